From an optimization exercise on the open Yosys and OpenROAD flow, aimed at small area; shortcuts taken in it are not production practice. At most, simulation tests tie the RTL to the original design; equivalence was not proved. Runs are listed by start time; runs that overlapped did not see each other's results, and the first one shown may already differ from the original design. The series may have gaps, and a smaller design here may also do less where the tests do not look. The RTL of runs 2, 16, 23, 25 and 26 was laid out without a check of its function. Power figures rest on the tool's default switching activity, not on a simulated workload.

## flow/config.mk

```make
export PLATFORM = sky130hd
export DESIGN_NAME = alu
export DESIGN_NICKNAME = alu
export VERILOG_FILES = /design/flow/design.v
export SDC_FILE = /design/flow/constraint.sdc
export NUM_CORES = 4
export LEC_CHECK = 0
export CAP_MARGIN = 20
export CORE_MARGIN = 2
export CORE_UTILIZATION = 40
export SLEW_MARGIN = 20
```

## flow/constraint.sdc

```tcl
create_clock -name core_clock -period 5.0 [get_ports {clk}]
set_input_delay 1.0000 -clock core_clock [delete_from_list [all_inputs] [get_ports {clk}]]
set_output_delay 1.0000 -clock core_clock [all_outputs]
set_load 0.01 [all_outputs]
```

## flow/design.v

```verilog
module alu(clk, rst, d1,d2, op,dout );
    input clk,rst;
    input [3:0] op;
    output reg [31:0] dout;
    input [31:0] d1;
    input [31:0] d2;
    wire signed[31:0] d1s,d2s;
    reg [31:0] ones;
    reg [31:0] test;
    assign d1s = d1;
    assign d2s = d2;
always @ (posedge clk) begin
    if(rst==1'b1) begin
        dout<=32'b0;
        ones<=32'hFFFFFFFF;
    end
    else begin
        case(op)
            4'b0000 : dout<=d1+d2;
            4'b0001 : dout<=d1-d2;
            4'b0011  : dout<=d1|d2;
            4'b0100 : dout<=d1^d2;
            4'b0010 : dout<=d1&d2;
            4'b0101 : dout<=d1>>d2;
            4'b0110 : dout<=d1<<d2;
            4'b1000 : if(d1[31]==1'b1) begin  
                        dout<=( (d1>>d2) | (ones<<(31-d2)) );  
                   end
                   else begin
                        dout<=d1>>d2; 
                   end
            4'b0111 : if(d1s < d2s) dout<=32'b1; else dout <=32'b0;
            4'b1001 : if(d1 < d2) dout<=32'b1; else dout <=32'b0;
        endcase
    end
end
endmodule
```

## flow/run.sh

```bash
#!/bin/bash
# synth_recipe.tcl (not shown) runs the flow's synth.tcl, then flattens the netlist and writes it again
# the make line also repeats each setting of config.mk as NAME=value (left out here)
make -C /OpenROAD-flow-scripts/flow DESIGN_CONFIG=/design/flow/config.mk WORK_HOME=/design/flow/orfs CLKGATE_MAP_FILE= SYNTH_SCRIPT=/design/flow/synth_recipe.tcl finish
```

==> summary.md, run 1 <==
| Metric | Value |
|---|---|
| Status | no timing/DRC/antenna violations |
| Setup Buffers After CTS | 0 |
| Cell row count | 59 |
| Fmax | 0.217 GHz |
| Setup crit end kind | flip-flop |
| Peak VDD IR | 0.102 mV |
| Total detailed-routing wirelength | roughly 57 mm |
| CP Class | input pin to flip-flop |
| Post-CTS Hold Buffers | 0 |
| Cell variety after synth | 76 |
| Top flop regs | dout: 32 flops |
| Share of cells above drive strength 1 | 0.123 |
| Grt total ovfl | 0 |
| Xor and xnor area share after synthesis | 0.0213 |
| Switching Share | 0.487 |
| Internal power | about 1.1 mW |
| Slew Viols, Final | 0 |
| Post-synth EDFFs | 0 |
| Syn_nets | 1747 |
| Die Wd | 168 um |
| Largest net degree at the start of global routing | 83 |
| I/O Pins | 102 |
| Area grow syn2layout | 18.7% |
| Clock latency on the worst-skew pair | 290 ps |
| Placed cell count | 2004 |
| Final number of setup-violating endpoints | 0 |
| Synthesized area per cell | 6.79 um^2 |
| Drt initial violations | 2072 |
| GRT Util Overall | 0.396 |
| Period minus WS final | between 4000 and 5000 ps |
| Die height | 168 um |
| Slowest CP cell | clkdlybuf4s50_1 |
| Vias in the first global route | 12500 |
| Unrepaired setup endpoints after global routing | no |
| Seq pwr share | 0.147 |
| Synth warn | 1 |
| Non-Filler Instances | between 2000 and 2500 |
| Syn Inst Count | 1578 |
| Crit path cell chain | clkdlybuf4s50_1 > inv_1 > ha_1 > or4_1 > or3_1 > a21oi_1 > nor4_1 > buf_4 > or3_1 > a211oi_1 > o21ai_0 > a21oi_1 > o21ai_0 |
| Compound-cell area share of the yosys netlist | 0.357 |
| Worst Clk Skew | 0 ps |
| Lkg Pwr | 5.07 nW |
| NetSw | 1.01 mW |
| Slew @ Worst Pin | between 800 and 900 ps |
| Pre-antenna DRT Iters | 8 |
| Register area share after synthesis | 0.0598 |
| Number of H-tree levels | 2 |
| Initial antenna violation count | 1 |
| WL/cell | 28.5 um |
| Setup TNS | 0 ps |
| Max-Slew Margin vs Limit | 0.394 |
| Post-synthesis mux area share | 0.144 |
| Final ANT Viol Nets | 0 |
| Max reg flops | 32 |
| Crit Path Max Fanout | 5 |
| Largest family of logic cells by synthesized area | compound AO/OA/AOI/OAI gates |
| Post-synth top flop | dfxtp_1 |
| Vias per cell | 6.88 |
| Post-layout nets | ~1800 |
| Die area | 28100 um^2 |
| Largest Register | dout |
| Max-capacitance violation count | 0 |
| Critical Path AT | 4770 ps |
| Hpwl dp | 45.4 mm |
| Core Region | 26200 um^2 |
| Worst hold path class | flip-flop to flip-flop |
| Clock Path Buffers | 2 |
| TritonCTS Buffers | 5 |
| Worst stage delay on the critical path | 610 ps |
| Port-buffer cells | a little over 100 |
| CTS tree | done |
| Clock sinks | 32 |
| Post_cts resized | 0 |
| Final period util | 0.920 |
| Flops & latches, synth | 32 |
| Post-Synth Adder-Cell Area | 0.117 |
| Root Buffer | clkbuf_16 |
| Clk pwr share | 0.200 |
| Vias | 13800 |
| RePlAce Congestion | between 1 and 1.5 |
| Power per cell area | 163 nW/um^2 |
| Worst EP required | 5170 ps |
| Fillers | about 2800 |
| Simple-gate share of the synthesized area | 0.222 |
| DRC | 0 |
| Fin. Hold Viols | 0 |
| Clk slew on worst S/H paths | 70 ps |
| Gate power share | 0.654 |
| Starting Density | 0.409 |
| First-pass GRT wire length | 83.6 mm |
| Syn Std Cell Area | approximately 11000 um^2 |
| Worst setup SP type | input pin |
| Async set-reset flop share out of synthesis | 0 |
## cell usage after synthesis (7+ instances only)
cell,count,area share
nor2_1,175,0.061
a21oi_1,143,0.067
nand2_1,131,0.046
o21ai_0,119,0.056
ha_1,97,0.11
inv_1,96,0.034
clkbuf_1,93,0.033
mux2i_1,65,0.061
nor3_1,47,0.022
a211oi_1,36,0.025
a221oi_1,35,0.029
dfxtp_1,32,0.060
nand3_1,29,0.014
a31oi_1,28,0.016
mux4_2,27,0.057
o22ai_1,27,0.016
mux2_2,25,0.026
nor4_1,23,0.013
xnor2_1,23,0.019
o221ai_1,20,0.016
nand2b_1,19,0.011
buf_1,17,0.0060
nand4_1,17,0.0099
o211ai_1,17,0.012
o31ai_1,15,0.011
a21o_1,14,0.0098
or3_1,14,0.0082
o21a_1,13,0.0091
a22oi_1,11,0.0077
a311oi_1,11,0.0090
o21bai_1,11,0.0077
buf_2,10,0.0047
nor2b_1,9,0.0053
o31a_1,8,0.0065
or4_1,8,0.0056
a211o_1,7,0.0057
## layout make-up
| cell class | count | area, um^2 | share of cell area |
|---|---|---|---|
| repair buffers | 212 | 1850 | 0.146 |
| multi-input cells | 1327 | 9250 | 0.727 |
| inverters | 98 | 368 | 0.0289 |
| flip-flops and latches | 32 | 641 | 0.0504 |
| diodes | 1 | 2.50 | 0.000197 |
| well taps | 335 | 419 | 0.0330 |
| clock inverters | 1 | 30.0 | 0.00236 |
| clock buffers | 7 | 153 | 0.0120 |
## kinds of logic (layout without fill, tap and decap cells)
kind of cell / Yosys count / after routing
fa+ha+maj: 99 / 99
compound gates: 578 / 578
simple gates: 507 / 507
flops: 32 / 32
buf+inv: 219 / 318
other cells: 0 / 1
mux: 117 / 117
xor+xnor: 26 / 26
## metal layers
| metal | vias up | routed length [um] | track usage |
|---|---|---|---|
| met1 | 6548 | 23600 | 0.545 |
| met2 | 990 | 23500 | 0.580 |
| li1 | 6149 | - | - |
| met4 | 0 | 3770 | 0.208 |
| met5 | - | 0 | 0 |
| met3 | 160 | 6510 | 0.0801 |
## power groups by stage
stage	Sequential [mW]	Combinational, mW	Clock, mW
after floorplan	0.313	0.765	0
after global placement	0.308	1.31	0
after detailed placement	0.308	1.31	0
after CTS	0.302	1.31	0.417
after global routing	0.305	1.44	0.425
final	0.304	1.35	0.414
## worst paths after layout
check / start / to / cells after the start / slack [ps]
max: d2[11] / dout[0] / 13 / 400
min: dout[9] / dout[9] / 2 / 500
max reg2reg: dout[0] / dout[0] / 4 / 3840
min reg2reg: dout[9] / dout[9] / 2 / 500
## critical path, delay by kind of cell
kind | cells | cell delay, ps
and+or+nand+nor | 4 | 1400
buffers and inverters | 3 | 880
adders and majority gates | 1 | 310
AOI/OAI and AO/OA | 5 | 1180
## cell usage in the layout, fill, tap and decap left out, types with 17 or more instances in the layout
master | Yosys | layout
o211ai_1 | 17 | 17
nand2b_1 | 19 | 19
a211oi_1 | 36 | 36
nor4_1 | 23 | 23
mux2_2 | 25 | 25
nand3_1 | 29 | 29
o22ai_1 | 27 | 27
a31oi_1 | 28 | 28
mux2i_1 | 65 | 65
a221oi_1 | 35 | 35
inv_1 | 96 | 96
nor3_1 | 47 | 45
o21ai_0 | 119 | 119
clkdlybuf4s50_1 | 0 | 96
buf_4 | 0 | 112
nor2_1 | 175 | 175
xnor2_1 | 23 | 23
nand4_1 | 17 | 17
dfxtp_1 | 32 | 32
mux4_2 | 27 | 27
nand2_1 | 131 | 131
a21oi_1 | 143 | 142
o221ai_1 | 20 | 20
ha_1 | 97 | 97
## metrics by stage
stage / util / hold slack (ps) / setup slack, ps / instance area, um^2 / total power [mW]
after floorplan: - / 507 / 812 / 10700 / 1.08
after detailed placement: 0.478 / 498 / 175 / 12500 / 1.61
after CTS: 0.485 / 507 / 462 / 12700 / 2.03
final: 0.485 / 501 / 400 / 12700 / 2.07
after global routing: 0.485 / 521 / 233 / 12700 / 2.17
after global placement: 0.478 / 485 / 196 / 12500 / 1.62
==> run 2, diff against run 1 <==
==> flow/design.v (replaced) <==
module alu(clk, rst, d1, d2, op, dout);
    input clk, rst;
    input [3:0] op;
    input [31:0] d1;
    input [31:0] d2;
    output reg [31:0] dout;
    wire is_add  = (op == 4'd0);
    wire is_sub  = (op == 4'd1);
    wire is_and  = (op == 4'd2);
    wire is_or   = (op == 4'd3);
    wire is_xor  = (op == 4'd4);
    wire is_srl  = (op == 4'd5);
    wire is_sll  = (op == 4'd6);
    wire is_slt  = (op == 4'd7);
    wire is_sra  = (op == 4'd8);
    wire is_sltu = (op == 4'd9);
    wire hold    = op[3] & (op[2] | op[1]);
    wire        sub = is_sub | is_slt | is_sltu;
    wire [31:0] bx  = d2 ^ {32{sub}};
    wire [31:0] pp  = d1 ^ bx;
    wire [31:0] gg  = d1 & bx;
    wire [32:0] pg0 = {pp, 1'b0};
    wire [32:0] gg0 = {gg, sub};
    wire G0_1 = gg0[1] | (pg0[1] & gg0[0]);
    wire P0_1 = pg0[1] & pg0[0];
    wire G0_3 = gg0[3] | (pg0[3] & gg0[2]);
    wire P0_3 = pg0[3] & pg0[2];
    wire G0_5 = gg0[5] | (pg0[5] & gg0[4]);
    wire P0_5 = pg0[5] & pg0[4];
    wire G0_7 = gg0[7] | (pg0[7] & gg0[6]);
    wire P0_7 = pg0[7] & pg0[6];
    wire G0_9 = gg0[9] | (pg0[9] & gg0[8]);
    wire P0_9 = pg0[9] & pg0[8];
    wire G0_11 = gg0[11] | (pg0[11] & gg0[10]);
    wire P0_11 = pg0[11] & pg0[10];
    wire G0_13 = gg0[13] | (pg0[13] & gg0[12]);
    wire P0_13 = pg0[13] & pg0[12];
    wire G0_15 = gg0[15] | (pg0[15] & gg0[14]);
    wire P0_15 = pg0[15] & pg0[14];
    wire G0_17 = gg0[17] | (pg0[17] & gg0[16]);
    wire P0_17 = pg0[17] & pg0[16];
    wire G0_19 = gg0[19] | (pg0[19] & gg0[18]);
    wire P0_19 = pg0[19] & pg0[18];
    wire G0_21 = gg0[21] | (pg0[21] & gg0[20]);
    wire P0_21 = pg0[21] & pg0[20];
    wire G0_23 = gg0[23] | (pg0[23] & gg0[22]);
    wire P0_23 = pg0[23] & pg0[22];
    wire G0_25 = gg0[25] | (pg0[25] & gg0[24]);
    wire P0_25 = pg0[25] & pg0[24];
    wire G0_27 = gg0[27] | (pg0[27] & gg0[26]);
    wire P0_27 = pg0[27] & pg0[26];
    wire G0_29 = gg0[29] | (pg0[29] & gg0[28]);
    wire P0_29 = pg0[29] & pg0[28];
    wire G0_31 = gg0[31] | (pg0[31] & gg0[30]);
    wire P0_31 = pg0[31] & pg0[30];
    wire G1_3 = G0_3 | (P0_3 & G0_1);
    wire P1_3 = P0_3 & P0_1;
    wire G1_7 = G0_7 | (P0_7 & G0_5);
    wire P1_7 = P0_7 & P0_5;
    wire G1_11 = G0_11 | (P0_11 & G0_9);
    wire P1_11 = P0_11 & P0_9;
    wire G1_15 = G0_15 | (P0_15 & G0_13);
    wire P1_15 = P0_15 & P0_13;
    wire G1_19 = G0_19 | (P0_19 & G0_17);
    wire P1_19 = P0_19 & P0_17;
    wire G1_23 = G0_23 | (P0_23 & G0_21);
    wire P1_23 = P0_23 & P0_21;
    wire G1_27 = G0_27 | (P0_27 & G0_25);
    wire P1_27 = P0_27 & P0_25;
    wire G1_31 = G0_31 | (P0_31 & G0_29);
    wire P1_31 = P0_31 & P0_29;
    wire G2_7 = G1_7 | (P1_7 & G1_3);
    wire P2_7 = P1_7 & P1_3;
    wire G2_15 = G1_15 | (P1_15 & G1_11);
    wire P2_15 = P1_15 & P1_11;
    wire G2_23 = G1_23 | (P1_23 & G1_19);
    wire P2_23 = P1_23 & P1_19;
    wire G2_31 = G1_31 | (P1_31 & G1_27);
    wire P2_31 = P1_31 & P1_27;
    wire G3_15 = G2_15 | (P2_15 & G2_7);
    wire P3_15 = P2_15 & P2_7;
    wire G3_31 = G2_31 | (P2_31 & G2_23);
    wire P3_31 = P2_31 & P2_23;
    wire G4_31 = G3_31 | (P3_31 & G3_15);
    wire P4_31 = P3_31 & P3_15;
    wire G6_23 = G2_23 | (P2_23 & G3_15);
    wire P6_23 = P2_23 & P3_15;
    wire G7_11 = G1_11 | (P1_11 & G2_7);
    wire P7_11 = P1_11 & P2_7;
    wire G7_19 = G1_19 | (P1_19 & G3_15);
    wire P7_19 = P1_19 & P3_15;
    wire G7_27 = G1_27 | (P1_27 & G6_23);
    wire P7_27 = P1_27 & P6_23;
    wire G8_5 = G0_5 | (P0_5 & G1_3);
    wire P8_5 = P0_5 & P1_3;
    wire G8_9 = G0_9 | (P0_9 & G2_7);
    wire P8_9 = P0_9 & P2_7;
    wire G8_13 = G0_13 | (P0_13 & G7_11);
    wire P8_13 = P0_13 & P7_11;
    wire G8_17 = G0_17 | (P0_17 & G3_15);
    wire P8_17 = P0_17 & P3_15;
    wire G8_21 = G0_21 | (P0_21 & G7_19);
    wire P8_21 = P0_21 & P7_19;
    wire G8_25 = G0_25 | (P0_25 & G6_23);
    wire P8_25 = P0_25 & P6_23;
    wire G8_29 = G0_29 | (P0_29 & G7_27);
    wire P8_29 = P0_29 & P7_27;
    wire G9_2 = gg0[2] | (pg0[2] & G0_1);
    wire P9_2 = pg0[2] & P0_1;
    wire G9_4 = gg0[4] | (pg0[4] & G1_3);
    wire P9_4 = pg0[4] & P1_3;
    wire G9_6 = gg0[6] | (pg0[6] & G8_5);
    wire P9_6 = pg0[6] & P8_5;
    wire G9_8 = gg0[8] | (pg0[8] & G2_7);
    wire P9_8 = pg0[8] & P2_7;
    wire G9_10 = gg0[10] | (pg0[10] & G8_9);
    wire P9_10 = pg0[10] & P8_9;
    wire G9_12 = gg0[12] | (pg0[12] & G7_11);
    wire P9_12 = pg0[12] & P7_11;
    wire G9_14 = gg0[14] | (pg0[14] & G8_13);
    wire P9_14 = pg0[14] & P8_13;
    wire G9_16 = gg0[16] | (pg0[16] & G3_15);
    wire P9_16 = pg0[16] & P3_15;
    wire G9_18 = gg0[18] | (pg0[18] & G8_17);
    wire P9_18 = pg0[18] & P8_17;
    wire G9_20 = gg0[20] | (pg0[20] & G7_19);
    wire P9_20 = pg0[20] & P7_19;
    wire G9_22 = gg0[22] | (pg0[22] & G8_21);
    wire P9_22 = pg0[22] & P8_21;
    wire G9_24 = gg0[24] | (pg0[24] & G6_23);
    wire P9_24 = pg0[24] & P6_23;
    wire G9_26 = gg0[26] | (pg0[26] & G8_25);
    wire P9_26 = pg0[26] & P8_25;
    wire G9_28 = gg0[28] | (pg0[28] & G7_27);
    wire P9_28 = pg0[28] & P7_27;
    wire G9_30 = gg0[30] | (pg0[30] & G8_29);
    wire P9_30 = pg0[30] & P8_29;
    wire G9_32 = gg0[32] | (pg0[32] & G4_31);
    wire P9_32 = pg0[32] & P4_31;
    wire [32:0] cy;
    assign cy[0] = gg0[0];
    assign cy[1] = G0_1;
    assign cy[2] = G9_2;
    assign cy[3] = G1_3;
    assign cy[4] = G9_4;
    assign cy[5] = G8_5;
    assign cy[6] = G9_6;
    assign cy[7] = G2_7;
    assign cy[8] = G9_8;
    assign cy[9] = G8_9;
    assign cy[10] = G9_10;
    assign cy[11] = G7_11;
    assign cy[12] = G9_12;
    assign cy[13] = G8_13;
    assign cy[14] = G9_14;
    assign cy[15] = G3_15;
    assign cy[16] = G9_16;
    assign cy[17] = G8_17;
    assign cy[18] = G9_18;
    assign cy[19] = G7_19;
    assign cy[20] = G9_20;
    assign cy[21] = G8_21;
    assign cy[22] = G9_22;
    assign cy[23] = G6_23;
    assign cy[24] = G9_24;
    assign cy[25] = G8_25;
    assign cy[26] = G9_26;
    assign cy[27] = G7_27;
    assign cy[28] = G9_28;
    assign cy[29] = G8_29;
    assign cy[30] = G9_30;
    assign cy[31] = G4_31;
    assign cy[32] = G9_32;
    wire [31:0] sum = pp ^ cy[31:0];
    wire        ltu = ~cy[32];
    wire        lt  = ltu ^ d1[31] ^ d2[31];
    wire        big = |d2[31:5];
    wire [31:0] ar, x, y, yr;
    genvar i;
    generate for (i = 0; i < 32; i = i + 1) begin : g_rev
        assign ar[i] = d1[31 - i];
        assign yr[i] = y[31 - i];
    end endgenerate
    assign x = is_sll ? ar : d1;
    wire fill = is_sra & d1[31];
    wire [31:0] s0 = d2[0] ? {fill, x[31:1]}          : x;
    wire [31:0] s1 = d2[1] ? {{2{fill}}, s0[31:2]}    : s0;
    wire [31:0] s2 = d2[2] ? {{4{fill}}, s1[31:4]}    : s1;
    wire [31:0] s3 = d2[3] ? {{8{fill}}, s2[31:8]}    : s2;
    assign      y  = d2[4] ? {{16{fill}}, s3[31:16]}  : s3;
    wire nr    = ~rst;
    wire e_sum = nr & (is_add | is_sub);
    wire e_p   = nr & (is_xor | is_or);
    wire e_g   = nr & (is_and | is_or);
    wire e_r   = nr & (is_srl | is_sra) & ~big;
    wire e_l   = nr & is_sll & ~big;
    wire e_h   = nr & hold;
    wire e_lt  = nr & ((is_slt & lt) | (is_sltu & ltu));
    wire [31:0] nxt = ({32{e_sum}} & sum) | ({32{e_p}} & pp) | ({32{e_g}} & gg)
                    | ({32{e_r}} & y) | ({32{e_l}} & yr) | ({32{e_h}} & dout)
                    | {31'd0, e_lt};
    always @(posedge clk)
        dout <= nxt;
endmodule
==> summary.md, run 2 <==
| Metric | Value |
|---|---|
| Worst hold margin | 531 ps (+30.7 ps) |
| Clock sinks | 32 (unchanged) |
| Syn Inst Count | 680 (-57%) |
| Leading cell type in the layout, fill and taps excluded | buf_4 |
| CP Class | input pin to flip-flop |
| Fin. Hold Viols | 0 (unchanged) |
| Worst setup SP type | input pin |
| Crit Path Max Fanout | 6 (+1) |
| Worst stage delay on the critical path | 500 ps (-110 ps) |
| CTS tree | done |
| Worst hold path class | flip-flop to flip-flop |
| Syn_nets | 798 (-54%) |
| Setup crit end | dout[29] |
| Synth warn | 1 (unchanged) |
| Async set-reset flop share out of synthesis | 0 (unchanged) |
| Core Region | 13800 um^2 (-47%) |
| Total detailed-routing wirelength | 24.4 mm (-58%) |
| Grt total ovfl | 0 (unchanged) |
| Initial antenna violation count | 1 (unchanged) |
| Vias per cell | 6.40 (-6.9%) |
| Hpwl dp | 19.2 mm (-58%) |
| Worst Clk Skew | 0 ps (unchanged) |
| Most frequent cells in the layout | buf_4, clkdlybuf4s50_1, mux2i_1 |
| Post-CTS Hold Buffers | 0 (unchanged) |
| Max-Slew Margin vs Limit | 0.248 (-0.147) |
| Clock latency on the worst-skew pair | 280 ps (about the same) |
| DRC | 0 (unchanged) |
| Area grow syn2layout | 39.6% |
| CP most frequent cell | buf_4 |
| Share of cells above drive strength 1 | 0.234 (+0.111) |
| TritonCTS Buffers | 5 (unchanged) |
| Worst flop-to-flop path startpoint | dout[17] |
| Crit path cell chain | clkdlybuf4s15_1 > and3b_2 > o21ai_4 > buf_6 > buf_12 > buf_4 > buf_8 > xnor2_1 > ha_1 > nand2_1 > o21ai_2 > a41o_1 > o31a_1 > a2111oi_2 > or3_4 > buf_4 > buf_4 > fa_1 > o21ai_0 > a221o_1 > a211o_1 |
| Final number of setup-violating endpoints | 0 (unchanged) |
| Slew Viols, Final | 0 (unchanged) |
| Largest Register | dout |
| Vias in the first global route | 6216 (-50%) |
| Flops & latches, synth | 32 (unchanged) |
| GRT Util Overall | 0.319 (-0.0764) |
| WL/cell | 23.6 um (-17%) |
| Clk slew on worst S/H paths | 50 ps (-20 ps) |
| Power per cell area | 201 nW/um^2 (+24%) |
| Dpl ws | -703 ps (-877 ps) |
| Max reg flops | 32 (unchanged) |
| Slowest CP cell | fa_1 |
| Status | no timing/DRC/antenna violations |
| Fmax | 0.204 GHz (-5.9%) |
| Critical path buffers and inverters | 7 (+4) |
| Post-synth EDFFs | 0 (unchanged) |
| Final period util | 0.978 (+0.0581) |
| First-pass GRT wire length | 35.9 mm (-57%) |
| Critical Path AT | 5050 ps (+280 ps) |
| Die Wd | 123 um (-27%) |
| Yosys top cell area share | 0.126 (+0.0125) |
| Antenna diodes | 0 (-1) |
| Slew @ Worst Pin | 1130 ps (+234 ps) |
| Setup TNS | 0 ps (unchanged) |
| Count leader, synth | mux2i_1 |
| Top post-synthesis cells by area | mux2i_1, dfxtp_1, mux4_2, ha_1, fa_1 |
| Critical path depth | 21 (+8) |
| Number of H-tree levels | 2 (unchanged) |
| Period minus WS final | 4890 ps (+291 ps) |
| Post-layout nets | 969 (-47%) |
| CP top delay family | compound AO/OA/AOI/OAI gates |
| Setup crit end kind | flip-flop |
| Final ANT Viol Nets | 0 (unchanged) |
| Post-synth top flop | dfxtp_1 |
| Clock Path Buffers | 2 (unchanged) |
| Cell variety after synth | 61 (-20%) |
| Worst reg2reg setup slack | 3820 ps (-20 ps) |
| Starting Density | 0.409 (about the same) |
| Largest net degree at the start of global routing | 41 (-51%) |
| List of most frequent post-synthesis cells | mux2i_1, nand2_1, a21oi_1 |
| Peak VDD IR | 0.129 mV (+26%) |
| HP Start | dout[14] |
| Port-buffer cells | 101 (unchanged) |
| RePlAce Congestion | 1.01 (about the same) |
| Worst Setup Slack, final | 109 ps (-291 ps) |
| I/O Pins | 102 (unchanged) |
| Area leader, netlist | mux2i_1 |
| Drt initial violations | 834 (-60%) |
| Pre-antenna DRT Iters | 8 (unchanged) |
| FF-to-FF End | dout[17] |
| Cell row count | 43 (-27%) |
| Vias | 6608 (-52%) |
| Lkg Pwr | 3.26 nW (-36%) |
| Worst reg2reg path depth | 5 (+1) |
| Die height | 123 um (-27%) |
| Synthesized area per cell | 8.31 um^2 (+22%) |
| Syn Std Cell Area | 5650 um^2 (-47%) |
| Top flop regs | dout: 32 flops |
| Worst setup startpoint | op[2] |
| Die area | 15100 um^2 (-46%) |
| Root Buffer | clkbuf_16 |
| Max-capacitance violation count | 0 (unchanged) |
| Worst EP required | 5160 ps (about the same) |
| Register area share after synthesis | 0.113 (+0.0536) |
-- run 2: cell types whose count changed in the layout (fill, tap and decap cells not counted), sizes merged, moves of 43 or more --
| cell | before | now |
|---|---|---|
| a21oi | 143 | 60 |
| o21ai | 120 | 46 |
| nand2 | 131 | 69 |
| nor2 | 175 | 50 |
| inv | 97 | 15 |
| nor3 | 51 | 8 |
| ha | 97 | 32 |
-- run 2: how the worst min path moves through the flow --
stage	end	cells after the start
CTS	dout[14]	2
detailed placement	dout[14]	2
finish	dout[14]	2
global placement	dout[14]	2
global route	dout[14]	2
floorplan	dout[26]	2
-- run 2: cell families after synthesis --
| family | share of synthesized area |
|---|---|
| AOI/OAI and AO/OA | 0.268 |
| buffers and inverters | 0.0551 |
| and+or+nand+nor | 0.146 |
| adders and majority gates | 0.128 |
| DFF | 0.113 |
| muxes | 0.233 |
| xor gates and xnor gates | 0.0558 |
-- run 2: area by class of cell --
class	instances	area, um^2
multi-input combinational	581	4890
inverter	15	56.3
clock buffer	6	139
clock inverter	2	10.0
fill	1237	5940
sequential	32	641
tap	180	225
timing repair buffer	216	1930
-- run 2: worst reg2reg max path, stage by stage (launching register included) --
cell and delay (ps):
dfxtp_1 310, nand2_1 70, o21ai_0 110, a221o_1 350, a21oi_1 110, o21ai_0 100
-- run 2: stage by stage --
step | instance area [um^2] | power, mW | util | std cells
after floorplan | 5680 | 0.792 | - | 680
after CTS | 7780 | 1.55 | 0.563 | 1031
final | 7890 | 1.59 | 0.570 | 1032
after global routing | 7890 | 1.67 | 0.570 | 1032
after global placement | 7450 | 1.19 | 0.539 | 1012
after detailed placement | 7450 | 1.20 | 0.539 | 1012
-- run 2: where the power goes --
part | total [mW] | switching [mW] | internal [mW]
clock | 0.317 | 0.121 | 0.196
sequential | 0.312 | 0.0234 | 0.289
combinational | 0.960 | 0.490 | 0.470
total | 1.59 | 0.634 | 0.955
-- run 2: timing repair --
| action | 4_1_cts | 5_1_grt |
|---|---|---|
| resized for setup | 26 | 26 |
| endpoints found under the setup margin | 11 | 12 |
| setup buffers | 10 | 1 |
| pin swaps | 19 | 25 |
| cloned | 1 | 0 |
-- run 2: per-layer routing --
metal,track usage,routed length [um]
met3,0.0539,2660
met4,0.0970,629
met2,0.480,10500
met5,0,0
met1,0.464,10600
==> run 3, diff against run 2 <==
--- a/flow/design.v
+++ b/flow/design.v
@@ -176,17 +176,222 @@
     wire        lt  = ltu ^ d1[31] ^ d2[31];
     wire        big = |d2[31:5];
-    wire [31:0] ar, x, y, yr;
+    wire [31:0] y, yr;
     genvar i;
+    wire sh_l = is_sll;
+    wire sh_r = is_srl | is_sra;
+    wire sh_on = sh_l | sh_r;
+    wire fill = is_sra & d1[31];
+    wire [31:0] t0;
+    assign t0[0] = ~((sh_l & d1[31]) | (sh_r & d1[0]));
+    assign t0[1] = ~((sh_l & d1[30]) | (sh_r & d1[1]));
+    assign t0[2] = ~((sh_l & d1[29]) | (sh_r & d1[2]));
+    assign t0[3] = ~((sh_l & d1[28]) | (sh_r & d1[3]));
+    assign t0[4] = ~((sh_l & d1[27]) | (sh_r & d1[4]));
+    assign t0[5] = ~((sh_l & d1[26]) | (sh_r & d1[5]));
+    assign t0[6] = ~((sh_l & d1[25]) | (sh_r & d1[6]));
+    assign t0[7] = ~((sh_l & d1[24]) | (sh_r & d1[7]));
+    assign t0[8] = ~((sh_l & d1[23]) | (sh_r & d1[8]));
+    assign t0[9] = ~((sh_l & d1[22]) | (sh_r & d1[9]));
+    assign t0[10] = ~((sh_l & d1[21]) | (sh_r & d1[10]));
+    assign t0[11] = ~((sh_l & d1[20]) | (sh_r & d1[11]));
+    assign t0[12] = ~((sh_l & d1[19]) | (sh_r & d1[12]));
+    assign t0[13] = ~((sh_l & d1[18]) | (sh_r & d1[13]));
+    assign t0[14] = ~((sh_l & d1[17]) | (sh_r & d1[14]));
+    assign t0[15] = ~((sh_l & d1[16]) | (sh_r & d1[15]));
+    assign t0[16] = ~((sh_l & d1[15]) | (sh_r & d1[16]));
+    assign t0[17] = ~((sh_l & d1[14]) | (sh_r & d1[17]));
+    assign t0[18] = ~((sh_l & d1[13]) | (sh_r & d1[18]));
+    assign t0[19] = ~((sh_l & d1[12]) | (sh_r & d1[19]));
+    assign t0[20] = ~((sh_l & d1[11]) | (sh_r & d1[20]));
+    assign t0[21] = ~((sh_l & d1[10]) | (sh_r & d1[21]));
+    assign t0[22] = ~((sh_l & d1[9]) | (sh_r & d1[22]));
+    assign t0[23] = ~((sh_l & d1[8]) | (sh_r & d1[23]));
+    assign t0[24] = ~((sh_l & d1[7]) | (sh_r & d1[24]));
+    assign t0[25] = ~((sh_l & d1[6]) | (sh_r & d1[25]));
+    assign t0[26] = ~((sh_l & d1[5]) | (sh_r & d1[26]));
+    assign t0[27] = ~((sh_l & d1[4]) | (sh_r & d1[27]));
+    assign t0[28] = ~((sh_l & d1[3]) | (sh_r & d1[28]));
+    assign t0[29] = ~((sh_l & d1[2]) | (sh_r & d1[29]));
+    assign t0[30] = ~((sh_l & d1[1]) | (sh_r & d1[30]));
+    assign t0[31] = ~((sh_l & d1[0]) | (sh_r & d1[31]));
+    wire m0 = sh_on & d2[0];
+    wire n0 = sh_on & ~d2[0];
+    wire [31:0] t1;
+    assign t1[0] = ~((m0 & t0[1]) | (n0 & t0[0]));
+    assign t1[1] = ~((m0 & t0[2]) | (n0 & t0[1]));
+    assign t1[2] = ~((m0 & t0[3]) | (n0 & t0[2]));
+    assign t1[3] = ~((m0 & t0[4]) | (n0 & t0[3]));
+    assign t1[4] = ~((m0 & t0[5]) | (n0 & t0[4]));
+    assign t1[5] = ~((m0 & t0[6]) | (n0 & t0[5]));
+    assign t1[6] = ~((m0 & t0[7]) | (n0 & t0[6]));
+    assign t1[7] = ~((m0 & t0[8]) | (n0 & t0[7]));
+    assign t1[8] = ~((m0 & t0[9]) | (n0 & t0[8]));
+    assign t1[9] = ~((m0 & t0[10]) | (n0 & t0[9]));
+    assign t1[10] = ~((m0 & t0[11]) | (n0 & t0[10]));
+    assign t1[11] = ~((m0 & t0[12]) | (n0 & t0[11]));
+    assign t1[12] = ~((m0 & t0[13]) | (n0 & t0[12]));
+    assign t1[13] = ~((m0 & t0[14]) | (n0 & t0[13]));
+    assign t1[14] = ~((m0 & t0[15]) | (n0 & t0[14]));
+    assign t1[15] = ~((m0 & t0[16]) | (n0 & t0[15]));
+    assign t1[16] = ~((m0 & t0[17]) | (n0 & t0[16]));
+    assign t1[17] = ~((m0 & t0[18]) | (n0 & t0[17]));
+    assign t1[18] = ~((m0 & t0[19]) | (n0 & t0[18]));
+    assign t1[19] = ~((m0 & t0[20]) | (n0 & t0[19]));
+    assign t1[20] = ~((m0 & t0[21]) | (n0 & t0[20]));
+    assign t1[21] = ~((m0 & t0[22]) | (n0 & t0[21]));
+    assign t1[22] = ~((m0 & t0[23]) | (n0 & t0[22]));
+    assign t1[23] = ~((m0 & t0[24]) | (n0 & t0[23]));
+    assign t1[24] = ~((m0 & t0[25]) | (n0 & t0[24]));
+    assign t1[25] = ~((m0 & t0[26]) | (n0 & t0[25]));
+    assign t1[26] = ~((m0 & t0[27]) | (n0 & t0[26]));
+    assign t1[27] = ~((m0 & t0[28]) | (n0 & t0[27]));
+    assign t1[28] = ~((m0 & t0[29]) | (n0 & t0[28]));
+    assign t1[29] = ~((m0 & t0[30]) | (n0 & t0[29]));
+    assign t1[30] = ~((m0 & t0[31]) | (n0 & t0[30]));
+    assign t1[31] = ~((m0 & ~fill) | (n0 & t0[31]));
+    wire m1 = sh_on & d2[1];
+    wire n1 = sh_on & ~d2[1];
+    wire [31:0] t2;
+    assign t2[0] = ~((m1 & t1[2]) | (n1 & t1[0]));
+    assign t2[1] = ~((m1 & t1[3]) | (n1 & t1[1]));
+    assign t2[2] = ~((m1 & t1[4]) | (n1 & t1[2]));
+    assign t2[3] = ~((m1 & t1[5]) | (n1 & t1[3]));
+    assign t2[4] = ~((m1 & t1[6]) | (n1 & t1[4]));
+    assign t2[5] = ~((m1 & t1[7]) | (n1 & t1[5]));
+    assign t2[6] = ~((m1 & t1[8]) | (n1 & t1[6]));
+    assign t2[7] = ~((m1 & t1[9]) | (n1 & t1[7]));
+    assign t2[8] = ~((m1 & t1[10]) | (n1 & t1[8]));
+    assign t2[9] = ~((m1 & t1[11]) | (n1 & t1[9]));
+    assign t2[10] = ~((m1 & t1[12]) | (n1 & t1[10]));
+    assign t2[11] = ~((m1 & t1[13]) | (n1 & t1[11]));
+    assign t2[12] = ~((m1 & t1[14]) | (n1 & t1[12]));
+    assign t2[13] = ~((m1 & t1[15]) | (n1 & t1[13]));
+    assign t2[14] = ~((m1 & t1[16]) | (n1 & t1[14]));
+    assign t2[15] = ~((m1 & t1[17]) | (n1 & t1[15]));
+    assign t2[16] = ~((m1 & t1[18]) | (n1 & t1[16]));
+    assign t2[17] = ~((m1 & t1[19]) | (n1 & t1[17]));
+    assign t2[18] = ~((m1 & t1[20]) | (n1 & t1[18]));
+    assign t2[19] = ~((m1 & t1[21]) | (n1 & t1[19]));
+    assign t2[20] = ~((m1 & t1[22]) | (n1 & t1[20]));
+    assign t2[21] = ~((m1 & t1[23]) | (n1 & t1[21]));
+    assign t2[22] = ~((m1 & t1[24]) | (n1 & t1[22]));
+    assign t2[23] = ~((m1 & t1[25]) | (n1 & t1[23]));
+    assign t2[24] = ~((m1 & t1[26]) | (n1 & t1[24]));
+    assign t2[25] = ~((m1 & t1[27]) | (n1 & t1[25]));
+    assign t2[26] = ~((m1 & t1[28]) | (n1 & t1[26]));
+    assign t2[27] = ~((m1 & t1[29]) | (n1 & t1[27]));
+    assign t2[28] = ~((m1 & t1[30]) | (n1 & t1[28]));
+    assign t2[29] = ~((m1 & t1[31]) | (n1 & t1[29]));
+    assign t2[30] = ~((m1 & fill) | (n1 & t1[30]));
+    assign t2[31] = ~((m1 & fill) | (n1 & t1[31]));
+    wire m2 = sh_on & d2[2];
+    wire n2 = sh_on & ~d2[2];
+    wire [31:0] t3;
+    assign t3[0] = ~((m2 & t2[4]) | (n2 & t2[0]));
+    assign t3[1] = ~((m2 & t2[5]) | (n2 & t2[1]));
+    assign t3[2] = ~((m2 & t2[6]) | (n2 & t2[2]));
+    assign t3[3] = ~((m2 & t2[7]) | (n2 & t2[3]));
+    assign t3[4] = ~((m2 & t2[8]) | (n2 & t2[4]));
+    assign t3[5] = ~((m2 & t2[9]) | (n2 & t2[5]));
+    assign t3[6] = ~((m2 & t2[10]) | (n2 & t2[6]));
+    assign t3[7] = ~((m2 & t2[11]) | (n2 & t2[7]));
+    assign t3[8] = ~((m2 & t2[12]) | (n2 & t2[8]));
+    assign t3[9] = ~((m2 & t2[13]) | (n2 & t2[9]));
+    assign t3[10] = ~((m2 & t2[14]) | (n2 & t2[10]));
+    assign t3[11] = ~((m2 & t2[15]) | (n2 & t2[11]));
+    assign t3[12] = ~((m2 & t2[16]) | (n2 & t2[12]));
+    assign t3[13] = ~((m2 & t2[17]) | (n2 & t2[13]));
+    assign t3[14] = ~((m2 & t2[18]) | (n2 & t2[14]));
+    assign t3[15] = ~((m2 & t2[19]) | (n2 & t2[15]));
+    assign t3[16] = ~((m2 & t2[20]) | (n2 & t2[16]));
+    assign t3[17] = ~((m2 & t2[21]) | (n2 & t2[17]));
+    assign t3[18] = ~((m2 & t2[22]) | (n2 & t2[18]));
+    assign t3[19] = ~((m2 & t2[23]) | (n2 & t2[19]));
+    assign t3[20] = ~((m2 & t2[24]) | (n2 & t2[20]));
+    assign t3[21] = ~((m2 & t2[25]) | (n2 & t2[21]));
+    assign t3[22] = ~((m2 & t2[26]) | (n2 & t2[22]));
+    assign t3[23] = ~((m2 & t2[27]) | (n2 & t2[23]));
+    assign t3[24] = ~((m2 & t2[28]) | (n2 & t2[24]));
+    assign t3[25] = ~((m2 & t2[29]) | (n2 & t2[25]));
+    assign t3[26] = ~((m2 & t2[30]) | (n2 & t2[26]));
+    assign t3[27] = ~((m2 & t2[31]) | (n2 & t2[27]));
+    assign t3[28] = ~((m2 & ~fill) | (n2 & t2[28]));
+    assign t3[29] = ~((m2 & ~fill) | (n2 & t2[29]));
+    assign t3[30] = ~((m2 & ~fill) | (n2 & t2[30]));
+    assign t3[31] = ~((m2 & ~fill) | (n2 & t2[31]));
+    wire m3 = sh_on & d2[3];
+    wire n3 = sh_on & ~d2[3];
+    wire [31:0] t4;
+    assign t4[0] = ~((m3 & t3[8]) | (n3 & t3[0]));
+    assign t4[1] = ~((m3 & t3[9]) | (n3 & t3[1]));
+    assign t4[2] = ~((m3 & t3[10]) | (n3 & t3[2]));
+    assign t4[3] = ~((m3 & t3[11]) | (n3 & t3[3]));
+    assign t4[4] = ~((m3 & t3[12]) | (n3 & t3[4]));
+    assign t4[5] = ~((m3 & t3[13]) | (n3 & t3[5]));
+    assign t4[6] = ~((m3 & t3[14]) | (n3 & t3[6]));
+    assign t4[7] = ~((m3 & t3[15]) | (n3 & t3[7]));
+    assign t4[8] = ~((m3 & t3[16]) | (n3 & t3[8]));
+    assign t4[9] = ~((m3 & t3[17]) | (n3 & t3[9]));
+    assign t4[10] = ~((m3 & t3[18]) | (n3 & t3[10]));
+    assign t4[11] = ~((m3 & t3[19]) | (n3 & t3[11]));
+    assign t4[12] = ~((m3 & t3[20]) | (n3 & t3[12]));
+    assign t4[13] = ~((m3 & t3[21]) | (n3 & t3[13]));
+    assign t4[14] = ~((m3 & t3[22]) | (n3 & t3[14]));
+    assign t4[15] = ~((m3 & t3[23]) | (n3 & t3[15]));
+    assign t4[16] = ~((m3 & t3[24]) | (n3 & t3[16]));
+    assign t4[17] = ~((m3 & t3[25]) | (n3 & t3[17]));
+    assign t4[18] = ~((m3 & t3[26]) | (n3 & t3[18]));
+    assign t4[19] = ~((m3 & t3[27]) | (n3 & t3[19]));
+    assign t4[20] = ~((m3 & t3[28]) | (n3 & t3[20]));
+    assign t4[21] = ~((m3 & t3[29]) | (n3 & t3[21]));
+    assign t4[22] = ~((m3 & t3[30]) | (n3 & t3[22]));
+    assign t4[23] = ~((m3 & t3[31]) | (n3 & t3[23]));
+    assign t4[24] = ~((m3 & fill) | (n3 & t3[24]));
+    assign t4[25] = ~((m3 & fill) | (n3 & t3[25]));
+    assign t4[26] = ~((m3 & fill) | (n3 & t3[26]));
+    assign t4[27] = ~((m3 & fill) | (n3 & t3[27]));
+    assign t4[28] = ~((m3 & fill) | (n3 & t3[28]));
+    assign t4[29] = ~((m3 & fill) | (n3 & t3[29]));
+    assign t4[30] = ~((m3 & fill) | (n3 & t3[30]));
+    assign t4[31] = ~((m3 & fill) | (n3 & t3[31]));
+    wire m4 = sh_on & d2[4];
+    wire n4 = sh_on & ~d2[4];
+    wire [31:0] t5;
+    assign t5[0] = ~((m4 & t4[16]) | (n4 & t4[0]));
+    assign t5[1] = ~((m4 & t4[17]) | (n4 & t4[1]));
+    assign t5[2] = ~((m4 & t4[18]) | (n4 & t4[2]));
+    assign t5[3] = ~((m4 & t4[19]) | (n4 & t4[3]));
+    assign t5[4] = ~((m4 & t4[20]) | (n4 & t4[4]));
+    assign t5[5] = ~((m4 & t4[21]) | (n4 & t4[5]));
+    assign t5[6] = ~((m4 & t4[22]) | (n4 & t4[6]));
+    assign t5[7] = ~((m4 & t4[23]) | (n4 & t4[7]));
+    assign t5[8] = ~((m4 & t4[24]) | (n4 & t4[8]));
+    assign t5[9] = ~((m4 & t4[25]) | (n4 & t4[9]));
+    assign t5[10] = ~((m4 & t4[26]) | (n4 & t4[10]));
+    assign t5[11] = ~((m4 & t4[27]) | (n4 & t4[11]));
+    assign t5[12] = ~((m4 & t4[28]) | (n4 & t4[12]));
+    assign t5[13] = ~((m4 & t4[29]) | (n4 & t4[13]));
+    assign t5[14] = ~((m4 & t4[30]) | (n4 & t4[14]));
+    assign t5[15] = ~((m4 & t4[31]) | (n4 & t4[15]));
+    assign t5[16] = ~((m4 & ~fill) | (n4 & t4[16]));
+    assign t5[17] = ~((m4 & ~fill) | (n4 & t4[17]));
+    assign t5[18] = ~((m4 & ~fill) | (n4 & t4[18]));
+    assign t5[19] = ~((m4 & ~fill) | (n4 & t4[19]));
+    assign t5[20] = ~((m4 & ~fill) | (n4 & t4[20]));
+    assign t5[21] = ~((m4 & ~fill) | (n4 & t4[21]));
+    assign t5[22] = ~((m4 & ~fill) | (n4 & t4[22]));
+    assign t5[23] = ~((m4 & ~fill) | (n4 & t4[23]));
+    assign t5[24] = ~((m4 & ~fill) | (n4 & t4[24]));
+    assign t5[25] = ~((m4 & ~fill) | (n4 & t4[25]));
+    assign t5[26] = ~((m4 & ~fill) | (n4 & t4[26]));
+    assign t5[27] = ~((m4 & ~fill) | (n4 & t4[27]));
+    assign t5[28] = ~((m4 & ~fill) | (n4 & t4[28]));
+    assign t5[29] = ~((m4 & ~fill) | (n4 & t4[29]));
+    assign t5[30] = ~((m4 & ~fill) | (n4 & t4[30]));
+    assign t5[31] = ~((m4 & ~fill) | (n4 & t4[31]));
+    assign y = t5;
     generate for (i = 0; i < 32; i = i + 1) begin : g_rev
-        assign ar[i] = d1[31 - i];
         assign yr[i] = y[31 - i];
     end endgenerate
-    assign x = is_sll ? ar : d1;
-    wire fill = is_sra & d1[31];
-    wire [31:0] s0 = d2[0] ? {fill, x[31:1]}          : x;
-    wire [31:0] s1 = d2[1] ? {{2{fill}}, s0[31:2]}    : s0;
-    wire [31:0] s2 = d2[2] ? {{4{fill}}, s1[31:4]}    : s1;
-    wire [31:0] s3 = d2[3] ? {{8{fill}}, s2[31:8]}    : s2;
-    assign      y  = d2[4] ? {{16{fill}}, s3[31:16]}  : s3;
     wire nr    = ~rst;
     wire e_sum = nr & (is_add | is_sub);
==> flow/flow/run.sh (new file) <==
#!/bin/bash
# Own layout flow: the standard ORFS flow, with
#  - ORFS's synthesis run unchanged except that ABC maps with an area script
#    (flow/abc_area.script) in place of the delay-oriented one;
#  - ports buffered with sky130_fd_sc_hd__buf_1.
# Each tool's output goes to the ORFS logs under orfs/logs; make's to flow.log.
set -euo pipefail
W=$PWD
export AREA_ABC_SCRIPT=$W/flow/abc_area.script
{ head -n 1 synth_recipe.tcl; echo "source $W/flow/abc_hook.tcl"; tail -n +2 synth_recipe.tcl; } > synth_area.tcl
EXTRA=()
if [[ -f flow/make_args.txt ]]; then mapfile -t EXTRA < flow/make_args.txt; fi
bash standard.sh SYNTH_SCRIPT=$W/synth_area.tcl "${EXTRA[@]}" finish > flow.log 2>&1
==> flow/flow/abc_area.script (new file) <==
&get -n
&st
&dch
&nf -R 1000
&put
topo
stime -c
buffer -c
upsize -c
dnsize -c
==> flow/flow/abc_hook.tcl (new file) <==
# Run ABC with an area-oriented script instead of ORFS's delay-oriented one.
# Everything else in ORFS's synthesis is left as it is.
proc abc {args} {
  set i [lsearch -exact $args -script]
  if { $i >= 0 } {
    set args [lreplace $args [expr {$i + 1}] [expr {$i + 1}] $::env(AREA_ABC_SCRIPT)]
  }
  set j [lsearch -exact $args -D]
  if { $j >= 0 } {
    set args [lreplace $args $j [expr {$j + 1}]]
  }
  yosys abc {*}$args
}
==> flow/flow/make_args.txt (new file) <==
BUFFER_PORTS_ARGS=-buffer_cell sky130_fd_sc_hd__buf_1
==> flow/standard.sh (new file) <==
#!/bin/bash
# synth_recipe.tcl (not shown) runs the flow's synth.tcl, then flattens the netlist and writes it again
# the make line also repeats each setting of config.mk as NAME=value (left out here)
make -C /OpenROAD-flow-scripts/flow DESIGN_CONFIG=/design/flow/config.mk WORK_HOME=/design/flow/orfs CLKGATE_MAP_FILE= SYNTH_SCRIPT=/design/flow/synth_recipe.tcl "${@:-finish}"
removed: flow/run.sh
==> summary.md, run 3 <==
| Metric | Value |
|---|---|
| CP Class | input pin to flip-flop |
| Post-synth top flop | dfxtp_1 |
| Vias per cell | 6.59 (+3.0%) |
| Top flop regs | dout: 32 flops |
| Hpwl dp | 16.5 mm (-14%) |
| Syn_nets | 801 (+0.38%) |
| Pre-antenna DRT Iters | 6 (-2) |
| First-pass GRT wire length | 32.3 mm (-9.8%) |
| Setup TNS | 0 ps (unchanged) |
| I/O Pins | 102 (unchanged) |
| Clock sinks | 32 (unchanged) |
| Final number of setup-violating endpoints | 0 (unchanged) |
| Clock latency on the worst-skew pair | 280 ps (about the same) |
| Die height | 116 um (-5.8%) |
| Max reg flops | 32 (unchanged) |
| Max-Slew Margin vs Limit | 0.312 (+0.0648) |
| Slew @ Worst Pin | 1020 ps (-106 ps) |
| Vias in the first global route | 5987 (-3.7%) |
| Multi-input gate area | 4070 um^2 (-17%) |
| GRT Util Overall | 0.312 (-0.00740) |
| Post-synth EDFFs | 0 (unchanged) |
| Max-capacitance violation count | 0 (unchanged) |
| Register area share after synthesis | 0.128 (+0.0150) |
| Final ANT Viol Nets | 0 (unchanged) |
| Die area | 13400 um^2 (-11%) |
| Worst stage delay on the critical path | 420 ps (-80 ps) |
| Crit Path Max Fanout | 4 (-2) |
| Slowest CP cell | fa_1 |
| Clock Path Buffers | 2 (unchanged) |
| Crit path cell chain | buf_1 > inv_1 > nand2_1 > o21a_2 > xnor2_1 > ha_1 > a21oi_1 > nand2_2 > nand3_2 > nand2_2 > a31oi_4 > nor3_4 > nor3_2 > nor2_2 > inv_2 > nor3_2 > nor3_2 > o31a_1 > o31ai_2 > fa_1 > a222oi_1 > o21ai_1 > a221o_1 |
| Lkg Pwr | 2.21 nW (-32%) |
| Area leader, netlist | dfxtp_1 |
| Period minus WS final | 4670 ps (-219 ps) |
| Most frequent cells in the layout | o22ai_1, buf_1, nand2_1, a21oi_1, nor2_1 |
| Antenna diodes | 0 (unchanged) |
| Async set-reset flop share out of synthesis | 0 (unchanged) |
| Grt total ovfl | 0 (unchanged) |
| Total detailed-routing wirelength | 20.9 mm (-14%) |
| Slew Viols, Final | 0 (unchanged) |
| Syn Inst Count | 683 (+0.44%) |
| Dpl ws | -43.8 ps (+659 ps) |
| Largest net degree at the start of global routing | 36 (-12%) |
| Synth warn | 1 (unchanged) |
| CTS tree | done |
| Count leader, synth | o22ai_1 |
| Layout Utilization | 0.485 (-0.0857) |
| Root Buffer | clkbuf_16 |
| WL/cell | 22.3 um (-5.7%) |
| Register area | 641 um^2 (unchanged) |
| Largest Register | dout |
| Cell row count | 40 (-7.0%) |
| List of most frequent post-synthesis cells | o22ai_1, a21oi_1, nand2_1 |
| Unrepaired setup endpoints after global routing | no |
| CP most frequent cell | nor3_2 |
| Worst setup SP type | input pin |
| Area grow syn2layout | 17.6% |
| Worst EP required | 5170 ps (about the same) |
| Core Region | 12100 um^2 (-12%) |
| Worst hold path class | flip-flop to flip-flop |
| Final period util | 0.934 (-0.0438) |
| Die Wd | 116 um (-5.8%) |
| Drt initial violations | 791 (-5.2%) |
| Power per cell area | 223 nW/um^2 (+11%) |
| Share of cells above drive strength 1 | 0.0973 (-0.136) |
| Syn Std Cell Area | 4990 um^2 (-12%) |
| Port-buffer cells | 101 (unchanged) |
| Non-Filler Instances | 939 (-9.0%) |
| Peak VDD IR | 0.155 mV (+20%) |
| Yosys top cell area share | 0.128 (+0.00255) |
| Synthesized area per cell | 7.31 um^2 (-12%) |
| Vias | 6190 (-6.3%) |
| Status | no timing/DRC/antenna violations |
| Fmax | 0.214 GHz (+4.7%) |
| RePlAce Congestion | 0.956 (-5.7%) |
| TritonCTS Buffers | 5 (unchanged) |
| Flops & latches, synth | 32 (unchanged) |
| Post-layout nets | 888 (-8.4%) |
| Initial antenna violation count | 0 (-1) |
| Top post-synthesis cells by area | dfxtp_1, o22ai_1, ha_1, xnor2_1, fa_1 |
| Post-CTS Hold Buffers | 0 (unchanged) |
| Cell variety after synth | 51 (-16%) |
| Clk slew on worst S/H paths | 60 ps (about the same) |
| Setup crit end kind | flip-flop |
| DRC | 0 (unchanged) |
| Worst Clk Skew | 0 ps (unchanged) |
| Fin. Hold Viols | 0 (unchanged) |
| Worst Setup Slack, final | 329 ps (+219 ps) |
| Critical Path AT | 4840 ps (-210 ps) |
| Fillers | 1277 (+3.2%) |
| Number of H-tree levels | 2 (unchanged) |
| Starting Density | 0.412 (+0.00353) |
| Placed cell count | 931 (-8.0%) |
[run 3: cell count changes in the layout (fill, tap and decap cells not counted), sizes merged, moves of 9 or more]
cell,previous run,this run
a221o,22,1
a222oi,11,26
a22o,0,30
a22oi,9,28
buf,117,142
clkdlybuf4s50,95,0
mux2,10,0
mux2i,71,1
mux4,22,0
nand2,69,60
nand3,4,29
o21ai,46,17
o22ai,1,100
[run 3: path summary, 6_finish.rpt]
kind,start,endpoint,slack [ps],cells past startpoint
setup / recovery,op[1],dout[31],330,23
hold / removal,dout[24],dout[24],520,2
setup reg to reg,dout[31],dout[31],3910,3
hold reg to reg,dout[24],dout[24],520,2
[run 3: cell families (layout without fill, tap and decap cells)]
group | count (synthesis) | count (layout) | share of synthesized area
flip-flops | 32 | 32 | 0.128
AND/OR/NAND/NOR | 174 | 174 | 0.160
adder cells (fa/ha/maj) | 48 | 48 | 0.144
XOR/XNOR | 50 | 50 | 0.0877
buffers and inverters | 84 | 172 | 0.0702
multiplexers | 1 | 1 | 0.00451
AO/OA/AOI/OAI | 294 | 294 | 0.405
[run 3: report_power, final]
part / internal [mW] / switching [mW]
clock network: 0.235 / 0.136
logic: 0.253 / 0.391
registers: 0.278 / 0.0145
[run 3: worst max-delay path, delay by kind of cell]
family | cells | cell delay, ps
AND/OR/NAND/NOR | 9 | 1010
XOR/XNOR | 1 | 150
buffers and inverters | 3 | 290
adder cells (fa/ha/maj) | 2 | 770
AO/OA/AOI/OAI | 8 | 1610
[run 3: area by class of cell]
| cell class | instances | share of cell area |
|---|---|---|
| timing repair buffer | 143 | 0.119 |
| inverter | 21 | 0.0134 |
| tap | 168 | 0.0358 |
| clock inverter | 3 | 0.00725 |
| clock buffer | 5 | 0.0213 |
| multi-input combinational | 567 | 0.694 |
| sequential | 32 | 0.109 |
[run 3: through the flow]
stage / power [mW] / area (um^2) / hold WS (ps)
after global routing: 1.38 / 5870 / 539
after detailed placement: 0.916 / 5660 / 505
final: 1.31 / 5870 / 521
after global placement: 0.907 / 5660 / 505
after CTS: 1.29 / 5830 / 518
after floorplan: 0.715 / 5010 / 534
[run 3: repair_timing]
item / in CTS / in global routing
buffers inserted: 0 / 0
resized for setup: 0 / 8
setup endpoints to repair: 0 / 4
[run 3: routing by layer]
layer | track usage | share of wire
met1 | 0.411 | 0.41
met2 | 0.503 | 0.46
met4 | 0.162 | 0.056
met3 | 0.0371 | 0.080
met5 | 0 | 0
==> run 4, diff against run 3 <==
==> flow/flow/make_args.txt (replaced) <==
BUFFER_PORTS_ARGS=-buffer_cell sky130_fd_sc_hd__buf_1
CTS_ARGS=-sink_clustering_enable -repair_clock_nets -dont_use_dummy_load -buf_list sky130_fd_sc_hd__clkbuf_8
--- a/flow/config.mk
+++ b/flow/config.mk
@@ -6,6 +6,7 @@
 export NUM_CORES = 4
 export LEC_CHECK = 0
-export CAP_MARGIN = 20
+export CAP_MARGIN = 0
 export CORE_MARGIN = 2
-export CORE_UTILIZATION = 40
-export SLEW_MARGIN = 20
+export CORE_UTILIZATION = 60
+export PLACE_DENSITY = 0.7
+export SLEW_MARGIN = 0
==> summary.md, run 4 <==
| Metric | Value |
|---|---|
| Flops & latches, synth | 32 (unchanged) |
| Internal power | 641 uW (-16%) |
| CP top delay family | compound AO/OA/AOI/OAI gates |
| Grt total ovfl | 0 (unchanged) |
| Synth warn | 1 (unchanged) |
| Peak VDD IR | 0.136 mV (-12%) |
| Drt initial violations | 1178 (+49%) |
| I/O Pins | 102 (unchanged) |
| Status | no timing/DRC/antenna violations |
| Slowest CP cell | fa_1 |
| Clk slew on worst S/H paths | 70 ps (about the same) |
| Slew Viols, Final | 0 (unchanged) |
| Final number of setup-violating endpoints | 0 (unchanged) |
| Register area share after synthesis | 0.128 (unchanged) |
| Number of H-tree levels | 2 (unchanged) |
| Critical path buffers and inverters | 3 (unchanged) |
| Layout Utilization | 0.712 (+0.227) |
| Crit path cell chain | buf_1 > nor2b_4 > nand3_2 > o21a_4 > xnor2_1 > ha_1 > nand3_2 > nand2_2 > nand3_2 > nand2_2 > a31oi_1 > buf_4 > nor3_4 > nor3_2 > nor2_2 > inv_2 > nor3_2 > nor3_2 > o31a_1 > o31ai_4 > fa_1 > a222oi_1 > o21ai_1 > a221o_1 |
| Die area | 9060 um^2 (-32%) |
| Cell row count | 33 (-18%) |
| Clk pwr share | 0.168 (-0.115) |
| Root Buffer | clkbuf_8 |
| Worst stage delay on the critical path | 450 ps (+30 ps) |
| TritonCTS Buffers | 5 (unchanged) |
| RePlAce Congestion | 0.979 (+2.4%) |
| Seq pwr share | 0.251 (+0.027) |
| Share of cells above drive strength 1 | 0.106 (+0.00826) |
| Area grow syn2layout | 16.0% |
| Placed cell count | 873 (-6.2%) |
| Vias | 6431 (+3.9%) |
| Fmax | 0.210 GHz (-1.7%) |
| Port-buffer cells | 101 (unchanged) |
| Starting Density | 0.614 (+0.202) |
| CTS tree | done |
| Die Wd | 95.2 um (-18%) |
| Gate power share | 0.582 (+0.089) |
| Worst setup SP type | input pin |
| Area leader, netlist | dfxtp_1 |
| Cell variety after synth | 51 (unchanged) |
| Worst hold margin | 516 ps (-5.39 ps) |
| Placed cell area | 5630 um^2 (-0.51%) |
| Worst reg2reg setup slack | 3800 ps (-110 ps) |
| Largest net degree at the start of global routing | 36 (unchanged) |
| Clock Path Buffers | 2 (unchanged) |
| Lkg Pwr | 2.22 nW (+0.47%) |
| WL/cell | 22.6 um (+1.2%) |
| Hpwl dp | 15.0 mm (-9.1%) |
| NetSw | 523 uW (-3.6%) |
| Max reg flops | 32 (unchanged) |
| DRC | 0 (unchanged) |
| Total detailed-routing wirelength | 19.9 mm (-4.9%) |
| Core Region | 8130 um^2 (-33%) |
| Worst hold path class | flip-flop to flip-flop |
| Initial antenna violation count | 0 (unchanged) |
| Critical Path AT | 4940 ps (+100 ps) |
| Vias per cell | 7.29 (+11%) |
| Top flop regs | dout: 32 flops |
| Largest Register | dout |
| Clock latency on the worst-skew pair | 290 ps (about the same) |
| Crit Path Max Fanout | 4 (unchanged) |
| Antenna diodes | 0 (unchanged) |
| Yosys top cell area share | 0.128 (unchanged) |
| GRT Util Overall | 0.428 (+0.116) |
| First-pass GRT wire length | 30.0 mm (-7.3%) |
| Top post-synthesis cells by area | dfxtp_1, o22ai_1, ha_1, xnor2_1, fa_1 |
| Non-Filler Instances | 882 (-6.1%) |
| Count leader, synth | o22ai_1 |
| Max-capacitance violation count | 0 (unchanged) |
| Max-Slew Margin vs Limit | 0.410 (+0.0979) |
| Worst Clk Skew | 0 ps (unchanged) |
| Slew @ Worst Pin | 881 ps (-142 ps) |
| Leading cell type in the layout, fill and taps excluded | buf_1 |
| Period minus WS final | 4750 ps (+81.2 ps) |
| Most frequent cells in the layout | buf_1, o22ai_1, nand2_1, a21oi_1, nor2_1 |
| Pre-antenna DRT Iters | 9 (+3) |
| Die height | 95.2 um (-18%) |
| Post-synth top flop | dfxtp_1 |
| Setup crit end kind | flip-flop |
| Post-CTS Hold Buffers | 0 (unchanged) |
| Worst EP required | 5180 ps (about the same) |
| Synthesized area per cell | 7.31 um^2 (unchanged) |
| Syn_nets | 801 (unchanged) |
| Fillers | 714 (-44%) |
| CP Class | input pin to flip-flop |
| Clock sinks | 32 (unchanged) |
| List of most frequent post-synthesis cells | o22ai_1, a21oi_1, nand2_1 |
| Post-layout nets | 897 (+1.0%) |
| Fin. Hold Viols | 0 (unchanged) |
| Power per cell area | 201 nW/um^2 (-9.8%) |
| Final Cell Area | 5790 um^2 (-1.4%) |
| Syn Std Cell Area | 4990 um^2 (unchanged) |
| Async set-reset flop share out of synthesis | 0 (unchanged) |
| Switching Share | 0.449 (+0.0347) |
| Vias in the first global route | 5791 (-3.3%) |
| Post-synth EDFFs | 0 (unchanged) |
| Final ANT Viol Nets | 0 (unchanged) |
| Final period util | 0.951 (+0.0162) |
| Syn Inst Count | 683 (unchanged) |
| Pwr Total | 1.16 mW (-11%) |
run 4: changes by cell type in the layout (fill, tap and decap cells not counted), sizes merged:
cell,delta
bufinv,-1
clkbuf,-1
clkinv,-1
clkinvlp,-1
buf,+10
run 4: final timing paths:
kind / startpoint / end / cells past startpoint
worst max-delay path: op[3] / dout[31] / 24
worst min-delay path: dout[12] / dout[12] / 2
worst max register to register: dout[31] / dout[31] / 3
worst min register to register: dout[12] / dout[12] / 2
run 4: what timing repair did:
item                       in CTS  in global routing
setup endpoints to repair       0                  2
buffers inserted                0                  4
resized for setup               0                  9
run 4: cell type report:
| cell class | count | area (um^2) | area share |
|---|---|---|---|
| Sequential cell | 32 | 641 | 0.111 |
| Inverter | 21 | 78.8 | 0.0136 |
| Clock buffer | 5 | 68.8 | 0.0119 |
| Tap cell | 105 | 131 | 0.0227 |
| Timing Repair Buffer | 152 | 778 | 0.134 |
| Multi-Input combinational cell | 567 | 4090 | 0.707 |
run 4: power by group through the flow:
stage | registers [mW] | clock network (mW) | logic, mW
floorplan | 0.305 | 0 | 0.410
global placement | 0.295 | 0 | 0.608
detailed placement | 0.297 | 0 | 0.631
CTS | 0.291 | 0.194 | 0.637
global route | 0.293 | 0.202 | 0.729
finish | 0.292 | 0.195 | 0.677
run 4: cells by family (layout without fill, tap and decap cells):
| family | Yosys count | count (layout) | synth area share |
|---|---|---|---|
| compound gates | 294 | 294 | 0.405 |
| xor+xnor | 50 | 50 | 0.0877 |
| fa+ha+maj | 48 | 48 | 0.144 |
| buf+inv | 84 | 178 | 0.0702 |
| flops | 32 | 32 | 0.128 |
| mux | 1 | 1 | 0.00451 |
| simple gates | 174 | 174 | 0.160 |
run 4: per-layer routing:
| metal | vias up | GRT usage | share of wire |
|---|---|---|---|
| li1 | 2860 | - | - |
| met5 | - | 0 | 0 |
| met4 | 0 | 0.157 | 0.034 |
| met1 | 2991 | 0.592 | 0.39 |
| met3 | 65 | 0.104 | 0.14 |
| met2 | 515 | 0.646 | 0.44 |
run 4: tightest hold or removal path: cells and delay by family (launching register included):
family,cells,cell delay [ps]
DFF,1,330
and+or+nand+nor,1,80
AOI/OAI and AO/OA,1,80
run 4: metrics by stage:
step                      TNS, ps  setup slack [ps]
final                           0               247
after global routing        -3.05             -3.05
after CTS                       0              97.6
after detailed placement     -268              -211
after global placement          0              33.6
after floorplan                 0              5.55
==> run 5, diff against run 4 <==
--- a/flow/config.mk
+++ b/flow/config.mk
@@ -6,7 +6,6 @@
 export NUM_CORES = 4
 export LEC_CHECK = 0
-export CAP_MARGIN = 0
+export CAP_MARGIN = 20
 export CORE_MARGIN = 2
-export CORE_UTILIZATION = 60
-export PLACE_DENSITY = 0.7
-export SLEW_MARGIN = 0
+export CORE_UTILIZATION = 40
+export SLEW_MARGIN = 20
==> summary.md, run 5 <==
| Metric | Value |
|---|---|
| Fin. Hold Viols | 0 (unchanged) |
| Post-synth top flop | dfxtp_1 |
| Clk slew on worst S/H paths | 60 ps (about the same) |
| Synth warn | 1 (unchanged) |
| Gate power share | 0.567 (-0.015) |
| List of most frequent post-synthesis cells | o22ai_1, a21oi_1, nand2_1 |
| Starting Density | 0.412 (-0.202) |
| Internal power | 623 uW (-2.8%) |
| Hpwl dp | 16.5 mm (+10%) |
| Lkg Pwr | 2.17 nW (-2.2%) |
| Setup TNS | 0 ps (unchanged) |
| Grt total ovfl | 0 (unchanged) |
| Placed cell area | 5660 um^2 (+0.51%) |
| Area leader, netlist | dfxtp_1 |
| Total detailed-routing wirelength | 21.0 mm (+5.7%) |
| Yosys top cell area share | 0.128 (unchanged) |
| Root Buffer | clkbuf_8 |
| NetSw | 517 uW (-1.1%) |
| I/O Pins | 102 (unchanged) |
| Period minus WS final | 4740 ps (-10.0 ps) |
| Area grow syn2layout | 15.8% |
| Most frequent cells in the layout | o22ai_1, buf_1, nand2_1, a21oi_1, nor2_1 |
| Post-CTS Hold Buffers | 0 (unchanged) |
| Vias per cell | 6.62 (-9.2%) |
| Setup crit end kind | flip-flop |
| Cell row count | 40 (+21%) |
| Peak VDD IR | 0.112 mV (-18%) |
| Slew @ Worst Pin | 1020 ps (+137 ps) |
| Max reg flops | 32 (unchanged) |
| Cell variety after synth | 51 (unchanged) |
| Max-capacitance violation count | 0 (unchanged) |
| Worst setup SP type | input pin |
| Largest Register | dout |
| Antenna diodes | 0 (unchanged) |
| WL/cell | 22.4 um (-0.49%) |
| Die area | 13400 um^2 (+48%) |
| Worst hold path class | flip-flop to flip-flop |
| Final Cell Area | 5780 um^2 (-0.17%) |
| Vias in the first global route | 5985 (+3.4%) |
| Register area share after synthesis | 0.128 (unchanged) |
| DRC | 0 (unchanged) |
| Critical Path AT | 4910 ps (-30 ps) |
| First-pass GRT wire length | 32.3 mm (+7.7%) |
| Synthesized area per cell | 7.31 um^2 (unchanged) |
| CTS tree | done |
| Final period util | 0.949 (-0.00201) |
| Top post-synthesis cells by area | dfxtp_1, o22ai_1, ha_1, xnor2_1, fa_1 |
| CP Class | input pin to flip-flop |
| Worst EP required | 5170 ps (about the same) |
| Die Wd | 116 um (+22%) |
| Crit Path Max Fanout | 4 (unchanged) |
| Syn Inst Count | 683 (unchanged) |
| Drt initial violations | 812 (-31%) |
| Clk pwr share | 0.176 (+0.008) |
| Die height | 116 um (+22%) |
| Core Region | 12100 um^2 (+49%) |
| Top flop regs | dout: 32 flops |
| Status | no timing/DRC/antenna violations |
| TritonCTS Buffers | 5 (unchanged) |
| Final number of setup-violating endpoints | 0 (unchanged) |
| Pwr Total | 1.14 mW (-2.0%) |
| Number of H-tree levels | 2 (unchanged) |
| Final ANT Viol Nets | 0 (unchanged) |
| Worst hold margin | 521 ps (+5.60 ps) |
| RePlAce Congestion | 0.956 (-2.3%) |
| Post-synth EDFFs | 0 (unchanged) |
| Seq pwr share | 0.257 (+0.006) |
| Post-layout nets | 889 (-0.89%) |
| Power per cell area | 197 nW/um^2 (-1.9%) |
| Vias | 6201 (-3.6%) |
| Flops & latches, synth | 32 (unchanged) |
| Clock Path Buffers | 2 (unchanged) |
| Syn Std Cell Area | 4990 um^2 (unchanged) |
| Share of cells above drive strength 1 | 0.0949 (-0.0106) |
| Layout Utilization | 0.477 (-0.235) |
| Fmax | 0.211 GHz (+0.21%) |
| Pre-antenna DRT Iters | 6 (-3) |
| Max-Slew Margin vs Limit | 0.315 (-0.0951) |
| Async set-reset flop share out of synthesis | 0 (unchanged) |
| Switching Share | 0.454 (+0.00447) |
| Count leader, synth | o22ai_1 |
| GRT Util Overall | 0.311 (-0.117) |
| Initial antenna violation count | 0 (unchanged) |
| Largest net degree at the start of global routing | 36 (unchanged) |
| Syn_nets | 801 (unchanged) |
| Slew Viols, Final | 0 (unchanged) |
| Clock latency on the worst-skew pair | 290 ps (about the same) |
| Port-buffer cells | 101 (unchanged) |
| Clock sinks | 32 (unchanged) |
| Worst Clk Skew | 0 ps (unchanged) |
run 5: cell type report:
class / instances / area, um^2
multi-input cells: 567 / 4070
inverters: 21 / 78.8
flip-flops and latches: 32 / 641
fillers: 1290 / 6330
clock buffers: 5 / 68.8
well taps: 168 / 210
repair buffers: 144 / 707
run 5: logic make-up after synthesis:
| logic type | share of synthesized area |
|---|---|
| xor gates and xnor gates | 0.0877 |
| DFF | 0.128 |
| AOI/OAI and AO/OA | 0.405 |
| adders and majority gates | 0.144 |
| muxes | 0.00451 |
| buffers and inverters | 0.0702 |
| and+or+nand+nor | 0.160 |
run 5: metal layers:
| metal | up-vias | GRT usage | wire length [um] |
|---|---|---|---|
| met5 | - | 0 | 0 |
| met4 | 0 | 0.163 | 1230 |
| met3 | 55 | 0.0429 | 1550 |
| met2 | 338 | 0.501 | 9540 |
| met1 | 2978 | 0.407 | 8720 |
| li1 | 2830 | - | - |
run 5: worst paths after layout:
kind,startpoint,to,slack [ps],cells past startpoint
worst max-delay path,op[1],dout[0],260,26
worst min-delay path,dout[1],dout[1],520,2
worst max register to register,dout[31],dout[31],3910,3
worst min register to register,dout[1],dout[1],520,2
run 5: critical path: stages:
cell and delay, ps:
buf_1 130, inv_1 90, nand2_1 70, o21a_2 260
xnor2_1 150, ha_1 350, a21oi_1 180, nand2_2 100
nand3_2 90, nand2_2 90, a31oi_4 260, nor3_4 60
nor3_2 190, nor2_2 70, inv_2 80, nor3_2 50
nor3_2 250, o31a_1 210, o31ai_2 80, fa_1 480
xnor2_1 190, nor2_1 60, nor2_1 90, o21ai_0 80
a21oi_1 130, o211ai_1 90
run 5: through the flow:
step           worst slack (ps)  cells
5_1_grt                   -4.65    937
4_1_cts                     230    936
3_5_place_dp              -43.8    931
3_3_place_gp               76.9    931
2_1_floorplan              5.55    683
6_report                    257    937
run 5: what timing repair did:
item	4_1_cts	5_1_grt
setup endpoints to repair	0	3
hold endpoints to repair	0	0
gates resized for setup	0	8
setup buffers	0	1
run 5: power groups by stage:
stage / registers [mW] / clock network, mW / logic [mW]
final: 0.293 / 0.201 / 0.647
after global routing: 0.295 / 0.211 / 0.710
after CTS: 0.292 / 0.204 / 0.624
after detailed placement: 0.297 / 0 / 0.619
after global placement: 0.298 / 0 / 0.609
after floorplan: 0.305 / 0 / 0.410
==> run 6, diff against run 5 <==
==> flow/flow/make_args.txt (replaced) <==
BUFFER_PORTS_ARGS=-buffer_cell sky130_fd_sc_hd__buf_1
CTS_ARGS=-sink_clustering_enable -repair_clock_nets -dont_use_dummy_load -buf_list sky130_fd_sc_hd__clkbuf_8 -sink_clustering_size 32 -sink_clustering_max_diameter 150
==> summary.md, run 6 <==
| Metric | Value |
|---|---|
| Final number of setup-violating endpoints | 0 (unchanged) |
| Fin. Hold Viols | 0 (unchanged) |
| Top flop regs | dout: 32 flops |
| Die Wd | 116 um (unchanged) |
| Cell variety after synth | 51 (unchanged) |
| WL/cell | 22.4 um (unchanged) |
| Post-CTS Hold Buffers | 0 (unchanged) |
| Post-synth EDFFs | 0 (unchanged) |
| Slew Viols, Final | 0 (unchanged) |
| Vias | 6201 (unchanged) |
| Critical Path AT | 4910 ps (about the same) |
| Max reg flops | 32 (unchanged) |
| Post-synth top flop | dfxtp_1 |
| I/O Pins | 102 (unchanged) |
| GRT Util Overall | 0.311 (unchanged) |
| Crit Path Max Fanout | 4 (unchanged) |
| Hpwl dp | 16.5 mm (unchanged) |
| Pre-antenna DRT Iters | 6 (unchanged) |
| Worst flop-to-flop path startpoint | dout[31] |
| Die height | 116 um (unchanged) |
| Initial antenna violation count | 0 (unchanged) |
| Root Buffer | clkbuf_8 |
| Drt initial violations | 812 (unchanged) |
| Seq pwr share | 0.257 (about the same) |
| Final ANT Viol Nets | 0 (unchanged) |
| Largest Register | dout |
| Area leader, netlist | dfxtp_1 |
| Clock latency on the worst-skew pair | 290 ps (about the same) |
| Flops & latches, synth | 32 (unchanged) |
| Peak VDD IR | 0.112 mV (unchanged) |
| CTS tree | done |
| Slew @ Worst Pin | 1020 ps (unchanged) |
| CP Class | input pin to flip-flop |
| Worst setup SP type | input pin |
| Number of H-tree levels | 2 (unchanged) |
| Switching Share | 0.454 (unchanged) |
| TritonCTS Buffers | 5 (unchanged) |
| Worst hold path class | flip-flop to flip-flop |
| Setup crit end kind | flip-flop |
| Placed cell count | 931 (unchanged) |
| Period minus WS final | 4740 ps (unchanged) |
| Register area share after synthesis | 0.128 (unchanged) |
| List of most frequent post-synthesis cells | o22ai_1, a21oi_1, nand2_1 |
| Worst EP required | 5170 ps (about the same) |
| Max-capacitance violation count | 0 (unchanged) |
| Clock Path Buffers | 2 (unchanged) |
| Port-buffer cells | 101 (unchanged) |
| Worst reg2reg path depth | 3 (unchanged) |
| Final period util | 0.949 (unchanged) |
| Starting Density | 0.412 (unchanged) |
| Setup crit end | dout[0] |
| Fmax | 0.211 GHz (unchanged) |
| Antenna diodes | 0 (unchanged) |
| Power per cell area | 197 nW/um^2 (unchanged) |
| Most frequent cells in the layout | o22ai_1, buf_1, nand2_1, a21oi_1, nor2_1 |
| Total detailed-routing wirelength | 21.0 mm (unchanged) |
| Synthesized area per cell | 7.31 um^2 (unchanged) |
| Worst Clk Skew | 0 ps (unchanged) |
| Die area | 13400 um^2 (unchanged) |
| Clk slew on worst S/H paths | 60 ps (about the same) |
| Count leader, synth | o22ai_1 |
| Vias per cell | 6.62 (unchanged) |
| Share of cells above drive strength 1 | 0.0949 (unchanged) |
| Yosys top cell area share | 0.128 (unchanged) |
| NetSw | 517 uW (unchanged) |
| Clk pwr share | 0.176 (about the same) |
| Core Region | 12100 um^2 (unchanged) |
| Internal power | 623 uW (unchanged) |
| Syn Std Cell Area | 4990 um^2 (unchanged) |
| Hold depth | 2 (unchanged) |
| Syn_nets | 801 (unchanged) |
| Post-layout nets | 889 (unchanged) |
| Area grow syn2layout | 15.8% (unchanged) |
| First-pass GRT wire length | 32.3 mm (unchanged) |
| Non-Filler Instances | 937 (unchanged) |
| Setup TNS | 0 ps (unchanged) |
| Status | no timing/DRC/antenna violations |
| DRC | 0 (unchanged) |
| Vias in the first global route | 5985 (unchanged) |
| RePlAce Congestion | 0.956 (unchanged) |
| Syn Inst Count | 683 (unchanged) |
| Top post-synthesis cells by area | dfxtp_1, o22ai_1, ha_1, xnor2_1, fa_1 |
| Layout Utilization | 0.477 (unchanged) |
| Largest net degree at the start of global routing | 36 (unchanged) |
| Cell row count | 40 (unchanged) |
| Worst setup startpoint | op[1] |
| Worst reg2reg setup slack | 3910 ps (about the same) |
| Grt total ovfl | 0 (unchanged) |
| Clock sinks | 32 (unchanged) |
| Synth warn | 1 (unchanged) |
| Async set-reset flop share out of synthesis | 0 (unchanged) |
| Final Cell Area | 5780 um^2 (unchanged) |
| Max-Slew Margin vs Limit | 0.315 (unchanged) |
| Placed cell area | 5660 um^2 (unchanged) |
| Gate power share | 0.567 (about the same) |
| Lkg Pwr | 2.17 nW (unchanged) |
| FF-to-FF End | dout[31] |
==> run 6: cell counts after synthesis <==
No cell type changed its count.
==> run 6: timing repair <==
| action | CTS | global route |
|---|---|---|
| setup endpoints to repair | 0 | 3 |
| setup buffers | 0 | 1 |
| gates resized for setup | 0 | 8 |
==> run 6: critical path, cell delays in order <==
cell	delay [ps]
buf_1	130
inv_1	90
nand2_1	70
o21a_2	260
xnor2_1	150
ha_1	350
a21oi_1	180
nand2_2	100
nand3_2	90
nand2_2	90
a31oi_4	260
nor3_4	60
nor3_2	190
nor2_2	70
inv_2	80
nor3_2	50
nor3_2	250
o31a_1	210
o31ai_2	80
fa_1	480
xnor2_1	190
nor2_1	60
nor2_1	90
o21ai_0	80
a21oi_1	130
o211ai_1	90
==> run 6: worst min path at each step <==
stage | start | slack, ps | end
2_1_floorplan | dout[24] | 530 | dout[24]
3_3_place_gp | dout[30] | 510 | dout[30]
3_5_place_dp | dout[1] | 510 | dout[1]
4_1_cts | dout[1] | 520 | dout[1]
5_1_grt | dout[1] | 540 | dout[1]
6_report | dout[1] | 520 | dout[1]
==> run 6: power by group through the flow <==
stage	Sequential [mW]	Clock [mW]	Combinational [mW]
2_1_floorplan	0.305	0	0.410
3_3_place_gp	0.298	0	0.609
3_5_place_dp	0.297	0	0.619
4_1_cts	0.292	0.204	0.624
5_1_grt	0.295	0.211	0.710
6_report	0.293	0.201	0.647
==> run 6: layout make-up <==
cell class / count / area [um^2]
Multi-Input combinational cell: 567 / 4070
Tap cell: 168 / 210
Fill cell: 1290 / 6330
Clock buffer: 5 / 68.8
Inverter: 21 / 78.8
Timing Repair Buffer: 144 / 707
Sequential cell: 32 / 641
==> run 6: routing by layer <==
layer,global-route usage,routed length [um],up-vias
met1,0.407,8720,2978
met5,0,0,-
met2,0.501,9540,338
met3,0.0429,1550,55
li1,-,-,2830
met4,0.163,1230,0
==> run 6: cells by family (layout without fill, tap and decap cells) <==
family,count (synthesis),after routing,share of synthesized area
simple gates,174,174,0.160
fa+ha+maj,48,48,0.144
buf+inv,84,170,0.0702
compound gates,294,294,0.405
xor+xnor,50,50,0.0877
mux,1,1,0.00451
flops,32,32,0.128
==> run 6: per-stage QoR <==
step           hold slack, ps  total power, mW  worst slack, ps
6_report                  521             1.14              257
5_1_grt                   541             1.22            -4.65
4_1_cts                   520             1.12              230
3_5_place_dp              505            0.916            -43.8
3_3_place_gp              505            0.907             76.9
2_1_floorplan             534            0.715             5.55
==> run 7, diff against run 6 <==
==> flow/flow/make_args.txt (replaced) <==
BUFFER_PORTS_ARGS=-buffer_cell sky130_fd_sc_hd__buf_1
CTS_ARGS=-sink_clustering_enable -repair_clock_nets -dont_use_dummy_load -buf_list sky130_fd_sc_hd__clkbuf_8
RECOVER_POWER=100
==> summary.md, run 7 <==
| Metric | Value |
|---|---|
| CP Class | input pin to flip-flop |
| Vias per cell | 6.60 (-0.29%) |
| Critical Path AT | 4920 ps (about the same) |
| Largest net degree at the start of global routing | 36 (unchanged) |
| List of most frequent post-synthesis cells | o22ai_1, a21oi_1, nand2_1 |
| Post-layout nets | 889 (unchanged) |
| Syn Inst Count | 683 (unchanged) |
| Die Wd | 116 um (unchanged) |
| Die height | 116 um (unchanged) |
| Status | no timing/DRC/antenna violations |
| Core Region | 12100 um^2 (unchanged) |
| Register area share after synthesis | 0.128 (unchanged) |
| Worst EP required | 5170 ps (about the same) |
| CP most frequent cell | nor3_2 |
| TritonCTS Buffers | 5 (unchanged) |
| Clk slew on worst S/H paths | 80 ps (+20 ps) |
| Cell row count | 40 (unchanged) |
| Worst setup SP type | input pin |
| GRT Util Overall | 0.311 (unchanged) |
| Max-capacitance violation count | 0 (unchanged) |
| Multi-input gate area | 4070 um^2 (-0.18%) |
| Synth warn | 1 (unchanged) |
| Peak VDD IR | 0.111 mV (-0.67%) |
| Slowest CP cell | fa_1 |
| Syn Std Cell Area | 4990 um^2 (unchanged) |
| Port-buffer cells | 101 (unchanged) |
| Fin. Hold Viols | 0 (unchanged) |
| Post-synth EDFFs | 0 (unchanged) |
| Lkg Pwr | 2.17 nW (about the same) |
| Max reg flops | 32 (unchanged) |
| Post-CTS Hold Buffers | 0 (unchanged) |
| Power per cell area | 197 nW/um^2 (about the same) |
| Max-Slew Margin vs Limit | 0.262 (-0.0528) |
| Vias in the first global route | 5985 (unchanged) |
| First-pass GRT wire length | 32.3 mm (unchanged) |
| Pre-antenna DRT Iters | 9 (+3) |
| Worst Clk Skew | 0 ps (unchanged) |
| Largest Register | dout |
| WL/cell | 22.4 um (about the same) |
| Dpl ws | -43.8 ps (unchanged) |
| CTS tree | done |
| Antenna diodes | 0 (unchanged) |
| I/O Pins | 102 (unchanged) |
| Fillers | 1292 (+0.16%) |
| Vias | 6183 (-0.29%) |
| Grt total ovfl | 0 (unchanged) |
| DRC | 0 (unchanged) |
| Async set-reset flop share out of synthesis | 0 (unchanged) |
| Hpwl dp | 16.5 mm (unchanged) |
| Count leader, synth | o22ai_1 |
| Syn_nets | 801 (unchanged) |
| Root Buffer | clkbuf_8 |
| Clock Path Buffers | 2 (unchanged) |
| Register area | 641 um^2 (unchanged) |
| Share of cells above drive strength 1 | 0.0923 (-0.00260) |
| Flops & latches, synth | 32 (unchanged) |
| Total detailed-routing wirelength | 21.0 mm (about the same) |
| Top post-synthesis cells by area | dfxtp_1, o22ai_1, ha_1, xnor2_1, fa_1 |
| Worst hold path class | flip-flop to flip-flop |
| Setup crit end kind | flip-flop |
| Slew @ Worst Pin | 1110 ps (+87.7 ps) |
| Most frequent cells in the layout | o22ai_1, buf_1, nand2_1, a21oi_1, nor2_1 |
| Initial antenna violation count | 0 (unchanged) |
| Area grow syn2layout | 15.6% |
| Fmax | 0.210 GHz (-0.23%) |
| Area leader, netlist | dfxtp_1 |
| Final period util | 0.951 (+0.00219) |
| Yosys top cell area share | 0.128 (unchanged) |
| Drt initial violations | 843 (+3.8%) |
| Starting Density | 0.412 (unchanged) |
| Worst Setup Slack, final | 247 ps (-11.0 ps) |
| Synthesized area per cell | 7.31 um^2 (unchanged) |
| Worst hold margin | 527 ps (+5.32 ps) |
| Top flop regs | dout: 32 flops |
| Number of H-tree levels | 2 (unchanged) |
| Post-synth top flop | dfxtp_1 |
| Crit Path Max Fanout | 4 (unchanged) |
| Final ANT Viol Nets | 0 (unchanged) |
| Clock latency on the worst-skew pair | 290 ps (about the same) |
| RePlAce Congestion | 0.956 (unchanged) |
| Period minus WS final | 4750 ps (+11.0 ps) |
| Cell variety after synth | 51 (unchanged) |
| Slew Viols, Final | 0 (unchanged) |
| Die area | 13400 um^2 (unchanged) |
| Worst stage delay on the critical path | 480 ps (about the same) |
| Final number of setup-violating endpoints | 0 (unchanged) |
| Clock sinks | 32 (unchanged) |
-- run 7: changes by cell type in the layout (fill, tap and decap cells not counted) --
cell and delta:
nand2b_1 +1, nor3_2 -1, nand2b_2 -1, nor3_1 +1
-- run 7: critical path, delay by kind of cell --
family | cells | cell delay, ps
buffers and inverters | 3 | 300
adder cells (fa/ha/maj) | 2 | 840
XOR/XNOR | 2 | 350
AO/OA/AOI/OAI | 8 | 1300
AND/OR/NAND/NOR | 11 | 1120
-- run 7: metal layers --
| layer | GRT usage | share of wire |
|---|---|---|
| met5 | 0 | 0 |
| met3 | 0.0429 | 0.087 |
| met4 | 0.163 | 0.058 |
| met1 | 0.407 | 0.40 |
| met2 | 0.501 | 0.45 |
-- run 7: layout make-up --
cell class	instances	area share
multi-input combinational	567	0.704
inverter	21	0.0137
timing repair buffer	144	0.123
tap	168	0.0364
clock buffer	5	0.0119
sequential	32	0.111
-- run 7: final timing paths --
path / from / endpoint / slack, ps / cells after the start
worst max register to register: dout[31] / dout[31] / 3900 / 3
worst max-delay path: op[1] / dout[0] / 250 / 26
worst min register to register: dout[24] / dout[24] / 530 / 2
worst min-delay path: dout[24] / dout[24] / 530 / 2
-- run 7: what timing repair did --
item | in CTS | in global routing
resized for setup | 0 | 8
buffers inserted | 0 | 1
setup endpoints to repair | 0 | 3
-- run 7: power breakdown --
part           leakage (nW)  switching (mW)  internal (mW)
clock                0.0359           0.111         0.0901
sequential            0.262          0.0148          0.278
combinational          1.87           0.391          0.255
-- run 7: logic make-up after synthesis --
group / synth area share
simple gates: 0.160
flops: 0.128
compound gates: 0.405
mux: 0.00451
fa+ha+maj: 0.144
buf+inv: 0.0702
xor+xnor: 0.0877
-- run 7: stage by stage --
stage	area, um^2	util	power [mW]	instances	TNS (ps)
floorplan	5010	-	0.715	683	0
global placement	5660	0.468	0.907	931	0
detailed placement	5660	0.468	0.916	931	-85.5
CTS	5730	0.473	1.12	936	0
global route	5770	0.476	1.22	937	-4.65
finish	5770	0.476	1.14	937	0
==> run 8, diff against run 7 <==
==> flow/flow/abc_area.script (replaced) <==
&get -n
&st
&dch
&nf -R 1000
&put
==> summary.md, run 8 <==
| Metric | Value |
|---|---|
| Lkg Pwr | 2.19 nW (+1.3%) |
| Largest net degree at the start of global routing | 36 (unchanged) |
| Gate power share | 0.580 (+0.013) |
| Grt total ovfl | 0 (unchanged) |
| Cell row count | 39 (-2.5%) |
| Vias in the first global route | 5925 (-1.0%) |
| Cell variety after synth | 38 (-25%) |
| Fillers | 1220 (-5.6%) |
| Peak VDD IR | 0.121 mV (+8.8%) |
| Starting Density | 0.409 (-0.00358) |
| Antenna diodes | 0 (unchanged) |
| Count leader, synth | o22ai_1 |
| Clock latency on the worst-skew pair | 320 ps (+30 ps) |
| CP Class | input pin to flip-flop |
| Async set-reset flop share out of synthesis | 0 (unchanged) |
| I/O Pins | 102 (unchanged) |
| Max-capacitance violation count | 0 (unchanged) |
| Area leader, netlist | dfxtp_1 |
| Pwr Total | 1.18 mW (+3.8%) |
| Syn_nets | 738 (-7.9%) |
| Root Buffer | clkbuf_8 |
| Pre-antenna DRT Iters | 6 (-3) |
| NetSw | 534 uW (+3.4%) |
| Critical Path AT | 4960 ps (+40 ps) |
| Initial antenna violation count | 0 (unchanged) |
| Clock sinks | 32 (unchanged) |
| Die Wd | 112 um (-3.2%) |
| Layout Utilization | 0.516 (+0.0398) |
| Final ANT Viol Nets | 0 (unchanged) |
| Largest Register | dout |
| Post-synth EDFFs | 0 (unchanged) |
| Vias per cell | 6.78 (+2.7%) |
| Worst hold margin | 522 ps (-5.07 ps) |
| Switching Share | 0.452 (-0.00175) |
| GRT Util Overall | 0.326 (+0.0148) |
| List of most frequent post-synthesis cells | o22ai_1, nand2_1, a21oi_1 |
| HP Start | dout[4] |
| First-pass GRT wire length | 32.3 mm (+0.17%) |
| Max reg flops | 32 (unchanged) |
| Total detailed-routing wirelength | 21.0 mm (about the same) |
| Crit Path Max Fanout | 4 (unchanged) |
| Worst Setup Slack, final | 245 ps (-1.79 ps) |
| Die area | 12500 um^2 (-6.3%) |
| Worst reg2reg setup slack | 3910 ps (about the same) |
| Fin. Hold Viols | 0 (unchanged) |
| Met3 routed WL | 1.81 mm (-0.66%) |
| Unrepaired setup endpoints after global routing | no |
| Final Cell Area | 5890 um^2 (+2.1%) |
| Power per cell area | 201 nW/um^2 (+1.6%) |
| Leading cell type in the layout, fill and taps excluded | o22ai_1 |
| Status | no timing/DRC/antenna violations |
| Final period util | 0.951 (about the same) |
| Port-buffer cells | 101 (unchanged) |
| Post-synth top flop | dfxtp_1 |
| Synthesized area per cell | 7.52 um^2 (+3.0%) |
| Worst EP required | 5210 ps (+40 ps) |
| WL/cell | 22.6 um (+0.90%) |
| Synth warn | 1 (unchanged) |
| Placed cell area | 5720 um^2 (+1.0%) |
| Most frequent cells in the layout | o22ai_1, buf_1, nand2_1, a21oi_1, buf_4 |
| Clock Path Buffers | 2 (unchanged) |
| Drt initial violations | 801 (-5.0%) |
| Slew @ Worst Pin | 881 ps (-225 ps) |
| TritonCTS Buffers | 5 (unchanged) |
| Top flop regs | dout: 32 flops |
| DRC | 0 (unchanged) |
| Syn Std Cell Area | 4660 um^2 (-6.5%) |
| Worst Clk Skew | 0 ps (unchanged) |
| Worst setup startpoint | op[2] |
| Top post-synthesis cells by area | dfxtp_1, o22ai_1, ha_1, xnor2_1, fa_1 |
| Slowest CP cell | fa_1 |
| Register area share after synthesis | 0.137 (+0.00899) |
| DR top layer | met4 |
| Setup crit end kind | flip-flop |
| Final number of setup-violating endpoints | 0 (unchanged) |
| Max-Slew Margin vs Limit | 0.413 (+0.150) |
| Worst stage delay on the critical path | 500 ps (+20 ps) |
| Vias | 6289 (+1.7%) |
| WL met1 | 9.02 mm (+7.0%) |
| Worst hold path class | flip-flop to flip-flop |
| Die height | 112 um (-3.2%) |
| Number of H-tree levels | 2 (unchanged) |
| Period minus WS final | 4760 ps (+1.79 ps) |
| Wire length on met2 | 9.54 mm (about the same) |
| Seq pwr share | 0.246 (-0.011) |
| Flops & latches, synth | 32 (unchanged) |
| Hpwl dp | 16.2 mm (-1.4%) |
| Clk slew on worst S/H paths | 80 ps (about the same) |
| Fmax | 0.210 GHz (about the same) |
| Internal power | 649 uW (+4.1%) |
| Syn Inst Count | 620 (-9.2%) |
| Slew Viols, Final | 0 (unchanged) |
| Dpl ws | -161 ps (-117 ps) |
| CTS tree | done |
| Post-layout nets | 905 (+1.8%) |
| Share of cells above drive strength 1 | 0.110 (+0.0172) |
| RePlAce Congestion | 1.04 (+8.7%) |
| Core Region | 11400 um^2 (-5.7%) |
| Worst flop-to-flop path startpoint | dout[31] |
| Clk pwr share | 0.174 (-0.003) |
| Yosys top cell area share | 0.137 (+0.00899) |
| Area grow syn2layout | 26.4% |
| Worst setup SP type | input pin |
==> run 8: cell types whose count changed after synthesis, moves of 2 or more <==
cell	change
clkbuf_1	-41
clkinv_1	+21
inv_1	-20
buf_2	-15
and2_0	+3
and2_1	-3
buf_1	-3
nor3_1	+3
nor3_2	-3
o21ai_0	+3
o21ai_1	-3
buf_4	-2
nand2_1	+2
nand2_2	-2
==> run 8: per-stage QoR <==
stage / instances / setup TNS [ps]
after floorplan: 620 / 0
after global placement: 917 / 0
after detailed placement: 917 / -330
after CTS: 922 / 0
after global routing: 928 / 0
final: 928 / 0
==> run 8: kinds of logic (layout without fill, tap and decap cells) <==
family / Yosys count / after routing / synth area share
and+or+nand+nor: 174 / 174 / 0.163
buffers and inverters: 21 / 186 / 0.0169
DFF: 32 / 32 / 0.137
AOI/OAI and AO/OA: 294 / 294 / 0.432
muxes: 1 / 1 / 0.00215
xor gates and xnor gates: 50 / 50 / 0.0939
adders and majority gates: 48 / 48 / 0.155
==> run 8: final timing paths <==
check             depth (start not counted)  endpoint
setup reg to reg                          3  dout[31]
hold / removal                            2   dout[4]
setup / recovery                         25  dout[29]
hold reg to reg                           2   dout[4]
==> run 8: cell type report <==
| class | count | area [um^2] | share of cell area |
|---|---|---|---|
| multi-input combinational | 567 | 4080 | 0.692 |
| timing repair buffer | 160 | 847 | 0.144 |
| sequential | 32 | 641 | 0.109 |
| tap | 143 | 179 | 0.0304 |
| inverter | 21 | 80.1 | 0.0136 |
| clock buffer | 5 | 68.8 | 0.0117 |
==> run 8: repair_timing <==
| item | in CTS | in global routing |
|---|---|---|
| setup endpoints to repair | 0 | 4 |
| gates resized for setup | 0 | 9 |
| hold buffers | 0 | 0 |
| hold endpoints to repair | 0 | 0 |
| buffers inserted | 0 | 6 |
==> run 8: power groups by stage <==
stage	combinational (mW)	sequential [mW]	clock [mW]
finish	0.686	0.290	0.206
global route	0.748	0.293	0.218
floorplan	0.392	0.305	0
global placement	0.636	0.296	0
detailed placement	0.646	0.296	0
CTS	0.650	0.290	0.211
==> run 8: routing by layer <==
metal,vias to the layer above,track usage
met1,3019,0.451
met2,362,0.522
li1,2859,-
met4,0,0.103
met5,-,0
met3,49,0.0528
==> run 8: worst max-delay path, delay by kind of cell <==
| kind | cells | cell delay [ps] |
|---|---|---|
| simple gates | 12 | 1440 |
| buf+inv | 4 | 480 |
| fa+ha+maj | 2 | 810 |
| xor+xnor | 1 | 140 |
| compound gates | 6 | 1080 |
==> run 9, diff against run 8 <==
--- a/flow/design.v
+++ b/flow/design.v
@@ -16,4 +16,6 @@
     wire is_sltu = (op == 4'd9);
     wire hold    = op[3] & (op[2] | op[1]);
+    wire nr      = ~rst;
+    genvar i;
     wire        sub = is_sub | is_slt | is_sltu;
     wire [31:0] bx  = d2 ^ {32{sub}};
@@ -172,14 +174,13 @@
     assign cy[31] = G4_31;
     assign cy[32] = G9_32;
-    wire [31:0] sum = pp ^ cy[31:0];
     wire        ltu = ~cy[32];
     wire        lt  = ltu ^ d1[31] ^ d2[31];
-    wire        big = |d2[31:5];
-    wire [31:0] y, yr;
-    genvar i;
-    wire sh_l = is_sll;
-    wire sh_r = is_srl | is_sra;
-    wire sh_on = sh_l | sh_r;
-    wire fill = is_sra & d1[31];
+    wire        use_cy = is_add | is_sub;
+    wire [31:0] sum = pp ^ (cy[31:0] & {32{use_cy}});
+    wire        big  = |d2[31:5];
+    wire        sh_l = is_sll;
+    wire        sh_r = is_srl | is_sra;
+    wire        sh_on = sh_l | sh_r;
+    wire        fill = is_sra & d1[31];
     wire [31:0] t0;
     assign t0[0] = ~((sh_l & d1[31]) | (sh_r & d1[0]));
@@ -390,19 +391,17 @@
     assign t5[30] = ~((m4 & ~fill) | (n4 & t4[30]));
     assign t5[31] = ~((m4 & ~fill) | (n4 & t4[31]));
-    assign y = t5;
-    generate for (i = 0; i < 32; i = i + 1) begin : g_rev
-        assign yr[i] = y[31 - i];
+    wire [31:0] y = t5;
+    wire e_r = nr & sh_r & ~big;
+    wire e_l = nr & sh_l & ~big;
+    wire [31:0] shres;
+    generate for (i = 0; i < 32; i = i + 1) begin : g_sh
+        assign shres[i] = (e_r & y[i]) | (e_l & y[31 - i]);
     end endgenerate
-    wire nr    = ~rst;
-    wire e_sum = nr & (is_add | is_sub);
-    wire e_p   = nr & (is_xor | is_or);
-    wire e_g   = nr & (is_and | is_or);
-    wire e_r   = nr & (is_srl | is_sra) & ~big;
-    wire e_l   = nr & is_sll & ~big;
     wire e_h   = nr & hold;
     wire e_lt  = nr & ((is_slt & lt) | (is_sltu & ltu));
-    wire [31:0] nxt = ({32{e_sum}} & sum) | ({32{e_p}} & pp) | ({32{e_g}} & gg)
-                    | ({32{e_r}} & y) | ({32{e_l}} & yr) | ({32{e_h}} & dout)
-                    | {31'd0, e_lt};
+    wire e_sum = nr & (is_add | is_sub | is_xor | is_or);
+    wire e_g   = nr & (is_and | is_or);
+    wire [31:0] nxt = ({32{e_sum}} & sum) | ({32{e_g}} & gg) | shres
+                    | ({32{e_h}} & dout) | {31'd0, e_lt};
     always @(posedge clk)
         dout <= nxt;
==> flow/flow/abc_area.script (replaced) <==
&get -n
&st
&dch
&nf -R 1000
&put
topo
stime -c
buffer -c
upsize -c
dnsize -c
==> summary.md, run 9 <==
| Metric | Value |
|---|---|
| Placed cell area | 5430 um^2 (-5.1%) |
| Leading cell type in the layout, fill and taps excluded | o22ai_1 |
| Top post-synthesis cells by area | dfxtp_1, o22ai_1, a22oi_1, xnor2_1, ha_1 |
| Clock sinks | 32 (unchanged) |
| Cell row count | 40 (+2.6%) |
| Vias | 6026 (-4.2%) |
| Power per cell area | 192 nW/um^2 (-4.3%) |
| Final Cell Area | 5510 um^2 (-6.5%) |
| Vias in the first global route | 5388 (-9.1%) |
| Most frequent cells in the layout | o22ai_1, buf_1, a21oi_1 |
| CP top delay family | compound AO/OA/AOI/OAI gates |
| Initial antenna violation count | 0 (unchanged) |
| Largest Register | dout |
| Critical path depth | 22 (-12%) |
| Starting Density | 0.405 (-0.00302) |
| Syn Std Cell Area | 4810 um^2 (+3.1%) |
| Slew Viols, Final | 0 (unchanged) |
| Lkg Pwr | 2.03 nW (-7.4%) |
| Syn Inst Count | 695 (+12%) |
| Status | no timing/DRC/antenna violations |
| Fin. Hold Viols | 0 (unchanged) |
| Crit path cell chain | buf_1 > nor2b_2 > nand3_1 > a21boi_4 > buf_4 > xnor2_1 > ha_1 > a21oi_1 > nor2_1 > a2111oi_4 > nor3_1 > or3_4 > a211oi_4 > o31ai_1 > a21oi_2 > nand2b_1 > and2b_1 > xnor2_1 > xor2_1 > nor2_1 > a41oi_1 > o21ai_1 |
| WL/cell | 21.5 um (-5.1%) |
| First-pass GRT wire length | 29.8 mm (-7.9%) |
| Die area | 12900 um^2 (+3.0%) |
| Die height | 114 um (+1.5%) |
| Worst hold path class | flip-flop to flip-flop |
| Drt initial violations | 704 (-12%) |
| Max-Slew Margin vs Limit | 0.483 (+0.0702) |
| Flops & latches, synth | 32 (unchanged) |
| Crit Path Max Fanout | 6 (+2) |
| Count leader, synth | o22ai_1 |
| Peak VDD IR | 0.133 mV (+10%) |
| Root Buffer | clkbuf_8 |
| Critical Path AT | 4940 ps (-20 ps) |
| Final number of setup-violating endpoints | 0 (unchanged) |
| Worst stage delay on the critical path | 410 ps (-90 ps) |
| Layout Utilization | 0.465 (-0.0514) |
| Area leader, netlist | dfxtp_1 |
| TritonCTS Buffers | 5 (unchanged) |
| Max-capacitance violation count | 0 (unchanged) |
| Die Wd | 114 um (+1.5%) |
| Worst EP required | 5150 ps (-60 ps) |
| Critical path buffers and inverters | 2 (-2) |
| GRT Util Overall | 0.297 (-0.0289) |
| FF-to-FF End | dout[0] |
| Area grow syn2layout | 14.6% |
| Async set-reset flop share out of synthesis | 0 (unchanged) |
| Clock latency on the worst-skew pair | 270 ps (-50 ps) |
| Port-buffer cells | 101 (unchanged) |
| Register area share after synthesis | 0.133 (-0.00414) |
| DRC | 0 (unchanged) |
| Share of cells above drive strength 1 | 0.0697 (-0.0399) |
| Worst flop-to-flop path startpoint | dout[0] |
| Post-synth EDFFs | 0 (unchanged) |
| Clock Path Buffers | 2 (unchanged) |
| Max reg flops | 32 (unchanged) |
| Setup crit end | dout[0] |
| Slew @ Worst Pin | 774 ps (-107 ps) |
| Period minus WS final | 4790 ps (+35.5 ps) |
| Grt total ovfl | 0 (unchanged) |
| Clk slew on worst S/H paths | 60 ps (-20 ps) |
| Synth warn | 1 (unchanged) |
| Worst Clk Skew | 0 ps (unchanged) |
| Worst setup startpoint | op[2] |
| CP Class | input pin to flip-flop |
| I/O Pins | 102 (unchanged) |
| Core Region | 11900 um^2 (+3.9%) |
| Worst setup SP type | input pin |
| Post-layout nets | 879 (-2.9%) |
| Hpwl dp | 16.1 mm (-0.89%) |
| Synthesized area per cell | 6.92 um^2 (-8.0%) |
| Final period util | 0.958 (+0.00710) |
| Final ANT Viol Nets | 0 (unchanged) |
| Setup crit end kind | flip-flop |
| Pre-antenna DRT Iters | 5 (-1) |
| Syn_nets | 797 (+8.0%) |
| Number of H-tree levels | 2 (unchanged) |
| Vias per cell | 6.54 (-3.6%) |
| RePlAce Congestion | 1.01 (-3.0%) |
| Slowest CP cell | or3_4 |
| Largest net degree at the start of global routing | 36 (unchanged) |
| Antenna diodes | 0 (unchanged) |
| CTS tree | done |
| Worst reg2reg setup slack | 4300 ps (+390 ps) |
| Total detailed-routing wirelength | 19.8 mm (-5.7%) |
| Post-synth top flop | dfxtp_1 |
| Cell variety after synth | 50 (+32%) |
| List of most frequent post-synthesis cells | o22ai_1, a21oi_1, a22oi_1 |
| Worst reg2reg path depth | 2 (-1) |
| Yosys top cell area share | 0.133 (-0.00414) |
| Top flop regs | dout: 32 flops |
| Fmax | 0.209 GHz (-0.74%) |
==> run 9: worst min-delay path by stage <==
stage,startpoint,end,slack (ps),cells after the start
after global routing,dout[29],dout[29],480,2
after floorplan,dout[10],dout[10],480,2
after global placement,dout[18],dout[18],440,2
after CTS,dout[29],dout[29],460,2
final,dout[29],dout[29],450,2
after detailed placement,dout[29],dout[29],440,2
==> run 9: what timing repair did <==
| action | 4_1_cts | 5_1_grt |
|---|---|---|
| resized for setup | 0 | 2 |
| endpoints found under the setup margin | 0 | 1 |
| hold buffers | 0 | 0 |
| setup buffers | 0 | 2 |
| hold endpoints to repair | 0 | 0 |
==> run 9: cell type report <==
cell class                      count  area [um^2]
Multi-Input combinational cell    596         3970
Sequential cell                    32          641
Tap cell                          147          184
Clock buffer                        5         68.8
Fill cell                        1234         6350
Inverter                            7         26.3
Timing Repair Buffer              135          627
==> run 9: layer usage <==
| layer | vias up | GRT usage | part of all wire |
|---|---|---|---|
| met5 | - | 0 | 0 |
| met4 | 0 | 0.0894 | 0.030 |
| met3 | 43 | 0.0319 | 0.076 |
| met2 | 302 | 0.514 | 0.48 |
| met1 | 2827 | 0.390 | 0.42 |
| li1 | 2854 | - | - |
==> run 9: power breakdown <==
group,internal (mW),switching (mW),total [mW]
clock,0.0897,0.0943,0.184
combinational,0.228,0.356,0.585
sequential,0.277,0.0135,0.290
total,0.595,0.464,1.06
==> run 9: metrics by stage <==
stage                     power [mW]  hold WS [ps]  std cells  setup WS (ps)  TNS (ps)
after floorplan                0.679           482        695           40.1         0
after global placement         0.852           439        915           79.8         0
after detailed placement       0.859           441        915          -13.6     -13.6
after CTS                       1.04           455        920            256         0
after global routing            1.12           480        922          -75.0     -75.0
final                           1.06           452        922            209         0
==> run 9: logic make-up after synthesis <==
logic type | synth area share
mux | 0.00468
xor+xnor | 0.109
flops | 0.133
fa+ha+maj | 0.0832
compound gates | 0.431
simple gates | 0.186
buf+inv | 0.0533
==> run 9: worst reg2reg max path, cell delays in order (launching register included) <==
cell and delay [ps]:
dfxtp_1 350, a21oi_1 140, o21ai_1 80
==> run 10, diff against run 9 <==
==> flow/flow/abc_area.script (replaced) <==
&get -n
&st
&synch2
&nf -R 1000 -p
&put
topo
stime -c
buffer -c
upsize -c
dnsize -c
==> summary.md, run 10 <==
| Metric | Value |
|---|---|
| Status | no timing/DRC/antenna violations |
| Die area | 12700 um^2 (-1.3%) |
| CP Class | input pin to flip-flop |
| Crit Path Max Fanout | 13 (+7) |
| Xor and xnor area share after synthesis | 0.122 (+0.0126) |
| Syn Std Cell Area | 4740 um^2 (-1.4%) |
| Pre-antenna DRT Iters | 9 (+4) |
| Post-synth EDFFs | 0 (unchanged) |
| Fillers | 1217 (-1.4%) |
| Worst hold path class | flip-flop to flip-flop |
| Total detailed-routing wirelength | 20.4 mm (+3.2%) |
| WL/cell | 23.4 um (+8.8%) |
| Max reg flops | 32 (unchanged) |
| Power per cell area | 200 nW/um^2 (+4.1%) |
| Largest Register | dout |
| Die Wd | 113 um (-0.66%) |
| Vias | 6027 (+0.017%) |
| DRC | 0 (unchanged) |
| Starting Density | 0.412 (+0.00651) |
| Max-capacitance violation count | 0 (unchanged) |
| Fin. Hold Viols | 0 (unchanged) |
| Largest family of logic cells by synthesized area | compound AO/OA/AOI/OAI gates |
| Fmax | 0.220 GHz (+5.3%) |
| Period minus WS final | 4550 ps (-241 ps) |
| Synthesized area per cell | 7.16 um^2 (+3.4%) |
| Vias in the first global route | 5357 (-0.58%) |
| TritonCTS Buffers | 5 (unchanged) |
| Worst stage delay on the critical path | 330 ps (-80 ps) |
| Syn Inst Count | 663 (-4.6%) |
| Area grow syn2layout | 12.3% |
| GRT Util Overall | 0.308 (+0.0106) |
| Top post-synthesis cells by area | dfxtp_1, o22ai_1, xnor2_1, ha_1, a222oi_1 |
| Post-CTS Hold Buffers | 0 (unchanged) |
| Area leader, netlist | dfxtp_1 |
| Unrepaired setup endpoints after global routing | no |
| Post-layout nets | 835 (-5.0%) |
| Final period util | 0.910 (-0.0483) |
| Worst hold margin | 506 ps (+53.9 ps) |
| Number of H-tree levels | 2 (unchanged) |
| Top flop regs | dout: 32 flops |
| Antenna diodes | 0 (unchanged) |
| CP most frequent cell | nand2_2 |
| Largest net degree at the start of global routing | 36 (unchanged) |
| Synth warn | 1 (unchanged) |
| Post-synth top flop | dfxtp_1 |
| CTS tree | done |
| Vias per cell | 6.90 (+5.5%) |
| Clock latency on the worst-skew pair | 290 ps (+20 ps) |
| Worst setup SP type | input pin |
| Worst Clk Skew | 0 ps (unchanged) |
| Yosys top cell area share | 0.135 (+0.00183) |
| I/O Pins | 102 (unchanged) |
| Slew Viols, Final | 0 (unchanged) |
| Final ANT Viol Nets | 0 (unchanged) |
| Count leader, synth | o22ai_1 |
| Flops & latches, synth | 32 (unchanged) |
| Critical Path AT | 4700 ps (-240 ps) |
| Syn_nets | 765 (-4.0%) |
| Core Region | 11500 um^2 (-2.9%) |
| Most frequent cells in the layout | o22ai_1, buf_1, nand2_1 |
| Lkg Pwr | 1.92 nW (-5.4%) |
| Grt total ovfl | 0 (unchanged) |
| Cell row count | 39 (-2.5%) |
| DR top layer | met4 |
| Post_cts resized | 0 (unchanged) |
| WL met1 | 8.58 mm (+3.7%) |
| Root Buffer | clkbuf_8 |
| Wire length on met2 | 9.14 mm (-3.0%) |
| Clock sinks | 32 (unchanged) |
| First-pass GRT wire length | 30.8 mm (+3.5%) |
| Critical path buffers and inverters | 2 (unchanged) |
| Crit path cell chain | buf_1 > nor2b_4 > nand2_2 > o21ai_2 > nand2_2 > buf_4 > xnor2_1 > ha_1 > nand2_1 > o21ai_0 > a21oi_2 > nor2b_2 > a221o_1 > and4b_1 > nand2_1 > nand2_2 > a21oi_4 > o31ai_2 > a21oi_2 > and4b_1 > a41oi_1 > o221ai_1 |
| Setup crit end kind | flip-flop |
| Die height | 113 um (-0.66%) |
| Async set-reset flop share out of synthesis | 0 (unchanged) |
| CP top delay family | simple AND/OR/NAND/NOR gates |
| Max-Slew Margin vs Limit | 0.381 (-0.102) |
| Cell variety after synth | 56 (+12%) |
| RePlAce Congestion | 1.01 (+0.40%) |
| Clk slew on worst S/H paths | 70 ps (about the same) |
| Peak VDD IR | 0.170 mV (+27%) |
| Worst EP required | 5150 ps (about the same) |
| Setup TNS | 0 ps (unchanged) |
| Register area share after synthesis | 0.135 (+0.00183) |
| Post-synthesis mux area share | 0.00422 (-0.000463) |
| Slew @ Worst Pin | 929 ps (+155 ps) |
| Slowest CP cell | ha_1 |
| Post-Synth Adder-Cell Area | 0.0844 (+0.00114) |
| Port-buffer cells | 101 (unchanged) |
| Final number of setup-violating endpoints | 0 (unchanged) |
| Leading cell type in the layout, fill and taps excluded | o22ai_1 |
| Met3 routed WL | 2.32 mm (+54%) |
| List of most frequent post-synthesis cells | o22ai_1, nand2_1, o21ai_0 |
| Simple-gate share of the synthesized area | 0.153 (-0.0325) |
| Compound-cell area share of the yosys netlist | 0.450 (+0.0194) |
| Drt initial violations | 908 (+29%) |
| Share of cells above drive strength 1 | 0.0616 (-0.00812) |
| Clock Path Buffers | 2 (unchanged) |
| Pwr Total | 1.06 mW (+0.57%) |
| Initial antenna violation count | 0 (unchanged) |
| Setup Buffers After CTS | 0 (unchanged) |
| Hpwl dp | 15.8 mm (-1.8%) |
[run 10: layout make-up]
| type | count | area, um^2 | share of cell area |
|---|---|---|---|
| Multi-Input combinational cell | 569 | 3890 | 0.730 |
| Sequential cell | 32 | 641 | 0.120 |
| Timing Repair Buffer | 123 | 544 | 0.102 |
| Tap cell | 143 | 179 | 0.0336 |
| Clock buffer | 5 | 68.8 | 0.0129 |
| Inverter | 2 | 7.51 | 0.00141 |
[run 10: stage by stage]
stage | cells | area (um^2) | setup slack, ps | util
after global routing | 874 | 5330 | 92.2 | 0.463
after CTS | 874 | 5330 | 477 | 0.463
after global placement | 869 | 5250 | 242 | 0.456
final | 874 | 5330 | 450 | 0.463
after floorplan | 663 | 4740 | 435 | -
after detailed placement | 869 | 5260 | 180 | 0.457
[run 10: kinds of logic (layout without fill, tap and decap cells)]
| logic type | Yosys count | in the layout |
|---|---|---|
| compound gates | 310 | 310 |
| xor+xnor | 66 | 66 |
| fa+ha+maj | 32 | 32 |
| buf+inv | 62 | 130 |
| flops | 32 | 32 |
| mux | 2 | 2 |
| simple gates | 159 | 159 |
[run 10: power by group]
| part | total [mW] | internal, mW | switching [mW] |
|---|---|---|---|
| Sequential | 0.290 | 0.276 | 0.0132 |
| Clock | 0.194 | 0.0899 | 0.104 |
| Combinational | 0.581 | 0.217 | 0.365 |
[run 10: routing by layer]
layer / GRT usage / vias up
met1: 0.435 / 2812
met2: 0.494 / 415
li1: - / 2762
met5: 0 / -
met3: 0.0471 / 38
met4: 0.0740 / 0
[run 10: tightest hold or removal path, cell delays in order (launching register included)]
cell      delay (ps)
dfxtp_1          330
a222oi_1          90
nand2_1           60
[run 10: final timing paths]
check / from / end / slack [ps] / cells past startpoint
max: op[2] / dout[0] / 450 / 22
min reg2reg: dout[20] / dout[20] / 510 / 2
max reg2reg: dout[0] / dout[0] / 3870 / 3
min: dout[20] / dout[20] / 510 / 2
==> run 11, diff against run 10 <==
--- a/flow/flow/run.sh
+++ b/flow/flow/run.sh
@@ -1,8 +1,12 @@
 #!/bin/bash
-# Own layout flow: the standard ORFS flow, with
+# Own layout flow: the standard ORFS flow (standard.sh), with
 #  - ORFS's synthesis run unchanged except that ABC maps with an area script
-#    (flow/abc_area.script) in place of the delay-oriented one;
-#  - ports buffered with sky130_fd_sc_hd__buf_1.
-# Each tool's output goes to the ORFS logs under orfs/logs; make's to flow.log.
+#    (flow/abc_area.script, hooked in by flow/abc_hook.tcl) in place of the
+#    delay-oriented one;
+#  - the extra make settings in flow/make_args.txt (one per line): ports
+#    buffered with sky130_fd_sc_hd__buf_1, clock tree built from clkbuf_8
+#    without dummy loads, and ORFS's power recovery (gate downsizing) after
+#    global routing.
+# The tools' logs are ORFS's own, under orfs/logs; make's output is flow.log.
 set -euo pipefail
 W=$PWD
==> flow/flow/abc_area.script (replaced) <==
&get -n
&st
&dch
&nf -R 1000
&put
topo
stime -c
buffer -c
upsize -c
dnsize -c
==> summary.md, run 11 <==
| Metric | Value |
|---|---|
| Cell variety after synth | 50 (-11%) |
| Power per cell area | 192 nW/um^2 (-3.9%) |
| Crit Path Max Fanout | 6 (-7) |
| Number of H-tree levels | 2 (unchanged) |
| Count leader, synth | o22ai_1 |
| Syn Inst Count | 695 (+4.8%) |
| Max-capacitance violation count | 0 (unchanged) |
| Register area share after synthesis | 0.133 (-0.00183) |
| Worst EP required | 5150 ps (about the same) |
| List of most frequent post-synthesis cells | o22ai_1, a21oi_1, a22oi_1 |
| Synthesized area per cell | 6.92 um^2 (-3.3%) |
| Root Buffer | clkbuf_8 |
| I/O Pins | 102 (unchanged) |
| Drt initial violations | 704 (-22%) |
| Worst Clk Skew | 0 ps (unchanged) |
| Clock Path Buffers | 2 (unchanged) |
| Post-synth EDFFs | 0 (unchanged) |
| Vias in the first global route | 5388 (+0.58%) |
| First-pass GRT wire length | 29.8 mm (-3.4%) |
| Hpwl dp | 16.1 mm (+1.9%) |
| Status | no timing/DRC/antenna violations |
| Slew Viols, Final | 0 (unchanged) |
| Area leader, netlist | dfxtp_1 |
| Leading cell type in the layout, fill and taps excluded | o22ai_1 |
| Max-Slew Margin vs Limit | 0.483 (+0.102) |
| Async set-reset flop share out of synthesis | 0 (unchanged) |
| Slew @ Worst Pin | 774 ps (-155 ps) |
| Post-synth top flop | dfxtp_1 |
| Post-CTS Hold Buffers | 0 (unchanged) |
| Lkg Pwr | 2.03 nW (+5.7%) |
| Port-buffer cells | 101 (unchanged) |
| Core Region | 11900 um^2 (+3.0%) |
| Syn_nets | 797 (+4.2%) |
| RePlAce Congestion | 1.01 (-0.40%) |
| Total detailed-routing wirelength | 19.8 mm (-3.1%) |
| Setup crit end kind | flip-flop |
| Critical Path AT | 4940 ps (+240 ps) |
| Flops & latches, synth | 32 (unchanged) |
| Share of cells above drive strength 1 | 0.0697 (+0.00812) |
| Cell row count | 40 (+2.6%) |
| GRT Util Overall | 0.297 (-0.0106) |
| Worst setup SP type | input pin |
| Dpl ws | -13.6 ps (-194 ps) |
| DRC | 0 (unchanged) |
| TritonCTS Buffers | 5 (unchanged) |
| Die Wd | 114 um (+0.66%) |
| Fin. Hold Viols | 0 (unchanged) |
| Vias per cell | 6.54 (-5.2%) |
| Clk slew on worst S/H paths | 60 ps (about the same) |
| Initial antenna violation count | 0 (unchanged) |
| Final period util | 0.958 (+0.0483) |
| Top flop regs | dout: 32 flops |
| Grt total ovfl | 0 (unchanged) |
| Worst hold path class | flip-flop to flip-flop |
| Antenna diodes | 0 (unchanged) |
| Final number of setup-violating endpoints | 0 (unchanged) |
| Peak VDD IR | 0.133 mV (-22%) |
| Clock sinks | 32 (unchanged) |
| Largest net degree at the start of global routing | 36 (unchanged) |
| Most frequent cells in the layout | o22ai_1, buf_1, a21oi_1 |
| Worst Setup Slack, final | 209 ps (-241 ps) |
| Yosys top cell area share | 0.133 (-0.00183) |
| Synth warn | 1 (unchanged) |
| CTS tree | done |
| CP Class | input pin to flip-flop |
| Largest Register | dout |
| Max reg flops | 32 (unchanged) |
| Pre-antenna DRT Iters | 5 (-4) |
| Fmax | 0.209 GHz (-5.0%) |
| Period minus WS final | 4790 ps (+241 ps) |
| Clock latency on the worst-skew pair | 270 ps (-20 ps) |
| Post-layout nets | 879 (+5.3%) |
| Top post-synthesis cells by area | dfxtp_1, o22ai_1, a22oi_1, xnor2_1, ha_1 |
| Final ANT Viol Nets | 0 (unchanged) |
| Die area | 12900 um^2 (+1.3%) |
| Pwr Total | 1.06 mW (-0.57%) |
| Die height | 114 um (+0.66%) |
| WL/cell | 21.5 um (-8.1%) |
| Syn Std Cell Area | 4810 um^2 (+1.4%) |
| Starting Density | 0.405 (-0.00651) |
| Area grow syn2layout | 14.6% |
| Vias | 6026 (-0.017%) |
-- run 11: cell types whose count changed in the layout (fill, tap and decap cells not counted), moves of 5 or more --
cell      delta
a22oi_1     +58
o21ai_0     -42
a21oi_1     +35
a222oi_1    -26
nand3_1     +25
o211ai_1    -15
o221ai_1    -13
buf_4       +10
nor2_1      +10
nand2_1      -8
and3_1       +5
inv_1        +5
xor2_1       -5
-- run 11: kinds of logic (layout without fill, tap and decap cells) --
kind of cell    count (synthesis)  count (layout)  synth area share
xor+xnor                       60              60             0.109
fa+ha+maj                      32              32            0.0832
compound gates                309             309             0.431
simple gates                  194             194             0.186
mux                             1               1           0.00468
buf+inv                        67             147            0.0533
flops                          32              32             0.133
-- run 11: repair_timing --
| item | 4_1_cts | 5_1_grt |
|---|---|---|
| resized for setup | 0 | 2 |
| setup endpoints to repair | 0 | 1 |
| buffers inserted | 0 | 2 |
-- run 11: metal layers --
layer	share of wire	global-route usage
met2	0.48	0.514
met5	0	0
met3	0.076	0.0319
met4	0.030	0.0894
met1	0.42	0.390
-- run 11: layout make-up --
class | count | area (um^2)
fill | 1234 | 6350
multi-input combinational | 596 | 3970
sequential | 32 | 641
timing repair buffer | 135 | 627
tap | 147 | 184
clock buffer | 5 | 68.8
inverter | 7 | 26.3
-- run 11: report_power, final --
group          internal, mW  switching (mW)
Clock                0.0897          0.0943
Sequential            0.277          0.0135
Combinational         0.228           0.356
-- run 11: path summary, 6_finish.rpt --
path,start,end,slack [ps],cells past startpoint
worst max register to register,dout[0],dout[0],4300,2
worst min-delay path,dout[29],dout[29],450,2
worst min register to register,dout[29],dout[29],450,2
worst max-delay path,op[2],dout[0],210,22
-- run 11: per-stage QoR --
step / instance area [um^2] / cells / setup TNS [ps] / hold WS [ps] / util
floorplan: 4810 / 695 / 0 / 482 / -
global placement: 5430 / 915 / 0 / 439 / 0.457
detailed placement: 5430 / 915 / -13.6 / 441 / 0.457
CTS: 5500 / 920 / 0 / 455 / 0.463
global route: 5510 / 922 / -75.0 / 480 / 0.465
finish: 5510 / 922 / 0 / 452 / 0.465
-- run 11: worst max-delay path: stages --
cell and delay, ps:
buf_1 150, nor2b_2 230, nand3_1 130, a21boi_4 190, buf_4 180, xnor2_1 130, ha_1 340, a21oi_1 190
nor2_1 90, a2111oi_4 400, nor3_1 110, or3_4 410, a211oi_4 220, o31ai_1 150, a21oi_2 160, nand2b_1 110
and2b_1 150, xnor2_1 130, xor2_1 160, nor2_1 50, a41oi_1 170, o21ai_1 80
==> run 12, diff against run 11 <==
==> flow/flow/abc_area.script (replaced) <==
&get -n
&st
&synch2
&nf -R 1000 -p
&put
topo
stime -c
buffer -c
upsize -c
dnsize -c
--- a/flow/config.mk
+++ b/flow/config.mk
@@ -9,3 +9,5 @@
 export CORE_MARGIN = 2
 export CORE_UTILIZATION = 40
+export GPL_TIMING_DRIVEN = 0
+export SETUP_SLACK_MARGIN = 0.05
 export SLEW_MARGIN = 20
==> summary.md, run 12 <==
| Metric | Value |
|---|---|
| Status | no timing/DRC/antenna violations |
| Post-synth EDFFs | 0 (unchanged) |
| Clock Path Buffers | 2 (unchanged) |
| Final number of setup-violating endpoints | 0 (unchanged) |
| Drt initial violations | 952 (+35%) |
| Share of cells above drive strength 1 | 0.0405 (-0.0292) |
| Unrepaired setup endpoints after global routing | no |
| Register area share after synthesis | 0.135 (+0.00183) |
| Most frequent cells in the layout | buf_1, o22ai_1, nand2_1 |
| Vias in the first global route | 6047 (+12%) |
| Hpwl dp | 19.3 mm (+20%) |
| Leading cell type in the layout, fill and taps excluded | buf_1 |
| TritonCTS Buffers | 5 (unchanged) |
| Port-buffer cells | 95 (-5.9%) |
| Simple-gate share of the synthesized area | 0.153 (-0.0325) |
| Die Wd | 113 um (-0.66%) |
| Critical Path AT | 4950 ps (about the same) |
| Worst Clk Skew | 0 ps (unchanged) |
| Largest Register | dout |
| Post-Synth Adder-Cell Area | 0.0844 (+0.00114) |
| Switching Share | 0.463 (+0.0249) |
| Placed cell area | 5310 um^2 (-2.2%) |
| Pre-antenna DRT Iters | 6 (+1) |
| Worst setup SP type | input pin |
| Final period util | 0.958 (about the same) |
| Period minus WS final | 4790 ps (-3.01 ps) |
| Number of H-tree levels | 2 (unchanged) |
| Syn Std Cell Area | 4740 um^2 (-1.4%) |
| Initial antenna violation count | 0 (unchanged) |
| Grt total ovfl | 0 (unchanged) |
| Max reg flops | 32 (unchanged) |
| Fin. Hold Viols | 0 (unchanged) |
| Flops & latches, synth | 32 (unchanged) |
| Largest family of logic cells by synthesized area | compound AO/OA/AOI/OAI gates |
| Crit Path Max Fanout | 10 (+4) |
| Synth warn | 1 (unchanged) |
| Dpl ws | -579 ps (-565 ps) |
| Cell variety after synth | 56 (+12%) |
| DRC | 0 (unchanged) |
| Top flop regs | dout: 32 flops |
| Worst setup startpoint | op[2] |
| Starting Density | 0.412 (+0.00651) |
| Slew Viols, Final | 0 (unchanged) |
| Multi-input gate area | 3890 um^2 (-2.0%) |
| CTS tree | done |
| Non-Filler Instances | 908 (-1.5%) |
| Largest net degree at the start of global routing | 11 (-69%) |
| Worst flop-to-flop path startpoint | dout[0] |
| Setup Buffers After CTS | 0 (unchanged) |
| Final Cell Area | 5400 um^2 (-2.0%) |
| Antenna diodes | 0 (unchanged) |
| Vias per cell | 6.95 (+6.4%) |
| Cell row count | 39 (-2.5%) |
| Fmax | 0.209 GHz (about the same) |
| Syn_nets | 765 (-4.0%) |
| Root Buffer | clkbuf_8 |
| Clock latency on the worst-skew pair | 300 ps (+30 ps) |
| Setup crit end | dout[26] |
| Gate power share | 0.554 (+0.002) |
| Placed cell count | 903 (-1.3%) |
| Setup crit end kind | flip-flop |
| Internal power | 583 uW (-2.0%) |
| WL/cell | 26.2 um (+22%) |
| Lkg Pwr | 1.92 nW (-5.5%) |
| Area grow syn2layout | 13.8% |
| Yosys top cell area share | 0.135 (+0.00183) |
| Syn Inst Count | 663 (-4.6%) |
| GRT Util Overall | 0.371 (+0.0738) |
| Power per cell area | 201 nW/um^2 (+4.7%) |
| FF-to-FF End | dout[0] |
| Pwr Total | 1.09 mW (+2.5%) |
| NetSw | 503 uW (+8.4%) |
| Max-Slew Margin vs Limit | 0.301 (-0.182) |
| Worst reg2reg setup slack | 3840 ps (-460 ps) |
| Post-layout nets | 869 (-1.1%) |
| Area leader, netlist | dfxtp_1 |
| Core Region | 11500 um^2 (-2.9%) |
| Fillers | 1227 (-0.57%) |
| Seq pwr share | 0.266 (-0.008) |
| Slew @ Worst Pin | 1050 ps (+272 ps) |
| Total detailed-routing wirelength | 23.8 mm (+20%) |
| Top post-synthesis cells by area | dfxtp_1, o22ai_1, xnor2_1, ha_1, a222oi_1 |
| CP Class | input pin to flip-flop |
| Post-synthesis mux area share | 0.00422 (-0.000463) |
| Worst Setup Slack, final | 212 ps (+3.01 ps) |
| Worst hold path class | flip-flop to flip-flop |
| Die height | 113 um (-0.66%) |
| Clk pwr share | 0.180 (+0.006) |
| RePlAce Congestion | 1.09 (+8.6%) |
| Count leader, synth | o22ai_1 |
| Final ANT Viol Nets | 0 (unchanged) |
| Clock sinks | 32 (unchanged) |
| Synthesized area per cell | 7.16 um^2 (+3.4%) |
| Clk slew on worst S/H paths | 70 ps (about the same) |
| Compound-cell area share of the yosys netlist | 0.450 (+0.0194) |
| Worst EP required | 5160 ps (about the same) |
| Register area | 641 um^2 (unchanged) |
| I/O Pins | 102 (unchanged) |
| Peak VDD IR | 0.133 mV (-0.40%) |
| Async set-reset flop share out of synthesis | 0 (unchanged) |
| Xor and xnor area share after synthesis | 0.122 (+0.0126) |
| Vias | 6314 (+4.8%) |
| List of most frequent post-synthesis cells | o22ai_1, nand2_1, o21ai_0 |
| First-pass GRT wire length | 35.9 mm (+21%) |
| Post-synth top flop | dfxtp_1 |
| Max-capacitance violation count | 0 (unchanged) |
| Worst reg2reg path depth | 3 (+1) |
| Die area | 12700 um^2 (-1.3%) |
run 12: changes by cell type after synthesis, sizes merged, moves of 5 or more:
cell,before,now
o221ai,0,13
nand3,37,11
nor2,58,49
and3,6,1
nand2,57,68
inv,7,2
a21oi,71,39
o211ai,0,15
a22oi,67,9
o21ai,12,54
xor2,11,16
clkbuf,51,42
buf,9,18
a222oi,0,26
run 12: logic make-up after synthesis:
kind of cell / count (synthesis)
mux: 2
compound gates: 310
simple gates: 159
xor+xnor: 66
fa+ha+maj: 32
flops: 32
buf+inv: 62
run 12: worst min-delay path by stage:
stage,from,endpoint,cells after the start
after floorplan,dout[11],dout[11],2
after global placement,dout[11],dout[11],2
after detailed placement,dout[23],dout[23],2
after CTS,dout[20],dout[20],2
after global routing,dout[23],dout[23],2
final,dout[20],dout[20],2
run 12: worst max-delay path, stage by stage:
cell and delay (ps):
buf_4 160, nor2b_4 190, nand2_2 100, nor2_1 530
or2_1 180, buf_2 210, nand2_1 90, clkbuf_1 280
o21ai_0 540, mux2i_1 290, o22ai_1 350, o21ai_0 200
o21ai_0 440, o21ai_0 160, a21oi_1 130, o21ai_0 90
run 12: stage by stage:
step	TNS [ps]	hold slack [ps]	util
after floorplan	0	538	-
final	0	520	0.469
after CTS	0	522	0.467
after global placement	-2100	486	0.458
after detailed placement	-3260	503	0.461
after global routing	0	545	0.469
run 12: final cells by class:
class	instances	share of cell area
plain buffers	60	0.0459
inverters	2	0.00139
well taps	143	0.0331
clock buffers	5	0.0127
multi-input cells	569	0.720
flip-flops and latches	32	0.119
repair buffers	97	0.0684
run 12: layer usage:
metal | wire [um] | track usage
met3 | 2240 | 0.0573
met2 | 10900 | 0.606
met1 | 9410 | 0.476
met5 | 0 | 0
met4 | 1270 | 0.188
run 12: what timing repair did:
action,4_1_cts,5_1_grt
hold buffers,0,0
endpoints found under the setup margin,7,5
resized for setup,8,11
run 12: power by group through the flow:
stage / sequential (mW) / combinational (mW) / clock, mW
after floorplan: 0.302 / 0.383 / 0
after global placement: 0.294 / 0.570 / 0
final: 0.289 / 0.602 / 0.195
after detailed placement: 0.294 / 0.574 / 0
after CTS: 0.289 / 0.578 / 0.195
after global routing: 0.291 / 0.648 / 0.204
==> run 13, diff against run 12 <==
--- a/flow/config.mk
+++ b/flow/config.mk
@@ -9,5 +9,3 @@
 export CORE_MARGIN = 2
 export CORE_UTILIZATION = 40
-export GPL_TIMING_DRIVEN = 0
-export SETUP_SLACK_MARGIN = 0.05
 export SLEW_MARGIN = 20
==> summary.md, run 13 <==
| Metric | Value |
|---|---|
| Status | no timing/DRC/antenna violations |
| I/O Pins | 102 (unchanged) |
| FF-to-FF End | dout[0] |
| List of most frequent post-synthesis cells | o22ai_1, nand2_1, o21ai_0 |
| Post-synth EDFFs | 0 (unchanged) |
| Post-layout nets | 835 (-3.9%) |
| Lkg Pwr | 1.92 nW (+0.15%) |
| Total detailed-routing wirelength | 20.4 mm (-14%) |
| Post-CTS Hold Buffers | 0 (unchanged) |
| Critical Path AT | 4700 ps (-250 ps) |
| First-pass GRT wire length | 30.8 mm (-14%) |
| Worst setup SP type | input pin |
| Met3 routed WL | 2.32 mm (+3.5%) |
| Setup Buffers After CTS | 0 (unchanged) |
| Syn_nets | 765 (unchanged) |
| Largest net degree at the start of global routing | 36 (+25) |
| Flops & latches, synth | 32 (unchanged) |
| Worst stage delay on the critical path | 330 ps (-210 ps) |
| Worst EP required | 5150 ps (about the same) |
| HP Start | dout[20] |
| Cell row count | 39 (unchanged) |
| Pwr Total | 1.06 mW (-1.9%) |
| Slew Viols, Final | 0 (unchanged) |
| Worst hold path class | flip-flop to flip-flop |
| Post_cts resized | 0 (-8) |
| Final period util | 0.910 (-0.0476) |
| DRC | 0 (unchanged) |
| Syn Inst Count | 663 (unchanged) |
| Hpwl dp | 15.8 mm (-18%) |
| Crit path cell chain | buf_1 > nor2b_4 > nand2_2 > o21ai_2 > nand2_2 > buf_4 > xnor2_1 > ha_1 > nand2_1 > o21ai_0 > a21oi_2 > nor2b_2 > a221o_1 > and4b_1 > nand2_1 > nand2_2 > a21oi_4 > o31ai_2 > a21oi_2 > and4b_1 > a41oi_1 > o221ai_1 |
| Starting Density | 0.412 (unchanged) |
| RePlAce Congestion | 1.01 (-7.5%) |
| Die height | 113 um (unchanged) |
| Vias in the first global route | 5357 (-11%) |
| Final ANT Viol Nets | 0 (unchanged) |
| Vias | 6027 (-4.5%) |
| Largest Register | dout |
| Port-buffer cells | 101 (+6.3%) |
| Synthesized area per cell | 7.16 um^2 (unchanged) |
| CP most frequent cell | nand2_2 |
| Clock Path Buffers | 2 (unchanged) |
| Placed cell count | 869 (-3.8%) |
| Die Wd | 113 um (unchanged) |
| Non-Filler Instances | 874 (-3.7%) |
| Worst setup startpoint | op[2] |
| Top flop regs | dout: 32 flops |
| Syn Std Cell Area | 4740 um^2 (unchanged) |
| WL/cell | 23.4 um (-11%) |
| CTS tree | done |
| Core Region | 11500 um^2 (unchanged) |
| Clk slew on worst S/H paths | 70 ps (about the same) |
| Vias per cell | 6.90 (-0.83%) |
| Number of H-tree levels | 2 (unchanged) |
| Period minus WS final | 4550 ps (-238 ps) |
| Worst Clk Skew | 0 ps (unchanged) |
| Die area | 12700 um^2 (unchanged) |
| Most frequent cells in the layout | o22ai_1, buf_1, nand2_1 |
| Crit Path Max Fanout | 13 (+3) |
| Register area share after synthesis | 0.135 (unchanged) |
| Slowest CP cell | ha_1 |
| Root Buffer | clkbuf_8 |
| Area leader, netlist | dfxtp_1 |
| Worst hold margin | 506 ps (-13.7 ps) |
| Power per cell area | 200 nW/um^2 (-0.59%) |
| Yosys top cell area share | 0.135 (unchanged) |
| Antenna diodes | 0 (unchanged) |
| TritonCTS Buffers | 5 (unchanged) |
| Wire length on met2 | 9.14 mm (-16%) |
| Worst flop-to-flop path startpoint | dout[0] |
| Drt initial violations | 908 (-4.6%) |
| Area grow syn2layout | 12.3% |
| Async set-reset flop share out of synthesis | 0 (unchanged) |
| Max reg flops | 32 (unchanged) |
| Final number of setup-violating endpoints | 0 (unchanged) |
| CP Class | input pin to flip-flop |
| Setup crit end kind | flip-flop |
| Cell variety after synth | 56 (unchanged) |
| Post-synth top flop | dfxtp_1 |
| Clock latency on the worst-skew pair | 290 ps (about the same) |
| Slew @ Worst Pin | 929 ps (-117 ps) |
| Worst reg2reg path depth | 3 (unchanged) |
| Clock sinks | 32 (unchanged) |
| Pre-antenna DRT Iters | 9 (+3) |
| GRT Util Overall | 0.308 (-0.0633) |
| Fmax | 0.220 GHz (+5.2%) |
| Peak VDD IR | 0.170 mV (+28%) |
| Grt total ovfl | 0 (unchanged) |
| Max-capacitance violation count | 0 (unchanged) |
| Initial antenna violation count | 0 (unchanged) |
| DR top layer | met4 |
| Top post-synthesis cells by area | dfxtp_1, o22ai_1, xnor2_1, ha_1, a222oi_1 |
| Leading cell type in the layout, fill and taps excluded | o22ai_1 |
| Synth warn | 1 (unchanged) |
| Fin. Hold Viols | 0 (unchanged) |
| Share of cells above drive strength 1 | 0.0616 (+0.0210) |
| Worst reg2reg setup slack | 3870 ps (+30 ps) |
| Max-Slew Margin vs Limit | 0.381 (+0.0797) |
| Setup crit end | dout[0] |
| Unrepaired setup endpoints after global routing | no |
| WL met1 | 8.58 mm (-8.8%) |
| Count leader, synth | o22ai_1 |
| Setup TNS | 0 ps (unchanged) |
-- run 13: critical path: cells and delay by family --
family                     cells  cell delay, ps
AOI/OAI and AO/OA              9            1420
xor gates and xnor gates       1             130
adders and majority gates      1             330
buffers and inverters          2             390
and+or+nand+nor                9            1420
-- run 13: worst min path at each step --
| stage | endpoint | slack, ps | cells after the start |
|---|---|---|---|
| global route | dout[20] | 550 | 2 |
| global placement | dout[11] | 490 | 2 |
| detailed placement | dout[20] | 490 | 2 |
| finish | dout[20] | 510 | 2 |
| floorplan | dout[11] | 540 | 2 |
| CTS | dout[20] | 510 | 2 |
-- run 13: kinds of logic after synthesis --
kind of cell | count (synthesis) | synth area share
DFF | 32 | 0.135
xor gates and xnor gates | 66 | 0.122
buffers and inverters | 62 | 0.0514
adders and majority gates | 32 | 0.0844
muxes | 2 | 0.00422
AOI/OAI and AO/OA | 310 | 0.450
and+or+nand+nor | 159 | 0.153
-- run 13: area by class of cell --
type | instances | area (um^2)
fill | 1217 | 6190
multi-input combinational | 569 | 3890
sequential | 32 | 641
timing repair buffer | 123 | 544
tap | 143 | 179
clock buffer | 5 | 68.8
inverter | 2 | 7.51
-- run 13: per-layer routing --
layer,GRT usage,vias to the layer above
met2,0.494,415
li1,-,2762
met5,0,-
met3,0.0471,38
met1,0.435,2812
met4,0.0740,0
-- run 13: power breakdown --
| group | total [mW] | switching, mW | leakage (nW) | internal, mW |
|---|---|---|---|---|
| Sequential | 0.290 | 0.0132 | 0.262 | 0.276 |
| Clock | 0.194 | 0.104 | 0.0359 | 0.0899 |
| Combinational | 0.581 | 0.365 | 1.62 | 0.217 |
| Total | 1.06 | 0.482 | 1.92 | 0.583 |
-- run 13: stage by stage --
step,instance area (um^2),worst slack [ps],util
global route,5330,92.2,0.463
detailed placement,5260,180,0.457
floorplan,4740,435,-
global placement,5250,242,0.456
CTS,5330,477,0.463
finish,5330,450,0.463
==> run 14, diff against run 13 <==
==> flow/flow/make_args.txt (replaced) <==
BUFFER_PORTS_ARGS=-buffer_cell sky130_fd_sc_hd__buf_1
CTS_ARGS=-repair_clock_nets -dont_use_dummy_load -buf_list sky130_fd_sc_hd__clkbuf_8
RECOVER_POWER=100
==> summary.md, run 14 <==
| Metric | Value |
|---|---|
| Status | no timing/DRC/antenna violations |
| Power per cell area | 200 nW/um^2 (unchanged) |
| Vias | 6027 (unchanged) |
| Multi-input gate area | 3890 um^2 (unchanged) |
| Drt initial violations | 908 (unchanged) |
| Async set-reset flop share out of synthesis | 0 (unchanged) |
| Post_cts resized | 0 (unchanged) |
| Syn Inst Count | 663 (unchanged) |
| Crit path cell chain | buf_1 > nor2b_4 > nand2_2 > o21ai_2 > nand2_2 > buf_4 > xnor2_1 > ha_1 > nand2_1 > o21ai_0 > a21oi_2 > nor2b_2 > a221o_1 > and4b_1 > nand2_1 > nand2_2 > a21oi_4 > o31ai_2 > a21oi_2 > and4b_1 > a41oi_1 > o221ai_1 |
| CP top delay family | simple AND/OR/NAND/NOR gates |
| Worst reg2reg path depth | 3 (unchanged) |
| Synthesized area per cell | 7.16 um^2 (unchanged) |
| Lkg Pwr | 1.92 nW (unchanged) |
| Die height | 113 um (unchanged) |
| Clock latency on the worst-skew pair | 290 ps (about the same) |
| Vias per cell | 6.90 (unchanged) |
| Unrepaired setup endpoints after global routing | no |
| Pre-antenna DRT Iters | 9 (unchanged) |
| Largest Register | dout |
| DRC | 0 (unchanged) |
| CTS tree | done |
| Die area | 12700 um^2 (unchanged) |
| Setup TNS | 0 ps (unchanged) |
| Syn_nets | 765 (unchanged) |
| Clock sinks | 32 (unchanged) |
| Cell row count | 39 (unchanged) |
| Port-buffer cells | 101 (unchanged) |
| RePlAce Congestion | 1.01 (unchanged) |
| Count leader, synth | o22ai_1 |
| Slew @ Worst Pin | 929 ps (unchanged) |
| Area grow syn2layout | 12.3% (unchanged) |
| Max-capacitance violation count | 0 (unchanged) |
| Syn Std Cell Area | 4740 um^2 (unchanged) |
| Number of H-tree levels | 2 (unchanged) |
| Vias in the first global route | 5357 (unchanged) |
| Worst EP required | 5150 ps (about the same) |
| Die Wd | 113 um (unchanged) |
| Yosys top cell area share | 0.135 (unchanged) |
| CP Class | input pin to flip-flop |
| Max reg flops | 32 (unchanged) |
| Period minus WS final | 4550 ps (unchanged) |
| Worst hold path class | flip-flop to flip-flop |
| Post-synth top flop | dfxtp_1 |
| Largest net degree at the start of global routing | 36 (unchanged) |
| Grt total ovfl | 0 (unchanged) |
| Final period util | 0.910 (unchanged) |
| Critical path buffers and inverters | 2 (unchanged) |
| Worst reg2reg setup slack | 3870 ps (about the same) |
| Root Buffer | clkbuf_8 |
| Synth warn | 1 (unchanged) |
| Post-CTS Hold Buffers | 0 (unchanged) |
| FF-to-FF End | dout[0] |
| Cell variety after synth | 56 (unchanged) |
| Setup Buffers After CTS | 0 (unchanged) |
| Top flop regs | dout: 32 flops |
| Most frequent cells in the layout | o22ai_1, buf_1, nand2_1 |
| Worst setup SP type | input pin |
| Leading cell type in the layout, fill and taps excluded | o22ai_1 |
| Fillers | 1217 (unchanged) |
| Worst setup startpoint | op[2] |
| Post-synth EDFFs | 0 (unchanged) |
| GRT Util Overall | 0.308 (unchanged) |
| Initial antenna violation count | 0 (unchanged) |
| CP most frequent cell | nand2_2 |
| Register area share after synthesis | 0.135 (unchanged) |
| Area leader, netlist | dfxtp_1 |
| Clock Path Buffers | 2 (unchanged) |
| Worst flop-to-flop path startpoint | dout[0] |
| First-pass GRT wire length | 30.8 mm (unchanged) |
| Fin. Hold Viols | 0 (unchanged) |
| Share of cells above drive strength 1 | 0.0616 (unchanged) |
| Final ANT Viol Nets | 0 (unchanged) |
| Setup crit end kind | flip-flop |
| Pwr Total | 1.06 mW (unchanged) |
| Core Region | 11500 um^2 (unchanged) |
| Setup crit end | dout[0] |
| Total detailed-routing wirelength | 20.4 mm (unchanged) |
| Max-Slew Margin vs Limit | 0.381 (unchanged) |
| List of most frequent post-synthesis cells | o22ai_1, nand2_1, o21ai_0 |
| Antenna diodes | 0 (unchanged) |
| Register area | 641 um^2 (unchanged) |
| Hold depth | 2 (unchanged) |
| Final number of setup-violating endpoints | 0 (unchanged) |
| Slew Viols, Final | 0 (unchanged) |
| Peak VDD IR | 0.170 mV (unchanged) |
| Critical path depth | 22 (unchanged) |
| Worst stage delay on the critical path | 330 ps (about the same) |
| Slowest CP cell | ha_1 |
| Fmax | 0.220 GHz (unchanged) |
| Clk slew on worst S/H paths | 70 ps (about the same) |
| TritonCTS Buffers | 5 (unchanged) |
| Crit Path Max Fanout | 13 (unchanged) |
| WL/cell | 23.4 um (unchanged) |
| Top post-synthesis cells by area | dfxtp_1, o22ai_1, xnor2_1, ha_1, a222oi_1 |
| Critical Path AT | 4700 ps (about the same) |
| Starting Density | 0.412 (unchanged) |
| Worst Clk Skew | 0 ps (unchanged) |
| I/O Pins | 102 (unchanged) |
| Flops & latches, synth | 32 (unchanged) |
| Hpwl dp | 15.8 mm (unchanged) |
| Post-layout nets | 835 (unchanged) |
[run 14: cell counts after synthesis]
Identical to the previous run, type by type.
[run 14: stage by stage]
stage               std cells  hold slack [ps]  cell area, um^2  utilization  setup slack, ps
floorplan                 663              538             4740            -              435
finish                    874              506             5330        0.463              450
CTS                       874              513             5330        0.463              477
detailed placement        869              494             5260        0.457              180
global route              874              552             5330        0.463             92.2
global placement          869              488             5250        0.456              242
[run 14: worst min-delay path: stages (launching register included)]
cell	delay, ps
dfxtp_1	330
a222oi_1	90
nand2_1	60
[run 14: cell families (layout without fill, tap and decap cells)]
family	Yosys count	in the layout	synth area share
xor gates and xnor gates	66	66	0.122
and+or+nand+nor	159	159	0.153
adders and majority gates	32	32	0.0844
buffers and inverters	62	130	0.0514
muxes	2	2	0.00422
DFF	32	32	0.135
AOI/OAI and AO/OA	310	310	0.450
[run 14: how the worst min path moves through the flow]
stage	to	slack, ps	start
after floorplan	dout[11]	540	dout[11]
after global placement	dout[11]	490	dout[11]
after detailed placement	dout[20]	490	dout[20]
after CTS	dout[20]	510	dout[20]
after global routing	dout[20]	550	dout[20]
final	dout[20]	510	dout[20]
[run 14: layout make-up]
type | instances | area share
repair buffers | 123 | 0.102
flip-flops and latches | 32 | 0.120
inverters | 2 | 0.00141
multi-input cells | 569 | 0.730
well taps | 143 | 0.0336
clock buffers | 5 | 0.0129
[run 14: power by group]
| part | internal [mW] | leakage [nW] | total, mW | switching [mW] |
|---|---|---|---|---|
| combinational | 0.217 | 1.62 | 0.581 | 0.365 |
| clock | 0.0899 | 0.0359 | 0.194 | 0.104 |
| sequential | 0.276 | 0.262 | 0.290 | 0.0132 |
[run 14: routing by layer]
layer,up-vias,global-route usage,wire (um)
met5,-,0,0
met4,0,0.0740,389
met3,38,0.0471,2320
met2,415,0.494,9140
met1,2812,0.435,8580
li1,2762,-,-
==> run 15, diff against run 14 <==
==> flow/flow/make_args.txt (replaced) <==
BUFFER_PORTS_ARGS=-buffer_cell sky130_fd_sc_hd__buf_1
CTS_ARGS=-sink_clustering_enable -repair_clock_nets -dont_use_dummy_load -buf_list sky130_fd_sc_hd__clkbuf_8
RECOVER_POWER=100
--- a/flow/config.mk
+++ b/flow/config.mk
@@ -6,6 +6,6 @@
 export NUM_CORES = 4
 export LEC_CHECK = 0
-export CAP_MARGIN = 20
+export CAP_MARGIN = 0
 export CORE_MARGIN = 2
 export CORE_UTILIZATION = 40
-export SLEW_MARGIN = 20
+export SLEW_MARGIN = 0
==> summary.md, run 15 <==
| Metric | Value |
|---|---|
| Max-capacitance violation count | 0 (unchanged) |
| Non-Filler Instances | 874 (unchanged) |
| Unrepaired setup endpoints after global routing | no |
| Worst stage delay on the critical path | 380 ps (+50 ps) |
| Worst Setup Slack, final | 344 ps (-106 ps) |
| Peak VDD IR | 0.109 mV (-36%) |
| Fillers | 1209 (-0.66%) |
| Worst hold path class | flip-flop to flip-flop |
| Max reg flops | 32 (unchanged) |
| Antenna diodes | 0 (unchanged) |
| Clk pwr share | 0.181 (about the same) |
| Flops & latches, synth | 32 (unchanged) |
| Power per cell area | 199 nW/um^2 (-0.36%) |
| Multi-input gate area | 3870 um^2 (-0.32%) |
| Syn Std Cell Area | 4740 um^2 (unchanged) |
| Clk slew on worst S/H paths | 80 ps (about the same) |
| Seq pwr share | 0.274 (+0.002) |
| Top post-synthesis cells by area | dfxtp_1, o22ai_1, xnor2_1, ha_1, a222oi_1 |
| Post-CTS Hold Buffers | 0 (unchanged) |
| Dpl ws | 153 ps (-27.6 ps) |
| Final period util | 0.931 (+0.0212) |
| Async set-reset flop share out of synthesis | 0 (unchanged) |
| Register area share after synthesis | 0.135 (unchanged) |
| Total detailed-routing wirelength | 20.4 mm (about the same) |
| Status | no timing/DRC/antenna violations |
| Fmax | 0.215 GHz (-2.3%) |
| GRT Util Overall | 0.311 (+0.00315) |
| Final number of setup-violating endpoints | 0 (unchanged) |
| Clock sinks | 32 (unchanged) |
| Gate power share | 0.545 (about the same) |
| Setup Buffers After CTS | 0 (unchanged) |
| CP Class | input pin to flip-flop |
| Slew Viols, Final | 0 (unchanged) |
| Post-synth top flop | dfxtp_1 |
| Worst setup SP type | input pin |
| Worst Clk Skew | 0 ps (unchanged) |
| Port-buffer cells | 101 (unchanged) |
| I/O Pins | 102 (unchanged) |
| Area grow syn2layout | 12.0% |
| Final Cell Area | 5320 um^2 (-0.23%) |
| Leading cell type in the layout, fill and taps excluded | o22ai_1 |
| Post_cts resized | 0 (unchanged) |
| Hpwl dp | 15.9 mm (+0.53%) |
| NetSw | 477 uW (-1.1%) |
| Lkg Pwr | 1.92 nW (-0.12%) |
| Cell row count | 39 (unchanged) |
| Post-layout nets | 835 (unchanged) |
| Slowest CP cell | a221o_1 |
| Register area | 641 um^2 (unchanged) |
| Largest Register | dout |
| Setup TNS | 0 ps (unchanged) |
| Count leader, synth | o22ai_1 |
| Crit path cell chain | buf_1 > nor2b_4 > nand2_2 > o21ai_2 > nand2_2 > xnor2_1 > ha_1 > a21oi_1 > o21ai_2 > a21oi_2 > nor2b_2 > a221o_1 > and4b_1 > nand2_1 > nand2_2 > a21oi_2 > o31ai_2 > a21oi_2 > xnor2_1 > a41oi_1 > o221ai_1 |
| Syn_nets | 765 (unchanged) |
| Internal power | 582 uW (-0.20%) |
| TritonCTS Buffers | 5 (unchanged) |
| Synth warn | 1 (unchanged) |
| Area leader, netlist | dfxtp_1 |
| Cell variety after synth | 56 (unchanged) |
| Share of cells above drive strength 1 | 0.0616 (unchanged) |
| Vias | 6020 (-0.12%) |
| Placed cell count | 869 (unchanged) |
| Switching Share | 0.450 (-0.00217) |
| RePlAce Congestion | 1.01 (unchanged) |
| Initial antenna violation count | 0 (unchanged) |
| CTS tree | done |
| Slew @ Worst Pin | 1350 ps (+423 ps) |
| Clock latency on the worst-skew pair | 280 ps (about the same) |
| Number of H-tree levels | 2 (unchanged) |
| Die area | 12700 um^2 (unchanged) |
| Starting Density | 0.412 (unchanged) |
| Core Region | 11500 um^2 (unchanged) |
| Clock Path Buffers | 2 (unchanged) |
| Syn Inst Count | 663 (unchanged) |
| First-pass GRT wire length | 30.9 mm (+0.29%) |
| Fin. Hold Viols | 0 (unchanged) |
| WL/cell | 23.4 um (about the same) |
| Vias in the first global route | 5479 (+2.3%) |
| Synthesized area per cell | 7.16 um^2 (unchanged) |
| Most frequent cells in the layout | o22ai_1, buf_1, nand2_1 |
| Die height | 113 um (unchanged) |
| Die Wd | 113 um (unchanged) |
| Drt initial violations | 845 (-6.9%) |
| Final ANT Viol Nets | 0 (unchanged) |
| Root Buffer | clkbuf_8 |
| Vias per cell | 6.89 (-0.12%) |
| DRC | 0 (unchanged) |
| Top flop regs | dout: 32 flops |
| Yosys top cell area share | 0.135 (unchanged) |
| Setup crit end kind | flip-flop |
| Critical Path AT | 4780 ps (+80 ps) |
| Largest net degree at the start of global routing | 36 (unchanged) |
| Post-synth EDFFs | 0 (unchanged) |
| Worst EP required | 5130 ps (-20 ps) |
| Pre-antenna DRT Iters | 6 (-3) |
| Crit Path Max Fanout | 13 (unchanged) |
| Max-Slew Margin vs Limit | 0.0977 (-0.283) |
| Grt total ovfl | 0 (unchanged) |
| Placed cell area | 5250 um^2 (about the same) |
| List of most frequent post-synthesis cells | o22ai_1, nand2_1, o21ai_0 |
| Period minus WS final | 4660 ps (+106 ps) |
-- run 15: cells by family after synthesis --
group	Yosys count	share of synthesized area
AOI/OAI and AO/OA	310	0.450
DFF	32	0.135
xor gates and xnor gates	66	0.122
adders and majority gates	32	0.0844
buffers and inverters	62	0.0514
muxes	2	0.00422
and+or+nand+nor	159	0.153
-- run 15: final timing paths --
check,startpoint,end,slack [ps],cells past startpoint
hold / removal,dout[20],dout[20],510,2
setup reg to reg,dout[15],dout[15],3890,3
setup / recovery,op[2],dout[0],340,21
hold reg to reg,dout[20],dout[20],510,2
-- run 15: per-layer routing --
metal / vias to the layer above / track usage / part of all wire
met4: 0 / 0.0959 / 0.026
met5: - / 0 / 0
met2: 370 / 0.487 / 0.45
met1: 2840 / 0.434 / 0.42
met3: 49 / 0.0573 / 0.11
li1: 2761 / - / -
-- run 15: per-stage QoR --
step	power [mW]	hold WS, ps	utilization
after detailed placement	0.856	494	0.456
after floorplan	0.685	538	-
after CTS	1.05	515	0.462
after global routing	1.12	554	0.462
final	1.06	511	0.462
after global placement	0.846	488	0.456
-- run 15: layout make-up --
type	count	share of cell area
Tap cell	143	0.0337
Inverter	2	0.00141
Multi-Input combinational cell	569	0.729
Sequential cell	32	0.121
Timing Repair Buffer	123	0.102
Clock buffer	5	0.0129
-- run 15: power by group through the flow --
stage	Combinational, mW	Sequential, mW	Clock [mW]
5_1_grt	0.626	0.291	0.204
4_1_cts	0.563	0.290	0.196
3_3_place_gp	0.552	0.294	0
2_1_floorplan	0.383	0.302	0
3_5_place_dp	0.560	0.295	0
6_report	0.576	0.290	0.192
-- run 15: worst max-delay path: cells and delay by family --
kind            cells  cell delay [ps]
fa+ha+maj           1              330
xor+xnor            2              310
buf+inv             1              110
simple gates        7             1010
compound gates     10             2000
==> run 16, diff against run 15 <==
--- a/flow/design.v
+++ b/flow/design.v
@@ -177,5 +177,7 @@
     wire        lt  = ltu ^ d1[31] ^ d2[31];
     wire        use_cy = is_add | is_sub;
-    wire [31:0] sum = pp ^ (cy[31:0] & {32{use_cy}});
+    wire        use_g  = is_or | is_and;
+    wire        use_p  = is_and;
+    wire [31:0] sum = pp ^ ((cy[31:0] & {32{use_cy}}) | (gg & {32{use_g}}) | (pp & {32{use_p}}));
     wire        big  = |d2[31:5];
     wire        sh_l = is_sll;
@@ -400,7 +402,6 @@
     wire e_h   = nr & hold;
     wire e_lt  = nr & ((is_slt & lt) | (is_sltu & ltu));
-    wire e_sum = nr & (is_add | is_sub | is_xor | is_or);
-    wire e_g   = nr & (is_and | is_or);
-    wire [31:0] nxt = ({32{e_sum}} & sum) | ({32{e_g}} & gg) | shres
+    wire e_sum = nr & (is_add | is_sub | is_xor | is_or | is_and);
+    wire [31:0] nxt = ({32{e_sum}} & sum) | shres
                     | ({32{e_h}} & dout) | {31'd0, e_lt};
     always @(posedge clk)
==> flow/flow/abc_area.script (replaced) <==
&get -n
&st
&synch2
&nf -R 1000 -p -F 8 -A 4
&put
topo
stime -c
buffer -c
upsize -c
dnsize -c
--- a/flow/config.mk
+++ b/flow/config.mk
@@ -6,6 +6,6 @@
 export NUM_CORES = 4
 export LEC_CHECK = 0
-export CAP_MARGIN = 0
+export CAP_MARGIN = 20
 export CORE_MARGIN = 2
 export CORE_UTILIZATION = 40
-export SLEW_MARGIN = 0
+export SLEW_MARGIN = 20
==> summary.md, run 16 <==
| Metric | Value |
|---|---|
| Setup TNS | 0 ps (unchanged) |
| Power per cell area | 199 nW/um^2 (-0.16%) |
| Fmax | 0.219 GHz (+2.0%) |
| FF-to-FF End | dout[0] |
| DRC | 0 (unchanged) |
| Placed cell count | 885 (+1.8%) |
| Count leader, synth | o22ai_1 |
| Synth warn | 1 (unchanged) |
| Clk slew on worst S/H paths | 80 ps (about the same) |
| Leading cell type in the layout, fill and taps excluded | o22ai_1 |
| Largest net degree at the start of global routing | 35 (-2.8%) |
| Syn Inst Count | 680 (+2.6%) |
| Final ANT Viol Nets | 0 (unchanged) |
| I/O Pins | 102 (unchanged) |
| Vias in the first global route | 5482 (+0.055%) |
| Slowest CP cell | nand2_1 |
| Die area | 12900 um^2 (+1.2%) |
| Post-layout nets | 848 (+1.6%) |
| Total detailed-routing wirelength | 20.2 mm (-0.97%) |
| CTS tree | done |
| Clock sinks | 32 (unchanged) |
| Critical path depth | 15 (-29%) |
| Top flop regs | dout: 32 flops |
| Most frequent cells in the layout | o22ai_1, o21ai_0, buf_1 |
| Fin. Hold Viols | 0 (unchanged) |
| Worst EP required | 5150 ps (+20 ps) |
| Cell variety after synth | 53 (-5.4%) |
| Async set-reset flop share out of synthesis | 0 (unchanged) |
| Slew Viols, Final | 0 (unchanged) |
| Worst reg2reg path depth | 2 (-1) |
| CP Class | input pin to flip-flop |
| Clock Path Buffers | 2 (unchanged) |
| Port-buffer cells | 101 (unchanged) |
| Period minus WS final | 4560 ps (-91.9 ps) |
| Gate power share | 0.555 (+0.010) |
| Syn Std Cell Area | 4800 um^2 (+1.3%) |
| Unrepaired setup endpoints after global routing | no |
| Cell row count | 40 (+2.6%) |
| CP top delay family | compound AO/OA/AOI/OAI gates |
| Max-capacitance violation count | 0 (unchanged) |
| Final period util | 0.913 (-0.0184) |
| Slew @ Worst Pin | 959 ps (-393 ps) |
| Drt initial violations | 821 (-2.8%) |
| Worst reg2reg setup slack | 4020 ps (+130 ps) |
| Peak VDD IR | 0.123 mV (+13%) |
| Internal power | 575 uW (-1.1%) |
| Worst hold path class | flip-flop to flip-flop |
| Yosys top cell area share | 0.167 (+0.0316) |
| Antenna diodes | 0 (unchanged) |
| Largest Register | dout |
| Starting Density | 0.405 (-0.00693) |
| Critical path buffers and inverters | 2 (+1) |
| Max reg flops | 32 (unchanged) |
| Worst setup startpoint | op[1] |
| Post-synth top flop | dfxtp_1 |
| Initial antenna violation count | 1 (+1) |
| Worst Setup Slack, final | 436 ps (+91.9 ps) |
| NetSw | 487 uW (+2.2%) |
| Dpl ws | 112 ps (-41.2 ps) |
| Setup crit end | dout[22] |
| WL/cell | 22.7 um (-2.7%) |
| Vias | 6104 (+1.4%) |
| Switching Share | 0.459 (+0.00820) |
| Core Region | 11900 um^2 (+3.0%) |
| Final number of setup-violating endpoints | 0 (unchanged) |
| Synthesized area per cell | 7.07 um^2 (-1.3%) |
| CP most frequent cell | o22ai_1 |
| Clock latency on the worst-skew pair | 280 ps (about the same) |
| Critical Path AT | 4710 ps (-70 ps) |
| Number of H-tree levels | 2 (unchanged) |
| Worst stage delay on the critical path | 460 ps (+80 ps) |
| Post-CTS Hold Buffers | 0 (unchanged) |
| Pwr Total | 1.06 mW (+0.38%) |
| Crit Path Max Fanout | 27 (+14) |
| List of most frequent post-synthesis cells | o22ai_1, o21ai_0, nand2_1 |
| Crit path cell chain | clkbuf_1 > clkbuf_1 > or2_2 > nor3b_2 > a21o_1 > or2_2 > nand2_1 > o22ai_1 > o22ai_1 > o22ai_1 > o22ai_1 > o22ai_1 > o22ai_1 > a21oi_1 > o21ai_0 |
| Seq pwr share | 0.271 (-0.003) |
| Post-synth EDFFs | 0 (unchanged) |
| Max-Slew Margin vs Limit | 0.361 (+0.263) |
| Syn_nets | 783 (+2.4%) |
| Worst setup SP type | input pin |
| Setup crit end kind | flip-flop |
| Top post-synthesis cells by area | o22ai_1, dfxtp_1, o21ai_0, ha_1, a22o_1 |
| TritonCTS Buffers | 5 (unchanged) |
| Clk pwr share | 0.174 (-0.007) |
| Vias per cell | 6.86 (-0.43%) |
| Register area share after synthesis | 0.133 (-0.00169) |
| Worst hold margin | 501 ps (-9.67 ps) |
| Fillers | 1229 (+1.7%) |
| Pre-antenna DRT Iters | 6 (unchanged) |
| Flops & latches, synth | 32 (unchanged) |
| Worst Clk Skew | 0 ps (unchanged) |
| Area leader, netlist | o22ai_1 |
| GRT Util Overall | 0.304 (-0.00653) |
| Status | no timing/DRC/antenna violations |
| Die height | 114 um (+0.61%) |
| Lkg Pwr | 1.87 nW (-2.4%) |
| First-pass GRT wire length | 30.9 mm (-0.18%) |
| RePlAce Congestion | 0.973 (-3.8%) |
| Non-Filler Instances | 890 (+1.8%) |
| Die Wd | 114 um (+0.61%) |
| Hpwl dp | 16.1 mm (+1.6%) |
| Share of cells above drive strength 1 | 0.0606 (-0.000994) |
| Grt total ovfl | 0 (unchanged) |
| Root Buffer | clkbuf_8 |
| Area grow syn2layout | 11.2% |
| Worst flop-to-flop path startpoint | dout[0] |
-- run 16: cell types whose count changed after synthesis, moves of 6 or more --
cell      change
xor2_1       -15
xnor2_1      -11
a222oi_1     -15
a22o_1       +13
nand2_1      -13
o21ai_0      +63
o21a_1       +10
buf_1         -9
o22ai_1      +26
clkbuf_1     +10
o211ai_1     -15
nor2_1       -32
o221a_2       +6
-- run 16: area by class of cell --
| type | instances | area (um^2) | area share |
|---|---|---|---|
| clock buffer | 5 | 68.8 | 0.0129 |
| inverter | 4 | 15.0 | 0.00281 |
| multi-input combinational | 581 | 3910 | 0.732 |
| sequential | 32 | 641 | 0.120 |
| tap | 147 | 184 | 0.0344 |
| timing repair buffer | 121 | 526 | 0.0983 |
-- run 16: through the flow --
| step | utilization | area [um^2] |
|---|---|---|
| 5_1_grt | 0.451 | 5340 |
| 3_3_place_gp | 0.444 | 5270 |
| 2_1_floorplan | - | 4800 |
| 4_1_cts | 0.451 | 5350 |
| 3_5_place_dp | 0.445 | 5280 |
| 6_report | 0.451 | 5340 |
-- run 16: routing by layer --
layer	up-vias	share of wire	global-route usage
met2	333	0.45	0.490
met1	2844	0.44	0.420
met5	-	0.00064	0
met3	58	0.074	0.0324
li1	2867	-	-
met4	2	0.042	0.115
-- run 16: how the worst min path moves through the flow --
stage          startpoint       end  slack (ps)  cells after the start
2_1_floorplan    dout[13]  dout[13]         500                      2
3_3_place_gp     dout[13]  dout[13]         460                      2
3_5_place_dp     dout[23]  dout[23]         480                      2
4_1_cts          dout[14]  dout[14]         510                      2
5_1_grt          dout[13]  dout[13]         530                      2
6_report         dout[14]  dout[14]         500                      2
-- run 16: cells by family after synthesis --
group / Yosys count / synth area share
compound gates: 394 / 0.536
buf+inv: 67 / 0.0565
simple gates: 113 / 0.113
fa+ha+maj: 33 / 0.0859
xor+xnor: 40 / 0.0729
mux: 1 / 0.00208
flops: 32 / 0.133
-- run 16: what timing repair did --
item	in CTS	in global routing
buffers inserted	0	0
gates resized for setup	0	2
endpoints found under the setup margin	0	4
-- run 16: worst min-delay path, stage by stage (launching register included) --
cell	delay (ps)
dfxtp_1	330
a221oi_1	70
o21ai_0	60
-- run 16: power groups by stage --
stage	registers (mW)	logic [mW]	clock network (mW)
global route	0.289	0.640	0.197
CTS	0.287	0.576	0.187
detailed placement	0.293	0.573	0
floorplan	0.298	0.378	0
finish	0.288	0.590	0.185
global placement	0.292	0.571	0
==> run 17, diff against run 16 <==
--- a/flow/design.v
+++ b/flow/design.v
@@ -177,7 +177,5 @@
     wire        lt  = ltu ^ d1[31] ^ d2[31];
     wire        use_cy = is_add | is_sub;
-    wire        use_g  = is_or | is_and;
-    wire        use_p  = is_and;
-    wire [31:0] sum = pp ^ ((cy[31:0] & {32{use_cy}}) | (gg & {32{use_g}}) | (pp & {32{use_p}}));
+    wire [31:0] sum = pp ^ (cy[31:0] & {32{use_cy}});
     wire        big  = |d2[31:5];
     wire        sh_l = is_sll;
@@ -402,6 +400,7 @@
     wire e_h   = nr & hold;
     wire e_lt  = nr & ((is_slt & lt) | (is_sltu & ltu));
-    wire e_sum = nr & (is_add | is_sub | is_xor | is_or | is_and);
-    wire [31:0] nxt = ({32{e_sum}} & sum) | shres
+    wire e_sum = nr & (is_add | is_sub | is_xor | is_or);
+    wire e_g   = nr & (is_and | is_or);
+    wire [31:0] nxt = ({32{e_sum}} & sum) | ({32{e_g}} & gg) | shres
                     | ({32{e_h}} & dout) | {31'd0, e_lt};
     always @(posedge clk)
--- a/flow/config.mk
+++ b/flow/config.mk
@@ -6,6 +6,6 @@
 export NUM_CORES = 4
 export LEC_CHECK = 0
-export CAP_MARGIN = 20
+export CAP_MARGIN = 0
 export CORE_MARGIN = 2
 export CORE_UTILIZATION = 40
-export SLEW_MARGIN = 20
+export SLEW_MARGIN = 0
==> summary.md, run 17 <==
| Metric | Value |
|---|---|
| Vias | 5971 (-2.2%) |
| Initial antenna violation count | 0 (-1) |
| WL/cell | 22.8 um (+0.46%) |
| NetSw | 460 uW (-5.5%) |
| Worst hold margin | 520 ps (+18.8 ps) |
| Drt initial violations | 823 (+0.24%) |
| Worst EP required | 5130 ps (-20 ps) |
| Number of H-tree levels | 2 (unchanged) |
| FF-to-FF End | dout[9] |
| Share of cells above drive strength 1 | 0.0557 (-0.00485) |
| Area grow syn2layout | 11.4% |
| Peak VDD IR | 0.130 mV (+6.3%) |
| Synth warn | 1 (unchanged) |
| Post-synth EDFFs | 0 (unchanged) |
| Top flop regs | dout: 32 flops |
| Xor and xnor area share after synthesis | 0.122 (+0.0494) |
| Hpwl dp | 15.3 mm (-5.4%) |
| Post-synth top flop | dfxtp_1 |
| Largest family of logic cells by synthesized area | compound AO/OA/AOI/OAI gates |
| Post-Synth Adder-Cell Area | 0.0847 (-0.00124) |
| Setup crit end kind | flip-flop |
| Grt total ovfl | 0 (unchanged) |
| Vias in the first global route | 5239 (-4.4%) |
| Worst setup SP type | input pin |
| Total detailed-routing wirelength | 19.6 mm (-2.8%) |
| Unrepaired setup endpoints after global routing | no |
| Leading cell type in the layout, fill and taps excluded | o22ai_1 |
| CP Class | input pin to flip-flop |
| Clk slew on worst S/H paths | 60 ps (-20 ps) |
| Async set-reset flop share out of synthesis | 0 (unchanged) |
| Count leader, synth | o22ai_1 |
| Core Region | 11500 um^2 (-3.3%) |
| DRC | 0 (unchanged) |
| Worst hold path class | flip-flop to flip-flop |
| Worst reg2reg path depth | 2 (unchanged) |
| Simple-gate share of the synthesized area | 0.144 (+0.0315) |
| Cell variety after synth | 51 (-3.8%) |
| Cell row count | 39 (-2.5%) |
| Max-Slew Margin vs Limit | 0.358 (-0.00243) |
| TritonCTS Buffers | 5 (unchanged) |
| Crit Path Max Fanout | 15 (-44%) |
| Setup TNS | 0 ps (unchanged) |
| Die Wd | 113 um (-0.78%) |
| Internal power | 579 uW (+0.55%) |
| Post-synthesis mux area share | 0.00212 (+0.0000342) |
| Flops & latches, synth | 32 (unchanged) |
| GRT Util Overall | 0.295 (-0.00885) |
| Status | no timing/DRC/antenna violations |
| Post-layout nets | 822 (-3.1%) |
| Top post-synthesis cells by area | o22ai_1, dfxtp_1, xnor2_1, ha_1, o21ai_0 |
| Register area share after synthesis | 0.136 (+0.00219) |
| Seq pwr share | 0.279 (+0.008) |
| Vias per cell | 6.93 (+1.1%) |
| Gate power share | 0.540 (-0.015) |
| Clock Path Buffers | 2 (unchanged) |
| List of most frequent post-synthesis cells | o22ai_1, nand2_1, o21ai_0 |
| Largest net degree at the start of global routing | 34 (-2.9%) |
| Setup Buffers After CTS | 0 (unchanged) |
| Non-Filler Instances | 861 (-3.3%) |
| Starting Density | 0.412 (+0.00716) |
| Final number of setup-violating endpoints | 0 (unchanged) |
| Compound-cell area share of the yosys netlist | 0.456 (-0.0809) |
| Die height | 113 um (-0.78%) |
| HP Start | dout[20] |
| Max reg flops | 32 (unchanged) |
| Final ANT Viol Nets | 0 (unchanged) |
| Yosys top cell area share | 0.148 (-0.0184) |
| Critical Path AT | 4760 ps (+50 ps) |
| Synthesized area per cell | 7.24 um^2 (+2.5%) |
| Die area | 12700 um^2 (-1.6%) |
| Post_cts resized | 0 (unchanged) |
| Clock latency on the worst-skew pair | 280 ps (about the same) |
| Slew Viols, Final | 0 (unchanged) |
| Fin. Hold Viols | 0 (unchanged) |
| Root Buffer | clkbuf_8 |
| Hold Path Sink | dout[20] |
| Post-CTS Hold Buffers | 0 (unchanged) |
| Syn Inst Count | 653 (-4.0%) |
| Slew @ Worst Pin | 960 ps (+1.32 ps) |
| Fmax | 0.216 GHz (-1.4%) |
| Port-buffer cells | 101 (unchanged) |
| Pre-antenna DRT Iters | 8 (+2) |
| Clock sinks | 32 (unchanged) |
| First-pass GRT wire length | 29.7 mm (-3.9%) |
| Worst flop-to-flop path startpoint | dout[9] |
| Area leader, netlist | o22ai_1 |
| Final period util | 0.926 (+0.0129) |
| CTS tree | done |
| RePlAce Congestion | 0.992 (+2.0%) |
| Worst reg2reg setup slack | 3780 ps (-240 ps) |
| Period minus WS final | 4630 ps (+64.4 ps) |
| Most frequent cells in the layout | o22ai_1, buf_1, nand2_1 |
| Lkg Pwr | 1.90 nW (+1.3%) |
| Syn_nets | 755 (-3.6%) |
| Clk pwr share | 0.181 (+0.007) |
| Power per cell area | 197 nW/um^2 (-0.81%) |
| Placed cell count | 856 (-3.3%) |
| Hold depth | 2 (unchanged) |
| Switching Share | 0.443 (-0.0154) |
| Worst Clk Skew | 0 ps (unchanged) |
| Largest Register | dout |
| Max-capacitance violation count | 0 (unchanged) |
| Antenna diodes | 0 (unchanged) |
| I/O Pins | 102 (unchanged) |
| Syn Std Cell Area | 4730 um^2 (-1.6%) |
-- run 17: cell count changes in the layout (fill, tap and decap cells not counted), moves of 12 or more --
| cell | delta |
|---|---|
| o22ai_1 | -16 |
| o21ai_0 | -65 |
| o211ai_1 | +15 |
| nor2_1 | +17 |
| a22o_1 | -13 |
| nand2_1 | +12 |
| xor2_1 | +16 |
| a222oi_1 | +13 |
-- run 17: metrics by stage --
stage	area [um^2]	utilization	worst slack (ps)	power (mW)
3_3_place_gp	5200	0.454	384	0.834
3_5_place_dp	5200	0.454	243	0.839
5_1_grt	5270	0.459	148	1.10
2_1_floorplan	4730	-	665	0.681
6_report	5270	0.459	372	1.04
4_1_cts	5270	0.460	534	1.03
-- run 17: logic make-up (layout without fill, tap and decap cells) --
| logic type | Yosys count | count (layout) |
|---|---|---|
| buffers and inverters | 62 | 127 |
| AND/OR/NAND/NOR | 145 | 145 |
| adder cells (fa/ha/maj) | 32 | 32 |
| AO/OA/AOI/OAI | 315 | 315 |
| multiplexers | 1 | 1 |
| XOR/XNOR | 66 | 66 |
| flip-flops | 32 | 32 |
-- run 17: area by class of cell --
class / count / area, um^2
timing repair buffer: 119 / 527
sequential: 32 / 641
fill: 1163 / 6200
tap: 143 / 179
multi-input combinational: 559 / 3840
inverter: 3 / 11.3
clock buffer: 5 / 68.8
-- run 17: power by group through the flow --
stage / Clock, mW / Combinational [mW] / Sequential (mW)
2_1_floorplan: 0 / 0.379 / 0.302
3_3_place_gp: 0 / 0.539 / 0.294
3_5_place_dp: 0 / 0.544 / 0.295
4_1_cts: 0.189 / 0.547 / 0.290
5_1_grt: 0.201 / 0.605 / 0.291
6_report: 0.188 / 0.561 / 0.290
-- run 17: worst max path at each step --
stage | from | to | cells past startpoint | slack [ps]
6_report | op[2] | dout[0] | 21 | 370
5_1_grt | op[2] | dout[30] | 21 | 150
4_1_cts | op[2] | dout[0] | 21 | 530
3_5_place_dp | op[2] | dout[0] | 21 | 240
3_3_place_gp | op[2] | dout[30] | 21 | 380
2_1_floorplan | op[1] | dout[0] | 22 | 670
-- run 17: per-layer routing --
| metal | track usage | share of wire | up-vias | routed length (um) |
|---|---|---|---|---|
| met3 | 0.0370 | 0.097 | 45 | 1910 |
| li1 | - | - | 2729 | - |
| met1 | 0.430 | 0.44 | 2838 | 8560 |
| met2 | 0.453 | 0.44 | 359 | 8700 |
| met5 | 0 | 0 | - | 0 |
| met4 | 0.0951 | 0.024 | 0 | 470 |
-- run 17: worst max-delay path: stages --
cell and delay [ps]:
clkbuf_1 280, nand3b_4 140, o21ai_2 90, nand2_2 320, xnor2_1 240, ha_1 350
a21oi_1 210, o21ai_0 130, a21oi_2 200, nor2b_1 100, a221o_1 380, and4b_1 210
nand2_1 90, nand2_2 100, a21oi_4 200, o31ai_2 120, a21oi_2 190, xnor2_1 140
o21ai_1 70, nand3b_1 100, o211ai_1 90
==> run 18, diff against run 17 <==
==> flow/flow/make_args.txt (replaced) <==
BUFFER_PORTS_ARGS=-buffer_cell sky130_fd_sc_hd__buf_1
CTS_ARGS=-repair_clock_nets -dont_use_dummy_load -buf_list sky130_fd_sc_hd__clkbuf_16 -sink_clustering_enable -sink_clustering_size 32
RECOVER_POWER=100
--- a/flow/config.mk
+++ b/flow/config.mk
@@ -6,6 +6,6 @@
 export NUM_CORES = 4
 export LEC_CHECK = 0
-export CAP_MARGIN = 0
+export CAP_MARGIN = 20
 export CORE_MARGIN = 2
 export CORE_UTILIZATION = 40
-export SLEW_MARGIN = 0
+export SLEW_MARGIN = 20
==> summary.md, run 18 <==
| Metric | Value |
|---|---|
| Seq pwr share | 0.255 (-0.024) |
| Worst hold path class | flip-flop to flip-flop |
| Setup TNS | 0 ps (unchanged) |
| Placed cell area | 5200 um^2 (unchanged) |
| Period minus WS final | 4630 ps (-0.146 ps) |
| Worst flop-to-flop path startpoint | dout[9] |
| Root Buffer | clkbuf_16 |
| Max-capacitance violation count | 0 (unchanged) |
| Most frequent cells in the layout | o22ai_1, buf_1, nand2_1 |
| CTS tree | done |
| Count leader, synth | o22ai_1 |
| Clk pwr share | 0.253 (+0.072) |
| I/O Pins | 102 (unchanged) |
| Number of H-tree levels | 2 (unchanged) |
| Area leader, netlist | o22ai_1 |
| CP top delay family | compound AO/OA/AOI/OAI gates |
| Drt initial violations | 788 (-4.3%) |
| Pwr Total | 1.14 mW (+9.6%) |
| Post-synth top flop | dfxtp_1 |
| Syn_nets | 755 (unchanged) |
| Largest family of logic cells by synthesized area | compound AO/OA/AOI/OAI gates |
| Worst EP required | 5130 ps (about the same) |
| Worst reg2reg setup slack | 3800 ps (+20 ps) |
| Flops & latches, synth | 32 (unchanged) |
| Top flop regs | dout: 32 flops |
| Synthesized area per cell | 7.24 um^2 (unchanged) |
| Share of cells above drive strength 1 | 0.0543 (-0.00139) |
| Xor and xnor area share after synthesis | 0.122 (unchanged) |
| Core Region | 11500 um^2 (unchanged) |
| Setup crit end kind | flip-flop |
| Grt total ovfl | 0 (unchanged) |
| Clock Path Buffers | 2 (unchanged) |
| GRT Util Overall | 0.297 (+0.00135) |
| Top post-synthesis cells by area | o22ai_1, dfxtp_1, xnor2_1, ha_1, o21ai_0 |
| Async set-reset flop share out of synthesis | 0 (unchanged) |
| Post-synthesis mux area share | 0.00212 (unchanged) |
| Final Cell Area | 5330 um^2 (+1.1%) |
| Die area | 12700 um^2 (unchanged) |
| Worst setup SP type | input pin |
| TritonCTS Buffers | 5 (unchanged) |
| Worst Clk Skew | 0 ps (unchanged) |
| Status | no timing/DRC/antenna violations |
| Initial antenna violation count | 0 (unchanged) |
| Port-buffer cells | 101 (unchanged) |
| Largest Register | dout |
| Pre-antenna DRT Iters | 7 (-1) |
| Hpwl dp | 15.3 mm (unchanged) |
| Critical Path AT | 4750 ps (about the same) |
| Cell row count | 39 (unchanged) |
| Final period util | 0.926 (about the same) |
| FF-to-FF End | dout[9] |
| Critical path buffers and inverters | 1 (unchanged) |
| Final number of setup-violating endpoints | 0 (unchanged) |
| Synth warn | 1 (unchanged) |
| Cell variety after synth | 51 (unchanged) |
| Compound-cell area share of the yosys netlist | 0.456 (unchanged) |
| Power per cell area | 214 nW/um^2 (+8.4%) |
| Hold depth | 2 (unchanged) |
| Setup Buffers After CTS | 0 (unchanged) |
| Dpl ws | 243 ps (unchanged) |
| Clock sinks | 32 (unchanged) |
| Post-layout nets | 822 (unchanged) |
| Register area share after synthesis | 0.136 (unchanged) |
| Max reg flops | 32 (unchanged) |
| Yosys top cell area share | 0.148 (unchanged) |
| Post-synth EDFFs | 0 (unchanged) |
| Die Wd | 113 um (unchanged) |
| Switching Share | 0.416 (-0.0272) |
| Post-Synth Adder-Cell Area | 0.0847 (unchanged) |
| Worst reg2reg path depth | 2 (unchanged) |
| Slowest CP cell | a221o_1 |
| Layout Utilization | 0.464 (+0.00502) |
| Post-CTS Hold Buffers | 0 (unchanged) |
| Slew @ Worst Pin | 943 ps (-17.4 ps) |
| Slew Viols, Final | 0 (unchanged) |
| DRC | 0 (unchanged) |
| Unrepaired setup endpoints after global routing | no |
| Lkg Pwr | 1.93 nW (+1.6%) |
| Clk slew on worst S/H paths | 50 ps (about the same) |
| Crit path cell chain | clkbuf_1 > nand3b_4 > o21ai_2 > nand2_4 > xnor2_1 > ha_1 > a21oi_1 > o21ai_0 > a21oi_1 > nor2b_1 > a221o_1 > and4b_1 > nand2_1 > nand2_2 > a21oi_4 > o31ai_2 > a21oi_2 > xnor2_1 > o21ai_1 > nand3b_1 > o211ai_1 |
| Syn Inst Count | 653 (unchanged) |
| Vias | 5957 (-0.23%) |
| Die height | 113 um (unchanged) |
| List of most frequent post-synthesis cells | o22ai_1, nand2_1, o21ai_0 |
| Antenna diodes | 0 (unchanged) |
| Largest net degree at the start of global routing | 34 (unchanged) |
| NetSw | 474 uW (+2.9%) |
| Syn Std Cell Area | 4730 um^2 (unchanged) |
| Non-Filler Instances | 861 (unchanged) |
| Hold Path Sink | dout[20] |
| Worst hold margin | 511 ps (-8.99 ps) |
| Post_cts resized | 0 (unchanged) |
| Gate power share | 0.492 (-0.048) |
| Fmax | 0.216 GHz (about the same) |
| Peak VDD IR | 0.117 mV (-9.9%) |
| Placed cell count | 856 (unchanged) |
| Simple-gate share of the synthesized area | 0.144 (unchanged) |
| CP Class | input pin to flip-flop |
| Leading cell type in the layout, fill and taps excluded | o22ai_1 |
| First-pass GRT wire length | 29.7 mm (about the same) |
| Final ANT Viol Nets | 0 (unchanged) |
| Fin. Hold Viols | 0 (unchanged) |
| Total detailed-routing wirelength | 19.7 mm (+0.24%) |
| Internal power | 665 uW (+15%) |
| Starting Density | 0.412 (unchanged) |
| Worst Setup Slack, final | 372 ps (+0.146 ps) |
| Clock latency on the worst-skew pair | 280 ps (about the same) |
| WL/cell | 22.9 um (+0.24%) |
| RePlAce Congestion | 0.992 (unchanged) |
| Crit Path Max Fanout | 15 (unchanged) |
| Vias in the first global route | 5223 (-0.31%) |
| Worst stage delay on the critical path | 390 ps (about the same) |
| HP Start | dout[20] |
| Area grow syn2layout | 12.7% |
| Vias per cell | 6.92 (-0.23%) |
| Max-Slew Margin vs Limit | 0.370 (+0.0117) |
[run 18: cells by family after synthesis]
family          count (synthesis)
compound gates                315
xor+xnor                       66
fa+ha+maj                      32
buf+inv                        62
flops                          32
mux                             1
simple gates                  145
[run 18: layout make-up]
class                      instances  area [um^2]
fill                            1158         6140
sequential                        32          641
inverter                           3         11.3
clock buffer                       5          125
multi-input combinational        559         3840
tap                              143          179
timing repair buffer             119          527
[run 18: worst reg2reg max path, cell delays in order (launching register included)]
cell	delay, ps
dfxtp_1	320
a222oi_1	410
o221ai_1	270
[run 18: layer usage]
metal	part of all wire	global-route usage
met1	0.42	0.431
met2	0.44	0.451
met3	0.11	0.0402
met4	0.031	0.100
met5	0	0
[run 18: power groups by stage]
stage / Combinational, mW / Clock [mW] / Sequential [mW]
2_1_floorplan: 0.379 / 0 / 0.302
6_report: 0.560 / 0.288 / 0.291
4_1_cts: 0.547 / 0.288 / 0.290
3_3_place_gp: 0.539 / 0 / 0.294
3_5_place_dp: 0.544 / 0 / 0.295
5_1_grt: 0.605 / 0.301 / 0.292
[run 18: how the worst max path moves through the flow]
| stage | start | endpoint | slack [ps] | cells after the start |
|---|---|---|---|---|
| CTS | op[2] | dout[0] | 520 | 21 |
| detailed placement | op[2] | dout[0] | 240 | 21 |
| finish | op[2] | dout[0] | 370 | 21 |
| floorplan | op[1] | dout[0] | 670 | 22 |
| global route | op[2] | dout[30] | 170 | 21 |
| global placement | op[2] | dout[30] | 380 | 21 |
==> run 19, diff against run 18 <==
==> flow/flow/make_args.txt (replaced) <==
BUFFER_PORTS_ARGS=-buffer_cell sky130_fd_sc_hd__buf_1
CTS_ARGS=-repair_clock_nets -dont_use_dummy_load -buf_list sky130_fd_sc_hd__clkbuf_8 -sink_clustering_enable -sink_buffer_max_cap_derate 1.0 -sink_clustering_size 32 -sink_clustering_max_diameter 300
RECOVER_POWER=100
==> summary.md, run 19 <==
| Metric | Value |
|---|---|
| Grt total ovfl | 0 (unchanged) |
| Hpwl dp | 15.3 mm (unchanged) |
| Drt initial violations | 823 (+4.4%) |
| Worst EP required | 5130 ps (about the same) |
| Core Region | 11500 um^2 (unchanged) |
| First-pass GRT wire length | 29.7 mm (about the same) |
| TritonCTS Buffers | 5 (unchanged) |
| Area leader, netlist | o22ai_1 |
| Syn Inst Count | 653 (unchanged) |
| Top post-synthesis cells by area | o22ai_1, dfxtp_1, xnor2_1, ha_1, o21ai_0 |
| Fillers | 1163 (+0.43%) |
| Largest net degree at the start of global routing | 34 (unchanged) |
| DR top layer | met4 |
| GRT Util Overall | 0.295 (-0.00135) |
| Final number of setup-violating endpoints | 0 (unchanged) |
| Fin. Hold Viols | 0 (unchanged) |
| Syn Std Cell Area | 4730 um^2 (unchanged) |
| Count leader, synth | o22ai_1 |
| Wire length on met2 | 8.70 mm (+1.2%) |
| Max reg flops | 32 (unchanged) |
| Top flop regs | dout: 32 flops |
| Fmax | 0.216 GHz (about the same) |
| Worst hold path class | flip-flop to flip-flop |
| Root Buffer | clkbuf_8 |
| Slew @ Worst Pin | 960 ps (+17.4 ps) |
| CP Class | input pin to flip-flop |
| Async set-reset flop share out of synthesis | 0 (unchanged) |
| Yosys top cell area share | 0.148 (unchanged) |
| RePlAce Congestion | 0.992 (unchanged) |
| Met3 routed WL | 1.91 mm (-12%) |
| Lkg Pwr | 1.90 nW (-1.6%) |
| Multi-input gate area | 3840 um^2 (about the same) |
| Post-synth top flop | dfxtp_1 |
| Vias per cell | 6.93 (+0.24%) |
| Final ANT Viol Nets | 0 (unchanged) |
| Vias | 5971 (+0.24%) |
| Vias in the first global route | 5239 (+0.31%) |
| Cell row count | 39 (unchanged) |
| Setup TNS | 0 ps (unchanged) |
| Power per cell area | 197 nW/um^2 (-7.7%) |
| Peak VDD IR | 0.130 mV (+11%) |
| Setup crit end kind | flip-flop |
| Period minus WS final | 4630 ps (+0.146 ps) |
| WL met1 | 8.56 mm (+2.8%) |
| Pwr Total | 1.04 mW (-8.7%) |
| Slew Viols, Final | 0 (unchanged) |
| Final Cell Area | 5270 um^2 (-1.1%) |
| Die Wd | 113 um (unchanged) |
| Largest Register | dout |
| Max-capacitance violation count | 0 (unchanged) |
| Post-synth EDFFs | 0 (unchanged) |
| Worst Clk Skew | 0 ps (unchanged) |
| Number of H-tree levels | 2 (unchanged) |
| Crit Path Max Fanout | 15 (unchanged) |
| Flops & latches, synth | 32 (unchanged) |
| Starting Density | 0.412 (unchanged) |
| Clk slew on worst S/H paths | 60 ps (about the same) |
| Synth warn | 1 (unchanged) |
| Max-Slew Margin vs Limit | 0.358 (-0.0117) |
| Register area share after synthesis | 0.136 (unchanged) |
| Share of cells above drive strength 1 | 0.0557 (+0.00139) |
| Final period util | 0.926 (about the same) |
| Worst reg2reg setup slack | 3780 ps (-20 ps) |
| CTS tree | done |
| Die height | 113 um (unchanged) |
| Post_cts resized | 0 (unchanged) |
| Worst Setup Slack, final | 372 ps (-0.146 ps) |
| I/O Pins | 102 (unchanged) |
| Unrepaired setup endpoints after global routing | no |
| Synthesized area per cell | 7.24 um^2 (unchanged) |
| Dpl ws | 243 ps (unchanged) |
| Total detailed-routing wirelength | 19.6 mm (-0.24%) |
| Critical Path AT | 4760 ps (about the same) |
| Antenna diodes | 0 (unchanged) |
| Status | no timing/DRC/antenna violations |
| WL/cell | 22.8 um (-0.24%) |
| Port-buffer cells | 101 (unchanged) |
| Clock Path Buffers | 2 (unchanged) |
| DRC | 0 (unchanged) |
| Most frequent cells in the layout | o22ai_1, buf_1, nand2_1 |
| Syn_nets | 755 (unchanged) |
| Area grow syn2layout | 11.4% |
| Die area | 12700 um^2 (unchanged) |
| Worst hold margin | 520 ps (+8.99 ps) |
| Initial antenna violation count | 0 (unchanged) |
| Setup Buffers After CTS | 0 (unchanged) |
| Register area | 641 um^2 (unchanged) |
| Cell variety after synth | 51 (unchanged) |
| Hold depth | 2 (unchanged) |
| Worst reg2reg path depth | 2 (unchanged) |
| Post-CTS Hold Buffers | 0 (unchanged) |
| Leading cell type in the layout, fill and taps excluded | o22ai_1 |
| Pre-antenna DRT Iters | 8 (+1) |
| List of most frequent post-synthesis cells | o22ai_1, nand2_1, o21ai_0 |
| Clock latency on the worst-skew pair | 280 ps (about the same) |
| Placed cell area | 5200 um^2 (unchanged) |
| Post-layout nets | 822 (unchanged) |
| Worst setup SP type | input pin |
| Clock sinks | 32 (unchanged) |
run 19: cell counts after synthesis:
Identical to the previous run, type by type.
run 19: report_power, final:
| part | internal [mW] | switching (mW) |
|---|---|---|
| clock network | 0.0898 | 0.0978 |
| registers | 0.276 | 0.0138 |
| logic | 0.212 | 0.349 |
run 19: cell type report:
cell class / count / area share
multi-input cells: 559 / 0.729
flip-flops and latches: 32 / 0.122
repair buffers: 119 / 0.100
well taps: 143 / 0.0340
clock buffers: 5 / 0.0131
inverters: 3 / 0.00214
run 19: final timing paths:
| kind | from | to |
|---|---|---|
| hold reg to reg | dout[20] | dout[20] |
| setup / recovery | op[2] | dout[0] |
| hold / removal | dout[20] | dout[20] |
| setup reg to reg | dout[9] | dout[9] |
run 19: kinds of logic (layout without fill, tap and decap cells):
| logic type | Yosys count | after routing | synth area share |
|---|---|---|---|
| AO/OA/AOI/OAI | 315 | 315 | 0.456 |
| buffers and inverters | 62 | 127 | 0.0556 |
| flip-flops | 32 | 32 | 0.136 |
| AND/OR/NAND/NOR | 145 | 145 | 0.144 |
| multiplexers | 1 | 1 | 0.00212 |
| XOR/XNOR | 66 | 66 | 0.122 |
| adder cells (fa/ha/maj) | 32 | 32 | 0.0847 |
run 19: worst max-delay path: stages:
cell and delay [ps]:
clkbuf_1 280, nand3b_4 140, o21ai_2 90, nand2_2 320, xnor2_1 240, ha_1 350, a21oi_1 210, o21ai_0 130
a21oi_2 200, nor2b_1 100, a221o_1 380, and4b_1 210, nand2_1 90, nand2_2 100, a21oi_4 200, o31ai_2 120
a21oi_2 190, xnor2_1 140, o21ai_1 70, nand3b_1 100, o211ai_1 90
run 19: metal layers:
metal	track usage	vias to the layer above
li1	-	2729
met1	0.430	2838
met3	0.0370	45
met2	0.453	359
met4	0.0951	0
met5	0	-
run 19: metrics by stage:
stage | cells | util
after detailed placement | 856 | 0.454
final | 861 | 0.459
after global placement | 856 | 0.454
after global routing | 861 | 0.459
after CTS | 861 | 0.460
after floorplan | 653 | -
==> run 20, diff against run 19 <==
==> flow/flow/make_args.txt (replaced) <==
BUFFER_PORTS_ARGS=-buffer_cell sky130_fd_sc_hd__buf_1
CTS_ARGS=-sink_clustering_enable -repair_clock_nets -dont_use_dummy_load -buf_list sky130_fd_sc_hd__clkbuf_8
RECOVER_POWER=100
==> summary.md, run 20 <==
| Metric | Value |
|---|---|
| Total detailed-routing wirelength | 19.6 mm (unchanged) |
| Die Wd | 113 um (unchanged) |
| Vias per cell | 6.93 (unchanged) |
| Final period util | 0.926 (unchanged) |
| Final ANT Viol Nets | 0 (unchanged) |
| Port-buffer cells | 101 (unchanged) |
| Fin. Hold Viols | 0 (unchanged) |
| List of most frequent post-synthesis cells | o22ai_1, nand2_1, o21ai_0 |
| First-pass GRT wire length | 29.7 mm (unchanged) |
| Peak VDD IR | 0.130 mV (unchanged) |
| CP Class | input pin to flip-flop |
| Leading cell type in the layout, fill and taps excluded | o22ai_1 |
| Die area | 12700 um^2 (unchanged) |
| Number of H-tree levels | 2 (unchanged) |
| Worst setup SP type | input pin |
| CTS tree | done |
| Register area | 641 um^2 (unchanged) |
| Setup TNS | 0 ps (unchanged) |
| Cell variety after synth | 51 (unchanged) |
| Clock Path Buffers | 2 (unchanged) |
| Fillers | 1163 (unchanged) |
| Largest net degree at the start of global routing | 34 (unchanged) |
| Async set-reset flop share out of synthesis | 0 (unchanged) |
| Post-CTS Hold Buffers | 0 (unchanged) |
| DRC | 0 (unchanged) |
| RePlAce Congestion | 0.992 (unchanged) |
| Grt total ovfl | 0 (unchanged) |
| WL/cell | 22.8 um (unchanged) |
| Core Region | 11500 um^2 (unchanged) |
| Post-synth top flop | dfxtp_1 |
| I/O Pins | 102 (unchanged) |
| Root Buffer | clkbuf_8 |
| Count leader, synth | o22ai_1 |
| Area leader, netlist | o22ai_1 |
| Clock sinks | 32 (unchanged) |
| Initial antenna violation count | 0 (unchanged) |
| Top post-synthesis cells by area | o22ai_1, dfxtp_1, xnor2_1, ha_1, o21ai_0 |
| Clk slew on worst S/H paths | 60 ps (about the same) |
| Fmax | 0.216 GHz (unchanged) |
| Period minus WS final | 4630 ps (unchanged) |
| Setup crit end kind | flip-flop |
| Post-synth EDFFs | 0 (unchanged) |
| Max-Slew Margin vs Limit | 0.358 (unchanged) |
| Slew @ Worst Pin | 960 ps (unchanged) |
| Synth warn | 1 (unchanged) |
| Crit Path Max Fanout | 15 (unchanged) |
| Status | no timing/DRC/antenna violations |
| Worst Clk Skew | 0 ps (unchanged) |
| Hpwl dp | 15.3 mm (unchanged) |
| Vias | 5971 (unchanged) |
| Unrepaired setup endpoints after global routing | no |
| Area grow syn2layout | 11.4% (unchanged) |
| Synthesized area per cell | 7.24 um^2 (unchanged) |
| Max reg flops | 32 (unchanged) |
| Worst EP required | 5130 ps (about the same) |
| GRT Util Overall | 0.295 (unchanged) |
| Max-capacitance violation count | 0 (unchanged) |
| Setup Buffers After CTS | 0 (unchanged) |
| Antenna diodes | 0 (unchanged) |
| Post-layout nets | 822 (unchanged) |
| Pre-antenna DRT Iters | 8 (unchanged) |
| Critical Path AT | 4760 ps (about the same) |
| Vias in the first global route | 5239 (unchanged) |
| Yosys top cell area share | 0.148 (unchanged) |
| Clock latency on the worst-skew pair | 280 ps (about the same) |
| Drt initial violations | 823 (unchanged) |
| Die height | 113 um (unchanged) |
| Worst hold path class | flip-flop to flip-flop |
| Power per cell area | 197 nW/um^2 (unchanged) |
| Post_cts resized | 0 (unchanged) |
| Syn Inst Count | 653 (unchanged) |
| Starting Density | 0.412 (unchanged) |
| Lkg Pwr | 1.90 nW (unchanged) |
| Syn Std Cell Area | 4730 um^2 (unchanged) |
| Final Cell Area | 5270 um^2 (unchanged) |
| Register area share after synthesis | 0.136 (unchanged) |
| Largest Register | dout |
| Flops & latches, synth | 32 (unchanged) |
| Final number of setup-violating endpoints | 0 (unchanged) |
| Multi-input gate area | 3840 um^2 (unchanged) |
| Share of cells above drive strength 1 | 0.0557 (unchanged) |
| Slew Viols, Final | 0 (unchanged) |
| Most frequent cells in the layout | o22ai_1, buf_1, nand2_1 |
| TritonCTS Buffers | 5 (unchanged) |
| Placed cell area | 5200 um^2 (unchanged) |
| Cell row count | 39 (unchanged) |
| Syn_nets | 755 (unchanged) |
| Top flop regs | dout: 32 flops |
run 20: cell counts after synthesis:
Identical to the previous run, type by type.
run 20: final timing paths:
path                            startpoint       end  slack, ps  cells past startpoint
worst max register to register     dout[9]   dout[9]       3780                      2
worst max-delay path                 op[2]   dout[0]        370                     21
worst min register to register    dout[20]  dout[20]        520                      2
worst min-delay path              dout[20]  dout[20]        520                      2
run 20: worst max-delay path: stages:
cell and delay (ps):
clkbuf_1 280, nand3b_4 140, o21ai_2 90, nand2_2 320, xnor2_1 240, ha_1 350, a21oi_1 210, o21ai_0 130
a21oi_2 200, nor2b_1 100, a221o_1 380, and4b_1 210, nand2_1 90, nand2_2 100, a21oi_4 200, o31ai_2 120
a21oi_2 190, xnor2_1 140, o21ai_1 70, nand3b_1 100, o211ai_1 90
run 20: logic make-up after synthesis:
group	after synthesis	share of synthesized area
XOR/XNOR	66	0.122
adder cells (fa/ha/maj)	32	0.0847
buffers and inverters	62	0.0556
AND/OR/NAND/NOR	145	0.144
AO/OA/AOI/OAI	315	0.456
multiplexers	1	0.00212
flip-flops	32	0.136
run 20: cell type report:
| class | count | share of cell area |
|---|---|---|
| clock buffers | 5 | 0.0131 |
| multi-input cells | 559 | 0.729 |
| inverters | 3 | 0.00214 |
| repair buffers | 119 | 0.100 |
| flip-flops and latches | 32 | 0.122 |
| well taps | 143 | 0.0340 |
run 20: power by group:
part	internal [mW]	switching, mW
registers	0.276	0.0138
logic	0.212	0.349
clock network	0.0898	0.0978
total	0.579	0.460
run 20: per-stage QoR:
step                      setup WS, ps   util  hold slack, ps  instances  total power [mW]
after floorplan                    665      -             538        653             0.681
after global placement             384  0.454             489        856             0.834
after detailed placement           243  0.454             496        856             0.839
after CTS                          534  0.460             514        861              1.03
after global routing               148  0.459             545        861              1.10
final                              372  0.459             520        861              1.04
run 20: metal layers:
metal	GRT usage	share of wire	up-vias	routed length, um
met5	0	0	-	0
met3	0.0370	0.097	45	1910
met2	0.453	0.44	359	8700
met4	0.0951	0.024	0	470
li1	-	-	2729	-
met1	0.430	0.44	2838	8560
==> run 21, diff against run 20 <==
==> flow/flow/make_args.txt (replaced) <==
BUFFER_PORTS_ARGS=-buffer_cell sky130_fd_sc_hd__buf_1
CTS_ARGS=-sink_clustering_enable -repair_clock_nets -dont_use_dummy_load -buf_list sky130_fd_sc_hd__clkbuf_8
RECOVER_POWER=100
GPL_KEEP_OVERFLOW=0.3
==> summary.md, run 21 <==
| Metric | Value |
|---|---|
| Worst hold margin | 495 ps (-24.9 ps) |
| Most frequent cells in the layout | o22ai_1, buf_1, nand2_1 |
| Area grow syn2layout | 17.6% |
| Setup crit end kind | flip-flop |
| Top post-synthesis cells by area | o22ai_1, dfxtp_1, xnor2_1, ha_1, o21ai_0 |
| Final ANT Viol Nets | 0 (unchanged) |
| Fin. Hold Viols | 0 (unchanged) |
| WL/cell | 22.3 um (-2.4%) |
| Leading cell type in the layout, fill and taps excluded | o22ai_1 |
| Gate power share | 0.555 (+0.015) |
| Worst setup SP type | input pin |
| Number of H-tree levels | 2 (unchanged) |
| CP most frequent cell | a21oi_1 |
| Largest net degree at the start of global routing | 34 (unchanged) |
| Clock Path Buffers | 2 (unchanged) |
| Syn Inst Count | 653 (unchanged) |
| Share of cells above drive strength 1 | 0.0967 (+0.0410) |
| Critical path buffers and inverters | 2 (+1) |
| CP top delay family | compound AO/OA/AOI/OAI gates |
| Crit Path Max Fanout | 14 (-1) |
| Cell variety after synth | 51 (unchanged) |
| Slew @ Worst Pin | 1130 ps (+173 ps) |
| Critical Path AT | 4650 ps (-110 ps) |
| DRC | 0 (unchanged) |
| Async set-reset flop share out of synthesis | 0 (unchanged) |
| Post-synth EDFFs | 0 (unchanged) |
| Clk slew on worst S/H paths | 70 ps (about the same) |
| Vias per cell | 6.77 (-2.3%) |
| Post-synth top flop | dfxtp_1 |
| Core Region | 11500 um^2 (unchanged) |
| Die Wd | 113 um (unchanged) |
| CP Class | input pin to flip-flop |
| Vias | 6082 (+1.9%) |
| Max reg flops | 32 (unchanged) |
| Die area | 12700 um^2 (unchanged) |
| Crit path cell chain | buf_1 > buf_4 > o21ai_2 > nand2_4 > xnor2_1 > ha_1 > a21oi_1 > o21ai_2 > a21oi_1 > nor2b_1 > a221o_1 > and4b_1 > nand2_1 > nand2_2 > a21oi_4 > o31ai_2 > a21oi_1 > xnor2_1 > o21ai_1 > nand3b_1 > o211ai_1 |
| Final number of setup-violating endpoints | 0 (unchanged) |
| Pre-antenna DRT Iters | 7 (-1) |
| Yosys top cell area share | 0.148 (unchanged) |
| Cell row count | 39 (unchanged) |
| Clock latency on the worst-skew pair | 280 ps (about the same) |
| Starting Density | 0.412 (unchanged) |
| Worst flop-to-flop path startpoint | dout[9] |
| Vias in the first global route | 5648 (+7.8%) |
| Fillers | 1164 (+0.086%) |
| HP Start | dout[11] |
| Internal power | 604 uW (+4.4%) |
| Drt initial violations | 789 (-4.1%) |
| Met2 Use GR | 0.483 (+0.0299) |
| Port-buffer cells | 101 (unchanged) |
| Unrepaired setup endpoints after global routing | no |
| NetSw | 470 uW (+2.2%) |
| Lkg Pwr | 2.08 nW (+9.5%) |
| Flops & latches, synth | 32 (unchanged) |
| GRT busiest layer | met2 |
| Antenna diodes | 0 (unchanged) |
| RePlAce Congestion | 0.977 (-1.5%) |
| Worst Clk Skew | 0 ps (unchanged) |
| Max-capacitance violation count | 0 (unchanged) |
| Synthesized area per cell | 7.24 um^2 (unchanged) |
| Setup Buffers After CTS | 0 (unchanged) |
| Syn_nets | 755 (unchanged) |
| Power per cell area | 193 nW/um^2 (-2.0%) |
| Post_cts resized | 0 (unchanged) |
| Initial antenna violation count | 0 (unchanged) |
| Slew Viols, Final | 0 (unchanged) |
| Switching Share | 0.438 (-0.00536) |
| Root Buffer | clkbuf_8 |
| Peak VDD IR | 0.118 mV (-9.9%) |
| Status | no timing/DRC/antenna violations |
| Max-Slew Margin vs Limit | 0.238 (-0.120) |
| Largest Register | dout |
| GRT Util Overall | 0.304 (+0.00883) |
| Register area share after synthesis | 0.136 (unchanged) |
| Worst hold path class | flip-flop to flip-flop |
| Post-CTS Hold Buffers | 0 (unchanged) |
| Period minus WS final | 4530 ps (-103 ps) |
| Worst EP required | 5120 ps (about the same) |
| Post-layout nets | 859 (+4.5%) |
| Worst setup startpoint | op[2] |
| Syn Std Cell Area | 4730 um^2 (unchanged) |
| Setup TNS | 0 ps (unchanged) |
| Die height | 113 um (unchanged) |
| TritonCTS Buffers | 5 (unchanged) |
| I/O Pins | 102 (unchanged) |
| Synth warn | 1 (unchanged) |
| Grt total ovfl | 0 (unchanged) |
| GR Util met3 | 0.0589 (+0.0220) |
| M1 GR Usage | 0.415 (-0.0152) |
| Count leader, synth | o22ai_1 |
| Area leader, netlist | o22ai_1 |
| Slowest CP cell | a221o_1 |
| Fmax | 0.221 GHz (+2.3%) |
| Top flop regs | dout: 32 flops |
| List of most frequent post-synthesis cells | o22ai_1, nand2_1, o21ai_0 |
| Seq pwr share | 0.270 (-0.009) |
| Total detailed-routing wirelength | 20.0 mm (+1.8%) |
| Clk pwr share | 0.175 (-0.006) |
| Hpwl dp | 15.6 mm (+2.5%) |
| Clock sinks | 32 (unchanged) |
| Worst stage delay on the critical path | 360 ps (-20 ps) |
| CTS tree | done |
| Final period util | 0.905 (-0.0206) |
| First-pass GRT wire length | 30.8 mm (+3.7%) |
## run 21: changes by cell type in the layout (fill, tap and decap cells not counted), sizes merged
| cell | before | now |
|---|---|---|
| clkbuf | 7 | 10 |
| buf | 117 | 151 |
## run 21: cells by family after synthesis
family,count (synthesis),share of synthesized area
XOR/XNOR,66,0.122
buffers and inverters,62,0.0556
adder cells (fa/ha/maj),32,0.0847
multiplexers,1,0.00212
AO/OA/AOI/OAI,315,0.456
flip-flops,32,0.136
AND/OR/NAND/NOR,145,0.144
## run 21: stage by stage
step	instances	utilization	instance area [um^2]	worst slack, ps	total power, mW
2_1_floorplan	653	-	4730	665	0.681
3_3_place_gp	893	0.481	5510	513	0.869
3_5_place_dp	893	0.481	5510	396	0.876
4_1_cts	898	0.487	5580	683	1.06
5_1_grt	898	0.485	5560	194	1.14
6_report	898	0.485	5560	475	1.07
## run 21: final cells by class
| cell class | instances | area, um^2 | area share |
|---|---|---|---|
| Clock buffer | 5 | 68.8 | 0.0124 |
| Tap cell | 143 | 179 | 0.0322 |
| Multi-Input combinational cell | 559 | 3860 | 0.694 |
| Sequential cell | 32 | 641 | 0.115 |
| Inverter | 3 | 11.3 | 0.00203 |
| Timing Repair Buffer | 156 | 802 | 0.144 |
## run 21: routing by layer
| layer | routed length, um | part of all wire | vias to the layer above |
|---|---|---|---|
| met4 | 586 | 0.029 | 0 |
| met5 | 0 | 0 | - |
| met1 | 8400 | 0.42 | 2873 |
| met3 | 2080 | 0.10 | 46 |
| li1 | - | - | 2799 |
| met2 | 8930 | 0.45 | 364 |
## run 21: worst register-to-register path: cells and delay by family, from the launching register on
kind	cells	cell delay, ps
AOI/OAI and AO/OA	2	740
DFF	1	310
## run 21: path summary, 6_finish.rpt
kind | end | slack (ps) | cells after the start
setup / recovery | dout[0] | 470 | 21
hold / removal | dout[11] | 500 | 2
setup reg to reg | dout[9] | 3750 | 2
hold reg to reg | dout[11] | 500 | 2
## run 21: power groups by stage
stage                     Sequential [mW]  Clock (mW)  Combinational, mW
after floorplan                     0.302           0              0.379
after global placement              0.294           0              0.575
after detailed placement            0.295           0              0.581
after CTS                           0.290       0.189              0.585
after global routing                0.291       0.200              0.646
final                               0.290       0.188              0.597
==> run 22, diff against run 21 <==
==> flow/flow/make_args.txt (replaced) <==
BUFFER_PORTS_ARGS=-buffer_cell sky130_fd_sc_hd__buf_1
CTS_ARGS=-sink_clustering_enable -repair_clock_nets -dont_use_dummy_load -buf_list sky130_fd_sc_hd__clkbuf_8
RECOVER_POWER=100
--- a/flow/config.mk
+++ b/flow/config.mk
@@ -9,3 +9,4 @@
 export CORE_MARGIN = 2
 export CORE_UTILIZATION = 40
+export PLACE_DENSITY = 0.8
 export SLEW_MARGIN = 20
==> summary.md, run 22 <==
| Metric | Value |
|---|---|
| Synth warn | 1 (unchanged) |
| I/O Pins | 102 (unchanged) |
| Share of cells above drive strength 1 | 0.0529 (-0.0438) |
| Lkg Pwr | 1.90 nW (-8.5%) |
| Vias | 6002 (-1.3%) |
| Final number of setup-violating endpoints | 0 (unchanged) |
| Setup crit end | dout[30] |
| Final period util | 0.909 (+0.00418) |
| Setup TNS | 0 ps (unchanged) |
| TritonCTS Buffers | 5 (unchanged) |
| Clock sinks | 32 (unchanged) |
| Worst stage delay on the critical path | 390 ps (+30 ps) |
| Vias in the first global route | 5092 (-9.8%) |
| Area leader, netlist | o22ai_1 |
| Setup Buffers After CTS | 0 (unchanged) |
| Async set-reset flop share out of synthesis | 0 (unchanged) |
| Vias per cell | 6.96 (+2.8%) |
| Die height | 113 um (unchanged) |
| Non-Filler Instances | 862 (-4.0%) |
| Worst reg2reg setup slack | 3820 ps (+70 ps) |
| Worst flop-to-flop path startpoint | dout[0] |
| Slew Viols, Final | 0 (unchanged) |
| Period minus WS final | 4550 ps (+20.9 ps) |
| Grt total ovfl | 0 (unchanged) |
| GRT Util Overall | 0.269 (-0.0352) |
| Port-buffer cells | 101 (unchanged) |
| Critical path buffers and inverters | 2 (unchanged) |
| Initial antenna violation count | 0 (unchanged) |
| Met3 routed WL | 2.08 mm (-0.14%) |
| Top post-synthesis cells by area | o22ai_1, dfxtp_1, xnor2_1, ha_1, o21ai_0 |
| Synthesized area per cell | 7.24 um^2 (unchanged) |
| Total detailed-routing wirelength | 18.0 mm (-9.9%) |
| Peak VDD IR | 0.148 mV (+26%) |
| Final ANT Viol Nets | 0 (unchanged) |
| Count leader, synth | o22ai_1 |
| Status | no timing/DRC/antenna violations |
| Number of H-tree levels | 2 (unchanged) |
| Worst EP required | 5160 ps (+40 ps) |
| Antenna diodes | 0 (unchanged) |
| CP top delay family | compound AO/OA/AOI/OAI gates |
| Worst Setup Slack, final | 454 ps (-20.9 ps) |
| Top flop regs | dout: 32 flops |
| Post-CTS Hold Buffers | 0 (unchanged) |
| Flops & latches, synth | 32 (unchanged) |
| Die area | 12700 um^2 (unchanged) |
| FF-to-FF End | dout[0] |
| DRC | 0 (unchanged) |
| Worst setup startpoint | op[2] |
| Setup crit end kind | flip-flop |
| Post-synth EDFFs | 0 (unchanged) |
| Power per cell area | 197 nW/um^2 (+1.9%) |
| Cell variety after synth | 51 (unchanged) |
| Core Region | 11500 um^2 (unchanged) |
| CP Class | input pin to flip-flop |
| Critical path depth | 21 (unchanged) |
| Fillers | 1185 (+1.8%) |
| Max-capacitance violation count | 0 (unchanged) |
| Unrepaired setup endpoints after global routing | no |
| Drt initial violations | 1019 (+29%) |
| Largest Register | dout |
| Register area share after synthesis | 0.136 (unchanged) |
| Slew @ Worst Pin | 877 ps (-256 ps) |
| Yosys top cell area share | 0.148 (unchanged) |
| CTS tree | done |
| Crit path cell chain | buf_1 > buf_4 > o21ai_2 > nand2_4 > xnor2_1 > ha_1 > a21oi_1 > o21ai_2 > a21oi_1 > nor2b_1 > a221o_1 > and4b_1 > nand2_1 > nand2_1 > a21oi_4 > o21ai_0 > a21oi_1 > nor2_1 > xor2_1 > nand2_1 > o211ai_1 |
| Wire length on met2 | 7.88 mm (-12%) |
| Crit Path Max Fanout | 20 (+6) |
| Starting Density | 0.412 (unchanged) |
| Worst hold path class | flip-flop to flip-flop |
| Syn Std Cell Area | 4730 um^2 (unchanged) |
| Cell row count | 39 (unchanged) |
| Max-Slew Margin vs Limit | 0.414 (+0.176) |
| Most frequent cells in the layout | o22ai_1, buf_1, nand2_1 |
| Largest net degree at the start of global routing | 34 (unchanged) |
| List of most frequent post-synthesis cells | o22ai_1, nand2_1, o21ai_0 |
| Pre-antenna DRT Iters | 9 (+2) |
| Critical Path AT | 4700 ps (+50 ps) |
| DR top layer | met4 |
| Area grow syn2layout | 11.2% |
| Clk slew on worst S/H paths | 80 ps (about the same) |
| First-pass GRT wire length | 27.6 mm (-10%) |
| Worst hold margin | 510 ps (+14.9 ps) |
| Max reg flops | 32 (unchanged) |
| Post-synth top flop | dfxtp_1 |
| Post-layout nets | 823 (-4.2%) |
| Syn_nets | 755 (unchanged) |
| Fin. Hold Viols | 0 (unchanged) |
| Worst reg2reg path depth | 3 (+1) |
| WL/cell | 20.9 um (-6.1%) |
| RePlAce Congestion | 1.03 (+5.4%) |
| Clock latency on the worst-skew pair | 310 ps (+30 ps) |
| Post_cts resized | 0 (unchanged) |
| Syn Inst Count | 653 (unchanged) |
| Placed cell count | 857 (-4.0%) |
| Worst setup SP type | input pin |
| Slowest CP cell | a221o_1 |
| Clock Path Buffers | 2 (unchanged) |
| Fmax | 0.220 GHz (-0.46%) |
| Dpl ws | 338 ps (-58.7 ps) |
| Root Buffer | clkbuf_8 |
| WL met1 | 7.22 mm (-14%) |
| Hpwl dp | 13.9 mm (-11%) |
| Die Wd | 113 um (unchanged) |
| Leading cell type in the layout, fill and taps excluded | o22ai_1 |
| Worst Clk Skew | 0 ps (unchanged) |
==> run 22: kinds of logic after synthesis <==
| family | after synthesis | share of synthesized area |
|---|---|---|
| buffers and inverters | 62 | 0.0556 |
| adders and majority gates | 32 | 0.0847 |
| and+or+nand+nor | 145 | 0.144 |
| DFF | 32 | 0.136 |
| muxes | 1 | 0.00212 |
| AOI/OAI and AO/OA | 315 | 0.456 |
| xor gates and xnor gates | 66 | 0.122 |
==> run 22: worst min-delay path by stage <==
stage	slack (ps)	from	to	cells past startpoint
final	510	dout[11]	dout[11]	2
after global routing	570	dout[22]	dout[22]	2
after CTS	520	dout[11]	dout[11]	2
after detailed placement	510	dout[11]	dout[11]	2
after global placement	490	dout[20]	dout[20]	2
after floorplan	540	dout[11]	dout[11]	2
==> run 22: power by group <==
part           leakage [nW]  internal, mW  switching [mW]
clock network        0.0359        0.0898           0.104
logic                  1.60         0.211           0.342
registers             0.262         0.276          0.0133
==> run 22: metrics by stage <==
step | util | total power [mW] | instance area, um^2
CTS | 0.459 | 1.02 | 5270
detailed placement | 0.453 | 0.827 | 5200
global placement | 0.453 | 0.823 | 5200
finish | 0.459 | 1.04 | 5260
floorplan | - | 0.681 | 4730
global route | 0.459 | 1.09 | 5260
==> run 22: final cells by class <==
cell class	instances	area, um^2	share of cell area
multi-input combinational	559	3840	0.730
sequential	32	641	0.122
tap	143	179	0.0340
clock buffer	5	68.8	0.0131
timing repair buffer	120	522	0.0992
inverter	3	11.3	0.00214
==> run 22: routing by layer <==
layer | global-route usage | vias up
met5 | 0 | -
met4 | 0.127 | 0
met3 | 0.0295 | 71
met2 | 0.422 | 447
met1 | 0.370 | 2746
li1 | - | 2738
==> run 22: tightest hold or removal path, cell delays in order (launching register included) <==
cell	delay [ps]
dfxtp_1	330
a222oi_1	90
nand2_1	60
==> run 23, diff against run 22 <==
--- a/flow/design.v
+++ b/flow/design.v
@@ -56,122 +56,168 @@
     wire G0_31 = gg0[31] | (pg0[31] & gg0[30]);
     wire P0_31 = pg0[31] & pg0[30];
+    wire G1_2 = gg0[2] | (pg0[2] & G0_1);
+    wire P1_2 = pg0[2] & P0_1;
     wire G1_3 = G0_3 | (P0_3 & G0_1);
     wire P1_3 = P0_3 & P0_1;
+    wire G1_6 = gg0[6] | (pg0[6] & G0_5);
+    wire P1_6 = pg0[6] & P0_5;
     wire G1_7 = G0_7 | (P0_7 & G0_5);
     wire P1_7 = P0_7 & P0_5;
+    wire G1_10 = gg0[10] | (pg0[10] & G0_9);
+    wire P1_10 = pg0[10] & P0_9;
     wire G1_11 = G0_11 | (P0_11 & G0_9);
     wire P1_11 = P0_11 & P0_9;
+    wire G1_14 = gg0[14] | (pg0[14] & G0_13);
+    wire P1_14 = pg0[14] & P0_13;
     wire G1_15 = G0_15 | (P0_15 & G0_13);
     wire P1_15 = P0_15 & P0_13;
+    wire G1_18 = gg0[18] | (pg0[18] & G0_17);
+    wire P1_18 = pg0[18] & P0_17;
     wire G1_19 = G0_19 | (P0_19 & G0_17);
     wire P1_19 = P0_19 & P0_17;
+    wire G1_22 = gg0[22] | (pg0[22] & G0_21);
+    wire P1_22 = pg0[22] & P0_21;
     wire G1_23 = G0_23 | (P0_23 & G0_21);
     wire P1_23 = P0_23 & P0_21;
+    wire G1_26 = gg0[26] | (pg0[26] & G0_25);
+    wire P1_26 = pg0[26] & P0_25;
     wire G1_27 = G0_27 | (P0_27 & G0_25);
     wire P1_27 = P0_27 & P0_25;
+    wire G1_30 = gg0[30] | (pg0[30] & G0_29);
+    wire P1_30 = pg0[30] & P0_29;
     wire G1_31 = G0_31 | (P0_31 & G0_29);
     wire P1_31 = P0_31 & P0_29;
+    wire G2_4 = gg0[4] | (pg0[4] & G1_3);
+    wire P2_4 = pg0[4] & P1_3;
+    wire G2_5 = G0_5 | (P0_5 & G1_3);
+    wire P2_5 = P0_5 & P1_3;
+    wire G2_6 = G1_6 | (P1_6 & G1_3);
+    wire P2_6 = P1_6 & P1_3;
     wire G2_7 = G1_7 | (P1_7 & G1_3);
     wire P2_7 = P1_7 & P1_3;
+    wire G2_12 = gg0[12] | (pg0[12] & G1_11);
+    wire P2_12 = pg0[12] & P1_11;
+    wire G2_13 = G0_13 | (P0_13 & G1_11);
+    wire P2_13 = P0_13 & P1_11;
+    wire G2_14 = G1_14 | (P1_14 & G1_11);
+    wire P2_14 = P1_14 & P1_11;
     wire G2_15 = G1_15 | (P1_15 & G1_11);
     wire P2_15 = P1_15 & P1_11;
+    wire G2_20 = gg0[20] | (pg0[20] & G1_19);
+    wire P2_20 = pg0[20] & P1_19;
+    wire G2_21 = G0_21 | (P0_21 & G1_19);
+    wire P2_21 = P0_21 & P1_19;
+    wire G2_22 = G1_22 | (P1_22 & G1_19);
+    wire P2_22 = P1_22 & P1_19;
     wire G2_23 = G1_23 | (P1_23 & G1_19);
     wire P2_23 = P1_23 & P1_19;
+    wire G2_28 = gg0[28] | (pg0[28] & G1_27);
+    wire P2_28 = pg0[28] & P1_27;
+    wire G2_29 = G0_29 | (P0_29 & G1_27);
+    wire P2_29 = P0_29 & P1_27;
+    wire G2_30 = G1_30 | (P1_30 & G1_27);
+    wire P2_30 = P1_30 & P1_27;
     wire G2_31 = G1_31 | (P1_31 & G1_27);
     wire P2_31 = P1_31 & P1_27;
+    wire G3_8 = gg0[8] | (pg0[8] & G2_7);
+    wire P3_8 = pg0[8] & P2_7;
+    wire G3_9 = G0_9 | (P0_9 & G2_7);
+    wire P3_9 = P0_9 & P2_7;
+    wire G3_10 = G1_10 | (P1_10 & G2_7);
+    wire P3_10 = P1_10 & P2_7;
+    wire G3_11 = G1_11 | (P1_11 & G2_7);
+    wire P3_11 = P1_11 & P2_7;
+    wire G3_12 = G2_12 | (P2_12 & G2_7);
+    wire P3_12 = P2_12 & P2_7;
+    wire G3_13 = G2_13 | (P2_13 & G2_7);
+    wire P3_13 = P2_13 & P2_7;
+    wire G3_14 = G2_14 | (P2_14 & G2_7);
+    wire P3_14 = P2_14 & P2_7;
     wire G3_15 = G2_15 | (P2_15 & G2_7);
     wire P3_15 = P2_15 & P2_7;
+    wire G3_24 = gg0[24] | (pg0[24] & G2_23);
+    wire P3_24 = pg0[24] & P2_23;
+    wire G3_25 = G0_25 | (P0_25 & G2_23);
+    wire P3_25 = P0_25 & P2_23;
+    wire G3_26 = G1_26 | (P1_26 & G2_23);
+    wire P3_26 = P1_26 & P2_23;
+    wire G3_27 = G1_27 | (P1_27 & G2_23);
+    wire P3_27 = P1_27 & P2_23;
+    wire G3_28 = G2_28 | (P2_28 & G2_23);
+    wire P3_28 = P2_28 & P2_23;
+    wire G3_29 = G2_29 | (P2_29 & G2_23);
+    wire P3_29 = P2_29 & P2_23;
+    wire G3_30 = G2_30 | (P2_30 & G2_23);
+    wire P3_30 = P2_30 & P2_23;
     wire G3_31 = G2_31 | (P2_31 & G2_23);
     wire P3_31 = P2_31 & P2_23;
+    wire G4_16 = gg0[16] | (pg0[16] & G3_15);
+    wire P4_16 = pg0[16] & P3_15;
+    wire G4_17 = G0_17 | (P0_17 & G3_15);
+    wire P4_17 = P0_17 & P3_15;
+    wire G4_18 = G1_18 | (P1_18 & G3_15);
+    wire P4_18 = P1_18 & P3_15;
+    wire G4_19 = G1_19 | (P1_19 & G3_15);
+    wire P4_19 = P1_19 & P3_15;
+    wire G4_20 = G2_20 | (P2_20 & G3_15);
+    wire P4_20 = P2_20 & P3_15;
+    wire G4_21 = G2_21 | (P2_21 & G3_15);
+    wire P4_21 = P2_21 & P3_15;
+    wire G4_22 = G2_22 | (P2_22 & G3_15);
+    wire P4_22 = P2_22 & P3_15;
+    wire G4_23 = G2_23 | (P2_23 & G3_15);
+    wire P4_23 = P2_23 & P3_15;
+    wire G4_24 = G3_24 | (P3_24 & G3_15);
+    wire P4_24 = P3_24 & P3_15;
+    wire G4_25 = G3_25 | (P3_25 & G3_15);
+    wire P4_25 = P3_25 & P3_15;
+    wire G4_26 = G3_26 | (P3_26 & G3_15);
+    wire P4_26 = P3_26 & P3_15;
+    wire G4_27 = G3_27 | (P3_27 & G3_15);
+    wire P4_27 = P3_27 & P3_15;
+    wire G4_28 = G3_28 | (P3_28 & G3_15);
+    wire P4_28 = P3_28 & P3_15;
+    wire G4_29 = G3_29 | (P3_29 & G3_15);
+    wire P4_29 = P3_29 & P3_15;
+    wire G4_30 = G3_30 | (P3_30 & G3_15);
+    wire P4_30 = P3_30 & P3_15;
     wire G4_31 = G3_31 | (P3_31 & G3_15);
     wire P4_31 = P3_31 & P3_15;
-    wire G6_23 = G2_23 | (P2_23 & G3_15);
-    wire P6_23 = P2_23 & P3_15;
-    wire G7_11 = G1_11 | (P1_11 & G2_7);
-    wire P7_11 = P1_11 & P2_7;
-    wire G7_19 = G1_19 | (P1_19 & G3_15);
-    wire P7_19 = P1_19 & P3_15;
-    wire G7_27 = G1_27 | (P1_27 & G6_23);
-    wire P7_27 = P1_27 & P6_23;
-    wire G8_5 = G0_5 | (P0_5 & G1_3);
-    wire P8_5 = P0_5 & P1_3;
-    wire G8_9 = G0_9 | (P0_9 & G2_7);
-    wire P8_9 = P0_9 & P2_7;
-    wire G8_13 = G0_13 | (P0_13 & G7_11);
-    wire P8_13 = P0_13 & P7_11;
-    wire G8_17 = G0_17 | (P0_17 & G3_15);
-    wire P8_17 = P0_17 & P3_15;
-    wire G8_21 = G0_21 | (P0_21 & G7_19);
-    wire P8_21 = P0_21 & P7_19;
-    wire G8_25 = G0_25 | (P0_25 & G6_23);
-    wire P8_25 = P0_25 & P6_23;
-    wire G8_29 = G0_29 | (P0_29 & G7_27);
-    wire P8_29 = P0_29 & P7_27;
-    wire G9_2 = gg0[2] | (pg0[2] & G0_1);
-    wire P9_2 = pg0[2] & P0_1;
-    wire G9_4 = gg0[4] | (pg0[4] & G1_3);
-    wire P9_4 = pg0[4] & P1_3;
-    wire G9_6 = gg0[6] | (pg0[6] & G8_5);
-    wire P9_6 = pg0[6] & P8_5;
-    wire G9_8 = gg0[8] | (pg0[8] & G2_7);
-    wire P9_8 = pg0[8] & P2_7;
-    wire G9_10 = gg0[10] | (pg0[10] & G8_9);
-    wire P9_10 = pg0[10] & P8_9;
-    wire G9_12 = gg0[12] | (pg0[12] & G7_11);
-    wire P9_12 = pg0[12] & P7_11;
-    wire G9_14 = gg0[14] | (pg0[14] & G8_13);
-    wire P9_14 = pg0[14] & P8_13;
-    wire G9_16 = gg0[16] | (pg0[16] & G3_15);
-    wire P9_16 = pg0[16] & P3_15;
-    wire G9_18 = gg0[18] | (pg0[18] & G8_17);
-    wire P9_18 = pg0[18] & P8_17;
-    wire G9_20 = gg0[20] | (pg0[20] & G7_19);
-    wire P9_20 = pg0[20] & P7_19;
-    wire G9_22 = gg0[22] | (pg0[22] & G8_21);
-    wire P9_22 = pg0[22] & P8_21;
-    wire G9_24 = gg0[24] | (pg0[24] & G6_23);
-    wire P9_24 = pg0[24] & P6_23;
-    wire G9_26 = gg0[26] | (pg0[26] & G8_25);
-    wire P9_26 = pg0[26] & P8_25;
-    wire G9_28 = gg0[28] | (pg0[28] & G7_27);
-    wire P9_28 = pg0[28] & P7_27;
-    wire G9_30 = gg0[30] | (pg0[30] & G8_29);
-    wire P9_30 = pg0[30] & P8_29;
-    wire G9_32 = gg0[32] | (pg0[32] & G4_31);
-    wire P9_32 = pg0[32] & P4_31;
+    wire G5_32 = gg0[32] | (pg0[32] & G4_31);
+    wire P5_32 = pg0[32] & P4_31;
     wire [32:0] cy;
     assign cy[0] = gg0[0];
     assign cy[1] = G0_1;
-    assign cy[2] = G9_2;
+    assign cy[2] = G1_2;
     assign cy[3] = G1_3;
-    assign cy[4] = G9_4;
-    assign cy[5] = G8_5;
-    assign cy[6] = G9_6;
+    assign cy[4] = G2_4;
+    assign cy[5] = G2_5;
+    assign cy[6] = G2_6;
     assign cy[7] = G2_7;
-    assign cy[8] = G9_8;
-    assign cy[9] = G8_9;
-    assign cy[10] = G9_10;
-    assign cy[11] = G7_11;
-    assign cy[12] = G9_12;
-    assign cy[13] = G8_13;
-    assign cy[14] = G9_14;
+    assign cy[8] = G3_8;
+    assign cy[9] = G3_9;
+    assign cy[10] = G3_10;
+    assign cy[11] = G3_11;
+    assign cy[12] = G3_12;
+    assign cy[13] = G3_13;
+    assign cy[14] = G3_14;
     assign cy[15] = G3_15;
-    assign cy[16] = G9_16;
-    assign cy[17] = G8_17;
-    assign cy[18] = G9_18;
-    assign cy[19] = G7_19;
-    assign cy[20] = G9_20;
-    assign cy[21] = G8_21;
-    assign cy[22] = G9_22;
-    assign cy[23] = G6_23;
-    assign cy[24] = G9_24;
-    assign cy[25] = G8_25;
-    assign cy[26] = G9_26;
-    assign cy[27] = G7_27;
-    assign cy[28] = G9_28;
-    assign cy[29] = G8_29;
-    assign cy[30] = G9_30;
+    assign cy[16] = G4_16;
+    assign cy[17] = G4_17;
+    assign cy[18] = G4_18;
+    assign cy[19] = G4_19;
+    assign cy[20] = G4_20;
+    assign cy[21] = G4_21;
+    assign cy[22] = G4_22;
+    assign cy[23] = G4_23;
+    assign cy[24] = G4_24;
+    assign cy[25] = G4_25;
+    assign cy[26] = G4_26;
+    assign cy[27] = G4_27;
+    assign cy[28] = G4_28;
+    assign cy[29] = G4_29;
+    assign cy[30] = G4_30;
     assign cy[31] = G4_31;
-    assign cy[32] = G9_32;
+    assign cy[32] = G5_32;
     wire        ltu = ~cy[32];
     wire        lt  = ltu ^ d1[31] ^ d2[31];
--- a/flow/config.mk
+++ b/flow/config.mk
@@ -9,4 +9,3 @@
 export CORE_MARGIN = 2
 export CORE_UTILIZATION = 40
-export PLACE_DENSITY = 0.8
 export SLEW_MARGIN = 20
==> summary.md, run 23 <==
| Metric | Value |
|---|---|
| DRC | 0 (unchanged) |
| Count leader, synth | o22ai_1 |
| Root Buffer | clkbuf_8 |
| Final Cell Area | 5310 um^2 (+1.0%) |
| Worst hold path class | flip-flop to flip-flop |
| RePlAce Congestion | 1.01 (-1.5%) |
| Max reg flops | 32 (unchanged) |
| Clock latency on the worst-skew pair | 290 ps (-20 ps) |
| Top flop regs | dout: 32 flops |
| Setup TNS | 0 ps (unchanged) |
| Fmax | 0.215 GHz (-2.3%) |
| Worst setup SP type | input pin |
| Largest net degree at the start of global routing | 37 (+8.8%) |
| Vias | 5981 (-0.35%) |
| Worst Clk Skew | 0 ps (unchanged) |
| Post-CTS Hold Buffers | 0 (unchanged) |
| Worst EP required | 5140 ps (-20 ps) |
| Syn_nets | 749 (-0.79%) |
| Critical Path AT | 4800 ps (+100 ps) |
| Area grow syn2layout | 11.7% |
| Placed cell area | 5260 um^2 (+1.1%) |
| Flops & latches, synth | 32 (unchanged) |
| Core Region | 11500 um^2 (+0.43%) |
| Crit Path Max Fanout | 17 (-15%) |
| Setup Buffers After CTS | 0 (unchanged) |
| First-pass GRT wire length | 31.4 mm (+14%) |
| TritonCTS Buffers | 5 (unchanged) |
| Grt total ovfl | 0 (unchanged) |
| Total detailed-routing wirelength | 20.8 mm (+15%) |
| Number of H-tree levels | 2 (unchanged) |
| Die area | 12800 um^2 (+0.61%) |
| Worst stage delay on the critical path | 350 ps (-40 ps) |
| Port-buffer cells | 101 (unchanged) |
| Cell row count | 39 (unchanged) |
| Lkg Pwr | 1.92 nW (+1.3%) |
| Die Wd | 113 um (+0.31%) |
| Pwr Total | 1.07 mW (+3.1%) |
| Final ANT Viol Nets | 0 (unchanged) |
| Clock Path Buffers | 2 (unchanged) |
| Critical path buffers and inverters | 2 (unchanged) |
| Leading cell type in the layout, fill and taps excluded | o22ai_1 |
| Crit path cell chain | clkbuf_1 > nor2b_2 > nand2_1 > o21ai_2 > nand2_4 > buf_4 > xnor2_1 > ha_1 > a21oi_1 > o21ai_0 > a41o_1 > and3_1 > nand3_2 > o21ai_4 > nand3_2 > nand2_2 > a221oi_2 > o21ba_1 > xnor2_1 > o21ai_1 > nand3b_1 > o211ai_1 |
| Worst hold margin | 515 ps (+5.20 ps) |
| Fin. Hold Viols | 0 (unchanged) |
| Slew @ Worst Pin | 920 ps (+42.3 ps) |
| Post-layout nets | 821 (-0.24%) |
| List of most frequent post-synthesis cells | o22ai_1, nand2_1, xnor2_1 |
| CP Class | input pin to flip-flop |
| Pre-antenna DRT Iters | 25 (+16) |
| Cell variety after synth | 55 (+7.8%) |
| Async set-reset flop share out of synthesis | 0 (unchanged) |
| CP top delay family | compound AO/OA/AOI/OAI gates |
| I/O Pins | 102 (unchanged) |
| WL/cell | 24.2 um (+16%) |
| Yosys top cell area share | 0.141 (-0.00751) |
| Period minus WS final | 4650 ps (+107 ps) |
| Syn Inst Count | 647 (-0.92%) |
| Power per cell area | 201 nW/um^2 (+2.0%) |
| Syn Std Cell Area | 4760 um^2 (+0.64%) |
| Vias per cell | 6.95 (-0.12%) |
| Synthesized area per cell | 7.35 um^2 (+1.6%) |
| Clk slew on worst S/H paths | 80 ps (about the same) |
| Starting Density | 0.413 (+0.000861) |
| Setup crit end kind | flip-flop |
| Unrepaired setup endpoints after global routing | no |
| Top post-synthesis cells by area | o22ai_1, dfxtp_1, xnor2_1, ha_1, a22o_1 |
| Max-Slew Margin vs Limit | 0.385 (-0.0283) |
| Final period util | 0.931 (+0.0215) |
| Post-synth EDFFs | 0 (unchanged) |
| Synth warn | 1 (unchanged) |
| Most frequent cells in the layout | o22ai_1, buf_1, nand2_1 |
| Status | no timing/DRC/antenna violations |
| Post-synth top flop | dfxtp_1 |
| Post_cts resized | 0 (unchanged) |
| Vias in the first global route | 5446 (+7.0%) |
| Share of cells above drive strength 1 | 0.0586 (+0.00573) |
| Antenna diodes | 0 (unchanged) |
| Final number of setup-violating endpoints | 0 (unchanged) |
| Slowest CP cell | a221oi_2 |
| Drt initial violations | 771 (-24%) |
| Register area share after synthesis | 0.135 (-0.000855) |
| Area leader, netlist | o22ai_1 |
| Hpwl dp | 16.2 mm (+16%) |
| Layout Utilization | 0.461 (+0.00284) |
| Initial antenna violation count | 0 (unchanged) |
| Largest Register | dout |
| Peak VDD IR | 0.123 mV (-17%) |
| Slew Viols, Final | 0 (unchanged) |
| CTS tree | done |
| Max-capacitance violation count | 0 (unchanged) |
| Clock sinks | 32 (unchanged) |
| Die height | 113 um (+0.31%) |
| GRT Util Overall | 0.314 (+0.0452) |
-- run 23: cell types whose count changed in the layout (fill, tap and decap cells not counted), sizes merged, moves of 3 or more --
| cell | delta |
|---|---|
| mux2i | +4 |
| a21o | +5 |
| o21a | +3 |
| nand4 | +3 |
| a21oi | -6 |
| nor2 | -6 |
| clkbuf | +4 |
| o22ai | -5 |
| nand2 | -12 |
-- run 23: final cells by class --
type,count,area [um^2]
sequential,32,641
tap,143,179
fill,1228,6200
multi-input combinational,552,3870
clock buffer,5,68.8
inverter,5,18.8
timing repair buffer,123,537
-- run 23: where the power goes --
part	total (mW)	switching (mW)	leakage (nW)	internal, mW
Combinational	0.580	0.360	1.63	0.220
Clock	0.198	0.108	0.0359	0.0900
Sequential	0.290	0.0138	0.262	0.276
-- run 23: logic make-up after synthesis --
| family | count (synthesis) | share of synthesized area |
|---|---|---|
| mux | 5 | 0.0105 |
| compound gates | 315 | 0.459 |
| simple gates | 134 | 0.137 |
| xor+xnor | 66 | 0.122 |
| flops | 32 | 0.135 |
| fa+ha+maj | 32 | 0.0842 |
| buf+inv | 63 | 0.0537 |
-- run 23: worst paths after layout --
kind | from | end | slack (ps) | cells past startpoint
setup / recovery | op[3] | dout[0] | 350 | 22
hold / removal | dout[18] | dout[18] | 520 | 2
setup reg to reg | dout[0] | dout[0] | 3920 | 3
hold reg to reg | dout[18] | dout[18] | 520 | 2
-- run 23: worst min-delay path, cell delays in order (launching register included) --
cell and delay, ps:
dfxtp_1 340, a222oi_1 90, nand2_1 60
-- run 23: per-layer routing --
| metal | vias up | global-route usage | wire length (um) |
|---|---|---|---|
| li1 | 2737 | - | - |
| met1 | 2808 | 0.439 | 8780 |
| met2 | 393 | 0.501 | 9390 |
| met3 | 43 | 0.0455 | 2020 |
| met4 | 0 | 0.0992 | 613 |
| met5 | - | 0 | 0 |
-- run 23: stage by stage --
stage                     worst slack (ps)  instances
final                                  346        860
after global routing                  64.6        860
after CTS                              447        860
after detailed placement               154        855
after global placement                 269        855
after floorplan                        560        647
==> run 24, diff against run 23 <==
==> flow/design.v: back to that of run 9 <==
==> flow/flow/make_args.txt (replaced) <==
BUFFER_PORTS_ARGS=-buffer_cell sky130_fd_sc_hd__buf_1
CTS_ARGS=-sink_clustering_enable -repair_clock_nets -dont_use_dummy_load -buf_list sky130_fd_sc_hd__clkbuf_8
RECOVER_POWER=100
ADDER_MAP_FILE=
==> summary.md, run 24 <==
| Metric | Value |
|---|---|
| Status | no timing/DRC/antenna violations |
| Area leader, netlist | o22ai_1 |
| Slew Viols, Final | 0 (unchanged) |
| Cell row count | 40 (+2.6%) |
| Synth warn | 1 (unchanged) |
| WL/cell | 23.2 um (-4.1%) |
| Unrepaired setup endpoints after global routing | no |
| Gate power share | 0.546 (+0.003) |
| Die height | 115 um (+1.5%) |
| Top post-synthesis cells by area | o22ai_1, dfxtp_1, xnor2_1, a22o_1, nand2_1 |
| I/O Pins | 102 (unchanged) |
| Leading cell type in the layout, fill and taps excluded | o22ai_1 |
| Clk pwr share | 0.185 (about the same) |
| Clock sinks | 32 (unchanged) |
| Register area share after synthesis | 0.131 (-0.00412) |
| TritonCTS Buffers | 5 (unchanged) |
| DRC | 0 (unchanged) |
| Worst Clk Skew | 0 ps (unchanged) |
| Max-Slew Margin vs Limit | 0.326 (-0.0596) |
| Async set-reset flop share out of synthesis | 0 (unchanged) |
| Max-capacitance violation count | 0 (unchanged) |
| Total detailed-routing wirelength | 21.6 mm (+4.0%) |
| Hold depth | 2 (unchanged) |
| Seq pwr share | 0.269 (-0.002) |
| Largest Register | dout |
| Drt initial violations | 796 (+3.2%) |
| Antenna diodes | 0 (unchanged) |
| Clk slew on worst S/H paths | 70 ps (about the same) |
| Root Buffer | clkbuf_8 |
| Fin. Hold Viols | 0 (unchanged) |
| Most frequent cells in the layout | o22ai_1, buf_1, nand2_1 |
| Vias per cell | 6.83 (-1.8%) |
| Cell variety after synth | 62 (+13%) |
| Critical Path AT | 4730 ps (-70 ps) |
| Largest net degree at the start of global routing | 34 (-8.1%) |
| Vias in the first global route | 5833 (+7.1%) |
| Final ANT Viol Nets | 0 (unchanged) |
| Post_cts resized | 0 (unchanged) |
| Hpwl dp | 16.8 mm (+3.6%) |
| Port-buffer cells | 101 (unchanged) |
| Internal power | 580 uW (-1.1%) |
| Yosys top cell area share | 0.154 (+0.0135) |
| Number of H-tree levels | 2 (unchanged) |
| Grt total ovfl | 0 (unchanged) |
| Slew @ Worst Pin | 1010 ps (+91.7 ps) |
| Placed cell count | 928 (+8.5%) |
| Period minus WS final | 4570 ps (-81.6 ps) |
| Post-layout nets | 858 (+4.5%) |
| Flops & latches, synth | 32 (unchanged) |
| Fmax | 0.219 GHz (+1.8%) |
| Area grow syn2layout | 13.0% |
| Post-synth top flop | dfxtp_1 |
| Syn_nets | 780 (+4.1%) |
| Lkg Pwr | 1.89 nW (-1.6%) |
| Top flop regs | dout: 32 flops |
| Core Region | 12000 um^2 (+4.3%) |
| Worst reg2reg setup slack | 3960 ps (+40 ps) |
| Final number of setup-violating endpoints | 0 (unchanged) |
| GRT Util Overall | 0.324 (+0.00924) |
| Setup TNS | 0 ps (unchanged) |
| Setup crit end kind | flip-flop |
| First-pass GRT wire length | 32.9 mm (+4.8%) |
| Clock Path Buffers | 2 (unchanged) |
| Clock latency on the worst-skew pair | 300 ps (about the same) |
| Crit Path Max Fanout | 16 (-1) |
| RePlAce Congestion | 0.951 (-6.3%) |
| Syn Inst Count | 710 (+9.7%) |
| Synthesized area per cell | 6.91 um^2 (-6.0%) |
| Max reg flops | 32 (unchanged) |
| Worst setup SP type | input pin |
| Worst reg2reg path depth | 3 (unchanged) |
| Vias | 6369 (+6.5%) |
| Die area | 13200 um^2 (+3.0%) |
| Worst hold path class | flip-flop to flip-flop |
| Count leader, synth | o22ai_1 |
| Non-Filler Instances | 933 (+8.5%) |
| Worst EP required | 5160 ps (+20 ps) |
| CTS tree | done |
| Starting Density | 0.409 (-0.00454) |
| Syn Std Cell Area | 4910 um^2 (+3.2%) |
| List of most frequent post-synthesis cells | o22ai_1, nand2_1, nor2_1 |
| Power per cell area | 194 nW/um^2 (-3.4%) |
| Die Wd | 115 um (+1.5%) |
| Final period util | 0.914 (-0.0163) |
| Initial antenna violation count | 0 (unchanged) |
| Switching Share | 0.462 (+0.0104) |
| NetSw | 497 uW (+3.1%) |
| Pre-antenna DRT Iters | 6 (-76%) |
| Share of cells above drive strength 1 | 0.0763 (+0.0178) |
| CP Class | input pin to flip-flop |
| Post-CTS Hold Buffers | 0 (unchanged) |
| Post-synth EDFFs | 0 (unchanged) |
| Setup Buffers After CTS | 0 (unchanged) |
| Peak VDD IR | 0.104 mV (-15%) |
[run 24: cell count changes after synthesis, sizes merged, moves of 6 or more]
cell,change
buf,-13
a22oi,-7
o22ai,+14
nor2,+36
o221ai,-6
xor2,+8
a221oi,+15
a222oi,-20
xnor2,+12
or3,+6
clkbuf,+13
ha,-32
nand2,+15
maj3,+7
[run 24: worst paths after layout]
check,end,from
worst max-delay path,dout[0],op[2]
worst min-delay path,dout[12],dout[12]
worst max register to register,dout[2],dout[2]
worst min register to register,dout[12],dout[12]
[run 24: metal layers]
layer  vias up  part of all wire  track usage
met1      2982              0.42        0.445
li1       2896                 -            -
met5         -                 0            0
met3        60             0.097       0.0527
met2       431              0.45        0.515
met4         0             0.032        0.113
[run 24: power by group through the flow]
stage	logic [mW]	registers [mW]	clock network [mW]
2_1_floorplan	0.387	0.301	0
3_3_place_gp	0.571	0.295	0
3_5_place_dp	0.572	0.295	0
4_1_cts	0.574	0.289	0.198
5_1_grt	0.635	0.291	0.202
6_report	0.588	0.289	0.199
[run 24: cell families (layout without fill, tap and decap cells)]
logic type | count (synthesis) | in the layout | synth area share
xor gates and xnor gates | 86 | 86 | 0.161
buffers and inverters | 68 | 144 | 0.0579
DFF | 32 | 32 | 0.131
AOI/OAI and AO/OA | 313 | 313 | 0.432
adders and majority gates | 7 | 7 | 0.0148
and+or+nand+nor | 198 | 198 | 0.192
muxes | 6 | 6 | 0.0122
[run 24: final cells by class]
class / instances / area [um^2]
tap: 147 / 184
multi-input combinational: 610 / 4020
sequential: 32 / 641
clock buffer: 5 / 68.8
fill: 1288 / 6470
inverter: 10 / 37.5
timing repair buffer: 129 / 598
[run 24: worst max-delay path: stages]
cell,delay (ps)
buf_1,190
nand3b_4,130
o21ai_2,100
nand2_4,220
buf_12,240
xor2_2,170
xor2_1,280
nor2_1,110
nand2_1,80
o211ai_1,110
a31oi_2,250
nor3b_2,100
a31oi_1,360
nor3_2,100
and2_4,180
a21oi_4,200
o21ai_2,120
nand4b_1,110
nand2_1,100
a21oi_2,170
xnor2_1,140
o21ai_1,80
nand3b_1,80
o211ai_1,80
[run 24: stage by stage]
step / setup WS, ps / hold slack [ps] / power [mW] / utilization / area, um^2
5_1_grt: 94.5 / 491 / 1.13 / 0.462 / 5550
6_report: 428 / 466 / 1.08 / 0.462 / 5550
3_5_place_dp: 210 / 449 / 0.867 / 0.457 / 5490
3_3_place_gp: 359 / 452 / 0.866 / 0.457 / 5490
2_1_floorplan: 874 / 494 / 0.689 / - / 4910
4_1_cts: 500 / 463 / 1.06 / 0.463 / 5560
==> run 25, diff against run 24 <==
--- a/flow/design.v
+++ b/flow/design.v
@@ -19,7 +19,7 @@
     genvar i;
     wire        sub = is_sub | is_slt | is_sltu;
-    wire [31:0] bx  = d2 ^ {32{sub}};
-    wire [31:0] pp  = d1 ^ bx;
-    wire [31:0] gg  = d1 & bx;
+    wire [31:0] hh  = d1 ^ d2;
+    wire [31:0] pp  = hh ^ {32{sub}};
+    wire [31:0] gg  = d1 & ~pp;
     wire [32:0] pg0 = {pp, 1'b0};
     wire [32:0] gg0 = {gg, sub};
==> flow/flow/make_args.txt (replaced) <==
BUFFER_PORTS_ARGS=-buffer_cell sky130_fd_sc_hd__buf_1
CTS_ARGS=-sink_clustering_enable -repair_clock_nets -dont_use_dummy_load -buf_list sky130_fd_sc_hd__clkbuf_8
RECOVER_POWER=100
==> summary.md, run 25 <==
| Metric | Value |
|---|---|
| Most frequent cells in the layout | o22ai_1, buf_1, xnor2_1 |
| Largest Register | dout |
| Clock latency on the worst-skew pair | 290 ps (about the same) |
| Unrepaired setup endpoints after global routing | no |
| Gate power share | 0.570 (+0.024) |
| Setup crit end kind | flip-flop |
| First-pass GRT wire length | 32.3 mm (-1.9%) |
| Seq pwr share | 0.257 (-0.012) |
| Drt initial violations | 698 (-12%) |
| Setup Buffers After CTS | 0 (unchanged) |
| Pre-antenna DRT Iters | 7 (+1) |
| Peak VDD IR | 0.133 mV (+27%) |
| Fin. Hold Viols | 0 (unchanged) |
| Vias | 6321 (-0.75%) |
| Xor and xnor area share after synthesis | 0.159 (-0.00182) |
| Syn Inst Count | 709 (-0.14%) |
| Synthesized area per cell | 7.09 um^2 (+2.6%) |
| Pwr Total | 1.13 mW (+4.8%) |
| Setup TNS | 0 ps (unchanged) |
| Power per cell area | 198 nW/um^2 (+1.8%) |
| Core Region | 12200 um^2 (+1.3%) |
| Crit path cell chain | buf_1 > nor2b_4 > nand2_2 > o21ai_2 > nand2_4 > buf_4 > xnor2_1 > nor4_1 > a221o_1 > a21oi_4 > nor2_4 > a21oi_4 > o41ai_2 > a31oi_1 > or3_1 > nand3_1 > o211ai_1 |
| Flops & latches, synth | 32 (unchanged) |
| Worst hold margin | 490 ps (+23.5 ps) |
| Slew Viols, Final | 0 (unchanged) |
| Total detailed-routing wirelength | 21.7 mm (+0.44%) |
| Clock sinks | 32 (unchanged) |
| Final Cell Area | 5710 um^2 (+3.0%) |
| Post-synth top flop | dfxtp_1 |
| Largest net degree at the start of global routing | 37 (+8.8%) |
| Dpl ws | 68.2 ps (-142 ps) |
| Share of cells above drive strength 1 | 0.0862 (+0.00985) |
| Critical Path AT | 4830 ps (+100 ps) |
| Syn Std Cell Area | 5030 um^2 (+2.4%) |
| Simple-gate share of the synthesized area | 0.187 (-0.00429) |
| Worst stage delay on the critical path | 600 ps (+240 ps) |
| Top flop regs | dout: 32 flops |
| Antenna diodes | 0 (unchanged) |
| Met3 routed WL | 2.09 mm (-0.57%) |
| TritonCTS Buffers | 5 (unchanged) |
| CP most frequent cell | a21oi_4 |
| WL/cell | 22.7 um (-2.1%) |
| Worst EP required | 5150 ps (about the same) |
| Placed cell area | 5660 um^2 (+3.2%) |
| Post-Synth Adder-Cell Area | 0.00199 (-0.0128) |
| CP Class | input pin to flip-flop |
| Worst hold path class | flip-flop to flip-flop |
| Die Wd | 116 um (+1.2%) |
| Vias in the first global route | 5647 (-3.2%) |
| Max-capacitance violation count | 0 (unchanged) |
| Clock Path Buffers | 2 (unchanged) |
| DR top layer | met4 |
| Clk slew on worst S/H paths | 70 ps (about the same) |
| Compound-cell area share of the yosys netlist | 0.433 (+0.00124) |
| Max-Slew Margin vs Limit | 0.333 (+0.00736) |
| Cell variety after synth | 62 (unchanged) |
| Syn_nets | 779 (-0.13%) |
| Async set-reset flop share out of synthesis | 0 (unchanged) |
| Worst Clk Skew | 0 ps (unchanged) |
| Vias per cell | 6.61 (-3.2%) |
| Top post-synthesis cells by area | o22ai_1, dfxtp_1, xnor2_1, a22o_1, nor2_1 |
| Post-synth EDFFs | 0 (unchanged) |
| Max reg flops | 32 (unchanged) |
| Area grow syn2layout | 13.6% |
| Starting Density | 0.413 (+0.00473) |
| Post-synthesis mux area share | 0.0363 (+0.0241) |
| Number of H-tree levels | 2 (unchanged) |
| Synth warn | 1 (unchanged) |
| Fillers | 1289 (+0.078%) |
| Lkg Pwr | 1.95 nW (+3.0%) |
| Post_cts resized | 0 (unchanged) |
| DRC | 0 (unchanged) |
| Largest family of logic cells by synthesized area | compound AO/OA/AOI/OAI gates |
| WL met1 | 9.53 mm (+5.1%) |
| Post-layout nets | 861 (+0.35%) |
| Cell row count | 40 (unchanged) |
| GRT Util Overall | 0.314 (-0.00928) |
| Final ANT Viol Nets | 0 (unchanged) |
| Register area share after synthesis | 0.127 (-0.00309) |
| Post-CTS Hold Buffers | 0 (unchanged) |
| Worst Setup Slack, final | 316 ps (-112 ps) |
| Period minus WS final | 4680 ps (+112 ps) |
| CTS tree | done |
| Port-buffer cells | 101 (unchanged) |
| Status | no timing/DRC/antenna violations |
| RePlAce Congestion | 0.966 (+1.7%) |
| NetSw | 520 uW (+4.7%) |
| Die area | 13500 um^2 (+2.3%) |
| Hpwl dp | 16.9 mm (+0.60%) |
| Internal power | 609 uW (+5.0%) |
| Yosys top cell area share | 0.141 (-0.0136) |
| Area leader, netlist | o22ai_1 |
| Count leader, synth | o22ai_1 |
| Root Buffer | clkbuf_8 |
| List of most frequent post-synthesis cells | o22ai_1, xnor2_1, nor2_1 |
| Slew @ Worst Pin | 997 ps (-14.3 ps) |
| Initial antenna violation count | 0 (unchanged) |
| Worst setup SP type | input pin |
| Final period util | 0.937 (+0.0224) |
| Die height | 116 um (+1.2%) |
| Crit Path Max Fanout | 16 (unchanged) |
| Fmax | 0.213 GHz (-2.4%) |
| Grt total ovfl | 0 (unchanged) |
| Leading cell type in the layout, fill and taps excluded | o22ai_1 |
| Clk pwr share | 0.173 (-0.012) |
| Wire length on met2 | 9.54 mm (-2.2%) |
| Switching Share | 0.461 (-0.000717) |
| Slowest CP cell | nor4_1 |
| I/O Pins | 102 (unchanged) |
| Final number of setup-violating endpoints | 0 (unchanged) |
==> run 25: changes by cell type after synthesis, sizes merged, moves of 5 or more <==
cell,delta
nand2,-16
xor2,-8
o21ai,-7
a32oi,+5
xnor2,+7
o22ai,-8
mux2i,+10
maj3,-6
==> run 25: final timing paths <==
kind              endpoint  depth (start not counted)     start  slack, ps
setup / recovery  dout[31]                         17     op[3]        320
hold / removal    dout[12]                          2  dout[12]        490
setup reg to reg   dout[0]                          3   dout[0]       3900
hold reg to reg   dout[12]                          2  dout[12]        490
==> run 25: worst max-delay path, delay by kind of cell <==
family	cells	cell delay [ps]
XOR/XNOR	1	220
buffers and inverters	2	530
AND/OR/NAND/NOR	7	1640
AO/OA/AOI/OAI	7	1420
==> run 25: cell type report <==
type,instances,area (um^2),share of cell area
Clock buffer,5,68.8,0.0121
Inverter,7,26.3,0.00460
Multi-Input combinational cell,609,4130,0.724
Sequential cell,32,641,0.112
Tap cell,168,210,0.0368
Timing Repair Buffer,136,631,0.110
==> run 25: cells by family after synthesis <==
group                      count (synthesis)
AOI/OAI and AO/OA                        311
and+or+nand+nor                          194
xor gates and xnor gates                  85
buffers and inverters                     68
DFF                                       32
muxes                                     18
adders and majority gates                  1
==> run 25: per-stage QoR <==
stage | utilization | instances
finish | 0.469 | 957
global route | 0.469 | 957
CTS | 0.471 | 957
detailed placement | 0.466 | 952
global placement | 0.466 | 952
floorplan | - | 709
==> run 25: power groups by stage <==
stage / combinational, mW / clock, mW / sequential [mW]
finish: 0.644 / 0.195 / 0.290
global route: 0.691 / 0.205 / 0.292
CTS: 0.633 / 0.197 / 0.289
detailed placement: 0.629 / 0 / 0.295
global placement: 0.625 / 0 / 0.295
floorplan: 0.426 / 0 / 0.302
==> run 25: layer usage <==
metal  track usage  vias to the layer above
li1              -                     2930
met1         0.450                     2992
met2         0.480                      351
met3        0.0618                       48
met4        0.0889                        0
met5             0                        -
==> run 26, diff against run 25 <==
--- a/flow/design.v
+++ b/flow/design.v
@@ -19,7 +19,7 @@
     genvar i;
     wire        sub = is_sub | is_slt | is_sltu;
-    wire [31:0] hh  = d1 ^ d2;
-    wire [31:0] pp  = hh ^ {32{sub}};
-    wire [31:0] gg  = d1 & ~pp;
+    wire [31:0] bx  = d2 ^ {32{sub}};
+    wire [31:0] pp  = d1 ^ bx;
+    wire [31:0] gg  = d1 & bx;
     wire [32:0] pg0 = {pp, 1'b0};
     wire [32:0] gg0 = {gg, sub};
@@ -356,45 +356,13 @@
     assign t4[30] = ~((m3 & fill) | (n3 & t3[30]));
     assign t4[31] = ~((m3 & fill) | (n3 & t3[31]));
-    wire m4 = sh_on & d2[4];
-    wire n4 = sh_on & ~d2[4];
-    wire [31:0] t5;
-    assign t5[0] = ~((m4 & t4[16]) | (n4 & t4[0]));
-    assign t5[1] = ~((m4 & t4[17]) | (n4 & t4[1]));
-    assign t5[2] = ~((m4 & t4[18]) | (n4 & t4[2]));
-    assign t5[3] = ~((m4 & t4[19]) | (n4 & t4[3]));
-    assign t5[4] = ~((m4 & t4[20]) | (n4 & t4[4]));
-    assign t5[5] = ~((m4 & t4[21]) | (n4 & t4[5]));
-    assign t5[6] = ~((m4 & t4[22]) | (n4 & t4[6]));
-    assign t5[7] = ~((m4 & t4[23]) | (n4 & t4[7]));
-    assign t5[8] = ~((m4 & t4[24]) | (n4 & t4[8]));
-    assign t5[9] = ~((m4 & t4[25]) | (n4 & t4[9]));
-    assign t5[10] = ~((m4 & t4[26]) | (n4 & t4[10]));
-    assign t5[11] = ~((m4 & t4[27]) | (n4 & t4[11]));
-    assign t5[12] = ~((m4 & t4[28]) | (n4 & t4[12]));
-    assign t5[13] = ~((m4 & t4[29]) | (n4 & t4[13]));
-    assign t5[14] = ~((m4 & t4[30]) | (n4 & t4[14]));
-    assign t5[15] = ~((m4 & t4[31]) | (n4 & t4[15]));
-    assign t5[16] = ~((m4 & ~fill) | (n4 & t4[16]));
-    assign t5[17] = ~((m4 & ~fill) | (n4 & t4[17]));
-    assign t5[18] = ~((m4 & ~fill) | (n4 & t4[18]));
-    assign t5[19] = ~((m4 & ~fill) | (n4 & t4[19]));
-    assign t5[20] = ~((m4 & ~fill) | (n4 & t4[20]));
-    assign t5[21] = ~((m4 & ~fill) | (n4 & t4[21]));
-    assign t5[22] = ~((m4 & ~fill) | (n4 & t4[22]));
-    assign t5[23] = ~((m4 & ~fill) | (n4 & t4[23]));
-    assign t5[24] = ~((m4 & ~fill) | (n4 & t4[24]));
-    assign t5[25] = ~((m4 & ~fill) | (n4 & t4[25]));
-    assign t5[26] = ~((m4 & ~fill) | (n4 & t4[26]));
-    assign t5[27] = ~((m4 & ~fill) | (n4 & t4[27]));
-    assign t5[28] = ~((m4 & ~fill) | (n4 & t4[28]));
-    assign t5[29] = ~((m4 & ~fill) | (n4 & t4[29]));
-    assign t5[30] = ~((m4 & ~fill) | (n4 & t4[30]));
-    assign t5[31] = ~((m4 & ~fill) | (n4 & t4[31]));
-    wire [31:0] y = t5;
-    wire e_r = nr & sh_r & ~big;
-    wire e_l = nr & sh_l & ~big;
+    wire [31:0] y = ~t4;
+    wire [31:0] y16 = {{16{fill}}, y[31:16]};
+    wire e_r0 = nr & sh_r & ~big & ~d2[4];
+    wire e_r1 = nr & sh_r & ~big &  d2[4];
+    wire e_l0 = nr & sh_l & ~big & ~d2[4];
+    wire e_l1 = nr & sh_l & ~big &  d2[4];
     wire [31:0] shres;
     generate for (i = 0; i < 32; i = i + 1) begin : g_sh
-        assign shres[i] = (e_r & y[i]) | (e_l & y[31 - i]);
+        assign shres[i] = (e_r0 & y[i]) | (e_r1 & y16[i]) | (e_l0 & y[31 - i]) | (e_l1 & y16[31 - i]);
     end endgenerate
     wire e_h   = nr & hold;
==> summary.md, run 26 <==
| Metric | Value |
|---|---|
| Status | no timing/DRC/antenna violations |
| Power per cell area | 196 nW/um^2 (-0.91%) |
| Vias | 5946 (-5.9%) |
| Post-synth EDFFs | 0 (unchanged) |
| Port-buffer cells | 101 (unchanged) |
| Fmax | 0.213 GHz (-0.13%) |
| Clock latency on the worst-skew pair | 280 ps (about the same) |
| WL/cell | 23.7 um (+4.2%) |
| Count leader, synth | o22ai_1 |
| Crit path cell chain | clkbuf_1 > nor2_1 > nand2_1 > nor2_1 > a31o_2 > or2_0 > nand2_1 > o22ai_1 > o22ai_1 > o21ai_0 > o21ai_0 > mux2_2 > a221oi_1 > nand2_1 |
| Fillers | 1187 (-7.9%) |
| Register area share after synthesis | 0.134 (+0.00675) |
| GRT Util Overall | 0.303 (-0.0117) |
| Critical Path AT | 4860 ps (+30 ps) |
| Syn Inst Count | 648 (-8.6%) |
| Starting Density | 0.414 (+0.00122) |
| Setup TNS | 0 ps (unchanged) |
| Multi-input gate area | 3890 um^2 (-5.8%) |
| List of most frequent post-synthesis cells | o22ai_1, nand2_1, xnor2_1 |
| Area leader, netlist | o22ai_1 |
| Slew Viols, Final | 0 (unchanged) |
| Setup crit end kind | flip-flop |
| Final Cell Area | 5360 um^2 (-6.1%) |
| Final period util | 0.938 (+0.00120) |
| Drt initial violations | 810 (+16%) |
| Die Wd | 113 um (-2.5%) |
| Cell row count | 39 (-2.5%) |
| FF-to-FF End | dout[29] |
| Top post-synthesis cells by area | o22ai_1, dfxtp_1, xnor2_1, ha_1, nand2_1 |
| Post-synth top flop | dfxtp_1 |
| Peak VDD IR | 0.0934 mV (-30%) |
| Async set-reset flop share out of synthesis | 0 (unchanged) |
| Critical path buffers and inverters | 1 (-1) |
| Hold depth | 2 (unchanged) |
| Max-Slew Margin vs Limit | 0.235 (-0.0978) |
| Pre-antenna DRT Iters | 17 (+10) |
| Root Buffer | clkbuf_8 |
| Die area | 12800 um^2 (-4.9%) |
| Vias per cell | 6.91 (+4.6%) |
| Worst hold path class | flip-flop to flip-flop |
| I/O Pins | 102 (unchanged) |
| Worst reg2reg path depth | 4 (+1) |
| Period minus WS final | 4690 ps (+6.01 ps) |
| Layout Utilization | 0.465 (-0.00410) |
| Register area | 641 um^2 (unchanged) |
| Synthesized area per cell | 7.37 um^2 (+3.9%) |
| Leading cell type in the layout, fill and taps excluded | o22ai_1 |
| Area grow syn2layout | 12.3% |
| Initial antenna violation count | 0 (unchanged) |
| Clock sinks | 32 (unchanged) |
| Syn_nets | 750 (-3.7%) |
| Vias in the first global route | 5445 (-3.6%) |
| TritonCTS Buffers | 5 (unchanged) |
| DRC | 0 (unchanged) |
| Worst flop-to-flop path startpoint | dout[29] |
| Synth warn | 1 (unchanged) |
| Most frequent cells in the layout | o22ai_1, buf_1, nand2_1 |
| Max reg flops | 32 (unchanged) |
| Max-capacitance violation count | 0 (unchanged) |
| First-pass GRT wire length | 30.2 mm (-6.7%) |
| Total detailed-routing wirelength | 20.4 mm (-6.2%) |
| Share of cells above drive strength 1 | 0.0682 (-0.0179) |
| Clk slew on worst S/H paths | 80 ps (about the same) |
| Die height | 113 um (-2.5%) |
| Hold Path Sink | dout[12] |
| RePlAce Congestion | 0.986 (+2.0%) |
| Pwr Total | 1.05 mW (-7.0%) |
| Cell variety after synth | 53 (-15%) |
| Post-layout nets | 822 (-4.5%) |
| CP top delay family | compound AO/OA/AOI/OAI gates |
| HP Start | dout[12] |
| Largest Register | dout |
| Placed cell area | 5290 um^2 (-6.5%) |
| Final number of setup-violating endpoints | 0 (unchanged) |
| Number of H-tree levels | 2 (unchanged) |
| Grt total ovfl | 0 (unchanged) |
| Unrepaired setup endpoints after global routing | no |
| Hpwl dp | 15.5 mm (-7.9%) |
| Setup Buffers After CTS | 0 (unchanged) |
| CP Class | input pin to flip-flop |
| Worst Clk Skew | 0 ps (unchanged) |
| Worst setup SP type | input pin |
| CP most frequent cell | nand2_1 |
| Slew @ Worst Pin | 1130 ps (+138 ps) |
| Yosys top cell area share | 0.149 (+0.00876) |
| Clock Path Buffers | 2 (unchanged) |
| Post_cts resized | 0 (unchanged) |
| Worst reg2reg setup slack | 3610 ps (-290 ps) |
| Fin. Hold Viols | 0 (unchanged) |
| Core Region | 11500 um^2 (-5.3%) |
| Top flop regs | dout: 32 flops |
| Syn Std Cell Area | 4770 um^2 (-5.0%) |
| Final ANT Viol Nets | 0 (unchanged) |
| Flops & latches, synth | 32 (unchanged) |
| Post-CTS Hold Buffers | 0 (unchanged) |
| CTS tree | done |
| Worst EP required | 5170 ps (+20 ps) |
| Worst stage delay on the critical path | 460 ps (-140 ps) |
| Crit Path Max Fanout | 11 (-5) |
| Antenna diodes | 0 (unchanged) |
| Slowest CP cell | or2_0 |
| Lkg Pwr | 2.02 nW (+3.8%) |
| Largest net degree at the start of global routing | 35 (-5.4%) |
run 26: worst max-delay path by stage:
stage               start        to  slack (ps)  cells after the start
floorplan           op[3]   dout[0]         530                     23
global placement    op[2]   dout[0]         330                     22
detailed placement  op[2]  dout[31]         170                     20
CTS                 op[2]  dout[31]         440                     20
global route        op[2]  dout[30]          70                     21
finish              op[2]  dout[17]         310                     14
run 26: routing by layer:
layer | part of all wire | up-vias | GRT usage
met2 | 0.46 | 419 | 0.488
li1 | - | 2718 | -
met5 | 0 | - | 0
met4 | 0.032 | 0 | 0.119
met1 | 0.39 | 2760 | 0.397
met3 | 0.12 | 49 | 0.0600
run 26: logic make-up after synthesis:
logic type                 Yosys count  synth area share
adders and majority gates           32            0.0839
xor gates and xnor gates            66             0.121
buffers and inverters               64            0.0545
and+or+nand+nor                    166             0.161
AOI/OAI and AO/OA                  286             0.440
muxes                                2           0.00472
DFF                                 32             0.134
run 26: metrics by stage:
stage | setup slack [ps] | cells | hold slack, ps
6_report | 310 | 861 | 548
5_1_grt | 74.2 | 861 | 593
4_1_cts | 443 | 861 | 556
3_5_place_dp | 167 | 856 | 535
3_3_place_gp | 332 | 856 | 515
2_1_floorplan | 530 | 648 | 559
run 26: cell type report:
type	count	area share
well taps	143	0.0334
multi-input cells	552	0.726
repair buffers	124	0.105
inverters	5	0.00350
flip-flops and latches	32	0.120
clock buffers	5	0.0128
run 26: tightest hold or removal path: cells and delay by family, from the launching register on:
| kind | cells | cell delay [ps] |
|---|---|---|
| compound gates | 1 | 100 |
| flops | 1 | 350 |
| simple gates | 1 | 80 |
run 26: power by group:
part,switching [mW],internal (mW),leakage (nW)
registers,0.0151,0.276,0.262
logic,0.352,0.216,1.73
clock network,0.101,0.0899,0.0359
==> run 27, diff against run 26 <==
==> flow/design.v: back to that of run 9 <==
--- a/flow/config.mk
+++ b/flow/config.mk
@@ -9,3 +9,4 @@
 export CORE_MARGIN = 2
 export CORE_UTILIZATION = 40
+export PLACE_DENSITY = 0.9
 export SLEW_MARGIN = 20
==> summary.md, run 27 <==
| Metric | Value |
|---|---|
| Max reg flops | 32 (unchanged) |
| Vias | 6076 (+2.2%) |
| Antenna diodes | 0 (unchanged) |
| Clock Path Buffers | 2 (unchanged) |
| Syn Std Cell Area | 4730 um^2 (-0.97%) |
| Layout Utilization | 0.459 (-0.00664) |
| Final period util | 0.934 (-0.00395) |
| Worst stage delay on the critical path | 390 ps (-70 ps) |
| Post-CTS Hold Buffers | 0 (unchanged) |
| Cell variety after synth | 51 (-3.8%) |
| Crit path cell chain | buf_1 > buf_4 > o21ai_2 > nand2_4 > xnor2_1 > ha_1 > a21oi_1 > o21ai_2 > a21oi_1 > nor2b_1 > a221o_1 > and4b_1 > nand2_1 > nand2_1 > a21oi_4 > o31ai_1 > a21oi_2 > xnor2_1 > o21ai_1 > nand3b_1 > o211ai_1 |
| Worst reg2reg path depth | 3 (-1) |
| Total detailed-routing wirelength | 18.2 mm (-10%) |
| Area leader, netlist | o22ai_1 |
| Port-buffer cells | 101 (unchanged) |
| RePlAce Congestion | 1.08 (+9.0%) |
| Fmax | 0.214 GHz (+0.42%) |
| Vias per cell | 7.05 (+2.1%) |
| Root Buffer | clkbuf_8 |
| Starting Density | 0.412 (-0.00227) |
| Max-capacitance violation count | 0 (unchanged) |
| Hpwl dp | 14.1 mm (-9.2%) |
| Pre-antenna DRT Iters | 9 (-8) |
| Area grow syn2layout | 11.3% |
| List of most frequent post-synthesis cells | o22ai_1, nand2_1, o21ai_0 |
| Largest Register | dout |
| Setup TNS | 0 ps (unchanged) |
| Status | no timing/DRC/antenna violations |
| Hold Path Sink | dout[20] |
| Clk slew on worst S/H paths | 70 ps (about the same) |
| Critical Path AT | 4790 ps (-70 ps) |
| Post-synth top flop | dfxtp_1 |
| Fillers | 1146 (-3.5%) |
| I/O Pins | 102 (unchanged) |
| Period minus WS final | 4670 ps (-19.7 ps) |
| Post-layout nets | 823 (+0.12%) |
| Critical path depth | 21 (+7) |
| Number of H-tree levels | 2 (unchanged) |
| Worst Clk Skew | 0 ps (unchanged) |
| Synthesized area per cell | 7.24 um^2 (-1.7%) |
| CTS tree | done |
| Vias in the first global route | 5385 (-1.1%) |
| Slew @ Worst Pin | 1140 ps (+6.20 ps) |
| Setup Buffers After CTS | 0 (unchanged) |
| Grt total ovfl | 0 (unchanged) |
| Synth warn | 1 (unchanged) |
| Async set-reset flop share out of synthesis | 0 (unchanged) |
| Max-Slew Margin vs Limit | 0.233 (-0.00247) |
| WL/cell | 21.2 um (-11%) |
| Share of cells above drive strength 1 | 0.0529 (-0.0154) |
| Yosys top cell area share | 0.148 (-0.00118) |
| First-pass GRT wire length | 28.1 mm (-7.0%) |
| Die height | 113 um (-0.47%) |
| Die area | 12700 um^2 (-0.93%) |
| Drt initial violations | 1212 (+50%) |
| Syn Inst Count | 653 (+0.77%) |
| Worst EP required | 5120 ps (-50 ps) |
| Slowest CP cell | a221o_1 |
| Worst flop-to-flop path startpoint | dout[0] |
| Flops & latches, synth | 32 (unchanged) |
| Power per cell area | 197 nW/um^2 (+0.39%) |
| Crit Path Max Fanout | 20 (+9) |
| Top post-synthesis cells by area | o22ai_1, dfxtp_1, xnor2_1, ha_1, o21ai_0 |
| GRT Util Overall | 0.273 (-0.0299) |
| Unrepaired setup endpoints after global routing | no |
| Clock latency on the worst-skew pair | 270 ps (about the same) |
| FF-to-FF End | dout[0] |
| Peak VDD IR | 0.138 mV (+48%) |
| Register area share after synthesis | 0.136 (+0.00131) |
| Post_cts resized | 0 (unchanged) |
| Worst hold path class | flip-flop to flip-flop |
| Leading cell type in the layout, fill and taps excluded | o22ai_1 |
| Lkg Pwr | 1.90 nW (-6.3%) |
| Die Wd | 113 um (-0.47%) |
| Core Region | 11500 um^2 (-0.42%) |
| Top flop regs | dout: 32 flops |
| Clock sinks | 32 (unchanged) |
| Initial antenna violation count | 0 (unchanged) |
| HP Start | dout[20] |
| Setup crit end kind | flip-flop |
| Post-synth EDFFs | 0 (unchanged) |
| Slew Viols, Final | 0 (unchanged) |
| Fin. Hold Viols | 0 (unchanged) |
| DRC | 0 (unchanged) |
| Worst setup SP type | input pin |
| Worst reg2reg setup slack | 3810 ps (+200 ps) |
| Syn_nets | 755 (+0.67%) |
| Cell row count | 39 (unchanged) |
| Most frequent cells in the layout | o22ai_1, buf_1, nand2_1 |
| CP Class | input pin to flip-flop |
| Count leader, synth | o22ai_1 |
| TritonCTS Buffers | 5 (unchanged) |
| Final ANT Viol Nets | 0 (unchanged) |
| Largest net degree at the start of global routing | 34 (-2.9%) |
| Hold depth | 2 (unchanged) |
| Final number of setup-violating endpoints | 0 (unchanged) |
| Critical path buffers and inverters | 2 (+1) |
| CP top delay family | compound AO/OA/AOI/OAI gates |
-- run 27: cell types whose count changed after synthesis, moves of 6 or more --
cell | previous run | this run
a221o_1 | 30 | 1
nand3_1 | 20 | 11
o21ai_0 | 25 | 50
buf_2 | 16 | 6
o211ai_1 | 0 | 15
a221oi_1 | 15 | 4
a222oi_1 | 16 | 24
nand2_1 | 83 | 64
o221ai_1 | 0 | 13
nor2_1 | 27 | 34
o21a_1 | 2 | 8
-- run 27: layer usage --
metal | part of all wire | up-vias | GRT usage | wire length [um]
li1 | - | 2744 | - | -
met1 | 0.37 | 2697 | 0.363 | 6810
met2 | 0.43 | 550 | 0.428 | 7900
met3 | 0.14 | 85 | 0.0450 | 2630
met4 | 0.050 | 0 | 0.134 | 906
met5 | 0 | - | 0 | 0
-- run 27: power breakdown --
part	total [mW]	internal [mW]	switching [mW]	leakage, nW
Clock	0.188	0.0899	0.0979	0.0359
Combinational	0.557	0.211	0.346	1.60
Sequential	0.290	0.276	0.0135	0.262
Total	1.03	0.578	0.457	1.90
-- run 27: how the worst max path moves through the flow --
stage,to,from,slack [ps]
5_1_grt,dout[0],op[2],140
4_1_cts,dout[0],op[2],600
3_3_place_gp,dout[30],op[2],470
3_5_place_dp,dout[0],op[2],330
6_report,dout[0],op[2],330
2_1_floorplan,dout[0],op[1],670
-- run 27: kinds of logic (layout without fill, tap and decap cells) --
group	Yosys count	in the layout	share of synthesized area
and+or+nand+nor	145	145	0.144
DFF	32	32	0.136
muxes	1	1	0.00212
adders and majority gates	32	32	0.0847
AOI/OAI and AO/OA	315	315	0.456
xor gates and xnor gates	66	66	0.122
buffers and inverters	62	128	0.0556
-- run 27: through the flow --
| stage | hold WS, ps | cell area, um^2 | setup slack, ps | instances | total power, mW |
|---|---|---|---|---|---|
| finish | 519 | 5260 | 330 | 862 | 1.03 |
| floorplan | 538 | 4730 | 665 | 653 | 0.681 |
| global placement | 493 | 5200 | 471 | 857 | 0.821 |
| detailed placement | 509 | 5200 | 332 | 857 | 0.831 |
| CTS | 523 | 5270 | 603 | 862 | 1.01 |
| global route | 535 | 5260 | 139 | 862 | 1.09 |
-- run 27: final cells by class --
class	count	area (um^2)	area share
Clock buffer	5	68.8	0.0131
Tap cell	143	179	0.0340
Timing Repair Buffer	120	522	0.0992
Multi-Input combinational cell	559	3840	0.730
Sequential cell	32	641	0.122
Inverter	3	11.3	0.00214
-- run 27: worst min-delay path, stage by stage, from the launching register on --
cell	delay (ps)
dfxtp_1	330
a222oi_1	90
nand2_1	70
==> run 28, diff against run 27 <==
==> flow/flow/make_args.txt (replaced) <==
BUFFER_PORTS_ARGS=-buffer_cell sky130_fd_sc_hd__buf_1
CTS_ARGS=-sink_clustering_enable -repair_clock_nets -dont_use_dummy_load -root_buf sky130_fd_sc_hd__clkbuf_8 -buf_list sky130_fd_sc_hd__clkbuf_4
RECOVER_POWER=100
--- a/flow/config.mk
+++ b/flow/config.mk
@@ -9,4 +9,5 @@
 export CORE_MARGIN = 2
 export CORE_UTILIZATION = 40
-export PLACE_DENSITY = 0.9
+export GPL_ROUTABILITY_DRIVEN = 0
+export PLACE_DENSITY = 0.8
 export SLEW_MARGIN = 20
==> summary.md, run 28 <==
| Metric | Value |
|---|---|
| Status | no timing/DRC/antenna violations |
| Slew @ Worst Pin | 861 ps (-281 ps) |
| Fillers | 1152 (+0.52%) |
| Drt initial violations | 1048 (-14%) |
| CP Class | input pin to flip-flop |
| Worst Setup Slack, final | 417 ps (+87.5 ps) |
| Worst flop-to-flop path startpoint | dout[0] |
| Root Buffer | clkbuf_8 |
| Critical Path AT | 4720 ps (-70 ps) |
| CTS tree | done |
| Area grow syn2layout | 11.0% |
| Grt total ovfl | 0 (unchanged) |
| Port-buffer cells | 101 (unchanged) |
| Lkg Pwr | 1.89 nW (-0.26%) |
| Peak VDD IR | 0.111 mV (-20%) |
| Clock sinks | 32 (unchanged) |
| Synth warn | 1 (unchanged) |
| First-pass GRT wire length | 26.8 mm (-4.6%) |
| Share of cells above drive strength 1 | 0.0501 (-0.00271) |
| Number of H-tree levels | 2 (unchanged) |
| Setup TNS | 0 ps (unchanged) |
| Initial antenna violation count | 0 (unchanged) |
| Max-Slew Margin vs Limit | 0.425 (+0.192) |
| FF-to-FF End | dout[0] |
| Async set-reset flop share out of synthesis | 0 (unchanged) |
| Area leader, netlist | o22ai_1 |
| Final period util | 0.917 (-0.0175) |
| Largest Register | dout |
| WL/cell | 20.5 um (-3.2%) |
| Fin. Hold Viols | 0 (unchanged) |
| TritonCTS Buffers | 5 (unchanged) |
| Vias | 5924 (-2.5%) |
| Antenna diodes | 0 (unchanged) |
| Worst Clk Skew | 0 ps (unchanged) |
| Hpwl dp | 13.6 mm (-3.5%) |
| Post-synth EDFFs | 0 (unchanged) |
| Syn_nets | 755 (unchanged) |
| Die area | 12700 um^2 (unchanged) |
| Worst hold path class | flip-flop to flip-flop |
| Largest net degree at the start of global routing | 34 (unchanged) |
| Non-Filler Instances | 861 (-0.12%) |
| Crit Path Max Fanout | 20 (unchanged) |
| Hold Path Sink | dout[20] |
| Vias in the first global route | 5168 (-4.0%) |
| Clock latency on the worst-skew pair | 290 ps (+20 ps) |
| Die height | 113 um (unchanged) |
| Post-synth top flop | dfxtp_1 |
| Register area share after synthesis | 0.136 (unchanged) |
| Multi-input gate area | 3840 um^2 (about the same) |
| GRT Util Overall | 0.260 (-0.0123) |
| Top flop regs | dout: 32 flops |
| Post-layout nets | 822 (-0.12%) |
| Final number of setup-violating endpoints | 0 (unchanged) |
| Clock Path Buffers | 2 (unchanged) |
| Cell variety after synth | 51 (unchanged) |
| Period minus WS final | 4580 ps (-87.5 ps) |
| Worst setup SP type | input pin |
| I/O Pins | 102 (unchanged) |
| Unrepaired setup endpoints after global routing | no |
| Setup crit end kind | flip-flop |
| Fmax | 0.218 GHz (+1.9%) |
| HP Start | dout[20] |
| Starting Density | 0.412 (unchanged) |
| Cell row count | 39 (unchanged) |
| Slew Viols, Final | 0 (unchanged) |
| Pre-antenna DRT Iters | 9 (unchanged) |
| Max-capacitance violation count | 0 (unchanged) |
| Hold depth | 2 (unchanged) |
| Yosys top cell area share | 0.148 (unchanged) |
| DRC | 0 (unchanged) |
| Clk slew on worst S/H paths | 70 ps (about the same) |
| Layout Utilization | 0.458 (-0.00109) |
| Synthesized area per cell | 7.24 um^2 (unchanged) |
| List of most frequent post-synthesis cells | o22ai_1, nand2_1, o21ai_0 |
| Vias per cell | 6.88 (-2.4%) |
| Register area | 641 um^2 (unchanged) |
| Final ANT Viol Nets | 0 (unchanged) |
| Post-CTS Hold Buffers | 0 (unchanged) |
| Leading cell type in the layout, fill and taps excluded | o22ai_1 |
| Placed cell count | 856 (-0.12%) |
| Dpl ws | 313 ps (-19.4 ps) |
| Power per cell area | 196 nW/um^2 (-0.37%) |
| Post_cts resized | 0 (unchanged) |
| Core Region | 11500 um^2 (unchanged) |
| Max reg flops | 32 (unchanged) |
| Count leader, synth | o22ai_1 |
| Die Wd | 113 um (unchanged) |
| Worst reg2reg setup slack | 3900 ps (+90 ps) |
| Syn Std Cell Area | 4730 um^2 (unchanged) |
| Top post-synthesis cells by area | o22ai_1, dfxtp_1, xnor2_1, ha_1, o21ai_0 |
| Setup Buffers After CTS | 0 (unchanged) |
| Total detailed-routing wirelength | 17.6 mm (-3.3%) |
| Worst EP required | 5140 ps (+20 ps) |
| Most frequent cells in the layout | o22ai_1, buf_1, nand2_1 |
| Syn Inst Count | 653 (unchanged) |
| Flops & latches, synth | 32 (unchanged) |
| Worst reg2reg path depth | 3 (unchanged) |
==> run 28: cell counts after synthesis <==
Identical to the previous run, type by type.
==> run 28: per-stage QoR <==
stage / area, um^2 / hold WS (ps) / total power [mW]
detailed placement: 5190 / 499 / 0.825
CTS: 5260 / 517 / 1.01
floorplan: 4730 / 538 / 0.681
global placement: 5190 / 494 / 0.819
global route: 5250 / 538 / 1.08
finish: 5250 / 510 / 1.03
==> run 28: cell families after synthesis <==
group,Yosys count,share of synthesized area
compound gates,315,0.456
xor+xnor,66,0.122
fa+ha+maj,32,0.0847
buf+inv,62,0.0556
flops,32,0.136
mux,1,0.00212
simple gates,145,0.144
==> run 28: final cells by class <==
cell class | count | area share
inverter | 3 | 0.00215
sequential | 32 | 0.122
timing repair buffer | 119 | 0.0973
multi-input combinational | 559 | 0.731
clock buffer | 5 | 0.0131
tap | 143 | 0.0341
==> run 28: where the power goes <==
group | switching (mW) | internal (mW) | total [mW]
Sequential | 0.0141 | 0.276 | 0.291
Combinational | 0.338 | 0.210 | 0.549
Clock | 0.0994 | 0.0897 | 0.189
==> run 28: worst max-delay path by stage <==
stage               startpoint        to  depth (start not counted)
floorplan                op[1]   dout[0]                         22
global placement         op[2]  dout[30]                         21
detailed placement       op[2]   dout[0]                         21
CTS                      op[2]   dout[0]                         21
global route             op[2]   dout[0]                         21
finish                   op[2]   dout[0]                         21
==> run 28: worst max-delay path, cell delays in order <==
cell      delay (ps)
buf_1            110
buf_4            170
o21ai_2          170
nand2_4          220
xnor2_1          270
ha_1             300
a21oi_1          180
o21ai_2          110
a21oi_1          260
nor2b_1          130
a221o_1          390
and4b_1          220
nand2_1           70
nand2_1          150
a21oi_4          220
o31ai_2          120
a21oi_2          200
xnor2_1          140
o21ai_1           90
nand3b_1          90
o211ai_1          90
==> run 28: metal layers <==
layer	global-route usage	up-vias	part of all wire
li1	-	2730	-
met3	0.0455	90	0.12
met2	0.401	420	0.43
met5	0	-	0
met4	0.145	0	0.055
met1	0.345	2684	0.39
==> run 29, diff against run 28 <==
==> flow/flow/make_args.txt (replaced) <==
BUFFER_PORTS_ARGS=-buffer_cell sky130_fd_sc_hd__buf_1
CTS_ARGS=-sink_clustering_enable -repair_clock_nets -dont_use_dummy_load -buf_list sky130_fd_sc_hd__clkbuf_8
RECOVER_POWER=100
==> summary.md, run 29 <==
| Metric | Value |
|---|---|
| CP Class | input pin to flip-flop |
| Root Buffer | clkbuf_8 |
| Worst reg2reg path depth | 3 (unchanged) |
| TritonCTS Buffers | 5 (unchanged) |
| Synthesized area per cell | 7.24 um^2 (unchanged) |
| Power per cell area | 196 nW/um^2 (unchanged) |
| List of most frequent post-synthesis cells | o22ai_1, nand2_1, o21ai_0 |
| Largest Register | dout |
| Setup Buffers After CTS | 0 (unchanged) |
| Lkg Pwr | 1.89 nW (unchanged) |
| Vias | 5924 (unchanged) |
| Post_cts resized | 0 (unchanged) |
| GRT Util Overall | 0.260 (unchanged) |
| Number of H-tree levels | 2 (unchanged) |
| Period minus WS final | 4580 ps (unchanged) |
| Simple-gate share of the synthesized area | 0.144 (unchanged) |
| Unrepaired setup endpoints after global routing | no |
| WL/cell | 20.5 um (unchanged) |
| Worst reg2reg setup slack | 3900 ps (about the same) |
| Syn_nets | 755 (unchanged) |
| Max-Slew Margin vs Limit | 0.425 (unchanged) |
| Max-capacitance violation count | 0 (unchanged) |
| Async set-reset flop share out of synthesis | 0 (unchanged) |
| Non-Filler Instances | 861 (unchanged) |
| Status | no timing/DRC/antenna violations |
| Vias per cell | 6.88 (unchanged) |
| Post-layout nets | 822 (unchanged) |
| Antenna diodes | 0 (unchanged) |
| Pre-antenna DRT Iters | 9 (unchanged) |
| Yosys top cell area share | 0.148 (unchanged) |
| Top post-synthesis cells by area | o22ai_1, dfxtp_1, xnor2_1, ha_1, o21ai_0 |
| Worst setup startpoint | op[2] |
| Xor and xnor area share after synthesis | 0.122 (unchanged) |
| Die Wd | 113 um (unchanged) |
| Count leader, synth | o22ai_1 |
| Layout Utilization | 0.458 (unchanged) |
| First-pass GRT wire length | 26.8 mm (unchanged) |
| Worst Setup Slack, final | 417 ps (unchanged) |
| Post-synth EDFFs | 0 (unchanged) |
| Leading cell type in the layout, fill and taps excluded | o22ai_1 |
| Grt total ovfl | 0 (unchanged) |
| Drt initial violations | 1048 (unchanged) |
| Final period util | 0.917 (unchanged) |
| Largest net degree at the start of global routing | 34 (unchanged) |
| Critical Path AT | 4720 ps (about the same) |
| Fillers | 1152 (unchanged) |
| Top flop regs | dout: 32 flops |
| Hold depth | 2 (unchanged) |
| Setup TNS | 0 ps (unchanged) |
| Worst EP required | 5140 ps (about the same) |
| Clock Path Buffers | 2 (unchanged) |
| Hpwl dp | 13.6 mm (unchanged) |
| Starting Density | 0.412 (unchanged) |
| Final number of setup-violating endpoints | 0 (unchanged) |
| Clk slew on worst S/H paths | 70 ps (about the same) |
| Syn Inst Count | 653 (unchanged) |
| Worst setup SP type | input pin |
| Final ANT Viol Nets | 0 (unchanged) |
| Area grow syn2layout | 11.0% (unchanged) |
| Area leader, netlist | o22ai_1 |
| CTS tree | done |
| Total detailed-routing wirelength | 17.6 mm (unchanged) |
| Worst flop-to-flop path startpoint | dout[0] |
| Fmax | 0.218 GHz (unchanged) |
| Post-Synth Adder-Cell Area | 0.0847 (unchanged) |
| HP Start | dout[20] |
| Largest family of logic cells by synthesized area | compound AO/OA/AOI/OAI gates |
| Worst hold path class | flip-flop to flip-flop |
| Clock latency on the worst-skew pair | 290 ps (about the same) |
| Dpl ws | 313 ps (unchanged) |
| Register area | 641 um^2 (unchanged) |
| Die height | 113 um (unchanged) |
| Port-buffer cells | 101 (unchanged) |
| Multi-input gate area | 3840 um^2 (unchanged) |
| Cell row count | 39 (unchanged) |
| Cell variety after synth | 51 (unchanged) |
| Compound-cell area share of the yosys netlist | 0.456 (unchanged) |
| Share of cells above drive strength 1 | 0.0501 (unchanged) |
| Post-synthesis mux area share | 0.00212 (unchanged) |
| Slew @ Worst Pin | 861 ps (unchanged) |
| Most frequent cells in the layout | o22ai_1, buf_1, nand2_1 |
| Max reg flops | 32 (unchanged) |
| Initial antenna violation count | 0 (unchanged) |
| Post-CTS Hold Buffers | 0 (unchanged) |
| Setup crit end kind | flip-flop |
| Placed cell count | 856 (unchanged) |
| FF-to-FF End | dout[0] |
| Synth warn | 1 (unchanged) |
| Die area | 12700 um^2 (unchanged) |
| Core Region | 11500 um^2 (unchanged) |
| Register area share after synthesis | 0.136 (unchanged) |
| Slew Viols, Final | 0 (unchanged) |
| DRC | 0 (unchanged) |
| Post-synth top flop | dfxtp_1 |
| Hold Path Sink | dout[20] |
| Vias in the first global route | 5168 (unchanged) |
| Flops & latches, synth | 32 (unchanged) |
| Peak VDD IR | 0.111 mV (unchanged) |
| Worst Clk Skew | 0 ps (unchanged) |
| Syn Std Cell Area | 4730 um^2 (unchanged) |
| Fin. Hold Viols | 0 (unchanged) |
| Crit Path Max Fanout | 20 (unchanged) |
| I/O Pins | 102 (unchanged) |
| Pwr Total | 1.03 mW (unchanged) |
| Clock sinks | 32 (unchanged) |
==> run 29: cell type report <==
cell class,count,area share
tap,143,0.0341
inverter,3,0.00215
sequential,32,0.122
multi-input combinational,559,0.731
timing repair buffer,119,0.0973
clock buffer,5,0.0131
==> run 29: layer usage <==
metal / vias to the layer above / wire length, um / global-route usage
met3: 90 / 2140 / 0.0455
met2: 420 / 7630 / 0.401
met5: - / 0 / 0
met1: 2684 / 6900 / 0.345
li1: 2730 / - / -
met4: 0 / 965 / 0.145
==> run 29: kinds of logic after synthesis <==
| logic type | after synthesis |
|---|---|
| multiplexers | 1 |
| XOR/XNOR | 66 |
| flip-flops | 32 |
| buffers and inverters | 62 |
| adder cells (fa/ha/maj) | 32 |
| AO/OA/AOI/OAI | 315 |
| AND/OR/NAND/NOR | 145 |
==> run 29: through the flow <==
stage	hold slack, ps	area (um^2)
2_1_floorplan	538	4730
3_3_place_gp	494	5190
3_5_place_dp	499	5190
4_1_cts	517	5260
5_1_grt	538	5250
6_report	510	5250
==> run 29: power breakdown <==
group	switching (mW)	leakage, nW	total [mW]	internal [mW]
combinational	0.338	1.59	0.549	0.210
sequential	0.0141	0.262	0.291	0.276
clock	0.0994	0.0359	0.189	0.0897
total	0.452	1.89	1.03	0.577
==> run 29: worst max path at each step <==
stage	to	slack, ps	cells after the start
floorplan	dout[0]	670	22
detailed placement	dout[0]	310	21
finish	dout[0]	420	21
global placement	dout[30]	440	21
global route	dout[0]	180	21
CTS	dout[0]	600	21
==> run 29: worst max-delay path, cell delays in order <==
cell	delay, ps
buf_1	110
buf_4	170
o21ai_2	170
nand2_4	220
xnor2_1	270
ha_1	300
a21oi_1	180
o21ai_2	110
a21oi_1	260
nor2b_1	130
a221o_1	390
and4b_1	220
nand2_1	70
nand2_1	150
a21oi_4	220
o31ai_2	120
a21oi_2	200
xnor2_1	140
o21ai_1	90
nand3b_1	90
o211ai_1	90
==> run 30, diff against run 29 <==
==> flow/flow/abc_area.script (replaced) <==
&get -n
&st
&dc2
&synch2
&nf -R 1000 -p -F 8 -A 4
&put
topo
stime -c
buffer -c
upsize -c
dnsize -c
==> summary.md, run 30 <==
| Metric | Value |
|---|---|
| Vias in the first global route | 5224 (+1.1%) |
| Clock sinks | 32 (unchanged) |
| Lkg Pwr | 1.85 nW (-2.0%) |
| Grt total ovfl | 0 (unchanged) |
| Pwr Total | 1.01 mW (-2.0%) |
| Drt initial violations | 1105 (+5.4%) |
| Die height | 113 um (-0.17%) |
| Async set-reset flop share out of synthesis | 0 (unchanged) |
| Cell row count | 39 (unchanged) |
| Post-synth top flop | dfxtp_1 |
| List of most frequent post-synthesis cells | o22ai_1, xnor2_1, clkbuf_1 |
| Seq pwr share | 0.289 (+0.006) |
| Vias per cell | 7.11 (+3.3%) |
| I/O Pins | 102 (unchanged) |
| Top post-synthesis cells by area | dfxtp_1, o22ai_1, xnor2_1, ha_1, a22o_1 |
| Final number of setup-violating endpoints | 0 (unchanged) |
| DRC | 0 (unchanged) |
| Top flop regs | dout: 32 flops |
| Fin. Hold Viols | 0 (unchanged) |
| Post_cts resized | 0 (unchanged) |
| Die area | 12700 um^2 (-0.34%) |
| Clock Path Buffers | 2 (unchanged) |
| Final period util | 0.944 (+0.0278) |
| Area grow syn2layout | 12.1% |
| Largest Register | dout |
| Internal power | 570 uW (-1.1%) |
| Final ANT Viol Nets | 0 (unchanged) |
| Largest net degree at the start of global routing | 36 (+5.9%) |
| Leading cell type in the layout, fill and taps excluded | buf_1 |
| Vias | 5979 (+0.93%) |
| Status | no timing/DRC/antenna violations |
| Fillers | 1151 (-0.087%) |
| Count leader, synth | o22ai_1 |
| Initial antenna violation count | 0 (unchanged) |
| Register area share after synthesis | 0.136 (+0.000468) |
| Setup crit end kind | flip-flop |
| Period minus WS final | 4720 ps (+139 ps) |
| Worst EP required | 5200 ps (+60 ps) |
| Max-capacitance violation count | 0 (unchanged) |
| Synth warn | 1 (unchanged) |
| Flops & latches, synth | 32 (unchanged) |
| Max reg flops | 32 (unchanged) |
| Antenna diodes | 0 (unchanged) |
| Die Wd | 113 um (-0.17%) |
| GRT Util Overall | 0.271 (+0.0109) |
| Synthesized area per cell | 7.47 um^2 (+3.1%) |
| Post-synth EDFFs | 0 (unchanged) |
| Max-Slew Margin vs Limit | 0.268 (-0.157) |
| Starting Density | 0.411 (-0.00142) |
| Yosys top cell area share | 0.136 (-0.0122) |
| Peak VDD IR | 0.154 mV (+39%) |
| Port-buffer cells | 101 (unchanged) |
| Area leader, netlist | dfxtp_1 |
| Post-CTS Hold Buffers | 0 (unchanged) |
| TritonCTS Buffers | 5 (unchanged) |
| Root Buffer | clkbuf_8 |
| Cell variety after synth | 53 (+3.9%) |
| Total detailed-routing wirelength | 18.1 mm (+2.4%) |
| Clock latency on the worst-skew pair | 290 ps (about the same) |
| Clk slew on worst S/H paths | 70 ps (about the same) |
| First-pass GRT wire length | 27.9 mm (+4.1%) |
| Critical Path AT | 4920 ps (+200 ps) |
| Core Region | 11500 um^2 (unchanged) |
| Multi-input gate area | 3860 um^2 (+0.68%) |
| Crit Path Max Fanout | 4 (-80%) |
| Worst Clk Skew | 0 ps (unchanged) |
| Worst hold path class | flip-flop to flip-flop |
| Slew Viols, Final | 0 (unchanged) |
| Clk pwr share | 0.190 (+0.006) |
| Setup TNS | 0 ps (unchanged) |
| Worst reg2reg path depth | 3 (unchanged) |
| Fmax | 0.212 GHz (-2.9%) |
| Share of cells above drive strength 1 | 0.0659 (+0.0158) |
| CTS tree | done |
| Power per cell area | 191 nW/um^2 (-2.6%) |
| Worst setup SP type | input pin |
| Hold depth | 2 (unchanged) |
| Post-layout nets | 802 (-2.4%) |
| Pre-antenna DRT Iters | 8 (-1) |
| WL/cell | 21.5 um (+4.8%) |
| Number of H-tree levels | 2 (unchanged) |
| Gate power share | 0.521 (-0.013) |
| Syn Std Cell Area | 4710 um^2 (-0.34%) |
| Switching Share | 0.434 (-0.00497) |
| Unrepaired setup endpoints after global routing | no |
| Syn Inst Count | 631 (-3.4%) |
| Setup Buffers After CTS | 0 (unchanged) |
| Syn_nets | 733 (-2.9%) |
| Most frequent cells in the layout | buf_1, o22ai_1, xnor2_1 |
| Slew @ Worst Pin | 1100 ps (+237 ps) |
| NetSw | 438 uW (-3.1%) |
| Hpwl dp | 13.9 mm (+2.0%) |
| CP Class | input pin to flip-flop |
| Register area | 641 um^2 (unchanged) |
run 30: metal layers:
metal  up-vias  global-route usage  part of all wire
li1       2677                   -                 -
met1      2671               0.373              0.38
met2       539               0.435              0.44
met3        92              0.0470              0.15
met4         0              0.0829             0.040
met5         -                   0                 0
run 30: final timing paths:
kind	from	to	slack, ps
setup / recovery	op[1]	dout[30]	280
setup reg to reg	dout[0]	dout[0]	3900
hold reg to reg	dout[15]	dout[15]	540
hold / removal	dout[15]	dout[15]	540
run 30: power by group through the flow:
stage	combinational, mW	sequential [mW]	clock [mW]
after detailed placement	0.508	0.296	0
after global placement	0.501	0.296	0
after global routing	0.563	0.292	0.199
after CTS	0.511	0.290	0.189
final	0.525	0.291	0.192
after floorplan	0.354	0.302	0
run 30: area by class of cell:
cell class | count | area share
Multi-Input combinational cell | 537 | 0.732
Sequential cell | 32 | 0.121
Timing Repair Buffer | 120 | 0.0974
Tap cell | 143 | 0.0339
Clock buffer | 5 | 0.0130
Inverter | 4 | 0.00284
run 30: stage by stage:
| stage | setup WS, ps | instances | cell area, um^2 | hold WS (ps) | utilization |
|---|---|---|---|---|---|
| after global routing | 26.2 | 841 | 5280 | 561 | 0.461 |
| after detailed placement | 145 | 836 | 5220 | 513 | 0.456 |
| after floorplan | 210 | 631 | 4710 | 538 | - |
| after global placement | 343 | 836 | 5220 | 511 | 0.456 |
| final | 278 | 841 | 5280 | 536 | 0.461 |
| after CTS | 397 | 841 | 5290 | 533 | 0.462 |
run 30: critical path, stage by stage:
cell	delay, ps
buf_1	150
nand2_2	100
nor2_2	170
o21ai_4	100
xnor2_1	130
ha_1	310
a21o_1	190
a21o_1	190
a21o_1	190
a21oi_1	270
o21ai_1	140
a21o_1	220
a21oi_2	170
o21ai_1	120
nand2_1	120
o21ai_2	90
nand3_1	110
o211ai_2	100
nand2_1	130
o21ai_2	100
nand3_2	110
a21oi_2	80
a22oi_1	250
xnor2_1	170
nand2_1	70
o211ai_1	120
run 30: cells by family after synthesis:
| kind of cell | count (synthesis) | share of synthesized area |
|---|---|---|
| AOI/OAI and AO/OA | 315 | 0.479 |
| xor gates and xnor gates | 61 | 0.113 |
| adders and majority gates | 32 | 0.0850 |
| buffers and inverters | 62 | 0.0513 |
| DFF | 32 | 0.136 |
| muxes | 6 | 0.0127 |
| and+or+nand+nor | 123 | 0.123 |
==> run 31, diff against run 30 <==
==> flow/flow/abc_area.script (replaced) <==
&get -n
&st
&synch2
&nf -R 1000 -p -F 8 -A 4
&put
topo
stime -c
buffer -c
upsize -c
dnsize -c
==> flow/flow/make_args.txt (replaced) <==
BUFFER_PORTS_ARGS=-buffer_cell sky130_fd_sc_hd__buf_1
CTS_ARGS=-sink_clustering_enable -repair_clock_nets -dont_use_dummy_load -buf_list sky130_fd_sc_hd__clkbuf_8
RECOVER_POWER=100
MATCH_CELL_FOOTPRINT=0
==> summary.md, run 31 <==
| Metric | Value |
|---|---|
| Fmax | 0.218 GHz (+3.0%) |
| Largest Register | dout |
| Crit Path Max Fanout | 20 (+16) |
| Power per cell area | 196 nW/um^2 (+2.7%) |
| I/O Pins | 102 (unchanged) |
| Worst EP required | 5140 ps (-60 ps) |
| Synthesized area per cell | 7.24 um^2 (-3.0%) |
| Post-synth EDFFs | 0 (unchanged) |
| Peak VDD IR | 0.111 mV (-28%) |
| Count leader, synth | o22ai_1 |
| Flops & latches, synth | 32 (unchanged) |
| Register area share after synthesis | 0.136 (-0.000468) |
| Post-synth top flop | dfxtp_1 |
| Fin. Hold Viols | 0 (unchanged) |
| Die height | 113 um (+0.17%) |
| Slew @ Worst Pin | 861 ps (-237 ps) |
| List of most frequent post-synthesis cells | o22ai_1, nand2_1, o21ai_0 |
| Post-layout nets | 822 (+2.5%) |
| Synth warn | 1 (unchanged) |
| FF-to-FF End | dout[0] |
| Top flop regs | dout: 32 flops |
| NetSw | 452 uW (+3.2%) |
| Worst setup SP type | input pin |
| Gate power share | 0.534 (+0.013) |
| Vias | 5924 (-0.92%) |
| Hold Path Sink | dout[20] |
| Syn Inst Count | 653 (+3.5%) |
| DRC | 0 (unchanged) |
| Syn_nets | 755 (+3.0%) |
| Worst flop-to-flop path startpoint | dout[0] |
| Antenna diodes | 0 (unchanged) |
| Final period util | 0.917 (-0.0278) |
| Post-CTS Hold Buffers | 0 (unchanged) |
| Worst hold path class | flip-flop to flip-flop |
| Drt initial violations | 1048 (-5.2%) |
| Area grow syn2layout | 11.0% |
| Clk pwr share | 0.184 (-0.006) |
| Grt total ovfl | 0 (unchanged) |
| Lkg Pwr | 1.89 nW (+2.0%) |
| Fillers | 1152 (+0.087%) |
| Internal power | 577 uW (+1.1%) |
| Cell variety after synth | 51 (-3.8%) |
| Total detailed-routing wirelength | 17.6 mm (-2.3%) |
| Share of cells above drive strength 1 | 0.0501 (-0.0158) |
| Setup Buffers After CTS | 0 (unchanged) |
| Final ANT Viol Nets | 0 (unchanged) |
| Unrepaired setup endpoints after global routing | no |
| Worst reg2reg setup slack | 3900 ps (about the same) |
| Leading cell type in the layout, fill and taps excluded | o22ai_1 |
| Number of H-tree levels | 2 (unchanged) |
| Layout Utilization | 0.458 (-0.00295) |
| TritonCTS Buffers | 5 (unchanged) |
| Yosys top cell area share | 0.148 (+0.0122) |
| Non-Filler Instances | 861 (+2.4%) |
| CP Class | input pin to flip-flop |
| Worst Clk Skew | 0 ps (unchanged) |
| Critical Path AT | 4720 ps (-200 ps) |
| Pre-antenna DRT Iters | 9 (+1) |
| Post_cts resized | 0 (unchanged) |
| Async set-reset flop share out of synthesis | 0 (unchanged) |
| Hpwl dp | 13.6 mm (-1.9%) |
| Status | no timing/DRC/antenna violations |
| Die area | 12700 um^2 (+0.34%) |
| Initial antenna violation count | 0 (unchanged) |
| Period minus WS final | 4580 ps (-139 ps) |
| Vias per cell | 6.88 (-3.2%) |
| Setup crit end kind | flip-flop |
| Seq pwr share | 0.283 (-0.006) |
| Max-Slew Margin vs Limit | 0.425 (+0.157) |
| Register area | 641 um^2 (unchanged) |
| Max reg flops | 32 (unchanged) |
| First-pass GRT wire length | 26.8 mm (-3.9%) |
| Top post-synthesis cells by area | o22ai_1, dfxtp_1, xnor2_1, ha_1, o21ai_0 |
| Syn Std Cell Area | 4730 um^2 (+0.35%) |
| Slew Viols, Final | 0 (unchanged) |
| CTS tree | done |
| Setup TNS | 0 ps (unchanged) |
| Area leader, netlist | o22ai_1 |
| Hold depth | 2 (unchanged) |
| Largest net degree at the start of global routing | 34 (-5.6%) |
| Worst hold margin | 510 ps (-26.6 ps) |
| Pwr Total | 1.03 mW (+2.0%) |
| Max-capacitance violation count | 0 (unchanged) |
| WL/cell | 20.5 um (-4.6%) |
| HP Start | dout[20] |
| GRT Util Overall | 0.260 (-0.0109) |
| Most frequent cells in the layout | o22ai_1, buf_1, nand2_1 |
| Worst reg2reg path depth | 3 (unchanged) |
| Port-buffer cells | 101 (unchanged) |
| Final number of setup-violating endpoints | 0 (unchanged) |
| Clk slew on worst S/H paths | 70 ps (about the same) |
| Clock latency on the worst-skew pair | 290 ps (about the same) |
| Placed cell count | 856 (+2.4%) |
| Cell row count | 39 (unchanged) |
| Root Buffer | clkbuf_8 |
| Switching Share | 0.439 (+0.00497) |
| Multi-input gate area | 3840 um^2 (-0.68%) |
| Core Region | 11500 um^2 (unchanged) |
| Starting Density | 0.412 (+0.00142) |
| Die Wd | 113 um (+0.17%) |
| Clock sinks | 32 (unchanged) |
| Vias in the first global route | 5168 (-1.1%) |
| Clock Path Buffers | 2 (unchanged) |
run 31: kinds of logic (layout without fill, tap and decap cells):
logic type,count (synthesis),count (layout),synth area share
AO/OA/AOI/OAI,315,315,0.456
AND/OR/NAND/NOR,145,145,0.144
XOR/XNOR,66,66,0.122
buffers and inverters,62,127,0.0556
adder cells (fa/ha/maj),32,32,0.0847
flip-flops,32,32,0.136
multiplexers,1,1,0.00212
run 31: layer usage:
layer / GRT usage / routed length [um] / vias to the layer above / share of wire
met5: 0 / 0 / - / 0
met4: 0.145 / 965 / 0 / 0.055
met3: 0.0455 / 2140 / 90 / 0.12
met2: 0.401 / 7630 / 420 / 0.43
met1: 0.345 / 6900 / 2684 / 0.39
li1: - / - / 2730 / -
run 31: layout make-up:
cell class / count / area share
multi-input combinational: 559 / 0.731
clock buffer: 5 / 0.0131
timing repair buffer: 119 / 0.0973
inverter: 3 / 0.00215
tap: 143 / 0.0341
sequential: 32 / 0.122
run 31: critical path, stage by stage:
cell and delay (ps):
buf_1 110, buf_4 170, o21ai_2 170, nand2_4 220, xnor2_1 270, ha_1 300
a21oi_1 180, o21ai_2 110, a21oi_1 260, nor2b_1 130, a221o_1 390, and4b_1 220
nand2_1 70, nand2_1 150, a21oi_4 220, o31ai_2 120, a21oi_2 200, xnor2_1 140
o21ai_1 90, nand3b_1 90, o211ai_1 90
run 31: power groups by stage:
stage               registers [mW]  clock network [mW]  logic, mW
floorplan                    0.302                   0      0.379
global placement             0.295                   0      0.524
detailed placement           0.295                   0      0.529
CTS                          0.290               0.190      0.532
global route                 0.292               0.202      0.590
finish                       0.291               0.189      0.549
run 31: worst max-delay path by stage:
stage               start        to  slack [ps]  depth (start not counted)
floorplan           op[1]   dout[0]         670                         22
global placement    op[2]  dout[30]         440                         21
detailed placement  op[2]   dout[0]         310                         21
CTS                 op[2]   dout[0]         600                         21
global route        op[2]   dout[0]         180                         21
finish              op[2]   dout[0]         420                         21
run 31: stage by stage:
step	cell area (um^2)	worst slack, ps
2_1_floorplan	4730	665
3_3_place_gp	5190	444
3_5_place_dp	5190	313
4_1_cts	5260	601
5_1_grt	5250	185
6_report	5250	417
==> run 32, diff against run 31 <==
==> flow/flow/make_args.txt (replaced) <==
BUFFER_PORTS_ARGS=-buffer_cell sky130_fd_sc_hd__buf_1
CTS_ARGS=-sink_clustering_enable -repair_clock_nets -dont_use_dummy_load -buf_list sky130_fd_sc_hd__clkbuf_8
RECOVER_POWER=100
--- a/flow/config.mk
+++ b/flow/config.mk
@@ -12,2 +12,3 @@
 export PLACE_DENSITY = 0.8
 export SLEW_MARGIN = 20
+export TNS_END_PERCENT = 0
==> summary.md, run 32 <==
| Metric | Value |
|---|---|
| Status | no timing/DRC/antenna violations |
| Placed cell area | 5190 um^2 (unchanged) |
| Area grow syn2layout | 11.0% (unchanged) |
| Max-Slew Margin vs Limit | 0.425 (unchanged) |
| CP Class | input pin to flip-flop |
| Post-CTS Hold Buffers | 0 (unchanged) |
| Post-synth top flop | dfxtp_1 |
| Starting Density | 0.412 (unchanged) |
| Slew Viols, Final | 0 (unchanged) |
| WL/cell | 20.5 um (unchanged) |
| Final Cell Area | 5250 um^2 (unchanged) |
| TritonCTS Buffers | 5 (unchanged) |
| Clock Path Buffers | 2 (unchanged) |
| Clock sinks | 32 (unchanged) |
| First-pass GRT wire length | 26.8 mm (unchanged) |
| Vias per cell | 6.88 (unchanged) |
| Pwr Total | 1.03 mW (unchanged) |
| Xor and xnor area share after synthesis | 0.122 (unchanged) |
| GRT Util Overall | 0.260 (unchanged) |
| Final ANT Viol Nets | 0 (unchanged) |
| Critical Path AT | 4720 ps (about the same) |
| Number of H-tree levels | 2 (unchanged) |
| Die area | 12700 um^2 (unchanged) |
| Post-layout nets | 822 (unchanged) |
| Top flop regs | dout: 32 flops |
| Power per cell area | 196 nW/um^2 (unchanged) |
| Flops & latches, synth | 32 (unchanged) |
| Setup crit end kind | flip-flop |
| Crit Path Max Fanout | 20 (unchanged) |
| Core Region | 11500 um^2 (unchanged) |
| Antenna diodes | 0 (unchanged) |
| Grt total ovfl | 0 (unchanged) |
| Clk slew on worst S/H paths | 70 ps (about the same) |
| Fin. Hold Viols | 0 (unchanged) |
| Lkg Pwr | 1.89 nW (unchanged) |
| Syn Std Cell Area | 4730 um^2 (unchanged) |
| Post_cts resized | 0 (unchanged) |
| Fmax | 0.218 GHz (unchanged) |
| Compound-cell area share of the yosys netlist | 0.456 (unchanged) |
| Unrepaired setup endpoints after global routing | no |
| Cell variety after synth | 51 (unchanged) |
| Initial antenna violation count | 0 (unchanged) |
| Clock latency on the worst-skew pair | 290 ps (about the same) |
| Period minus WS final | 4580 ps (unchanged) |
| Most frequent cells in the layout | o22ai_1, buf_1, nand2_1 |
| Drt initial violations | 1048 (unchanged) |
| Post-synth EDFFs | 0 (unchanged) |
| Syn_nets | 755 (unchanged) |
| Largest net degree at the start of global routing | 34 (unchanged) |
| Fillers | 1152 (unchanged) |
| Worst EP required | 5140 ps (about the same) |
| Vias | 5924 (unchanged) |
| Final number of setup-violating endpoints | 0 (unchanged) |
| Worst reg2reg setup slack | 3900 ps (about the same) |
| Root Buffer | clkbuf_8 |
| Worst setup SP type | input pin |
| Die height | 113 um (unchanged) |
| Die Wd | 113 um (unchanged) |
| Pre-antenna DRT Iters | 9 (unchanged) |
| Hpwl dp | 13.6 mm (unchanged) |
| Syn Inst Count | 653 (unchanged) |
| Largest Register | dout |
| Synthesized area per cell | 7.24 um^2 (unchanged) |
| Peak VDD IR | 0.111 mV (unchanged) |
| Synth warn | 1 (unchanged) |
| Async set-reset flop share out of synthesis | 0 (unchanged) |
| Slew @ Worst Pin | 861 ps (unchanged) |
| Final period util | 0.917 (unchanged) |
| Port-buffer cells | 101 (unchanged) |
| Share of cells above drive strength 1 | 0.0501 (unchanged) |
| Area leader, netlist | o22ai_1 |
| Setup TNS | 0 ps (unchanged) |
| List of most frequent post-synthesis cells | o22ai_1, nand2_1, o21ai_0 |
| Setup Buffers After CTS | 0 (unchanged) |
| Max-capacitance violation count | 0 (unchanged) |
| Register area share after synthesis | 0.136 (unchanged) |
| Max reg flops | 32 (unchanged) |
| CTS tree | done |
| Total detailed-routing wirelength | 17.6 mm (unchanged) |
| Worst hold path class | flip-flop to flip-flop |
| Layout Utilization | 0.458 (unchanged) |
| Cell row count | 39 (unchanged) |
| Largest family of logic cells by synthesized area | compound AO/OA/AOI/OAI gates |
| Worst Clk Skew | 0 ps (unchanged) |
| Vias in the first global route | 5168 (unchanged) |
| Top post-synthesis cells by area | o22ai_1, dfxtp_1, xnor2_1, ha_1, o21ai_0 |
| I/O Pins | 102 (unchanged) |
| Post-synthesis mux area share | 0.00212 (unchanged) |
| Simple-gate share of the synthesized area | 0.144 (unchanged) |
| DRC | 0 (unchanged) |
| Post-Synth Adder-Cell Area | 0.0847 (unchanged) |
| Yosys top cell area share | 0.148 (unchanged) |
| Count leader, synth | o22ai_1 |
| Leading cell type in the layout, fill and taps excluded | o22ai_1 |
-- run 32: cell counts in the layout (fill, tap and decap cells not counted) --
Identical to the previous run, type by type.
-- run 32: path summary, 6_finish.rpt --
kind | start | end | cells after the start
max | op[2] | dout[0] | 21
min | dout[20] | dout[20] | 2
max reg2reg | dout[0] | dout[0] | 3
min reg2reg | dout[20] | dout[20] | 2
-- run 32: per-layer routing --
layer  vias up  track usage  wire length [um]
met5         -            0                 0
met2       420        0.401              7630
met3        90       0.0455              2140
li1       2730            -                 -
met1      2684        0.345              6900
met4         0        0.145               965
-- run 32: kinds of logic after synthesis --
family / after synthesis
mux: 1
flops: 32
buf+inv: 62
compound gates: 315
simple gates: 145
fa+ha+maj: 32
xor+xnor: 66
-- run 32: report_power, final --
group          internal [mW]  switching (mW)
sequential             0.276          0.0141
clock                 0.0897          0.0994
combinational          0.210           0.338
-- run 32: area by class of cell --
type / count / area [um^2] / area share
Clock buffer: 5 / 68.8 / 0.0131
Timing Repair Buffer: 119 / 510 / 0.0973
Sequential cell: 32 / 641 / 0.122
Tap cell: 143 / 179 / 0.0341
Multi-Input combinational cell: 559 / 3840 / 0.731
Inverter: 3 / 11.3 / 0.00215
-- run 32: worst max-delay path, stage by stage --
cell,delay (ps)
buf_1,110
buf_4,170
o21ai_2,170
nand2_4,220
xnor2_1,270
ha_1,300
a21oi_1,180
o21ai_2,110
a21oi_1,260
nor2b_1,130
a221o_1,390
and4b_1,220
nand2_1,70
nand2_1,150
a21oi_4,220
o31ai_2,120
a21oi_2,200
xnor2_1,140
o21ai_1,90
nand3b_1,90
o211ai_1,90
-- run 32: through the flow --
step	worst slack, ps	cells	hold WS (ps)
4_1_cts	601	861	517
2_1_floorplan	665	653	538
3_5_place_dp	313	856	499
3_3_place_gp	444	856	494
5_1_grt	185	861	538
6_report	417	861	510
==> run 33, diff against run 32 <==
--- a/flow/config.mk
+++ b/flow/config.mk
@@ -8,7 +8,6 @@
 export CAP_MARGIN = 20
 export CORE_MARGIN = 2
-export CORE_UTILIZATION = 40
+export CORE_UTILIZATION = 30
 export GPL_ROUTABILITY_DRIVEN = 0
 export PLACE_DENSITY = 0.8
 export SLEW_MARGIN = 20
-export TNS_END_PERCENT = 0
==> summary.md, run 33 <==
| Metric | Value |
|---|---|
| Total detailed-routing wirelength | 18.8 mm (+6.8%) |
| Max-Slew Margin vs Limit | 0.238 (-0.187) |
| Synth warn | 1 (unchanged) |
| Area grow syn2layout | 12.8% |
| Port-buffer cells | 101 (unchanged) |
| Cell variety after synth | 51 (unchanged) |
| Critical Path AT | 4780 ps (+60 ps) |
| Syn Std Cell Area | 4730 um^2 (unchanged) |
| Final number of setup-violating endpoints | 0 (unchanged) |
| Vias in the first global route | 5351 (+3.5%) |
| Syn_nets | 755 (unchanged) |
| Hpwl dp | 14.6 mm (+7.2%) |
| Fin. Hold Viols | 0 (unchanged) |
| Fmax | 0.217 GHz (-0.78%) |
| Largest net degree at the start of global routing | 34 (unchanged) |
| WL/cell | 20.3 um (-0.93%) |
| Post-synth EDFFs | 0 (unchanged) |
| DRC | 0 (unchanged) |
| List of most frequent post-synthesis cells | o22ai_1, nand2_1, o21ai_0 |
| Largest Register | dout |
| Worst hold margin | 525 ps (+15.0 ps) |
| Internal power | 577 uW (about the same) |
| Status | no timing/DRC/antenna violations |
| CP top delay family | compound AO/OA/AOI/OAI gates |
| Flops & latches, synth | 32 (unchanged) |
| Multi-input gate area | 3850 um^2 (+0.29%) |
| Grt total ovfl | 0 (unchanged) |
| Slew @ Worst Pin | 1130 ps (+273 ps) |
| Crit path cell chain | buf_1 > clkbuf_1 > o21ai_2 > nand2_4 > xnor2_1 > ha_1 > a21oi_1 > o21ai_2 > a21oi_2 > nor2b_1 > a221o_1 > and4b_1 > nand2_1 > nand2_2 > a21oi_4 > o31ai_2 > a21oi_1 > xnor2_1 > o21ai_1 > nand3b_1 > o211ai_1 |
| Yosys top cell area share | 0.148 (unchanged) |
| Dpl ws | 291 ps (-21.7 ps) |
| Die height | 130 um (+15%) |
| Max reg flops | 32 (unchanged) |
| Period minus WS final | 4620 ps (+35.8 ps) |
| First-pass GRT wire length | 28.6 mm (+6.8%) |
| Number of H-tree levels | 2 (unchanged) |
| Clock Path Buffers | 2 (unchanged) |
| Gate power share | 0.534 (about the same) |
| Post_cts resized | 0 (unchanged) |
| CP Class | input pin to flip-flop |
| Setup Buffers After CTS | 0 (unchanged) |
| Worst Clk Skew | 0 ps (unchanged) |
| Top post-synthesis cells by area | o22ai_1, dfxtp_1, xnor2_1, ha_1, o21ai_0 |
| Clk slew on worst S/H paths | 70 ps (about the same) |
| Slowest CP cell | a221o_1 |
| Max-capacitance violation count | 0 (unchanged) |
| Synthesized area per cell | 7.24 um^2 (unchanged) |
| Clk pwr share | 0.185 (about the same) |
| Clock sinks | 32 (unchanged) |
| Core Region | 15300 um^2 (+34%) |
| I/O Pins | 102 (unchanged) |
| Post-CTS Hold Buffers | 0 (unchanged) |
| Drt initial violations | 962 (-8.2%) |
| Power per cell area | 195 nW/um^2 (-0.59%) |
| TritonCTS Buffers | 5 (unchanged) |
| Syn Inst Count | 653 (unchanged) |
| Initial antenna violation count | 0 (unchanged) |
| Cell row count | 45 (+15%) |
| Leading cell type in the layout, fill and taps excluded | o22ai_1 |
| Placed cell area | 5280 um^2 (+1.6%) |
| Async set-reset flop share out of synthesis | 0 (unchanged) |
| Final ANT Viol Nets | 0 (unchanged) |
| Worst EP required | 5160 ps (+20 ps) |
| Setup TNS | 0 ps (unchanged) |
| Root Buffer | clkbuf_8 |
| Slew Viols, Final | 0 (unchanged) |
| Critical path depth | 21 (unchanged) |
| Layout Utilization | 0.348 (-0.109) |
| Worst reg2reg setup slack | 3900 ps (about the same) |
| Area leader, netlist | o22ai_1 |
| Setup crit end | dout[0] |
| Unrepaired setup endpoints after global routing | no |
| Clock latency on the worst-skew pair | 300 ps (about the same) |
| Post-synth top flop | dfxtp_1 |
| Most frequent cells in the layout | o22ai_1, buf_1, nand2_1 |
| Placed cell count | 923 (+7.8%) |
| Worst setup startpoint | op[2] |
| Register area share after synthesis | 0.136 (unchanged) |
| Setup crit end kind | flip-flop |
| Pre-antenna DRT Iters | 8 (-1) |
| Count leader, synth | o22ai_1 |
| Worst reg2reg path depth | 3 (unchanged) |
| Starting Density | 0.309 (-0.104) |
| Top flop regs | dout: 32 flops |
| Fillers | 1683 (+46%) |
| Final period util | 0.924 (+0.00717) |
| Worst flop-to-flop path startpoint | dout[0] |
| Peak VDD IR | 0.0904 mV (-18%) |
| Antenna diodes | 0 (unchanged) |
| Die Wd | 130 um (+15%) |
| NetSw | 462 uW (+2.3%) |
| Non-Filler Instances | 928 (+7.8%) |
| Share of cells above drive strength 1 | 0.0516 (+0.00146) |
| Seq pwr share | 0.281 (-0.002) |
| Critical path buffers and inverters | 2 (unchanged) |
| Worst Setup Slack, final | 382 ps (-35.8 ps) |
| Vias per cell | 6.52 (-5.2%) |
| Die area | 16800 um^2 (+32%) |
| CTS tree | done |
| Post-layout nets | 821 (-0.12%) |
| Worst stage delay on the critical path | 390 ps (about the same) |
| Pwr Total | 1.04 mW (+1.0%) |
| Final Cell Area | 5330 um^2 (+1.6%) |
| GRT Util Overall | 0.215 (-0.0456) |
| Crit Path Max Fanout | 19 (-5.0%) |
| Vias | 6050 (+2.1%) |
| Switching Share | 0.445 (+0.00562) |
| FF-to-FF End | dout[0] |
| Worst setup SP type | input pin |
| Register area | 641 um^2 (unchanged) |
| Worst hold path class | flip-flop to flip-flop |
| Lkg Pwr | 1.88 nW (-0.45%) |
-- run 33: cell counts after synthesis --
No cell type changed its count.
-- run 33: area by class of cell --
cell class / instances / share of cell area
Timing Repair Buffer: 118 / 0.0936
Clock buffer: 5 / 0.0129
Sequential cell: 32 / 0.120
Inverter: 3 / 0.00211
Tap cell: 211 / 0.0495
Multi-Input combinational cell: 559 / 0.722
-- run 33: how the worst min path moves through the flow --
| stage | from | to | slack, ps | cells past startpoint |
|---|---|---|---|---|
| after floorplan | dout[11] | dout[11] | 540 | 2 |
| after global placement | dout[20] | dout[20] | 490 | 2 |
| after detailed placement | dout[20] | dout[20] | 500 | 2 |
| after CTS | dout[20] | dout[20] | 520 | 2 |
| after global routing | dout[20] | dout[20] | 530 | 2 |
| final | dout[20] | dout[20] | 520 | 2 |
-- run 33: kinds of logic after synthesis --
kind of cell             after synthesis  synth area share
flip-flops                            32             0.136
XOR/XNOR                              66             0.122
multiplexers                           1           0.00212
AO/OA/AOI/OAI                        315             0.456
buffers and inverters                 62            0.0556
adder cells (fa/ha/maj)               32            0.0847
AND/OR/NAND/NOR                      145             0.144
-- run 33: worst reg2reg max path, delay by kind of cell (launching register included) --
kind           cells  cell delay (ps)
AO/OA/AOI/OAI      3              640
flip-flops         1              330
-- run 33: per-layer routing --
layer	part of all wire	up-vias	track usage
li1	-	2733	-
met1	0.38	2749	0.279
met2	0.45	478	0.346
met3	0.12	90	0.0314
met4	0.055	0	0.111
met5	0	-	0
-- run 33: power groups by stage --
stage / Clock [mW] / Combinational, mW / Sequential (mW)
3_3_place_gp: 0 / 0.524 / 0.297
6_report: 0.192 / 0.554 / 0.292
5_1_grt: 0.197 / 0.598 / 0.293
2_1_floorplan: 0 / 0.379 / 0.302
3_5_place_dp: 0 / 0.533 / 0.297
4_1_cts: 0.190 / 0.537 / 0.292

## afterwards: timing with drivers on the ports
The flow's constraints put no driver on any port. The routed layouts listed below were extracted and timed again, unchanged, in two steps. Step 1: set_driving_cell puts a clkbuf_16 on clk and a buf_2 on each other input, an assumption about the parent block. Step 2, shift: input delay + t, output delay - t, t = (earliest + latest rising clock arrival at the registers) / 2. This alone moves slack from input paths to output paths. Three values: ideal ports, drivers, drivers and shift; two values: the first two.
| run | t (ns) | setup WS [ns] | worst setup path after step 2 | clock arrival spread, ns | worst slew at a driven data input, ns |
|---|---|---|---|---|---|
| run 1 | 0.333 | 0.400 / 0.418 / 0.085 | input to register | 0.013 / 0.013 | 0.05 |
| run 2 | 0.320 | 0.109 / 0.121 / -0.198 | input to register | 0.009 / 0.009 | 0.05 |
| run 3 | 0.321 | 0.329 / 0.342 / 0.021 | input to register | 0.008 / 0.008 | 0.04 |
| run 4 | 0.319 | 0.247 / 0.257 / -0.061 | input to register | 0.017 / 0.017 | 0.04 |
| run 5 | 0.328 | 0.257 / 0.267 / -0.060 | input to register | 0.019 / 0.019 | 0.04 |
| run 6 | 0.328 | 0.257 / 0.267 / -0.060 | input to register | 0.019 / 0.019 | 0.04 |
| run 7 | 0.327 | 0.247 / 0.256 / -0.070 | input to register | 0.016 / 0.017 | 0.04 |
| run 8 | 0.348 | 0.245 / 0.241 / -0.107 | input to register | 0.013 / 0.014 | 0.04 |
| run 9 | 0.311 | 0.209 / 0.216 / -0.095 | input to register | 0.017 / 0.017 | 0.04 |
| run 10 | 0.323 | 0.450 / 0.461 / 0.138 | input to register | 0.008 / 0.007 | 0.04 |
| run 11 | 0.311 | 0.209 / 0.216 / -0.095 | input to register | 0.017 / 0.017 | 0.04 |
| run 12 | 0.332 | 0.212 / 0.216 / -0.115 | input to register | 0.007 / 0.007 | 0.04 |
| run 13 | 0.323 | 0.450 / 0.461 / 0.138 | input to register | 0.008 / 0.007 | 0.04 |
| run 14 | 0.323 | 0.450 / 0.461 / 0.138 | input to register | 0.008 / 0.007 | 0.04 |
| run 15 | 0.322 | 0.344 / 0.354 / 0.032 | input to register | 0.016 / 0.016 | 0.04 |
| run 16 | 0.303 | 0.436 / 0.440 / 0.137 | input to register | 0.020 / 0.019 | 0.04 |
| run 17 | 0.316 | 0.372 / 0.376 / 0.060 | input to register | 0.013 / 0.014 | 0.03 |
| run 18 | 0.315 | 0.372 / 0.381 / 0.066 | input to register | 0.009 / 0.009 | 0.03 |
| run 19 | 0.316 | 0.372 / 0.376 / 0.060 | input to register | 0.013 / 0.014 | 0.03 |
| run 20 | 0.316 | 0.372 / 0.376 / 0.060 | input to register | 0.013 / 0.014 | 0.03 |
| run 21 | 0.320 | 0.475 / 0.487 / 0.167 | input to register | 0.012 / 0.012 | 0.04 |
| run 22 | 0.329 | 0.454 / 0.463 / 0.134 | input to register | 0.015 / 0.016 | 0.04 |
| run 23 | 0.327 | 0.346 / 0.355 / 0.029 | input to register | 0.010 / 0.011 | 0.04 |
| run 24 | 0.334 | 0.428 / 0.439 / 0.106 | input to register | 0.012 / 0.011 | 0.06 |
| run 25 | 0.326 | 0.316 / 0.321 / -0.005 | input to register | 0.009 / 0.009 | 0.04 |
| run 26 | 0.314 | 0.310 / 0.322 / 0.008 | input to register | 0.014 / 0.014 | 0.03 |
| run 27 | 0.310 | 0.330 / 0.340 / 0.030 | input to register | 0.020 / 0.020 | 0.04 |
| run 28 | 0.326 | 0.417 / 0.430 / 0.104 | input to register | 0.009 / 0.010 | 0.04 |
| run 29 | 0.326 | 0.417 / 0.430 / 0.104 | input to register | 0.009 / 0.010 | 0.04 |
| run 30 | 0.316 | 0.278 / 0.285 / -0.031 | input to register | 0.012 / 0.012 | 0.04 |
| run 31 | 0.326 | 0.417 / 0.430 / 0.104 | input to register | 0.009 / 0.010 | 0.04 |
| run 32 | 0.326 | 0.417 / 0.430 / 0.104 | input to register | 0.009 / 0.010 | 0.04 |
| run 33 | 0.329 | 0.382 / 0.393 / 0.064 | input to register | 0.010 / 0.010 | 0.06 |
With both steps, setup timing fails in 11 of these runs, where it was met with ideal ports. The setup slack of run 8, which loses most, moves by -0.004 ns with the drivers and by -0.352 ns with both steps.
